Source: an optimization exercise on an open RTL-to-GDS flow (aim: small area and a short achievable clock period). Production flows keep margins and buffers that such runs may drop.
Where RTL was checked, it was by simulation tests only, not by an equivalence proof against the original.
The runs stand in the order in which they began. Some may have run side by side, so a run need not build on the results above it, and the first need not be the original design.
Some runs may be left out. An edit can pass the tests and still lose a function that they never use.
No functional check of the RTL was part of runs 7 to 14, 17 to 19 and 22.
Power is estimated from default activity; no workload was simulated.

[design.v]
`default_nettype none
module as2650(
	input clk,
	input rst,
	input [7:0] bus_in,
	output [7:0] bus_out,
	output le_lo,
	output le_hi,
	output OEb,
	output WEb,
	output bus_dir,
	output IOC,
	output IOD,
	input [6:0] irqs,
	output flag,
	input sense,
	output reg [7:0] ext_io_addr,
	output reg io_bus_cyc,
	output reg io_bus_we,
	output reg [7:0] io_bus_out,
	input [7:0] io_bus_in,
	output [7:0] debug_psl,
	output [7:0] debug_psu,
	output [32:0] la_data_out,
	input wb_hidden_rom_enable,
	output reg cpu_hidden_rom_enable,
	output WE_ram
);
reg trap;
reg [7:0] irqs_latch;
wire [2:0] irq_num = irqs_latch[7] ? 3'h7 : (irqs_latch[6] ? 3'h6 : (irqs_latch[5] ? 3'h5 : (irqs_latch[4] ? 3'h4 : (irqs_latch[3] ? 3'h3 : (irqs_latch[2] ? 3'h2 : (irqs_latch[1] ? 3'h1 : 3'h0))))));
reg [7:0] regs [7:0];
reg [7:0] psu;
assign debug_psu = psu;
assign flag = psu[6];
reg [7:0] psl;
assign debug_psl = psl;
reg [15:0] stack [15:0];
wire [15:0] TOS = stack[psu[3:0] - 1];
reg [12:0] PC;
reg [2:0] page_reg; 
reg [11:0] ivectors_base;
reg [15:0] last_addr;
reg [3:0] cycle;
reg [7:0] insin;
reg [15:0] instruction_args_latch;
reg extend;
reg [1:0] warmup;
reg halted;
wire reset = rst || warmup;
reg indirect_cyc;
reg [1:0] indexed_cyc;
reg [15:0] indirect_target;
reg relative_cyc;
wire [7:0] instruction = cycle == FETCH ? bus_in : insin;
localparam FETCH = 0;
localparam PARAM1 = 1;
localparam PARAM2 = 2;
localparam DATA1 = 3;
localparam IO1 = 4;
localparam IO2 = 5;
localparam INVALID = 6;
localparam HALT = 7;
localparam EXT_IO1 = 8;
localparam EXT_IO2 = 9;
localparam EXT_IO3 = 10;
localparam EXT_IO4 = 11;
localparam INTERRUPT_ACTION1 = 12;
wire [7:0] reg_plus_1 = instr_reg_v + 1;
wire [7:0] reg_minus_1 = instr_reg_v - 1;
wire [1:0] index_control = extend ? 2'b11 : indexed_cyc;
wire [7:0] index = instr_reg_v;
wire is_data_fetch_cycle = relative_cyc || indirect_cyc || cycle == DATA1 || is_interrupt_cycle;
wire is_interrupt_cycle = cycle == INTERRUPT_ACTION1;
wire is_instr_fetch_cycle = (cycle == FETCH || cycle == PARAM1 || cycle == PARAM2) && !is_data_fetch_cycle;
wire le_lo_act = (is_instr_fetch_cycle || is_data_fetch_cycle) && (requested_addr[7:0] != last_addr[7:0] && requested_addr[15:8] == last_addr[15:8]) && !IO_cyc;
assign le_lo = le_lo_act && !reset;
wire le_hi_act = (is_instr_fetch_cycle || is_data_fetch_cycle) && (requested_addr[15:8] != last_addr[15:8]) && !IO_cyc;
assign le_hi = le_hi_act && !reset;
wire [15:0] requested_addr = (cycle == DATA1
								? (indirect_cyc || extend ? instruction_args_latch : {page_reg, instruction_args_latch[12:0]})
								: (is_instr_fetch_cycle ? {page_reg, PC} : (indirect_cyc || relative_cyc ? indirect_target : 0))
									+ (!is_instr_fetch_cycle && cycle == PARAM2 ? 1 : 0))
								+ (indexed_data1 ? index : 0);
wire write_cyc = cycle == DATA1 && is_store || (cycle == PARAM1 && relative_cyc && is_store);
assign OEb = !(((is_instr_fetch_cycle || is_data_fetch_cycle) && last_addr == requested_addr) || (IO_cyc && is_IO_READ)) || reset || write_cyc;
assign WE_ram = write_cyc && !reset && (last_addr == requested_addr);
assign WEb = !(write_cyc || (is_IO_WRITE && cycle == IO1)) || reset || (last_addr != requested_addr && !IO_cyc);
assign bus_out = is_IO_WRITE && IO_cyc ? instr_reg_v : (le_lo_act ? requested_addr[7:0] : (le_hi_act ? requested_addr[15:8] : alu_instr_reg));
assign bus_dir = !(!WEb || le_lo_act || le_hi_act || (is_IO_WRITE && IO_cyc)) || reset;
wire IO_cyc = cycle == IO1 || cycle == IO2;
assign IOC = IO_cyc && !insin[6];
assign IOD = IO_cyc && insin[6];
wire is_RETURN = (instruction[7:2] == 6'b000101 || instruction[7:2] == 6'b001101) && !extend;
wire is_DAR = instruction[7:2] == 6'b100101 && !extend;
wire is_CLR = instruction[7:2] == 6'h31 && !extend;
wire is_EXT = instruction == 8'hB7 && !extend;
wire is_HALT = instruction == 8'h40 && !extend;
wire is_NOP = instruction == 8'hC0 && !extend;
wire is_XCHG = instruction == 8'h91 && !extend;
wire is_MUL = instruction == 8'h90 && !extend;
wire is_ZBR = (instruction == 8'h9B || instruction == 8'hBB) && !extend;
wire is_BXA = (instruction == 8'h9F || instruction == 8'hBF) && !extend;
wire is_LPS = instruction[7:1] == 7'h49 && !extend;
wire is_SPS = instruction[7:1] == 7'h09 && !extend;
wire is_BRANCH = instruction[4:3] == 2'b11;
wire needs_param = (instruction[3:2] == 2'b01 || instruction[3:2] == 2'b10) && !is_RETURN && !is_DAR && !is_CLR && !is_EXT && !extend;
wire needs_2_param = instruction[3:2] == 2'b11 || (extend && instruction[3:2] == 2'b10);
wire is_indexed = ((instruction[3:2] == 2'b11 && instruction_args_latch[14:13] != 2'b00) && !is_BRANCH && !indirect_cyc && !extend) || (extend && (instruction[7:2] == 6'h03 || instruction[7:2] == 6'h33));
wire is_indirect_pre = (instruction[3:2] == 2'b10 || instruction[3:2] == 2'b11) && !indirect_cyc && !extend;
wire is_indirect_p1 = bus_in[7] && is_indirect_pre;
wire is_indirect_p2 = instruction_args_latch[15] && is_indirect_pre;
wire is_store = (instruction[7:4] == 4'hC && !is_NOP && !extend) || (instruction[7:3] == 5'h19 && extend);
wire is_COM = instruction[7:4] == 4'hE && !extend;
wire is_ALU_op = !instruction[4] && !is_store && !is_HALT && !is_COM && (!extend || instruction[3] == 1);
wire is_immediate = instruction[3:2] == 2'b01;
wire is_zero_reg = instruction[3:2] == 2'b00;
wire is_add_sub = instruction[7:5] == 3'h4 || instruction[7:5] == 3'h5;
wire is_relative = instruction[3:2] == 2'b10;
wire is_PUSH = instruction == 8'h10 && !extend;
wire is_POP = instruction == 8'h11 && !extend;
wire is_TPS = instruction[7:1] == 7'h5A && !extend;
wire is_CPS = instruction[7:1] == 7'h3A && !extend;
wire is_PPS = instruction[7:1] == 7'h3B && !extend;
wire is_RRR = instruction[7:2] == 6'h14 && !extend;
wire is_RRL = instruction[7:2] == 6'h34 && !extend;
wire is_TMI = instruction[7:2] == 6'h3D && !extend;
wire is_IO_READ = (instruction[7:2] == 6'h0C || instruction[7:2] == 6'h1C) && !extend;
wire is_IO_WRITE = (instruction[7:2] == 6'h2C || instruction[7:2] == 6'h3C) && !extend;
wire is_CPL = instruction[7:2] == 6'h38 && extend;
wire is_PSHS = instruction == 8'h10 && extend;
wire is_POPS = instruction == 8'h11 && extend;
wire is_SVB = instruction == 8'h12 && extend;
wire is_CHRP = instruction == 8'h13 && extend;
wire is_EXT_IO = (instruction[7:2] == 6'h15 || instruction[7:2] == 6'h35) && !extend;
wire is_TRAP = instruction == 8'h90 && extend;
wire is_CLRT = instruction == 8'h91 && extend;
wire is_LIR = instruction == 8'h92 && extend;
wire is_SIR = instruction == 8'h93 && extend;
wire [2:0] instr_reg_a = {psl[4], instruction[1:0]};
wire [7:0] instr_reg_v = regs[instr_reg_a];
wire [12:0] relative_eff_address_pre = PC + 1 + {bus_in[6], bus_in[6], bus_in[6], bus_in[6], bus_in[6], bus_in[6], bus_in[6:0]};
wire [15:0] relative_eff_address = {page_reg, relative_eff_address_pre};
wire is_CC_BRANCH = instruction[7:4] == 4'h1 || instruction[7:4] == 4'h3 || instruction[7:4] == 4'h9 || instruction[7:4] == 4'hB;
wire is_REG_BRANCH = !is_CC_BRANCH;
wire is_BRANCH_SUB = instruction[7:4] != 4'hF && instruction[5:4] == 2'b11;
wire [7:0] branch_compare_reg = instruction[7:4] == 4'hD ? reg_plus_1 : (instruction[7:4] == 4'hF ? reg_minus_1 : instr_reg_v);
wire should_branch = (is_CC_BRANCH && instruction[7] && psl[7:6] != instruction[1:0]) || (is_CC_BRANCH && !instruction[7] && instruction[1:0] == 2'b11) || (is_CC_BRANCH && !instruction[7] && psl[7:6] == instruction[1:0] || (is_REG_BRANCH && branch_compare_reg != 8'h00)) || is_ZBR || is_BXA;
wire [15:0] zbr_target = {(bus_in[6] ? 10'b0000000111 : 10'h000), bus_in[5:0]};
wire [2:0] r0_a = {psl[4], 2'b00};
wire [2:0] r1_a = {psl[4], 2'b01};
wire [2:0] r2_a = {psl[4], 2'b10};
wire [2:0] r3_a = {psl[4], 2'b11};
assign la_data_out = {halted, regs[r3_a], regs[r2_a], regs[r1_a], regs[r0_a]};
wire [15:0] mul_res = regs[r0_a] * regs[r1_a];
wire [7:0] rrr = psl[3] ? {psl[0], instr_reg_v[7:1]} : {instr_reg_v[0], instr_reg_v[7:1]};
wire [7:0] rrl = psl[3] ? {instr_reg_v[6:0], psl[0]} : {instr_reg_v[6:0], instr_reg_v[7]};
wire indexed_data1 = indexed_cyc && cycle == DATA1;
wire [7:0] alu_instr_reg = indexed_data1 ? regs[r0_a] : instr_reg_v;
wire [7:0] alu_input1 = is_zero_reg ? regs[r0_a] : alu_instr_reg;
wire [7:0] alu_input2 = is_zero_reg ? instr_reg_v : bus_in;
wire [2:0] alu_op = instruction[7:5];
reg [8:0] alu_next;
always @(*) begin
	case(alu_op)
		1: alu_next = {psl[0], alu_input1 ^ alu_input2};
		2: alu_next = {psl[0], alu_input1 & alu_input2};
		3: alu_next = {psl[0], alu_input1 | alu_input2};
		4: alu_next = {1'b0, alu_input1} + {1'b0, alu_input2} + {8'h00, (psl[3] && psl[0])};
		5: alu_next = {1'b0, alu_input1} + {1'b0, ~alu_input2} + {8'h00, (!psl[3] || psl[0])};
		default: alu_next = {psl[0], alu_input2};
	endcase
end
wire next_idc = alu_next[4] != alu_input1[4] ^ (instruction[7:5] == 5 ? ~alu_input2[4] : alu_input2[4]);
wire next_ovf = alu_input1[7] == alu_input2[7] && alu_next[7] != alu_input1[7];
always @(posedge clk) begin
	if(rst || (warmup != 0)) begin
		psl <= 8'h00;
		psu <= 8'h20;  
		cycle <= 4'h0;
		last_addr <= 16'hAAAA;
		insin <= 8'h00;
		instruction_args_latch <= 16'h0000;
		PC <= 13'h0000;
		extend <= 1'b0;
		warmup <= rst ? 2'b11 : warmup - 1;
		halted <= 1'b0;
		indirect_cyc <= 1'b0;
		indirect_target <= 16'h0000;
		relative_cyc <= 1'b0;
		regs[0] <= 8'h00;
		regs[1] <= 8'h00;
		regs[2] <= 8'h00;
		regs[3] <= 8'h00;
		regs[4] <= 8'h00;
		regs[5] <= 8'h00;
		regs[6] <= 8'h00;
		regs[7] <= 8'h00;
		indexed_cyc <= 2'b00;
		page_reg <= 3'b000;
		ivectors_base <= 12'h000;
		chirp_ptr <= 3'b000;
		ext_io_addr <= 8'h00;
		io_bus_cyc <= 1'b0;
		io_bus_we <= 1'b0;
		io_bus_out <= 8'h00;
		trap <= 1'b0;
		cpu_hidden_rom_enable <= wb_hidden_rom_enable;
	end else begin
		psu[7] <= sense;
		if(psl[4]) regs[3'b000] <= regs[3'b100];
		else regs[3'b100] <= regs[3'b000];
		if(le_lo_act) last_addr[7:0] <= requested_addr[7:0];
		if(le_hi_act) last_addr[15:8] <= requested_addr[15:8];
		if(cycle == FETCH) begin
			indirect_cyc <= 1'b0;
			relative_cyc <= 1'b0;
			indexed_cyc <= 2'b00;
			instruction_args_latch <= 16'h0000;
			if(last_addr == requested_addr) begin
				PC <= PC + 1;
				insin <= bus_in;
				if(is_LIR) begin
					instruction_args_latch <= {regs[r3_a], regs[r2_a]};
					cycle <= DATA1;
					extend <= 1'b0;
					insin <= 8'h0C;
				end else if(is_SIR) begin
					instruction_args_latch <= {regs[r3_a], regs[r2_a]};
					cycle <= DATA1;
					extend <= 1'b0;
					insin <= 8'hCC;
				end else if(needs_param || needs_2_param) begin
					if(is_BRANCH && !should_branch) begin
						PC <= PC + (needs_2_param ? 3 : 2);
						cycle <= FETCH;
						if(is_REG_BRANCH) regs[instr_reg_a] <= branch_compare_reg;
					end else cycle <= PARAM1;
				end else begin
					if(is_HALT) halted <= 1'b1;
					extend <= is_EXT;
					if(is_CPL) begin
						regs[instr_reg_a] <= ~instr_reg_v;
					end
					if(is_TRAP) begin
						trap <= 1'b1;
					end
					if(is_CLRT) begin
						trap <= 1'b0;
					end
					if(is_XCHG) begin
						regs[r0_a] <= regs[r1_a];
						regs[r1_a] <= regs[r0_a];
					end
					if(is_PUSH) begin
						stack[psu[3:0]] <= {regs[r1_a], regs[r0_a]};
						psu[3:0] <= psu[3:0] + 1;
					end
					if(is_POP) begin
						regs[r0_a] <= TOS[7:0];
						regs[r1_a] <= TOS[15:8];
						psu[3:0] <= psu[3:0] - 1;
					end
					if(is_PSHS) begin
						stack[psu[3:0]] <= {psu, psl};
						psu[3:0] <= psu[3:0] + 1;
					end
					if(is_POPS) begin
						psl <= TOS[7:0];
						psu <= {TOS[15:12], psu[3:0] - 4'b0001};
					end
					if(is_SVB) begin
						ivectors_base <= {regs[r1_a], regs[r0_a][7:4]};
					end
					if(is_CHRP) begin
						regs[r0_a] <= {1'b0, chirpchar};
						chirp_ptr <= chirp_ptr + 1;
						psl[7:6] <= 2'b01;
					end
					if(is_CLR) begin
						regs[instr_reg_a] <= 8'h00;
					end
					if(is_RETURN) begin
						if(instruction[1:0] == 2'b11 || instruction[1:0] == psl[7:6]) begin
							PC <= TOS[12:0];
							page_reg <= TOS[15:13];
							psu[3:0] <= psu[3:0] - 1;
							if(instruction[5]) psu[5] <= 1'b0;
						end
					end
					if(is_MUL) begin
						regs[r0_a] <= mul_res[7:0];
						regs[r1_a] <= mul_res[15:8];
						psl[7:6] <= mul_res > 32767 ? 'b10 : (mul_res != 0 ? 'b01 : 'b00);
					end
					if(is_COM && is_zero_reg) begin
						perform_compare(regs[r0_a], regs[instr_reg_a]);
					end else if(is_ALU_op && is_zero_reg) begin
						perform_alu_op(r0_a);
					end else if(is_store && !is_NOP && is_zero_reg) begin
						regs[instr_reg_a] <= regs[r0_a];
						set_cc_for(regs[r0_a]);
					end 
					if(is_DAR) begin
						regs[instr_reg_a] <= {regs[instr_reg_a][7:4] + (psl[0] ? 4'h0 : 4'hA), regs[instr_reg_a][3:0] + (psl[5] ? 4'h0 : 4'hA)};
					end 
					if(is_RRR) begin
						if(psl[3]) begin
							psl[0] <= instr_reg_v[0];
							psl[5] <= instr_reg_v[6];
						end
						set_cc_for(rrr);
						regs[instr_reg_a] <= rrr;
					end 
					if(is_RRL) begin
						if(psl[3]) begin
							psl[0] <= instr_reg_v[7];
							psl[5] <= instr_reg_v[4];
						end
						set_cc_for(rrl);
						regs[instr_reg_a] <= rrl;
					end
					if(is_LPS) begin
						if(instruction[0]) psl <= regs[r0_a];
						else psu <= regs[r0_a];
					end
					if(is_SPS) begin
						if(instruction[0]) begin
							regs[r0_a] <= psl;
							set_cc_for(psl);
						end else begin
							regs[r0_a] <= psu;
							set_cc_for(psu);
						end
					end
					cycle <= is_HALT ? HALT : (is_IO_READ || is_IO_WRITE ? IO1 : FETCH);
				end
			end
		end
		if(cycle == PARAM1) begin
			if(last_addr == requested_addr) begin
				if(is_instr_fetch_cycle) PC <= PC + 1;
				if(is_immediate || relative_cyc) begin
					if(is_store) begin
					end else if(is_ALU_op) begin
						perform_alu_op(instr_reg_a);
					end else begin
						if(is_TPS) begin
							if(((instruction[0] ? psl : psu) & bus_in) == bus_in) psl[7:6] <= 2'b00;
							else psl[7:6] <= 2'b01;
						end
						if(is_CPS) begin
							if(instruction[0]) psl <= psl & ~bus_in;
							else psu <= psu & ~bus_in;
						end
						if(is_PPS) begin
							if(instruction[0]) psl <= psl | bus_in;
							else psu <= psu | bus_in;
						end
						if(is_EXT_IO) begin
							ext_io_addr <= bus_in;
						end
						if(is_COM) begin
							perform_compare(alu_instr_reg, bus_in);
						end
						if(is_TMI) begin
							if((instr_reg_v & bus_in) == instr_reg_v) psl[7:6] <= 2'b00;
							else psl[7:6] <= 2'b01;
						end
					end
					cycle <= is_EXT_IO ? EXT_IO1 : FETCH;
					extend <= 1'b0;
					relative_cyc <= 1'b0;
				end else if(needs_2_param || indirect_cyc) begin
					cycle <= PARAM2;
				end else if(is_relative && is_indirect_p1) begin
					indirect_target <= is_ZBR ? zbr_target : relative_eff_address;
					indirect_cyc <= 1'b1;
				end else if(is_relative && !is_indirect_p1) begin
					if(is_BRANCH) begin
						if(is_ZBR) perform_branch(zbr_target);
						else perform_branch(relative_eff_address);
						extend <= 1'b0;
						cycle <= FETCH;
					end else begin
						relative_cyc <= 1'b1;
						indirect_target <= relative_eff_address;
					end
				end
				instruction_args_latch[15:8] <= bus_in;
			end
		end
		if(cycle == PARAM2) begin
			if(last_addr == requested_addr) begin
				if(is_instr_fetch_cycle) PC <= PC + 1;
				if(!indirect_cyc && instruction_args_latch[14:13] != 2'b00 && !is_BRANCH) begin
					indexed_cyc <= is_indexed ? instruction_args_latch[14:13] : 2'b00;
					regs[instr_reg_a] <= !is_indexed || instruction_args_latch[14:13] == 2'b11 || extend ? regs[instr_reg_a] : (instruction_args_latch[14:13] == 2'b01 ? reg_plus_1 : reg_minus_1);
				end
				if(is_indirect_p2 && !indirect_cyc) begin
					indirect_cyc <= 1'b1;
					indirect_target <= is_BRANCH ? {page_reg[2], instruction_args_latch[14:8], bus_in} : {page_reg, instruction_args_latch[12:8], bus_in};
					cycle <= PARAM1;
				end else if(is_BRANCH) begin
					if(instruction == 8'h1F) begin
						cpu_hidden_rom_enable <= 1'b0;
					end
					perform_branch((indirect_cyc || extend ? {instruction_args_latch[15:8], bus_in} : {page_reg[2], instruction_args_latch[14:8], bus_in}) + (is_BXA ? {8'h00, regs[r3_a]} : 16'h0000));
					cycle <= FETCH;
					extend <= 1'b0;
				end else cycle <= DATA1;
				instruction_args_latch[7:0] <= bus_in;
			end
		end
		if(cycle == DATA1) begin
			if(last_addr == requested_addr) begin
				indirect_cyc <= 1'b0;
				indexed_cyc <= 2'b00;
				instruction_args_latch <= 16'h0000;
				if(is_store) begin
				end else if(is_COM) begin
					perform_compare(alu_instr_reg, bus_in);
				end else if(is_ALU_op) begin
					perform_alu_op(indexed_data1 ? r0_a : instr_reg_a);
				end
				cycle <= FETCH;
				extend <= 1'b0;
			end
		end
		if(cycle == IO1) begin
			cycle <= IO2;
		end
		if(cycle == IO2) begin
			if(is_IO_READ) begin
				regs[instr_reg_a] <= bus_in;
				psl[7:6] <= bus_in > 127 ? 2'b10 : (bus_in == 0 ? 2'b00 : 2'b01);
			end
			cycle <= FETCH;
		end
		if(cycle == EXT_IO1) begin
			io_bus_cyc <= 1'b0;
			io_bus_out <= instr_reg_v;
			io_bus_we <= instruction[7];
			cycle <= EXT_IO2;
		end
		if(cycle == EXT_IO2) begin
			io_bus_cyc <= 1'b1;
			cycle <= EXT_IO3;
		end
		if(cycle == EXT_IO3) begin
			cycle <= EXT_IO4;
		end
		if(cycle == EXT_IO4) begin
			io_bus_cyc <= 1'b0;
			if(!instruction[7]) begin
				regs[instr_reg_a] <= io_bus_in;
				set_cc_for(io_bus_in);
			end
			io_bus_we <= 1'b0;
			cycle <= FETCH;
		end
		if(cycle == INTERRUPT_ACTION1) begin
			insin <= 8'h3F;
			indirect_cyc <= 1'b1;
			indirect_target <= {ivectors_base, irq_num, 1'b0};
			psu[5] <= 1'b1;
			cycle <= PARAM1;
		end
		if(cycle == HALT || (cycle == FETCH && last_addr != requested_addr)) begin
			if(irqs != 0 && !psu[5]) begin
				irqs_latch <= {irqs[6], irqs[5], irqs[4], trap, irqs[3], irqs[2], irqs[1], irqs[0]};
				cycle <= INTERRUPT_ACTION1;
			end
		end
	end
end
task set_cc_for(input [7:0] val);
	begin
		psl[7:6] <= val > 127 ? 'b10 : (val != 0 ? 'b01 : 'b00);
	end
endtask
task perform_alu_op(input [2:0] targ_reg);
	begin
		regs[targ_reg] <= alu_next[7:0];
		psl[0] <= alu_next[8];
		set_cc_for(alu_next[7:0]);
		if(is_add_sub) begin
			psl[5] <= next_idc;
			psl[2] <= next_ovf;
		end
	end
endtask
task perform_compare(input [7:0] in1, input [7:0] in2);
	begin
		if(in1 == in2) psl[7:6] <= 2'b00;
		else if(psl[1] || in1[7] == in2[7]) begin
			if(in1 > in2) psl[7:6] <= 2'b01;
			else if(in1 < in2) psl[7:6] <= 2'b10;
		end else psl[7:6] <= in1[7] ? 2'b10 : 2'b01;
	end
endtask
task perform_branch(input [15:0] target);
	begin
			if(is_BRANCH_SUB) begin
				stack[psu[3:0]] <= {page_reg, indirect_cyc || is_interrupt_cycle ? PC : PC + 13'h0001};
				psu[3:0] <= psu[3:0] + 1;
			end
			PC <= target[12:0];
			page_reg <= target[15:13];
			if(is_REG_BRANCH) regs[instr_reg_a] <= branch_compare_reg;
	end
endtask
reg [2:0] chirp_ptr;
reg [6:0] chirpchar;
always @(*) begin
	case(chirp_ptr)
		0: chirpchar = 7'h43;
		1: chirpchar = 7'h68;
		2: chirpchar = 7'h69;
		3: chirpchar = 7'h72;
		4: chirpchar = 7'h70;
		5: chirpchar = 7'h21;
		6: chirpchar = 13;
		7: chirpchar = 10;
	endcase
end
endmodule
[run.sh]
#!/bin/bash
# synth_recipe.tcl (not shown) runs the flow's synth.tcl, then flattens the netlist and writes it again
# the make line also repeats each setting of config.mk as NAME=value (left out here)
make -C /OpenROAD-flow-scripts/flow DESIGN_CONFIG=/design/flow/config.mk WORK_HOME=/design/flow/orfs CLKGATE_MAP_FILE= SYNTH_SCRIPT=/design/flow/synth_recipe.tcl finish
[config.mk]
export PLATFORM = sky130hd
export DESIGN_NAME = as2650
export DESIGN_NICKNAME = as2650
export VERILOG_FILES = /design/flow/design.v
export SDC_FILE = /design/flow/constraint.sdc
export NUM_CORES = 4
export LEC_CHECK = 0
export CAP_MARGIN = 20
export CORE_MARGIN = 2
export CORE_UTILIZATION = 40
export SLEW_MARGIN = 20
[constraint.sdc]
create_clock -name core_clock -period 16.0 [get_ports {clk}]
set_input_delay 3.2000 -clock core_clock [delete_from_list [all_inputs] [get_ports {clk}]]
set_output_delay 3.2000 -clock core_clock [all_outputs]
set_load 0.01 [all_outputs]
==> reports/results.tsv, run 1 <==
stage	metric	value	unit
clocking	htreeDepth	2	
layout	nNetsFinal	4076	
yosys	ys_seq_elements	469	
yosys	synth_nets	4026	
placement	port_buffers	111	
grt	grt_pass1_wl	227000	um
placement	place_congestion	1.10	
timing	skew	20.8	ps
grt	grt_max_degree	43	
yosys	synth.distinct_cells	110	
yosys	syn_avg_cell_area	8.92	um2
yosys	synth_seq_area_share	37.2	%
drt	vias	33500	
grt	grt-ovfl-total	0	
floorplan	boundaryPins	112	
yosys	synthCells	3828	
setup_path	critical_path_required	12800	ps
grt	antenna_found_initial	10	
floorplan	num_rows	107	
setup_path	crit_fanout	27	
layout	final_cell_mix	432 x nand2_1, 419 x nor2_1, 330 x edfxtp_1	
power_and_ir_drop	leakage	13.4	nW
drt	vias_per_cell	6.59	
clocking	post_cts_buffers	0	
layout	largest_reg_flops	256	
grt	grt_pass1_vias	31000	
setup_path	worstSetupEndpointType	output port	
clocking	cts-buffers-inserted	52	
timing	worst_pin_slew	1380	ps
timing	maxSlewViolCount	0	
clocking	cts-root-buf	clkbuf_16	
outcome	outcome	no timing/DRC/antenna violations	
layout	layout-drive-gt1-share	10.6	%
layout	area_growth	13.3	%
timing	rsz0062_at_grt	no	
yosys	synth-warning-count	1	
yosys	syn_area	0.0341	mm2
clocking	path_clk_slew	70	ps
clocking	postCtsHoldBufs	0	
drt	drtIter0Drc	4829	
power_and_ir_drop	powerDensity	74.5	mW/mm2
floorplan	die_h	296	um
clocking	cts_tree	done	
clocking	clk_latency	660	ps
flow_run	cap_violations	0	
timing	whs	493	ps
floorplan	die_w	296	um
timing	tns	0	ps
yosys	async_reset_ff_share	0	%
drt	postRouteAntennaNets	0	
yosys	synth-edff-count	330	
grt	groute.usage.overall	35.9	%
setup_path	start_kind	input port	
layout	layout_commonest_cell	nand2_1	
drt	wl	160000	um
drt	firstDrtPassIters	8	
timing	final-hold-violation-count	0	
min_path	worstHoldPathType	register to register	
drt	wl_per_cell	31.6	um
timing	slew_headroom	7.70	%
timing	max_freq	70.4	MHz
drt	drc	0	
clocking	clkSinkCount	469	
setup_path	arrival	11000	ps
placement	dp_hpwl	117000	um
timing	fin_crit	14200	ps
yosys	synthFlopType	edfxtp_1	
layout	seq_area	0.0127	mm2
floorplan	start_util	40.2	%
setup_path	worstSetupPathType	input port to output port	
power_and_ir_drop	ir_worst_vdd	0.0994	mV
layout	fillCellCount	8308	
timing	finalSetupViolCount	0	
clocking	cts_buffer_depth	3	
floorplan	core	0.0849	mm2
clocking	post_cts_resized	0	
layout	multiInputGateArea	0.0199	mm2
timing	post-route-period-util	88.7	%
floorplan	dieArea	0.0877	mm2
==> worst paths after layout <==
| kind | cells past startpoint | slack [ps] | startpoint | endpoint |
|---|---|---|---|---|
| setup / recovery | 25 | 1800 | bus_in[0] | bus_out[4] |
| hold / removal | 2 | 490 | ivectors_base[7] | indirect_target[11] |
| setup reg to reg | 23 | 5290 | cycle[2] | stack[5][7] |
| hold reg to reg | 2 | 490 | ivectors_base[7] | indirect_target[11] |
==> power by group <==
part / internal [W] / switching, W / leakage (nW)
clock network: 0.000691 / 0.000571 / 0.844
registers: 0.00130 / 0.00000353 / 4.01
logic: 0.0000886 / 0.000229 / 8.57
==> routing by layer <==
layer / up-vias / wire length (um) / track usage, %
met5: - / 40 / 0
met4: 6 / 14800 / 27.1
met3: 676 / 18400 / 9.67
met2: 2311 / 66400 / 51.8
met1: 16200 / 60800 / 45.7
li1: 14300 / - / -
==> per-stage QoR <==
step	instance area, um2	util, %	cells	total power [W]	setup WS, ps
5_1_grt	38700	45.6	5066	0.00294	1410
2_1_floorplan	34100	-	3828	0.00149	4530
3_3_place_gp	36800	43.4	4964	0.00163	2160
6_report	38700	45.6	5074	0.00288	1800
3_5_place_dp	36900	43.4	4967	0.00163	2050
4_1_cts	38600	45.5	5065	0.00287	2030
==> cells in the mapped netlist (22+ instances only) <==
library cell,number,share of area [%]
inv_1,161,1.8
a21oi_1,254,3.7
buf_2,27,0.40
buf_1,27,0.30
xor2_1,39,1.0
nand4_1,36,0.66
fa_1,43,2.5
o22ai_1,61,1.1
o211ai_1,64,1.4
nand2b_1,22,0.40
a22oi_1,47,1.0
a31oi_1,41,0.75
nand2_1,432,4.7
mux2_2,26,0.86
xnor2_1,98,2.5
ha_1,128,4.7
nand3_1,133,1.9
nor4_1,29,0.53
nor2_1,425,4.7
and3_1,23,0.42
o31ai_1,24,0.53
mux4_2,74,4.9
mux2i_1,82,2.4
a221oi_1,24,0.62
o21ai_0,267,3.9
clkbuf_1,191,2.1
and2_1,27,0.49
nor3_1,90,1.3
a211oi_1,80,1.8
dfxtp_1,139,8.2
a21o_1,22,0.48
or3_1,24,0.44
edfxtp_1,330,29
==> worst max-delay path, stage by stage <==
cell,delay (ps)
clkdlybuf4s50_1,590
clkinv_1,500
o21ai_4,660
mux2i_1,210
a21oi_2,200
buf_4,230
nor2_1,80
ha_1,270
inv_1,70
fa_1,210
nor2b_1,80
o2111ai_1,170
nand3_1,130
o41ai_1,750
nor2_1,220
xnor2_1,200
o31ai_1,530
and4bb_1,970
nand2_1,200
nand2_1,450
nor2_1,140
a21oi_1,180
nand2_1,80
nand2_1,90
clkdlybuf4s50_1,530
==> cell families (layout without fill, tap and decap cells) <==
| group | Yosys count | count (layout) | share of synthesized area, % |
|---|---|---|---|
| compound gates | 1093 | 1093 | 20.6 |
| xor+xnor | 139 | 139 | 3.65 |
| fa+ha+maj | 171 | 171 | 7.21 |
| buf+inv | 430 | 524 | 4.98 |
| flops | 469 | 469 | 37.2 |
| mux | 183 | 183 | 8.21 |
| other cells | 0 | 8 | 0 |
| simple gates | 1343 | 1343 | 18.2 |
==> layout make-up <==
cell class | count | area share, %
antenna | 8 | 0.0517
clock buffer | 56 | 3.40
clock inverter | 42 | 1.17
inverter | 174 | 1.69
multi-input combinational | 2929 | 51.5
sequential | 469 | 32.8
tap | 1144 | 3.70
timing repair buffer | 252 | 5.62
==> run 2: changes to the inputs <==
==> design.v (replaced) <==
`default_nettype none
module as2650(
	input clk,
	input rst,
	input [7:0] bus_in,
	output [7:0] bus_out,
	output le_lo,
	output le_hi,
	output OEb,
	output WEb,
	output bus_dir,
	output IOC,
	output IOD,
	input [6:0] irqs,
	output flag,
	input sense,
	output reg [7:0] ext_io_addr,
	output reg io_bus_cyc,
	output reg io_bus_we,
	output reg [7:0] io_bus_out,
	input [7:0] io_bus_in,
	output [7:0] debug_psl,
	output [7:0] debug_psu,
	output [32:0] la_data_out,
	input wb_hidden_rom_enable,
	output reg cpu_hidden_rom_enable,
	output WE_ram
);
localparam FETCH = 0;
localparam PARAM1 = 1;
localparam PARAM2 = 2;
localparam DATA1 = 3;
localparam IO1 = 4;
localparam IO2 = 5;
localparam INVALID = 6;
localparam HALT = 7;
localparam EXT_IO1 = 8;
localparam EXT_IO2 = 9;
localparam EXT_IO3 = 10;
localparam EXT_IO4 = 11;
localparam INTERRUPT_ACTION1 = 12;
reg trap;
reg [2:0] irq_num;
reg [7:0] r0, r1, r2, r3, r5, r6, r7;
reg [7:0] psu;
reg [7:0] psl;
assign debug_psu = psu;
assign debug_psl = psl;
assign flag = psu[6];
reg [15:0] stack [15:0];
reg [12:0] PC;
reg [2:0] page_reg;
reg [11:0] ivectors_base;
reg [15:0] last_addr;
reg [3:0] cycle;
reg [7:0] insin;
reg [15:0] instruction_args_latch;
reg extend;
reg [1:0] warmup;
reg halted;
wire reset = rst || warmup != 2'b00;
reg indirect_cyc;
reg [1:0] indexed_cyc;
reg [15:0] indirect_target;
reg relative_cyc;
reg [2:0] chirp_ptr;
wire [3:0] sp = psu[3:0];
wire [3:0] sp_m1 = sp - 4'd1;
wire [3:0] sp_p1 = sp + 4'd1;
wire [15:0] TOS = stack[sp_m1];
function [7:0] rd;
	input [2:0] a;
	begin
		case(a)
			3'd1: rd = r1;
			3'd2: rd = r2;
			3'd3: rd = r3;
			3'd5: rd = r5;
			3'd6: rd = r6;
			3'd7: rd = r7;
			default: rd = r0;
		endcase
	end
endfunction
wire [7:0] r1_v = psl[4] ? r5 : r1;
wire [7:0] r2_v = psl[4] ? r6 : r2;
wire [7:0] r3_v = psl[4] ? r7 : r3;
assign la_data_out = {halted, r3_v, r2_v, r1_v, r0};
wire [7:0] instruction = cycle == FETCH ? bus_in : insin;
wire is_RETURN = (instruction[7:2] == 6'b000101 || instruction[7:2] == 6'b001101) && !extend;
wire is_DAR = instruction[7:2] == 6'b100101 && !extend;
wire is_CLR = instruction[7:2] == 6'h31 && !extend;
wire is_EXT = instruction == 8'hB7 && !extend;
wire is_HALT = instruction == 8'h40 && !extend;
wire is_NOP = instruction == 8'hC0 && !extend;
wire is_XCHG = instruction == 8'h91 && !extend;
wire is_MUL = instruction == 8'h90 && !extend;
wire is_ZBR = (instruction == 8'h9B || instruction == 8'hBB) && !extend;
wire is_BXA = (instruction == 8'h9F || instruction == 8'hBF) && !extend;
wire is_LPS = instruction[7:1] == 7'h49 && !extend;
wire is_SPS = instruction[7:1] == 7'h09 && !extend;
wire is_BRANCH = instruction[4:3] == 2'b11;
wire needs_param = (instruction[3:2] == 2'b01 || instruction[3:2] == 2'b10) && !is_RETURN && !is_DAR && !is_CLR && !is_EXT && !extend;
wire needs_2_param = instruction[3:2] == 2'b11 || (extend && instruction[3:2] == 2'b10);
wire is_indexed = ((instruction[3:2] == 2'b11 && instruction_args_latch[14:13] != 2'b00) && !is_BRANCH && !indirect_cyc && !extend) || (extend && (instruction[7:2] == 6'h03 || instruction[7:2] == 6'h33));
wire is_indirect_pre = (instruction[3:2] == 2'b10 || instruction[3:2] == 2'b11) && !indirect_cyc && !extend;
wire is_indirect_p1 = bus_in[7] && is_indirect_pre;
wire is_indirect_p2 = instruction_args_latch[15] && is_indirect_pre;
wire is_store = (instruction[7:4] == 4'hC && !is_NOP && !extend) || (instruction[7:3] == 5'h19 && extend);
wire is_COM = instruction[7:4] == 4'hE && !extend;
wire is_ALU_op = !instruction[4] && !is_store && !is_HALT && !is_COM && (!extend || instruction[3] == 1);
wire is_immediate = instruction[3:2] == 2'b01;
wire is_zero_reg = instruction[3:2] == 2'b00;
wire is_add_sub = instruction[7:5] == 3'h4 || instruction[7:5] == 3'h5;
wire is_relative = instruction[3:2] == 2'b10;
wire is_PUSH = instruction == 8'h10 && !extend;
wire is_POP = instruction == 8'h11 && !extend;
wire is_TPS = instruction[7:1] == 7'h5A && !extend;
wire is_CPS = instruction[7:1] == 7'h3A && !extend;
wire is_PPS = instruction[7:1] == 7'h3B && !extend;
wire is_RRR = instruction[7:2] == 6'h14 && !extend;
wire is_RRL = instruction[7:2] == 6'h34 && !extend;
wire is_TMI = instruction[7:2] == 6'h3D && !extend;
wire is_IO_READ = (instruction[7:2] == 6'h0C || instruction[7:2] == 6'h1C) && !extend;
wire is_IO_WRITE = (instruction[7:2] == 6'h2C || instruction[7:2] == 6'h3C) && !extend;
wire is_CPL = instruction[7:2] == 6'h38 && extend;
wire is_PSHS = instruction == 8'h10 && extend;
wire is_POPS = instruction == 8'h11 && extend;
wire is_SVB = instruction == 8'h12 && extend;
wire is_CHRP = instruction == 8'h13 && extend;
wire is_EXT_IO = (instruction[7:2] == 6'h15 || instruction[7:2] == 6'h35) && !extend;
wire is_TRAP = instruction == 8'h90 && extend;
wire is_CLRT = instruction == 8'h91 && extend;
wire is_LIR = instruction == 8'h92 && extend;
wire is_SIR = instruction == 8'h93 && extend;
wire [2:0] instr_reg_a = {psl[4], instruction[1:0]};
wire [7:0] instr_reg_v = rd(instr_reg_a);
wire is_store_q = (insin[7:4] == 4'hC && insin != 8'hC0 && !extend) || (insin[7:3] == 5'h19 && extend);
wire is_IO_READ_q = (insin[7:2] == 6'h0C || insin[7:2] == 6'h1C) && !extend;
wire is_IO_WRITE_q = (insin[7:2] == 6'h2C || insin[7:2] == 6'h3C) && !extend;
wire [7:0] instr_reg_v_q = rd({psl[4], insin[1:0]});
wire [12:0] PC_p1 = PC + 13'd1;
wire [12:0] PC_p23 = PC + (needs_2_param ? 13'd3 : 13'd2);
wire [12:0] relative_eff_address_pre = PC_p1 + {{6{bus_in[6]}}, bus_in[6:0]};
wire [15:0] relative_eff_address = {page_reg, relative_eff_address_pre};
wire is_CC_BRANCH = instruction[7:4] == 4'h1 || instruction[7:4] == 4'h3 || instruction[7:4] == 4'h9 || instruction[7:4] == 4'hB;
wire is_REG_BRANCH = !is_CC_BRANCH;
wire is_BRANCH_SUB = instruction[7:4] != 4'hF && instruction[5:4] == 2'b11;
wire [7:0] reg_plus_1 = instr_reg_v + 8'd1;
wire [7:0] reg_minus_1 = instr_reg_v - 8'd1;
wire [7:0] branch_compare_reg = instruction[7:4] == 4'hD ? reg_plus_1 : (instruction[7:4] == 4'hF ? reg_minus_1 : instr_reg_v);
wire bcr_nonzero = instruction[7:4] == 4'hD ? instr_reg_v != 8'hFF : (instruction[7:4] == 4'hF ? instr_reg_v != 8'h01 : instr_reg_v != 8'h00);
wire should_branch = (is_CC_BRANCH && instruction[7] && psl[7:6] != instruction[1:0]) || (is_CC_BRANCH && !instruction[7] && instruction[1:0] == 2'b11) || (is_CC_BRANCH && !instruction[7] && psl[7:6] == instruction[1:0] || (is_REG_BRANCH && bcr_nonzero)) || is_ZBR || is_BXA;
wire [15:0] zbr_target = {(bus_in[6] ? 10'b0000000111 : 10'h000), bus_in[5:0]};
wire is_interrupt_cycle = cycle == INTERRUPT_ACTION1;
wire is_data_fetch_cycle = relative_cyc || indirect_cyc || cycle == DATA1 || is_interrupt_cycle;
wire is_instr_fetch_cycle = (cycle == FETCH || cycle == PARAM1 || cycle == PARAM2) && !is_data_fetch_cycle;
wire indexed_data1 = indexed_cyc != 2'b00 && cycle == DATA1;
wire IO_cyc = cycle == IO1 || cycle == IO2;
wire [15:0] requested_addr = (cycle == DATA1
								? (indirect_cyc || extend ? instruction_args_latch : {page_reg, instruction_args_latch[12:0]})
								: (is_instr_fetch_cycle ? {page_reg, PC} : (indirect_cyc || relative_cyc ? indirect_target : 16'h0000))
									+ (!is_instr_fetch_cycle && cycle == PARAM2 ? 16'd1 : 16'd0))
								+ (indexed_data1 ? {8'h00, instr_reg_v_q} : 16'h0000);
wire hit = last_addr == requested_addr;
wire hi_eq = requested_addr[15:8] == last_addr[15:8];
wire lo_eq = requested_addr[7:0] == last_addr[7:0];
wire mem_cyc = (is_instr_fetch_cycle || is_data_fetch_cycle) && !IO_cyc;
wire le_lo_act = mem_cyc && !lo_eq && hi_eq;
wire le_hi_act = mem_cyc && !hi_eq;
assign le_lo = le_lo_act && !reset;
assign le_hi = le_hi_act && !reset;
wire write_cyc = (cycle == DATA1 || (cycle == PARAM1 && relative_cyc)) && is_store_q;
wire [7:0] alu_instr_reg_q = indexed_data1 ? r0 : instr_reg_v_q;
assign OEb = !(((is_instr_fetch_cycle || is_data_fetch_cycle) && hit) || (IO_cyc && is_IO_READ_q)) || reset || write_cyc;
assign WE_ram = write_cyc && !reset && hit;
assign WEb = !(write_cyc || (is_IO_WRITE_q && cycle == IO1)) || reset || (!hit && !IO_cyc);
assign bus_out = is_IO_WRITE_q && IO_cyc ? instr_reg_v_q : (le_lo_act ? requested_addr[7:0] : (le_hi_act ? requested_addr[15:8] : alu_instr_reg_q));
assign bus_dir = !(!WEb || le_lo_act || le_hi_act || (is_IO_WRITE_q && IO_cyc)) || reset;
assign IOC = IO_cyc && !insin[6];
assign IOD = IO_cyc && insin[6];
wire [15:0] mul_res = r0 * r1_v;
wire [7:0] rrr = psl[3] ? {psl[0], instr_reg_v[7:1]} : {instr_reg_v[0], instr_reg_v[7:1]};
wire [7:0] rrl = psl[3] ? {instr_reg_v[6:0], psl[0]} : {instr_reg_v[6:0], instr_reg_v[7]};
wire [7:0] alu_instr_reg = indexed_data1 ? r0 : instr_reg_v;
wire [7:0] alu_input1 = is_zero_reg ? r0 : alu_instr_reg;
wire [7:0] alu_input2 = is_zero_reg ? instr_reg_v : bus_in;
wire [2:0] alu_op = instruction[7:5];
wire alu_inv = alu_op != 3'd4;
wire alu_cin = alu_op == 3'd4 ? (psl[3] && psl[0]) : (alu_op == 3'd5 ? (!psl[3] || psl[0]) : 1'b0);
wire [8:0] alu_sum = {1'b0, alu_input1} + {1'b0, alu_inv ? ~alu_input2 : alu_input2} + {8'h00, alu_cin};
reg [8:0] alu_next;
always @(*) begin
	case(alu_op)
		1: alu_next = {psl[0], alu_input1 ^ alu_input2};
		2: alu_next = {psl[0], alu_input1 & alu_input2};
		3: alu_next = {psl[0], alu_input1 | alu_input2};
		4: alu_next = alu_sum;
		5: alu_next = alu_sum;
		default: alu_next = {psl[0], alu_input2};
	endcase
end
wire next_idc = alu_next[4] != alu_input1[4] ^ (alu_op == 5 ? ~alu_input2[4] : alu_input2[4]);
wire next_ovf = alu_input1[7] == alu_input2[7] && alu_next[7] != alu_input1[7];
wire cmp_eq = alu_input1 == alu_input2;
wire cmp_gt = alu_sum[8];
wire [1:0] cmp_cc = cmp_eq ? 2'b00 : ((psl[1] || alu_input1[7] == alu_input2[7]) ? (cmp_gt ? 2'b01 : 2'b10) : (alu_input1[7] ? 2'b10 : 2'b01));
function [1:0] cc_of;
	input [7:0] v;
	begin
		cc_of = v[7] ? 2'b10 : (v != 8'h00 ? 2'b01 : 2'b00);
	end
endfunction
reg [6:0] chirpchar;
always @(*) begin
	case(chirp_ptr)
		0: chirpchar = 7'h43;
		1: chirpchar = 7'h68;
		2: chirpchar = 7'h69;
		3: chirpchar = 7'h72;
		4: chirpchar = 7'h70;
		5: chirpchar = 7'h21;
		6: chirpchar = 7'd13;
		7: chirpchar = 7'd10;
	endcase
end
wire [7:0] irqs_all = {irqs[6], irqs[5], irqs[4], trap, irqs[3], irqs[2], irqs[1], irqs[0]};
wire [2:0] irq_enc = irqs_all[7] ? 3'h7 : (irqs_all[6] ? 3'h6 : (irqs_all[5] ? 3'h5 : (irqs_all[4] ? 3'h4 : (irqs_all[3] ? 3'h3 : (irqs_all[2] ? 3'h2 : (irqs_all[1] ? 3'h1 : 3'h0))))));
reg trap_n;
reg [2:0] irq_num_n;
reg [7:0] psu_n, psl_n;
reg [12:0] PC_n;
reg [2:0] page_n;
reg [11:0] ivb_n;
reg [15:0] last_n;
reg [3:0] cycle_n;
reg [7:0] insin_n;
reg [15:0] args_n;
reg extend_n, halted_n, ind_n, rel_n;
reg [1:0] idx_n;
reg [15:0] it_n;
reg [2:0] chirp_n;
reg [7:0] eio_addr_n, ioout_n;
reg iocyc_n, iowe_n, chre_n;
reg wb_en;
reg [2:0] wb_a;
reg [7:0] wb_d;
reg pr_en;
reg [15:0] pr_d;
reg st_en;
reg [15:0] st_d;
always @(*) begin
	trap_n = trap;
	irq_num_n = irq_num;
	psu_n = psu;
	psl_n = psl;
	PC_n = PC;
	page_n = page_reg;
	ivb_n = ivectors_base;
	last_n = last_addr;
	cycle_n = cycle;
	insin_n = insin;
	args_n = instruction_args_latch;
	extend_n = extend;
	halted_n = halted;
	ind_n = indirect_cyc;
	rel_n = relative_cyc;
	idx_n = indexed_cyc;
	it_n = indirect_target;
	chirp_n = chirp_ptr;
	eio_addr_n = ext_io_addr;
	ioout_n = io_bus_out;
	iocyc_n = io_bus_cyc;
	iowe_n = io_bus_we;
	chre_n = cpu_hidden_rom_enable;
	wb_en = 1'b0;
	wb_a = instr_reg_a;
	wb_d = alu_next[7:0];
	pr_en = 1'b0;
	pr_d = mul_res;
	st_en = 1'b0;
	st_d = {page_reg, indirect_cyc ? PC : PC_p1};
	psu_n[7] = sense;
	if(le_lo_act) last_n[7:0] = requested_addr[7:0];
	if(le_hi_act) last_n[15:8] = requested_addr[15:8];
	case(cycle)
	FETCH: begin
		ind_n = 1'b0;
		rel_n = 1'b0;
		idx_n = 2'b00;
		args_n = 16'h0000;
		if(hit) begin
			PC_n = PC_p1;
			insin_n = bus_in;
			if(is_LIR) begin
				args_n = {r3_v, r2_v};
				cycle_n = DATA1;
				extend_n = 1'b0;
				insin_n = 8'h0C;
			end else if(is_SIR) begin
				args_n = {r3_v, r2_v};
				cycle_n = DATA1;
				extend_n = 1'b0;
				insin_n = 8'hCC;
			end else if(needs_param || needs_2_param) begin
				if(is_BRANCH && !should_branch) begin
					PC_n = PC_p23;
					cycle_n = FETCH;
					if(is_REG_BRANCH) begin
						wb_en = 1'b1;
						wb_d = branch_compare_reg;
					end
				end else cycle_n = PARAM1;
			end else begin
				if(is_HALT) halted_n = 1'b1;
				extend_n = is_EXT;
				if(is_CPL) begin
					wb_en = 1'b1;
					wb_d = ~instr_reg_v;
				end
				if(is_TRAP) trap_n = 1'b1;
				if(is_CLRT) trap_n = 1'b0;
				if(is_XCHG) begin
					pr_en = 1'b1;
					pr_d = {r0, r1_v};
				end
				if(is_PUSH) begin
					st_en = 1'b1;
					st_d = {r1_v, r0};
					psu_n[3:0] = sp_p1;
				end
				if(is_POP) begin
					pr_en = 1'b1;
					pr_d = TOS;
					psu_n[3:0] = sp_m1;
				end
				if(is_PSHS) begin
					st_en = 1'b1;
					st_d = {psu, psl};
					psu_n[3:0] = sp_p1;
				end
				if(is_POPS) begin
					psl_n = TOS[7:0];
					psu_n = {TOS[15:12], sp_m1};
				end
				if(is_SVB) ivb_n = {r1_v, r0[7:4]};
				if(is_CHRP) begin
					wb_en = 1'b1;
					wb_a = 3'b000;
					wb_d = {1'b0, chirpchar};
					chirp_n = chirp_ptr + 3'd1;
					psl_n[7:6] = 2'b01;
				end
				if(is_CLR) begin
					wb_en = 1'b1;
					wb_d = 8'h00;
				end
				if(is_RETURN) begin
					if(instruction[1:0] == 2'b11 || instruction[1:0] == psl[7:6]) begin
						PC_n = TOS[12:0];
						page_n = TOS[15:13];
						psu_n[3:0] = sp_m1;
						if(instruction[5]) psu_n[5] = 1'b0;
					end
				end
				if(is_MUL) begin
					pr_en = 1'b1;
					pr_d = mul_res;
					psl_n[7:6] = mul_res[15] ? 2'b10 : (mul_res != 16'h0000 ? 2'b01 : 2'b00);
				end
				if(is_COM && is_zero_reg) begin
					psl_n[7:6] = cmp_cc;
				end else if(is_ALU_op && is_zero_reg) begin
					wb_en = 1'b1;
					wb_a = 3'b000;
					wb_d = alu_next[7:0];
					psl_n[0] = alu_next[8];
					psl_n[7:6] = cc_of(alu_next[7:0]);
					if(is_add_sub) begin
						psl_n[5] = next_idc;
						psl_n[2] = next_ovf;
					end
				end else if(is_store && !is_NOP && is_zero_reg) begin
					wb_en = 1'b1;
					wb_d = r0;
					psl_n[7:6] = cc_of(r0);
				end
				if(is_DAR) begin
					wb_en = 1'b1;
					wb_d = {instr_reg_v[7:4] + (psl[0] ? 4'h0 : 4'hA), instr_reg_v[3:0] + (psl[5] ? 4'h0 : 4'hA)};
				end
				if(is_RRR) begin
					if(psl[3]) begin
						psl_n[0] = instr_reg_v[0];
						psl_n[5] = instr_reg_v[6];
					end
					psl_n[7:6] = cc_of(rrr);
					wb_en = 1'b1;
					wb_d = rrr;
				end
				if(is_RRL) begin
					if(psl[3]) begin
						psl_n[0] = instr_reg_v[7];
						psl_n[5] = instr_reg_v[4];
					end
					psl_n[7:6] = cc_of(rrl);
					wb_en = 1'b1;
					wb_d = rrl;
				end
				if(is_LPS) begin
					if(instruction[0]) psl_n = r0;
					else psu_n = r0;
				end
				if(is_SPS) begin
					wb_en = 1'b1;
					wb_a = 3'b000;
					if(instruction[0]) begin
						wb_d = psl;
						psl_n[7:6] = cc_of(psl);
					end else begin
						wb_d = psu;
						psl_n[7:6] = cc_of(psu);
					end
				end
				cycle_n = is_HALT ? HALT : (is_IO_READ || is_IO_WRITE ? IO1 : FETCH);
			end
		end
	end
	PARAM1: begin
		if(hit) begin
			if(is_instr_fetch_cycle) PC_n = PC_p1;
			if(is_immediate || relative_cyc) begin
				if(is_store) begin
				end else if(is_ALU_op) begin
					wb_en = 1'b1;
					wb_d = alu_next[7:0];
					psl_n[0] = alu_next[8];
					psl_n[7:6] = cc_of(alu_next[7:0]);
					if(is_add_sub) begin
						psl_n[5] = next_idc;
						psl_n[2] = next_ovf;
					end
				end else begin
					if(is_TPS) begin
						if(((instruction[0] ? psl : psu) & bus_in) == bus_in) psl_n[7:6] = 2'b00;
						else psl_n[7:6] = 2'b01;
					end
					if(is_CPS) begin
						if(instruction[0]) psl_n = psl & ~bus_in;
						else psu_n = psu & ~bus_in;
					end
					if(is_PPS) begin
						if(instruction[0]) psl_n = psl | bus_in;
						else psu_n = psu | bus_in;
					end
					if(is_EXT_IO) begin
						eio_addr_n = bus_in;
					end
					if(is_COM) begin
						psl_n[7:6] = cmp_cc;
					end
					if(is_TMI) begin
						if((instr_reg_v & bus_in) == instr_reg_v) psl_n[7:6] = 2'b00;
						else psl_n[7:6] = 2'b01;
					end
				end
				cycle_n = is_EXT_IO ? EXT_IO1 : FETCH;
				extend_n = 1'b0;
				rel_n = 1'b0;
			end else if(needs_2_param || indirect_cyc) begin
				cycle_n = PARAM2;
			end else if(is_relative && is_indirect_p1) begin
				it_n = is_ZBR ? zbr_target : relative_eff_address;
				ind_n = 1'b1;
			end else if(is_relative && !is_indirect_p1) begin
				if(is_BRANCH) begin
					if(is_BRANCH_SUB) begin
						st_en = 1'b1;
						psu_n[3:0] = sp_p1;
					end
					PC_n = is_ZBR ? zbr_target[12:0] : relative_eff_address[12:0];
					page_n = is_ZBR ? zbr_target[15:13] : relative_eff_address[15:13];
					if(is_REG_BRANCH) begin
						wb_en = 1'b1;
						wb_d = branch_compare_reg;
					end
					extend_n = 1'b0;
					cycle_n = FETCH;
				end else begin
					rel_n = 1'b1;
					it_n = relative_eff_address;
				end
			end
			args_n[15:8] = bus_in;
		end
	end
	PARAM2: begin
		if(hit) begin
			if(is_instr_fetch_cycle) PC_n = PC_p1;
			if(!indirect_cyc && instruction_args_latch[14:13] != 2'b00 && !is_BRANCH) begin
				idx_n = is_indexed ? instruction_args_latch[14:13] : 2'b00;
				if(is_indexed && instruction_args_latch[14:13] != 2'b11 && !extend) begin
					wb_en = 1'b1;
					wb_d = instruction_args_latch[14:13] == 2'b01 ? reg_plus_1 : reg_minus_1;
				end
			end
			if(is_indirect_p2 && !indirect_cyc) begin
				ind_n = 1'b1;
				it_n = is_BRANCH ? {page_reg[2], instruction_args_latch[14:8], bus_in} : {page_reg, instruction_args_latch[12:8], bus_in};
				cycle_n = PARAM1;
			end else if(is_BRANCH) begin
				if(instruction == 8'h1F) chre_n = 1'b0;
				if(is_BRANCH_SUB) begin
					st_en = 1'b1;
					psu_n[3:0] = sp_p1;
				end
				{page_n, PC_n} = (indirect_cyc || extend ? {instruction_args_latch[15:8], bus_in} : {page_reg[2], instruction_args_latch[14:8], bus_in}) + (is_BXA ? {8'h00, r3_v} : 16'h0000);
				if(is_REG_BRANCH) begin
					wb_en = 1'b1;
					wb_d = branch_compare_reg;
				end
				cycle_n = FETCH;
				extend_n = 1'b0;
			end else cycle_n = DATA1;
			args_n[7:0] = bus_in;
		end
	end
	DATA1: begin
		if(hit) begin
			ind_n = 1'b0;
			idx_n = 2'b00;
			args_n = 16'h0000;
			if(is_store) begin
			end else if(is_COM) begin
				psl_n[7:6] = cmp_cc;
			end else if(is_ALU_op) begin
				wb_en = 1'b1;
				wb_a = indexed_data1 ? 3'b000 : instr_reg_a;
				wb_d = alu_next[7:0];
				psl_n[0] = alu_next[8];
				psl_n[7:6] = cc_of(alu_next[7:0]);
				if(is_add_sub) begin
					psl_n[5] = next_idc;
					psl_n[2] = next_ovf;
				end
			end
			cycle_n = FETCH;
			extend_n = 1'b0;
		end
	end
	IO1: begin
		cycle_n = IO2;
	end
	IO2: begin
		if(is_IO_READ) begin
			wb_en = 1'b1;
			wb_d = bus_in;
			psl_n[7:6] = cc_of(bus_in);
		end
		cycle_n = FETCH;
	end
	EXT_IO1: begin
		iocyc_n = 1'b0;
		ioout_n = instr_reg_v;
		iowe_n = instruction[7];
		cycle_n = EXT_IO2;
	end
	EXT_IO2: begin
		iocyc_n = 1'b1;
		cycle_n = EXT_IO3;
	end
	EXT_IO3: begin
		cycle_n = EXT_IO4;
	end
	EXT_IO4: begin
		iocyc_n = 1'b0;
		if(!instruction[7]) begin
			wb_en = 1'b1;
			wb_d = io_bus_in;
			psl_n[7:6] = cc_of(io_bus_in);
		end
		iowe_n = 1'b0;
		cycle_n = FETCH;
	end
	INTERRUPT_ACTION1: begin
		insin_n = 8'h3F;
		ind_n = 1'b1;
		it_n = {ivectors_base, irq_num, 1'b0};
		psu_n[5] = 1'b1;
		cycle_n = PARAM1;
	end
	default: begin
	end
	endcase
	if(cycle == HALT || (cycle == FETCH && !hit)) begin
		if(irqs != 7'h00 && !psu[5]) begin
			irq_num_n = irq_enc;
			cycle_n = INTERRUPT_ACTION1;
		end
	end
end
always @(posedge clk) begin
	if(reset) begin
		psl <= 8'h00;
		psu <= 8'h20;  
		cycle <= 4'h0;
		last_addr <= 16'hAAAA;
		insin <= 8'h00;
		instruction_args_latch <= 16'h0000;
		PC <= 13'h0000;
		extend <= 1'b0;
		warmup <= rst ? 2'b11 : warmup - 2'd1;
		halted <= 1'b0;
		indirect_cyc <= 1'b0;
		indirect_target <= 16'h0000;
		relative_cyc <= 1'b0;
		r0 <= 8'h00;
		r1 <= 8'h00;
		r2 <= 8'h00;
		r3 <= 8'h00;
		r5 <= 8'h00;
		r6 <= 8'h00;
		r7 <= 8'h00;
		indexed_cyc <= 2'b00;
		page_reg <= 3'b000;
		ivectors_base <= 12'h000;
		chirp_ptr <= 3'b000;
		ext_io_addr <= 8'h00;
		io_bus_cyc <= 1'b0;
		io_bus_we <= 1'b0;
		io_bus_out <= 8'h00;
		trap <= 1'b0;
		cpu_hidden_rom_enable <= wb_hidden_rom_enable;
	end else begin
		trap <= trap_n;
		irq_num <= irq_num_n;
		psu <= psu_n;
		psl <= psl_n;
		PC <= PC_n;
		page_reg <= page_n;
		ivectors_base <= ivb_n;
		last_addr <= last_n;
		cycle <= cycle_n;
		insin <= insin_n;
		instruction_args_latch <= args_n;
		extend <= extend_n;
		halted <= halted_n;
		indirect_cyc <= ind_n;
		relative_cyc <= rel_n;
		indexed_cyc <= idx_n;
		indirect_target <= it_n;
		chirp_ptr <= chirp_n;
		ext_io_addr <= eio_addr_n;
		io_bus_out <= ioout_n;
		io_bus_cyc <= iocyc_n;
		io_bus_we <= iowe_n;
		cpu_hidden_rom_enable <= chre_n;
		if(pr_en) begin
			r0 <= pr_d[7:0];
			if(psl[4]) r5 <= pr_d[15:8];
			else r1 <= pr_d[15:8];
		end
		if(wb_en) begin
			case(wb_a)
				3'd1: r1 <= wb_d;
				3'd2: r2 <= wb_d;
				3'd3: r3 <= wb_d;
				3'd5: r5 <= wb_d;
				3'd6: r6 <= wb_d;
				3'd7: r7 <= wb_d;
				default: r0 <= wb_d;
			endcase
		end
	end
end
always @(posedge clk) begin
	if(!reset && st_en) stack[sp] <= st_d;
end
endmodule
==> run 2 against run 1 <==
- sequential power shrank 5%
- synthesized cell count shrank 2.0%
- clock power is essentially flat
- sequential share of layout area shrank 1.8 points
==> reports/results.tsv, run 2 <==
stage	metric	value	unit	change
min_path	hp-start	indexed_cyc[0]		
timing	fin_crit	12050	ps	-2140 ps
power_and_ir_drop	ir_worst_vdd	0.0926	mV	-6.9%
yosys	synth-warning-count	1		unchanged
grt	grt_max_degree	66		+53%
drt	vias	32200		-3.8%
timing	tns	0	ps	unchanged
floorplan	start_util	40.2	%	about the same
yosys	ys_seq_elements	457		-2.6%
drt	drc	0		unchanged
yosys	async_reset_ff_share	0	%	unchanged
layout	layout-drive-gt1-share	11.6	%	+0.95 points
setup_path	r2r_slack	5880	ps	+590 ps
timing	finalSetupViolCount	0		unchanged
grt	groute.usage.overall	34.7	%	-1.2 points
setup_path	r2r-start	relative_cyc		
layout	area_growth	13.5	%	
yosys	syn_avg_cell_area	8.92	um2	about the same
timing	skew	40.8	ps	+20.0 ps
clocking	htreeDepth	2		unchanged
yosys	synth_most_common_cell	nor2_1		
yosys	synth_common_cells	389 x nor2_1, 354 x nand2_1, 299 x a21oi_1		
yosys	synth-xor-area-share	4.09	%	+0.45 points
setup_path	cpPeakStageDelay	970	ps	about the same
grt	grt_pass1_vias	30300		-2.4%
clocking	cts_tree	done		
yosys	synthTopCellsByArea	edfxtp_1 24%, dfxtp_1 12%, mux4_2 5.3%, mux2i_1 4.6%, a21oi_1 4.5%		
drt	vias_per_cell	6.56		-0.50%
yosys	synth_top_area_share	23.5	%	-5.5 points
floorplan	die_w	293	um	-1.0%
setup_path	worstSetupPathType	register to output port		
timing	post-route-period-util	75.3	%	-13 points
grt	grt_pass1_wl	218000	um	-4.0%
layout	finalNonFillerCells	4907		-3.3%
placement	port_buffers	111		unchanged
clocking	cts_buffer_depth	3		unchanged
yosys	synth-edff-count	262		-21%
setup_path	critical_path_required	12800	ps	about the same
layout	layout_commonest_cell	nor2_1		
yosys	synth_seq_area_share	35.2	%	-2.0 points
placement	pre_cts_ws	4880	ps	+2820 ps
layout	largest_reg_flops	256		unchanged
placement	place_congestion	1.09		-0.69%
yosys	synth-compound-area-share	21.2	%	+0.56 points
clocking	post_cts_buffers	0		unchanged
clocking	clkSinkCount	457		-2.6%
setup_path	start_kind	register		
yosys	synthAdderAreaFrac	6.53	%	-0.69 points
layout	nNetsFinal	3960		-2.8%
layout	finalCoreUtilization	45.6	%	+0.048 points
timing	slew_headroom	15.6	%	+7.9 points
drt	postRouteAntennaNets	0		unchanged
clocking	postCtsHoldBufs	0		unchanged
setup_path	arrival	8850	ps	-2150 ps
setup_path	critPathSlowestCell	nor4_4		
setup_path	reg2reg_depth	24		+4.3%
yosys	muxShareOfSynthArea	11.1	%	+2.9 points
timing	final-hold-violation-count	0		unchanged
placement	placed_cells	4808		-3.2%
drt	drtIter0Drc	4238		-12%
min_path	holdPathEnd	indexed_cyc[0]		
placement	dp_hpwl	109000	um	-7.0%
clocking	cts-buffers-inserted	53		+1.9%
setup_path	path_cells	nor4_4 > nand2_1 > o21ai_0 > ha_1 > o211a_1 > a41oi_1 > nor2_1 > nand2_1 > nor3_1 > xor2_1 > o21ai_0 > ha_1 > or3_1 > o31ai_1 > nor4_1 > a2111oi_0 > a21boi_0 > a211oi_2 > and3_1 > nand2b_1 > o211ai_1 > a31oi_1 > clkdlybuf4s50_1		
setup_path	r2r-end	stack[6][6]		
floorplan	dieArea	0.0859	mm2	-2.0%
drt	firstDrtPassIters	7		-1
yosys	synth.distinct_cells	105		-4.5%
timing	fin_ws	3950	ps	+2140 ps
yosys	yosysTopAreaCell	edfxtp_1		
flow_run	cap_violations	0		unchanged
yosys	synth_top_family_by_area	compound AO/OA/AOI/OAI gates		
floorplan	die_h	293	um	-1.0%
clocking	clk_latency	670	ps	about the same
yosys	syn_area	0.0334	mm2	-2.1%
floorplan	boundaryPins	112		unchanged
clocking	cts-root-buf	clkbuf_16		
power_and_ir_drop	powerDensity	72.5	mW/mm2	-2.6%
grt	grt-ovfl-total	0		unchanged
layout	final_area	0.0379	mm2	-1.9%
drt	wl_per_cell	31.0	um	-1.9%
yosys	synthCells	3750		-2.0%
timing	worst_pin_slew	1270	ps	-118 ps
drt	wl	152000	um	-5.2%
floorplan	core	0.0832	mm2	-2.0%
clocking	post_cts_resized	0		unchanged
outcome	outcome	no timing/DRC/antenna violations		
min_path	worstHoldPathType	register to register		
floorplan	num_rows	106		-0.93%
timing	maxSlewViolCount	0		unchanged
yosys	synthSimpleGateAreaFrac	17.0	%	-1.2 points
yosys	synth_nets	3926		-2.5%
setup_path	crit_fanout	18		-33%
setup_path	worstSetupEndpointType	output port		
layout	final_cell_mix	375 x nor2_1, 354 x nand2_1, 289 x a21oi_1		
timing	rsz0062_at_grt	no		
grt	antenna_found_initial	4		-6
yosys	synthFlopType	edfxtp_1		
clocking	path_clk_slew	60	ps	about the same
min_path	hold_depth	2		unchanged
timing	max_freq	83.0	MHz	+18%
power_and_ir_drop	leakage	12.9	nW	-4.0%
placement	placed_area	0.0361	mm2	-2.0%
-- run 2: critical path, delay by kind of cell (launching register included) --
kind | cells | cell delay, ps
and+or+nand+nor | 9 | 3830
AOI/OAI and AO/OA | 10 | 2620
buffers and inverters | 1 | 590
DFF | 1 | 520
adders and majority gates | 2 | 480
xor gates and xnor gates | 1 | 170
-- run 2: cell families (layout without fill, tap and decap cells) --
logic type / count (synthesis) / count (layout)
DFF: 457 / 457
buffers and inverters: 432 / 508
adders and majority gates: 150 / 150
muxes: 267 / 267
other: 0 / 1
xor gates and xnor gates: 150 / 150
and+or+nand+nor: 1209 / 1209
AOI/OAI and AO/OA: 1085 / 1085
-- run 2: per-stage QoR --
step / power, W / hold WS [ps]
after floorplan: 0.00141 / 432
final: 0.00275 / 473
after detailed placement: 0.00152 / 463
after global placement: 0.00152 / 445
after CTS: 0.00276 / 471
after global routing: 0.00282 / 489
-- run 2: how the worst max path moves through the flow --
stage / startpoint / to / slack (ps) / cells past startpoint
3_3_place_gp: relative_cyc / bus_out[6] / 4900 / 23
5_1_grt: relative_cyc / bus_out[5] / 3140 / 23
3_5_place_dp: relative_cyc / bus_out[6] / 4880 / 23
2_1_floorplan: cycle[2] / bus_dir / 6370 / 26
4_1_cts: relative_cyc / bus_out[6] / 4140 / 23
6_report: relative_cyc / bus_out[6] / 3950 / 23
-- run 2: final cells by class --
cell class | count | area (um2)
Antenna cell | 1 | 2.50
Clock buffer | 63 | 1410
Clock inverter | 34 | 353
Fill cell | 8085 | 45200
Inverter | 153 | 577
Multi-Input combinational cell | 2861 | 20300
Sequential cell | 457 | 11800
Tap cell | 1080 | 1350
Timing Repair Buffer | 258 | 2210
-- run 2: per-layer routing --
| layer | share of wire [%] | global-route usage [%] |
|---|---|---|
| met1 | 38 | 43.7 |
| met2 | 42 | 51.6 |
| met3 | 11 | 8.97 |
| met4 | 8.7 | 24.8 |
| met5 | 0.024 | 0 |
-- run 2: power breakdown --
group          switching (W)  total [W]  internal, W
Combinational       0.000196   0.000280    0.0000843
Clock               0.000539    0.00124     0.000702
Sequential       0.000000844    0.00123      0.00123
==> run 3: changes to the inputs <==
--- a/design.v
+++ b/design.v
@@ -159,7 +159,3 @@
 wire IO_cyc = cycle == IO1 || cycle == IO2;
-wire [15:0] requested_addr = (cycle == DATA1
-								? (indirect_cyc || extend ? instruction_args_latch : {page_reg, instruction_args_latch[12:0]})
-								: (is_instr_fetch_cycle ? {page_reg, PC} : (indirect_cyc || relative_cyc ? indirect_target : 16'h0000))
-									+ (!is_instr_fetch_cycle && cycle == PARAM2 ? 16'd1 : 16'd0))
-								+ (indexed_data1 ? {8'h00, instr_reg_v_q} : 16'h0000);
+reg [15:0] requested_addr;
 wire hit = last_addr == requested_addr;
@@ -601,4 +597,11 @@
 end
+wire fetch_n = (cycle_n == FETCH || cycle_n == PARAM1 || cycle_n == PARAM2) && !(rel_n || ind_n);
+wire [7:0] index_n = (cycle == PARAM2 && !indirect_cyc && !extend && instruction_args_latch[14:13] == 2'b01) ? instr_reg_v_q + 8'd1 :
+					((cycle == PARAM2 && !indirect_cyc && !extend && instruction_args_latch[14:13] == 2'b10) ? instr_reg_v_q - 8'd1 : instr_reg_v_q);
+wire [15:0] req_n = cycle_n == DATA1
+		? ((ind_n || extend_n) ? args_n : {page_n, args_n[12:0]}) + (idx_n != 2'b00 ? {8'h00, index_n} : 16'h0000)
+		: (fetch_n ? {page_n, PC_n} : ((ind_n || rel_n) ? it_n : 16'h0000) + (cycle_n == PARAM2 ? 16'd1 : 16'd0));
 always @(posedge clk) begin
 	if(reset) begin
+		requested_addr <= 16'h0000;
 		psl <= 8'h00;
@@ -635,2 +638,3 @@
 		trap <= trap_n;
+		requested_addr <= req_n;
 		irq_num <= irq_num_n;
==> run 3 against run 2 <==
- synthesized cell count up 3.2%
- non-clock buffer count rose by 12
- combinational power grew 3%
- cell count increased by 4.3%
- final area grew 3.3%
- first-iteration DRC count rose by 17%
- maximum frequency is 21% higher
- total power is 1.4% higher
- critical path type is now input port to register
- largest cell class unchanged
- highest routed layer unchanged
==> reports/results.tsv, run 3 <==
stage	metric	value	unit	change
outcome	outcome	no timing/DRC/antenna violations		
setup_path	critPathSlowestCell	o21ai_2		
power_and_ir_drop	leakage	12.8	nW	-0.61%
layout	largest_reg_flops	256		unchanged
setup_path	critical_path_required	16520	ps	+3720 ps
layout	finalCoreUtilization	45.9	%	+0.27 points
yosys	syn_area	0.0346	mm2	+3.5%
timing	maxSlewViolCount	0		unchanged
setup_path	r2r-end	r5[6]		
floorplan	dieArea	0.0889	mm2	+3.5%
yosys	synth.distinct_cells	106		+0.95%
floorplan	die_h	298	um	+1.7%
placement	dp_hpwl	124000	um	+14%
clocking	cts-buffers-inserted	53		unchanged
grt	grt-ovfl-total	0		unchanged
yosys	synth_most_common_cell	nor2_1		
timing	skew	45.8	ps	+5.01 ps
layout	layout_commonest_cell	nor2_1		
power_and_ir_drop	p_clk_share	44.2	%	-0.9 points
layout	nNetsFinal	4102		+3.6%
timing	fin_crit	9930	ps	-2120 ps
timing	tns	0	ps	unchanged
clocking	htreeDepth	2		unchanged
yosys	synthFlopType	edfxtp_1		
yosys	synth-warning-count	1		unchanged
setup_path	worstSetupEndpointType	register		
yosys	synth-edff-count	262		unchanged
power_and_ir_drop	p_int	0.00204	W	+1.1%
power_and_ir_drop	swShare	26.9	%	+0.20 points
setup_path	worst-path-buf-inv	5		+4
clocking	cts-root-buf	clkbuf_16		
timing	worst_pin_slew	1220	ps	-48.5 ps
setup_path	reg2reg_depth	29		+21%
drt	wl_per_cell	33.6	um	+8.5%
drt	drc	0		unchanged
yosys	ys_seq_elements	473		+3.5%
setup_path	r2r_slack	7690	ps	+1810 ps
clocking	clkSinkCount	473		+3.5%
timing	rsz0062_at_grt	no		
min_path	hp-start	io_bus_out[3]		
floorplan	boundaryPins	112		unchanged
timing	slew_headroom	18.2	%	+2.6 points
clocking	cts_buffer_depth	3		unchanged
setup_path	start_kind	input port		
yosys	synthTopCellsByArea	edfxtp_1 23%, dfxtp_1 12%, mux4_2 5.7%, nor2_1 4.7%, ha_1 4.1%		
clocking	clk_latency	670	ps	about the same
drt	drtIter0Drc	4964		+17%
layout	area_growth	13.3	%	
drt	wl	172000	um	+13%
min_path	hold_depth	2		unchanged
grt	grt_pass1_vias	32300		+6.8%
power_and_ir_drop	comb_power_share	10.3	%	about the same
setup_path	crit_cells	24		+4.3%
setup_path	crit_family	compound AO/OA/AOI/OAI gates		
min_path	worstHoldPathType	register to register		
setup_path	cpPeakStageDelay	590	ps	-380 ps
yosys	synth_common_cells	433 x nor2_1, 352 x nand2_1, 262 x edfxtp_1		
timing	final-hold-violation-count	0		unchanged
floorplan	start_util	40.5	%	+0.31 points
setup_path	arrival	10450	ps	+1600 ps
power_and_ir_drop	powerDensity	71.2	mW/mm2	-1.8%
yosys	synth_seq_area_share	34.9	%	-0.27 points
placement	port_buffers	111		unchanged
drt	firstDrtPassIters	8		+1
clocking	post_cts_resized	0		unchanged
grt	antenna_found_initial	12		+8
yosys	async_reset_ff_share	0	%	unchanged
clocking	cts_tree	done		
clocking	path_clk_slew	60	ps	about the same
grt	grt_pass1_wl	241000	um	+11%
yosys	synthCells	3870		+3.2%
floorplan	core	0.0854	mm2	+2.7%
timing	post-route-period-util	62.1	%	-13 points
drt	postRouteAntennaNets	0		unchanged
drt	vias	34400		+6.8%
flow_run	cap_violations	0		unchanged
layout	layout-drive-gt1-share	12.4	%	+0.80 points
layout	final_cell_mix	419 x nor2_1, 352 x nand2_1, 262 x edfxtp_1		
yosys	syn_avg_cell_area	8.94	um2	+0.30%
setup_path	worstSetupPathType	input port to register		
min_path	holdPathEnd	io_bus_out[3]		
power_and_ir_drop	switching_power	0.000752	W	+2.2%
power_and_ir_drop	pwr-share-seq	45.5	%	+0.8 points
yosys	synth_nets	4050		+3.2%
drt	vias_per_cell	6.72		+2.4%
placement	pre_cts_ws	5800	ps	+921 ps
grt	groute.usage.overall	37.6	%	+2.9 points
grt	grt_max_degree	65		-1.5%
yosys	yosysTopAreaCell	edfxtp_1		
setup_path	crit_fanout	29		+11
timing	fin_ws	6070	ps	+2120 ps
layout	fillCellCount	8373		+3.6%
placement	place_congestion	1.09		about the same
timing	max_freq	101	MHz	+21%
timing	finalSetupViolCount	0		unchanged
floorplan	die_w	298	um	+1.7%
clocking	post_cts_buffers	0		unchanged
setup_path	path_cells	clkdlybuf4s50_1 > buf_4 > inv_1 > o21ai_2 > a21oi_1 > o211a_1 > inv_1 > ha_1 > o21ai_0 > nor4_2 > nand2_2 > a31oi_1 > a31oi_1 > nor4_1 > ha_1 > ha_1 > inv_1 > a221oi_1 > nand2_1 > nor4_2 > a211oi_1 > a31o_2 > a21oi_1 > o22ai_1		
power_and_ir_drop	ir_worst_vdd	0.121	mV	+31%
yosys	synth_top_area_share	22.7	%	-0.80 points
setup_path	r2r-start	cycle[1]		
floorplan	num_rows	107		+0.94%
clocking	postCtsHoldBufs	0		unchanged
## run 3: per-stage QoR
step | instances | area, um2 | power [W] | hold slack, ps
2_1_floorplan | 3870 | 34600 | 0.00145 | 438
3_3_place_gp | 5009 | 37400 | 0.00157 | 442
3_5_place_dp | 5009 | 37400 | 0.00157 | 447
4_1_cts | 5108 | 39100 | 0.00279 | 455
5_1_grt | 5112 | 39200 | 0.00286 | 482
6_report | 5118 | 39200 | 0.00279 | 451
## run 3: layout make-up
| cell class | count | area (um2) | area share, % |
|---|---|---|---|
| Clock buffer | 68 | 1400 | 3.58 |
| Antenna cell | 8 | 20.0 | 0.0511 |
| Sequential cell | 473 | 12100 | 30.9 |
| Clock inverter | 31 | 309 | 0.788 |
| Timing Repair Buffer | 270 | 2300 | 5.86 |
| Tap cell | 1144 | 1430 | 3.65 |
| Inverter | 141 | 534 | 1.36 |
| Multi-Input combinational cell | 2983 | 21100 | 53.8 |
## run 3: worst min-delay path, cell delays in order (launching register included)
cell	delay, ps
dfxtp_1	300
nand2_1	50
a21oi_1	50
## run 3: power by group through the flow
| stage | clock network (W) | logic (W) | registers, W |
|---|---|---|---|
| final | 0.00123 | 0.000288 | 0.00127 |
| after global routing | 0.00129 | 0.000296 | 0.00127 |
| after CTS | 0.00125 | 0.000273 | 0.00127 |
| after detailed placement | 0 | 0.000272 | 0.00130 |
| after global placement | 0 | 0.000275 | 0.00130 |
| after floorplan | 0 | 0.000156 | 0.00130 |
## run 3: worst max path at each step
| stage | from | endpoint |
|---|---|---|
| 6_report | bus_in[0] | requested_addr[12] |
| 5_1_grt | bus_in[0] | requested_addr[12] |
| 4_1_cts | bus_in[0] | requested_addr[12] |
| 3_5_place_dp | bus_in[0] | requested_addr[12] |
| 3_3_place_gp | bus_in[0] | requested_addr[14] |
| 2_1_floorplan | bus_in[0] | requested_addr[14] |
## run 3: per-layer routing
metal  part of all wire, %  track usage (%)  vias to the layer above
met1                    38             48.4                    16700
met5                 0.091            0.487                        -
li1                      -                -                    14600
met4                   8.5             26.0                       12
met3                    12             10.5                      674
met2                    41             54.5                     2430
## run 3: logic make-up after synthesis
group                    Yosys count  synth area share [%]
adder cells (fa/ha/maj)          153                  6.40
multiplexers                     240                  10.3
flip-flops                       473                  34.9
AO/OA/AOI/OAI                   1085                  21.0
buffers and inverters            414                  4.74
AND/OR/NAND/NOR                 1347                  18.6
XOR/XNOR                         158                  4.00
==> run 4: changes to the inputs <==
--- a/design.v
+++ b/design.v
@@ -16,6 +16,6 @@
 	input sense,
-	output reg [7:0] ext_io_addr,
-	output reg io_bus_cyc,
-	output reg io_bus_we,
-	output reg [7:0] io_bus_out,
+	output [7:0] ext_io_addr,
+	output io_bus_cyc,
+	output io_bus_we,
+	output [7:0] io_bus_out,
 	input [7:0] io_bus_in,
@@ -70,12 +70,13 @@
 wire [15:0] TOS = stack[sp_m1];
+wire [7:0] r1_v = psl[4] ? r5 : r1;
+wire [7:0] r2_v = psl[4] ? r6 : r2;
+wire [7:0] r3_v = psl[4] ? r7 : r3;
+assign la_data_out = {halted, r3_v, r2_v, r1_v, r0};
 function [7:0] rd;
-	input [2:0] a;
+	input [1:0] a;
 	begin
 		case(a)
-			3'd1: rd = r1;
-			3'd2: rd = r2;
-			3'd3: rd = r3;
-			3'd5: rd = r5;
-			3'd6: rd = r6;
-			3'd7: rd = r7;
+			2'd1: rd = r1_v;
+			2'd2: rd = r2_v;
+			2'd3: rd = r3_v;
 			default: rd = r0;
@@ -84,6 +85,2 @@
 endfunction
-wire [7:0] r1_v = psl[4] ? r5 : r1;
-wire [7:0] r2_v = psl[4] ? r6 : r2;
-wire [7:0] r3_v = psl[4] ? r7 : r3;
-assign la_data_out = {halted, r3_v, r2_v, r1_v, r0};
 wire [7:0] instruction = cycle == FETCH ? bus_in : insin;
@@ -136,3 +133,3 @@
 wire [2:0] instr_reg_a = {psl[4], instruction[1:0]};
-wire [7:0] instr_reg_v = rd(instr_reg_a);
+wire [7:0] instr_reg_v = rd(instruction[1:0]);
 wire is_store_q = (insin[7:4] == 4'hC && insin != 8'hC0 && !extend) || (insin[7:3] == 5'h19 && extend);
@@ -140,3 +137,3 @@
 wire is_IO_WRITE_q = (insin[7:2] == 6'h2C || insin[7:2] == 6'h3C) && !extend;
-wire [7:0] instr_reg_v_q = rd({psl[4], insin[1:0]});
+wire [7:0] instr_reg_v_q = rd(insin[1:0]);
 wire [12:0] PC_p1 = PC + 13'd1;
@@ -176,4 +173,38 @@
 assign IOC = IO_cyc && !insin[6];
+assign io_bus_cyc = cycle == EXT_IO3 || cycle == EXT_IO4;
+assign io_bus_we = insin[7];
+assign io_bus_out = instr_reg_v_q;
+assign ext_io_addr = instruction_args_latch[15:8];
 assign IOD = IO_cyc && insin[6];
-wire [15:0] mul_res = r0 * r1_v;
+reg [15:0] mul_res;
+function [1:0] fadd;
+	input x, y, z;
+	begin
+		fadd = {(x & y) | (x & z) | (y & z), x ^ y ^ z};
+	end
+endfunction
+integer mi, mj;
+reg [7:0] ms, mc;
+reg [1:0] mt;
+always @(*) begin
+	for(mj = 0; mj < 8; mj = mj + 1) begin
+		ms[mj] = r0[mj] & r1_v[0];
+		mc[mj] = 1'b0;
+	end
+	mul_res[0] = ms[0];
+	for(mi = 1; mi < 8; mi = mi + 1) begin
+		for(mj = 0; mj < 8; mj = mj + 1) begin
+			mt = fadd(r0[mj] & r1_v[mi], mj < 7 ? ms[mj + 1] : 1'b0, mc[mj]);
+			ms[mj] = mt[0];
+			mc[mj] = mt[1];
+		end
+		mul_res[mi] = ms[0];
+	end
+	mt = 2'b00;
+	for(mj = 0; mj < 7; mj = mj + 1) begin
+		mt = fadd(ms[mj + 1], mc[mj], mt[1]);
+		mul_res[8 + mj] = mt[0];
+	end
+	mul_res[15] = mc[7] ^ mt[1];
+end
 wire [7:0] rrr = psl[3] ? {psl[0], instr_reg_v[7:1]} : {instr_reg_v[0], instr_reg_v[7:1]};
@@ -209,15 +240,4 @@
 endfunction
-reg [6:0] chirpchar;
-always @(*) begin
-	case(chirp_ptr)
-		0: chirpchar = 7'h43;
-		1: chirpchar = 7'h68;
-		2: chirpchar = 7'h69;
-		3: chirpchar = 7'h72;
-		4: chirpchar = 7'h70;
-		5: chirpchar = 7'h21;
-		6: chirpchar = 7'd13;
-		7: chirpchar = 7'd10;
-	endcase
-end
+wire [55:0] chirp_tab = {7'd10, 7'd13, 7'h21, 7'h70, 7'h72, 7'h69, 7'h68, 7'h43};
+wire [6:0] chirpchar = chirp_tab[{chirp_ptr, 3'b000} - {3'b000, chirp_ptr} +: 7];
 wire [7:0] irqs_all = {irqs[6], irqs[5], irqs[4], trap, irqs[3], irqs[2], irqs[1], irqs[0]};
@@ -238,5 +258,5 @@
 reg [2:0] chirp_n;
-reg [7:0] eio_addr_n, ioout_n;
-reg iocyc_n, iowe_n, chre_n;
+reg chre_n;
 reg wb_en;
+reg cc_wb;
 reg [2:0] wb_a;
@@ -266,7 +286,4 @@
 	chirp_n = chirp_ptr;
-	eio_addr_n = ext_io_addr;
-	ioout_n = io_bus_out;
-	iocyc_n = io_bus_cyc;
-	iowe_n = io_bus_we;
 	chre_n = cpu_hidden_rom_enable;
+	cc_wb = 1'b0;
 	wb_en = 1'b0;
@@ -286,3 +303,2 @@
 		idx_n = 2'b00;
-		args_n = 16'h0000;
 		if(hit) begin
@@ -373,3 +389,3 @@
 					psl_n[0] = alu_next[8];
-					psl_n[7:6] = cc_of(alu_next[7:0]);
+					cc_wb = 1'b1;
 					if(is_add_sub) begin
@@ -381,3 +397,3 @@
 					wb_d = r0;
-					psl_n[7:6] = cc_of(r0);
+					cc_wb = 1'b1;
 				end
@@ -392,3 +408,3 @@
 					end
-					psl_n[7:6] = cc_of(rrr);
+					cc_wb = 1'b1;
 					wb_en = 1'b1;
@@ -401,3 +417,3 @@
 					end
-					psl_n[7:6] = cc_of(rrl);
+					cc_wb = 1'b1;
 					wb_en = 1'b1;
@@ -414,6 +430,6 @@
 						wb_d = psl;
-						psl_n[7:6] = cc_of(psl);
+						cc_wb = 1'b1;
 					end else begin
 						wb_d = psu;
-						psl_n[7:6] = cc_of(psu);
+						cc_wb = 1'b1;
 					end
@@ -433,3 +449,3 @@
 					psl_n[0] = alu_next[8];
-					psl_n[7:6] = cc_of(alu_next[7:0]);
+					cc_wb = 1'b1;
 					if(is_add_sub) begin
@@ -451,5 +467,2 @@
 					end
-					if(is_EXT_IO) begin
-						eio_addr_n = bus_in;
-					end
 					if(is_COM) begin
@@ -527,3 +540,2 @@
 			idx_n = 2'b00;
-			args_n = 16'h0000;
 			if(is_store) begin
@@ -536,3 +548,3 @@
 				psl_n[0] = alu_next[8];
-				psl_n[7:6] = cc_of(alu_next[7:0]);
+				cc_wb = 1'b1;
 				if(is_add_sub) begin
@@ -553,3 +565,3 @@
 			wb_d = bus_in;
-			psl_n[7:6] = cc_of(bus_in);
+			cc_wb = 1'b1;
 		end
@@ -558,5 +570,2 @@
 	EXT_IO1: begin
-		iocyc_n = 1'b0;
-		ioout_n = instr_reg_v;
-		iowe_n = instruction[7];
 		cycle_n = EXT_IO2;
@@ -564,3 +573,2 @@
 	EXT_IO2: begin
-		iocyc_n = 1'b1;
 		cycle_n = EXT_IO3;
@@ -571,3 +579,2 @@
 	EXT_IO4: begin
-		iocyc_n = 1'b0;
 		if(!instruction[7]) begin
@@ -575,5 +582,4 @@
 			wb_d = io_bus_in;
-			psl_n[7:6] = cc_of(io_bus_in);
+			cc_wb = 1'b1;
 		end
-		iowe_n = 1'b0;
 		cycle_n = FETCH;
@@ -590,2 +596,3 @@
 	endcase
+	if(cc_wb) psl_n[7:6] = cc_of(wb_d);
 	if(cycle == HALT || (cycle == FETCH && !hit)) begin
@@ -611,3 +618,2 @@
 		insin <= 8'h00;
-		instruction_args_latch <= 16'h0000;
 		PC <= 13'h0000;
@@ -617,3 +623,2 @@
 		indirect_cyc <= 1'b0;
-		indirect_target <= 16'h0000;
 		relative_cyc <= 1'b0;
@@ -630,6 +635,2 @@
 		chirp_ptr <= 3'b000;
-		ext_io_addr <= 8'h00;
-		io_bus_cyc <= 1'b0;
-		io_bus_we <= 1'b0;
-		io_bus_out <= 8'h00;
 		trap <= 1'b0;
@@ -648,3 +649,2 @@
 		insin <= insin_n;
-		instruction_args_latch <= args_n;
 		extend <= extend_n;
@@ -654,8 +654,3 @@
 		indexed_cyc <= idx_n;
-		indirect_target <= it_n;
 		chirp_ptr <= chirp_n;
-		ext_io_addr <= eio_addr_n;
-		io_bus_out <= ioout_n;
-		io_bus_cyc <= iocyc_n;
-		io_bus_we <= iowe_n;
 		cpu_hidden_rom_enable <= chre_n;
@@ -682,2 +677,6 @@
 end
+always @(posedge clk) begin
+	instruction_args_latch <= args_n;
+	indirect_target <= it_n;
+end
 endmodule
==> run 4 against run 3 <==
- still clean
- cell count fell by 4.1%
- first-iteration DRC count rose by 6.0%
- die area fell by 2.8%
- maximum frequency fell by 1.8%
- wire length fell by 4.6%
- setup slack got worse by 180 ps
- global-route usage fell by 0.56 points
- highest routed layer unchanged
==> reports/results.tsv, run 4 <==
stage	metric	value	unit	change
outcome	outcome	no timing/DRC/antenna violations		
setup_path	worstSetupEndpointType	register		
timing	maxSlewViolCount	0		unchanged
clocking	postCtsHoldBufs	0		unchanged
yosys	synth-warning-count	1		unchanged
power_and_ir_drop	swShare	26.8	%	-0.13 points
clocking	post_cts_buffers	0		unchanged
drt	wl_met3	21400	um	+4.1%
setup_path	worst-path-buf-inv	5		unchanged
timing	skew	36.0	ps	-9.76 ps
yosys	synth_top_area_share	23.4	%	+0.66 points
drt	vias_per_cell	6.84		+1.8%
floorplan	boundaryPins	112		unchanged
grt	grt_pass1_vias	30900		-4.3%
power_and_ir_drop	total_power	0.00261	W	-6.4%
power_and_ir_drop	switching_power	0.000700	W	-6.9%
clocking	htreeDepth	2		unchanged
yosys	synthFlopType	edfxtp_1		
clocking	cts_buffer_depth	3		unchanged
timing	worst_pin_slew	1210	ps	-10.7 ps
yosys	synth_nets	3930		-3.0%
setup_path	crit_top_cell	fa_1		
floorplan	dieArea	0.0864	mm2	-2.8%
yosys	synth.distinct_cells	103		-2.8%
timing	slew_headroom	17.2	%	-0.96 points
clocking	clk_latency	630	ps	-40 ps
yosys	synth-edff-count	262		unchanged
setup_path	worstSetupPathType	register to register		
placement	port_buffers	111		unchanged
flow_run	cap_violations	0		unchanged
layout	fillCellCount	8083		-3.5%
power_and_ir_drop	leakage	12.2	nW	-4.8%
floorplan	die_h	294	um	-1.4%
yosys	synthTopCellsByArea	edfxtp_1 23%, dfxtp_1 11%, mux4_2 6.0%, nor2_1 4.5%, nand2_1 3.8%		
layout	layout_commonest_cell	nor2_1		
drt	maxUsedRoutingLayer	met5		
power_and_ir_drop	comb_power_share	10.8	%	+0.5 points
setup_path	critPathSlowestCell	mux2i_1		
yosys	async_reset_ff_share	0	%	unchanged
timing	whs	461	ps	+10.5 ps
drt	drtIter0Drc	5261		+6.0%
layout	finalCoreUtilization	45.2	%	-0.66 points
min_path	worstHoldPathType	register to register		
placement	dp_hpwl	118000	um	-5.0%
grt	grt_pass1_wl	231000	um	-4.4%
grt	grt-ovfl-total	0		unchanged
floorplan	num_rows	106		-0.93%
layout	area_growth	12.2	%	
setup_path	crit_fanout	21		-28%
floorplan	die_w	294	um	-1.4%
clocking	path_clk_slew	70	ps	about the same
drt	route.met2.wl	67700	um	-4.8%
setup_path	critical_path_required	16460	ps	-60 ps
floorplan	core	0.0834	mm2	-2.3%
grt	grt_max_degree	81		+25%
yosys	synth_seq_area_share	34.5	%	-0.47 points
power_and_ir_drop	p_int	0.00191	W	-6.3%
timing	tns	0	ps	unchanged
drt	wl_per_cell	33.5	um	-0.49%
yosys	yosysTopAreaCell	edfxtp_1		
layout	finalNonFillerCells	4906		-4.1%
yosys	syn_area	0.0336	mm2	-2.8%
setup_path	cpPeakStageDelay	760	ps	+170 ps
layout	nNetsFinal	3957		-3.5%
drt	wl	164000	um	-4.6%
timing	post-route-period-util	63.2	%	+1.1 points
timing	final-hold-violation-count	0		unchanged
timing	rsz0062_at_grt	no		
timing	max_freq	98.9	MHz	-1.8%
timing	fin_crit	10110	ps	+181 ps
setup_path	arrival	10570	ps	+120 ps
timing	finalSetupViolCount	0		unchanged
yosys	ys_seq_elements	448		-5.3%
drt	firstDrtPassIters	7		-1
power_and_ir_drop	ir_worst_vdd	0.0895	mV	-26%
clocking	clkSinkCount	448		-5.3%
layout	largest_reg_flops	256		unchanged
placement	place_congestion	1.05		-3.2%
yosys	synth_most_common_cell	nor2_1		
power_and_ir_drop	powerDensity	69.2	mW/mm2	-2.8%
clocking	cts-root-buf	clkbuf_16		
yosys	synthCells	3759		-2.9%
grt	groute.usage.overall	37.0	%	-0.56 points
layout	final_cell_mix	393 x nor2_1, 341 x nand2_1, 262 x edfxtp_1		
power_and_ir_drop	pwr-share-seq	46.4	%	+0.9 points
drt	drc	0		unchanged
layout	layout-drive-gt1-share	11.7	%	-0.68 points
drt	postRouteAntennaNets	0		unchanged
yosys	syn_avg_cell_area	8.95	um2	about the same
power_and_ir_drop	p_clk_share	42.9	%	-1.3 points
placement	placed_cells	4814		-3.9%
clocking	cts_tree	done		
grt	antenna_found_initial	12		unchanged
drt	vias	33600		-2.4%
floorplan	start_util	40.3	%	-0.21 points
drt	drt-met1-wl	63400	um	-3.4%
yosys	synth_common_cells	405 x nor2_1, 341 x nand2_1, 262 x edfxtp_1		
clocking	post_cts_resized	0		unchanged
setup_path	crit_family	adder cells		
clocking	cts-buffers-inserted	49		-7.5%
setup_path	start_kind	register		
[run 4: cell count changes after synthesis, sizes merged, moves of 14 or more]
| cell | before | now |
|---|---|---|
| a211oi | 62 | 94 |
| a21oi | 261 | 227 |
| and3 | 44 | 24 |
| buf | 51 | 80 |
| clkbuf | 222 | 206 |
| dfxtp | 211 | 186 |
| ha | 113 | 91 |
| nor2 | 433 | 409 |
| nor2b | 36 | 22 |
| nor3 | 114 | 89 |
| xnor2 | 109 | 91 |
[run 4: area by class of cell]
cell class	count	area (um2)	area share, %
Multi-Input combinational cell	2871	20400	54.1
Timing Repair Buffer	262	2230	5.92
Antenna cell	7	17.5	0.0464
Tap cell	1080	1350	3.58
Clock buffer	61	1320	3.50
Sequential cell	448	11600	30.7
Inverter	154	581	1.54
Clock inverter	23	218	0.577
[run 4: power groups by stage]
stage / clock [W] / combinational, W / sequential [W]
final: 0.00112 / 0.000281 / 0.00121
after global placement: 0 / 0.000265 / 0.00124
after floorplan: 0 / 0.000156 / 0.00124
after global routing: 0.00117 / 0.000287 / 0.00121
after detailed placement: 0 / 0.000262 / 0.00124
after CTS: 0.00113 / 0.000264 / 0.00121
[run 4: layer usage]
metal	vias up	global-route usage (%)
li1	14100	-
met1	16400	49.1
met2	2457	53.4
met3	633	11.4
met4	14	20.8
met5	-	0
[run 4: worst reg2reg max path: cells and delay by family, from the launching register on]
| kind | cells | cell delay, ps |
|---|---|---|
| buf+inv | 5 | 690 |
| compound gates | 6 | 920 |
| flops | 1 | 720 |
| fa+ha+maj | 14 | 5630 |
| mux | 1 | 770 |
| simple gates | 5 | 1230 |
[run 4: cell families after synthesis]
| family | share of synthesized area, % |
|---|---|
| buffers and inverters | 5.27 |
| DFF | 34.5 |
| AOI/OAI and AO/OA | 21.3 |
| xor gates and xnor gates | 3.93 |
| muxes | 10.5 |
| adders and majority gates | 6.60 |
| and+or+nand+nor | 17.9 |
[run 4: final timing paths]
| kind | start | to | slack (ps) | depth (start not counted) |
|---|---|---|---|---|
| hold reg to reg | indexed_cyc[0] | indexed_cyc[0] | 460 | 2 |
| setup reg to reg | psl[4] | psl[6] | 5890 | 31 |
| hold / removal | indexed_cyc[0] | indexed_cyc[0] | 460 | 2 |
| setup / recovery | psl[4] | psl[6] | 5890 | 31 |
[run 4: per-stage QoR]
| stage | area (um2) | setup slack [ps] |
|---|---|---|
| 2_1_floorplan | 33600 | 7260 |
| 5_1_grt | 37700 | 5690 |
| 4_1_cts | 37700 | 5960 |
| 3_5_place_dp | 36100 | 5960 |
| 6_report | 37700 | 5890 |
| 3_3_place_gp | 36100 | 6100 |
==> run 5: changes to the inputs <==
--- a/design.v
+++ b/design.v
@@ -147,3 +147,2 @@
 wire [7:0] reg_minus_1 = instr_reg_v - 8'd1;
-wire [7:0] branch_compare_reg = instruction[7:4] == 4'hD ? reg_plus_1 : (instruction[7:4] == 4'hF ? reg_minus_1 : instr_reg_v);
 wire bcr_nonzero = instruction[7:4] == 4'hD ? instr_reg_v != 8'hFF : (instruction[7:4] == 4'hF ? instr_reg_v != 8'h01 : instr_reg_v != 8'h00);
@@ -244,15 +243,22 @@
 wire [2:0] irq_enc = irqs_all[7] ? 3'h7 : (irqs_all[6] ? 3'h6 : (irqs_all[5] ? 3'h5 : (irqs_all[4] ? 3'h4 : (irqs_all[3] ? 3'h3 : (irqs_all[2] ? 3'h2 : (irqs_all[1] ? 3'h1 : 3'h0))))));
+localparam WB_ALU = 4'd0, WB_REG = 4'd1, WB_INC = 4'd2, WB_DEC = 4'd3, WB_NOT = 4'd4, WB_CHRP = 4'd5, WB_ZERO = 4'd6, WB_R0 = 4'd7,
+	WB_DAR = 4'd8, WB_RRR = 4'd9, WB_RRL = 4'd10, WB_PSL = 4'd11, WB_PSU = 4'd12, WB_BUS = 4'd13, WB_IO = 4'd14;
+localparam PCS_HOLD = 3'd0, PCS_P1 = 3'd1, PCS_P23 = 3'd2, PCS_REL = 3'd3, PCS_ZBR = 3'd4, PCS_ABS = 3'd5, PCS_TOS = 3'd6;
+localparam ITS_HOLD = 3'd0, ITS_ZBR = 3'd1, ITS_REL = 3'd2, ITS_IND2 = 3'd3, ITS_INT = 3'd4;
+localparam A_HOLD = 2'd0, A_BUS = 2'd1, A_REG = 2'd2;
+localparam ST_PC = 2'd0, ST_R10 = 2'd1, ST_PS = 2'd2;
+localparam PR_MUL = 2'd0, PR_XCHG = 2'd1, PR_TOS = 2'd2;
+localparam INS_HOLD = 3'd0, INS_BUS = 3'd1, INS_0C = 3'd2, INS_CC = 3'd3, INS_3F = 3'd4;
+localparam ALL_FIELDS = 2'd0, ALL_TOS = 2'd1, ALL_R0 = 2'd2, ALL_CP = 2'd3;
+localparam CC_HOLD = 3'd0, CC_CMP = 3'd1, CC_WB = 3'd2, CC_MUL = 3'd3, CC_01 = 3'd4, CC_TPS = 3'd5, CC_TMI = 3'd6;
+localparam F_HOLD = 2'd0, F_ALU = 2'd1, F_RRR = 2'd2, F_RRL = 2'd3;
+localparam SP_HOLD = 2'd0, SP_INC = 2'd1, SP_DEC = 2'd2;
+localparam II_HOLD = 2'd0, II_CLR = 2'd1, II_SET = 2'd2;
+wire [3:0] bcr_sel = instruction[7:4] == 4'hD ? WB_INC : (instruction[7:4] == 4'hF ? WB_DEC : WB_REG);
 reg trap_n;
 reg [2:0] irq_num_n;
-reg [7:0] psu_n, psl_n;
-reg [12:0] PC_n;
-reg [2:0] page_n;
 reg [11:0] ivb_n;
-reg [15:0] last_n;
 reg [3:0] cycle_n;
-reg [7:0] insin_n;
-reg [15:0] args_n;
 reg extend_n, halted_n, ind_n, rel_n;
 reg [1:0] idx_n;
-reg [15:0] it_n;
 reg [2:0] chirp_n;
@@ -260,9 +266,11 @@
 reg wb_en;
-reg cc_wb;
 reg [2:0] wb_a;
-reg [7:0] wb_d;
+reg [3:0] wb_sel;
 reg pr_en;
-reg [15:0] pr_d;
+reg [1:0] pr_sel;
 reg st_en;
-reg [15:0] st_d;
+reg [1:0] st_sel;
+reg [2:0] pc_sel, it_sel, ins_sel, cc_sel;
+reg [1:0] ah_sel, al_sel, psl_all, psu_all, c_sel, idc_sel, sp_sel, ii_sel;
+reg ovf_sel, cp_set;
 always @(*) begin
@@ -270,11 +278,4 @@
 	irq_num_n = irq_num;
-	psu_n = psu;
-	psl_n = psl;
-	PC_n = PC;
-	page_n = page_reg;
 	ivb_n = ivectors_base;
-	last_n = last_addr;
 	cycle_n = cycle;
-	insin_n = insin;
-	args_n = instruction_args_latch;
 	extend_n = extend;
@@ -284,16 +285,25 @@
 	idx_n = indexed_cyc;
-	it_n = indirect_target;
 	chirp_n = chirp_ptr;
 	chre_n = cpu_hidden_rom_enable;
-	cc_wb = 1'b0;
 	wb_en = 1'b0;
 	wb_a = instr_reg_a;
-	wb_d = alu_next[7:0];
+	wb_sel = WB_ALU;
 	pr_en = 1'b0;
-	pr_d = mul_res;
+	pr_sel = PR_MUL;
 	st_en = 1'b0;
-	st_d = {page_reg, indirect_cyc ? PC : PC_p1};
-	psu_n[7] = sense;
-	if(le_lo_act) last_n[7:0] = requested_addr[7:0];
-	if(le_hi_act) last_n[15:8] = requested_addr[15:8];
+	st_sel = ST_PC;
+	pc_sel = PCS_HOLD;
+	it_sel = ITS_HOLD;
+	ins_sel = INS_HOLD;
+	ah_sel = A_HOLD;
+	al_sel = A_HOLD;
+	psl_all = ALL_FIELDS;
+	psu_all = ALL_FIELDS;
+	cc_sel = CC_HOLD;
+	c_sel = F_HOLD;
+	idc_sel = F_HOLD;
+	ovf_sel = 1'b0;
+	sp_sel = SP_HOLD;
+	ii_sel = II_HOLD;
+	cp_set = 1'b0;
 	case(cycle)
@@ -304,17 +314,19 @@
 		if(hit) begin
-			PC_n = PC_p1;
-			insin_n = bus_in;
+			pc_sel = PCS_P1;
+			ins_sel = INS_BUS;
 			if(is_LIR) begin
-				args_n = {r3_v, r2_v};
+				ah_sel = A_REG;
+				al_sel = A_REG;
 				cycle_n = DATA1;
 				extend_n = 1'b0;
-				insin_n = 8'h0C;
+				ins_sel = INS_0C;
 			end else if(is_SIR) begin
-				args_n = {r3_v, r2_v};
+				ah_sel = A_REG;
+				al_sel = A_REG;
 				cycle_n = DATA1;
 				extend_n = 1'b0;
-				insin_n = 8'hCC;
+				ins_sel = INS_CC;
 			end else if(needs_param || needs_2_param) begin
 				if(is_BRANCH && !should_branch) begin
-					PC_n = PC_p23;
+					pc_sel = PCS_P23;
 					cycle_n = FETCH;
@@ -322,3 +334,3 @@
 						wb_en = 1'b1;
-						wb_d = branch_compare_reg;
+						wb_sel = bcr_sel;
 					end
@@ -330,3 +342,3 @@
 					wb_en = 1'b1;
-					wb_d = ~instr_reg_v;
+					wb_sel = WB_NOT;
 				end
@@ -336,3 +348,3 @@
 					pr_en = 1'b1;
-					pr_d = {r0, r1_v};
+					pr_sel = PR_XCHG;
 				end
@@ -340,4 +352,4 @@
 					st_en = 1'b1;
-					st_d = {r1_v, r0};
-					psu_n[3:0] = sp_p1;
+					st_sel = ST_R10;
+					sp_sel = SP_INC;
 				end
@@ -345,4 +357,4 @@
 					pr_en = 1'b1;
-					pr_d = TOS;
-					psu_n[3:0] = sp_m1;
+					pr_sel = PR_TOS;
+					sp_sel = SP_DEC;
 				end
@@ -350,8 +362,8 @@
 					st_en = 1'b1;
-					st_d = {psu, psl};
-					psu_n[3:0] = sp_p1;
+					st_sel = ST_PS;
+					sp_sel = SP_INC;
 				end
 				if(is_POPS) begin
-					psl_n = TOS[7:0];
-					psu_n = {TOS[15:12], sp_m1};
+					psl_all = ALL_TOS;
+					psu_all = ALL_TOS;
 				end
@@ -361,5 +373,5 @@
 					wb_a = 3'b000;
-					wb_d = {1'b0, chirpchar};
+					wb_sel = WB_CHRP;
 					chirp_n = chirp_ptr + 3'd1;
-					psl_n[7:6] = 2'b01;
+					cc_sel = CC_01;
 				end
@@ -367,3 +379,3 @@
 					wb_en = 1'b1;
-					wb_d = 8'h00;
+					wb_sel = WB_ZERO;
 				end
@@ -371,6 +383,5 @@
 					if(instruction[1:0] == 2'b11 || instruction[1:0] == psl[7:6]) begin
-						PC_n = TOS[12:0];
-						page_n = TOS[15:13];
-						psu_n[3:0] = sp_m1;
-						if(instruction[5]) psu_n[5] = 1'b0;
+						pc_sel = PCS_TOS;
+						sp_sel = SP_DEC;
+						if(instruction[5]) ii_sel = II_CLR;
 					end
@@ -379,7 +390,7 @@
 					pr_en = 1'b1;
-					pr_d = mul_res;
-					psl_n[7:6] = mul_res[15] ? 2'b10 : (mul_res != 16'h0000 ? 2'b01 : 2'b00);
+					pr_sel = PR_MUL;
+					cc_sel = CC_MUL;
 				end
 				if(is_COM && is_zero_reg) begin
-					psl_n[7:6] = cmp_cc;
+					cc_sel = CC_CMP;
 				end else if(is_ALU_op && is_zero_reg) begin
@@ -387,8 +398,8 @@
 					wb_a = 3'b000;
-					wb_d = alu_next[7:0];
-					psl_n[0] = alu_next[8];
-					cc_wb = 1'b1;
+					wb_sel = WB_ALU;
+					c_sel = F_ALU;
+					cc_sel = CC_WB;
 					if(is_add_sub) begin
-						psl_n[5] = next_idc;
-						psl_n[2] = next_ovf;
+						idc_sel = F_ALU;
+						ovf_sel = 1'b1;
 					end
@@ -396,4 +407,4 @@
 					wb_en = 1'b1;
-					wb_d = r0;
-					cc_wb = 1'b1;
+					wb_sel = WB_R0;
+					cc_sel = CC_WB;
 				end
@@ -401,3 +412,3 @@
 					wb_en = 1'b1;
-					wb_d = {instr_reg_v[7:4] + (psl[0] ? 4'h0 : 4'hA), instr_reg_v[3:0] + (psl[5] ? 4'h0 : 4'hA)};
+					wb_sel = WB_DAR;
 				end
@@ -405,8 +416,8 @@
 					if(psl[3]) begin
-						psl_n[0] = instr_reg_v[0];
-						psl_n[5] = instr_reg_v[6];
+						c_sel = F_RRR;
+						idc_sel = F_RRR;
 					end
-					cc_wb = 1'b1;
+					cc_sel = CC_WB;
 					wb_en = 1'b1;
-					wb_d = rrr;
+					wb_sel = WB_RRR;
 				end
@@ -414,12 +425,12 @@
 					if(psl[3]) begin
-						psl_n[0] = instr_reg_v[7];
-						psl_n[5] = instr_reg_v[4];
+						c_sel = F_RRL;
+						idc_sel = F_RRL;
 					end
-					cc_wb = 1'b1;
+					cc_sel = CC_WB;
 					wb_en = 1'b1;
-					wb_d = rrl;
+					wb_sel = WB_RRL;
 				end
 				if(is_LPS) begin
-					if(instruction[0]) psl_n = r0;
-					else psu_n = r0;
+					if(instruction[0]) psl_all = ALL_R0;
+					else psu_all = ALL_R0;
 				end
@@ -428,9 +439,4 @@
 					wb_a = 3'b000;
-					if(instruction[0]) begin
-						wb_d = psl;
-						cc_wb = 1'b1;
-					end else begin
-						wb_d = psu;
-						cc_wb = 1'b1;
-					end
+					wb_sel = instruction[0] ? WB_PSL : WB_PSU;
+					cc_sel = CC_WB;
 				end
@@ -442,3 +448,3 @@
 		if(hit) begin
-			if(is_instr_fetch_cycle) PC_n = PC_p1;
+			if(is_instr_fetch_cycle) pc_sel = PCS_P1;
 			if(is_immediate || relative_cyc) begin
@@ -447,29 +453,23 @@
 					wb_en = 1'b1;
-					wb_d = alu_next[7:0];
-					psl_n[0] = alu_next[8];
-					cc_wb = 1'b1;
+					wb_sel = WB_ALU;
+					c_sel = F_ALU;
+					cc_sel = CC_WB;
 					if(is_add_sub) begin
-						psl_n[5] = next_idc;
-						psl_n[2] = next_ovf;
+						idc_sel = F_ALU;
+						ovf_sel = 1'b1;
 					end
 				end else begin
-					if(is_TPS) begin
-						if(((instruction[0] ? psl : psu) & bus_in) == bus_in) psl_n[7:6] = 2'b00;
-						else psl_n[7:6] = 2'b01;
-					end
+					if(is_TPS) cc_sel = CC_TPS;
 					if(is_CPS) begin
-						if(instruction[0]) psl_n = psl & ~bus_in;
-						else psu_n = psu & ~bus_in;
+						cp_set = 1'b0;
+						if(instruction[0]) psl_all = ALL_CP;
+						else psu_all = ALL_CP;
 					end
 					if(is_PPS) begin
-						if(instruction[0]) psl_n = psl | bus_in;
-						else psu_n = psu | bus_in;
-					end
-					if(is_COM) begin
-						psl_n[7:6] = cmp_cc;
-					end
-					if(is_TMI) begin
-						if((instr_reg_v & bus_in) == instr_reg_v) psl_n[7:6] = 2'b00;
-						else psl_n[7:6] = 2'b01;
+						cp_set = 1'b1;
+						if(instruction[0]) psl_all = ALL_CP;
+						else psu_all = ALL_CP;
 					end
+					if(is_COM) cc_sel = CC_CMP;
+					if(is_TMI) cc_sel = CC_TMI;
 				end
@@ -481,3 +481,3 @@
 			end else if(is_relative && is_indirect_p1) begin
-				it_n = is_ZBR ? zbr_target : relative_eff_address;
+				it_sel = is_ZBR ? ITS_ZBR : ITS_REL;
 				ind_n = 1'b1;
@@ -487,9 +487,8 @@
 						st_en = 1'b1;
-						psu_n[3:0] = sp_p1;
+						sp_sel = SP_INC;
 					end
-					PC_n = is_ZBR ? zbr_target[12:0] : relative_eff_address[12:0];
-					page_n = is_ZBR ? zbr_target[15:13] : relative_eff_address[15:13];
+					pc_sel = is_ZBR ? PCS_ZBR : PCS_REL;
 					if(is_REG_BRANCH) begin
 						wb_en = 1'b1;
-						wb_d = branch_compare_reg;
+						wb_sel = bcr_sel;
 					end
@@ -499,6 +498,6 @@
 					rel_n = 1'b1;
-					it_n = relative_eff_address;
+					it_sel = ITS_REL;
 				end
 			end
-			args_n[15:8] = bus_in;
+			ah_sel = A_BUS;
 		end
@@ -507,3 +506,3 @@
 		if(hit) begin
-			if(is_instr_fetch_cycle) PC_n = PC_p1;
+			if(is_instr_fetch_cycle) pc_sel = PCS_P1;
 			if(!indirect_cyc && instruction_args_latch[14:13] != 2'b00 && !is_BRANCH) begin
@@ -512,3 +511,3 @@
 					wb_en = 1'b1;
-					wb_d = instruction_args_latch[14:13] == 2'b01 ? reg_plus_1 : reg_minus_1;
+					wb_sel = instruction_args_latch[14:13] == 2'b01 ? WB_INC : WB_DEC;
 				end
@@ -517,3 +516,3 @@
 				ind_n = 1'b1;
-				it_n = is_BRANCH ? {page_reg[2], instruction_args_latch[14:8], bus_in} : {page_reg, instruction_args_latch[12:8], bus_in};
+				it_sel = ITS_IND2;
 				cycle_n = PARAM1;
@@ -523,8 +522,8 @@
 					st_en = 1'b1;
-					psu_n[3:0] = sp_p1;
+					sp_sel = SP_INC;
 				end
-				{page_n, PC_n} = (indirect_cyc || extend ? {instruction_args_latch[15:8], bus_in} : {page_reg[2], instruction_args_latch[14:8], bus_in}) + (is_BXA ? {8'h00, r3_v} : 16'h0000);
+				pc_sel = PCS_ABS;
 				if(is_REG_BRANCH) begin
 					wb_en = 1'b1;
-					wb_d = branch_compare_reg;
+					wb_sel = bcr_sel;
 				end
@@ -533,3 +532,3 @@
 			end else cycle_n = DATA1;
-			args_n[7:0] = bus_in;
+			al_sel = A_BUS;
 		end
@@ -542,3 +541,3 @@
 			end else if(is_COM) begin
-				psl_n[7:6] = cmp_cc;
+				cc_sel = CC_CMP;
 			end else if(is_ALU_op) begin
@@ -546,8 +545,8 @@
 				wb_a = indexed_data1 ? 3'b000 : instr_reg_a;
-				wb_d = alu_next[7:0];
-				psl_n[0] = alu_next[8];
-				cc_wb = 1'b1;
+				wb_sel = WB_ALU;
+				c_sel = F_ALU;
+				cc_sel = CC_WB;
 				if(is_add_sub) begin
-					psl_n[5] = next_idc;
-					psl_n[2] = next_ovf;
+					idc_sel = F_ALU;
+					ovf_sel = 1'b1;
 				end
@@ -564,4 +563,4 @@
 			wb_en = 1'b1;
-			wb_d = bus_in;
-			cc_wb = 1'b1;
+			wb_sel = WB_BUS;
+			cc_sel = CC_WB;
 		end
@@ -581,4 +580,4 @@
 			wb_en = 1'b1;
-			wb_d = io_bus_in;
-			cc_wb = 1'b1;
+			wb_sel = WB_IO;
+			cc_sel = CC_WB;
 		end
@@ -587,6 +586,6 @@
 	INTERRUPT_ACTION1: begin
-		insin_n = 8'h3F;
+		ins_sel = INS_3F;
 		ind_n = 1'b1;
-		it_n = {ivectors_base, irq_num, 1'b0};
-		psu_n[5] = 1'b1;
+		it_sel = ITS_INT;
+		ii_sel = II_SET;
 		cycle_n = PARAM1;
@@ -596,3 +595,2 @@
 	endcase
-	if(cc_wb) psl_n[7:6] = cc_of(wb_d);
 	if(cycle == HALT || (cycle == FETCH && !hit)) begin
@@ -604,2 +602,122 @@
 end
+wire [7:0] dar_res = {instr_reg_v[7:4] + (psl[0] ? 4'h0 : 4'hA), instr_reg_v[3:0] + (psl[5] ? 4'h0 : 4'hA)};
+reg [7:0] wb_d;
+always @(*) begin
+	case(wb_sel)
+		WB_REG: wb_d = instr_reg_v;
+		WB_INC: wb_d = reg_plus_1;
+		WB_DEC: wb_d = reg_minus_1;
+		WB_NOT: wb_d = ~instr_reg_v;
+		WB_CHRP: wb_d = {1'b0, chirpchar};
+		WB_ZERO: wb_d = 8'h00;
+		WB_R0: wb_d = r0;
+		WB_DAR: wb_d = dar_res;
+		WB_RRR: wb_d = rrr;
+		WB_RRL: wb_d = rrl;
+		WB_PSL: wb_d = psl;
+		WB_PSU: wb_d = psu;
+		WB_BUS: wb_d = bus_in;
+		WB_IO: wb_d = io_bus_in;
+		default: wb_d = alu_next[7:0];
+	endcase
+end
+reg [15:0] pr_d;
+always @(*) begin
+	case(pr_sel)
+		PR_XCHG: pr_d = {r0, r1_v};
+		PR_TOS: pr_d = TOS;
+		default: pr_d = mul_res;
+	endcase
+end
+reg [15:0] st_d;
+always @(*) begin
+	case(st_sel)
+		ST_R10: st_d = {r1_v, r0};
+		ST_PS: st_d = {psu, psl};
+		default: st_d = {page_reg, indirect_cyc ? PC : PC_p1};
+	endcase
+end
+wire [15:0] abs_target = (indirect_cyc || extend ? {instruction_args_latch[15:8], bus_in} : {page_reg[2], instruction_args_latch[14:8], bus_in}) + (is_BXA ? {8'h00, r3_v} : 16'h0000);
+reg [15:0] pcp_n;
+always @(*) begin
+	case(pc_sel)
+		PCS_P1: pcp_n = {page_reg, PC_p1};
+		PCS_P23: pcp_n = {page_reg, PC_p23};
+		PCS_REL: pcp_n = relative_eff_address;
+		PCS_ZBR: pcp_n = zbr_target;
+		PCS_ABS: pcp_n = abs_target;
+		PCS_TOS: pcp_n = TOS;
+		default: pcp_n = {page_reg, PC};
+	endcase
+end
+wire [2:0] page_n = pcp_n[15:13];
+wire [12:0] PC_n = pcp_n[12:0];
+reg [15:0] it_n;
+always @(*) begin
+	case(it_sel)
+		ITS_ZBR: it_n = zbr_target;
+		ITS_REL: it_n = relative_eff_address;
+		ITS_IND2: it_n = is_BRANCH ? {page_reg[2], instruction_args_latch[14:8], bus_in} : {page_reg, instruction_args_latch[12:8], bus_in};
+		ITS_INT: it_n = {ivectors_base, irq_num, 1'b0};
+		default: it_n = indirect_target;
+	endcase
+end
+wire [15:0] args_n = {ah_sel == A_BUS ? bus_in : (ah_sel == A_REG ? r3_v : instruction_args_latch[15:8]),
+					al_sel == A_BUS ? bus_in : (al_sel == A_REG ? r2_v : instruction_args_latch[7:0])};
+reg [7:0] insin_n;
+always @(*) begin
+	case(ins_sel)
+		INS_BUS: insin_n = bus_in;
+		INS_0C: insin_n = 8'h0C;
+		INS_CC: insin_n = 8'hCC;
+		INS_3F: insin_n = 8'h3F;
+		default: insin_n = insin;
+	endcase
+end
+wire [15:0] last_n = {le_hi_act ? requested_addr[15:8] : last_addr[15:8], le_lo_act ? requested_addr[7:0] : last_addr[7:0]};
+reg [1:0] cc_n;
+always @(*) begin
+	case(cc_sel)
+		CC_CMP: cc_n = cmp_cc;
+		CC_WB: cc_n = cc_of(wb_d);
+		CC_MUL: cc_n = mul_res[15] ? 2'b10 : (mul_res != 16'h0000 ? 2'b01 : 2'b00);
+		CC_01: cc_n = 2'b01;
+		CC_TPS: cc_n = (((instruction[0] ? psl : psu) & bus_in) == bus_in) ? 2'b00 : 2'b01;
+		CC_TMI: cc_n = ((instr_reg_v & bus_in) == instr_reg_v) ? 2'b00 : 2'b01;
+		default: cc_n = psl[7:6];
+	endcase
+end
+reg c_n, idc_n;
+always @(*) begin
+	case(c_sel)
+		F_ALU: c_n = alu_next[8];
+		F_RRR: c_n = instr_reg_v[0];
+		F_RRL: c_n = instr_reg_v[7];
+		default: c_n = psl[0];
+	endcase
+	case(idc_sel)
+		F_ALU: idc_n = next_idc;
+		F_RRR: idc_n = instr_reg_v[6];
+		F_RRL: idc_n = instr_reg_v[4];
+		default: idc_n = psl[5];
+	endcase
+end
+wire ovf_n = ovf_sel ? next_ovf : psl[2];
+wire [3:0] sp_n = sp_sel == SP_INC ? sp_p1 : (sp_sel == SP_DEC ? sp_m1 : sp);
+wire ii_n = ii_sel == II_CLR ? 1'b0 : (ii_sel == II_SET ? 1'b1 : psu[5]);
+reg [7:0] psl_n, psu_n;
+always @(*) begin
+	case(psl_all)
+		ALL_TOS: psl_n = TOS[7:0];
+		ALL_R0: psl_n = r0;
+		ALL_CP: psl_n = cp_set ? (psl | bus_in) : (psl & ~bus_in);
+		default: psl_n = {cc_n, idc_n, psl[4:3], ovf_n, psl[1], c_n};
+	endcase
+	case(psu_all)
+		ALL_TOS: psu_n = {TOS[15:12], sp_m1};
+		ALL_R0: psu_n = r0;
+		ALL_CP: psu_n = cp_set ? (psu | bus_in) : (psu & ~bus_in);
+		default: psu_n = {sense, psu[6], ii_n, psu[4], sp_n};
+	endcase
+end
 wire fetch_n = (cycle_n == FETCH || cycle_n == PARAM1 || cycle_n == PARAM2) && !(rel_n || ind_n);
==> run 5 against run 4 <==
- sequential power hardly changed
- global-route usage is 6.6 points lower
- clock skew is 9.4 ps higher
- worst hold slack better by 6.6 ps
- total power is 3.9% lower
- critical endpoint is now r0[5]
- largest cell class unchanged
- largest power group unchanged
==> reports/results.tsv, run 5 <==
stage	metric	value	unit	change
outcome	outcome	no timing/DRC/antenna violations		
yosys	synth-warning-count	1		unchanged
timing	tns	0	ps	unchanged
grt	grt-ovfl-total	0		unchanged
floorplan	die_w	284	um	-3.4%
layout	final_area	0.0352	mm2	-6.8%
yosys	synth_most_common_cell	nand2_1		
setup_path	cpPeakStageDelay	870	ps	+110 ps
grt	antenna_found_initial	1		-11
timing	maxSlewViolCount	0		unchanged
clocking	cts_tree	done		
drt	vias_per_cell	6.37		-6.8%
drt	wl	126000	um	-23%
floorplan	die_h	284	um	-3.4%
clocking	clkSinkCount	448		unchanged
flow_run	cap_violations	0		unchanged
layout	seq_area	0.0116	mm2	about the same
layout	nNetsFinal	3553		-10%
clocking	cts-buffers-inserted	50		+2.0%
drt	postRouteAntennaNets	0		unchanged
yosys	synthTopCellsByArea	edfxtp_1 25%, dfxtp_1 12%, mux4_2 6.5%, mux2i_1 4.3%, ha_1 4.2%		
floorplan	boundaryPins	112		unchanged
yosys	async_reset_ff_share	0	%	unchanged
layout	layout-drive-gt1-share	11.1	%	-0.56 points
power_and_ir_drop	ir_worst_vdd	0.0911	mV	+1.8%
timing	fin_ws	6910	ps	+1030 ps
setup_path	path_cells	clkdlybuf4s50_1 > buf_4 > mux2i_1 > ha_1 > buf_4 > nor2b_1 > nand4_1 > o21ai_1 > nor4b_2 > o21bai_1 > a21oi_1 > nor4b_1 > a2111oi_0 > o21ai_0 > o21ai_0 > o31a_1 > mux2i_1 > nor2_1		
yosys	synthFlopType	edfxtp_1		
clocking	path_clk_slew	60	ps	about the same
setup_path	arrival	9620	ps	-950 ps
placement	placed_area	0.0335	mm2	-7.2%
grt	grt_pass1_vias	26300		-15%
drt	wl_per_cell	28.4	um	-15%
yosys	synth_common_cells	343 x nand2_1, 331 x nor2_1, 262 x edfxtp_1		
setup_path	worstSetupEndpointType	register		
timing	final-hold-violation-count	0		unchanged
yosys	synthCells	3359		-11%
placement	dp_hpwl	89100	um	-24%
floorplan	dieArea	0.0806	mm2	-6.7%
yosys	ys_seq_elements	448		unchanged
layout	largest_reg_flops	256		unchanged
floorplan	start_util	40.5	%	+0.15 points
floorplan	num_rows	102		-3.8%
yosys	synth-edff-count	262		unchanged
setup_path	critical_path_required	16540	ps	+80 ps
placement	port_buffers	111		unchanged
yosys	syn_area	0.0313	mm2	-6.8%
clocking	cts_buffer_depth	3		unchanged
layout	layout_commonest_cell	nand2_1		
grt	met1_usage	41.4	%	-7.8 points
clocking	clk_latency	640	ps	about the same
clocking	htreeDepth	2		unchanged
grt	groute.usage.overall	30.4	%	-6.6 points
yosys	synth_nets	3545		-9.8%
min_path	worstHoldPathType	register to register		
setup_path	crit_fanout	30		+43%
yosys	yosysTopAreaCell	edfxtp_1		
timing	max_freq	110	MHz	+11%
setup_path	crit_family	compound AO/OA/AOI/OAI gates		
power_and_ir_drop	powerDensity	71.4	mW/mm2	+3.2%
setup_path	worst-path-buf-inv	3		-2
setup_path	start_kind	input port		
yosys	syn_avg_cell_area	9.33	um2	+4.3%
grt	grt_max_degree	87		+7.4%
timing	post-route-period-util	56.8	%	-6.4 points
grt	busiest_layer	met2		
setup_path	worstSetupPathType	input port to register		
placement	pre_cts_ws	6420	ps	+457 ps
layout	diodes	0		-7
timing	finalSetupViolCount	0		unchanged
power_and_ir_drop	leakage	11.7	nW	-4.0%
floorplan	core	0.0775	mm2	-7.1%
timing	rsz0062_at_grt	no		
power_and_ir_drop	total_power	0.00251	W	-3.9%
layout	final_cell_mix	343 x nand2_1, 319 x nor2_1, 262 x edfxtp_1		
drt	drc	0		unchanged
timing	worst_pin_slew	1190	ps	-15.0 ps
layout	fillCellCount	7529		-6.9%
clocking	post_cts_buffers	0		unchanged
placement	place_congestion	1.03		-2.2%
setup_path	critPathSlowestCell	a2111oi_0		
timing	fin_crit	9090	ps	-1030 ps
layout	multiInputGateArea	0.0183	mm2	-10%
layout	finalNonFillerCells	4449		-9.3%
timing	skew	45.4	ps	+9.40 ps
yosys	synth_seq_area_share	37.0	%	+2.5 points
clocking	postCtsHoldBufs	0		unchanged
drt	firstDrtPassIters	9		+2
clocking	post_cts_resized	0		unchanged
drt	vias	28400		-16%
grt	grt_pass1_wl	183000	um	-21%
placement	placed_cells	4353		-9.6%
grt	grtUsageMet3	6.45	%	-4.9 points
yosys	synth.distinct_cells	101		-1.9%
drt	drtIter0Drc	3931		-25%
timing	slew_headroom	20.2	%	+3.0 points
layout	area_growth	12.2	%	about the same
grt	grtUsageMet2	44.7	%	-8.8 points
yosys	synth_top_area_share	25.1	%	+1.7 points
clocking	cts-root-buf	clkbuf_16		
-- run 5: changes by cell type in the layout (fill, tap and decap cells not counted), moves of 20 or more --
| cell | previous run | this run |
|---|---|---|
| nand2b_1 | 51 | 21 |
| nor2_1 | 393 | 319 |
| o21ai_0 | 232 | 198 |
| a211oi_1 | 88 | 40 |
| and2_1 | 46 | 70 |
| o221ai_1 | 34 | 11 |
| o211ai_1 | 35 | 15 |
| a31oi_1 | 49 | 21 |
| buf_4 | 151 | 90 |
| o21a_1 | 35 | 11 |
| nand3_1 | 120 | 53 |
| o22ai_1 | 58 | 19 |
| mux2i_1 | 110 | 133 |
-- run 5: kinds of logic after synthesis --
| family | count (synthesis) | synth area share [%] |
|---|---|---|
| AOI/OAI and AO/OA | 830 | 17.4 |
| xor gates and xnor gates | 137 | 3.83 |
| adders and majority gates | 160 | 7.65 |
| buffers and inverters | 405 | 5.14 |
| DFF | 448 | 37.0 |
| muxes | 254 | 11.8 |
| and+or+nand+nor | 1125 | 17.2 |
-- run 5: where the power goes --
group / switching, W / internal, W / total, W
clock network: 0.000504 / 0.000612 / 0.00112
logic: 0.000129 / 0.0000575 / 0.000186
registers: 0.000000603 / 0.00121 / 0.00121
total: 0.000633 / 0.00188 / 0.00251
-- run 5: worst reg2reg max path: cells and delay by family, from the launching register on --
kind | cells | cell delay, ps
AO/OA/AOI/OAI | 5 | 940
buffers and inverters | 6 | 740
adder cells (fa/ha/maj) | 14 | 5680
AND/OR/NAND/NOR | 4 | 740
flip-flops | 1 | 640
-- run 5: path summary, 6_finish.rpt --
path / start / end / slack, ps / cells past startpoint
max: bus_in[3] / r0[5] / 6910 / 18
min: last_addr[6] / last_addr[6] / 470 / 2
max reg2reg: psl[4] / psl[6] / 7160 / 29
min reg2reg: last_addr[6] / last_addr[6] / 470 / 2
-- run 5: metal layers --
layer,vias to the layer above,routed length (um)
met5,-,18
met1,13800,50500
met3,395,13900
li1,12300,-
met4,2,8530
met2,1834,53500
-- run 5: final cells by class --
type | count | share of cell area (%)
clock buffer | 70 | 3.95
clock inverter | 24 | 0.534
inverter | 158 | 1.69
multi-input combinational | 2506 | 52.0
sequential | 448 | 33.0
tap | 1040 | 3.70
timing repair buffer | 203 | 5.12
-- run 5: stage by stage --
stage	hold slack (ps)	util [%]
finish	468	45.4
global route	488	45.4
CTS	466	45.3
floorplan	432	-
global placement	460	43.3
detailed placement	458	43.3
==> run 6: changes to the inputs <==
--- a/design.v
+++ b/design.v
@@ -63,3 +63,2 @@
 reg [1:0] indexed_cyc;
-reg [15:0] indirect_target;
 reg relative_cyc;
@@ -139,4 +138,60 @@
 wire [12:0] PC_p1 = PC + 13'd1;
-wire [12:0] PC_p23 = PC + (needs_2_param ? 13'd3 : 13'd2);
-wire [12:0] relative_eff_address_pre = PC_p1 + {{6{bus_in[6]}}, bus_in[6:0]};
+wire q_RETURN = (insin[7:2] == 6'b000101 || insin[7:2] == 6'b001101) && !extend;
+wire q_DAR = insin[7:2] == 6'b100101 && !extend;
+wire q_CLR = insin[7:2] == 6'h31 && !extend;
+wire q_EXT = insin == 8'hB7 && !extend;
+wire q_HALT = insin == 8'h40 && !extend;
+wire q_NOP = insin == 8'hC0 && !extend;
+wire q_XCHG = insin == 8'h91 && !extend;
+wire q_MUL = insin == 8'h90 && !extend;
+wire q_ZBR = (insin == 8'h9B || insin == 8'hBB) && !extend;
+wire q_BXA = (insin == 8'h9F || insin == 8'hBF) && !extend;
+wire q_LPS = insin[7:1] == 7'h49 && !extend;
+wire q_SPS = insin[7:1] == 7'h09 && !extend;
+wire q_BRANCH = insin[4:3] == 2'b11;
+wire q_needs_param = (insin[3:2] == 2'b01 || insin[3:2] == 2'b10) && !q_RETURN && !q_DAR && !q_CLR && !q_EXT && !extend;
+wire q_needs_2_param = insin[3:2] == 2'b11 || (extend && insin[3:2] == 2'b10);
+wire q_indexed = ((insin[3:2] == 2'b11 && instruction_args_latch[14:13] != 2'b00) && !q_BRANCH && !indirect_cyc && !extend) || (extend && (insin[7:2] == 6'h03 || insin[7:2] == 6'h33));
+wire q_indirect_pre = (insin[3:2] == 2'b10 || insin[3:2] == 2'b11) && !indirect_cyc && !extend;
+wire q_indirect_p1 = bus_in[7] && q_indirect_pre;
+wire q_indirect_p2 = instruction_args_latch[15] && q_indirect_pre;
+wire q_store = (insin[7:4] == 4'hC && !q_NOP && !extend) || (insin[7:3] == 5'h19 && extend);
+wire q_COM = insin[7:4] == 4'hE && !extend;
+wire q_ALU_op = !insin[4] && !q_store && !q_HALT && !q_COM && (!extend || insin[3] == 1);
+wire q_immediate = insin[3:2] == 2'b01;
+wire q_zero_reg = insin[3:2] == 2'b00;
+wire q_add_sub = insin[7:5] == 3'h4 || insin[7:5] == 3'h5;
+wire q_relative = insin[3:2] == 2'b10;
+wire q_PUSH = insin == 8'h10 && !extend;
+wire q_POP = insin == 8'h11 && !extend;
+wire q_TPS = insin[7:1] == 7'h5A && !extend;
+wire q_CPS = insin[7:1] == 7'h3A && !extend;
+wire q_PPS = insin[7:1] == 7'h3B && !extend;
+wire q_RRR = insin[7:2] == 6'h14 && !extend;
+wire q_RRL = insin[7:2] == 6'h34 && !extend;
+wire q_TMI = insin[7:2] == 6'h3D && !extend;
+wire q_IO_READ = (insin[7:2] == 6'h0C || insin[7:2] == 6'h1C) && !extend;
+wire q_IO_WRITE = (insin[7:2] == 6'h2C || insin[7:2] == 6'h3C) && !extend;
+wire q_CPL = insin[7:2] == 6'h38 && extend;
+wire q_PSHS = insin == 8'h10 && extend;
+wire q_POPS = insin == 8'h11 && extend;
+wire q_SVB = insin == 8'h12 && extend;
+wire q_CHRP = insin == 8'h13 && extend;
+wire q_EXT_IO = (insin[7:2] == 6'h15 || insin[7:2] == 6'h35) && !extend;
+wire q_TRAP = insin == 8'h90 && extend;
+wire q_CLRT = insin == 8'h91 && extend;
+wire q_LIR = insin == 8'h92 && extend;
+wire q_SIR = insin == 8'h93 && extend;
+wire q_CC_BRANCH = insin[7:4] == 4'h1 || insin[7:4] == 4'h3 || insin[7:4] == 4'h9 || insin[7:4] == 4'hB;
+wire q_REG_BRANCH = !q_CC_BRANCH;
+wire q_BRANCH_SUB = insin[7:4] != 4'hF && insin[5:4] == 2'b11;
+wire [2:0] instr_reg_a_q = {psl[4], insin[1:0]};
+wire [12:0] PC_p2 = PC + 13'd2;
+wire [12:0] PC_p3 = PC + 13'd3;
+wire [12:0] PC_p23 = needs_2_param ? PC_p3 : PC_p2;
+wire [7:0] rel_lo = {1'b0, PC_p1[6:0]} + {1'b0, bus_in[6:0]};
+wire [5:0] rel_hi_p1 = PC_p1[12:7] + 6'd1;
+wire [5:0] rel_hi_m1 = PC_p1[12:7] - 6'd1;
+wire [5:0] rel_hi = rel_lo[7] == bus_in[6] ? PC_p1[12:7] : (rel_lo[7] ? rel_hi_p1 : rel_hi_m1);
+wire [12:0] relative_eff_address_pre = {rel_hi, rel_lo[6:0]};
 wire [15:0] relative_eff_address = {page_reg, relative_eff_address_pre};
@@ -201,8 +256,3 @@
 	end
-	mt = 2'b00;
-	for(mj = 0; mj < 7; mj = mj + 1) begin
-		mt = fadd(ms[mj + 1], mc[mj], mt[1]);
-		mul_res[8 + mj] = mt[0];
-	end
-	mul_res[15] = mc[7] ^ mt[1];
+	mul_res[15:8] = {1'b0, ms[7:1]} + mc;
 end
@@ -257,2 +307,3 @@
 wire [3:0] bcr_sel = instruction[7:4] == 4'hD ? WB_INC : (instruction[7:4] == 4'hF ? WB_DEC : WB_REG);
+wire [3:0] bcr_sel_q = insin[7:4] == 4'hD ? WB_INC : (insin[7:4] == 4'hF ? WB_DEC : WB_REG);
 reg trap_n;
@@ -449,5 +500,5 @@
 			if(is_instr_fetch_cycle) pc_sel = PCS_P1;
-			if(is_immediate || relative_cyc) begin
-				if(is_store) begin
-				end else if(is_ALU_op) begin
+			if(q_immediate || relative_cyc) begin
+				if(q_store) begin
+				end else if(q_ALU_op) begin
 					wb_en = 1'b1;
@@ -456,3 +507,3 @@
 					cc_sel = CC_WB;
-					if(is_add_sub) begin
+					if(q_add_sub) begin
 						idc_sel = F_ALU;
@@ -461,27 +512,27 @@
 				end else begin
-					if(is_TPS) cc_sel = CC_TPS;
-					if(is_CPS) begin
+					if(q_TPS) cc_sel = CC_TPS;
+					if(q_CPS) begin
 						cp_set = 1'b0;
-						if(instruction[0]) psl_all = ALL_CP;
+						if(insin[0]) psl_all = ALL_CP;
 						else psu_all = ALL_CP;
 					end
-					if(is_PPS) begin
+					if(q_PPS) begin
 						cp_set = 1'b1;
-						if(instruction[0]) psl_all = ALL_CP;
+						if(insin[0]) psl_all = ALL_CP;
 						else psu_all = ALL_CP;
 					end
-					if(is_COM) cc_sel = CC_CMP;
-					if(is_TMI) cc_sel = CC_TMI;
+					if(q_COM) cc_sel = CC_CMP;
+					if(q_TMI) cc_sel = CC_TMI;
 				end
-				cycle_n = is_EXT_IO ? EXT_IO1 : FETCH;
+				cycle_n = q_EXT_IO ? EXT_IO1 : FETCH;
 				extend_n = 1'b0;
 				rel_n = 1'b0;
-			end else if(needs_2_param || indirect_cyc) begin
+			end else if(q_needs_2_param || indirect_cyc) begin
 				cycle_n = PARAM2;
-			end else if(is_relative && is_indirect_p1) begin
-				it_sel = is_ZBR ? ITS_ZBR : ITS_REL;
+			end else if(q_relative && q_indirect_p1) begin
+				it_sel = q_ZBR ? ITS_ZBR : ITS_REL;
 				ind_n = 1'b1;
-			end else if(is_relative && !is_indirect_p1) begin
-				if(is_BRANCH) begin
-					if(is_BRANCH_SUB) begin
+			end else if(q_relative && !q_indirect_p1) begin
+				if(q_BRANCH) begin
+					if(q_BRANCH_SUB) begin
 						st_en = 1'b1;
@@ -489,6 +540,6 @@
 					end
-					pc_sel = is_ZBR ? PCS_ZBR : PCS_REL;
-					if(is_REG_BRANCH) begin
+					pc_sel = q_ZBR ? PCS_ZBR : PCS_REL;
+					if(q_REG_BRANCH) begin
 						wb_en = 1'b1;
-						wb_sel = bcr_sel;
+						wb_sel = bcr_sel_q;
 					end
@@ -507,5 +558,5 @@
 			if(is_instr_fetch_cycle) pc_sel = PCS_P1;
-			if(!indirect_cyc && instruction_args_latch[14:13] != 2'b00 && !is_BRANCH) begin
-				idx_n = is_indexed ? instruction_args_latch[14:13] : 2'b00;
-				if(is_indexed && instruction_args_latch[14:13] != 2'b11 && !extend) begin
+			if(!indirect_cyc && instruction_args_latch[14:13] != 2'b00 && !q_BRANCH) begin
+				idx_n = q_indexed ? instruction_args_latch[14:13] : 2'b00;
+				if(q_indexed && instruction_args_latch[14:13] != 2'b11 && !extend) begin
 					wb_en = 1'b1;
@@ -514,3 +565,3 @@
 			end
-			if(is_indirect_p2 && !indirect_cyc) begin
+			if(q_indirect_p2 && !indirect_cyc) begin
 				ind_n = 1'b1;
@@ -518,5 +569,5 @@
 				cycle_n = PARAM1;
-			end else if(is_BRANCH) begin
-				if(instruction == 8'h1F) chre_n = 1'b0;
-				if(is_BRANCH_SUB) begin
+			end else if(q_BRANCH) begin
+				if(insin == 8'h1F) chre_n = 1'b0;
+				if(q_BRANCH_SUB) begin
 					st_en = 1'b1;
@@ -525,5 +576,5 @@
 				pc_sel = PCS_ABS;
-				if(is_REG_BRANCH) begin
+				if(q_REG_BRANCH) begin
 					wb_en = 1'b1;
-					wb_sel = bcr_sel;
+					wb_sel = bcr_sel_q;
 				end
@@ -539,8 +590,8 @@
 			idx_n = 2'b00;
-			if(is_store) begin
-			end else if(is_COM) begin
+			if(q_store) begin
+			end else if(q_COM) begin
 				cc_sel = CC_CMP;
-			end else if(is_ALU_op) begin
+			end else if(q_ALU_op) begin
 				wb_en = 1'b1;
-				wb_a = indexed_data1 ? 3'b000 : instr_reg_a;
+				wb_a = indexed_data1 ? 3'b000 : instr_reg_a_q;
 				wb_sel = WB_ALU;
@@ -548,3 +599,3 @@
 				cc_sel = CC_WB;
-				if(is_add_sub) begin
+				if(q_add_sub) begin
 					idc_sel = F_ALU;
@@ -561,3 +612,3 @@
 	IO2: begin
-		if(is_IO_READ) begin
+		if(q_IO_READ) begin
 			wb_en = 1'b1;
@@ -578,3 +629,3 @@
 	EXT_IO4: begin
-		if(!instruction[7]) begin
+		if(!insin[7]) begin
 			wb_en = 1'b1;
@@ -639,3 +690,6 @@
 end
-wire [15:0] abs_target = (indirect_cyc || extend ? {instruction_args_latch[15:8], bus_in} : {page_reg[2], instruction_args_latch[14:8], bus_in}) + (is_BXA ? {8'h00, r3_v} : 16'h0000);
+wire [7:0] abs_hi = indirect_cyc || extend ? instruction_args_latch[15:8] : {page_reg[2], instruction_args_latch[14:8]};
+wire [7:0] abs_hi_p1 = abs_hi + 8'd1;
+wire [8:0] abs_lo = {1'b0, bus_in} + {1'b0, q_BXA ? r3_v : 8'h00};
+wire [15:0] abs_target = {abs_lo[8] ? abs_hi_p1 : abs_hi, abs_lo[7:0]};
 reg [15:0] pcp_n;
@@ -654,2 +708,5 @@
 wire [12:0] PC_n = pcp_n[12:0];
+wire it_step_up = cycle == PARAM1 && cycle_n == PARAM2;
+wire it_step_down = cycle == PARAM2 && cycle_n == FETCH;
+wire [15:0] it_held = requested_addr + (it_step_down ? 16'hFFFF : {15'h0000, it_step_up});
 reg [15:0] it_n;
@@ -659,5 +716,5 @@
 		ITS_REL: it_n = relative_eff_address;
-		ITS_IND2: it_n = is_BRANCH ? {page_reg[2], instruction_args_latch[14:8], bus_in} : {page_reg, instruction_args_latch[12:8], bus_in};
+		ITS_IND2: it_n = q_BRANCH ? {page_reg[2], instruction_args_latch[14:8], bus_in} : {page_reg, instruction_args_latch[12:8], bus_in};
 		ITS_INT: it_n = {ivectors_base, irq_num, 1'b0};
-		default: it_n = indirect_target;
+		default: it_n = it_held;
 	endcase
@@ -682,6 +739,6 @@
 		CC_WB: cc_n = cc_of(wb_d);
-		CC_MUL: cc_n = mul_res[15] ? 2'b10 : (mul_res != 16'h0000 ? 2'b01 : 2'b00);
+		CC_MUL: cc_n = mul_res[15] ? 2'b10 : ((r0 != 8'h00 && r1_v != 8'h00) ? 2'b01 : 2'b00);
 		CC_01: cc_n = 2'b01;
-		CC_TPS: cc_n = (((instruction[0] ? psl : psu) & bus_in) == bus_in) ? 2'b00 : 2'b01;
-		CC_TMI: cc_n = ((instr_reg_v & bus_in) == instr_reg_v) ? 2'b00 : 2'b01;
+		CC_TPS: cc_n = (((insin[0] ? psl : psu) & bus_in) == bus_in) ? 2'b00 : 2'b01;
+		CC_TMI: cc_n = ((instr_reg_v_q & bus_in) == instr_reg_v_q) ? 2'b00 : 2'b01;
 		default: cc_n = psl[7:6];
@@ -725,5 +782,8 @@
 					((cycle == PARAM2 && !indirect_cyc && !extend && instruction_args_latch[14:13] == 2'b10) ? instr_reg_v_q - 8'd1 : instr_reg_v_q);
-wire [15:0] req_n = cycle_n == DATA1
-		? ((ind_n || extend_n) ? args_n : {page_n, args_n[12:0]}) + (idx_n != 2'b00 ? {8'h00, index_n} : 16'h0000)
-		: (fetch_n ? {page_n, PC_n} : ((ind_n || rel_n) ? it_n : 16'h0000) + (cycle_n == PARAM2 ? 16'd1 : 16'd0));
+wire [7:0] d1_hi = indirect_cyc || extend ? instruction_args_latch[15:8] : {page_reg, instruction_args_latch[12:8]};
+wire [7:0] d1_hi_p1 = d1_hi + 8'd1;
+wire [8:0] d1_lo = {1'b0, bus_in} + {1'b0, idx_n != 2'b00 ? index_n : 8'h00};
+wire [15:0] d1_addr = cycle == PARAM2 ? {d1_lo[8] ? d1_hi_p1 : d1_hi, d1_lo[7:0]} :
+					(cycle == FETCH ? {page_reg, r3_v[4:0], r2_v} : requested_addr);
+wire [15:0] req_n = cycle_n == DATA1 ? d1_addr : (fetch_n ? pcp_n : ((ind_n || rel_n) ? it_n : 16'h0000));
 always @(posedge clk) begin
@@ -742,9 +802,2 @@
 		relative_cyc <= 1'b0;
-		r0 <= 8'h00;
-		r1 <= 8'h00;
-		r2 <= 8'h00;
-		r3 <= 8'h00;
-		r5 <= 8'h00;
-		r6 <= 8'h00;
-		r7 <= 8'h00;
 		indexed_cyc <= 2'b00;
@@ -774,18 +827,2 @@
 		cpu_hidden_rom_enable <= chre_n;
-		if(pr_en) begin
-			r0 <= pr_d[7:0];
-			if(psl[4]) r5 <= pr_d[15:8];
-			else r1 <= pr_d[15:8];
-		end
-		if(wb_en) begin
-			case(wb_a)
-				3'd1: r1 <= wb_d;
-				3'd2: r2 <= wb_d;
-				3'd3: r3 <= wb_d;
-				3'd5: r5 <= wb_d;
-				3'd6: r6 <= wb_d;
-				3'd7: r7 <= wb_d;
-				default: r0 <= wb_d;
-			endcase
-		end
 	end
@@ -795,5 +832,17 @@
 end
+wire [7:0] wd_lo = (pr_en ? pr_d[7:0] : wb_d) & {8{!reset}};
+wire [7:0] wd_hi = (pr_en ? pr_d[15:8] : wb_d) & {8{!reset}};
+wire [7:0] wd = wb_d & {8{!reset}};
+wire wr_any = wb_en && !pr_en;
+always @(posedge clk) begin
+	if(reset || pr_en || (wr_any && wb_a[1:0] == 2'd0)) r0 <= wd_lo;
+	if(reset || (pr_en && !psl[4]) || (wr_any && wb_a == 3'd1)) r1 <= wd_hi;
+	if(reset || (pr_en && psl[4]) || (wr_any && wb_a == 3'd5)) r5 <= wd_hi;
+	if(reset || (wr_any && wb_a == 3'd2)) r2 <= wd;
+	if(reset || (wr_any && wb_a == 3'd3)) r3 <= wd;
+	if(reset || (wr_any && wb_a == 3'd6)) r6 <= wd;
+	if(reset || (wr_any && wb_a == 3'd7)) r7 <= wd;
+end
 always @(posedge clk) begin
 	instruction_args_latch <= args_n;
-	indirect_target <= it_n;
 end
==> run 6 against run 5 <==
- critical path type unchanged
- area after synthesis down 1.4%
- worst hold slack worse by 1.9 ps
- first-iteration DRC count fell by 0.41%
- sequential share of layout area is 0.63 points higher
- highest routed layer is now met4
- critical endpoint is now requested_addr[15]
==> reports/results.tsv, run 6 <==
stage	metric	value	unit	change
timing	fin_crit	10700	ps	+1620 ps
yosys	synth-edff-count	326		+24%
floorplan	boundaryPins	112		unchanged
clocking	post_cts_resized	0		unchanged
drt	wl	128000	um	+1.1%
setup_path	critical_path_required	16540	ps	about the same
grt	antenna_found_initial	0		-1
grt	grt_pass1_wl	183000	um	-0.35%
setup_path	reg2reg_depth	29		unchanged
yosys	synth_most_common_cell	edfxtp_1		
drt	wl_per_cell	29.8	um	+5.0%
placement	dp_hpwl	91500	um	+2.7%
clocking	htreeDepth	2		unchanged
timing	final-hold-violation-count	0		unchanged
outcome	outcome	no timing/DRC/antenna violations		
floorplan	core	0.0762	mm2	-1.6%
layout	fillCellCount	7252		-3.7%
timing	whs	466	ps	-1.87 ps
layout	area_growth	13.2	%	
power_and_ir_drop	powerDensity	74.7	mW/mm2	+4.6%
yosys	yosysTopAreaCell	edfxtp_1		
timing	skew	56.4	ps	+11.0 ps
setup_path	arrival	11240	ps	+1620 ps
setup_path	crit_top_cell	a21oi_1		
yosys	synth_seq_area_share	38.0	%	+1.0 points
clocking	cts-buffers-inserted	49		-2.0%
layout	multiInputGateArea	0.0178	mm2	-2.9%
yosys	synth_nets	3380		-4.7%
floorplan	die_w	282	um	-0.69%
power_and_ir_drop	ir_worst_vdd	0.0780	mV	-14%
yosys	synth-warning-count	1		unchanged
yosys	syn_avg_cell_area	9.74	um2	+4.3%
clocking	post_cts_buffers	0		unchanged
timing	post-route-period-util	66.9	%	+10 points
floorplan	die_h	282	um	-0.69%
layout	nNetsFinal	3417		-3.8%
yosys	syn_area	0.0309	mm2	-1.4%
yosys	synthTopCellsByArea	edfxtp_1 32%, mux4_2 6.5%, dfxtp_1 6.3%, ha_1 5.2%, a21oi_1 3.7%		
drt	drtIter0Drc	3915		-0.41%
clocking	cts-root-buf	clkbuf_16		
yosys	ys_seq_elements	424		-5.4%
setup_path	crit_fanout	19		-37%
grt	grt_max_degree	57		-34%
timing	rsz0062_at_grt	no		
setup_path	critPathSlowestCell	mux2i_1		
flow_run	cap_violations	0		unchanged
clocking	clkSinkCount	424		-5.4%
setup_path	crit_path_start	bus_in[0]		
timing	finalSetupViolCount	0		unchanged
yosys	synth_top_area_share	31.7	%	+6.6 points
grt	groute.usage.overall	31.6	%	+1.2 points
clocking	cts_tree	done		
clocking	postCtsHoldBufs	0		unchanged
drt	drc	0		unchanged
timing	slew_headroom	13.7	%	-6.5 points
layout	final_cell_mix	326 x edfxtp_1, 277 x nor2_1, 246 x nand2_1		
layout	largest_reg_flops	256		unchanged
setup_path	worstSetupPathType	input port to register		
floorplan	num_rows	101		-0.98%
timing	maxSlewViolCount	0		unchanged
setup_path	start_kind	input port		
clocking	cts_buffer_depth	3		unchanged
setup_path	worstSetupEndpointType	register		
grt	grt_pass1_vias	26000		-1.4%
timing	worst_pin_slew	1260	ps	+66.6 ps
drt	vias	27800		-1.9%
timing	tns	0	ps	unchanged
setup_path	r2r-start	cycle[1]		
placement	port_buffers	111		unchanged
layout	seq_area	0.0118	mm2	+1.4%
floorplan	dieArea	0.0795	mm2	-1.4%
setup_path	worstSetupEndpoint	requested_addr[15]		
power_and_ir_drop	leakage	12.0	nW	+2.8%
clocking	path_clk_slew	50	ps	about the same
setup_path	cpPeakStageDelay	590	ps	-280 ps
min_path	worstHoldPathType	register to register		
drt	firstDrtPassIters	7		-2
layout	layout-drive-gt1-share	12.3	%	+1.2 points
floorplan	start_util	40.6	%	+0.099 points
yosys	synth_common_cells	326 x edfxtp_1, 290 x nor2_1, 246 x nand2_1		
yosys	synthCells	3175		-5.5%
drt	postRouteAntennaNets	0		unchanged
yosys	synthFlopType	edfxtp_1		
grt	grt-ovfl-total	0		unchanged
placement	place_congestion	1.04		+1.2%
clocking	clk_latency	630	ps	about the same
setup_path	r2r_slack	7230	ps	+70 ps
yosys	async_reset_ff_share	0	%	unchanged
yosys	synth.distinct_cells	109		+7.9%
timing	max_freq	93.4	MHz	-15%
setup_path	r2r-end	requested_addr[15]		
layout	layout_commonest_cell	edfxtp_1		
drt	vias_per_cell	6.49		+1.9%
==> run 6: changes by cell type after synthesis, sizes merged, moves of 15 or more <==
cell | previous run | this run
nand3 | 53 | 68
mux2i | 134 | 78
edfxtp | 262 | 326
nor2 | 334 | 291
a211oi | 45 | 29
dfxtp | 186 | 98
o21ai | 207 | 156
o211ai | 15 | 45
a21o | 20 | 36
and3 | 33 | 15
nand2 | 343 | 247
ha | 106 | 128
==> run 6: through the flow <==
| stage | util [%] | total power [W] | worst slack (ps) | cells | cell area, um2 |
|---|---|---|---|---|---|
| after floorplan | - | 0.00135 | 7460 | 3175 | 30900 |
| after global placement | 43.7 | 0.00146 | 5030 | 4188 | 33300 |
| after detailed placement | 43.7 | 0.00146 | 4970 | 4190 | 33300 |
| after CTS | 45.8 | 0.00261 | 5580 | 4279 | 34900 |
| after global routing | 45.9 | 0.00268 | 4900 | 4280 | 35000 |
| final | 45.9 | 0.00261 | 5300 | 4282 | 35000 |
==> run 6: power by group <==
| part | leakage, nW | internal (W) | switching, W |
|---|---|---|---|
| clock | 0.785 | 0.000687 | 0.000475 |
| sequential | 3.46 | 0.00118 | 0.00000425 |
| combinational | 7.80 | 0.0000861 | 0.000179 |
| total | 12.0 | 0.00195 | 0.000659 |
==> run 6: worst min path at each step <==
stage | slack [ps] | start | end | cells past startpoint
floorplan | 440 | halted | halted | 2
global placement | 450 | last_addr[14] | last_addr[14] | 2
detailed placement | 460 | halted | halted | 2
CTS | 470 | last_addr[14] | last_addr[14] | 2
global route | 490 | last_addr[14] | last_addr[14] | 2
finish | 470 | last_addr[14] | last_addr[14] | 2
==> run 6: layer usage <==
metal  global-route usage (%)  up-vias  part of all wire, %
met5                        0        -                    0
met4                     18.1        0                  6.8
met3                     7.33      424                   11
met2                     47.6     1741                   43
met1                     41.7    13600                   39
li1                         -    12000                    -
==> run 6: worst max-delay path: cells and delay by family <==
family | cells | cell delay, ps
compound gates | 16 | 3520
buf+inv | 6 | 1990
mux | 2 | 680
xor+xnor | 1 | 140
simple gates | 4 | 1000
fa+ha+maj | 2 | 670
==> run 6: cell type report <==
type,instances,share of cell area [%]
multi-input cells,2361,50.8
flip-flops and latches,424,33.6
repair buffers,223,5.58
clock buffers,66,3.84
well taps,1030,3.68
inverters,153,1.65
clock inverters,23,0.841
diodes,2,0.0143
==> run 6: cell families (layout without fill, tap and decap cells) <==
logic type	after synthesis	count (layout)	share of synthesized area [%]
compound gates	863	863	19.1
xor+xnor	138	138	3.91
fa+ha+maj	179	179	8.45
buf+inv	390	465	4.99
flops	424	424	38.0
mux	192	192	9.93
other cells	0	2	0
simple gates	989	989	15.6
==> run 7: changes to the inputs <==
--- a/design.v
+++ b/design.v
@@ -708,4 +708,4 @@
 wire [12:0] PC_n = pcp_n[12:0];
-wire it_step_up = cycle == PARAM1 && cycle_n == PARAM2;
-wire it_step_down = cycle == PARAM2 && cycle_n == FETCH;
+wire it_step_up = cycle == PARAM1 && hit;
+wire it_step_down = cycle == PARAM2 && hit;
 wire [15:0] it_held = requested_addr + (it_step_down ? 16'hFFFF : {15'h0000, it_step_up});
--- a/config.mk
+++ b/config.mk
@@ -10,2 +10,4 @@
 export CORE_UTILIZATION = 40
+export CTS_BUF_LIST = sky130_fd_sc_hd__clkbuf_8
+export CTS_CLUSTER_SIZE = 20
 export SLEW_MARGIN = 20
==> run 7 against run 6 <==
- wire length fell by 5.9%
- critical path depth fell by 11
- global-route usage fell by 1.8 points
- via count fell by 2.3%
- sequential share of layout area rose by 0.58 points
- clock-buffer cell count rose by 10
- highest routed layer unchanged
- total power fell by 7.8%
- clock skew rose by 2.8 ps
- cell count barely moved
- non-clock buffer count fell by 21
==> reports/results.tsv, run 7 <==
stage	metric	value	unit	change
outcome	outcome	no timing/DRC/antenna violations		
drt	vias_per_cell	6.35		-2.2%
drt	drc	0		unchanged
floorplan	start_util	40.4	%	-0.16 points
yosys	synth_nets	3350		-0.89%
layout	layout_commonest_cell	edfxtp_1		
yosys	synthTopCellsByArea	edfxtp_1 32%, dfxtp_1 6.4%, mux4_2 6.4%, ha_1 5.2%, nor2_1 3.7%		
layout	final_cell_mix	326 x edfxtp_1, 294 x nor2_1, 244 x nand2_1		
drt	drtIter0Drc	4003		+2.2%
setup_path	crit_fanout	27		+8
clocking	post_cts_buffers	0		unchanged
floorplan	boundaryPins	112		unchanged
yosys	synthFlopType	edfxtp_1		
floorplan	die_w	281	um	-0.27%
drt	wl	120000	um	-5.9%
timing	post-route-period-util	60.6	%	-6.3 points
setup_path	worstSetupEndpoint	psl[6]		
setup_path	r2r_slack	8020	ps	+790 ps
yosys	async_reset_ff_share	0	%	unchanged
timing	fin_ws	6310	ps	+1010 ps
yosys	syn_avg_cell_area	9.77	um2	+0.40%
floorplan	die_h	281	um	-0.27%
timing	maxSlewViolCount	0		unchanged
placement	place_congestion	1.00		-3.9%
placement	port_buffers	111		unchanged
setup_path	crit_path_start	bus_in[3]		
yosys	ys_seq_elements	424		unchanged
flow_run	cap_violations	0		unchanged
setup_path	worstSetupEndpointType	register		
placement	placed_cells	4143		-1.1%
power_and_ir_drop	powerDensity	70.1	mW/mm2	-6.2%
grt	groute.usage.overall	29.8	%	-1.8 points
clocking	htreeDepth	3		+1
power_and_ir_drop	ir_worst_vdd	0.0801	mV	+2.7%
grt	grt-ovfl-total	0		unchanged
yosys	synth-edff-count	326		unchanged
timing	max_freq	103	MHz	+10%
yosys	synthCells	3145		-0.94%
floorplan	num_rows	101		unchanged
floorplan	core	0.0761	mm2	-0.17%
clocking	cts_buffer_depth	3		unchanged
placement	dp_hpwl	85400	um	-6.7%
yosys	syn_area	0.0307	mm2	-0.55%
layout	area_growth	11.8	%	
drt	vias	27200		-2.3%
grt	grt_pass1_vias	25300		-2.7%
yosys	yosysTopAreaCell	edfxtp_1		
layout	largest_reg_flops	256		unchanged
clocking	cts_tree	done		
timing	whs	472	ps	+5.72 ps
drt	postRouteAntennaNets	0		unchanged
setup_path	critical_path_required	16550	ps	about the same
placement	pre_cts_ws	5930	ps	+959 ps
power_and_ir_drop	leakage	11.9	nW	-0.86%
floorplan	dieArea	0.0791	mm2	-0.55%
timing	skew	59.2	ps	+2.79 ps
grt	grt_pass1_wl	173000	um	-5.3%
clocking	clk_latency	710	ps	+80 ps
timing	rsz0062_at_grt	no		
yosys	synth.distinct_cells	107		-1.8%
yosys	synth_most_common_cell	edfxtp_1		
setup_path	reg2reg_depth	20		-31%
drt	firstDrtPassIters	10		+3
min_path	worstHoldPathType	register to register		
clocking	clkSinkCount	424		unchanged
timing	final-hold-violation-count	0		unchanged
clocking	cts-buffers-inserted	74		+51%
clocking	cts-root-buf	clkbuf_8		
timing	tns	0	ps	unchanged
timing	finalSetupViolCount	0		unchanged
clocking	path_clk_slew	70	ps	+20 ps
setup_path	arrival	10240	ps	-1000 ps
grt	antenna_found_initial	1		+1
setup_path	worstSetupPathType	input port to register		
clocking	post_cts_resized	0		unchanged
layout	nNetsFinal	3396		-0.61%
timing	worst_pin_slew	1170	ps	-90.5 ps
clocking	postCtsHoldBufs	0		unchanged
layout	layout-drive-gt1-share	11.9	%	-0.39 points
yosys	synth-warning-count	1		unchanged
grt	grt_max_degree	54		-5.3%
yosys	synth_top_area_share	31.8	%	+0.18 points
layout	finalNonFillerCells	4278		-0.093%
timing	slew_headroom	21.4	%	+7.7 points
setup_path	start_kind	input port		
setup_path	r2r-end	psl[6]		
setup_path	r2r-start	cycle[1]		
yosys	synth_seq_area_share	38.2	%	+0.21 points
yosys	synth_common_cells	326 x edfxtp_1, 307 x nor2_1, 244 x nand2_1		
timing	fin_crit	9690	ps	-1010 ps
drt	wl_per_cell	28.1	um	-5.8%
[run 7: cell types whose count changed after synthesis, moves of 17 or more]
cell	before	now
o211ai_1	44	20
mux2_2	24	41
nor2_1	290	307
and2_1	55	72
nor3_1	90	68
[run 7: layout make-up]
cell class	instances	area, um2
Inverter	146	549
Antenna cell	2	5.00
Fill cell	7336	41700
Clock inverter	55	343
Multi-Input combinational cell	2343	17600
Timing Repair Buffer	202	1800
Tap cell	1030	1290
Clock buffer	76	1050
Sequential cell	424	11800
[run 7: worst min-delay path by stage]
stage                            startpoint                end  slack, ps  cells past startpoint
after floorplan                      halted             halted        440                      2
after global placement               halted             halted        460                      2
after detailed placement             halted             halted        470                      2
after CTS                            halted             halted        490                      2
after global routing      ivectors_base[11]  ivectors_base[11]        510                      2
final                                halted             halted        470                      2
[run 7: worst max-delay path, cell delays in order]
cell and delay, ps:
clkdlybuf4s50_1 460, buf_4 270, mux2i_1 260, ha_1 610, nand2_1 290, nor2_1 90, a41oi_1 920, nand3_2 420
or2_1 470, nor4_1 890, a21oi_1 250, inv_1 160, ha_1 450, or3_1 200, or4_1 180, nand2_1 70
or3b_2 490, nor2_1 90, nand4b_1 100, o311a_1 340
[run 7: routing by layer]
metal	share of wire, %	track usage [%]	vias to the layer above
met5	0	0	-
met4	6.6	17.5	0
met3	11	6.60	389
met2	43	44.7	1768
met1	40	39.5	13200
li1	-	-	11900
[run 7: power by group]
| group | switching, W | internal, W |
|---|---|---|
| clock | 0.000478 | 0.000494 |
| sequential | 0.00000405 | 0.00118 |
| combinational | 0.000168 | 0.0000836 |
| total | 0.000650 | 0.00176 |
[run 7: kinds of logic after synthesis]
kind of cell,count (synthesis),synth area share (%)
buffers and inverters,378,4.92
flip-flops,424,38.2
XOR/XNOR,133,3.79
AND/OR/NAND/NOR,980,15.4
AO/OA/AOI/OAI,826,18.0
multiplexers,225,11.1
adder cells (fa/ha/maj),179,8.50
[run 7: through the flow]
step                      utilization, %  power (W)  instance area [um2]
after global routing                45.2    0.00248                34400
after CTS                           45.1    0.00242                34300
after global placement              43.3    0.00145                32900
after detailed placement            43.3    0.00145                33000
final                               45.2    0.00241                34400
after floorplan                        -    0.00135                30700
==> run 8: changes to the inputs <==
==> flow/run.sh (new file) <==
#!/bin/bash
# The standard layout (standard.sh: the standard flow's own synthesis and ORFS flow), except that the
# input and output ports are buffered with sky130_fd_sc_hd__buf_2 cells instead of the
# cell buffer_ports picks by default. Make's full output goes to flow_make.log here.
set -euo pipefail
export BUFFER_PORTS_ARGS="-buffer_cell sky130_fd_sc_hd__buf_2"
bash standard.sh finish > flow_make.log 2>&1
==> standard.sh (new file) <==
#!/bin/bash
# synth_recipe.tcl (not shown) runs the flow's synth.tcl, then flattens the netlist and writes it again
# the make line also repeats each setting of config.mk as NAME=value (left out here)
make -C /OpenROAD-flow-scripts/flow DESIGN_CONFIG=/design/flow/config.mk WORK_HOME=/design/flow/orfs CLKGATE_MAP_FILE= SYNTH_SCRIPT=/design/flow/synth_recipe.tcl "${@:-finish}"
--- a/config.mk
+++ b/config.mk
@@ -10,4 +10,2 @@
 export CORE_UTILIZATION = 40
-export CTS_BUF_LIST = sky130_fd_sc_hd__clkbuf_8
-export CTS_CLUSTER_SIZE = 20
 export SLEW_MARGIN = 20
removed: run.sh
==> run 8 against run 7 <==
- die area did not move
- largest power group unchanged
- clock power rose by about 10%
- critical endpoint unchanged
- flip-flop and latch count did not move
- wire length fell by 0.12%
- non-clock buffer count fell by 7
- sequential power barely moved
- cell count fell by 1.2%
- setup slack improved by 820 ps
==> reports/results.tsv, run 8 <==
stage	metric	value	unit	change
timing	final-hold-violation-count	0		unchanged
clocking	cts_buffer_depth	3		unchanged
yosys	ys_seq_elements	424		unchanged
setup_path	cpPeakStageDelay	920	ps	about the same
timing	rsz0062_at_grt	no		
setup_path	critPathSlowestCell	nor4_1		
placement	port_buffers	111		unchanged
clocking	htreeDepth	2		-1
placement	place_congestion	1.00		+0.19%
yosys	async_reset_ff_share	0	%	unchanged
timing	maxSlewViolCount	0		unchanged
layout	multiInputGateArea	0.0177	mm2	+0.36%
yosys	synthCells	3145		unchanged
timing	tns	0	ps	unchanged
flow_run	cap_violations	0		unchanged
yosys	synth_top_family_by_area	compound AO/OA/AOI/OAI gates		
grt	grtUsageMet3	6.43	%	-0.17 points
timing	max_freq	113	MHz	+9.3%
layout	final_cell_mix	326 x edfxtp_1, 294 x nor2_1, 244 x nand2_1		
grt	grtUsageMet2	44.4	%	-0.28 points
clocking	path_clk_slew	60	ps	about the same
placement	dp_hpwl	84500	um	-1.1%
yosys	syn_avg_cell_area	9.77	um2	unchanged
setup_path	arrival	9360	ps	-880 ps
layout	layout-drive-gt1-share	14.5	%	+2.6 points
drt	postRouteAntennaNets	0		unchanged
grt	groute.usage.overall	29.7	%	-0.090 points
floorplan	boundaryPins	112		unchanged
yosys	yosysTopAreaCell	edfxtp_1		
setup_path	crit_family	simple AND/OR/NAND/NOR gates		
yosys	synthFlopType	edfxtp_1		
grt	grt-ovfl-total	0		unchanged
yosys	synth-xor-area-share	3.79	%	unchanged
timing	finalSetupViolCount	0		unchanged
grt	grt_max_degree	51		-5.6%
yosys	synth-edff-count	326		unchanged
setup_path	worstSetupEndpointType	register		
layout	largest_reg_flops	256		unchanged
floorplan	core	0.0761	mm2	unchanged
yosys	synthAdderAreaFrac	8.50	%	unchanged
setup_path	crit_fanout	27		unchanged
floorplan	start_util	40.4	%	unchanged
drt	wl	120000	um	-0.12%
power_and_ir_drop	total_power	0.00250	W	+3.8%
yosys	synth_top_area_share	31.8	%	unchanged
floorplan	die_h	281	um	unchanged
yosys	synth-warning-count	1		unchanged
outcome	outcome	no timing/DRC/antenna violations		
yosys	synthSimpleGateAreaFrac	15.4	%	unchanged
yosys	muxShareOfSynthArea	11.1	%	unchanged
power_and_ir_drop	ir_worst_vdd	0.138	mV	+72%
drt	vias_per_cell	6.39		+0.60%
drt	drtIter0Drc	3806		-4.9%
clocking	cts-root-buf	clkbuf_16		
drt	wl_per_cell	28.4	um	+1.1%
min_path	worstHoldPathType	register to register		
setup_path	critical_path_required	16500	ps	-50 ps
clocking	post_cts_buffers	0		unchanged
timing	fin_crit	8860	ps	-824 ps
floorplan	num_rows	101		unchanged
yosys	synth_most_common_cell	edfxtp_1		
setup_path	path_cells	buf_2 > mux2i_1 > ha_1 > nand2_1 > nor2_1 > a41oi_1 > buf_4 > nand3_2 > or2_1 > nor4_1 > a21oi_1 > inv_1 > ha_1 > or3_1 > or4_1 > nand2_1 > or3b_2 > nor2_1 > nand4b_1 > o311a_1		
timing	worst_pin_slew	1270	ps	+103 ps
clocking	clk_latency	620	ps	-90 ps
grt	grt_pass1_vias	25200		-0.079%
yosys	synth_common_cells	326 x edfxtp_1, 307 x nor2_1, 244 x nand2_1		
grt	antenna_found_initial	2		+1
clocking	clkSinkCount	424		unchanged
layout	layout_commonest_cell	edfxtp_1		
clocking	postCtsHoldBufs	0		unchanged
layout	seq_area	0.0118	mm2	unchanged
yosys	synth-compound-area-share	18.0	%	unchanged
layout	area_growth	10.4	%	
timing	skew	34.8	ps	-24.4 ps
yosys	synth.distinct_cells	107		unchanged
setup_path	worst-path-buf-inv	3		unchanged
timing	slew_headroom	14.5	%	-6.9 points
yosys	synth_seq_area_share	38.2	%	unchanged
yosys	synthTopCellsByArea	edfxtp_1 32%, dfxtp_1 6.4%, mux4_2 6.4%, ha_1 5.2%, nor2_1 3.7%		
power_and_ir_drop	powerDensity	73.7	mW/mm2	+5.2%
drt	vias	27000		-0.62%
setup_path	start_kind	input port		
floorplan	dieArea	0.0791	mm2	unchanged
grt	met1_usage	39.8	%	+0.23 points
floorplan	die_w	281	um	unchanged
clocking	cts_tree	done		
setup_path	worstSetupPathType	input port to register		
timing	post-route-period-util	55.4	%	-5.2 points
yosys	synth_nets	3350		unchanged
power_and_ir_drop	leakage	12.0	nW	+0.20%
drt	firstDrtPassIters	7		-3
clocking	cts-buffers-inserted	47		-36%
clocking	post_cts_resized	0		unchanged
grt	busiest_layer	met2		
grt	grt_pass1_wl	173000	um	+0.14%
drt	drc	0		unchanged
layout	fillCellCount	7292		-0.60%
yosys	syn_area	0.0307	mm2	unchanged
layout	nNetsFinal	3362		-1.0%
run 8: cell counts after synthesis:
Identical to the previous run, type by type.
run 8: power breakdown:
part           total [W]  internal, W  switching (W)
logic           0.000242    0.0000747       0.000167
clock network    0.00107     0.000602       0.000472
registers        0.00118      0.00118     0.00000382
total            0.00250      0.00186       0.000643
run 8: final cells by class:
| type | count | share of cell area [%] |
|---|---|---|
| inverters | 146 | 1.62 |
| repair buffers | 195 | 3.51 |
| clock inverters | 27 | 0.734 |
| multi-input cells | 2343 | 52.0 |
| well taps | 1030 | 3.80 |
| flip-flops and latches | 424 | 34.6 |
| diodes | 2 | 0.0147 |
| clock buffers | 59 | 3.66 |
run 8: metal layers:
layer	routed length [um]	vias to the layer above
met4	8190	2
met5	13	-
li1	-	11800
met2	51600	1669
met3	13000	402
met1	47100	13200
run 8: logic make-up after synthesis:
logic type / after synthesis
buffers and inverters: 378
XOR/XNOR: 133
adder cells (fa/ha/maj): 179
AND/OR/NAND/NOR: 980
flip-flops: 424
AO/OA/AOI/OAI: 826
multiplexers: 225
run 8: worst min-delay path, cell delays in order, from the launching register on:
cell and delay (ps):
dfxtp_1 320, nor2_1 50, nor2_1 70
run 8: path summary, 6_finish.rpt:
check | from | end | slack [ps] | cells past startpoint
max | bus_in[3] | psl[6] | 7140 | 20
min | halted | halted | 470 | 2
max reg2reg | psl[4] | psl[6] | 8120 | 27
min reg2reg | halted | halted | 470 | 2
run 8: through the flow:
stage / utilization (%) / instances / hold slack, ps / area (um2) / worst slack (ps)
global placement: 42.5 / 4136 / 454 / 32300 / 6950
floorplan: - / 3145 / 441 / 30700 / 8250
CTS: 44.5 / 4222 / 480 / 33900 / 7410
finish: 44.6 / 4226 / 469 / 33900 / 7140
detailed placement: 42.5 / 4136 / 468 / 32400 / 6750
global route: 44.6 / 4224 / 496 / 33900 / 6830
==> run 9: changes to the inputs <==
--- a/config.mk
+++ b/config.mk
@@ -10,2 +10,3 @@
 export CORE_UTILIZATION = 40
+export CTS_BUF_LIST = sky130_fd_sc_hd__clkbuf_8
 export SLEW_MARGIN = 20
==> run 9 against run 8 <==
- register-to-register slack gained 20 ps
- first-iteration DRC count is 0.58% higher
- final area shrank 0.14%
- total power shrank 3.2%
- combinational power barely moved
- sequential share of layout area is essentially flat
- die area is the same
- critical path depth stayed put
- cell count is 1.2% higher
- worst hold slack improved by 1.6 ps
- clock-buffer cell count rose by 22
- via count is 0.60% higher
==> reports/results.tsv, run 9 <==
stage	metric	value	unit	change
outcome	outcome	no timing/DRC/antenna violations		
setup_path	crit_fanout	27		unchanged
clocking	cts-root-buf	clkbuf_8		
yosys	async_reset_ff_share	0	%	unchanged
setup_path	r2r_slack	8140	ps	+20 ps
yosys	synthCells	3145		unchanged
clocking	path_clk_slew	60	ps	about the same
clocking	cts_tree	done		
yosys	synthTopCellsByArea	edfxtp_1 32%, dfxtp_1 6.4%, mux4_2 6.4%, ha_1 5.2%, nor2_1 3.7%		
drt	wl	120000	um	+0.12%
power_and_ir_drop	p_int	0.00175	W	-5.8%
setup_path	worst-path-buf-inv	3		unchanged
drt	vias	27200		+0.60%
setup_path	crit_family	simple AND/OR/NAND/NOR gates		
power_and_ir_drop	leakage	12.1	nW	+0.78%
yosys	synth-warning-count	1		unchanged
floorplan	die_h	281	um	unchanged
layout	layout-drive-gt1-share	15.7	%	+1.2 points
min_path	worstHoldPathType	register to register		
setup_path	worstSetupEndpoint	psl[6]		
drt	wl_per_cell	28.1	um	-1.1%
clocking	cts-buffers-inserted	76		+62%
clocking	clk_latency	710	ps	+90 ps
power_and_ir_drop	total_power	0.00242	W	-3.2%
clocking	clkSinkCount	424		unchanged
placement	port_buffers	111		unchanged
yosys	synth-edff-count	326		unchanged
grt	grt-ovfl-total	0		unchanged
setup_path	critPathSlowestCell	nor4_1		
timing	max_freq	114	MHz	+1.1%
setup_path	crit_cells	20		unchanged
placement	place_congestion	1.00		unchanged
layout	finalCoreUtilization	44.5	%	-0.061 points
yosys	synth_common_cells	326 x edfxtp_1, 307 x nor2_1, 244 x nand2_1		
floorplan	dieArea	0.0791	mm2	unchanged
timing	rsz0062_at_grt	no		
setup_path	worstSetupEndpointType	register		
drt	postRouteAntennaNets	0		unchanged
yosys	synth_top_area_share	31.8	%	unchanged
drt	vias_per_cell	6.35		-0.60%
timing	tns	0	ps	unchanged
floorplan	die_w	281	um	unchanged
setup_path	reg2reg_depth	27		unchanged
floorplan	start_util	40.4	%	unchanged
layout	nNetsFinal	3391		+0.86%
drt	drtIter0Drc	3828		+0.58%
grt	grt_pass1_vias	25500		+1.2%
setup_path	critical_path_required	16600	ps	+100 ps
timing	skew	69.8	ps	+35.0 ps
grt	grt_max_degree	51		unchanged
setup_path	crit_path_start	bus_in[3]		
grt	grt_pass1_wl	174000	um	+0.25%
grt	groute.usage.overall	29.9	%	+0.15 points
setup_path	start_kind	input port		
timing	maxSlewViolCount	0		unchanged
drt	firstDrtPassIters	7		unchanged
power_and_ir_drop	comb_power_share	10.0	%	+0.3 points
power_and_ir_drop	switching_power	0.000669	W	+4.1%
clocking	post_cts_buffers	0		unchanged
drt	drc	0		unchanged
yosys	synthFlopType	edfxtp_1		
yosys	ys_seq_elements	424		unchanged
layout	final_cell_mix	326 x edfxtp_1, 294 x nor2_1, 244 x nand2_1		
layout	multiInputGateArea	0.0177	mm2	unchanged
power_and_ir_drop	ir_worst_vdd	0.0867	mV	-37%
grt	antenna_found_initial	3		+1
flow_run	cap_violations	0		unchanged
setup_path	r2r-start	psl[4]		
clocking	htreeDepth	3		+1
yosys	syn_area	0.0307	mm2	unchanged
setup_path	r2r-end	psl[6]		
yosys	synth_seq_area_share	38.2	%	unchanged
layout	area_growth	10.2	%	
yosys	syn_avg_cell_area	9.77	um2	unchanged
floorplan	boundaryPins	112		unchanged
power_and_ir_drop	powerDensity	71.4	mW/mm2	-3.1%
timing	fin_crit	8770	ps	-94.4 ps
setup_path	cpPeakStageDelay	920	ps	about the same
power_and_ir_drop	swShare	27.7	%	+1.9 points
timing	finalSetupViolCount	0		unchanged
layout	seq_area	0.0118	mm2	unchanged
power_and_ir_drop	p_clk_share	41.1	%	-1.9 points
power_and_ir_drop	pwr-share-seq	49.0	%	+1.6 points
setup_path	path_cells	buf_2 > mux2i_1 > ha_1 > nand2_1 > nor2_1 > a41oi_1 > buf_4 > nand3_2 > or2_1 > nor4_1 > a21oi_1 > inv_1 > ha_1 > or3_1 > or4_1 > nand2_1 > or3b_2 > nor2_1 > nand4b_1 > o311a_1		
layout	largest_reg_flops	256		unchanged
floorplan	core	0.0761	mm2	unchanged
floorplan	num_rows	101		unchanged
setup_path	worstSetupPathType	input port to register		
timing	post-route-period-util	54.8	%	-0.59 points
yosys	yosysTopAreaCell	edfxtp_1		
yosys	synth_most_common_cell	edfxtp_1		
setup_path	arrival	9370	ps	about the same
clocking	cts_buffer_depth	3		unchanged
clocking	postCtsHoldBufs	0		unchanged
yosys	synth.distinct_cells	107		unchanged
clocking	post_cts_resized	0		unchanged
timing	worst_pin_slew	1270	ps	-5.22 ps
layout	layout_commonest_cell	edfxtp_1		
placement	dp_hpwl	84500	um	unchanged
timing	slew_headroom	14.8	%	+0.35 points
timing	final-hold-violation-count	0		unchanged
yosys	synth_nets	3350		unchanged
layout	fillCellCount	7333		+0.56%
run 9: cells by family after synthesis:
logic type / synth area share, %
mux: 11.1
xor+xnor: 3.79
simple gates: 15.4
compound gates: 18.0
fa+ha+maj: 8.50
buf+inv: 4.92
flops: 38.2
run 9: worst min path at each step:
stage | depth (start not counted) | slack, ps | startpoint | endpoint
after floorplan | 2 | 440 | halted | halted
after global placement | 2 | 450 | halted | halted
after detailed placement | 2 | 470 | halted | halted
after CTS | 2 | 480 | halted | halted
after global routing | 2 | 500 | halted | halted
final | 2 | 470 | halted | halted
run 9: per-layer routing:
layer  wire (um)  vias to the layer above  track usage [%]
met2       51600                     1717             44.5
met5          11                        -                0
met4        8710                        2             17.7
li1            -                    11800                -
met3       12800                      446             6.66
met1       47100                    13200             39.7
run 9: power groups by stage:
| stage | logic, W | clock network, W | registers [W] |
|---|---|---|---|
| after floorplan | 0.000140 | 0 | 0.00121 |
| after global placement | 0.000230 | 0 | 0.00121 |
| after detailed placement | 0.000230 | 0 | 0.00121 |
| after CTS | 0.000231 | 0.00101 | 0.00118 |
| after global routing | 0.000251 | 0.00106 | 0.00118 |
| final | 0.000241 | 0.000993 | 0.00118 |
run 9: layout make-up:
type / instances / share of cell area [%]
inverters: 146 / 1.62
multi-input cells: 2343 / 52.1
repair buffers: 195 / 3.51
clock buffers: 81 / 3.29
flip-flops and latches: 424 / 34.7
diodes: 2 / 0.0148
clock inverters: 56 / 0.975
well taps: 1030 / 3.80
run 9: worst min-delay path, delay by kind of cell, from the launching register on:
kind | cells | cell delay, ps
flops | 1 | 330
simple gates | 2 | 120
run 9: through the flow:
step	hold slack, ps	area, um2	cells	setup WS [ps]
6_report	471	33900	4277	7230
5_1_grt	497	33900	4276	6930
4_1_cts	482	33800	4273	7520
3_5_place_dp	468	32400	4136	6750
3_3_place_gp	454	32300	4136	6950
2_1_floorplan	441	30700	3145	8250
==> run 10: changes to the inputs <==
==> flow/run.sh (replaced) <==
#!/bin/bash
# The standard layout (standard.sh: the standard flow's own synthesis and ORFS flow) with two changes:
# - the input and output ports are buffered with sky130_fd_sc_hd__buf_2 cells instead of
#   the cell buffer_ports picks by default;
# - ORFS's repair_timing steps aim for 8 ns of setup slack rather than 0, so that they size
#   up the slowest paths; the clock and constraints are the design's.
# Make's full output goes to flow_make.log here; ORFS's own logs are under orfs/logs.
set -euo pipefail
export BUFFER_PORTS_ARGS="-buffer_cell sky130_fd_sc_hd__buf_2"
export SETUP_SLACK_MARGIN=8
export TNS_END_PERCENT=5
bash standard.sh finish > flow_make.log 2>&1
--- a/config.mk
+++ b/config.mk
@@ -10,3 +10,2 @@
 export CORE_UTILIZATION = 40
-export CTS_BUF_LIST = sky130_fd_sc_hd__clkbuf_8
 export SLEW_MARGIN = 20
==> run 10 against run 9 <==
- sequential share of layout area fell by 0.23 points
- register-to-register slack gained 310 ps
- utilization increased by 0.30 points
- critical path depth shrank 10
- global-route usage decreased by 0.16 points
- clock skew is 32 ps lower
- largest power group unchanged
==> reports/results.tsv, run 10 <==
stage	metric	value	unit	change
yosys	synth-edff-count	326		unchanged
grt	groute.usage.overall	29.7	%	-0.16 points
setup_path	r2r_slack	8450	ps	+310 ps
timing	skew	37.3	ps	-32.5 ps
timing	maxSlewViolCount	0		unchanged
yosys	synthTopCellsByArea	edfxtp_1 32%, dfxtp_1 6.4%, mux4_2 6.4%, ha_1 5.2%, nor2_1 3.7%		
layout	multiInputGateArea	0.0177	mm2	+0.36%
yosys	synth-warning-count	1		unchanged
setup_path	start_kind	input port		
drt	postRouteAntennaNets	0		unchanged
power_and_ir_drop	leakage	12.0	nW	-0.19%
min_path	worstHoldPathType	register to register		
yosys	syn_avg_cell_area	9.77	um2	unchanged
power_and_ir_drop	comb_power_share	9.8	%	-0.2 points
grt	grt_max_degree	51		unchanged
floorplan	die_h	281	um	unchanged
drt	firstDrtPassIters	6		-1
placement	dp_hpwl	84500	um	unchanged
setup_path	critical_path_required	12800	ps	-3800 ps
grt	antenna_found_initial	1		-2
timing	fin_ws	8040	ps	+811 ps
floorplan	num_rows	101		unchanged
power_and_ir_drop	p_int	0.00186	W	+6.3%
floorplan	die_w	281	um	unchanged
yosys	synth_common_cells	326 x edfxtp_1, 307 x nor2_1, 244 x nand2_1		
timing	slew_headroom	14.3	%	-0.54 points
layout	finalCoreUtilization	44.9	%	+0.30 points
layout	area_growth	11.0	%	
drt	vias	27100		-0.45%
timing	finalSetupViolCount	0		unchanged
layout	nNetsFinal	3377		-0.41%
yosys	synth_nets	3350		unchanged
timing	final-hold-violation-count	0		unchanged
drt	vias_per_cell	6.38		+0.40%
min_path	holdPathEnd	halted		
placement	port_buffers	111		unchanged
floorplan	core	0.0761	mm2	unchanged
layout	seq_area	0.0118	mm2	unchanged
timing	post-route-period-util	49.7	%	-5.1 points
setup_path	reg2reg_depth	28		+3.7%
layout	final_area	0.0341	mm2	+0.68%
yosys	ys_seq_elements	424		unchanged
timing	fin_crit	7960	ps	-811 ps
placement	place_congestion	1.00		unchanged
clocking	cts_buffer_depth	3		unchanged
timing	tns	0	ps	unchanged
clocking	cts_tree	done		
layout	fillCellCount	7278		-0.75%
yosys	synth_seq_area_share	38.2	%	unchanged
layout	finalNonFillerCells	4241		-0.84%
yosys	synthCells	3145		unchanged
layout	final_cell_mix	326 x edfxtp_1, 293 x nor2_1, 244 x nand2_1		
yosys	synth_top_area_share	31.8	%	unchanged
placement	placed_area	0.0324	mm2	unchanged
yosys	synthFlopType	edfxtp_1		
clocking	clkSinkCount	424		unchanged
placement	placed_cells	4136		unchanged
flow_run	cap_violations	0		unchanged
setup_path	crit_fanout	43		+59%
clocking	cts-root-buf	clkbuf_16		
drt	wl_per_cell	28.3	um	+0.81%
layout	largest_reg_flops	256		unchanged
floorplan	start_util	40.4	%	unchanged
min_path	hp-start	halted		
power_and_ir_drop	switching_power	0.000644	W	-3.8%
grt	grt-ovfl-total	0		unchanged
clocking	clk_latency	620	ps	-90 ps
setup_path	arrival	4760	ps	-4610 ps
setup_path	crit_path_start	rst		
timing	worst_pin_slew	1270	ps	+8.08 ps
power_and_ir_drop	ir_worst_vdd	0.138	mV	+59%
yosys	async_reset_ff_share	0	%	unchanged
timing	max_freq	126	MHz	+10%
floorplan	boundaryPins	112		unchanged
layout	layout-drive-gt1-share	15.3	%	-0.42 points
layout	layout_commonest_cell	edfxtp_1		
min_path	hold_depth	2		unchanged
setup_path	r2r-end	psl[6]		
yosys	yosysTopAreaCell	edfxtp_1		
power_and_ir_drop	p_clk_share	42.9	%	+1.8 points
setup_path	r2r-start	psl[4]		
clocking	cts-buffers-inserted	47		-38%
yosys	synth.distinct_cells	107		unchanged
drt	drc	0		unchanged
power_and_ir_drop	swShare	25.7	%	-2.0 points
grt	grt_pass1_wl	173000	um	-0.30%
outcome	outcome	no timing/DRC/antenna violations		
yosys	synth_most_common_cell	edfxtp_1		
grt	grt_pass1_vias	25200		-1.2%
clocking	path_clk_slew	50	ps	about the same
setup_path	worstSetupPathType	input port to output port		
setup_path	worstSetupEndpointType	output port		
yosys	syn_area	0.0307	mm2	unchanged
timing	rsz0062_at_grt	yes		
power_and_ir_drop	pwr-share-seq	47.3	%	-1.7 points
clocking	htreeDepth	2		-1
placement	pre_cts_ws	6750	ps	unchanged
power_and_ir_drop	powerDensity	73.4	mW/mm2	+2.8%
drt	wl	120000	um	about the same
floorplan	dieArea	0.0791	mm2	unchanged
drt	drtIter0Drc	3748		-2.1%
==> run 10: cell counts after synthesis <==
Identical to the previous run, type by type.
==> run 10: worst max-delay path: stages <==
cell and delay [ps]:
buf_2 130, nor2b_4 90, buf_4 340, clkinv_2 80, buf_4 300, a21oi_1 180, o21ai_0 120, nand2_1 70
nand2_1 50, buf_2 150
==> run 10: layout make-up <==
class / instances / area share [%]
antenna: 2 / 0.0147
tap: 1030 / 3.78
clock buffer: 59 / 3.64
sequential: 424 / 34.5
clock inverter: 27 / 0.730
inverter: 146 / 1.62
timing repair buffer: 210 / 3.82
multi-input combinational: 2343 / 51.9
==> run 10: metrics by stage <==
step | power (W) | hold slack, ps
final | 0.00250 | 469
after global routing | 0.00257 | 496
after CTS | 0.00250 | 480
after detailed placement | 0.00144 | 468
after global placement | 0.00144 | 454
after floorplan | 0.00135 | 441
==> run 10: worst max path at each step <==
stage	to	slack, ps	depth (start not counted)
5_1_grt	bus_dir	7950	10
2_1_floorplan	r6[0]	8250	18
3_3_place_gp	psl[6]	6950	20
3_5_place_dp	psl[6]	6750	20
6_report	bus_dir	8040	10
4_1_cts	psl[6]	7800	20
==> run 10: power groups by stage <==
| stage | Combinational, W | Sequential [W] | Clock (W) |
|---|---|---|---|
| 5_1_grt | 0.000255 | 0.00118 | 0.00113 |
| 3_5_place_dp | 0.000230 | 0.00121 | 0 |
| 4_1_cts | 0.000231 | 0.00118 | 0.00109 |
| 2_1_floorplan | 0.000140 | 0.00121 | 0 |
| 3_3_place_gp | 0.000230 | 0.00121 | 0 |
| 6_report | 0.000246 | 0.00118 | 0.00107 |
==> run 10: cells by family (layout without fill, tap and decap cells) <==
group / count (synthesis) / after routing / synth area share [%]
compound gates: 826 / 826 / 18.0
xor+xnor: 133 / 133 / 3.79
fa+ha+maj: 179 / 179 / 8.50
buf+inv: 378 / 442 / 4.92
flops: 424 / 424 / 38.2
mux: 225 / 225 / 11.1
other cells: 0 / 2 / 0
simple gates: 980 / 980 / 15.4
==> run 10: repair_timing <==
item                       CTS  global route
pin swaps                    0             0
setup endpoints to repair   37           172
gates resized for setup      3            12
gates cloned                 0             0
setup buffers                0            16
hold buffers                 0             0
==> run 10: routing by layer <==
layer	up-vias	global-route usage (%)	share of wire [%]
li1	11800	-	-
met1	13200	39.7	39
met2	1685	44.4	43
met3	400	6.49	11
met4	2	17.0	6.7
met5	-	0	0.0092
==> run 11: changes to the inputs <==
--- a/flow/run.sh
+++ b/flow/run.sh
@@ -4,3 +4,3 @@
 #   the cell buffer_ports picks by default;
-# - ORFS's repair_timing steps aim for 8 ns of setup slack rather than 0, so that they size
+# - ORFS's repair_timing steps aim for 12 ns of setup slack rather than 0, so that they size
 #   up the slowest paths; the clock and constraints are the design's.
@@ -9,3 +9,3 @@
 export BUFFER_PORTS_ARGS="-buffer_cell sky130_fd_sc_hd__buf_2"
-export SETUP_SLACK_MARGIN=8
+export SETUP_SLACK_MARGIN=12
 export TNS_END_PERCENT=5
--- a/config.mk
+++ b/config.mk
@@ -10,2 +10,3 @@
 export CORE_UTILIZATION = 40
+export CTS_BUF_LIST = sky130_fd_sc_hd__clkbuf_8
 export SLEW_MARGIN = 20
==> run 11 against run 10 <==
- area after synthesis stayed put
- clock power about the same
- critical path depth down 1
- highest routed layer unchanged
- combinational power increased by 42%
- utilization increased by 5.3 points
- total power increased by 3.1%
- flip-flop and latch count unchanged
- clock skew up 12 ps
- wire length grew 7.7%
- final area rose by 12%
- synthesized cell count did not move
- critical path type unchanged
- first-iteration DRC count rose by 11%
==> reports/results.tsv, run 11 <==
stage	metric	value	unit	change
outcome	outcome	no timing/DRC/antenna violations		
placement	pre_cts_ws	7450	ps	+699 ps
yosys	syn_area	0.0307	mm2	unchanged
floorplan	num_rows	101		unchanged
setup_path	path_cells	buf_8 > nor2b_4 > buf_12 > clkinv_8 > a21oi_2 > o21ai_1 > nand2_1 > nand2_1 > buf_2		
clocking	htreeDepth	3		+1
drt	vias	29000		+7.3%
timing	finalSetupViolCount	0		unchanged
floorplan	start_util	40.4	%	unchanged
placement	placed_cells	4127		-0.22%
drt	vias_per_cell	6.43		+0.88%
grt	antenna_found_initial	6		+5
power_and_ir_drop	comb_power_share	13.6	%	+3.8 points
yosys	ys_seq_elements	424		unchanged
setup_path	worst-path-buf-inv	4		-1
clocking	cts_buffer_depth	3		unchanged
timing	whs	483	ps	+13.7 ps
grt	grt_max_degree	49		-3.9%
min_path	worstHoldPathType	register to register		
clocking	clkSinkCount	424		unchanged
clocking	path_clk_slew	60	ps	about the same
drt	drc	0		unchanged
clocking	cts-root-buf	clkbuf_8		
drt	postRouteAntennaNets	0		unchanged
timing	fin_ws	8690	ps	+654 ps
drt	wl_per_cell	28.7	um	+1.3%
timing	max_freq	137	MHz	+9.0%
yosys	synthCells	3145		unchanged
setup_path	cpPeakStageDelay	150	ps	-190 ps
yosys	yosysTopAreaCell	edfxtp_1		
yosys	synth.distinct_cells	107		unchanged
setup_path	worstSetupPathType	input port to output port		
setup_path	critical_path_required	12800	ps	about the same
power_and_ir_drop	total_power	0.00258	W	+3.1%
layout	area_growth	24.2	%	
yosys	synth-edff-count	326		unchanged
drt	firstDrtPassIters	10		+4
setup_path	worstSetupEndpointType	output port		
yosys	synth_nets	3350		unchanged
layout	final_cell_mix	326 x edfxtp_1, 276 x nor2_1, 252 x buf_4		
setup_path	crit_fanout	5		-88%
placement	place_congestion	1.01		+0.90%
setup_path	start_kind	input port		
setup_path	arrival	4110	ps	-650 ps
yosys	async_reset_ff_share	0	%	unchanged
timing	maxSlewViolCount	0		unchanged
layout	layout_commonest_cell	edfxtp_1		
yosys	synth_most_common_cell	edfxtp_1		
yosys	synth_top_area_share	31.8	%	unchanged
timing	final-hold-violation-count	0		unchanged
setup_path	crit_family	buffers and inverters		
timing	tns	0	ps	unchanged
placement	dp_hpwl	84600	um	about the same
layout	finalNonFillerCells	4509		+6.3%
clocking	cts_tree	done		
grt	grt_pass1_wl	184000	um	+6.1%
power_and_ir_drop	powerDensity	67.6	mW/mm2	-7.8%
yosys	synth_common_cells	326 x edfxtp_1, 307 x nor2_1, 244 x nand2_1		
grt	groute.usage.overall	31.5	%	+1.8 points
drt	drtIter0Drc	4142		+11%
timing	rsz0062_at_grt	yes		
setup_path	crit_top_cell	nand2_1		
floorplan	die_h	281	um	unchanged
layout	nNetsFinal	3626		+7.4%
timing	slew_headroom	24.1	%	+9.8 points
power_and_ir_drop	pwr-share-seq	45.9	%	-1.4 points
grt	grt-ovfl-total	0		unchanged
power_and_ir_drop	ir_worst_vdd	0.0824	mV	-40%
grt	grt_pass1_vias	26700		+5.9%
power_and_ir_drop	leakage	13.8	nW	+15%
timing	fin_crit	7310	ps	-654 ps
timing	worst_pin_slew	1130	ps	-148 ps
floorplan	boundaryPins	112		unchanged
clocking	clk_latency	710	ps	+90 ps
timing	post-route-period-util	45.7	%	-4.1 points
power_and_ir_drop	swShare	27.7	%	+2.0 points
power_and_ir_drop	switching_power	0.000715	W	+11%
floorplan	dieArea	0.0791	mm2	unchanged
flow_run	cap_violations	0		unchanged
yosys	synth_seq_area_share	38.2	%	unchanged
floorplan	die_w	281	um	unchanged
power_and_ir_drop	p_int	0.00187	W	+0.38%
yosys	synth-warning-count	1		unchanged
setup_path	critPathSlowestCell	buf_2		
power_and_ir_drop	p_clk_share	40.5	%	-2.4 points
layout	layout-drive-gt1-share	28.2	%	+13 points
clocking	cts-buffers-inserted	75		+60%
yosys	synthTopCellsByArea	edfxtp_1 32%, dfxtp_1 6.4%, mux4_2 6.4%, ha_1 5.2%, nor2_1 3.7%		
layout	largest_reg_flops	256		unchanged
drt	wl	129000	um	+7.7%
placement	port_buffers	111		unchanged
floorplan	core	0.0761	mm2	unchanged
yosys	synthFlopType	edfxtp_1		
yosys	syn_avg_cell_area	9.77	um2	unchanged
timing	skew	49.8	ps	+12.5 ps
-- run 11: changes by cell type in the layout (fill, tap and decap cells not counted), moves of 17 or more --
cell	change
buf_6	+31
buf_4	+154
nor2_1	-17
clkbuf_16	-48
mux2_2	-30
a21oi_2	+18
a21oi_1	-28
clkbuf_8	+80
buf_12	+18
mux2_4	+30
o21ai_0	-27
-- run 11: timing repair --
action                     CTS  global route
hold buffers                 0             0
gates resized for setup    221           246
buffers inserted           123           109
pin swaps                   32           110
setup endpoints to repair  813           808
gates cloned                 9             3
-- run 11: kinds of logic after synthesis --
family,Yosys count,share of synthesized area (%)
simple gates,980,15.4
compound gates,826,18.0
xor+xnor,133,3.79
buf+inv,378,4.92
flops,424,38.2
fa+ha+maj,179,8.50
mux,225,11.1
-- run 11: through the flow --
stage	area [um2]	utilization, %
2_1_floorplan	31100	-
5_1_grt	38200	50.2
3_3_place_gp	32500	42.7
3_5_place_dp	32500	42.7
6_report	38200	50.2
4_1_cts	36100	47.5
-- run 11: final timing paths --
kind / start / end / slack (ps) / depth (start not counted)
setup / recovery: rst / bus_dir / 8690 / 9
hold / removal: halted / halted / 480 / 2
setup reg to reg: psl[4] / psl[6] / 9340 / 27
hold reg to reg: halted / halted / 480 / 2
-- run 11: area by class of cell --
cell class | instances | area (um2)
fill | 6938 | 37900
timing repair buffer | 426 | 3500
sequential | 424 | 11800
tap | 1030 | 1290
inverter | 146 | 607
multi-input combinational | 2348 | 19500
clock buffer | 79 | 1090
antenna | 3 | 7.51
clock inverter | 53 | 425
-- run 11: per-layer routing --
metal  track usage, %  routed length [um]  part of all wire (%)
met2             47.1               54900                    42
met1             40.7               48400                    37
met3             8.92               15600                    12
met5                0                  24                 0.019
met4             18.6               10400                   8.0
-- run 11: tightest hold or removal path, stage by stage (launching register included) --
cell and delay, ps:
dfxtp_1 330, nor2_1 50, nor2_1 70
-- run 11: power groups by stage --
stage	sequential (W)	combinational (W)	clock [W]
finish	0.00119	0.000350	0.00105
global placement	0.00121	0.000235	0
floorplan	0.00121	0.000148	0
detailed placement	0.00121	0.000234	0
global route	0.00119	0.000360	0.00110
CTS	0.00119	0.000279	0.00106
==> run 12: changes to the inputs <==
--- a/flow/run.sh
+++ b/flow/run.sh
@@ -4,3 +4,3 @@
 #   the cell buffer_ports picks by default;
-# - ORFS's repair_timing steps aim for 12 ns of setup slack rather than 0, so that they size
+# - ORFS's repair_timing steps aim for 10 ns of setup slack rather than 0, so that they size
 #   up the slowest paths; the clock and constraints are the design's.
@@ -9,3 +9,3 @@
 export BUFFER_PORTS_ARGS="-buffer_cell sky130_fd_sc_hd__buf_2"
-export SETUP_SLACK_MARGIN=12
+export SETUP_SLACK_MARGIN=10
 export TNS_END_PERCENT=5
==> run 12 against run 11 <==
- still clean
- synthesized cell count stayed put
- register-to-register slack lost 30 ps
- critical path depth is the same
- wire length decreased by 1.4%
- final area fell by 2.2%
- flip-flop and latch count stayed put
- via count down 0.97%
- die area did not move
- total power shrank 0.98%
- sequential power about the same
- sequential share of layout area rose by 0.70 points
- worst hold slack worse by 2.1 ps
- largest cell class unchanged
==> reports/results.tsv, run 12 <==
stage	metric	value	unit	change
setup_path	cpPeakStageDelay	150	ps	about the same
setup_path	worstSetupEndpointType	output port		
setup_path	r2r_slack	9310	ps	-30 ps
power_and_ir_drop	leakage	13.4	nW	-2.6%
yosys	synth_seq_area_share	38.2	%	unchanged
grt	groute.usage.overall	31.4	%	-0.11 points
timing	skew	51.6	ps	+1.75 ps
drt	firstDrtPassIters	9		-1
timing	finalSetupViolCount	0		unchanged
floorplan	dieArea	0.0791	mm2	unchanged
setup_path	r2r-end	psl[6]		
timing	worst_pin_slew	1370	ps	+242 ps
setup_path	crit_fanout	5		unchanged
yosys	synth_nets	3350		unchanged
placement	port_buffers	111		unchanged
min_path	worstHoldPathType	register to register		
layout	largest_reg_flops	256		unchanged
flow_run	cap_violations	0		unchanged
setup_path	crit_top_cell	nand2_1		
yosys	syn_area	0.0307	mm2	unchanged
drt	vias_per_cell	6.43		about the same
min_path	hp-start	halted		
setup_path	worstSetupPathType	input port to output port		
drt	vias	28700		-0.97%
setup_path	path_cells	buf_8 > nor2b_4 > buf_12 > clkinv_8 > a21oi_2 > o21ai_1 > nand2_1 > nand2_1 > buf_2		
setup_path	crit_path_start	rst		
floorplan	num_rows	101		unchanged
yosys	synthCells	3145		unchanged
layout	nNetsFinal	3580		-1.3%
yosys	synthTopCellsByArea	edfxtp_1 32%, dfxtp_1 6.4%, mux4_2 6.4%, ha_1 5.2%, nor2_1 3.7%		
outcome	outcome	no timing/DRC/antenna violations		
setup_path	critPathSlowestCell	buf_2		
setup_path	arrival	4110	ps	about the same
timing	tns	0	ps	unchanged
clocking	htreeDepth	3		unchanged
timing	max_freq	137	MHz	about the same
timing	final-hold-violation-count	0		unchanged
yosys	synth-edff-count	326		unchanged
clocking	cts_buffer_depth	3		unchanged
clocking	cts_tree	done		
min_path	holdPathEnd	halted		
yosys	synth_top_area_share	31.8	%	unchanged
setup_path	r2r-start	psl[4]		
yosys	synth_most_common_cell	edfxtp_1		
layout	layout-drive-gt1-share	25.6	%	-2.6 points
power_and_ir_drop	ir_worst_vdd	0.0821	mV	-0.37%
timing	rsz0062_at_grt	yes		
min_path	hold_depth	2		unchanged
grt	grt_pass1_vias	26600		-0.58%
timing	post-route-period-util	45.7	%	about the same
timing	whs	481	ps	-2.10 ps
drt	postRouteAntennaNets	0		unchanged
grt	grt_pass1_wl	183000	um	-0.38%
clocking	cts-buffers-inserted	75		unchanged
drt	wl_per_cell	28.6	um	-0.45%
yosys	ys_seq_elements	424		unchanged
layout	area_growth	21.5	%	
floorplan	die_h	281	um	unchanged
floorplan	start_util	40.4	%	unchanged
yosys	synth_common_cells	326 x edfxtp_1, 307 x nor2_1, 244 x nand2_1		
clocking	clkSinkCount	424		unchanged
layout	layout_commonest_cell	edfxtp_1		
timing	fin_crit	7310	ps	+2.17 ps
floorplan	die_w	281	um	unchanged
grt	grt-ovfl-total	0		unchanged
yosys	synth.distinct_cells	107		unchanged
grt	antenna_found_initial	8		+2
setup_path	crit_family	buffers and inverters		
yosys	synth-warning-count	1		unchanged
yosys	synthFlopType	edfxtp_1		
placement	dp_hpwl	84600	um	unchanged
yosys	syn_avg_cell_area	9.77	um2	unchanged
yosys	yosysTopAreaCell	edfxtp_1		
power_and_ir_drop	powerDensity	68.5	mW/mm2	+1.3%
setup_path	critical_path_required	12800	ps	about the same
drt	drtIter0Drc	4125		-0.41%
grt	grt_max_degree	49		unchanged
floorplan	core	0.0761	mm2	unchanged
timing	slew_headroom	7.97	%	-16 points
setup_path	worst-path-buf-inv	4		unchanged
setup_path	reg2reg_depth	27		unchanged
clocking	clk_latency	710	ps	about the same
clocking	path_clk_slew	60	ps	about the same
drt	wl	128000	um	-1.4%
clocking	cts-root-buf	clkbuf_8		
layout	final_cell_mix	326 x edfxtp_1, 278 x nor2_1, 237 x nand2_1		
placement	place_congestion	1.01		unchanged
setup_path	start_kind	input port		
yosys	async_reset_ff_share	0	%	unchanged
floorplan	boundaryPins	112		unchanged
drt	drc	0		unchanged
timing	maxSlewViolCount	0		unchanged
-- run 12: worst register-to-register path, delay by kind of cell, from the launching register on --
family	cells	cell delay, ps
flops	1	370
buf+inv	4	370
fa+ha+maj	8	3330
mux	1	270
simple gates	7	1180
compound gates	7	1100
-- run 12: logic make-up after synthesis --
kind of cell	share of synthesized area (%)
AOI/OAI and AO/OA	18.0
xor gates and xnor gates	3.79
adders and majority gates	8.50
buffers and inverters	4.92
DFF	38.2
muxes	11.1
and+or+nand+nor	15.4
-- run 12: what timing repair did --
| action | in CTS | in global routing |
|---|---|---|
| setup endpoints to repair | 707 | 685 |
| resized for setup | 189 | 162 |
| endpoints found under the hold margin | 0 | 0 |
| hold buffers | 0 | 0 |
| setup buffers | 103 | 87 |
| cloned | 9 | 1 |
| pin swaps | 29 | 88 |
-- run 12: final cells by class --
type	count	area (um2)
tap	1030	1290
inverter	146	593
sequential	424	11800
multi-input combinational	2347	19000
timing repair buffer	381	3110
antenna	7	17.5
clock buffer	79	1090
fill	7018	38700
clock inverter	53	425
-- run 12: power by group --
part	switching [W]	internal, W	total, W
Combinational	0.000201	0.000126	0.000326
Sequential	0.00000570	0.00118	0.00119
Clock	0.000498	0.000547	0.00105
-- run 12: metal layers --
layer  vias to the layer above  wire length [um]  GRT usage, %
met2                      2030             54400          46.9
met1                     13900             48200          41.1
li1                      12300                 -             -
met4                         4              9910          18.4
met3                       582             15100          8.06
met5                         -                13             0
-- run 12: worst max-delay path by stage --
stage | endpoint | slack [ps] | cells after the start
after global placement | psl[6] | 7350 | 16
after detailed placement | psl[6] | 7450 | 20
after floorplan | WE_ram | 8770 | 4
after global routing | bus_dir | 8620 | 9
final | bus_dir | 8690 | 9
after CTS | bus_dir | 8720 | 9
-- run 12: through the flow --
step	util (%)	instances	cell area (um2)	total power, W	setup slack [ps]
after global routing	49.1	4462	37300	0.00263	8620
after global placement	42.7	4125	32500	0.00144	7350
after detailed placement	42.7	4127	32500	0.00144	7450
final	49.1	4467	37300	0.00256	8690
after CTS	47.1	4371	35800	0.00251	8720
after floorplan	-	3145	31100	0.00135	8770
==> run 13: changes to the inputs <==
--- a/design.v
+++ b/design.v
@@ -60,3 +60,4 @@
 reg halted;
-wire reset = rst || warmup != 2'b00;
+wire warm = warmup != 2'b00;
+wire reset = rst || warm;
 reg indirect_cyc;
@@ -217,11 +218,12 @@
 wire le_hi_act = mem_cyc && !hi_eq;
-assign le_lo = le_lo_act && !reset;
-assign le_hi = le_hi_act && !reset;
+assign le_lo = (le_lo_act && !warm) && !rst;
+assign le_hi = (le_hi_act && !warm) && !rst;
 wire write_cyc = (cycle == DATA1 || (cycle == PARAM1 && relative_cyc)) && is_store_q;
 wire [7:0] alu_instr_reg_q = indexed_data1 ? r0 : instr_reg_v_q;
-assign OEb = !(((is_instr_fetch_cycle || is_data_fetch_cycle) && hit) || (IO_cyc && is_IO_READ_q)) || reset || write_cyc;
-assign WE_ram = write_cyc && !reset && hit;
-assign WEb = !(write_cyc || (is_IO_WRITE_q && cycle == IO1)) || reset || (!hit && !IO_cyc);
+assign OEb = (!(((is_instr_fetch_cycle || is_data_fetch_cycle) && hit) || (IO_cyc && is_IO_READ_q)) || warm || write_cyc) || rst;
+assign WE_ram = (write_cyc && !warm && hit) && !rst;
+wire WEb_run = !(write_cyc || (is_IO_WRITE_q && cycle == IO1)) || (!hit && !IO_cyc);
+assign WEb = (WEb_run || warm) || rst;
 assign bus_out = is_IO_WRITE_q && IO_cyc ? instr_reg_v_q : (le_lo_act ? requested_addr[7:0] : (le_hi_act ? requested_addr[15:8] : alu_instr_reg_q));
-assign bus_dir = !(!WEb || le_lo_act || le_hi_act || (is_IO_WRITE_q && IO_cyc)) || reset;
+assign bus_dir = (!(!WEb_run || le_lo_act || le_hi_act || (is_IO_WRITE_q && IO_cyc)) || warm) || rst;
 assign IOC = IO_cyc && !insin[6];
--- a/flow/run.sh
+++ b/flow/run.sh
@@ -4,3 +4,3 @@
 #   the cell buffer_ports picks by default;
-# - ORFS's repair_timing steps aim for 10 ns of setup slack rather than 0, so that they size
+# - ORFS's repair_timing steps aim for 9 ns of setup slack rather than 0, so that they size
 #   up the slowest paths; the clock and constraints are the design's.
@@ -9,3 +9,3 @@
 export BUFFER_PORTS_ARGS="-buffer_cell sky130_fd_sc_hd__buf_2"
-export SETUP_SLACK_MARGIN=10
+export SETUP_SLACK_MARGIN=9
 export TNS_END_PERCENT=5
==> run 13 against run 12 <==
- combinational power is 14% lower
- flip-flop and latch count unchanged
- non-clock buffer count down 113
- wire length is 1.1% lower
- largest cell class unchanged
- register-to-register slack got worse by 160 ps
- synthesized cell count grew 0.89%
- still clean
- critical path depth fell by 2
==> reports/results.tsv, run 13 <==
stage	metric	value	unit	change
outcome	outcome	no timing/DRC/antenna violations		
placement	dp_hpwl	87200	um	+3.1%
timing	final-hold-violation-count	0		unchanged
drt	postRouteAntennaNets	0		unchanged
timing	tns	0	ps	unchanged
timing	slew_headroom	22.0	%	+14 points
yosys	yosysTopAreaCell	edfxtp_1		
yosys	synth-compound-area-share	18.0	%	-0.050 points
grt	grt_pass1_vias	26800		+0.79%
setup_path	crit_family	buffers and inverters		
layout	finalNonFillerCells	4373		-2.1%
timing	rsz0062_at_grt	yes		
floorplan	core	0.0762	mm2	+0.17%
clocking	cts_buffer_depth	3		unchanged
yosys	synth_nets	3378		+0.84%
yosys	synth_common_cells	326 x edfxtp_1, 301 x nor2_1, 236 x nand2_1		
placement	pre_cts_ws	7210	ps	-246 ps
floorplan	die_w	282	um	+0.19%
timing	whs	487	ps	+6.01 ps
clocking	clk_latency	700	ps	about the same
yosys	synth-xor-area-share	3.77	%	-0.015 points
placement	place_congestion	1.03		+2.0%
power_and_ir_drop	leakage	12.6	nW	-6.5%
drt	wl_per_cell	28.8	um	+1.0%
setup_path	path_cells	buf_6 > nor2b_4 > buf_12 > inv_16 > nor2_4 > nand2_1 > buf_2		
layout	nNetsFinal	3483		-2.7%
flow_run	cap_violations	0		unchanged
layout	largest_reg_flops	256		unchanged
timing	skew	71.2	ps	+19.6 ps
yosys	synth_top_area_share	31.7	%	-0.12 points
layout	area_growth	14.0	%	
yosys	synth_most_common_cell	edfxtp_1		
yosys	synth-edff-count	326		unchanged
grt	grt_max_degree	56		+14%
layout	layout-drive-gt1-share	19.6	%	-6.0 points
layout	final_cell_mix	326 x edfxtp_1, 276 x nor2_1, 234 x nand2_1		
placement	port_buffers	111		unchanged
yosys	synthSimpleGateAreaFrac	15.7	%	+0.35 points
yosys	synthFlopType	edfxtp_1		
power_and_ir_drop	total_power	0.00242	W	-5.5%
yosys	synthCells	3173		+0.89%
yosys	synthAdderAreaFrac	8.47	%	-0.033 points
grt	grt-ovfl-total	0		unchanged
floorplan	boundaryPins	112		unchanged
yosys	async_reset_ff_share	0	%	unchanged
yosys	synthTopCellsByArea	edfxtp_1 32%, dfxtp_1 6.4%, mux4_2 6.3%, ha_1 5.2%, a21oi_1 3.8%		
yosys	muxShareOfSynthArea	10.8	%	-0.38 points
layout	fillCellCount	7340		+4.6%
setup_path	worst-path-buf-inv	4		unchanged
timing	worst_pin_slew	1160	ps	-211 ps
timing	max_freq	140	MHz	+2.3%
setup_path	worstSetupPathType	input port to output port		
yosys	syn_avg_cell_area	9.73	um2	-0.50%
yosys	synth_top_family_by_area	compound AO/OA/AOI/OAI gates		
clocking	path_clk_slew	60	ps	about the same
clocking	cts-buffers-inserted	76		+1.3%
grt	groute.usage.overall	31.3	%	-0.13 points
yosys	syn_area	0.0309	mm2	+0.39%
layout	layout_commonest_cell	edfxtp_1		
drt	firstDrtPassIters	8		-1
timing	fin_ws	8860	ps	+163 ps
yosys	ys_seq_elements	424		unchanged
floorplan	die_h	282	um	+0.19%
timing	finalSetupViolCount	0		unchanged
power_and_ir_drop	ir_worst_vdd	0.0574	mV	-30%
placement	placed_cells	4165		+0.92%
yosys	synth.distinct_cells	101		-5.6%
clocking	cts_tree	done		
setup_path	critical_path_required	12800	ps	about the same
grt	grt_pass1_wl	182000	um	-0.57%
setup_path	critPathSlowestCell	buf_12		
yosys	synth-warning-count	1		unchanged
min_path	worstHoldPathType	register to register		
floorplan	num_rows	101		unchanged
power_and_ir_drop	powerDensity	68.7	mW/mm2	+0.27%
setup_path	crit_fanout	6		+1
drt	drc	0		unchanged
yosys	synth_seq_area_share	38.1	%	-0.15 points
clocking	clkSinkCount	424		unchanged
clocking	postCtsHoldBufs	0		unchanged
setup_path	start_kind	input port		
clocking	cts-root-buf	clkbuf_8		
drt	vias	28100		-2.1%
timing	fin_crit	7140	ps	-163 ps
drt	vias_per_cell	6.43		about the same
clocking	htreeDepth	3		unchanged
drt	drtIter0Drc	3905		-5.3%
floorplan	start_util	40.5	%	+0.091 points
setup_path	worstSetupEndpointType	output port		
floorplan	dieArea	0.0794	mm2	+0.39%
grt	antenna_found_initial	5		-3
setup_path	arrival	3940	ps	-170 ps
setup_path	cpPeakStageDelay	180	ps	+30 ps
drt	wl	126000	um	-1.1%
timing	maxSlewViolCount	0		unchanged
timing	post-route-period-util	44.7	%	-1.0 points
==> run 13: cell count changes after synthesis, sizes merged, moves of 11 or more <==
cell / previous run / this run
a21oi: 220 / 237
a31oi: 25 / 37
buf: 47 / 58
inv: 145 / 156
o21a: 24 / 10
o221ai: 17 / 6
==> run 13: cell type report <==
| cell class | instances | area [um2] | share of cell area (%) |
|---|---|---|---|
| Clock inverter | 58 | 287 | 0.814 |
| Timing Repair inverter | 2 | 17.5 | 0.0498 |
| Multi-Input combinational cell | 2349 | 18200 | 51.7 |
| Clock buffer | 79 | 1090 | 3.09 |
| Timing Repair Buffer | 268 | 1920 | 5.47 |
| Antenna cell | 6 | 15.0 | 0.0427 |
| Sequential cell | 424 | 11800 | 33.4 |
| Tap cell | 1030 | 1290 | 3.66 |
| Inverter | 157 | 622 | 1.77 |
==> run 13: worst paths after layout <==
path	start	endpoint	slack [ps]	depth (start not counted)
worst max-delay path	rst	WEb	8860	7
worst min register to register	last_addr[5]	last_addr[5]	490	2
worst max register to register	psl[4]	psl[6]	9150	29
worst min-delay path	last_addr[5]	last_addr[5]	490	2
==> run 13: report_power, final <==
part           total, W  switching (W)  internal (W)
registers       0.00119     0.00000535       0.00118
clock network  0.000951       0.000474      0.000477
logic          0.000279       0.000186     0.0000935
==> run 13: cell families (layout without fill, tap and decap cells) <==
| kind of cell | count (synthesis) | in the layout |
|---|---|---|
| AOI/OAI and AO/OA | 829 | 829 |
| and+or+nand+nor | 990 | 990 |
| xor gates and xnor gates | 133 | 133 |
| other | 0 | 6 |
| muxes | 218 | 218 |
| buffers and inverters | 400 | 564 |
| adders and majority gates | 179 | 179 |
| DFF | 424 | 424 |
==> run 13: repair_timing <==
item                       in CTS  in global routing
setup endpoints to repair     626                554
setup buffers                  48                 12
pin swaps                      14                 21
gates cloned                    5                  0
gates resized for setup        87                 49
==> run 13: metal layers <==
layer	GRT usage (%)	share of wire, %	vias to the layer above
met4	21.2	7.6	2
met3	6.84	10	490
met2	47.2	43	1783
met5	0	0.0079	-
li1	-	-	12100
met1	40.2	39	13800
==> run 13: stage by stage <==
stage / util [%] / cell area, um2
after floorplan: - / 31000
after global placement: 42.8 / 32600
after detailed placement: 42.8 / 32600
after CTS: 45.8 / 34900
after global routing: 46.2 / 35200
final: 46.2 / 35200
==> run 13: worst reg2reg max path: cells and delay by family, from the launching register on <==
kind,cells,cell delay (ps)
flip-flops,1,370
AO/OA/AOI/OAI,8,1140
buffers and inverters,5,540
multiplexers,2,550
AND/OR/NAND/NOR,6,760
adder cells (fa/ha/maj),8,3370
==> run 14: changes to the inputs <==
--- a/flow/run.sh
+++ b/flow/run.sh
@@ -4,3 +4,3 @@
 #   the cell buffer_ports picks by default;
-# - ORFS's repair_timing steps aim for 9 ns of setup slack rather than 0, so that they size
+# - ORFS's repair_timing steps aim for 10 ns of setup slack rather than 0, so that they size
 #   up the slowest paths; the clock and constraints are the design's.
@@ -9,3 +9,3 @@
 export BUFFER_PORTS_ARGS="-buffer_cell sky130_fd_sc_hd__buf_2"
-export SETUP_SLACK_MARGIN=9
+export SETUP_SLACK_MARGIN=10
 export TNS_END_PERCENT=5
==> run 14 against run 13 <==
- worst hold slack improved by 4.0 ps
- highest routed layer is now met4
- final area rose by 4.5%
- maximum frequency shrank 0.12%
- largest power group unchanged
- critical path type unchanged
==> reports/results.tsv, run 14 <==
stage	metric	value	unit	change
grt	grt-ovfl-total	0		unchanged
drt	drc	0		unchanged
clocking	htreeDepth	3		unchanged
grt	grt_pass1_wl	185000	um	+1.8%
timing	fin_crit	7150	ps	+8.80 ps
setup_path	arrival	3950	ps	about the same
setup_path	crit_top_cell	buf_8		
outcome	outcome	no timing/DRC/antenna violations		
clocking	clkSinkCount	424		unchanged
timing	tns	0	ps	unchanged
yosys	synthAdderAreaFrac	8.47	%	unchanged
power_and_ir_drop	powerDensity	70.5	mW/mm2	+2.7%
yosys	synthFlopType	edfxtp_1		
flow_run	cap_violations	0		unchanged
setup_path	r2r_slack	9240	ps	+90 ps
grt	grt_pass1_vias	26900		+0.54%
yosys	synthTopCellsByArea	edfxtp_1 32%, dfxtp_1 6.4%, mux4_2 6.3%, ha_1 5.2%, a21oi_1 3.8%		
power_and_ir_drop	ir_worst_vdd	0.0594	mV	+3.6%
clocking	cts-buffers-inserted	77		+1.3%
layout	area_growth	19.1	%	
grt	groute.usage.overall	32.0	%	+0.70 points
yosys	muxShareOfSynthArea	10.8	%	unchanged
layout	fillCellCount	7142		-2.7%
floorplan	core	0.0762	mm2	unchanged
timing	fin_ws	8850	ps	-8.80 ps
setup_path	cpPeakStageDelay	180	ps	about the same
timing	maxSlewViolCount	0		unchanged
timing	worst_pin_slew	1050	ps	-110 ps
setup_path	critical_path_required	12800	ps	about the same
timing	skew	58.6	ps	-12.6 ps
drt	firstDrtPassIters	6		-2
yosys	ys_seq_elements	424		unchanged
yosys	synth_most_common_cell	edfxtp_1		
placement	dp_hpwl	87900	um	+0.85%
yosys	synth_nets	3378		unchanged
floorplan	start_util	40.5	%	unchanged
yosys	synth_seq_area_share	38.1	%	unchanged
timing	rsz0062_at_grt	yes		
setup_path	crit_path_start	rst		
floorplan	die_h	282	um	unchanged
placement	pre_cts_ws	7280	ps	+71.5 ps
setup_path	worst-path-buf-inv	4		unchanged
min_path	worstHoldPathType	register to register		
setup_path	path_cells	buf_8 > nor2b_4 > buf_12 > buf_8 > nand3_2 > buf_6		
power_and_ir_drop	leakage	13.2	nW	+5.0%
clocking	cts-root-buf	clkbuf_8		
yosys	synth_common_cells	326 x edfxtp_1, 301 x nor2_1, 236 x nand2_1		
yosys	async_reset_ff_share	0	%	unchanged
clocking	cts_tree	done		
yosys	synth-warning-count	1		unchanged
placement	port_buffers	111		unchanged
timing	slew_headroom	29.9	%	+7.9 points
min_path	holdPathEnd	last_addr[7]		
setup_path	crit_family	buffers and inverters		
min_path	hold_depth	2		unchanged
layout	layout_commonest_cell	edfxtp_1		
setup_path	critPathSlowestCell	buf_12		
yosys	synthCells	3173		unchanged
placement	place_congestion	1.03		-0.42%
yosys	syn_area	0.0309	mm2	unchanged
clocking	postCtsHoldBufs	0		unchanged
yosys	synth.distinct_cells	101		unchanged
setup_path	r2r-end	psl[6]		
grt	antenna_found_initial	3		-2
drt	wl	129000	um	+2.4%
yosys	synth_top_family_by_area	compound AO/OA/AOI/OAI gates		
grt	grt_max_degree	65		+16%
layout	final_cell_mix	326 x edfxtp_1, 270 x nor2_1, 232 x nand2_1		
setup_path	reg2reg_depth	29		unchanged
timing	post-route-period-util	44.7	%	+0.055 points
placement	placed_area	0.0328	mm2	+0.46%
drt	postRouteAntennaNets	0		unchanged
drt	vias	28600		+1.8%
yosys	synth-xor-area-share	3.77	%	unchanged
yosys	syn_avg_cell_area	9.73	um2	unchanged
layout	finalCoreUtilization	48.2	%	+2.1 points
drt	wl_per_cell	29.1	um	+0.72%
drt	vias_per_cell	6.44		+0.15%
setup_path	worstSetupPathType	input port to output port		
timing	finalSetupViolCount	0		unchanged
layout	final_area	0.0368	mm2	+4.5%
floorplan	boundaryPins	112		unchanged
yosys	synth_top_area_share	31.7	%	unchanged
power_and_ir_drop	total_power	0.00259	W	+7.3%
yosys	yosysTopAreaCell	edfxtp_1		
setup_path	r2r-start	psl[4]		
yosys	synthSimpleGateAreaFrac	15.7	%	unchanged
yosys	synth-compound-area-share	18.0	%	unchanged
layout	nNetsFinal	3556		+2.1%
clocking	clk_latency	700	ps	about the same
setup_path	start_kind	input port		
floorplan	num_rows	101		unchanged
timing	final-hold-violation-count	0		unchanged
floorplan	dieArea	0.0794	mm2	unchanged
yosys	synth-edff-count	326		unchanged
min_path	hp-start	last_addr[7]		
drt	drtIter0Drc	3641		-6.8%
timing	max_freq	140	MHz	-0.12%
clocking	cts_buffer_depth	3		unchanged
setup_path	crit_fanout	5		-1
floorplan	die_w	282	um	unchanged
setup_path	worstSetupEndpointType	output port		
layout	layout-drive-gt1-share	23.9	%	+4.3 points
clocking	path_clk_slew	60	ps	about the same
layout	largest_reg_flops	256		unchanged
run 14: cell count changes in the layout (fill, tap and decap cells not counted), moves of 9 or more:
cell      previous run  this run
o21ai_0            149       138
a21oi_2             17        26
clkinv_1            23        12
a21oi_1            215       199
buf_6                4        15
buf_4              146       191
clkbuf_8            79        88
run 14: worst max path at each step:
| stage | end | slack, ps | cells past startpoint |
|---|---|---|---|
| floorplan | WEb | 9000 | 6 |
| global placement | r1[0] | 7260 | 20 |
| detailed placement | r1[0] | 7280 | 20 |
| CTS | le_lo | 8840 | 5 |
| global route | OEb | 8820 | 6 |
| finish | OEb | 8850 | 6 |
run 14: kinds of logic after synthesis:
group | Yosys count
and+or+nand+nor | 990
AOI/OAI and AO/OA | 829
DFF | 424
buffers and inverters | 400
muxes | 218
adders and majority gates | 179
xor gates and xnor gates | 133
run 14: metrics by stage:
stage          hold slack, ps  instances
2_1_floorplan             438       3173
3_3_place_gp              472       4163
3_5_place_dp              482       4164
4_1_cts                   495       4416
5_1_grt                   533       4442
6_report                  491       4445
run 14: final cells by class:
class                           count  area [um2]  share of cell area (%)
Multi-Input combinational cell   2353       18800                    51.2
Timing Repair inverter              2        17.5                  0.0476
Clock buffer                       87        1200                    3.26
Tap cell                         1030        1290                    3.51
Timing Repair Buffer              336        2610                    7.11
Antenna cell                        4        10.0                  0.0272
Clock inverter                     52         420                    1.14
Sequential cell                   424       11800                    32.0
Inverter                          157         636                    1.73
run 14: what timing repair did:
| item | in CTS | in global routing |
|---|---|---|
| pin swaps | 59 | 32 |
| gates cloned | 9 | 0 |
| resized for setup | 200 | 59 |
| endpoints found under the setup margin | 715 | 688 |
| buffers inserted | 104 | 25 |
run 14: worst reg2reg max path, delay by kind of cell (launching register included):
family,cells,cell delay (ps)
fa+ha+maj,8,3310
compound gates,8,1080
simple gates,6,780
mux,2,580
buf+inv,5,560
flops,1,360
run 14: power by group:
part	internal (W)	switching (W)	leakage, nW	total [W]
Sequential	0.00118	0.00000502	3.46	0.00119
Combinational	0.000106	0.000193	8.83	0.000299
Clock	0.000603	0.000505	0.908	0.00111
run 14: routing by layer:
| metal | global-route usage [%] | share of wire [%] | vias up |
|---|---|---|---|
| met5 | 0 | 0 | - |
| met4 | 20.4 | 7.6 | 0 |
| met3 | 7.38 | 11 | 496 |
| met2 | 48.4 | 43 | 1976 |
| met1 | 41.2 | 38 | 13900 |
| li1 | - | - | 12200 |
==> run 15: changes to the inputs <==
--- a/design.v
+++ b/design.v
@@ -218,12 +218,12 @@
 wire le_hi_act = mem_cyc && !hi_eq;
-assign le_lo = (le_lo_act && !warm) && !rst;
-assign le_hi = (le_hi_act && !warm) && !rst;
+assign le_lo = le_lo_act && !rst;
+assign le_hi = le_hi_act && !rst;
 wire write_cyc = (cycle == DATA1 || (cycle == PARAM1 && relative_cyc)) && is_store_q;
 wire [7:0] alu_instr_reg_q = indexed_data1 ? r0 : instr_reg_v_q;
-assign OEb = (!(((is_instr_fetch_cycle || is_data_fetch_cycle) && hit) || (IO_cyc && is_IO_READ_q)) || warm || write_cyc) || rst;
-assign WE_ram = (write_cyc && !warm && hit) && !rst;
+assign OEb = (!(((is_instr_fetch_cycle || is_data_fetch_cycle) && hit) || (IO_cyc && is_IO_READ_q)) || write_cyc) || rst;
+assign WE_ram = (write_cyc && hit) && !rst;
 wire WEb_run = !(write_cyc || (is_IO_WRITE_q && cycle == IO1)) || (!hit && !IO_cyc);
-assign WEb = (WEb_run || warm) || rst;
+assign WEb = WEb_run || rst;
 assign bus_out = is_IO_WRITE_q && IO_cyc ? instr_reg_v_q : (le_lo_act ? requested_addr[7:0] : (le_hi_act ? requested_addr[15:8] : alu_instr_reg_q));
-assign bus_dir = (!(!WEb_run || le_lo_act || le_hi_act || (is_IO_WRITE_q && IO_cyc)) || warm) || rst;
+assign bus_dir = (!(!WEb_run || le_lo_act || le_hi_act || (is_IO_WRITE_q && IO_cyc))) || rst;
 assign IOC = IO_cyc && !insin[6];
@@ -795,3 +795,3 @@
 		psu <= 8'h20;  
-		cycle <= 4'h0;
+		cycle <= (rst || warmup[1]) ? INVALID : FETCH;
 		last_addr <= 16'hAAAA;
--- a/flow/run.sh
+++ b/flow/run.sh
@@ -4,3 +4,3 @@
 #   the cell buffer_ports picks by default;
-# - ORFS's repair_timing steps aim for 10 ns of setup slack rather than 0, so that they size
+# - ORFS's repair_timing steps aim for 8.5 ns of setup slack rather than 0, so that they size
 #   up the slowest paths; the clock and constraints are the design's.
@@ -9,3 +9,3 @@
 export BUFFER_PORTS_ARGS="-buffer_cell sky130_fd_sc_hd__buf_2"
-export SETUP_SLACK_MARGIN=10
+export SETUP_SLACK_MARGIN=8.5
 export TNS_END_PERCENT=5
==> run 15 against run 14 <==
- maximum frequency shrank 5.6%
- non-clock buffer count down 114
- utilization decreased by 3.0 points
- global-route usage is 2.1 points lower
- setup slack worse by 420 ps
- flip-flop and latch count did not move
- final area decreased by 6.3%
- critical path depth grew 11
- register-to-register slack lost 410 ps
- sequential power about the same
- area after synthesis down 0.30%
- largest power group unchanged
- clock-buffer cell count down 11
==> reports/results.tsv, run 15 <==
stage	metric	value	unit	change
clocking	cts_buffer_depth	3		unchanged
layout	multiInputGateArea	0.0179	mm2	-4.7%
setup_path	start_kind	input port		
grt	grt_pass1_vias	25900		-4.0%
drt	postRouteAntennaNets	0		unchanged
yosys	muxShareOfSynthArea	11.0	%	+0.21 points
clocking	clk_latency	700	ps	about the same
layout	layout_commonest_cell	edfxtp_1		
timing	maxSlewViolCount	0		unchanged
drt	drtIter0Drc	3692		+1.4%
yosys	synth.distinct_cells	102		+0.99%
grt	antenna_found_initial	4		+1
power_and_ir_drop	switching_power	0.000629	W	-10%
floorplan	boundaryPins	112		unchanged
clocking	cts_tree	done		
clocking	htreeDepth	3		unchanged
yosys	synthSimpleGateAreaFrac	16.0	%	+0.23 points
setup_path	r2r-end	psl[6]		
layout	seq_area	0.0118	mm2	about the same
yosys	synth-warning-count	1		unchanged
setup_path	worstSetupEndpoint	r2[6]		
yosys	synthTopCellsByArea	edfxtp_1 32%, dfxtp_1 6.4%, mux4_2 6.1%, ha_1 5.2%, nand2_1 3.6%		
setup_path	worstSetupEndpointType	register		
clocking	clkSinkCount	424		unchanged
outcome	outcome	no timing/DRC/antenna violations		
yosys	ys_seq_elements	424		unchanged
power_and_ir_drop	swShare	26.4	%	-0.73 points
grt	groute.usage.overall	29.8	%	-2.1 points
floorplan	num_rows	101		unchanged
timing	worst_pin_slew	1060	ps	+13.4 ps
min_path	worstHoldPathType	register to register		
timing	rsz0062_at_grt	yes		
setup_path	critical_path_required	16410	ps	+3610 ps
timing	whs	469	ps	-22.5 ps
floorplan	core	0.0761	mm2	-0.17%
placement	port_buffers	111		unchanged
drt	vias	27600		-3.7%
yosys	synth-xor-area-share	3.73	%	-0.046 points
setup_path	r2r-start	psl[4]		
drt	wl	120000	um	-6.8%
layout	fillCellCount	7371		+3.2%
power_and_ir_drop	comb_power_share	8.5	%	-3.0 points
yosys	syn_area	0.0308	mm2	-0.30%
layout	nNetsFinal	3458		-2.8%
setup_path	arrival	7990	ps	+4040 ps
power_and_ir_drop	pwr-share-seq	49.6	%	+3.9 points
grt	grt-ovfl-total	0		unchanged
yosys	synth_seq_area_share	38.2	%	+0.11 points
yosys	synthCells	3179		+0.19%
grt	grt_max_degree	73		+12%
yosys	synthAdderAreaFrac	8.46	%	about the same
drt	firstDrtPassIters	9		+3
timing	fin_crit	7580	ps	+424 ps
drt	drc	0		unchanged
drt	wl_per_cell	27.8	um	-4.5%
clocking	cts-buffers-inserted	73		-5.2%
yosys	synth_common_cells	326 x edfxtp_1, 293 x nand2_1, 276 x nor2_1		
yosys	synth_nets	3384		+0.18%
setup_path	r2r_slack	8830	ps	-410 ps
floorplan	die_w	281	um	-0.15%
layout	final_cell_mix	326 x edfxtp_1, 291 x nand2_1, 259 x nor2_1		
setup_path	worstSetupPathType	input port to register		
yosys	synthFlopType	edfxtp_1		
placement	placed_cells	4186		+0.53%
placement	dp_hpwl	84700	um	-3.6%
timing	finalSetupViolCount	0		unchanged
power_and_ir_drop	p_clk_share	41.9	%	-0.8 points
layout	largest_reg_flops	256		unchanged
layout	layout-drive-gt1-share	17.2	%	-6.6 points
placement	place_congestion	1.03		+0.30%
yosys	synth-compound-area-share	17.7	%	-0.26 points
yosys	synth_most_common_cell	edfxtp_1		
setup_path	reg2reg_depth	20		-31%
layout	finalNonFillerCells	4338		-2.4%
setup_path	crit_path_start	bus_in[2]		
timing	post-route-period-util	47.4	%	+2.6 points
layout	area_growth	11.9	%	
floorplan	dieArea	0.0792	mm2	-0.29%
floorplan	start_util	40.4	%	-0.053 points
yosys	synth_top_family_by_area	compound AO/OA/AOI/OAI gates		
yosys	async_reset_ff_share	0	%	unchanged
power_and_ir_drop	powerDensity	69.3	mW/mm2	-1.8%
timing	final-hold-violation-count	0		unchanged
timing	tns	0	ps	unchanged
flow_run	cap_violations	0		unchanged
yosys	syn_avg_cell_area	9.68	um2	-0.48%
timing	skew	37.5	ps	-21.1 ps
yosys	synth-edff-count	326		unchanged
grt	grt_pass1_wl	175000	um	-5.7%
power_and_ir_drop	leakage	12.0	nW	-9.3%
floorplan	die_h	281	um	-0.15%
power_and_ir_drop	ir_worst_vdd	0.0665	mV	+12%
yosys	yosysTopAreaCell	edfxtp_1		
clocking	path_clk_slew	60	ps	about the same
power_and_ir_drop	p_int	0.00176	W	-7.1%
drt	vias_per_cell	6.36		-1.3%
clocking	cts-root-buf	clkbuf_8		
timing	slew_headroom	27.3	%	-2.6 points
timing	max_freq	132	MHz	-5.6%
setup_path	crit_fanout	21		+16
yosys	synth_top_area_share	31.8	%	+0.094 points
## run 15: kinds of logic (layout without fill, tap and decap cells)
family / Yosys count / count (layout)
AOI/OAI and AO/OA: 828 / 829
xor gates and xnor gates: 131 / 131
adders and majority gates: 178 / 178
buffers and inverters: 382 / 503
DFF: 424 / 424
muxes: 223 / 223
other: 0 / 7
and+or+nand+nor: 1013 / 1013
## run 15: power by group through the flow
stage	Clock, W	Sequential (W)	Combinational (W)
floorplan	0	0.00120	0.000116
global placement	0	0.00121	0.000188
detailed placement	0	0.00121	0.000188
CTS	0.00101	0.00118	0.000190
global route	0.00106	0.00118	0.000213
finish	0.000999	0.00118	0.000204
## run 15: per-stage QoR
stage | utilization, % | area, um2 | power (W) | setup WS, ps
2_1_floorplan | - | 30800 | 0.00132 | 8360
3_3_place_gp | 42.7 | 32500 | 0.00139 | 7350
3_5_place_dp | 42.7 | 32500 | 0.00139 | 7190
4_1_cts | 44.8 | 34000 | 0.00238 | 8350
5_1_grt | 45.3 | 34400 | 0.00245 | 8310
6_report | 45.3 | 34400 | 0.00239 | 8420
## run 15: layout make-up
type | instances | share of cell area [%]
multi-input cells | 2374 | 52.1
inverters | 158 | 1.74
diodes | 7 | 0.0509
flip-flops and latches | 424 | 34.1
clock buffers | 76 | 3.04
clock inverters | 47 | 1.11
repair buffers | 222 | 4.10
well taps | 1030 | 3.74
## run 15: repair_timing
action	CTS	global route
setup endpoints to repair	336	384
gates cloned	0	1
hold endpoints to repair	0	0
gates resized for setup	25	53
pin swaps	0	4
hold buffers	0	0
buffers inserted	2	19
## run 15: how the worst min path moves through the flow
stage / end / depth (start not counted) / slack, ps / startpoint
6_report: last_addr[4] / 2 / 470 / last_addr[4]
5_1_grt: last_addr[4] / 2 / 490 / last_addr[4]
4_1_cts: last_addr[4] / 2 / 470 / last_addr[4]
3_5_place_dp: last_addr[4] / 2 / 460 / last_addr[4]
3_3_place_gp: last_addr[0] / 2 / 460 / last_addr[0]
2_1_floorplan: halted / 2 / 440 / halted
## run 15: routing by layer
| metal | vias to the layer above | share of wire [%] | global-route usage [%] |
|---|---|---|---|
| li1 | 12000 | - | - |
| met1 | 13400 | 39 | 39.5 |
| met2 | 1801 | 43 | 45.8 |
| met3 | 414 | 11 | 6.93 |
| met4 | 2 | 5.7 | 15.2 |
| met5 | - | 0.015 | 0 |
## run 15: critical path, cell delays in order
cell       delay, ps
buf_2             90
buf_6            250
mux2i_1          180
inv_1            130
ha_1             210
or4bb_1          540
or3b_2           460
o2111ai_1        170
o31ai_4          200
a31oi_1          320
nor2_2           110
a21oi_1          160
buf_4            290
nand2_1          230
o311ai_0         690
o21ai_2          190
nor2_1           530
==> run 16: changes to the inputs <==
--- a/flow/run.sh
+++ b/flow/run.sh
@@ -4,3 +4,3 @@
 #   the cell buffer_ports picks by default;
-# - ORFS's repair_timing steps aim for 8.5 ns of setup slack rather than 0, so that they size
+# - ORFS's repair_timing steps aim for 9 ns of setup slack rather than 0, so that they size
 #   up the slowest paths; the clock and constraints are the design's.
@@ -9,3 +9,3 @@
 export BUFFER_PORTS_ARGS="-buffer_cell sky130_fd_sc_hd__buf_2"
-export SETUP_SLACK_MARGIN=8.5
+export SETUP_SLACK_MARGIN=9
 export TNS_END_PERCENT=5
==> run 16 against run 15 <==
- still clean on timing, DRC and antenna
- clock power about the same
- register-to-register slack better by 320 ps
- maximum frequency up 7.1%
- non-clock buffer count up 35
- sequential share of layout area down 0.92 points
==> reports/results.tsv, run 16 <==
stage	metric	value	unit	change
setup_path	path_cells	buf_2 > inv_2 > nand3_1 > buf_2		
timing	skew	47.0	ps	+9.52 ps
yosys	synth_most_common_cell	edfxtp_1		
setup_path	cpPeakStageDelay	200	ps	-490 ps
grt	grt_max_degree	67		-8.2%
floorplan	core	0.0761	mm2	unchanged
drt	firstDrtPassIters	10		+1
min_path	hp-start	last_addr[6]		
layout	area_growth	15.1	%	
min_path	holdPathEnd	last_addr[6]		
clocking	clkSinkCount	424		unchanged
yosys	async_reset_ff_share	0	%	unchanged
floorplan	start_util	40.4	%	unchanged
yosys	synth_common_cells	326 x edfxtp_1, 293 x nand2_1, 276 x nor2_1		
timing	max_freq	141	MHz	+7.1%
floorplan	dieArea	0.0792	mm2	unchanged
yosys	synth_nets	3384		unchanged
setup_path	start_kind	input port		
power_and_ir_drop	powerDensity	68.6	mW/mm2	-1.0%
yosys	ys_seq_elements	424		unchanged
clocking	path_clk_slew	50	ps	about the same
yosys	synth-edff-count	326		unchanged
setup_path	worstSetupEndpointType	output port		
grt	grt-ovfl-total	0		unchanged
grt	busiest_layer	met2		
setup_path	r2r_slack	9150	ps	+320 ps
power_and_ir_drop	ir_worst_vdd	0.0695	mV	+4.5%
yosys	yosysTopAreaCell	edfxtp_1		
clocking	htreeDepth	3		unchanged
layout	layout_commonest_cell	edfxtp_1		
layout	final_area	0.0354	mm2	+2.8%
floorplan	die_h	281	um	unchanged
yosys	synth_seq_area_share	38.2	%	unchanged
placement	place_congestion	1.03		-0.21%
min_path	hold_depth	2		unchanged
setup_path	worstSetupPathType	input port to output port		
clocking	cts_tree	done		
timing	tns	0	ps	unchanged
yosys	synthCells	3179		unchanged
drt	wl_per_cell	28.3	um	+2.0%
yosys	synth-warning-count	1		unchanged
timing	finalSetupViolCount	0		unchanged
timing	fin_crit	7070	ps	-504 ps
floorplan	num_rows	101		unchanged
clocking	cts-buffers-inserted	74		+1.4%
grt	grtUsageMet3	9.56	%	+2.6 points
yosys	synth_top_area_share	31.8	%	unchanged
outcome	outcome	no timing/DRC/antenna violations		
setup_path	arrival	3870	ps	-4120 ps
timing	maxSlewViolCount	0		unchanged
yosys	syn_avg_cell_area	9.68	um2	unchanged
setup_path	crit_top_cell	buf_2		
drt	drtIter0Drc	3912		+6.0%
drt	wl	124000	um	+3.0%
placement	port_buffers	111		unchanged
power_and_ir_drop	total_power	0.00243	W	+1.8%
grt	groute.usage.overall	30.7	%	+0.82 points
clocking	postCtsHoldBufs	0		unchanged
drt	postRouteAntennaNets	0		unchanged
timing	final-hold-violation-count	0		unchanged
drt	drc	0		unchanged
yosys	syn_area	0.0308	mm2	unchanged
layout	final_cell_mix	326 x edfxtp_1, 288 x nand2_1, 257 x nor2_1		
setup_path	r2r-end	psl[6]		
yosys	synthFlopType	edfxtp_1		
grt	antenna_found_initial	3		-1
floorplan	die_w	281	um	unchanged
setup_path	reg2reg_depth	23		+15%
timing	post-route-period-util	44.2	%	-3.1 points
flow_run	cap_violations	0		unchanged
setup_path	critical_path_required	12800	ps	-3610 ps
clocking	cts_buffer_depth	3		unchanged
setup_path	r2r-start	psl[4]		
timing	worst_pin_slew	1060	ps	-2.63 ps
placement	dp_hpwl	84800	um	about the same
clocking	clk_latency	710	ps	about the same
setup_path	critPathSlowestCell	buf_2		
timing	rsz0062_at_grt	yes		
yosys	synth.distinct_cells	102		unchanged
placement	pre_cts_ws	7100	ps	-86.9 ps
yosys	synthTopCellsByArea	edfxtp_1 32%, dfxtp_1 6.4%, mux4_2 6.1%, ha_1 5.2%, nand2_1 3.6%		
drt	vias	28000		+1.3%
timing	slew_headroom	27.5	%	+0.18 points
timing	whs	477	ps	+8.50 ps
power_and_ir_drop	leakage	12.3	nW	+3.0%
floorplan	boundaryPins	112		unchanged
clocking	cts-root-buf	clkbuf_8		
timing	fin_ws	8930	ps	+504 ps
drt	vias_per_cell	6.38		+0.30%
layout	largest_reg_flops	256		unchanged
grt	grtUsageMet2	44.3	%	-1.4 points
layout	nNetsFinal	3493		+1.0%
layout	layout-drive-gt1-share	20.6	%	+3.3 points
grt	grt_pass1_vias	25900		+0.29%
setup_path	crit_fanout	7		-67%
grt	met1_usage	41.8	%	+2.3 points
min_path	worstHoldPathType	register to register		
placement	placed_area	0.0327	mm2	+0.69%
grt	grt_pass1_wl	179000	um	+2.3%
==> run 16: cell counts after synthesis <==
No cell type changed its count.
==> run 16: cell families (layout without fill, tap and decap cells) <==
kind of cell / count (synthesis) / in the layout / synth area share, %
flops: 424 / 424 / 38.2
xor+xnor: 131 / 131 / 3.73
simple gates: 1013 / 1013 / 16.0
buf+inv: 382 / 550 / 4.95
mux: 223 / 223 / 11.0
fa+ha+maj: 178 / 178 / 8.46
compound gates: 828 / 828 / 17.7
other cells: 0 / 6 / 0
==> run 16: report_power, final <==
| part | switching [W] | total (W) | internal [W] |
|---|---|---|---|
| Sequential | 0.00000445 | 0.00118 | 0.00118 |
| Combinational | 0.000152 | 0.000222 | 0.0000701 |
| Clock | 0.000504 | 0.00102 | 0.000520 |
==> run 16: cell type report <==
cell class	instances	area, um2
flip-flops and latches	424	11800
multi-input cells	2373	18400
well taps	1030	1290
diodes	6	15.0
clock buffers	79	1090
inverters	158	607
clock inverters	56	395
fillers	7238	40700
repair buffers	257	1840
==> run 16: worst max path at each step <==
stage	from	endpoint	slack (ps)
2_1_floorplan	bus_in[0]	r5[0]	8910
3_3_place_gp	bus_in[0]	psl[6]	7310
3_5_place_dp	bus_in[0]	psl[6]	7100
4_1_cts	cycle[2]	bus_out[4]	8820
5_1_grt	bus_in[0]	psl[6]	8860
6_report	rst	OEb	8930
==> run 16: worst max-delay path: cells and delay by family <==
kind,cells,cell delay (ps)
and+or+nand+nor,1,160
buffers and inverters,3,500
==> run 16: metrics by stage <==
step | util, % | std cells
detailed placement | 43.0 | 4189
CTS | 45.8 | 4343
floorplan | - | 3179
global placement | 42.9 | 4184
finish | 46.6 | 4383
global route | 46.5 | 4379
==> run 16: per-layer routing <==
layer,routed length (um),up-vias
met5,57,-
met4,6420,2
met3,16900,425
met2,51900,1947
met1,48800,13500
li1,-,12000
==> run 16: repair_timing <==
item | 4_1_cts | 5_1_grt
setup buffers | 18 | 32
gates resized for setup | 105 | 74
setup endpoints to repair | 418 | 409
pin swaps | 10 | 17
cloned | 1 | 1
==> run 17: changes to the inputs <==
--- a/design.v
+++ b/design.v
@@ -656,22 +656,26 @@
 wire [7:0] dar_res = {instr_reg_v[7:4] + (psl[0] ? 4'h0 : 4'hA), instr_reg_v[3:0] + (psl[5] ? 4'h0 : 4'hA)};
-reg [7:0] wb_d;
-always @(*) begin
-	case(wb_sel)
-		WB_REG: wb_d = instr_reg_v;
-		WB_INC: wb_d = reg_plus_1;
-		WB_DEC: wb_d = reg_minus_1;
-		WB_NOT: wb_d = ~instr_reg_v;
-		WB_CHRP: wb_d = {1'b0, chirpchar};
-		WB_ZERO: wb_d = 8'h00;
-		WB_R0: wb_d = r0;
-		WB_DAR: wb_d = dar_res;
-		WB_RRR: wb_d = rrr;
-		WB_RRL: wb_d = rrl;
-		WB_PSL: wb_d = psl;
-		WB_PSU: wb_d = psu;
-		WB_BUS: wb_d = bus_in;
-		WB_IO: wb_d = io_bus_in;
-		default: wb_d = alu_next[7:0];
-	endcase
-end
+wire c_f = cycle == FETCH;
+wire c_p1 = cycle == PARAM1;
+wire c_p2 = cycle == PARAM2;
+wire s_bcr = (c_f && is_BRANCH) || ((c_p1 || c_p2) && q_BRANCH);
+wire [3:0] bcr_op = c_f ? instruction[7:4] : insin[7:4];
+wire s_inc = (s_bcr && bcr_op == 4'hD) || (c_p2 && !q_BRANCH && instruction_args_latch[14:13] == 2'b01);
+wire s_dec = (s_bcr && bcr_op == 4'hF) || (c_p2 && !q_BRANCH && instruction_args_latch[14:13] == 2'b10);
+wire s_reg = s_bcr && bcr_op != 4'hD && bcr_op != 4'hF;
+wire s_not = c_f && is_CPL;
+wire s_chrp = c_f && is_CHRP;
+wire s_r0 = c_f && is_store && is_zero_reg;
+wire s_dar = c_f && is_DAR;
+wire s_rrr = c_f && is_RRR;
+wire s_rrl = c_f && is_RRL;
+wire s_psl = c_f && is_SPS && instruction[0];
+wire s_psu = c_f && is_SPS && !instruction[0];
+wire s_bus = cycle == IO2;
+wire s_io = cycle == EXT_IO4;
+wire s_alu = (c_f && is_ALU_op && is_zero_reg) || (c_p1 && !q_BRANCH) || cycle == DATA1;
+wire [7:0] wb_other = ({8{s_inc}} & reg_plus_1) | ({8{s_dec}} & reg_minus_1) |
+				({8{s_reg}} & instr_reg_v) | ({8{s_not}} & ~instr_reg_v) | ({8{s_chrp}} & {1'b0, chirpchar}) |
+				({8{s_r0}} & r0) | ({8{s_dar}} & dar_res) | ({8{s_rrr}} & rrr) | ({8{s_rrl}} & rrl) |
+				({8{s_psl}} & psl) | ({8{s_psu}} & psu) | ({8{s_bus}} & bus_in) | ({8{s_io}} & io_bus_in);
+wire [7:0] wb_d = wb_other | ({8{s_alu}} & alu_next[7:0]);
 reg [15:0] pr_d;
@@ -740,3 +744,3 @@
 		CC_CMP: cc_n = cmp_cc;
-		CC_WB: cc_n = cc_of(wb_d);
+		CC_WB: cc_n = s_alu ? cc_of(alu_next[7:0]) : cc_of(wb_other);
 		CC_MUL: cc_n = mul_res[15] ? 2'b10 : ((r0 != 8'h00 && r1_v != 8'h00) ? 2'b01 : 2'b00);
--- a/config.mk
+++ b/config.mk
@@ -10,3 +10,5 @@
 export CORE_UTILIZATION = 40
-export CTS_BUF_LIST = sky130_fd_sc_hd__clkbuf_8
+export CTS_BUF_LIST = sky130_fd_sc_hd__clkbuf_16
+export CTS_CLUSTER_DIAMETER = 100
+export CTS_CLUSTER_SIZE = 24
 export SLEW_MARGIN = 20
==> run 17 against run 16 <==
- clock-buffer cell count fell by 55
- synthesized cell count is 1.3% lower
- area after synthesis is 0.82% lower
- worst hold slack worse by 27 ps
- maximum frequency decreased by 1.9%
- final area fell by 3.7%
- clock skew down 17 ps
- combinational power rose by 9%
==> reports/results.tsv, run 17 <==
stage	metric	value	unit	change
outcome	outcome	no timing/DRC/antenna violations		
layout	area_growth	11.7	%	
setup_path	r2r-end	psl[6]		
setup_path	crit_fanout	12		+5
timing	maxSlewViolCount	0		unchanged
setup_path	crit_path_start	psl[4]		
clocking	cts_tree	done		
yosys	synth_nets	3341		-1.3%
drt	wl_per_cell	29.6	um	+4.4%
timing	final-hold-violation-count	0		unchanged
setup_path	worstSetupEndpointType	output port		
timing	max_freq	139	MHz	-1.9%
layout	largest_reg_flops	256		unchanged
yosys	syn_area	0.0305	mm2	-0.82%
drt	vias	27800		-0.69%
floorplan	num_rows	101		unchanged
setup_path	critical_path_required	12800	ps	about the same
flow_run	cap_violations	0		unchanged
timing	fin_ws	8790	ps	-135 ps
power_and_ir_drop	powerDensity	61.1	mW/mm2	-11%
clocking	clk_latency	590	ps	-120 ps
setup_path	worstSetupEndpoint	bus_out[2]		
clocking	path_clk_slew	100	ps	+50 ps
yosys	synth-warning-count	1		unchanged
timing	fin_crit	7210	ps	+135 ps
yosys	synth_most_common_cell	edfxtp_1		
timing	rsz0062_at_grt	yes		
yosys	ys_seq_elements	424		unchanged
drt	wl	125000	um	+0.56%
floorplan	die_w	280	um	-0.40%
yosys	synthTopCellsByArea	edfxtp_1 32%, dfxtp_1 6.4%, mux4_2 6.3%, ha_1 5.2%, nor2_1 3.7%		
floorplan	start_util	40.3	%	-0.13 points
floorplan	die_h	280	um	-0.40%
min_path	worstHoldPathType	register to register		
timing	finalSetupViolCount	0		unchanged
timing	slew_headroom	17.5	%	-10 points
grt	grt_max_degree	64		-4.5%
yosys	synth-edff-count	326		unchanged
layout	fillCellCount	7273		+0.48%
yosys	synth_top_area_share	32.1	%	+0.26 points
clocking	clkSinkCount	424		unchanged
layout	multiInputGateArea	0.0178	mm2	-3.3%
placement	dp_hpwl	87600	um	+3.3%
drt	firstDrtPassIters	6		-4
setup_path	start_kind	register		
grt	groute.usage.overall	30.4	%	-0.26 points
setup_path	r2r_slack	9260	ps	+110 ps
setup_path	worstSetupPathType	register to output port		
timing	worst_pin_slew	1230	ps	+174 ps
grt	grt_pass1_vias	25200		-2.8%
drt	drtIter0Drc	3954		+1.1%
layout	layout_commonest_cell	edfxtp_1		
power_and_ir_drop	ir_worst_vdd	0.0697	mV	+0.28%
yosys	synth_seq_area_share	38.5	%	+0.31 points
timing	post-route-period-util	45.1	%	+0.84 points
grt	grt_pass1_wl	176000	um	-1.4%
yosys	synth.distinct_cells	90		-12%
drt	drc	0		unchanged
clocking	htreeDepth	1		-2
clocking	cts_buffer_depth	3		unchanged
grt	antenna_found_initial	2		-1
layout	final_cell_mix	326 x edfxtp_1, 284 x nor2_1, 236 x nand2_1		
floorplan	dieArea	0.0785	mm2	-0.81%
clocking	cts-buffers-inserted	23		-69%
drt	postRouteAntennaNets	0		unchanged
yosys	synth_common_cells	326 x edfxtp_1, 300 x nor2_1, 237 x nand2_1		
layout	layout-drive-gt1-share	17.3	%	-3.3 points
setup_path	reg2reg_depth	27		+17%
layout	nNetsFinal	3428		-1.9%
yosys	synthCells	3137		-1.3%
yosys	yosysTopAreaCell	edfxtp_1		
yosys	async_reset_ff_share	0	%	unchanged
timing	tns	0	ps	unchanged
placement	port_buffers	111		unchanged
setup_path	r2r-start	psl[4]		
power_and_ir_drop	leakage	12.0	nW	-2.8%
yosys	syn_avg_cell_area	9.73	um2	+0.51%
drt	vias_per_cell	6.58		+3.1%
clocking	cts-root-buf	clkbuf_16		
setup_path	arrival	4010	ps	+140 ps
floorplan	boundaryPins	112		unchanged
floorplan	core	0.0757	mm2	-0.50%
grt	grt-ovfl-total	0		unchanged
placement	pre_cts_ws	7380	ps	+274 ps
timing	skew	30.4	ps	-16.7 ps
placement	place_congestion	1.06		+3.4%
timing	whs	450	ps	-27.2 ps
yosys	synthFlopType	edfxtp_1		
layout	seq_area	0.0118	mm2	about the same
run 17: layout make-up:
| class | count | share of cell area (%) |
|---|---|---|
| multi-input cells | 2332 | 52.2 |
| flip-flops and latches | 424 | 34.5 |
| repair buffers | 279 | 5.76 |
| well taps | 978 | 3.59 |
| inverters | 164 | 1.84 |
| clock buffers | 24 | 1.76 |
| clock inverters | 17 | 0.301 |
| diodes | 2 | 0.0147 |
run 17: per-stage QoR:
step | std cells | area [um2] | total power (W) | utilization [%]
after floorplan | 3137 | 30600 | 0.00134 | -
after global placement | 4119 | 32400 | 0.00142 | 42.8
after detailed placement | 4120 | 32400 | 0.00142 | 42.8
after CTS | 4168 | 33300 | 0.00207 | 44.0
after global routing | 4218 | 34100 | 0.00214 | 45.0
final | 4220 | 34100 | 0.00208 | 45.0
run 17: routing by layer:
metal  part of all wire (%)  GRT usage, %
met1                     39          40.6
met2                     43          46.3
met3                     11          6.22
met4                    6.9          16.7
met5                  0.026             0
run 17: repair_timing:
item,4_1_cts,5_1_grt
gates resized for setup,33,76
endpoints found under the setup margin,285,568
cloned,0,5
buffers inserted,7,45
pin swaps,3,12
hold buffers,0,0
run 17: cell families (layout without fill, tap and decap cells):
kind of cell / Yosys count / after routing / share of synthesized area [%]
flip-flops: 424 / 424 / 38.5
multiplexers: 207 / 207 / 10.4
AO/OA/AOI/OAI: 816 / 816 / 17.9
adder cells (fa/ha/maj): 179 / 179 / 8.55
AND/OR/NAND/NOR: 993 / 993 / 15.8
other: 0 / 2 / 0
XOR/XNOR: 137 / 137 / 3.98
buffers and inverters: 381 / 484 / 4.90
run 17: power by group:
part           switching (W)  leakage, nW  internal [W]
combinational       0.000163         8.16     0.0000782
sequential        0.00000351         3.44       0.00118
clock               0.000383        0.384      0.000280
total               0.000549         12.0       0.00153
run 17: how the worst min path moves through the flow:
stage	end	cells past startpoint	startpoint
4_1_cts	halted	2	halted
5_1_grt	halted	2	halted
3_5_place_dp	halted	2	halted
3_3_place_gp	halted	2	halted
6_report	halted	2	halted
2_1_floorplan	halted	2	halted
run 17: worst max-delay path: stages, from the launching register on:
cell and delay [ps]:
dfxtp_4 390, buf_12 140, mux2i_1 700, inv_1 360
nand2_1 140, o21ai_0 90, a21oi_1 730, o21ai_0 390
mux2i_1 240, a21oi_1 90, buf_2 150
==> run 18: changes to the inputs <==
--- a/design.v
+++ b/design.v
@@ -262,5 +262,4 @@
 wire [7:0] rrl = psl[3] ? {instr_reg_v[6:0], psl[0]} : {instr_reg_v[6:0], instr_reg_v[7]};
-wire [7:0] alu_instr_reg = indexed_data1 ? r0 : instr_reg_v;
-wire [7:0] alu_input1 = is_zero_reg ? r0 : alu_instr_reg;
-wire [7:0] alu_input2 = is_zero_reg ? instr_reg_v : bus_in;
+wire [7:0] alu_input1 = cycle == FETCH ? r0 : alu_instr_reg_q;
+wire [7:0] alu_input2 = cycle == FETCH ? rd(bus_in[1:0]) : bus_in;
 wire [2:0] alu_op = instruction[7:5];
--- a/config.mk
+++ b/config.mk
@@ -10,5 +10,3 @@
 export CORE_UTILIZATION = 40
-export CTS_BUF_LIST = sky130_fd_sc_hd__clkbuf_16
-export CTS_CLUSTER_DIAMETER = 100
-export CTS_CLUSTER_SIZE = 24
+export CTS_BUF_LIST = sky130_fd_sc_hd__clkbuf_8
 export SLEW_MARGIN = 20
==> run 18 against run 17 <==
- critical path type unchanged
- clock-buffer cell count increased by 61
- highest routed layer unchanged
- wire length increased by 3.6%
- setup slack got worse by 9.4 ps
- still clean on timing, DRC and antenna
- clock skew increased by 43 ps
- global-route usage increased by 1.4 points
- maximum frequency decreased by 0.13%
- non-clock buffer count decreased by 45
- sequential power about the same
- utilization increased by 0.80 points
- largest cell class unchanged
- cell count increased by 4.1%
==> reports/results.tsv, run 18 <==
stage	metric	value	unit	change
outcome	outcome	no timing/DRC/antenna violations		
yosys	synth_most_common_cell	edfxtp_1		
timing	whs	469	ps	+19.0 ps
drt	wl	129000	um	+3.6%
clocking	cts_buffer_depth	3		unchanged
setup_path	r2r_slack	9340	ps	+80 ps
layout	fillCellCount	7317		+0.60%
setup_path	start_kind	register		
placement	placed_area	0.0327	mm2	+0.95%
timing	post-route-period-util	45.1	%	+0.059 points
timing	skew	73.8	ps	+43.4 ps
setup_path	arrival	4020	ps	about the same
layout	layout-drive-gt1-share	16.8	%	-0.47 points
yosys	async_reset_ff_share	0	%	unchanged
floorplan	boundaryPins	112		unchanged
grt	antenna_found_initial	3		+1
drt	vias_per_cell	6.48		-1.5%
timing	tns	0	ps	unchanged
timing	finalSetupViolCount	0		unchanged
yosys	synthAdderAreaFrac	8.38	%	-0.17 points
floorplan	dieArea	0.0795	mm2	+1.2%
grt	groute.usage.overall	31.8	%	+1.4 points
yosys	synth-warning-count	1		unchanged
layout	largest_reg_flops	256		unchanged
power_and_ir_drop	comb_power_share	8.7	%	-2.9 points
clocking	clkSinkCount	424		unchanged
yosys	synthTopCellsByArea	edfxtp_1 32%, mux4_2 6.8%, dfxtp_1 6.4%, ha_1 5.1%, nor2_1 3.9%		
yosys	synth_top_area_share	31.7	%	-0.38 points
layout	nNetsFinal	3506		+2.3%
yosys	yosysTopAreaCell	edfxtp_1		
yosys	synthFlopType	edfxtp_1		
layout	layout_commonest_cell	edfxtp_1		
yosys	ys_seq_elements	424		unchanged
clocking	htreeDepth	3		+2
setup_path	crit_path_start	psl[4]		
layout	final_area	0.0349	mm2	+2.5%
power_and_ir_drop	p_int	0.00183	W	+19%
layout	area_growth	13.1	%	
floorplan	core	0.0762	mm2	+0.67%
setup_path	worstSetupEndpointType	output port		
timing	max_freq	139	MHz	-0.13%
power_and_ir_drop	switching_power	0.000631	W	+15%
floorplan	die_w	282	um	+0.60%
clocking	cts-buffers-inserted	75		+230%
timing	slew_headroom	23.8	%	+6.3 points
setup_path	reg2reg_depth	25		-7.4%
timing	maxSlewViolCount	0		unchanged
setup_path	worstSetupPathType	register to output port		
setup_path	r2r-end	psl[6]		
yosys	synth.distinct_cells	95		+5.6%
setup_path	r2r-start	psl[4]		
floorplan	start_util	40.5	%	+0.22 points
power_and_ir_drop	leakage	12.2	nW	+1.5%
floorplan	die_h	282	um	+0.60%
drt	vias	28500		+2.5%
floorplan	num_rows	101		unchanged
placement	place_congestion	1.06		-0.59%
clocking	clk_latency	700	ps	+110 ps
drt	drc	0		unchanged
yosys	synth_common_cells	326 x edfxtp_1, 324 x nor2_1, 289 x nand2_1		
grt	grt_pass1_wl	185000	um	+4.8%
timing	rsz0062_at_grt	yes		
yosys	syn_avg_cell_area	9.59	um2	-1.4%
power_and_ir_drop	pwr-share-seq	48.1	%	-8.5 points
yosys	synth-edff-count	326		unchanged
clocking	cts-root-buf	clkbuf_8		
timing	worst_pin_slew	1140	ps	-88.4 ps
yosys	synthSimpleGateAreaFrac	15.6	%	-0.12 points
grt	grt_max_degree	51		-20%
timing	final-hold-violation-count	0		unchanged
yosys	synthCells	3221		+2.7%
min_path	worstHoldPathType	register to register		
power_and_ir_drop	p_clk_share	43.2	%	+11 points
yosys	synth_seq_area_share	38.0	%	-0.46 points
layout	final_cell_mix	326 x edfxtp_1, 309 x nor2_1, 288 x nand2_1		
setup_path	crit_fanout	19		+7
timing	fin_crit	7220	ps	+9.41 ps
layout	multiInputGateArea	0.0181	mm2	+1.6%
setup_path	worstSetupEndpoint	bus_out[2]		
drt	drtIter0Drc	3840		-2.9%
flow_run	cap_violations	0		unchanged
clocking	cts_tree	done		
clocking	path_clk_slew	60	ps	-40 ps
yosys	synth-compound-area-share	18.8	%	+0.93 points
yosys	synth_nets	3425		+2.5%
grt	grt-ovfl-total	0		unchanged
drt	firstDrtPassIters	6		unchanged
yosys	synth_top_family_by_area	compound AO/OA/AOI/OAI gates		
placement	port_buffers	111		unchanged
power_and_ir_drop	powerDensity	70.4	mW/mm2	+15%
placement	dp_hpwl	92400	um	+5.6%
yosys	syn_area	0.0309	mm2	+1.2%
layout	seq_area	0.0118	mm2	about the same
drt	wl_per_cell	29.4	um	-0.45%
setup_path	critical_path_required	12800	ps	about the same
power_and_ir_drop	swShare	25.6	%	-0.72 points
clocking	postCtsHoldBufs	0		unchanged
yosys	synth-xor-area-share	3.97	%	-0.0072 points
grt	grt_pass1_vias	26600		+5.6%
yosys	muxShareOfSynthArea	10.2	%	-0.17 points
drt	postRouteAntennaNets	0		unchanged
power_and_ir_drop	ir_worst_vdd	0.0702	mV	+0.77%
## run 18: changes by cell type after synthesis, moves of 12 or more
cell / delta
mux2i_1: -12
xnor2_1: +18
a21oi_1: +17
nor2_1: +24
nand2_1: +52
xor2_1: -14
nor4_1: -12
o221ai_1: +13
## run 18: routing by layer
layer  wire [um]  up-vias  track usage [%]  share of wire (%)
met5          13        -                0              0.010
met4       10100        2             20.6                7.8
met3       14500      488             7.40                 11
met2       55400     1911             47.8                 43
met1       49200    13800             41.0                 38
li1            -    12200                -                  -
## run 18: cell type report
class	instances	share of cell area, %
inverters	160	1.76
clock inverters	50	1.09
clock buffers	85	3.35
well taps	1030	3.69
repair buffers	234	4.63
flip-flops and latches	424	33.7
diodes	2	0.0143
multi-input cells	2407	51.8
## run 18: repair_timing
| action | in CTS | in global routing |
|---|---|---|
| resized for setup | 42 | 53 |
| buffers inserted | 0 | 22 |
| pin swaps | 2 | 8 |
| cloned | 0 | 2 |
| setup endpoints to repair | 428 | 521 |
## run 18: how the worst min path moves through the flow
stage | from | cells after the start | to
2_1_floorplan | halted | 2 | halted
3_3_place_gp | last_addr[4] | 2 | last_addr[4]
3_5_place_dp | last_addr[4] | 2 | last_addr[4]
4_1_cts | last_addr[4] | 2 | last_addr[4]
5_1_grt | last_addr[6] | 2 | last_addr[6]
6_report | last_addr[4] | 2 | last_addr[4]
## run 18: logic make-up (layout without fill, tap and decap cells)
group,count (synthesis),after routing
adders and majority gates,177,177
other,0,2
muxes,197,197
xor gates and xnor gates,140,140
DFF,424,424
AOI/OAI and AO/OA,871,871
buffers and inverters,390,529
and+or+nand+nor,1022,1022
## run 18: worst max-delay path: stages, from the launching register on
cell	delay, ps
dfxtp_2	450
buf_12	230
mux2i_2	570
inv_1	340
mux4_2	670
inv_1	190
o21ai_0	320
mux2i_1	300
o21ai_0	110
buf_2	160
## run 18: power by group through the flow
stage / registers (W) / logic [W] / clock network [W]
floorplan: 0.00120 / 0.000117 / 0
global placement: 0.00121 / 0.000195 / 0
detailed placement: 0.00121 / 0.000195 / 0
CTS: 0.00118 / 0.000197 / 0.00107
global route: 0.00118 / 0.000221 / 0.00112
finish: 0.00118 / 0.000214 / 0.00106
## run 18: stage by stage
stage               worst slack, ps  instances  total power, W  utilization (%)
floorplan                      8950       3221         0.00132                -
global placement               7600       4231         0.00140             42.9
detailed placement             7470       4231         0.00140             42.9
CTS                            8750       4366         0.00245             45.2
global route                   8770       4392         0.00253             45.8
finish                         8780       4392         0.00246             45.8
==> run 19: changes to the inputs <==
--- a/design.v
+++ b/design.v
@@ -262,4 +262,5 @@
 wire [7:0] rrl = psl[3] ? {instr_reg_v[6:0], psl[0]} : {instr_reg_v[6:0], instr_reg_v[7]};
-wire [7:0] alu_input1 = cycle == FETCH ? r0 : alu_instr_reg_q;
-wire [7:0] alu_input2 = cycle == FETCH ? rd(bus_in[1:0]) : bus_in;
+wire [7:0] alu_instr_reg = indexed_data1 ? r0 : instr_reg_v;
+wire [7:0] alu_input1 = is_zero_reg ? r0 : alu_instr_reg;
+wire [7:0] alu_input2 = is_zero_reg ? instr_reg_v : bus_in;
 wire [2:0] alu_op = instruction[7:5];
--- a/config.mk
+++ b/config.mk
@@ -9,4 +9,6 @@
 export CORE_MARGIN = 2
-export CORE_UTILIZATION = 40
-export CTS_BUF_LIST = sky130_fd_sc_hd__clkbuf_8
+export CORE_UTILIZATION = 50
+export CTS_BUF_LIST = sky130_fd_sc_hd__clkbuf_16
+export CTS_CLUSTER_DIAMETER = 100
+export CTS_CLUSTER_SIZE = 20
 export SLEW_MARGIN = 20
==> run 19 against run 18 <==
- register-to-register slack got worse by 70 ps
- synthesized cell count decreased by 2.6%
- maximum frequency increased by 2.1%
- setup slack improved by 150 ps
- final area decreased by 3.6%
- critical path depth unchanged
- wire length decreased by 2.0%
==> reports/results.tsv, run 19 <==
stage	metric	value	unit	change
clocking	cts-buffers-inserted	28		-63%
setup_path	worstSetupEndpointType	output port		
floorplan	core	0.0604	mm2	-21%
layout	final_area	0.0337	mm2	-3.6%
timing	maxSlewViolCount	0		unchanged
floorplan	boundaryPins	112		unchanged
drt	wl_per_cell	31.6	um	+7.4%
clocking	postCtsHoldBufs	0		unchanged
floorplan	die_w	251	um	-11%
yosys	syn_area	0.0305	mm2	-1.2%
layout	largest_reg_flops	256		unchanged
drt	wl	127000	um	-2.0%
grt	grt_pass1_wl	182000	um	-1.5%
grt	groute.usage.overall	39.1	%	+7.4 points
yosys	synthTopCellsByArea	edfxtp_1 32%, dfxtp_1 6.4%, mux4_2 6.3%, ha_1 5.2%, nor2_1 3.7%		
layout	layout-drive-gt1-share	16.2	%	-0.61 points
drt	firstDrtPassIters	7		+1
min_path	worstHoldPathType	register to register		
yosys	yosysTopAreaCell	edfxtp_1		
yosys	synth_nets	3341		-2.5%
layout	fillCellCount	5359		-27%
power_and_ir_drop	p_int	0.00158	W	-13%
floorplan	dieArea	0.0630	mm2	-21%
grt	antenna_found_initial	2		-1
timing	finalSetupViolCount	0		unchanged
placement	placed_area	0.0321	mm2	-1.8%
yosys	synth_seq_area_share	38.5	%	+0.46 points
drt	vias_per_cell	7.00		+7.9%
clocking	cts-root-buf	clkbuf_16		
grt	grt-ovfl-total	0		unchanged
drt	vias	28000		-1.6%
setup_path	critical_path_required	12800	ps	about the same
layout	nNetsFinal	3404		-2.9%
clocking	cts_tree	done		
timing	tns	0	ps	unchanged
drt	wl_met3	13600	um	-6.1%
power_and_ir_drop	swShare	27.1	%	+1.4 points
timing	fin_ws	8930	ps	+148 ps
setup_path	worstSetupPathType	register to output port		
layout	multiInputGateArea	0.0177	mm2	-2.0%
grt	grt_max_degree	65		+27%
floorplan	num_rows	90		-11%
power_and_ir_drop	leakage	11.9	nW	-2.3%
clocking	path_clk_slew	100	ps	+40 ps
min_path	hold_depth	2		unchanged
power_and_ir_drop	pwr-share-seq	54.5	%	+6.4 points
timing	rsz0062_at_grt	yes		
power_and_ir_drop	total_power	0.00217	W	-12%
power_and_ir_drop	switching_power	0.000587	W	-6.9%
clocking	clk_latency	660	ps	-40 ps
yosys	synth-edff-count	326		unchanged
drt	drt-met1-wl	49000	um	-0.34%
placement	pre_cts_ws	7160	ps	-303 ps
layout	layout_commonest_cell	edfxtp_1		
timing	skew	45.5	ps	-28.3 ps
setup_path	crit_fanout	12		-7
clocking	htreeDepth	1		-2
timing	slew_headroom	24.0	%	+0.24 points
yosys	synth_top_area_share	32.1	%	+0.38 points
timing	fin_crit	7070	ps	-148 ps
clocking	cts_buffer_depth	3		unchanged
yosys	syn_avg_cell_area	9.73	um2	+1.4%
yosys	synthFlopType	edfxtp_1		
drt	postRouteAntennaNets	0		unchanged
floorplan	start_util	50.6	%	+10 points
drt	drc	0		unchanged
power_and_ir_drop	powerDensity	64.4	mW/mm2	-8.5%
drt	drtIter0Drc	4192		+9.2%
yosys	synth_common_cells	326 x edfxtp_1, 300 x nor2_1, 237 x nand2_1		
timing	max_freq	141	MHz	+2.1%
yosys	synth-warning-count	1		unchanged
yosys	synth_most_common_cell	edfxtp_1		
yosys	synth.distinct_cells	90		-5.3%
drt	route.met2.wl	54900	um	-0.90%
clocking	clkSinkCount	424		unchanged
timing	post-route-period-util	44.2	%	-0.92 points
layout	final_cell_mix	326 x edfxtp_1, 285 x nor2_1, 236 x nand2_1		
power_and_ir_drop	comb_power_share	10.8	%	+2.1 points
power_and_ir_drop	p_clk_share	34.8	%	-8.4 points
timing	final-hold-violation-count	0		unchanged
drt	maxUsedRoutingLayer	met4		
timing	worst_pin_slew	1130	ps	-13.7 ps
yosys	async_reset_ff_share	0	%	unchanged
flow_run	cap_violations	0		unchanged
outcome	outcome	no timing/DRC/antenna violations		
yosys	ys_seq_elements	424		unchanged
setup_path	arrival	3870	ps	-150 ps
setup_path	start_kind	register		
placement	port_buffers	111		unchanged
setup_path	reg2reg_depth	24		-4.0%
floorplan	die_h	251	um	-11%
power_and_ir_drop	ir_worst_vdd	0.110	mV	+57%
yosys	synthCells	3137		-2.6%
placement	dp_hpwl	90700	um	-1.9%
grt	grt_pass1_vias	26500		-0.59%
layout	area_growth	10.3	%	
placement	place_congestion	1.02		-3.2%
layout	seq_area	0.0118	mm2	about the same
-- run 19: cell types whose count changed after synthesis, moves of 12 or more --
cell      before  now
xor2_1        46   60
xnor2_1       94   76
o221ai_1      26   13
nand2_1      289  237
nor4_1        22   34
nor2_1       324  300
mux2i_1       88  100
a21oi_1      237  220
-- run 19: per-stage QoR --
stage	utilization (%)	std cells	hold WS (ps)
after floorplan	-	3137	426
after global routing	55.8	4004	472
after global placement	53.2	3918	431
after detailed placement	53.2	3919	435
final	55.8	4005	445
after CTS	55.0	3979	448
-- run 19: cell families (layout without fill, tap and decap cells) --
| family | after synthesis | in the layout | share of synthesized area [%] |
|---|---|---|---|
| other | 0 | 1 | 0 |
| adder cells (fa/ha/maj) | 179 | 179 | 8.55 |
| AO/OA/AOI/OAI | 816 | 816 | 17.9 |
| multiplexers | 207 | 207 | 10.4 |
| AND/OR/NAND/NOR | 993 | 994 | 15.8 |
| flip-flops | 424 | 424 | 38.5 |
| buffers and inverters | 381 | 465 | 4.90 |
| XOR/XNOR | 137 | 137 | 3.98 |
-- run 19: worst paths after layout --
| kind | startpoint | endpoint | slack (ps) |
|---|---|---|---|
| max | psl[4] | bus_out[5] | 8930 |
| min | halted | halted | 450 |
| max reg2reg | psl[4] | psl[6] | 9270 |
| min reg2reg | halted | halted | 450 |
-- run 19: final cells by class --
class	instances	share of cell area, %
Antenna cell	1	0.00743
Clock buffer	28	2.08
Clock inverter	24	0.524
Inverter	164	1.89
Multi-Input combinational cell	2333	52.7
Sequential cell	424	34.9
Tap cell	782	2.91
Timing Repair Buffer	249	5.00
-- run 19: critical path: stages, from the launching register on --
cell	delay (ps)
dfxtp_4	480
mux2i_1	460
buf_4	270
clkinv_1	510
mux4_2	780
inv_1	190
o21ai_0	150
mux2i_1	160
a21oi_1	80
buf_2	140
-- run 19: per-layer routing --
layer  vias to the layer above  track usage, %
met1                     13700            52.8
met2                      1952            59.7
met5                         -               0
li1                      11900               -
met3                       475            7.49
met4                         0            21.5
-- run 19: power by group through the flow --
stage / combinational [W] / clock (W) / sequential [W]
after CTS: 0.000216 / 0.000762 / 0.00118
after global routing: 0.000243 / 0.000800 / 0.00118
after detailed placement: 0.000213 / 0 / 0.00121
final: 0.000233 / 0.000755 / 0.00118
after floorplan: 0.000132 / 0 / 0.00120
after global placement: 0.000211 / 0 / 0.00121
-- run 19: repair_timing --
| item | in CTS | in global routing |
|---|---|---|
| pin swaps | 4 | 6 |
| cloned | 1 | 2 |
| endpoints found under the setup margin | 381 | 655 |
| buffers inserted | 7 | 23 |
| resized for setup | 35 | 51 |
==> run 20: changes to the inputs <==
--- a/design.v
+++ b/design.v
@@ -716,3 +716,5 @@
 wire it_step_down = cycle == PARAM2 && hit;
-wire [15:0] it_held = requested_addr + (it_step_down ? 16'hFFFF : {15'h0000, it_step_up});
+wire [15:0] ra_p1 = requested_addr + 16'd1;
+wire [15:0] ra_m1 = requested_addr - 16'd1;
+wire [15:0] it_held = it_step_down ? ra_m1 : (it_step_up ? ra_p1 : requested_addr);
 reg [15:0] it_n;
--- a/config.mk
+++ b/config.mk
@@ -9,3 +9,3 @@
 export CORE_MARGIN = 2
-export CORE_UTILIZATION = 50
+export CORE_UTILIZATION = 40
 export CTS_BUF_LIST = sky130_fd_sc_hd__clkbuf_16
==> run 20 against run 19 <==
- synthesized cell count shrank 1.1%
- still clean
- non-clock buffer count fell by 7
- clock skew increased by 0.63 ps
- clock-buffer cell count fell by 1
- largest cell class unchanged
- via count decreased by 4.7%
- cell count increased by 3.7%
- utilization is 11 points lower
- final area hardly changed
- highest routed layer is now met5
==> reports/results.tsv, run 20 <==
stage	metric	value	unit	change
outcome	outcome	no timing/DRC/antenna violations		
power_and_ir_drop	powerDensity	63.0	mW/mm2	-2.1%
yosys	ys_seq_elements	424		unchanged
yosys	synth_most_common_cell	edfxtp_1		
timing	rsz0062_at_grt	yes		
yosys	synth_seq_area_share	38.7	%	+0.15 points
floorplan	dieArea	0.0782	mm2	+24%
setup_path	cpPeakStageDelay	590	ps	-190 ps
grt	grt-ovfl-total	0		unchanged
timing	slew_headroom	23.5	%	-0.57 points
clocking	cts_tree	done		
setup_path	arrival	7430	ps	+3560 ps
yosys	synthFlopType	edfxtp_1		
floorplan	num_rows	101		+12%
drt	drtIter0Drc	3933		-6.2%
drt	wl	120000	um	-5.5%
drt	drc	0		unchanged
floorplan	boundaryPins	112		unchanged
timing	finalSetupViolCount	0		unchanged
drt	firstDrtPassIters	7		unchanged
setup_path	start_kind	input port		
floorplan	core	0.0756	mm2	+25%
yosys	syn_avg_cell_area	9.80	um2	+0.71%
clocking	clk_latency	650	ps	about the same
setup_path	r2r_slack	9190	ps	-80 ps
layout	layout-drive-gt1-share	16.7	%	+0.46 points
flow_run	cap_violations	0		unchanged
yosys	yosysTopAreaCell	edfxtp_1		
timing	fin_crit	7170	ps	+99.5 ps
placement	dp_hpwl	84500	um	-6.8%
clocking	cts-root-buf	clkbuf_16		
timing	max_freq	139	MHz	-1.4%
timing	post-route-period-util	44.8	%	+0.62 points
setup_path	worstSetupPathType	input port to register		
clocking	clkSinkCount	424		unchanged
yosys	synth-warning-count	1		unchanged
timing	maxSlewViolCount	0		unchanged
yosys	synth.distinct_cells	99		+10%
timing	tns	0	ps	unchanged
timing	skew	46.1	ps	+0.630 ps
drt	vias	26700		-4.7%
setup_path	worstSetupEndpointType	register		
drt	vias_per_cell	6.42		-8.2%
drt	wl_met3	13200	um	-3.0%
yosys	synth-compound-area-share	17.3	%	-0.63 points
setup_path	crit_top_cell	nor3_1		
yosys	synthTopCellsByArea	edfxtp_1 32%, mux4_2 6.5%, dfxtp_1 6.5%, ha_1 5.2%, nor2_1 3.5%		
yosys	synth_top_area_share	32.2	%	+0.12 points
layout	nNetsFinal	3352		-1.5%
yosys	synth_top_family_by_area	compound AO/OA/AOI/OAI gates		
floorplan	die_h	280	um	+11%
setup_path	path_cells	buf_2 > inv_1 > mux2i_1 > nand4_1 > nor3_1 > nor3_1 > and3_1 > o311a_1 > o31ai_2 > nand3b_1 > o21ai_2		
yosys	synth_common_cells	326 x edfxtp_1, 284 x nor2_1, 266 x nand2_1		
clocking	cts_buffer_depth	3		unchanged
layout	area_growth	10.7	%	
layout	fillCellCount	7246		+35%
yosys	synthAdderAreaFrac	8.51	%	-0.041 points
drt	postRouteAntennaNets	0		unchanged
drt	wl_per_cell	28.8	um	-8.9%
yosys	synth_nets	3306		-1.0%
yosys	syn_area	0.0304	mm2	-0.38%
clocking	postCtsHoldBufs	0		unchanged
floorplan	start_util	40.2	%	-10 points
yosys	muxShareOfSynthArea	10.8	%	+0.42 points
yosys	async_reset_ff_share	0	%	unchanged
layout	finalCoreUtilization	44.5	%	-11 points
setup_path	crit_fanout	23		+11
clocking	cts-buffers-inserted	27		-3.6%
setup_path	critical_path_required	16260	ps	+3460 ps
placement	port_buffers	111		unchanged
yosys	synth-edff-count	326		unchanged
yosys	synthSimpleGateAreaFrac	16.1	%	+0.38 points
yosys	synth-xor-area-share	3.89	%	-0.088 points
setup_path	worst-path-buf-inv	2		-2
drt	drt-met1-wl	48300	um	-1.4%
drt	route.met2.wl	51400	um	-6.4%
setup_path	crit_family	simple AND/OR/NAND/NOR gates		
floorplan	die_w	280	um	+11%
grt	grt_pass1_vias	24800		-6.4%
placement	place_congestion	1.02		-0.27%
layout	final_cell_mix	326 x edfxtp_1, 267 x nor2_1, 263 x nand2_1		
layout	layout_commonest_cell	edfxtp_1		
power_and_ir_drop	leakage	11.8	nW	-0.26%
timing	final-hold-violation-count	0		unchanged
setup_path	critPathSlowestCell	buf_2		
grt	grt_max_degree	53		-18%
drt	maxUsedRoutingLayer	met5		
clocking	htreeDepth	1		unchanged
timing	worst_pin_slew	1150	ps	+16.2 ps
min_path	worstHoldPathType	register to register		
grt	groute.usage.overall	29.8	%	-9.4 points
power_and_ir_drop	ir_worst_vdd	0.0859	mV	-22%
grt	antenna_found_initial	7		+5
layout	largest_reg_flops	256		unchanged
yosys	synthCells	3103		-1.1%
clocking	path_clk_slew	100	ps	about the same
grt	grt_pass1_wl	172000	um	-5.3%
run 20: cell types whose count changed in the layout (fill, tap and decap cells not counted), sizes merged, moves of 17 or more:
cell | before | now
nor2 | 301 | 284
a21oi | 222 | 200
xnor2 | 76 | 94
inv | 175 | 152
a22oi | 34 | 54
nand2 | 237 | 266
mux2 | 21 | 40
a211oi | 60 | 40
xor2 | 60 | 41
run 20: what timing repair did:
item	4_1_cts	5_1_grt
gates resized for setup	35	46
pin swaps	0	10
buffers inserted	0	34
cloned	0	1
endpoints found under the setup margin	653	643
run 20: kinds of logic (layout without fill, tap and decap cells):
| logic type | count (synthesis) | in the layout |
|---|---|---|
| and+or+nand+nor | 1011 | 1011 |
| AOI/OAI and AO/OA | 778 | 778 |
| DFF | 424 | 424 |
| buffers and inverters | 365 | 432 |
| muxes | 213 | 213 |
| adders and majority gates | 177 | 177 |
| xor gates and xnor gates | 135 | 135 |
| other | 0 | 6 |
run 20: power breakdown:
part / total, W / switching (W) / internal [W] / leakage (nW)
clock network: 0.000728 / 0.000411 / 0.000317 / 0.447
registers: 0.00118 / 0.00000493 / 0.00118 / 3.43
logic: 0.000214 / 0.000144 / 0.0000693 / 7.97
total: 0.00212 / 0.000561 / 0.00156 / 11.8
run 20: layer usage:
metal	global-route usage, %	vias up
li1	-	11700
met1	41.1	13000
met2	44.7	1691
met3	5.96	321
met4	14.3	6
met5	0	-
run 20: metrics by stage:
step / worst slack (ps) / power, W / std cells / hold slack [ps] / instance area, um2
3_3_place_gp: 7450 / 0.00140 / 4061 / 439 / 32100
5_1_grt: 8790 / 0.00218 / 4148 / 487 / 33600
6_report: 8830 / 0.00212 / 4154 / 462 / 33700
4_1_cts: 8700 / 0.00212 / 4113 / 462 / 33100
2_1_floorplan: 8940 / 0.00132 / 3103 / 431 / 30500
3_5_place_dp: 7300 / 0.00140 / 4063 / 448 / 32200
run 20: area by class of cell:
class,instances,area (um2),area share (%)
clock buffers,27,676,2.01
well taps,978,1220,3.64
clock inverters,23,145,0.431
diodes,6,15.0,0.0446
inverters,140,532,1.58
repair buffers,242,1620,4.80
flip-flops and latches,424,11800,34.9
multi-input cells,2314,17700,52.6
run 20: path summary, 6_finish.rpt:
path / start / endpoint / depth (start not counted)
max: bus_in[4] / r7[3] / 11
min: ivectors_base[6] / ivectors_base[6] / 2
max reg2reg: psl[4] / psl[6] / 23
min reg2reg: ivectors_base[6] / ivectors_base[6] / 2
run 20: worst register-to-register path: stages, from the launching register on:
cell and delay, ps:
dfxtp_4 560, mux2_2 450, and2_1 180, ha_1 270, inv_1 50, fa_1 490, inv_1 50, fa_1 410
fa_1 520, fa_1 440, fa_1 420, fa_1 480, ha_1 300, a21o_1 170, a21o_1 190, a21oi_1 160
nor2b_1 70, o21a_1 180, o21a_1 240, nor4b_2 370, mux2i_1 180, mux2i_1 280, nor4bb_4 80, o31ai_1 210
==> run 21: changes to the inputs <==
--- a/config.mk
+++ b/config.mk
@@ -9,3 +9,3 @@
 export CORE_MARGIN = 2
-export CORE_UTILIZATION = 40
+export CORE_UTILIZATION = 60
 export CTS_BUF_LIST = sky130_fd_sc_hd__clkbuf_16
==> run 21 against run 20 <==
- non-clock buffer count decreased by 10
- setup slack got worse by 150 ps
- critical endpoint is now r0[5]
- largest power group unchanged
- flip-flop and latch count unchanged
- via count increased by 4.5%
- synthesized cell count unchanged
- global-route usage increased by 15 points
- clock power decreased by 2.9%
- cell count decreased by 7.7%
- wire length increased by 0.39%
- utilization increased by 22 points
- highest routed layer unchanged
==> reports/results.tsv, run 21 <==
stage	metric	value	unit	change
drt	wl	120000	um	+0.39%
setup_path	crit_fanout	23		unchanged
floorplan	die_h	229	um	-18%
drt	drc	0		unchanged
yosys	yosysTopAreaCell	edfxtp_1		
yosys	synth-warning-count	1		unchanged
drt	firstDrtPassIters	9		+2
grt	grt_pass1_wl	174000	um	+1.2%
floorplan	dieArea	0.0525	mm2	-33%
yosys	synth-edff-count	326		unchanged
yosys	synth.distinct_cells	99		unchanged
grt	grt-ovfl-total	0		unchanged
setup_path	worstSetupEndpointType	register		
outcome	outcome	no timing/DRC/antenna violations		
clocking	path_clk_slew	90	ps	about the same
timing	worst_pin_slew	1330	ps	+180 ps
timing	rsz0062_at_grt	yes		
clocking	postCtsHoldBufs	0		unchanged
setup_path	critical_path_required	16330	ps	+70 ps
yosys	synthTopCellsByArea	edfxtp_1 32%, mux4_2 6.5%, dfxtp_1 6.5%, ha_1 5.2%, nor2_1 3.5%		
clocking	clkSinkCount	424		unchanged
layout	final_cell_mix	326 x edfxtp_1, 268 x nor2_1, 263 x nand2_1		
yosys	syn_avg_cell_area	9.80	um2	unchanged
clocking	cts_buffer_depth	3		unchanged
yosys	synth_top_area_share	32.2	%	unchanged
yosys	synth_common_cells	326 x edfxtp_1, 284 x nor2_1, 266 x nand2_1		
floorplan	num_rows	82		-19%
placement	place_congestion	1.03		+0.30%
layout	nNetsFinal	3341		-0.33%
power_and_ir_drop	switching_power	0.000548	W	-2.3%
grt	grt_pass1_vias	26300		+6.2%
grt	groute.usage.overall	44.8	%	+15 points
timing	slew_headroom	11.4	%	-12 points
yosys	synth_most_common_cell	edfxtp_1		
timing	final-hold-violation-count	0		unchanged
yosys	ys_seq_elements	424		unchanged
yosys	synth_nets	3306		unchanged
clocking	cts-buffers-inserted	26		-3.7%
floorplan	start_util	60.7	%	+20 points
timing	post-route-period-util	45.7	%	+0.93 points
clocking	cts_tree	done		
setup_path	worstSetupPathType	input port to register		
layout	layout_commonest_cell	edfxtp_1		
grt	antenna_found_initial	6		-1
clocking	htreeDepth	1		unchanged
power_and_ir_drop	p_int	0.00156	W	-0.16%
setup_path	start_kind	input port		
drt	drtIter0Drc	4989		+27%
power_and_ir_drop	pwr-share-seq	56.0	%	+0.4 points
floorplan	die_w	229	um	-18%
power_and_ir_drop	p_clk_share	33.6	%	-0.7 points
timing	tns	0	ps	unchanged
grt	grt_max_degree	60		+13%
layout	area_growth	9.33	%	
layout	multiInputGateArea	0.0178	mm2	+0.45%
layout	largest_reg_flops	256		unchanged
setup_path	arrival	7650	ps	+220 ps
timing	skew	29.3	ps	-16.8 ps
power_and_ir_drop	powerDensity	63.4	mW/mm2	+0.55%
layout	final_area	0.0332	mm2	-1.3%
yosys	syn_area	0.0304	mm2	unchanged
timing	finalSetupViolCount	0		unchanged
clocking	clk_latency	620	ps	-30 ps
power_and_ir_drop	ir_worst_vdd	0.120	mV	+40%
yosys	async_reset_ff_share	0	%	unchanged
power_and_ir_drop	swShare	26.0	%	-0.41 points
drt	vias	27900		+4.5%
drt	vias_per_cell	7.27		+13%
yosys	synthCells	3103		unchanged
layout	layout-drive-gt1-share	16.6	%	-0.063 points
flow_run	cap_violations	0		unchanged
yosys	synthFlopType	edfxtp_1		
power_and_ir_drop	comb_power_share	10.4	%	+0.3 points
drt	wl_per_cell	31.3	um	+8.8%
timing	maxSlewViolCount	0		unchanged
floorplan	core	0.0501	mm2	-34%
power_and_ir_drop	total_power	0.00211	W	-0.71%
timing	fin_crit	7320	ps	+148 ps
placement	dp_hpwl	84100	um	-0.45%
floorplan	boundaryPins	112		unchanged
timing	whs	459	ps	-3.06 ps
power_and_ir_drop	leakage	11.8	nW	-0.65%
min_path	worstHoldPathType	register to register		
drt	postRouteAntennaNets	0		unchanged
layout	finalNonFillerCells	3833		-7.7%
layout	seq_area	0.0118	mm2	about the same
timing	max_freq	137	MHz	-2.0%
clocking	cts-root-buf	clkbuf_16		
placement	placed_area	0.0317	mm2	-1.5%
placement	placed_cells	3748		-7.8%
layout	fillCellCount	4013		-45%
placement	port_buffers	111		unchanged
yosys	synth_seq_area_share	38.7	%	unchanged
## run 21: cell counts after synthesis
No cell type changed its count.
## run 21: path summary, 6_finish.rpt
kind	from	to	slack, ps	depth (start not counted)
worst max-delay path	bus_in[4]	r0[5]	8680	13
worst min-delay path	ivectors_base[5]	ivectors_base[5]	460	2
worst max register to register	psl[4]	psl[6]	9220	23
worst min register to register	ivectors_base[5]	ivectors_base[5]	460	2
## run 21: timing repair
action                                  4_1_cts  5_1_grt
endpoints found under the setup margin      653      615
resized for setup                            43       58
setup buffers                                 2       30
pin swaps                                     1       11
## run 21: worst max-delay path, stage by stage
cell and delay (ps):
clkbuf_4 360, inv_1 570, mux2i_1 330, nand4_1 220
nor3_1 70, buf_4 170, nand2_1 320, o221a_2 260
o2111ai_1 130, a2111oi_1 1130, a21oi_1 450, nor2_1 350
a21oi_1 80
## run 21: final cells by class
type | count | share of cell area [%]
flip-flops and latches | 424 | 35.4
well taps | 672 | 2.53
diodes | 3 | 0.0226
inverters | 140 | 1.61
multi-input cells | 2314 | 53.5
clock inverters | 21 | 0.391
clock buffers | 27 | 2.03
repair buffers | 232 | 4.57
## run 21: cell families (layout without fill, tap and decap cells)
kind of cell / count (synthesis) / in the layout / share of synthesized area [%]
simple gates: 1011 / 1011 / 16.1
compound gates: 778 / 778 / 17.3
flops: 424 / 424 / 38.7
buf+inv: 365 / 420 / 4.71
mux: 213 / 213 / 10.8
fa+ha+maj: 177 / 177 / 8.51
xor+xnor: 135 / 135 / 3.89
other cells: 0 / 3 / 0
## run 21: metal layers
metal	track usage (%)	vias to the layer above	share of wire [%]
li1	-	11600	-
met3	12.6	553	14
met1	58.5	13400	36
met5	0	-	0.10
met2	66.5	2306	42
met4	26.7	4	7.7
## run 21: through the flow
step	setup slack, ps	util, %
6_report	8680	66.4
5_1_grt	8810	66.4
4_1_cts	8730	65.3
3_5_place_dp	7210	63.3
3_3_place_gp	7470	63.3
2_1_floorplan	8940	-
## run 21: power by group through the flow
| stage | clock (W) | combinational, W | sequential (W) |
|---|---|---|---|
| final | 0.000707 | 0.000219 | 0.00118 |
| after detailed placement | 0 | 0.000196 | 0.00121 |
| after CTS | 0.000706 | 0.000199 | 0.00118 |
| after global placement | 0 | 0.000193 | 0.00121 |
| after floorplan | 0 | 0.000121 | 0.00120 |
| after global routing | 0.000735 | 0.000226 | 0.00118 |
==> run 22: changes to the inputs <==
--- a/design.v
+++ b/design.v
@@ -43,3 +43,3 @@
 reg [2:0] irq_num;
-reg [7:0] r0, r1, r2, r3, r5, r6, r7;
+reg [7:0] r0, r1, r2, r3, s1, s2, s3;
 reg [7:0] psu;
@@ -70,5 +70,5 @@
 wire [15:0] TOS = stack[sp_m1];
-wire [7:0] r1_v = psl[4] ? r5 : r1;
-wire [7:0] r2_v = psl[4] ? r6 : r2;
-wire [7:0] r3_v = psl[4] ? r7 : r3;
+wire [7:0] r1_v = r1;
+wire [7:0] r2_v = r2;
+wire [7:0] r3_v = r3;
 assign la_data_out = {halted, r3_v, r2_v, r1_v, r0};
@@ -844,10 +844,16 @@
 wire wr_any = wb_en && !pr_en;
+wire [7:0] rmask8 = {8{!reset}};
+wire bank_sw = !reset && hit && (
+	(cycle == FETCH && ((bus_in == 8'h11 && extend && TOS[4] != psl[4]) || (bus_in == 8'h93 && !extend && r0[4] != psl[4]))) ||
+	(cycle == PARAM1 && !extend && insin[7:2] == 6'b011101 && insin[0] && bus_in[4] && (insin[1] != psl[4])));
 always @(posedge clk) begin
 	if(reset || pr_en || (wr_any && wb_a[1:0] == 2'd0)) r0 <= wd_lo;
-	if(reset || (pr_en && !psl[4]) || (wr_any && wb_a == 3'd1)) r1 <= wd_hi;
-	if(reset || (pr_en && psl[4]) || (wr_any && wb_a == 3'd5)) r5 <= wd_hi;
-	if(reset || (wr_any && wb_a == 3'd2)) r2 <= wd;
-	if(reset || (wr_any && wb_a == 3'd3)) r3 <= wd;
-	if(reset || (wr_any && wb_a == 3'd6)) r6 <= wd;
-	if(reset || (wr_any && wb_a == 3'd7)) r7 <= wd;
+	if(reset || bank_sw || pr_en || (wr_any && wb_a[1:0] == 2'd1)) r1 <= bank_sw ? s1 : wd_hi;
+	if(reset || bank_sw || (wr_any && wb_a[1:0] == 2'd2)) r2 <= bank_sw ? s2 : wd;
+	if(reset || bank_sw || (wr_any && wb_a[1:0] == 2'd3)) r3 <= bank_sw ? s3 : wd;
+	if(reset || bank_sw) begin
+		s1 <= r1 & rmask8;
+		s2 <= r2 & rmask8;
+		s3 <= r3 & rmask8;
+	end
 end
--- a/config.mk
+++ b/config.mk
@@ -9,3 +9,3 @@
 export CORE_MARGIN = 2
-export CORE_UTILIZATION = 60
+export CORE_UTILIZATION = 50
 export CTS_BUF_LIST = sky130_fd_sc_hd__clkbuf_16
==> run 22 against run 21 <==
- still clean on timing, DRC and antenna
- sequential share of layout area down 0.96 points
- area after synthesis up 2.3%
- setup slack better by 190 ps
- wire length up 7.0%
- flip-flop and latch count unchanged
- sequential power about the same
- clock-buffer cell count up 2
- maximum frequency up 2.6%
- non-clock buffer count up 13
- global-route usage down 5.4 points
- synthesized cell count up 2.5%
- critical endpoint is now OEb
- largest power group unchanged
==> reports/results.tsv, run 22 <==
stage	metric	value	unit	change
yosys	synthSimpleGateAreaFrac	16.9	%	+0.81 points
placement	port_buffers	111		unchanged
floorplan	die_w	253	um	+11%
clocking	clkSinkCount	424		unchanged
setup_path	worstSetupPathType	input port to output port		
grt	grtUsageMet2	60.3	%	-6.2 points
yosys	synth-compound-area-share	17.4	%	+0.096 points
yosys	synth-warning-count	1		unchanged
clocking	cts_tree	done		
timing	finalSetupViolCount	0		unchanged
yosys	synth-xor-area-share	3.73	%	-0.16 points
drt	wl_per_cell	31.5	um	+0.39%
clocking	htreeDepth	1		unchanged
timing	rsz0062_at_grt	yes		
setup_path	r2r-start	r0[7]		
min_path	hold_depth	2		unchanged
yosys	synth_seq_area_share	37.8	%	-0.86 points
grt	grt_pass1_vias	27000		+2.5%
yosys	muxShareOfSynthArea	11.1	%	+0.28 points
layout	layout-drive-gt1-share	16.6	%	+0.023 points
timing	slew_headroom	28.4	%	+17 points
yosys	synthTopCellsByArea	edfxtp_1 31%, mux4_2 7.1%, dfxtp_1 6.3%, ha_1 5.1%, nand2_1 3.6%		
placement	dp_hpwl	90800	um	+7.9%
timing	worst_pin_slew	1070	ps	-261 ps
drt	vias_per_cell	6.95		-4.4%
setup_path	critical_path_required	12800	ps	-3530 ps
setup_path	reg2reg_depth	20		-13%
drt	postRouteAntennaNets	0		unchanged
timing	post-route-period-util	44.6	%	-1.2 points
yosys	synth_most_common_cell	edfxtp_1		
grt	grt_max_degree	49		-18%
placement	place_congestion	1.03		about the same
setup_path	r2r-end	psl[6]		
yosys	synth_top_family_by_area	compound AO/OA/AOI/OAI gates		
floorplan	dieArea	0.0642	mm2	+22%
power_and_ir_drop	leakage	11.9	nW	+1.3%
timing	maxSlewViolCount	0		unchanged
drt	drc	0		unchanged
outcome	outcome	no timing/DRC/antenna violations		
clocking	postCtsHoldBufs	0		unchanged
placement	placed_area	0.0327	mm2	+3.2%
setup_path	worstSetupEndpointType	output port		
min_path	holdPathEnd	ivectors_base[6]		
layout	fillCellCount	5456		+36%
floorplan	die_h	253	um	+11%
min_path	hp-start	ivectors_base[6]		
grt	groute.usage.overall	39.4	%	-5.4 points
grt	grt-ovfl-total	0		unchanged
floorplan	start_util	50.5	%	-10 points
yosys	syn_area	0.0311	mm2	+2.3%
yosys	synthAdderAreaFrac	8.35	%	-0.16 points
min_path	worstHoldPathType	register to register		
clocking	cts_buffer_depth	3		unchanged
drt	vias	28400		+1.9%
layout	area_growth	9.85	%	
yosys	syn_avg_cell_area	9.78	um2	-0.19%
yosys	yosysTopAreaCell	edfxtp_1		
clocking	clk_latency	670	ps	+50 ps
clocking	path_clk_slew	80	ps	about the same
timing	final-hold-violation-count	0		unchanged
grt	grtUsageMet3	9.71	%	-2.9 points
power_and_ir_drop	powerDensity	63.2	mW/mm2	-0.26%
yosys	synthCells	3180		+2.5%
timing	max_freq	140	MHz	+2.6%
drt	drtIter0Drc	4122		-17%
yosys	synth.distinct_cells	97		-2.0%
drt	firstDrtPassIters	7		-2
layout	layout_commonest_cell	edfxtp_1		
yosys	ys_seq_elements	424		unchanged
timing	tns	0	ps	unchanged
setup_path	r2r_slack	9560	ps	+340 ps
layout	multiInputGateArea	0.0183	mm2	+2.9%
grt	met1_usage	51.5	%	-7.0 points
floorplan	boundaryPins	112		unchanged
layout	final_cell_mix	326 x edfxtp_1, 296 x nand2_1, 259 x nor2_1		
floorplan	core	0.0616	mm2	+23%
grt	busiest_layer	met2		
yosys	async_reset_ff_share	0	%	unchanged
timing	fin_crit	7130	ps	-186 ps
power_and_ir_drop	ir_worst_vdd	0.0935	mV	-22%
yosys	synth_nets	3383		+2.3%
flow_run	cap_violations	0		unchanged
setup_path	arrival	3930	ps	-3720 ps
yosys	synthFlopType	edfxtp_1		
layout	nNetsFinal	3424		+2.5%
grt	grt_pass1_wl	185000	um	+6.0%
clocking	cts-root-buf	clkbuf_16		
layout	largest_reg_flops	256		unchanged
grt	antenna_found_initial	3		-3
yosys	synth_top_area_share	31.5	%	-0.72 points
timing	skew	44.1	ps	+14.8 ps
yosys	synth-edff-count	326		unchanged
drt	wl	129000	um	+7.0%
clocking	cts-buffers-inserted	29		+12%
yosys	synth_common_cells	326 x edfxtp_1, 298 x nand2_1, 275 x nor2_1		
setup_path	crit_fanout	11		-52%
floorplan	num_rows	91		+11%
layout	seq_area	0.0118	mm2	about the same
layout	final_area	0.0342	mm2	+2.8%
setup_path	start_kind	input port		
## run 22: changes by cell type in the layout (fill, tap and decap cells not counted), sizes merged, moves of 14 or more
| cell | delta |
|---|---|
| a31oi | +14 |
| o21a | +17 |
| and2 | +33 |
| nor4 | +16 |
| and3 | -16 |
| buf | +14 |
| nand2 | +32 |
| a22oi | -20 |
| o21ai | -17 |
| a2111oi | +14 |
## run 22: worst max path at each step
stage / startpoint / endpoint / slack [ps] / cells after the start
floorplan: bus_in[0] / psl[6] / 8990 / 21
global placement: bus_in[3] / requested_addr[0] / 7530 / 15
detailed placement: bus_in[3] / requested_addr[8] / 7420 / 15
CTS: bus_in[0] / requested_addr[8] / 8830 / 15
global route: rst / OEb / 8840 / 3
finish: rst / OEb / 8870 / 3
## run 22: cell type report
class                      count  share of cell area, %
tap                          837                   3.07
antenna                        6                 0.0440
multi-input combinational   2382                   53.6
clock buffer                  29                   2.12
inverter                     139                   1.54
sequential                   424                   34.4
clock inverter                25                  0.571
timing repair buffer         245                   4.67
## run 22: logic make-up after synthesis
group           count (synthesis)
buf+inv                       375
flops                         424
compound gates                782
fa+ha+maj                     178
simple gates                 1074
mux                           216
xor+xnor                      131
## run 22: power breakdown
group / internal, W / leakage [nW] / switching (W) / total [W]
clock network: 0.000344 / 0.502 / 0.000426 / 0.000770
logic: 0.0000645 / 7.98 / 0.000140 / 0.000204
registers: 0.00118 / 3.44 / 0.00000937 / 0.00118
## run 22: critical path: stages
cell   delay [ps]
buf_2         190
or3_1         390
buf_2         150
## run 22: what timing repair did
action	4_1_cts	5_1_grt
resized for setup	34	39
cloned	0	1
setup buffers	6	19
hold endpoints to repair	0	0
setup endpoints to repair	356	337
pin swaps	1	9
## run 22: routing by layer
| layer | share of wire [%] | wire, um |
|---|---|---|
| met1 | 38 | 49000 |
| met2 | 44 | 56400 |
| met3 | 11 | 14700 |
| met4 | 6.6 | 8510 |
| met5 | 0.012 | 16 |
## run 22: through the flow
step	power [W]	hold WS [ps]	util, %	setup slack (ps)	cells
after floorplan	0.00132	431	-	8990	3180
after global placement	0.00140	438	53.1	7530	4000
after detailed placement	0.00140	448	53.1	7420	4000
after CTS	0.00216	461	54.9	8830	4060
after global routing	0.00222	479	55.4	8840	4081
final	0.00216	462	55.5	8870	4087
==> run 23: changes to the inputs <==
--- a/design.v
+++ b/design.v
@@ -43,3 +43,3 @@
 reg [2:0] irq_num;
-reg [7:0] r0, r1, r2, r3, s1, s2, s3;
+reg [7:0] r0, r1, r2, r3, r5, r6, r7;
 reg [7:0] psu;
@@ -70,5 +70,5 @@
 wire [15:0] TOS = stack[sp_m1];
-wire [7:0] r1_v = r1;
-wire [7:0] r2_v = r2;
-wire [7:0] r3_v = r3;
+wire [7:0] r1_v = psl[4] ? r5 : r1;
+wire [7:0] r2_v = psl[4] ? r6 : r2;
+wire [7:0] r3_v = psl[4] ? r7 : r3;
 assign la_data_out = {halted, r3_v, r2_v, r1_v, r0};
@@ -844,16 +844,10 @@
 wire wr_any = wb_en && !pr_en;
-wire [7:0] rmask8 = {8{!reset}};
-wire bank_sw = !reset && hit && (
-	(cycle == FETCH && ((bus_in == 8'h11 && extend && TOS[4] != psl[4]) || (bus_in == 8'h93 && !extend && r0[4] != psl[4]))) ||
-	(cycle == PARAM1 && !extend && insin[7:2] == 6'b011101 && insin[0] && bus_in[4] && (insin[1] != psl[4])));
 always @(posedge clk) begin
 	if(reset || pr_en || (wr_any && wb_a[1:0] == 2'd0)) r0 <= wd_lo;
-	if(reset || bank_sw || pr_en || (wr_any && wb_a[1:0] == 2'd1)) r1 <= bank_sw ? s1 : wd_hi;
-	if(reset || bank_sw || (wr_any && wb_a[1:0] == 2'd2)) r2 <= bank_sw ? s2 : wd;
-	if(reset || bank_sw || (wr_any && wb_a[1:0] == 2'd3)) r3 <= bank_sw ? s3 : wd;
-	if(reset || bank_sw) begin
-		s1 <= r1 & rmask8;
-		s2 <= r2 & rmask8;
-		s3 <= r3 & rmask8;
-	end
+	if(reset || (pr_en && !psl[4]) || (wr_any && wb_a == 3'd1)) r1 <= wd_hi;
+	if(reset || (pr_en && psl[4]) || (wr_any && wb_a == 3'd5)) r5 <= wd_hi;
+	if(reset || (wr_any && wb_a == 3'd2)) r2 <= wd;
+	if(reset || (wr_any && wb_a == 3'd3)) r3 <= wd;
+	if(reset || (wr_any && wb_a == 3'd6)) r6 <= wd;
+	if(reset || (wr_any && wb_a == 3'd7)) r7 <= wd;
 end
==> run 23 against run 22 <==
- maximum frequency is 2.3% higher
- combinational power rose by 6%
- register-to-register slack lost 380 ps
- critical path depth grew 15
- clock skew shrank 4.1 ps
- sequential share of layout area rose by 0.51 points
- cell count shrank 2.6%
==> reports/results.tsv, run 23 <==
stage	metric	value	unit	change
clocking	path_clk_slew	90	ps	about the same
floorplan	start_util	50.5	%	about the same
grt	busiest_layer	met2		
layout	largest_reg_flops	256		unchanged
setup_path	worstSetupPathType	input port to register		
yosys	synth_top_area_share	32.2	%	+0.72 points
yosys	syn_area	0.0304	mm2	-2.2%
timing	fin_ws	9030	ps	+163 ps
yosys	ys_seq_elements	424		unchanged
min_path	hp-start	ivectors_base[0]		
flow_run	cap_violations	0		unchanged
layout	seq_area	0.0118	mm2	about the same
floorplan	num_rows	90		-1.1%
timing	slew_headroom	21.1	%	-7.4 points
layout	final_area	0.0337	mm2	-1.4%
layout	fillCellCount	5357		-1.8%
power_and_ir_drop	leakage	12.0	nW	+0.67%
timing	skew	39.9	ps	-4.12 ps
yosys	synth-edff-count	326		unchanged
setup_path	worstSetupEndpointType	register		
setup_path	crit_fanout	25		+14
timing	maxSlewViolCount	0		unchanged
grt	grtUsageMet2	58.1	%	-2.2 points
layout	layout-drive-gt1-share	17.5	%	+0.84 points
grt	groute.usage.overall	38.1	%	-1.2 points
yosys	synth_common_cells	326 x edfxtp_1, 284 x nor2_1, 266 x nand2_1		
min_path	worstHoldPathType	register to register		
yosys	synthTopCellsByArea	edfxtp_1 32%, mux4_2 6.5%, dfxtp_1 6.5%, ha_1 5.2%, nor2_1 3.5%		
timing	max_freq	144	MHz	+2.3%
yosys	synthCells	3103		-2.4%
grt	grtUsageMet3	7.95	%	-1.8 points
clocking	clk_latency	640	ps	-30 ps
yosys	muxShareOfSynthArea	10.8	%	-0.28 points
yosys	yosysTopAreaCell	edfxtp_1		
yosys	async_reset_ff_share	0	%	unchanged
min_path	holdPathEnd	ivectors_base[0]		
yosys	synth.distinct_cells	99		+2.1%
floorplan	die_h	251	um	-1.1%
placement	port_buffers	111		unchanged
clocking	clkSinkCount	424		unchanged
timing	final-hold-violation-count	0		unchanged
clocking	cts_tree	done		
floorplan	dieArea	0.0628	mm2	-2.2%
drt	wl	123000	um	-4.7%
layout	nNetsFinal	3372		-1.5%
timing	fin_crit	6970	ps	-163 ps
drt	firstDrtPassIters	8		+1
layout	multiInputGateArea	0.0177	mm2	-3.2%
placement	dp_hpwl	87700	um	-3.4%
power_and_ir_drop	ir_worst_vdd	0.0836	mV	-11%
setup_path	r2r-start	psl[4]		
setup_path	arrival	7300	ps	+3370 ps
setup_path	reg2reg_depth	24		+20%
layout	layout_commonest_cell	edfxtp_1		
yosys	synth_top_family_by_area	compound AO/OA/AOI/OAI gates		
setup_path	start_kind	input port		
timing	tns	0	ps	unchanged
floorplan	die_w	251	um	-1.1%
clocking	cts-root-buf	clkbuf_16		
drt	vias_per_cell	6.82		-1.9%
layout	area_growth	10.7	%	
drt	drc	0		unchanged
yosys	synth-compound-area-share	17.3	%	-0.096 points
floorplan	core	0.0602	mm2	-2.2%
placement	place_congestion	1.01		-1.8%
floorplan	boundaryPins	112		unchanged
clocking	postCtsHoldBufs	0		unchanged
yosys	synth_nets	3306		-2.3%
layout	final_cell_mix	326 x edfxtp_1, 267 x nor2_1, 263 x nand2_1		
grt	grt_max_degree	62		+27%
yosys	synthSimpleGateAreaFrac	16.1	%	-0.81 points
setup_path	r2r_slack	9180	ps	-380 ps
layout	finalNonFillerCells	3979		-2.6%
grt	grt-ovfl-total	0		unchanged
timing	post-route-period-util	43.5	%	-1.0 points
timing	finalSetupViolCount	0		unchanged
yosys	synth_seq_area_share	38.7	%	+0.86 points
drt	drtIter0Drc	3531		-14%
grt	grt_pass1_wl	177000	um	-4.4%
clocking	htreeDepth	1		unchanged
yosys	synthFlopType	edfxtp_1		
yosys	synth_most_common_cell	edfxtp_1		
grt	grt_pass1_vias	25700		-4.6%
grt	antenna_found_initial	7		+4
grt	met1_usage	52.5	%	+0.91 points
drt	postRouteAntennaNets	0		unchanged
clocking	cts_buffer_depth	3		unchanged
yosys	synthAdderAreaFrac	8.51	%	+0.16 points
yosys	syn_avg_cell_area	9.80	um2	+0.19%
power_and_ir_drop	powerDensity	63.8	mW/mm2	+0.99%
placement	pre_cts_ws	7310	ps	-105 ps
setup_path	critical_path_required	16340	ps	+3540 ps
placement	placed_cells	3880		-3.0%
outcome	outcome	no timing/DRC/antenna violations		
drt	wl_per_cell	30.8	um	-2.1%
timing	rsz0062_at_grt	yes		
min_path	hold_depth	2		unchanged
drt	vias	27100		-4.5%
setup_path	r2r-end	psl[6]		
yosys	synth-warning-count	1		unchanged
timing	worst_pin_slew	1180	ps	+119 ps
yosys	synth-xor-area-share	3.89	%	+0.16 points
placement	placed_area	0.0320	mm2	-2.2%
clocking	cts-buffers-inserted	28		-3.4%
-- run 23: changes by cell type after synthesis, moves of 14 or more --
cell,before,now
and3_1,21,37
o21a_1,32,15
a31oi_1,36,22
a22oi_1,34,54
and2_1,104,71
nand2_1,298,266
-- run 23: cell type report --
cell class | count | area share, %
Clock buffer | 29 | 2.16
Inverter | 140 | 1.60
Clock inverter | 23 | 0.528
Sequential cell | 424 | 34.9
Antenna cell | 6 | 0.0446
Timing Repair Buffer | 261 | 5.24
Tap cell | 782 | 2.91
Multi-Input combinational cell | 2314 | 52.6
-- run 23: metrics by stage --
stage,hold slack [ps],total power [W],utilization [%]
floorplan,431,0.00132,-
global placement,441,0.00140,53.1
detailed placement,446,0.00140,53.1
CTS,458,0.00214,55.0
global route,485,0.00220,55.9
finish,462,0.00215,55.9
-- run 23: how the worst max path moves through the flow --
stage	from	to	slack, ps	cells past startpoint
after floorplan	bus_in[1]	r1[0]	8940	14
after global placement	bus_in[0]	r3[2]	7430	15
after detailed placement	bus_in[0]	r7[2]	7310	15
after CTS	bus_in[3]	psl[7]	8620	19
after global routing	bus_in[3]	psl[6]	8860	22
final	bus_in[0]	r5[2]	9030	18
-- run 23: worst max-delay path, cell delays in order --
cell and delay (ps):
buf_2 120, buf_12 160, a21oi_4 190, buf_8 180
mux2i_1 300, mux2i_4 150, clkinvlp_4 150, buf_4 130
ha_1 240, mux2i_1 120, nor2_1 180, a41o_1 330
a31oi_1 120, o311a_1 400, o31ai_4 450, nand3b_1 300
o31ai_1 310, buf_4 240
-- run 23: layer usage --
layer	vias up	wire [um]
met2	1735	53600
met5	-	23
li1	11700	-
met4	4	6440
met1	13400	48500
met3	347	13900
-- run 23: kinds of logic (layout without fill, tap and decap cells) --
group | after synthesis | in the layout
mux | 213 | 213
fa+ha+maj | 177 | 177
buf+inv | 365 | 453
xor+xnor | 135 | 135
flops | 424 | 424
compound gates | 778 | 778
other cells | 0 | 6
simple gates | 1011 | 1011
-- run 23: what timing repair did --
item | 4_1_cts | 5_1_grt
gates resized for setup | 44 | 59
buffers inserted | 5 | 35
pin swaps | 3 | 10
cloned | 0 | 1
setup endpoints to repair | 625 | 644
hold endpoints to repair | 0 | 0
-- run 23: power breakdown --
group | leakage (nW) | internal (W) | switching [W]
Combinational | 8.07 | 0.0000702 | 0.000146
Clock | 0.489 | 0.000340 | 0.000413
Sequential | 3.43 | 0.00118 | 0.00000508
Total | 12.0 | 0.00159 | 0.000564
==> run 24: changes to the inputs <==
--- a/flow/run.sh
+++ b/flow/run.sh
@@ -10,3 +10,3 @@
 export SETUP_SLACK_MARGIN=9
-export TNS_END_PERCENT=5
+export TNS_END_PERCENT=20
 bash standard.sh finish > flow_make.log 2>&1
==> run 24 against run 23 <==
- still clean on timing, DRC and antenna
- flip-flop and latch count is the same
- wire length grew 0.12%
- clock-buffer cell count is the same
- clock power is essentially flat
- largest power group unchanged
==> reports/results.tsv, run 24 <==
stage	metric	value	unit	change
outcome	outcome	no timing/DRC/antenna violations		
layout	seq_area	0.0118	mm2	unchanged
power_and_ir_drop	total_power	0.00215	W	-0.15%
grt	grt_max_degree	62		unchanged
power_and_ir_drop	leakage	12.0	nW	+0.29%
timing	fin_ws	9020	ps	-7.33 ps
layout	final_cell_mix	326 x edfxtp_1, 267 x nor2_1, 263 x nand2_1		
yosys	synth_seq_area_share	38.7	%	unchanged
yosys	async_reset_ff_share	0	%	unchanged
floorplan	die_w	251	um	unchanged
yosys	ys_seq_elements	424		unchanged
layout	multiInputGateArea	0.0177	mm2	unchanged
min_path	worstHoldPathType	register to register		
clocking	path_clk_slew	100	ps	about the same
timing	worst_pin_slew	1240	ps	+54.7 ps
grt	grt-ovfl-total	0		unchanged
grt	groute.usage.overall	38.2	%	+0.060 points
floorplan	num_rows	90		unchanged
layout	layout_commonest_cell	edfxtp_1		
grt	grt_pass1_wl	177000	um	+0.14%
yosys	synth-warning-count	1		unchanged
floorplan	start_util	50.5	%	unchanged
timing	slew_headroom	16.8	%	-4.3 points
drt	wl_per_cell	30.8	um	+0.17%
setup_path	start_kind	register		
clocking	cts-buffers-inserted	28		unchanged
clocking	cts_buffer_depth	3		unchanged
yosys	synthSimpleGateAreaFrac	16.1	%	unchanged
clocking	cts-root-buf	clkbuf_16		
timing	rsz0062_at_grt	yes		
drt	postRouteAntennaNets	0		unchanged
floorplan	core	0.0602	mm2	unchanged
yosys	synth_nets	3306		unchanged
drt	drtIter0Drc	3584		+1.5%
timing	finalSetupViolCount	0		unchanged
placement	place_congestion	1.01		unchanged
power_and_ir_drop	ir_worst_vdd	0.0841	mV	+0.65%
yosys	syn_area	0.0304	mm2	unchanged
yosys	synth-edff-count	326		unchanged
floorplan	dieArea	0.0628	mm2	unchanged
yosys	synthAdderAreaFrac	8.51	%	unchanged
setup_path	path_cells	buf_12 > buf_4 > mux2i_1 > inv_1 > buf_4 > mux4_2 > mux2_2 > mux2i_1 > o21ai_0 > buf_2		
timing	final-hold-violation-count	0		unchanged
yosys	muxShareOfSynthArea	10.8	%	unchanged
timing	whs	465	ps	+3.45 ps
placement	pre_cts_ws	7310	ps	unchanged
yosys	syn_avg_cell_area	9.80	um2	unchanged
yosys	synth.distinct_cells	99		unchanged
floorplan	boundaryPins	112		unchanged
floorplan	die_h	251	um	unchanged
layout	largest_reg_flops	256		unchanged
drt	firstDrtPassIters	9		+1
layout	layout-drive-gt1-share	17.4	%	-0.068 points
yosys	synth_top_area_share	32.2	%	unchanged
drt	vias	27100		-0.15%
layout	area_growth	10.8	%	about the same
setup_path	crit_fanout	9		-64%
clocking	postCtsHoldBufs	0		unchanged
setup_path	worstSetupEndpointType	output port		
layout	nNetsFinal	3373		+0.030%
setup_path	worstSetupPathType	register to output port		
grt	grt_pass1_vias	25800		+0.20%
placement	port_buffers	111		unchanged
yosys	synth-compound-area-share	17.3	%	unchanged
timing	post-route-period-util	43.6	%	+0.046 points
yosys	synthTopCellsByArea	edfxtp_1 32%, mux4_2 6.5%, dfxtp_1 6.5%, ha_1 5.2%, nor2_1 3.5%		
timing	tns	0	ps	unchanged
placement	placed_area	0.0320	mm2	unchanged
grt	antenna_found_initial	8		+1
clocking	htreeDepth	1		unchanged
yosys	synth_common_cells	326 x edfxtp_1, 284 x nor2_1, 266 x nand2_1		
yosys	synth-xor-area-share	3.89	%	unchanged
clocking	clk_latency	630	ps	about the same
timing	max_freq	143	MHz	-0.11%
setup_path	cpPeakStageDelay	630	ps	+180 ps
setup_path	critPathSlowestCell	mux4_2		
drt	drc	0		unchanged
timing	maxSlewViolCount	0		unchanged
setup_path	critical_path_required	12800	ps	-3540 ps
layout	fillCellCount	5382		+0.47%
yosys	synth_top_family_by_area	compound AO/OA/AOI/OAI gates		
yosys	yosysTopAreaCell	edfxtp_1		
flow_run	cap_violations	0		unchanged
yosys	synth_most_common_cell	edfxtp_1		
clocking	cts_tree	done		
setup_path	arrival	3780	ps	-3520 ps
power_and_ir_drop	powerDensity	63.7	mW/mm2	-0.16%
yosys	synthFlopType	edfxtp_1		
layout	final_area	0.0337	mm2	about the same
yosys	synthCells	3103		unchanged
clocking	clkSinkCount	424		unchanged
timing	fin_crit	6980	ps	+7.33 ps
drt	vias_per_cell	6.81		about the same
timing	skew	38.6	ps	-1.31 ps
placement	dp_hpwl	87700	um	unchanged
drt	wl	123000	um	+0.12%
run 24: cell counts after synthesis:
No cell type changed its count.
run 24: critical path: cells and delay by family, from the launching register on:
family | cells | cell delay, ps
AO/OA/AOI/OAI | 1 | 100
buffers and inverters | 5 | 1050
flip-flops | 1 | 390
multiplexers | 4 | 1580
run 24: area by class of cell:
cell class                 count  share of cell area (%)
timing repair buffer         262                    5.28
sequential                   424                    34.9
clock inverter                23                   0.528
multi-input combinational   2314                    52.6
tap                          782                    2.91
clock buffer                  29                    2.16
inverter                     140                    1.59
antenna                        3                  0.0223
run 24: repair_timing:
item                       4_1_cts  5_1_grt
cloned                           0        1
pin swaps                        7       12
setup endpoints to repair      625      215
buffers inserted                12       29
gates resized for setup         59       45
run 24: power by group:
group,internal [W],leakage (nW),switching (W)
combinational,0.0000695,8.11,0.000146
clock,0.000340,0.489,0.000410
sequential,0.00118,3.43,0.00000514
run 24: logic make-up after synthesis:
group                    Yosys count
flip-flops                       424
multiplexers                     213
AND/OR/NAND/NOR                 1011
AO/OA/AOI/OAI                    778
XOR/XNOR                         135
buffers and inverters            365
adder cells (fa/ha/maj)          177
run 24: worst paths after layout:
kind | from | endpoint | slack (ps) | cells after the start
setup / recovery | psl[4] | bus_out[4] | 9020 | 10
hold / removal | ivectors_base[2] | ivectors_base[2] | 460 | 2
setup reg to reg | psl[4] | psl[6] | 9240 | 23
hold reg to reg | ivectors_base[2] | ivectors_base[2] | 460 | 2
run 24: routing by layer:
metal  vias to the layer above  global-route usage, %  share of wire, %
met2                      1737                   58.3                44
met1                     13300                   52.2                40
met5                         -                      0             0.022
met4                         4                   17.3               5.3
met3                       337                   8.31                11
li1                      11700                      -                 -
run 24: stage by stage:
step / util, % / cells
after floorplan: - / 3103
after global placement: 53.1 / 3879
after detailed placement: 53.1 / 3880
after CTS: 55.2 / 3944
after global routing: 55.9 / 3974
final: 55.9 / 3977
==> run 25: changes to the inputs <==
--- a/flow/run.sh
+++ b/flow/run.sh
@@ -2,3 +2,3 @@
 # The standard layout (standard.sh: the standard flow's own synthesis and ORFS flow) with two changes:
-# - the input and output ports are buffered with sky130_fd_sc_hd__buf_2 cells instead of
+# - the input and output ports are buffered with sky130_fd_sc_hd__buf_1 cells instead of
 #   the cell buffer_ports picks by default;
@@ -8,5 +8,5 @@
 set -euo pipefail
-export BUFFER_PORTS_ARGS="-buffer_cell sky130_fd_sc_hd__buf_2"
+export BUFFER_PORTS_ARGS="-buffer_cell sky130_fd_sc_hd__buf_1"
 export SETUP_SLACK_MARGIN=9
-export TNS_END_PERCENT=20
+export TNS_END_PERCENT=5
 bash standard.sh finish > flow_make.log 2>&1
--- a/config.mk
+++ b/config.mk
@@ -7,3 +7,3 @@
 export LEC_CHECK = 0
-export CAP_MARGIN = 20
+export CAP_MARGIN = 10
 export CORE_MARGIN = 2
@@ -13,2 +13,2 @@
 export CTS_CLUSTER_SIZE = 20
-export SLEW_MARGIN = 20
+export SLEW_MARGIN = 10
==> run 25 against run 24 <==
- clock power is 0.7% lower
- setup slack worse by 120 ps
- flip-flop and latch count stayed put
- combinational power hardly changed
- clock-buffer cell count is 1 lower
- largest cell class unchanged
- synthesized cell count stayed put
- final area is 1.3% lower
- register-to-register slack worse by 40 ps
- sequential share of layout area is 0.44 points higher
- highest routed layer unchanged
==> reports/results.tsv, run 25 <==
stage	metric	value	unit	change
floorplan	core	0.0602	mm2	unchanged
yosys	synthFlopType	edfxtp_1		
timing	post-route-period-util	44.4	%	+0.77 points
yosys	syn_area	0.0304	mm2	unchanged
timing	finalSetupViolCount	0		unchanged
yosys	synthTopCellsByArea	edfxtp_1 32%, mux4_2 6.5%, dfxtp_1 6.5%, ha_1 5.2%, nor2_1 3.5%		
grt	grt_max_degree	62		unchanged
power_and_ir_drop	powerDensity	64.3	mW/mm2	+0.86%
clocking	clkSinkCount	424		unchanged
flow_run	cap_violations	0		unchanged
yosys	synth-xor-area-share	3.89	%	unchanged
drt	vias	27200		+0.34%
floorplan	start_util	50.5	%	unchanged
setup_path	path_cells	buf_4 > mux2i_1 > inv_1 > buf_4 > mux4_2 > inv_1 > o21ai_0 > mux2i_1 > o21ai_0 > buf_1		
setup_path	worstSetupEndpointType	output port		
yosys	synth.distinct_cells	99		unchanged
layout	layout_commonest_cell	edfxtp_1		
clocking	cts_tree	done		
timing	worst_pin_slew	1240	ps	+5.99 ps
setup_path	arrival	3900	ps	+120 ps
clocking	clk_latency	640	ps	about the same
grt	grt-ovfl-total	0		unchanged
layout	finalCoreUtilization	55.2	%	-0.71 points
layout	layout-drive-gt1-share	13.2	%	-4.2 points
drt	wl	123000	um	+0.25%
timing	fin_crit	7100	ps	+123 ps
setup_path	worstSetupPathType	register to output port		
grt	grt_pass1_vias	25600		-0.78%
setup_path	worst-path-buf-inv	5		unchanged
layout	final_cell_mix	326 x edfxtp_1, 267 x nor2_1, 263 x nand2_1		
floorplan	die_h	251	um	unchanged
power_and_ir_drop	ir_worst_vdd	0.0895	mV	+6.4%
setup_path	critPathSlowestCell	mux4_2		
timing	max_freq	141	MHz	-1.7%
clocking	cts-buffers-inserted	28		unchanged
layout	largest_reg_flops	256		unchanged
yosys	synthAdderAreaFrac	8.51	%	unchanged
yosys	ys_seq_elements	424		unchanged
grt	grt_pass1_wl	177000	um	+0.23%
timing	rsz0062_at_grt	yes		
yosys	synthCells	3103		unchanged
layout	nNetsFinal	3344		-0.86%
placement	dp_hpwl	87700	um	about the same
timing	final-hold-violation-count	0		unchanged
yosys	muxShareOfSynthArea	10.8	%	unchanged
drt	wl_per_cell	31.2	um	+1.0%
placement	port_buffers	111		unchanged
floorplan	boundaryPins	112		unchanged
timing	skew	41.2	ps	+2.62 ps
yosys	synth_nets	3306		unchanged
setup_path	crit_family	multiplexers		
timing	slew_headroom	16.8	%	+0.027 points
placement	place_congestion	1.01		-0.11%
timing	maxSlewViolCount	0		unchanged
floorplan	die_w	251	um	unchanged
yosys	synth_seq_area_share	38.7	%	unchanged
layout	area_growth	9.36	%	
power_and_ir_drop	leakage	11.5	nW	-4.8%
yosys	synth-compound-area-share	17.3	%	unchanged
drt	drtIter0Drc	3725		+3.9%
min_path	worstHoldPathType	register to register		
yosys	syn_avg_cell_area	9.80	um2	unchanged
yosys	synth-edff-count	326		unchanged
clocking	cts_buffer_depth	3		unchanged
setup_path	cpPeakStageDelay	630	ps	about the same
floorplan	num_rows	90		unchanged
yosys	synthSimpleGateAreaFrac	16.1	%	unchanged
yosys	async_reset_ff_share	0	%	unchanged
setup_path	r2r_slack	9200	ps	-40 ps
floorplan	dieArea	0.0628	mm2	unchanged
yosys	synth_top_area_share	32.2	%	unchanged
drt	drc	0		unchanged
yosys	synth_common_cells	326 x edfxtp_1, 284 x nor2_1, 266 x nand2_1		
grt	groute.usage.overall	38.4	%	+0.23 points
clocking	cts-root-buf	clkbuf_16		
drt	vias_per_cell	6.89		+1.1%
clocking	path_clk_slew	100	ps	about the same
clocking	htreeDepth	1		unchanged
grt	antenna_found_initial	7		-1
setup_path	critical_path_required	12800	ps	about the same
yosys	synth_top_family_by_area	compound AO/OA/AOI/OAI gates		
yosys	yosysTopAreaCell	edfxtp_1		
setup_path	crit_fanout	29		+20
drt	firstDrtPassIters	8		-1
drt	postRouteAntennaNets	0		unchanged
setup_path	start_kind	register		
outcome	outcome	no timing/DRC/antenna violations		
yosys	synth_most_common_cell	edfxtp_1		
yosys	synth-warning-count	1		unchanged
timing	tns	0	ps	unchanged
-- run 25: repair_timing --
action                     4_1_cts  5_1_grt
hold buffers                     0        0
pin swaps                        6        6
cloned                           0        1
setup endpoints to repair      647      461
resized for setup               61       31
setup buffers                    7       15
-- run 25: path summary, 6_finish.rpt --
| check | cells after the start | startpoint | endpoint |
|---|---|---|---|
| hold / removal | 2 | ivectors_base[1] | ivectors_base[1] |
| setup reg to reg | 23 | psl[4] | psl[6] |
| hold reg to reg | 2 | ivectors_base[1] | ivectors_base[1] |
| setup / recovery | 10 | psl[4] | bus_out[6] |
-- run 25: cell families (layout without fill, tap and decap cells) --
family	after synthesis	count (layout)
simple gates	1011	1012
compound gates	778	778
flops	424	424
buf+inv	365	424
mux	213	213
fa+ha+maj	177	177
xor+xnor	135	135
other cells	0	2
-- run 25: area by class of cell --
cell class,count,area (um2)
Fill cell,5347,27000
Multi-Input combinational cell,2315,17700
Inverter,140,538
Tap cell,782,978
Clock inverter,24,176
Sequential cell,424,11800
Antenna cell,2,5.00
Timing Repair Buffer,232,1400
Clock buffer,28,701
-- run 25: through the flow --
| stage | total power, W | cell area [um2] | hold WS (ps) | setup WS [ps] | std cells |
|---|---|---|---|---|---|
| detailed placement | 0.00140 | 31800 | 447 | 7350 | 3870 |
| finish | 0.00214 | 33200 | 464 | 8900 | 3947 |
| global placement | 0.00140 | 31800 | 440 | 7480 | 3870 |
| CTS | 0.00213 | 33000 | 459 | 8860 | 3929 |
| global route | 0.00218 | 33200 | 476 | 8830 | 3945 |
| floorplan | 0.00132 | 30500 | 431 | 8940 | 3103 |
-- run 25: layer usage --
layer  vias up  global-route usage [%]  wire length (um)
li1      11600                       -                 -
met5         -                       0                37
met2      1753                    58.2             53300
met1     13400                    52.5             48200
met3       340                    8.32             14200
met4         6                    18.6              7200
-- run 25: worst min-delay path, stage by stage (launching register included) --
cell and delay, ps:
dfxtp_1 320, nand2_1 50, a21oi_1 50
-- run 25: power breakdown --
part | total (W) | internal (W) | switching [W]
clock network | 0.000745 | 0.000330 | 0.000415
logic | 0.000212 | 0.0000666 | 0.000146
registers | 0.00118 | 0.00118 | 0.00000494
==> run 26: changes to the inputs <==
--- a/flow/run.sh
+++ b/flow/run.sh
@@ -2,3 +2,3 @@
 # The standard layout (standard.sh: the standard flow's own synthesis and ORFS flow) with two changes:
-# - the input and output ports are buffered with sky130_fd_sc_hd__buf_1 cells instead of
+# - the input and output ports are buffered with sky130_fd_sc_hd__buf_2 cells instead of
 #   the cell buffer_ports picks by default;
@@ -8,3 +8,3 @@
 set -euo pipefail
-export BUFFER_PORTS_ARGS="-buffer_cell sky130_fd_sc_hd__buf_1"
+export BUFFER_PORTS_ARGS="-buffer_cell sky130_fd_sc_hd__buf_2"
 export SETUP_SLACK_MARGIN=9
--- a/config.mk
+++ b/config.mk
@@ -7,3 +7,3 @@
 export LEC_CHECK = 0
-export CAP_MARGIN = 10
+export CAP_MARGIN = 20
 export CORE_MARGIN = 2
@@ -13,2 +13,3 @@
 export CTS_CLUSTER_SIZE = 20
-export SLEW_MARGIN = 10
+export PLACE_DENSITY = 0.8
+export SLEW_MARGIN = 20
==> run 26 against run 25 <==
- still clean
- combinational power barely moved
- clock skew fell by 4.9 ps
- clock power decreased by 7.0%
- total power fell by 2.5%
- register-to-register slack improved by 70 ps
- sequential share of layout area shrank 0.24 points
- worst hold slack got worse by 3.4 ps
- wire length shrank 4.3%
==> reports/results.tsv, run 26 <==
stage	metric	value	unit	change
yosys	synth-xor-area-share	3.89	%	unchanged
layout	largest_reg_flops	256		unchanged
min_path	worstHoldPathType	register to register		
drt	vias	27700		+2.0%
yosys	syn_area	0.0304	mm2	unchanged
power_and_ir_drop	leakage	11.8	nW	+3.3%
power_and_ir_drop	powerDensity	62.2	mW/mm2	-3.2%
floorplan	start_util	50.5	%	unchanged
floorplan	die_w	251	um	unchanged
placement	dp_hpwl	81000	um	-7.6%
setup_path	worstSetupEndpointType	register		
timing	max_freq	142	MHz	+0.93%
floorplan	dieArea	0.0628	mm2	unchanged
grt	grt_max_degree	62		unchanged
min_path	hold_depth	2		unchanged
yosys	async_reset_ff_share	0	%	unchanged
clocking	cts-buffers-inserted	26		-7.1%
yosys	yosysTopAreaCell	edfxtp_1		
timing	post-route-period-util	44.0	%	-0.41 points
clocking	htreeDepth	1		unchanged
setup_path	critical_path_required	16340	ps	+3540 ps
yosys	synth-compound-area-share	17.3	%	unchanged
timing	finalSetupViolCount	0		unchanged
yosys	synth-warning-count	1		unchanged
yosys	synth_nets	3306		unchanged
setup_path	start_kind	input port		
layout	layout_commonest_cell	edfxtp_1		
setup_path	crit_fanout	32		+10%
setup_path	crit_path_start	bus_in[2]		
yosys	synthCells	3103		unchanged
placement	port_buffers	111		unchanged
drt	drc	0		unchanged
clocking	cts_tree	done		
timing	final-hold-violation-count	0		unchanged
clocking	cts-root-buf	clkbuf_16		
yosys	syn_avg_cell_area	9.80	um2	unchanged
timing	maxSlewViolCount	0		unchanged
grt	antenna_found_initial	6		-1
drt	wl_per_cell	29.8	um	-4.3%
clocking	clk_latency	630	ps	about the same
setup_path	arrival	7380	ps	+3480 ps
flow_run	cap_violations	0		unchanged
layout	final_area	0.0335	mm2	+0.70%
clocking	clkSinkCount	424		unchanged
drt	wl	118000	um	-4.3%
yosys	muxShareOfSynthArea	10.8	%	unchanged
yosys	synth_seq_area_share	38.7	%	unchanged
layout	final_cell_mix	326 x edfxtp_1, 266 x nor2_1, 263 x nand2_1		
yosys	synth_most_common_cell	edfxtp_1		
floorplan	die_h	251	um	unchanged
timing	slew_headroom	12.9	%	-3.9 points
yosys	synthFlopType	edfxtp_1		
drt	firstDrtPassIters	7		-1
layout	layout-drive-gt1-share	16.5	%	+3.4 points
yosys	synth_common_cells	326 x edfxtp_1, 284 x nor2_1, 266 x nand2_1		
clocking	cts_buffer_depth	3		unchanged
clocking	path_clk_slew	100	ps	about the same
timing	tns	0	ps	unchanged
yosys	ys_seq_elements	424		unchanged
power_and_ir_drop	ir_worst_vdd	0.103	mV	+15%
timing	fin_crit	7030	ps	-65.3 ps
layout	nNetsFinal	3346		+0.060%
yosys	synth_top_area_share	32.2	%	unchanged
setup_path	worstSetupPathType	input port to register		
drt	postRouteAntennaNets	0		unchanged
grt	grt-ovfl-total	0		unchanged
setup_path	r2r_slack	9270	ps	+70 ps
drt	drtIter0Drc	4540		+22%
timing	worst_pin_slew	1290	ps	+50.4 ps
yosys	synthTopCellsByArea	edfxtp_1 32%, mux4_2 6.5%, dfxtp_1 6.5%, ha_1 5.2%, nor2_1 3.5%		
placement	placed_area	0.0318	mm2	+0.11%
yosys	synthAdderAreaFrac	8.51	%	unchanged
yosys	synth-edff-count	326		unchanged
yosys	synth_top_family_by_area	compound AO/OA/AOI/OAI gates		
floorplan	num_rows	90		unchanged
setup_path	reg2reg_depth	23		unchanged
placement	place_congestion	1.06		+5.6%
timing	skew	36.3	ps	-4.90 ps
grt	groute.usage.overall	36.3	%	-2.1 points
yosys	synth.distinct_cells	99		unchanged
grt	grt_pass1_wl	170000	um	-3.9%
yosys	synthSimpleGateAreaFrac	16.1	%	unchanged
timing	rsz0062_at_grt	yes		
setup_path	r2r-start	psl[4]		
floorplan	boundaryPins	112		unchanged
drt	vias_per_cell	7.03		+2.0%
outcome	outcome	no timing/DRC/antenna violations		
layout	area_growth	10.1	%	
grt	grt_pass1_vias	25700		+0.42%
min_path	hp-start	ivectors_base[6]		
floorplan	core	0.0602	mm2	unchanged
## run 26: cell counts after synthesis
No cell type changed its count.
## run 26: critical path, stage by stage
cell	delay, ps
buf_4	330
mux2i_4	170
inv_1	120
ha_1	190
nand2_1	160
a41o_1	340
a211oi_1	530
nand2_2	270
nor3_1	520
ha_1	670
a221oi_1	550
a21oi_1	80
nor2_1	150
nor2_1	60
## run 26: kinds of logic (layout without fill, tap and decap cells)
family | Yosys count | after routing
other | 0 | 4
flip-flops | 424 | 424
buffers and inverters | 365 | 425
AND/OR/NAND/NOR | 1011 | 1011
XOR/XNOR | 135 | 135
multiplexers | 213 | 213
adder cells (fa/ha/maj) | 177 | 177
AO/OA/AOI/OAI | 778 | 778
## run 26: layout make-up
class                      instances  area [um2]
antenna                            4        10.0
clock buffer                      26         651
clock inverter                    22         135
fill                            5172       26800
inverter                         140         531
multi-input combinational       2314       17900
sequential                       424       11800
tap                              782         978
timing repair buffer             237        1560
## run 26: timing repair
item                                    CTS  global route
buffers inserted                          5            36
resized for setup                        53            57
pin swaps                                 5            11
endpoints found under the setup margin  656           650
hold buffers                              0             0
## run 26: report_power, final
| part | switching [W] | internal (W) | total [W] | leakage (nW) |
|---|---|---|---|---|
| registers | 0.00000494 | 0.00118 | 0.00118 | 3.43 |
| clock network | 0.000390 | 0.000303 | 0.000693 | 0.442 |
| logic | 0.000142 | 0.0000678 | 0.000210 | 7.96 |
## run 26: path summary, 6_finish.rpt
check,to
setup / recovery,r0[2]
hold / removal,ivectors_base[6]
setup reg to reg,psl[6]
hold reg to reg,ivectors_base[6]
## run 26: stage by stage
stage          cells  utilization (%)  power [W]  hold WS [ps]  setup slack, ps
3_3_place_gp    3856             52.8    0.00139           439             7300
2_1_floorplan   3103                -    0.00132           431             8940
3_5_place_dp    3856             52.8    0.00140           445             7150
5_1_grt         3945             55.6    0.00213           472             8920
4_1_cts         3909             54.6    0.00207           461             8650
6_report        3949             55.6    0.00208           460             8970
## run 26: metal layers
metal  part of all wire, %  global-route usage [%]  vias up  routed length (um)
li1                      -                       -    11600                   -
met1                    35                    47.2    13300               41600
met2                    42                    53.8     2286               49800
met3                    15                    11.0      543               17300
met4                   7.6                    21.3        8                8930
met5                 0.050                       0        -                  59
==> run 27: changes to the inputs <==
--- a/design.v
+++ b/design.v
@@ -76,8 +76,9 @@
 	input [1:0] a;
+	input [7:0] v0, v1, v2, v3;
 	begin
 		case(a)
-			2'd1: rd = r1_v;
-			2'd2: rd = r2_v;
-			2'd3: rd = r3_v;
-			default: rd = r0;
+			2'd1: rd = v1;
+			2'd2: rd = v2;
+			2'd3: rd = v3;
+			default: rd = v0;
 		endcase
@@ -133,3 +134,3 @@
 wire [2:0] instr_reg_a = {psl[4], instruction[1:0]};
-wire [7:0] instr_reg_v = rd(instruction[1:0]);
+wire [7:0] instr_reg_v = rd(instruction[1:0], r0, r1_v, r2_v, r3_v);
 wire is_store_q = (insin[7:4] == 4'hC && insin != 8'hC0 && !extend) || (insin[7:3] == 5'h19 && extend);
@@ -137,3 +138,3 @@
 wire is_IO_WRITE_q = (insin[7:2] == 6'h2C || insin[7:2] == 6'h3C) && !extend;
-wire [7:0] instr_reg_v_q = rd(insin[1:0]);
+wire [7:0] instr_reg_v_q = rd(insin[1:0], r0, r1_v, r2_v, r3_v);
 wire [12:0] PC_p1 = PC + 13'd1;
--- a/config.mk
+++ b/config.mk
@@ -13,3 +13,2 @@
 export CTS_CLUSTER_SIZE = 20
-export PLACE_DENSITY = 0.8
 export SLEW_MARGIN = 20
==> run 27 against run 26 <==
- first-iteration DRC count down 12%
- clock-buffer cell count up 3
- area after synthesis is 0.50% higher
==> reports/results.tsv, run 27 <==
stage	metric	value	unit	change
yosys	async_reset_ff_share	0	%	unchanged
setup_path	r2r_slack	9070	ps	-200 ps
setup_path	critical_path_required	12800	ps	-3540 ps
placement	dp_hpwl	91700	um	+13%
drt	vias	27900		+0.50%
yosys	synth_nets	3352		+1.4%
placement	placed_area	0.0320	mm2	+0.62%
grt	grt_pass1_vias	26200		+1.9%
clocking	clk_latency	650	ps	+20 ps
yosys	synth_common_cells	326 x edfxtp_1, 300 x nor2_1, 234 x nand2_1		
yosys	synth-warning-count	1		unchanged
clocking	cts-root-buf	clkbuf_16		
power_and_ir_drop	ir_worst_vdd	0.0884	mV	-14%
layout	layout_commonest_cell	edfxtp_1		
yosys	yosysTopAreaCell	edfxtp_1		
layout	area_growth	11.8	%	
grt	grt_max_degree	52		-16%
clocking	cts_buffer_depth	3		unchanged
yosys	ys_seq_elements	424		unchanged
setup_path	reg2reg_depth	19		-17%
drt	postRouteAntennaNets	0		unchanged
setup_path	worstSetupEndpointType	output port		
layout	largest_reg_flops	256		unchanged
grt	antenna_found_initial	2		-4
setup_path	r2r-end	requested_addr[15]		
power_and_ir_drop	powerDensity	62.4	mW/mm2	+0.22%
clocking	cts-buffers-inserted	27		+3.8%
drt	wl	127000	um	+7.8%
layout	fillCellCount	5285		+2.2%
min_path	holdPathEnd	halted		
timing	final-hold-violation-count	0		unchanged
drt	drc	0		unchanged
grt	grt_pass1_wl	181000	um	+6.6%
drt	wl_per_cell	31.7	um	+6.4%
setup_path	path_cells	mux2i_1 > a211oi_1 > a21oi_1 > o21ai_0 > mux2i_1 > a21oi_1 > buf_2		
timing	post-route-period-util	44.9	%	+0.98 points
layout	diodes	0		-4
clocking	htreeDepth	1		unchanged
setup_path	critPathSlowestCell	mux2i_1		
floorplan	die_w	251	um	+0.25%
timing	max_freq	139	MHz	-2.2%
min_path	hp-start	halted		
timing	slew_headroom	23.0	%	+10 points
timing	finalSetupViolCount	0		unchanged
yosys	syn_avg_cell_area	9.70	um2	-0.97%
drt	drtIter0Drc	3974		-12%
floorplan	num_rows	90		unchanged
yosys	synth_top_area_share	32.0	%	-0.16 points
yosys	synthTopCellsByArea	edfxtp_1 32%, dfxtp_1 6.4%, mux4_2 6.2%, ha_1 5.2%, nor2_1 3.7%		
layout	final_cell_mix	326 x edfxtp_1, 282 x nor2_1, 231 x nand2_1		
drt	vias_per_cell	6.96		-0.88%
layout	final_area	0.0342	mm2	+2.0%
min_path	hold_depth	2		unchanged
placement	placed_cells	3910		+1.4%
setup_path	worstSetupPathType	register to output port		
floorplan	core	0.0604	mm2	+0.19%
timing	worst_pin_slew	1150	ps	-145 ps
power_and_ir_drop	total_power	0.00213	W	+2.2%
timing	fin_crit	7190	ps	+156 ps
setup_path	start_kind	register		
layout	finalNonFillerCells	4004		+1.4%
yosys	synthFlopType	edfxtp_1		
timing	tns	0	ps	unchanged
grt	groute.usage.overall	39.1	%	+2.8 points
timing	skew	54.3	ps	+17.9 ps
setup_path	arrival	3990	ps	-3390 ps
setup_path	r2r-start	cycle[0]		
flow_run	cap_violations	0		unchanged
floorplan	start_util	50.6	%	+0.16 points
clocking	postCtsHoldBufs	0		unchanged
setup_path	cpPeakStageDelay	910	ps	+240 ps
yosys	synth_most_common_cell	edfxtp_1		
timing	whs	474	ps	+13.8 ps
placement	place_congestion	1.04		-2.1%
timing	maxSlewViolCount	0		unchanged
yosys	synth.distinct_cells	97		-2.0%
grt	grt-ovfl-total	0		unchanged
floorplan	die_h	251	um	+0.25%
layout	layout-drive-gt1-share	17.3	%	+0.75 points
yosys	syn_area	0.0306	mm2	+0.50%
clocking	cts_tree	done		
clocking	clkSinkCount	424		unchanged
min_path	worstHoldPathType	register to register		
clocking	path_clk_slew	80	ps	-20 ps
yosys	synth_seq_area_share	38.5	%	-0.19 points
outcome	outcome	no timing/DRC/antenna violations		
yosys	synthCells	3149		+1.5%
floorplan	boundaryPins	112		unchanged
floorplan	dieArea	0.0631	mm2	+0.49%
placement	port_buffers	111		unchanged
drt	firstDrtPassIters	6		-1
setup_path	crit_fanout	17		-47%
timing	rsz0062_at_grt	yes		
yosys	synth-edff-count	326		unchanged
layout	nNetsFinal	3404		+1.7%
power_and_ir_drop	leakage	12.1	nW	+2.4%
run 27: cell count changes in the layout (fill, tap and decap cells not counted), moves of 8 or more:
| cell | previous run | this run |
|---|---|---|
| nand2_1 | 263 | 231 |
| nor2_1 | 266 | 282 |
| inv_1 | 152 | 166 |
| a22oi_1 | 54 | 41 |
| a211oi_1 | 39 | 51 |
| buf_12 | 4 | 15 |
| mux2_2 | 35 | 24 |
| nor3_1 | 78 | 67 |
| a221oi_2 | 0 | 10 |
| nor2b_1 | 35 | 25 |
| or4_1 | 16 | 6 |
| and2_1 | 71 | 62 |
| nand3_1 | 69 | 78 |
| a21boi_0 | 3 | 11 |
run 27: worst max-delay path: cells and delay by family, from the launching register on:
kind,cells,cell delay [ps]
compound gates,4,1410
mux,2,1180
flops,1,590
buf+inv,1,160
run 27: area by class of cell:
class	instances	area, um2	share of cell area (%)
sequential	424	11800	34.4
timing repair buffer	254	1870	5.46
inverter	164	638	1.87
tap	782	978	2.86
clock inverter	21	133	0.388
clock buffer	29	726	2.12
multi-input combinational	2330	18100	52.9
run 27: stage by stage:
| stage | setup WS, ps | util, % |
|---|---|---|
| floorplan | 8710 | - |
| CTS | 8800 | 55.2 |
| global route | 8830 | 56.6 |
| detailed placement | 6650 | 53.1 |
| global placement | 6710 | 53.1 |
| finish | 8810 | 56.6 |
run 27: layer usage:
metal / vias to the layer above / share of wire, % / GRT usage, %
met4: 0 / 7.2 / 22.4
met2: 1901 / 44 / 60.4
met5: - / 0 / 0
met1: 13600 / 39 / 52.4
li1: 11900 / - / -
met3: 462 / 11 / 6.42
run 27: cell families (layout without fill, tap and decap cells):
group                      after synthesis  after routing  share of synthesized area [%]
AOI/OAI and AO/OA                      832            832                           18.4
buffers and inverters                  395            468                           5.04
muxes                                  201            201                           10.1
and+or+nand+nor                        986            986                           15.7
DFF                                    424            424                           38.5
adders and majority gates              177            177                           8.47
xor gates and xnor gates               134            134                           3.84
run 27: power breakdown:
group          switching (W)  internal [W]
Combinational       0.000147     0.0000673
Clock               0.000402      0.000336
Sequential        0.00000369       0.00118
run 27: repair_timing:
item,CTS,global route
gates resized for setup,86,77
setup buffers,4,40
pin swaps,6,14
setup endpoints to repair,670,652
run 27: how the worst max path moves through the flow:
stage,from,end,slack [ps],depth (start not counted)
after floorplan,bus_in[4],stack[0][0],8710,11
after global placement,bus_in[0],r0[0],6710,16
after detailed placement,bus_in[0],r7[6],6650,16
after CTS,bus_in[2],requested_addr[7],8800,16
after global routing,bus_in[2],psl[0],8830,19
final,psl[4],bus_out[0],8810,7
==> run 28: changes to the inputs <==
--- a/flow/run.sh
+++ b/flow/run.sh
@@ -2,3 +2,3 @@
 # The standard layout (standard.sh: the standard flow's own synthesis and ORFS flow) with two changes:
-# - the input and output ports are buffered with sky130_fd_sc_hd__buf_2 cells instead of
+# - the input and output ports are buffered with sky130_fd_sc_hd__buf_1 cells instead of
 #   the cell buffer_ports picks by default;
@@ -8,3 +8,3 @@
 set -euo pipefail
-export BUFFER_PORTS_ARGS="-buffer_cell sky130_fd_sc_hd__buf_2"
+export BUFFER_PORTS_ARGS="-buffer_cell sky130_fd_sc_hd__buf_1"
 export SETUP_SLACK_MARGIN=9
--- a/config.mk
+++ b/config.mk
@@ -7,3 +7,3 @@
 export LEC_CHECK = 0
-export CAP_MARGIN = 20
+export CAP_MARGIN = 10
 export CORE_MARGIN = 2
@@ -13,2 +13,2 @@
 export CTS_CLUSTER_SIZE = 20
-export SLEW_MARGIN = 20
+export SLEW_MARGIN = 10
==> run 28 against run 27 <==
- setup slack better by 130 ps
- combinational power about the same
- clock power up 3.0%
- via count up 0.32%
- area after synthesis unchanged
- global-route usage up 0.55 points
- non-clock buffer count up 23
- clock skew down 19 ps
- synthesized cell count unchanged
- sequential share of layout area down 0.12 points
- die area unchanged
- critical path type is now input port to output port
==> reports/results.tsv, run 28 <==
stage	metric	value	unit	change
setup_path	arrival	3860	ps	-130 ps
min_path	worstHoldPathType	register to register		
yosys	yosysTopAreaCell	edfxtp_1		
setup_path	crit_family	buffers and inverters		
setup_path	worstSetupEndpointType	output port		
yosys	synthCells	3149		unchanged
layout	final_area	0.0343	mm2	+0.36%
layout	area_growth	12.2	%	
grt	groute.usage.overall	39.7	%	+0.55 points
grt	grt_pass1_wl	183000	um	+0.99%
setup_path	crit_fanout	11		-6
timing	fin_crit	7060	ps	-126 ps
placement	dp_hpwl	92800	um	+1.2%
setup_path	critical_path_required	12800	ps	about the same
yosys	synth.distinct_cells	97		unchanged
power_and_ir_drop	p_int	0.00158	W	+0.30%
clocking	cts-root-buf	clkbuf_16		
clocking	clk_latency	650	ps	about the same
outcome	outcome	no timing/DRC/antenna violations		
grt	grt-ovfl-total	0		unchanged
drt	drc	0		unchanged
power_and_ir_drop	pwr-share-seq	54.7	%	-0.6 points
yosys	synth_most_common_cell	edfxtp_1		
placement	placed_area	0.0320	mm2	-0.15%
clocking	postCtsHoldBufs	0		unchanged
layout	layout_commonest_cell	edfxtp_1		
power_and_ir_drop	p_clk_share	35.3	%	+0.7 points
grt	grt_pass1_vias	26300		+0.20%
yosys	async_reset_ff_share	0	%	unchanged
setup_path	worst-path-buf-inv	2		+1
floorplan	die_h	251	um	unchanged
drt	drtIter0Drc	4120		+3.7%
timing	slew_headroom	19.3	%	-3.7 points
setup_path	critPathSlowestCell	clkbuf_2		
power_and_ir_drop	comb_power_share	10.0	%	about the same
yosys	synth_top_area_share	32.0	%	unchanged
yosys	synth_top_family_by_area	compound AO/OA/AOI/OAI gates		
drt	vias_per_cell	6.94		-0.30%
yosys	synth-compound-area-share	18.4	%	unchanged
yosys	synthAdderAreaFrac	8.47	%	unchanged
clocking	clkSinkCount	424		unchanged
yosys	synth-edff-count	326		unchanged
timing	post-route-period-util	44.1	%	-0.79 points
power_and_ir_drop	powerDensity	62.8	mW/mm2	+0.75%
floorplan	num_rows	90		unchanged
flow_run	cap_violations	0		unchanged
power_and_ir_drop	switching_power	0.000571	W	+3.4%
power_and_ir_drop	swShare	26.5	%	+0.59 points
timing	rsz0062_at_grt	yes		
timing	skew	34.8	ps	-19.5 ps
grt	antenna_found_initial	1		-1
yosys	synthSimpleGateAreaFrac	15.7	%	unchanged
floorplan	die_w	251	um	unchanged
yosys	synthTopCellsByArea	edfxtp_1 32%, dfxtp_1 6.4%, mux4_2 6.2%, ha_1 5.2%, nor2_1 3.7%		
clocking	cts_buffer_depth	3		unchanged
power_and_ir_drop	leakage	11.9	nW	-2.0%
placement	port_buffers	111		unchanged
placement	place_congestion	1.05		+0.96%
floorplan	core	0.0604	mm2	unchanged
floorplan	start_util	50.6	%	unchanged
power_and_ir_drop	ir_worst_vdd	0.0978	mV	+11%
timing	whs	476	ps	+1.71 ps
yosys	synth_seq_area_share	38.5	%	unchanged
layout	final_cell_mix	326 x edfxtp_1, 280 x nor2_1, 231 x nand2_1		
grt	grt_max_degree	61		+17%
yosys	synth_nets	3352		unchanged
drt	postRouteAntennaNets	0		unchanged
timing	worst_pin_slew	1200	ps	+49.5 ps
clocking	cts_tree	done		
layout	layout-drive-gt1-share	14.7	%	-2.6 points
drt	vias	28000		+0.32%
drt	firstDrtPassIters	8		+2
layout	diodes	0		unchanged
clocking	htreeDepth	1		unchanged
layout	nNetsFinal	3428		+0.71%
timing	final-hold-violation-count	0		unchanged
yosys	syn_avg_cell_area	9.70	um2	unchanged
yosys	syn_area	0.0306	mm2	unchanged
layout	largest_reg_flops	256		unchanged
drt	wl	128000	um	+0.91%
timing	max_freq	142	MHz	+1.8%
timing	maxSlewViolCount	0		unchanged
timing	tns	0	ps	unchanged
yosys	synth-xor-area-share	3.84	%	unchanged
yosys	synth-warning-count	1		unchanged
clocking	path_clk_slew	90	ps	about the same
setup_path	path_cells	clkbuf_2 > a21oi_1 > o21ai_0 > buf_1		
yosys	synth_common_cells	326 x edfxtp_1, 300 x nor2_1, 234 x nand2_1		
setup_path	start_kind	input port		
setup_path	cpPeakStageDelay	190	ps	-720 ps
clocking	cts-buffers-inserted	28		+3.7%
setup_path	worstSetupPathType	input port to output port		
drt	wl_per_cell	31.8	um	+0.29%
yosys	ys_seq_elements	424		unchanged
yosys	muxShareOfSynthArea	10.1	%	unchanged
floorplan	dieArea	0.0631	mm2	unchanged
timing	finalSetupViolCount	0		unchanged
floorplan	boundaryPins	112		unchanged
yosys	synthFlopType	edfxtp_1		
run 28: worst register-to-register path, delay by kind of cell, from the launching register on:
family | cells | cell delay, ps
xor gates and xnor gates | 1 | 180
AOI/OAI and AO/OA | 7 | 3120
DFF | 1 | 620
adders and majority gates | 1 | 340
buffers and inverters | 2 | 890
muxes | 1 | 200
and+or+nand+nor | 6 | 1420
run 28: layout make-up:
type	count	area, um2
Clock inverter	23	174
Timing Repair Buffer	277	1870
Tap cell	782	978
Fill cell	5325	26100
Multi-Input combinational cell	2330	18100
Clock buffer	29	726
Sequential cell	424	11800
Inverter	164	627
run 28: layer usage:
layer,wire [um],GRT usage (%)
met5,10,0
met3,14900,9.79
met2,54600,59.6
met1,50100,53.3
met4,8440,20.8
run 28: final timing paths:
path | from | to | slack [ps] | depth (start not counted)
worst max-delay path | rst | WEb | 8940 | 4
worst min register to register | halted | halted | 480 | 2
worst min-delay path | halted | halted | 480 | 2
worst max register to register | requested_addr[11] | requested_addr[15] | 9180 | 18
run 28: kinds of logic after synthesis:
kind of cell             after synthesis
AND/OR/NAND/NOR                      986
AO/OA/AOI/OAI                        832
flip-flops                           424
buffers and inverters                395
multiplexers                         201
adder cells (fa/ha/maj)              177
XOR/XNOR                             134
run 28: power groups by stage:
stage / Combinational [W] / Clock (W) / Sequential, W
floorplan: 0.000114 / 0 / 0.00120
global placement: 0.000192 / 0 / 0.00120
detailed placement: 0.000192 / 0 / 0.00120
CTS: 0.000198 / 0.000765 / 0.00118
global route: 0.000223 / 0.000799 / 0.00118
finish: 0.000216 / 0.000760 / 0.00118
run 28: what timing repair did:
action / 4_1_cts / 5_1_grt
cloned: 0 / 1
pin swaps: 5 / 12
endpoints found under the setup margin: 642 / 656
resized for setup: 95 / 75
buffers inserted: 7 / 48
run 28: stage by stage:
stage | setup WS, ps | power [W] | utilization (%) | instances
6_report | 8940 | 0.00215 | 56.8 | 4029
5_1_grt | 8870 | 0.00220 | 56.8 | 4029
4_1_cts | 8770 | 0.00214 | 55.3 | 3980
3_5_place_dp | 6740 | 0.00140 | 53.0 | 3921
3_3_place_gp | 6950 | 0.00140 | 53.0 | 3921
2_1_floorplan | 8710 | 0.00132 | - | 3149
==> run 29: changes to the inputs <==
--- a/flow/run.sh
+++ b/flow/run.sh
@@ -10,3 +10,3 @@
 export SETUP_SLACK_MARGIN=9
-export TNS_END_PERCENT=5
+export TNS_END_PERCENT=0
 bash standard.sh finish > flow_make.log 2>&1
==> run 29 against run 28 <==
- highest routed layer unchanged
- critical path depth increased by 9
- sequential share of layout area increased by 0.48 points
- first-iteration DRC count increased by 2.4%
- largest cell class unchanged
- flip-flop and latch count unchanged
- non-clock buffer count decreased by 25
- utilization decreased by 0.78 points
- register-to-register slack improved by 70 ps
- die area unchanged
- synthesized cell count unchanged
- clock-buffer cell count unchanged
- sequential power about the same
==> reports/results.tsv, run 29 <==
stage	metric	value	unit	change
setup_path	crit_fanout	18		+7
grt	grt_max_degree	65		+6.6%
yosys	synth-warning-count	1		unchanged
timing	max_freq	139	MHz	-1.9%
clocking	postCtsHoldBufs	0		unchanged
layout	finalCoreUtilization	56.0	%	-0.78 points
drt	vias	28300		+1.0%
setup_path	crit_top_cell	o21ai_0		
floorplan	die_h	251	um	unchanged
yosys	synthTopCellsByArea	edfxtp_1 32%, dfxtp_1 6.4%, mux4_2 6.2%, ha_1 5.2%, nor2_1 3.7%		
drt	firstDrtPassIters	6		-2
yosys	synthCells	3149		unchanged
drt	drc	0		unchanged
grt	groute.usage.overall	40.3	%	+0.64 points
floorplan	die_w	251	um	unchanged
timing	skew	80.3	ps	+45.5 ps
setup_path	start_kind	input port		
drt	wl_per_cell	32.4	um	+1.8%
grt	grt_pass1_wl	186000	um	+1.5%
yosys	synthFlopType	edfxtp_1		
timing	finalSetupViolCount	0		unchanged
grt	antenna_found_initial	3		+2
placement	dp_hpwl	93500	um	+0.81%
drt	drtIter0Drc	4219		+2.4%
clocking	clkSinkCount	424		unchanged
setup_path	path_cells	buf_1 > buf_4 > clkinv_1 > mux2i_1 > buf_4 > nand2_1 > o21ai_0 > a21oi_1 > a311oi_4 > o21ai_1 > o21ai_0 > a221oi_1 > o21ai_0		
clocking	cts_buffer_depth	3		unchanged
floorplan	core	0.0604	mm2	unchanged
setup_path	arrival	7820	ps	+3960 ps
placement	place_congestion	1.01		-4.0%
setup_path	cpPeakStageDelay	790	ps	+600 ps
yosys	ys_seq_elements	424		unchanged
floorplan	start_util	50.6	%	unchanged
timing	fin_crit	7200	ps	+134 ps
yosys	syn_area	0.0306	mm2	unchanged
yosys	synth_nets	3352		unchanged
timing	rsz0062_at_grt	yes		
flow_run	cap_violations	0		unchanged
outcome	outcome	no timing/DRC/antenna violations		
yosys	synth_most_common_cell	edfxtp_1		
layout	layout_commonest_cell	edfxtp_1		
grt	grt_pass1_vias	26200		-0.053%
floorplan	dieArea	0.0631	mm2	unchanged
layout	layout-drive-gt1-share	13.6	%	-1.1 points
timing	tns	0	ps	unchanged
layout	final_area	0.0338	mm2	-1.4%
yosys	yosysTopAreaCell	edfxtp_1		
clocking	cts_tree	done		
layout	largest_reg_flops	256		unchanged
placement	placed_area	0.0319	mm2	-0.25%
placement	port_buffers	111		unchanged
clocking	htreeDepth	1		unchanged
yosys	synth.distinct_cells	97		unchanged
layout	area_growth	10.7	%	
min_path	worstHoldPathType	register to register		
timing	maxSlewViolCount	0		unchanged
timing	slew_headroom	23.3	%	+4.0 points
yosys	synth_top_area_share	32.0	%	unchanged
power_and_ir_drop	total_power	0.00217	W	+0.74%
power_and_ir_drop	powerDensity	64.2	mW/mm2	+2.1%
timing	post-route-period-util	45.0	%	+0.84 points
setup_path	worstSetupPathType	input port to register		
floorplan	num_rows	90		unchanged
clocking	cts-root-buf	clkbuf_16		
setup_path	critical_path_required	16620	ps	+3820 ps
timing	worst_pin_slew	1150	ps	-53.7 ps
layout	fillCellCount	5319		-0.11%
placement	placed_cells	3912		-0.23%
floorplan	boundaryPins	112		unchanged
yosys	synth_seq_area_share	38.5	%	unchanged
power_and_ir_drop	leakage	11.6	nW	-2.1%
yosys	syn_avg_cell_area	9.70	um2	unchanged
grt	grt-ovfl-total	0		unchanged
layout	nNetsFinal	3404		-0.70%
clocking	clk_latency	690	ps	+40 ps
layout	finalNonFillerCells	4009		-0.50%
setup_path	worstSetupEndpointType	register		
power_and_ir_drop	ir_worst_vdd	0.103	mV	+5.1%
clocking	path_clk_slew	100	ps	about the same
drt	postRouteAntennaNets	0		unchanged
setup_path	critPathSlowestCell	o21ai_0		
layout	final_cell_mix	326 x edfxtp_1, 282 x nor2_1, 231 x nand2_1		
yosys	synth_common_cells	326 x edfxtp_1, 300 x nor2_1, 234 x nand2_1		
clocking	cts-buffers-inserted	29		+3.6%
yosys	synth-edff-count	326		unchanged
drt	vias_per_cell	7.05		+1.5%
yosys	async_reset_ff_share	0	%	unchanged
timing	final-hold-violation-count	0		unchanged
drt	wl	130000	um	+1.3%
-- run 29: per-layer routing --
layer | vias up | share of wire (%) | global-route usage (%) | routed length [um]
met5 | - | 0.030 | 0 | 39
met4 | 6 | 7.3 | 22.1 | 9470
met3 | 466 | 12 | 9.40 | 15100
met2 | 1994 | 43 | 60.5 | 55300
met1 | 13900 | 38 | 54.2 | 49800
li1 | 11900 | - | - | -
-- run 29: cells by family (layout without fill, tap and decap cells) --
logic type	after synthesis	count (layout)	synth area share (%)
xor+xnor	134	134	3.84
flops	424	424	38.5
buf+inv	395	470	5.04
fa+ha+maj	177	177	8.47
simple gates	986	986	15.7
other cells	0	3	0
compound gates	832	832	18.4
mux	201	201	10.1
-- run 29: report_power, final --
| group | total, W | internal, W | switching [W] |
|---|---|---|---|
| registers | 0.00118 | 0.00118 | 0.00000361 |
| logic | 0.000217 | 0.0000661 | 0.000151 |
| clock network | 0.000774 | 0.000345 | 0.000429 |
| total | 0.00217 | 0.00159 | 0.000583 |
-- run 29: per-stage QoR --
stage,hold slack (ps),worst slack (ps)
4_1_cts,491,8790
5_1_grt,525,8830
3_3_place_gp,457,6960
2_1_floorplan,442,8520
6_report,490,8800
3_5_place_dp,471,6730
-- run 29: area by class of cell --
type	count	area (um2)	share of cell area (%)
timing repair buffer	252	1560	4.60
clock inverter	25	194	0.574
clock buffer	29	726	2.15
multi-input combinational	2330	18000	53.1
antenna	3	7.51	0.0222
tap	782	978	2.89
inverter	164	634	1.88
sequential	424	11800	34.8
-- run 29: critical path, delay by kind of cell --
kind                   cells  cell delay, ps
muxes                      1             330
AOI/OAI and AO/OA          7            2690
and+or+nand+nor            1             240
buffers and inverters      4            1320
-- run 29: repair_timing --
| item | CTS | global route |
|---|---|---|
| setup endpoints to repair | 636 | 662 |
| hold endpoints to repair | 0 | 0 |
| resized for setup | 84 | 63 |
| buffers inserted | 5 | 35 |
| pin swaps | 3 | 12 |
-- run 29: path summary, 6_finish.rpt --
| check | startpoint | endpoint | slack, ps | depth (start not counted) |
|---|---|---|---|---|
| max | bus_in[6] | requested_addr[1] | 8800 | 13 |
| min | halted | halted | 490 | 2 |
| min reg2reg | halted | halted | 490 | 2 |
| max reg2reg | psl[4] | r1[6] | 9250 | 24 |
==> run 30: changes to the inputs <==
--- a/flow/run.sh
+++ b/flow/run.sh
@@ -4,3 +4,3 @@
 #   the cell buffer_ports picks by default;
-# - ORFS's repair_timing steps aim for 9 ns of setup slack rather than 0, so that they size
+# - ORFS's repair_timing steps aim for 8.7 ns of setup slack rather than 0, so that they size
 #   up the slowest paths; the clock and constraints are the design's.
@@ -9,4 +9,4 @@
 export BUFFER_PORTS_ARGS="-buffer_cell sky130_fd_sc_hd__buf_1"
-export SETUP_SLACK_MARGIN=9
-export TNS_END_PERCENT=0
+export SETUP_SLACK_MARGIN=8.7
+export TNS_END_PERCENT=5
 bash standard.sh finish > flow_make.log 2>&1
==> run 30 against run 29 <==
- still clean
- maximum frequency is 3.5% lower
- total power is 3.0% lower
- sequential share of layout area is 0.37 points higher
- worst hold slack worse by 6.8 ps
- global-route usage is 1.0 points lower
- critical path type is now register to output port
- largest cell class unchanged
==> reports/results.tsv, run 30 <==
stage	metric	value	unit	change
outcome	outcome	no timing/DRC/antenna violations		
layout	layout-drive-gt1-share	12.3	%	-1.2 points
yosys	synth_seq_area_share	38.5	%	unchanged
timing	fin_crit	7460	ps	+264 ps
yosys	synth_nets	3352		unchanged
power_and_ir_drop	p_int	0.00155	W	-2.0%
layout	largest_reg_flops	256		unchanged
clocking	cts-root-buf	clkbuf_16		
grt	antenna_found_initial	3		unchanged
setup_path	crit_fanout	31		+13
power_and_ir_drop	comb_power_share	9.8	%	-0.2 points
drt	wl	127000	um	-2.3%
setup_path	worstSetupPathType	register to output port		
floorplan	num_rows	90		unchanged
grt	groute.usage.overall	39.3	%	-1.0 points
placement	placed_cells	3914		+0.051%
placement	place_congestion	1.04		+3.4%
layout	finalNonFillerCells	3993		-0.40%
layout	finalCoreUtilization	55.4	%	-0.61 points
floorplan	die_w	251	um	unchanged
setup_path	start_kind	register		
power_and_ir_drop	powerDensity	62.9	mW/mm2	-2.0%
grt	grt_max_degree	54		-17%
timing	finalSetupViolCount	0		unchanged
power_and_ir_drop	swShare	26.1	%	-0.76 points
yosys	synth-edff-count	326		unchanged
timing	rsz0062_at_grt	yes		
yosys	syn_avg_cell_area	9.70	um2	unchanged
setup_path	arrival	4260	ps	-3560 ps
grt	grt-ovfl-total	0		unchanged
grt	grt_pass1_wl	182000	um	-2.4%
yosys	ys_seq_elements	424		unchanged
power_and_ir_drop	ir_worst_vdd	0.0861	mV	-16%
drt	vias_per_cell	6.98		-1.0%
floorplan	start_util	50.6	%	unchanged
layout	nNetsFinal	3389		-0.44%
setup_path	worstSetupEndpointType	output port		
setup_path	reg2reg_depth	20		-17%
timing	skew	65.3	ps	-15.0 ps
yosys	synth.distinct_cells	97		unchanged
yosys	synthCells	3149		unchanged
timing	final-hold-violation-count	0		unchanged
clocking	cts_tree	done		
min_path	worstHoldPathType	register to register		
layout	area_growth	9.46	%	
clocking	cts_buffer_depth	3		unchanged
flow_run	cap_violations	0		unchanged
layout	final_area	0.0334	mm2	-1.1%
clocking	cts-buffers-inserted	27		-6.9%
timing	tns	0	ps	unchanged
power_and_ir_drop	leakage	11.5	nW	-1.2%
yosys	async_reset_ff_share	0	%	unchanged
clocking	clk_latency	660	ps	-30 ps
power_and_ir_drop	switching_power	0.000550	W	-5.7%
min_path	hold_depth	2		unchanged
drt	postRouteAntennaNets	0		unchanged
placement	dp_hpwl	91300	um	-2.3%
floorplan	boundaryPins	112		unchanged
yosys	synthTopCellsByArea	edfxtp_1 32%, dfxtp_1 6.4%, mux4_2 6.2%, ha_1 5.2%, nor2_1 3.7%		
drt	firstDrtPassIters	8		+2
timing	max_freq	134	MHz	-3.5%
yosys	syn_area	0.0306	mm2	unchanged
drt	wl_per_cell	31.8	um	-1.9%
power_and_ir_drop	p_clk_share	34.2	%	-1.5 points
timing	post-route-period-util	46.6	%	+1.6 points
drt	vias	27900		-1.4%
layout	final_cell_mix	326 x edfxtp_1, 284 x nor2_1, 233 x nand2_1		
layout	layout_commonest_cell	edfxtp_1		
clocking	path_clk_slew	90	ps	about the same
timing	worst_pin_slew	1340	ps	+192 ps
timing	maxSlewViolCount	0		unchanged
yosys	synthFlopType	edfxtp_1		
floorplan	core	0.0604	mm2	unchanged
power_and_ir_drop	pwr-share-seq	56.0	%	+1.7 points
floorplan	die_h	251	um	unchanged
power_and_ir_drop	total_power	0.00210	W	-3.0%
yosys	synth_common_cells	326 x edfxtp_1, 300 x nor2_1, 234 x nand2_1		
timing	slew_headroom	10.5	%	-13 points
placement	placed_area	0.0319	mm2	about the same
yosys	synth-warning-count	1		unchanged
yosys	yosysTopAreaCell	edfxtp_1		
yosys	synth_most_common_cell	edfxtp_1		
drt	drc	0		unchanged
floorplan	dieArea	0.0631	mm2	unchanged
placement	port_buffers	111		unchanged
setup_path	critical_path_required	12800	ps	-3820 ps
clocking	htreeDepth	1		unchanged
drt	drtIter0Drc	3901		-7.5%
yosys	synth_top_area_share	32.0	%	unchanged
clocking	clkSinkCount	424		unchanged
grt	grt_pass1_vias	26000		-1.1%
run 30: cell count changes in the layout (fill, tap and decap cells not counted), sizes merged:
cell | previous run | this run
clkbuf | 32 | 29
diode | 3 | 4
clkinv | 8 | 9
buf | 249 | 237
inv | 176 | 173
run 30: per-layer routing:
metal,GRT usage (%),share of wire [%],vias up
met4,19.8,6.3,2
met5,0,0.011,-
li1,-,-,11800
met1,52.9,39,13700
met2,60.0,44,1892
met3,8.68,11,411
run 30: power groups by stage:
stage | sequential [W] | clock, W | combinational, W
6_report | 0.00118 | 0.000720 | 0.000206
5_1_grt | 0.00118 | 0.000760 | 0.000213
4_1_cts | 0.00118 | 0.000728 | 0.000192
3_5_place_dp | 0.00120 | 0 | 0.000189
3_3_place_gp | 0.00120 | 0 | 0.000188
2_1_floorplan | 0.00120 | 0 | 0.000114
run 30: layout make-up:
class	instances	area, um2
Inverter	164	623
Clock inverter	23	149
Fill cell	5363	26900
Clock buffer	27	676
Multi-Input combinational cell	2330	17800
Tap cell	782	978
Timing Repair Buffer	239	1420
Sequential cell	424	11800
Antenna cell	4	10.0
run 30: through the flow:
| stage | hold WS (ps) | worst slack (ps) |
|---|---|---|
| floorplan | 442 | 8520 |
| global placement | 463 | 6720 |
| detailed placement | 473 | 6690 |
| CTS | 494 | 8530 |
| global route | 513 | 8540 |
| finish | 484 | 8540 |
run 30: final timing paths:
| kind | from | slack (ps) | end |
|---|---|---|---|
| setup / recovery | psl[4] | 8540 | bus_out[4] |
| hold reg to reg | halted | 480 | halted |
| setup reg to reg | psl[4] | 8870 | r5[6] |
| hold / removal | halted | 480 | halted |
run 30: kinds of logic (layout without fill, tap and decap cells):
kind of cell / after synthesis / in the layout / synth area share (%)
buffers and inverters: 395 / 453 / 5.04
flip-flops: 424 / 424 / 38.5
other: 0 / 4 / 0
adder cells (fa/ha/maj): 177 / 177 / 8.47
XOR/XNOR: 134 / 134 / 3.84
multiplexers: 201 / 201 / 10.1
AND/OR/NAND/NOR: 986 / 986 / 15.7
AO/OA/AOI/OAI: 832 / 832 / 18.4
run 30: timing repair:
item                       CTS  global route
hold buffers                 0             0
setup endpoints to repair  522           451
pin swaps                    0             7
resized for setup           56            48
buffers inserted             0            25
run 30: worst max-delay path, cell delays in order (launching register included):
cell and delay (ps):
dfxtp_2 330, buf_6 330, mux2i_1 750, inv_1 650, mux4_2 770, inv_1 200
o21ai_0 120, mux2i_1 190, a21oi_1 90, buf_1 150
==> run 31: changes to the inputs <==
--- a/flow/run.sh
+++ b/flow/run.sh
@@ -4,3 +4,3 @@
 #   the cell buffer_ports picks by default;
-# - ORFS's repair_timing steps aim for 8.7 ns of setup slack rather than 0, so that they size
+# - ORFS's repair_timing steps aim for 9 ns of setup slack rather than 0, so that they size
 #   up the slowest paths; the clock and constraints are the design's.
@@ -9,3 +9,3 @@
 export BUFFER_PORTS_ARGS="-buffer_cell sky130_fd_sc_hd__buf_1"
-export SETUP_SLACK_MARGIN=8.7
+export SETUP_SLACK_MARGIN=9
 export TNS_END_PERCENT=5
--- a/config.mk
+++ b/config.mk
@@ -9,3 +9,3 @@
 export CORE_MARGIN = 2
-export CORE_UTILIZATION = 50
+export CORE_UTILIZATION = 45
 export CTS_BUF_LIST = sky130_fd_sc_hd__clkbuf_16
==> run 31 against run 30 <==
- maximum frequency rose by 4.6%
- clock-buffer cell count rose by 2
- clock skew fell by 27 ps
- sequential share of layout area fell by 0.51 points
- utilization fell by 4.9 points
- critical path depth rose by 3
- worst hold slack improved by 15 ps
- clock power rose by 12%
- critical path type is now input port to register
- largest cell class unchanged
==> reports/results.tsv, run 31 <==
stage	metric	value	unit	change
yosys	synth_nets	3352		unchanged
grt	grt-ovfl-total	0		unchanged
timing	tns	0	ps	unchanged
placement	port_buffers	111		unchanged
min_path	holdPathEnd	halted		
yosys	syn_avg_cell_area	9.70	um2	unchanged
yosys	yosysTopAreaCell	edfxtp_1		
drt	wl	128000	um	+1.3%
timing	post-route-period-util	44.6	%	-2.0 points
clocking	cts_buffer_depth	3		unchanged
timing	slew_headroom	20.1	%	+9.6 points
floorplan	die_w	265	um	+5.3%
min_path	worstHoldPathType	register to register		
clocking	postCtsHoldBufs	0		unchanged
setup_path	start_kind	input port		
timing	fin_crit	7130	ps	-327 ps
yosys	synth-warning-count	1		unchanged
floorplan	start_util	45.5	%	-5.1 points
clocking	htreeDepth	1		unchanged
clocking	cts_tree	done		
setup_path	worstSetupEndpointType	register		
layout	layout_commonest_cell	edfxtp_1		
setup_path	path_cells	buf_1 > buf_4 > nor3b_2 > a32oi_1 > or4b_4 > a41o_4 > nor3_4 > nand4_1 > or2_2 > ha_1 > a221oi_1 > a21oi_4		
setup_path	arrival	7460	ps	+3200 ps
floorplan	dieArea	0.0700	mm2	+11%
drt	wl_met3	13100	um	-8.3%
clocking	clk_latency	650	ps	about the same
layout	final_area	0.0339	mm2	+1.5%
grt	grt_pass1_vias	26200		+1.1%
yosys	synthFlopType	edfxtp_1		
setup_path	r2r_slack	9170	ps	+300 ps
timing	skew	38.8	ps	-26.5 ps
flow_run	cap_violations	0		unchanged
yosys	synth_most_common_cell	edfxtp_1		
drt	vias	27600		-0.94%
grt	antenna_found_initial	6		+3
power_and_ir_drop	leakage	11.6	nW	+1.0%
clocking	clkSinkCount	424		unchanged
placement	placed_area	0.0321	mm2	+0.45%
layout	final_cell_mix	326 x edfxtp_1, 281 x nor2_1, 232 x nand2_1		
setup_path	crit_fanout	22		-29%
floorplan	die_h	265	um	+5.3%
layout	largest_reg_flops	256		unchanged
power_and_ir_drop	ir_worst_vdd	0.0910	mV	+5.7%
drt	drt-met1-wl	50600	um	+3.0%
placement	place_congestion	1.04		-0.25%
yosys	synth_top_area_share	32.0	%	unchanged
power_and_ir_drop	powerDensity	64.8	mW/mm2	+3.0%
timing	maxSlewViolCount	0		unchanged
layout	layout-drive-gt1-share	13.6	%	+1.2 points
floorplan	boundaryPins	112		unchanged
setup_path	crit_family	simple AND/OR/NAND/NOR gates		
timing	worst_pin_slew	1190	ps	-152 ps
timing	max_freq	140	MHz	+4.6%
setup_path	reg2reg_depth	19		-5.0%
setup_path	r2r-end	requested_addr[15]		
drt	postRouteAntennaNets	0		unchanged
yosys	synth_common_cells	326 x edfxtp_1, 300 x nor2_1, 234 x nand2_1		
setup_path	worstSetupPathType	input port to register		
placement	dp_hpwl	93700	um	+2.6%
drt	drc	0		unchanged
setup_path	r2r-start	cycle[0]		
drt	drtIter0Drc	3680		-5.7%
clocking	cts-buffers-inserted	29		+7.4%
yosys	synthTopCellsByArea	edfxtp_1 32%, dfxtp_1 6.4%, mux4_2 6.2%, ha_1 5.2%, nor2_1 3.7%		
min_path	hp-start	halted		
yosys	async_reset_ff_share	0	%	unchanged
yosys	synth_seq_area_share	38.5	%	unchanged
timing	rsz0062_at_grt	yes		
setup_path	cpPeakStageDelay	700	ps	-70 ps
drt	vias_per_cell	6.75		-3.3%
layout	area_growth	11.1	%	
yosys	synth.distinct_cells	97		unchanged
grt	groute.usage.overall	35.7	%	-3.5 points
floorplan	core	0.0672	mm2	+11%
layout	nNetsFinal	3396		+0.21%
drt	wl_per_cell	31.4	um	-1.2%
setup_path	critical_path_required	16330	ps	+3530 ps
yosys	ys_seq_elements	424		unchanged
setup_path	critPathSlowestCell	a221oi_1		
floorplan	num_rows	95		+5.6%
yosys	synth-edff-count	326		unchanged
yosys	synthCells	3149		unchanged
drt	route.met2.wl	55800	um	+0.74%
grt	grt_pass1_wl	184000	um	+1.2%
timing	final-hold-violation-count	0		unchanged
yosys	syn_area	0.0306	mm2	unchanged
timing	finalSetupViolCount	0		unchanged
outcome	outcome	no timing/DRC/antenna violations		
clocking	path_clk_slew	80	ps	about the same
drt	maxUsedRoutingLayer	met5		
drt	firstDrtPassIters	8		unchanged
grt	grt_max_degree	61		+13%
clocking	cts-root-buf	clkbuf_16		
setup_path	worst-path-buf-inv	2		-2
min_path	hold_depth	2		unchanged
run 31: cell types whose count changed in the layout (fill, tap and decap cells not counted), moves of 3 or more:
cell,previous run,this run
nor2_1,284,281
a211oi_1,51,47
a21oi_1,183,180
nor2_2,14,11
nor2_4,2,8
a211oi_2,0,4
run 31: layout make-up:
| class | instances | area [um2] |
|---|---|---|
| Sequential cell | 424 | 11800 |
| Inverter | 164 | 627 |
| Multi-Input combinational cell | 2330 | 18000 |
| Clock buffer | 29 | 726 |
| Timing Repair Buffer | 243 | 1490 |
| Timing Repair inverter | 1 | 5.00 |
| Fill cell | 6144 | 33200 |
| Antenna cell | 2 | 5.00 |
| Tap cell | 873 | 1090 |
| Clock inverter | 25 | 239 |
run 31: how the worst max path moves through the flow:
stage               from           to  slack, ps  cells after the start
6_report       bus_in[4]  stack[4][9]       8870                     12
5_1_grt        bus_in[2]  stack[4][9]       8790                     16
4_1_cts           psl[4]   bus_out[4]       8860                      9
3_5_place_dp   bus_in[0]        r5[1]       6730                     17
3_3_place_gp   bus_in[0]        r5[1]       6930                     17
2_1_floorplan  bus_in[4]  stack[0][0]       8710                     11
run 31: where the power goes:
group / leakage [nW] / total (W) / internal (W) / switching, W
clock network: 0.515 / 0.000805 / 0.000377 / 0.000429
registers: 3.50 / 0.00118 / 0.00118 / 0.00000317
logic: 7.59 / 0.000217 / 0.0000667 / 0.000150
run 31: worst min-delay path, cell delays in order, from the launching register on:
cell     delay [ps]
dfxtp_1         340
nor2_1           50
nor2_1           70
run 31: logic make-up (layout without fill, tap and decap cells):
family	count (synthesis)	after routing	share of synthesized area [%]
AND/OR/NAND/NOR	986	986	15.7
AO/OA/AOI/OAI	832	832	18.4
flip-flops	424	424	38.5
buffers and inverters	395	462	5.04
multiplexers	201	201	10.1
adder cells (fa/ha/maj)	177	177	8.47
XOR/XNOR	134	134	3.84
other	0	2	0
run 31: metrics by stage:
step / total power, W / hold WS (ps) / setup WS, ps / std cells / util (%)
2_1_floorplan: 0.00132 / 442 / 8710 / 3149 / -
3_3_place_gp: 0.00140 / 457 / 6930 / 4007 / 47.7
3_5_place_dp: 0.00140 / 479 / 6730 / 4008 / 47.7
4_1_cts: 0.00220 / 500 / 8860 / 4070 / 50.0
5_1_grt: 0.00225 / 515 / 8790 / 4089 / 50.5
6_report: 0.00220 / 499 / 8870 / 4091 / 50.5
run 31: per-layer routing:
| layer | global-route usage [%] | up-vias |
|---|---|---|
| li1 | - | 11900 |
| met1 | 47.2 | 13500 |
| met2 | 54.7 | 1754 |
| met3 | 7.68 | 445 |
| met4 | 19.8 | 4 |
| met5 | 0 | - |
run 31: timing repair:
action,4_1_cts,5_1_grt
cloned,0,1
setup buffers,8,18
endpoints found under the setup margin,612,507
hold endpoints to repair,0,0
resized for setup,99,52
pin swaps,7,11
==> run 32: changes to the inputs <==
--- a/config.mk
+++ b/config.mk
@@ -9,6 +9,6 @@
 export CORE_MARGIN = 2
-export CORE_UTILIZATION = 45
+export CORE_UTILIZATION = 50
 export CTS_BUF_LIST = sky130_fd_sc_hd__clkbuf_16
-export CTS_CLUSTER_DIAMETER = 100
-export CTS_CLUSTER_SIZE = 20
+export CTS_CLUSTER_DIAMETER = 80
+export CTS_CLUSTER_SIZE = 14
 export SLEW_MARGIN = 10
==> run 32 against run 31 <==
- flip-flop and latch count stayed put
- worst hold slack worse by 30 ps
- critical path depth shrank 8
- clock skew rose by 3.6 ps
- wire length rose by 0.12%
- global-route usage rose by 4.3 points
- first-iteration DRC count grew 16%
- die area decreased by 9.9%
- via count rose by 1.9%
- clock-buffer cell count up 14
- utilization rose by 7.2 points
==> reports/results.tsv, run 32 <==
stage	metric	value	unit	change
yosys	synth_nets	3352		unchanged
clocking	clk_latency	630	ps	-20 ps
yosys	synthTopCellsByArea	edfxtp_1 32%, dfxtp_1 6.4%, mux4_2 6.2%, ha_1 5.2%, nor2_1 3.7%		
min_path	hold_depth	2		unchanged
floorplan	boundaryPins	112		unchanged
setup_path	start_kind	input port		
setup_path	critical_path_required	12800	ps	-3530 ps
clocking	clkSinkCount	424		unchanged
setup_path	cpPeakStageDelay	190	ps	-510 ps
grt	groute.usage.overall	40.0	%	+4.3 points
layout	layout_commonest_cell	edfxtp_1		
setup_path	worst-path-buf-inv	2		unchanged
yosys	synth_seq_area_share	38.5	%	unchanged
setup_path	arrival	3850	ps	-3610 ps
floorplan	num_rows	90		-5.3%
yosys	yosysTopAreaCell	edfxtp_1		
grt	grt-ovfl-total	0		unchanged
clocking	cts_tree	done		
grt	grt_pass1_vias	26300		+0.38%
timing	maxSlewViolCount	0		unchanged
timing	fin_crit	7050	ps	-80.3 ps
yosys	synth_top_area_share	32.0	%	unchanged
outcome	outcome	no timing/DRC/antenna violations		
yosys	synthFlopType	edfxtp_1		
floorplan	start_util	50.6	%	+5.1 points
layout	largest_reg_flops	256		unchanged
flow_run	cap_violations	0		unchanged
min_path	hp-start	halted		
grt	antenna_found_initial	1		-5
yosys	synth_most_common_cell	edfxtp_1		
setup_path	crit_family	buffers and inverters		
setup_path	worstSetupEndpointType	output port		
setup_path	path_cells	clkbuf_2 > a21oi_1 > o21ai_0 > buf_1		
setup_path	critPathSlowestCell	clkbuf_2		
yosys	ys_seq_elements	424		unchanged
drt	vias	28100		+1.9%
timing	final-hold-violation-count	0		unchanged
drt	wl	129000	um	+0.12%
clocking	postCtsHoldBufs	0		unchanged
setup_path	reg2reg_depth	18		-1
min_path	worstHoldPathType	register to register		
drt	drtIter0Drc	4260		+16%
floorplan	core	0.0604	mm2	-10%
yosys	synth_common_cells	326 x edfxtp_1, 300 x nor2_1, 234 x nand2_1		
clocking	htreeDepth	2		+1
power_and_ir_drop	powerDensity	68.8	mW/mm2	+6.2%
layout	finalCoreUtilization	57.7	%	+7.2 points
setup_path	r2r_slack	9210	ps	+40 ps
layout	area_growth	14.0	%	
drt	firstDrtPassIters	9		+1
grt	grt_pass1_wl	184000	um	+0.24%
power_and_ir_drop	ir_worst_vdd	0.0998	mV	+9.6%
clocking	cts-root-buf	clkbuf_16		
timing	skew	42.4	ps	+3.59 ps
clocking	path_clk_slew	70	ps	about the same
timing	finalSetupViolCount	0		unchanged
clocking	cts-buffers-inserted	42		+45%
layout	final_area	0.0348	mm2	+2.7%
timing	max_freq	142	MHz	+1.1%
timing	post-route-period-util	44.1	%	-0.50 points
grt	grt_max_degree	61		unchanged
yosys	async_reset_ff_share	0	%	unchanged
drt	postRouteAntennaNets	0		unchanged
drt	wl_per_cell	31.7	um	+0.90%
layout	final_cell_mix	326 x edfxtp_1, 280 x nor2_1, 231 x nand2_1		
floorplan	dieArea	0.0631	mm2	-9.9%
yosys	syn_area	0.0306	mm2	unchanged
layout	nNetsFinal	3445		+1.4%
floorplan	die_w	251	um	-5.1%
yosys	synth-edff-count	326		unchanged
yosys	syn_avg_cell_area	9.70	um2	unchanged
yosys	synthCells	3149		unchanged
drt	vias_per_cell	6.93		+2.7%
timing	tns	0	ps	unchanged
timing	rsz0062_at_grt	yes		
placement	place_congestion	1.05		+1.0%
layout	fillCellCount	5283		-14%
floorplan	die_h	251	um	-5.1%
drt	drc	0		unchanged
setup_path	r2r-end	requested_addr[15]		
placement	placed_area	0.0320	mm2	-0.23%
setup_path	r2r-start	requested_addr[12]		
setup_path	crit_fanout	11		-50%
yosys	synth-warning-count	1		unchanged
timing	slew_headroom	18.8	%	-1.4 points
placement	dp_hpwl	92800	um	-0.98%
yosys	synth.distinct_cells	97		unchanged
clocking	cts_buffer_depth	3		unchanged
setup_path	worstSetupPathType	input port to output port		
power_and_ir_drop	leakage	12.2	nW	+4.9%
placement	port_buffers	111		unchanged
min_path	holdPathEnd	halted		
timing	worst_pin_slew	1210	ps	+22.9 ps
layout	layout-drive-gt1-share	15.4	%	+1.8 points
[run 32: cell counts after synthesis]
Identical to the previous run, type by type.
[run 32: timing repair]
action,CTS,global route
endpoints found under the setup margin,664,647
gates cloned,0,1
pin swaps,6,11
endpoints found under the hold margin,0,0
resized for setup,101,75
buffers inserted,9,49
[run 32: per-layer routing]
metal | vias to the layer above | wire, um | global-route usage [%]
li1 | 12000 | - | -
met1 | 13800 | 50500 | 53.4
met2 | 1913 | 54500 | 59.6
met3 | 460 | 15000 | 10.7
met4 | 2 | 8520 | 21.4
met5 | - | 13 | 0
[run 32: where the power goes]
group	internal [W]	leakage, nW	switching [W]	total (W)
Sequential	0.00118	3.50	0.00000332	0.00118
Combinational	0.0000669	7.92	0.000148	0.000215
Clock	0.000534	0.742	0.000470	0.00100
[run 32: worst max path at each step]
stage | from | slack, ps | endpoint | cells past startpoint
after global placement | bus_in[0] | 6950 | r7[3] | 17
final | rst | 8950 | WEb | 4
after floorplan | bus_in[4] | 8710 | stack[0][0] | 11
after global routing | bus_in[0] | 8860 | r5[7] | 22
after CTS | rst | 8800 | WEb | 4
after detailed placement | bus_in[0] | 6740 | r3[1] | 17
[run 32: layout make-up]
class / count / area, um2 / area share [%]
Inverter: 164 / 626 / 1.80
Multi-Input combinational cell: 2330 / 18200 / 52.1
Tap cell: 782 / 978 / 2.81
Antenna cell: 1 / 2.50 / 0.00718
Clock buffer: 43 / 1080 / 3.09
Timing Repair Buffer: 280 / 1930 / 5.55
Sequential cell: 424 / 11800 / 33.7
Clock inverter: 35 / 310 / 0.891
[run 32: worst reg2reg max path: cells and delay by family, from the launching register on]
family | cells | cell delay, ps
xor gates and xnor gates | 1 | 190
muxes | 1 | 200
AOI/OAI and AO/OA | 7 | 3090
adders and majority gates | 1 | 340
DFF | 1 | 610
buffers and inverters | 2 | 890
and+or+nand+nor | 6 | 1430
[run 32: per-stage QoR]
step	power (W)	hold WS (ps)	instances	setup slack, ps
2_1_floorplan	0.00132	442	3149	8710
3_3_place_gp	0.00140	453	3921	6950
3_5_place_dp	0.00140	460	3921	6740
4_1_cts	0.00239	477	4008	8800
5_1_grt	0.00246	508	4058	8860
6_report	0.00240	469	4059	8950
[run 32: logic make-up (layout without fill, tap and decap cells)]
logic type,count (synthesis),in the layout,synth area share [%]
multiplexers,201,201,10.1
other,0,1,0
XOR/XNOR,134,134,3.84
adder cells (fa/ha/maj),177,177,8.47
flip-flops,424,424,38.5
AO/OA/AOI/OAI,832,832,18.4
AND/OR/NAND/NOR,986,986,15.7
buffers and inverters,395,522,5.04

-- what the ideal ports hide --
Ports are ideal in the flow. The routed layouts listed here were re-timed in OpenROAD.
Step 1: set_driving_cell puts a clkbuf_16 on clk and a buf_2 on each other input, an assumption about the parent block.
Step 2 moves the port delays by t, midway between the first and last clock arrival at a register: inputs arrive t later, outputs are due t later. That takes back most of the time a late clock gives input paths.
a / b / c = ideal / step 1 / step 2; a / b = the first two.
run	t, ns	setup WS [ns]	hold WS [ns]	worst setup path after step 2
run 1	0.724	1.803 / 1.771 / 1.771	0.493 / 0.493 / 0.493	input to output
run 2	0.718	3.946 / 3.879 / 4.596	0.473 / 0.473 / 0.473	register to output
run 3	0.714	6.068 / 6.109 / 5.395	0.451 / 0.451 / 0.451	input to register
run 4	0.679	5.888 / 5.888 / 5.888	0.461 / 0.461 / 0.461	register to register
run 5	0.681	6.915 / 6.955 / 6.274	0.468 / 0.468 / 0.468	input to register
run 6	0.666	5.296 / 5.329 / 4.663	0.466 / 0.466 / 0.466	input to register
run 7	0.735	6.311 / 6.337 / 5.602	0.472 / 0.472 / 0.472	input to register
run 8	0.667	7.135 / 7.178 / 6.511	0.469 / 0.469 / 0.469	input to register
run 9	0.738	7.230 / 7.267 / 6.529	0.471 / 0.471 / 0.471	input to register
run 10	0.671	8.040 / 8.012 / 7.425	0.469 / 0.469 / 0.469	input to register
run 11	0.746	8.695 / 8.646 / 8.316	0.483 / 0.483 / 0.483	input to register
run 12	0.742	8.693 / 8.644 / 8.405	0.481 / 0.481 / 0.481	input to register
run 13	0.726	8.856 / 8.825 / 8.211	0.487 / 0.487 / 0.487	input to register
run 14	0.732	8.847 / 8.808 / 8.402	0.491 / 0.491 / 0.491	input to register
run 15	0.742	8.423 / 8.411 / 7.716	0.469 / 0.469 / 0.469	input to register
run 16	0.742	8.927 / 8.898 / 8.262	0.477 / 0.477 / 0.477	input to register
run 17	0.637	8.792 / 8.732 / 8.419	0.450 / 0.450 / 0.450	input to register
run 18	0.728	8.782 / 8.722 / 8.105	0.469 / 0.469 / 0.469	input to register
run 19	0.705	8.930 / 8.867 / 8.276	0.445 / 0.445 / 0.445	input to register
run 20	0.687	8.831 / 8.857 / 8.170	0.462 / 0.462 / 0.462	input to register
run 21	0.669	8.683 / 8.726 / 8.056	0.459 / 0.459 / 0.459	input to register
run 22	0.710	8.869 / 8.848 / 8.223	0.462 / 0.462 / 0.462	input to register
run 23	0.681	9.032 / 9.023 / 8.393	0.462 / 0.462 / 0.462	input to register
run 24	0.680	9.025 / 8.958 / 8.407	0.465 / 0.465 / 0.465	input to register
run 25	0.684	8.902 / 8.840 / 8.313	0.464 / 0.464 / 0.464	input to register
run 26	0.671	8.967 / 8.941 / 8.335	0.460 / 0.460 / 0.460	input to register
run 27	0.685	8.811 / 8.746 / 8.263	0.474 / 0.474 / 0.474	input to register
run 28	0.701	8.937 / 8.917 / 8.314	0.476 / 0.476 / 0.476	input to register
run 29	0.720	8.804 / 8.801 / 8.128	0.490 / 0.490 / 0.490	input to register
run 30	0.695	8.540 / 8.472 / 7.979	0.484 / 0.484 / 0.484	input to register
run 31	0.695	8.867 / 8.904 / 8.209	0.499 / 0.499 / 0.499	input to register
run 32	0.676	8.947 / 8.927 / 8.336	0.469 / 0.469 / 0.469	input to register
After both steps every run listed still meets setup and hold. The setup slack of run 7, which loses most, moves by +0.026 ns with the drivers and by -0.709 ns with both steps.
